Context: an optimization exercise on an open-source flow, tuned for small area, a short achievable clock period and few clock cycles. The choices shown serve that exercise and are no tape-out recipe.
At most, simulation tests tie the RTL to the original design; equivalence was not proved.
Order is by start time. A run may have started before the one above it ended, and the first run may already hold edits.
Not every run is shown, and edits may drop behaviour that the tests do not exercise.
No functional check of the RTL was part of runs 2 to 4, 8 to 13, 26 to 30, 38, 39 and 50.
The flow treats the clock pin as an ideal source, which a real chip does not have.

<file path="flow/config.mk">
export PLATFORM = sky130hd
export DESIGN_NAME = BAS
export DESIGN_NICKNAME = BAS
export VERILOG_FILES = /design/flow/design.v
export SDC_FILE = /design/flow/constraint.sdc
export NUM_CORES = 8
export LEC_CHECK = 0
export CAP_MARGIN = 20
export CORE_MARGIN = 2
export CORE_UTILIZATION = 45
export SLEW_MARGIN = 20
</file>
<file path="flow/constraint.sdc">
create_clock -name core_clock -period 72.0 [get_ports {clk}]
set_input_delay 14.4000 -clock core_clock [delete_from_list [all_inputs] [get_ports {clk}]]
set_output_delay 14.4000 -clock core_clock [all_outputs]
set_load 0.01 [all_outputs]
</file>
<file path="flow/design.v">
module Bfloat16_add(
    input [15:0]c,
    input [15:0]d,
    output reg [15:0]sum);
    wire [7:0]e1, e2;
    wire s1, s2;
    reg C, sign;
    reg [2:0]position;
    reg [7:0]n1, n2;    
    reg [7:0]exponent, S;
    reg [6:0]mantissa;
    assign e1 = c[14:7];
    assign e2 = d[14:7];
    assign s1 = c[15];
    assign s2 = d[15];
    always@(*)
    begin
        if(e1>e2)
        begin
            n1 = {1'b1, c[6:0]}; 
            n2 = {1'b1, d[6:0]}>>(e1-e2);
            sign = s1;
            if(~(s1^s2))
            begin
                {C, S} = n1+n2;
                if(C)
                begin
                    mantissa = S[7:1];
                    exponent = e1+1;
                end
                else
                begin
                    mantissa = S[6:0];
                    exponent = e1;
                end
            end
            else
            begin
                S = n1-n2;
                position = S[7]?0:(S[6]?1:(S[5]?2:(S[4]?3:(S[3]?4:(S[2]?5:S[1]?6:7)))));
                exponent = e1-position;
                case(position)
                    3'd0: mantissa = S[6:0];
                    3'd1: mantissa = {S[5:0], 1'd0};
                    3'd2: mantissa = {S[4:0], 2'd0};
                    3'd3: mantissa = {S[3:0], 3'd0};
                    3'd4: mantissa = {S[2:0], 4'd0};
                    3'd5: mantissa = {S[1:0], 5'd0};
                    3'd6: mantissa = {S[0], 6'd0};
                    3'd7: mantissa = 0;
                    default: mantissa = 0;               
                endcase
            end            
        end       
        else if(e2>e1)
        begin
            n1 = {1'b1, c[6:0]}>>(e2-e1); 
            n2 = {1'b1, d[6:0]};
            sign = s2;
            if(~(s1^s2))
            begin
                {C, S} = n1+n2;
                if(C)
                begin
                    mantissa = S[7:1];
                    exponent = e2+1;
                end
                else
                begin
                    mantissa = S[6:0];
                    exponent = e2;
                end
            end
            else
            begin
                S = n2-n1;
                position = S[7]?0:(S[6]?1:(S[5]?2:(S[4]?3:(S[3]?4:(S[2]?5:S[1]?6:7)))));
                exponent = e2-position;
                case(position)
                    3'd0: mantissa = S[6:0];
                    3'd1: mantissa = {S[5:0], 1'd0};
                    3'd2: mantissa = {S[4:0], 2'd0};
                    3'd3: mantissa = {S[3:0], 3'd0};
                    3'd4: mantissa = {S[2:0], 4'd0};
                    3'd5: mantissa = {S[1:0], 5'd0};
                    3'd6: mantissa = {S[0], 6'd0};
                    3'd7: mantissa = 0;
                    default: mantissa = 0;               
                endcase
            end            
        end
    else
    begin
         n1 = {1'b1, c[6:0]}; 
         n2 = {1'b1, d[6:0]};
         if(~(s1^s2))
         begin
            sign = s1;
            {C, S} = n1+n2;
            if(C)
            begin
                 mantissa = S[7:1];
                 exponent = e1+1;
            end
            else
            begin
                 mantissa = S[6:0];
                 exponent = e1;
            end
         end
         else
         begin
            if(n1>n2)
            begin
                S = n1-n2;
                position = S[6]?1:(S[5]?2:(S[4]?3:(S[3]?4:(S[2]?5:S[1]?6:7))));
                case(position)
                    3'd0: mantissa = S[6:0];
                    3'd1: mantissa = {S[5:0], 1'd0};
                    3'd2: mantissa = {S[4:0], 2'd0};
                    3'd3: mantissa = {S[3:0], 3'd0};
                    3'd4: mantissa = {S[2:0], 4'd0};
                    3'd5: mantissa = {S[1:0], 5'd0};
                    3'd6: mantissa = {S[0], 6'd0};
                    3'd7: mantissa = 7'd0;              
                endcase
                exponent = e1 - position;
                sign = s1;
            end
            else if(n2>n1)
            begin
                S = n2-n1;
                position = S[6]?1:(S[5]?2:(S[4]?3:(S[3]?4:(S[2]?5:S[1]?6:7))));
                case(position)
                    3'd0: mantissa = S[6:0];
                    3'd1: mantissa = {S[5:0], 1'd0};
                    3'd2: mantissa = {S[4:0], 2'd0};
                    3'd3: mantissa = {S[3:0], 3'd0};
                    3'd4: mantissa = {S[2:0], 4'd0};
                    3'd5: mantissa = {S[1:0], 5'd0};
                    3'd6: mantissa = {S[0], 6'd0};
                    3'd7: mantissa = 0;               
                endcase
                exponent = e2 - position;
                sign = s2;
            end
            else
            begin
                {sign, exponent, mantissa} = 0;
            end
         end
      end
      sum = {sign, exponent, mantissa};           
    end   
endmodule
module Bfloat16_mul(
    input [15:0]a, 
    input [15:0]b, 
    output reg [15:0]product);
    reg sign, carry;
    reg [15:0] mul, inter;
    reg [1:0]temp, position;
    reg [7:0]exponent, n1, n2;
    reg [6:0]mantissa;
    reg [7:0]roundoff;
    wire [4:0] point;
    wire [2:0]count1, count2;
    assign count1 = a[0]?3'd7:(a[1]?3'd6:(a[2]?3'd5:(a[3]?3'd4:(a[4]?3'd3:(a[5]?3'd2:(a[6]?3'd1:3'd0))))));
    assign count2 = b[0]?3'd7:(b[1]?3'd6:(b[2]?3'd5:(b[3]?3'd4:(b[4]?3'd3:(b[5]?3'd2:(b[6]?3'd1:3'd0))))));
    assign point = count1+count2;
    always@(*)
    begin
        if(count1 == 3'd7)
            n1 = {1'b1, a[6:0]};
        else if(count1 == 3'd6)
            n1 = {1'b0, 1'b1, a[6:1]};
        else if(count1 == 3'd5)
            n1 = {2'b0, 1'b1, a[6:2]};
        else if(count1 == 3'd4)
            n1 = {3'b0, 1'b1, a[6:3]};
        else if(count1 == 3'd3)
            n1 = {4'b0, 1'b1, a[6:4]};
        else if(count1 == 3'd2)
            n1 = {5'b0, 1'b1, a[6:5]};
        else if(count1 == 3'd1)
            n1 = {6'b0, 1'b1, a[6]};
        else
            n1 = {7'b0, 1'b1};
        if(count2 == 3'd7)
            n2 = {1'b1, b[6:0]};
        else if(count2 == 3'd6)
            n2 = {1'b0, 1'b1, b[6:1]};
        else if(count2 == 3'd5)
            n2 = {2'b0, 1'b1, b[6:2]};
        else if(count2 == 3'd4)
            n2 = {3'b0, 1'b1, b[6:3]};
        else if(count2 == 3'd3)
            n2 = {4'b0, 1'b1, b[6:4]};
        else if(count2 == 3'd2)
            n2 = {5'b0, 1'b1, b[6:5]};
        else if(count2 == 3'd1)
            n2 = {6'b0, 1'b1, b[6]};
        else
            n2 = {7'b0, 1'b1};
    end
    always@(*)
    begin
        if(a[14:0] == 0 | b[14:0] ==0)
        begin
            product = 0;
        end
        else if(a[14:7] == 255 | b[14:7] == 255)
        begin
            sign = a[15]^b[15];
            product = {sign, 8'd255, 7'b0};
        end
        else
        begin
            sign = a[15]^b[15];
            mul = n1*n2;
            temp = mul >> point;
            position = temp[1]?2'd2:(temp[0]?2'd1:2'd0);
            inter = mul[15]?mul:(mul[14]?(mul<<1):(mul[13]?(mul<<2):(mul[12]?(mul<<3):(mul[11]?(mul<<4):(mul[10]?(mul<<5):(mul[9]?(mul<<6):(mul[8]?(mul<<7):(mul[7]?(mul<<8):(mul[6]?(mul<<9):(mul[5]?(mul<<10):(mul[4]?(mul<<11):(mul[3]?(mul<<12):(mul[2]?(mul<<13):(mul[1]?(mul<<14):(mul<<15)))))))))))))));
            if(inter[7])
            begin
                {carry, roundoff} = inter[15:8]+1;
                if(carry)
                begin
                    mantissa = roundoff[7:1];
                    exponent = a[14:7] + b[14:7] - 127 + position;
                end
                else
                begin
                    mantissa = roundoff[6:0];
                    exponent = a[14:7] + b[14:7] - 127 + position - 1;
                end
            end
            else
            begin
                mantissa = inter[14:8]; 
                exponent = a[14:7] + b[14:7] - 127 + position - 1;
            end
            product = {sign, exponent, mantissa};
        end 
    end          
endmodule
module fitness_func(input [15:0]x, input [15:0]y, output [15:0]out);
    wire [15:0]num2 = 16'h4000;
    wire [15:0]num5 = 16'hC0A0;
    wire [15:0]num7 = 16'hC0E0;
    wire [15:0]w1, w2, w3, w4, w5, w6, w7, w8;
    Bfloat16_mul m1(num2, y, w1);
    Bfloat16_mul m2(num2, x, w2);
    Bfloat16_add a3(x, w1, w3);
    Bfloat16_add a4(w2, y, w4);
    Bfloat16_add a5(w3, num7, w5);
    Bfloat16_add a6(w4, num5, w6);
    Bfloat16_mul m7(w5, w5, w7);
    Bfloat16_mul m8(w6, w6, w8);
    Bfloat16_add a9(w7, w8, out);
endmodule
module twin_lfsr(input clk, input reset, input [8:0]seed1, input [8:0]seed2, output [15:0]n1, output [15:0]n2);
    reg [8:0]N1, N2;
    always @(posedge clk)
    begin
        if(reset)
        begin
            N1 <= seed1;
            N2 <= seed2;
        end
        else 
        begin
            N1[8] <= N1[7];             N2[8] <= N2[7];
            N1[7] <= N1[6];             N2[7] <= N2[6];
            N1[6] <= N1[5]^N1[8];       N2[6] <= N2[5]^N2[8];
            N1[5] <= N1[8];             N2[5] <= N2[8];
            N1[4] <= N1[0];             N2[4] <= N2[0];
            N1[3] <= N1[4];             N2[3] <= N2[4];
            N1[2] <= N1[3]^N1[0];       N2[2] <= N2[3]^N2[0];
            N1[1] <= N1[2];             N2[1] <= N2[2];
            N1[0] <= N1[1];             N2[0] <= N2[1];
        end
    end
    assign n1 = {N1[8], 5'b01111, N1[7], 1'b1, 1'b0, N1[6:0]};
    assign n2 = {N2[8], 5'b01111, N2[7], 1'b1, 1'b0, N2[6:0]};
endmodule
`timescale 1ns / 1ps
module BAS(input clk, input reset, input [8:0]count, input [8:0]seed1, input [8:0]seed2, input [15:0]xi, input [15:0]yi, input [15:0]P, input [15:0]E, output [15:0]xo, output [15:0]yo, output [15:0]fo, output reg [31:0]clk_cnt, output reg done);
    reg [8:0]counter;
    reg [15:0]x, y, f, x_temp, y_temp, r1, x1, y1;
    wire [15:0]dx, dy, xr, yr, xl, yl, dfx, dfy;
    wire [15:0]w1, w2, w3, w4, w5, w6, w7, w8, w9, w10, w11, fr, fl, f_temp, p_t, e_t;
    reg sign;
    reg [15:0]p, e, tt;
    twin_lfsr i1(clk, reset, seed1, seed2, dx, dy);
    assign w1 = {~dx[15], dx[14:0]};
    assign w2 = {~dy[15], dy[14:0]};
    Bfloat16_mul i2(p, dx, w3);
    Bfloat16_mul i3(p, dy, w4);
    Bfloat16_add i4(w3, x, xr);
    Bfloat16_add i5(w4, y, yr);
    Bfloat16_mul i6(p, w1, w5);
    Bfloat16_mul i7(p, w2, w6);
    Bfloat16_add i8(w5, x, xl);
    Bfloat16_add i9(w6, y, yl);
    fitness_func i10(xr, yr, fr);
    fitness_func i11(xl, yl, fl);
    fitness_func i12(x_temp, y_temp, f_temp);
    Bfloat16_mul i13(dfx, e, w7);
    Bfloat16_mul i14(dfy, e, w8);
    Bfloat16_add i15(x, w7, w9);
    Bfloat16_add i16(y, w8, w10);
    assign dfx = {sign, dx[14:0]};
    assign dfy = {sign, dy[14:0]};
    always@(posedge clk)
    begin
        if(reset) begin
            counter <= count;
            clk_cnt <= 0;
            done <= 0;
            x <= xi;
            y <= yi;
            p <= P;
            e <= E;
            f <= f_temp;
        end
        else begin
            counter <= (counter != 0)?(counter-1'b1):(counter);
            if(counter == 0)
            begin
                clk_cnt <= clk_cnt;
                done <= 1'b1;
                x <= x;
                y <= y;
                f <= f;
            end
            else
            begin
                clk_cnt <= clk_cnt + 1;
                done <= 0;
                x <= x1;
                y <= y1;
                f <= r1;
            end
        end
    end
    always@(*)
    begin
        if(fr[15] == 1'b1 & fl[15] == 1'b0)         sign = 1'b1;
        else if(fr[15] == 1'b0 & fl[15] == 1'b1)    sign = 1'b0;
        else
        begin
            if(fr[14:10] > fl[14:10])               sign = fr[15]?1'b1:1'b0;
            else if(fr[14:10] < fl[14:10])          sign = fr[15]?1'b0:1'b1;
            else
            begin
                if(fr[9:0] > fl[9:0])               sign = fr[15]?1'b1:1'b0;
                else                                sign = fr[15]?1'b0:1'b1;
            end
        end 
    end
    always@(*)
    begin
        if(reset) begin
            x_temp = xi;
            y_temp = yi;
        end
        else begin
            x_temp = w9;
            y_temp = w10;
        end            
    end
    always@(*)
    begin
        if(f_temp[15] == 1'b1 & f[15] == 1'b0) begin
            r1 = f_temp;
            x1 = x_temp;
            y1 = y_temp;
        end
        else if(f_temp[15] == 1'b0 & f[15] == 1'b1) begin   
            r1 = f;
            x1 = x;
            y1 = y;
        end
        else
        begin
            if(f_temp[14:10] > f[14:10]) begin
                r1 = f[15]?f_temp:f;
                x1 = f[15]?x_temp:x;
                y1 = f[15]?y_temp:y;
            end
            else if(f_temp[14:10] < f[14:10]) begin          
                r1 = f[15]?f:f_temp;
                x1 = f[15]?x:x_temp;
                y1 = f[15]?y:y_temp;
            end
            else
            begin
                if(f_temp[9:0] > f[9:0]) begin
                    r1 = f[15]?f_temp:f;
                    x1 = f[15]?x_temp:x;
                    y1 = f[15]?y_temp:y;
                 end
                else begin                                 
                    r1 = f[15]?f:f_temp;
                    x1 = f[15]?x:x_temp;
                    y1 = f[15]?y:y_temp;
                end
            end
        end           
    end
    assign xo = x;
    assign yo = y;
    assign fo = f;
endmodule
</file>
<file path="flow/run.sh">
#!/bin/bash
# synth_recipe.tcl (not shown) runs the flow's synth.tcl, then flattens the netlist and writes it again
# the make line also repeats each setting of config.mk as NAME=value (left out here)
make -C /OpenROAD-flow-scripts/flow DESIGN_CONFIG=/design/flow/config.mk WORK_HOME=/design/flow/orfs CLKGATE_MAP_FILE= SYNTH_SCRIPT=/design/flow/synth_recipe.tcl finish
</file>
==> notes.md, run 1 <==
Crit path top cell by count a21oi_1; largest net degree at the start of global routing 69; crit share post-route 95.10%; TritonCTS Buffers 25; GRT Util Overall 34.70%; run status complete, no violations; CTS root buffer clkbuf_16; Post-CTS Hold Buffers 0; Synth Register Bits 139; vias 171,400; row cnt 210; Initial Utilization 45.31%; Design Area, Final 0.1678 mm^2; H-tree levels 4; slowest CP cell or4b_4; worst skew pair latency 0.56 ns; maximum fanout along the worst path 12; DRC Markers 0; GRT overflow 0; share of layout cells above drive strength 1 13.53%; core area 0.3279 mm^2; CTS tree yes; Worst Hold Class reg2reg; Routed WL 616,000 um; vias in the first global route 157,300; fin. max-slew vios 0; DIE HEIGHT 578.6 um; Main synth FF type edfxtp_1; Post-Synthesis Mean Instance Area 6.708 um^2; Post-synth EDFFs 88; fmax 14.60 MHz; area grow syn2layout 12.94%; DRT Pass-1 Iters 12; CTS Sinks 139; worst-margin pin slew 1.264 ns; Clock Path Buffers 3; Critical Path RT 72.23 ns; Initial DRC Count 17,830; routed length per instance 22.89 um; Startpoint Class flop; Worst slew margin 15.75%; first-pass GRT wire length 936,300 um; synthesized instance count 22,150; asr flop ratio synth 0%; kind of critical path reg2reg; crit path capture type flop; via/cell ratio 6.369; Crit path arrival time 68.70 ns; boundary pin count 174; sequential area share after synthesis 2.466%; Clock Skew 0.04585 ns; Post-DP Area 0.1597 mm^2; number of I/O port buffers 172; Crit path largest cell delay 0.61 ns; Tmin final 68.47 ns; Max Cap Viol 0; endpoints failing setup 0; Yosys warning count 4; hpwl dp 492,800 um; Final GP Congestion 1.036; NumNets Final 24,700; Post-Syn Area 0.1486 mm^2; initial antenna violation count 14; die span in x 578.6 um; Die ar. 0.3348 mm^2; Worst-path clk slew 0.08 ns; antenna viol nets, final 0; library cells used by synthesis 160; endpoints failing hold 0
-- layer usage --
layer  track usage (%)  up-vias  wire length, um
met5                 0        -               45
met4             16.26        8            33410
met3             3.892     1388            47100
met2             56.14     7759           275400
met1             45.95    81060           260000
li1                  -    81170                -
-- cells in the mapped netlist (450+ instances only) --
cell,number,area (um^2)
nor3_1,585,2928
nand2_1,2006,7530
fa_1,480,9609
ha_1,1573,19680
xnor2_1,1053,9223
a21oi_1,1733,8673
o21ai_0,1349,6751
nand3_1,576,2883
clkbuf_1,955,3585
a21o_1,450,3378
inv_1,1623,6092
a211oi_1,489,3671
nor2_1,2710,10170
-- sequential cells by signal (all words and copies together), names as in the netlist --
| name | flops |
|---|---|
| e | 16 |
| i1.N1 | 9 |
| counter | 9 |
| y | 16 |
| i1.N2 | 9 |
| clk_cnt | 32 |
| f | 15 |
| done | 1 |
| x | 16 |
| p | 16 |
-- cell type report --
cell class	count	area, um^2
Sequential cell	139	3667
Fill cell	33530	160100
Inverter	1715	6469
Timing Repair Buffer	1556	12420
Multi-Input combinational cell	19110	139100
Antenna cell	4	10.01
Tap cell	4346	5438
Clock buffer	26	629.4
Clock inverter	7	57.56
-- placed cells by master (no fill, tap or decap), drive strengths merged, types with 90 or more instances in the layout --
| master | instances |
|---|---|
| a211o | 91 |
| a211oi | 510 |
| a21o | 452 |
| a21oi | 1744 |
| a221oi | 140 |
| a22oi | 99 |
| a311oi | 123 |
| a31oi | 301 |
| and2 | 191 |
| and3 | 191 |
| buf | 1375 |
| clkdlybuf4s50 | 171 |
| fa | 480 |
| ha | 1573 |
| inv | 1679 |
| mux2 | 133 |
| mux2i | 403 |
| nand2 | 2015 |
| nand2b | 229 |
| nand3 | 579 |
| nand4 | 198 |
| nor2 | 2720 |
| nor2b | 220 |
| nor3 | 598 |
| nor4 | 167 |
| o2111ai | 91 |
| o211ai | 325 |
| o21a | 157 |
| o21ai | 1445 |
| o21bai | 241 |
| o221ai | 119 |
| o22ai | 217 |
| o311ai | 90 |
| o31ai | 180 |
| or2 | 167 |
| or3 | 202 |
| xnor2 | 1059 |
| xor2 | 394 |
-- repair_timing --
action | 4_1_cts | 5_1_grt
endpoints found under the setup margin | 62 | 62
pin swaps | 5 | 247
resized for setup | 143 | 1050
setup buffers | 12 | 260
gates cloned | 0 | 12
-- path summary, 6_finish.rpt --
| path | to | startpoint | depth (start not counted) | slack (ns) |
|---|---|---|---|---|
| hold / removal | clk_cnt[16]$_SDFFE_PP0N_ | clk_cnt[16]$_SDFFE_PP0N_ | 2 | 0.51 |
| setup / recovery | y[12]$_DFFE_PP_ | p[6]$_DFFE_PP_ | 341 | 3.53 |
| hold reg to reg | clk_cnt[16]$_SDFFE_PP0N_ | clk_cnt[16]$_SDFFE_PP0N_ | 2 | 0.51 |
| setup reg to reg | y[12]$_DFFE_PP_ | p[6]$_DFFE_PP_ | 341 | 3.53 |
-- per-stage QoR --
| stage | hold slack, ns | worst slack [ns] | util (%) | instances | setup TNS (ns) |
|---|---|---|---|---|---|
| global route | 0.5302 | -0.5144 | 51.17 | 26900 | -23.10 |
| global placement | 0.4867 | -2.483 | 48.70 | 26590 | -115.48 |
| detailed placement | 0.4965 | -3.130 | 48.71 | 26590 | -149.82 |
| finish | 0.5072 | 3.529 | 51.18 | 26910 | 0 |
| floorplan | 0.4946 | 0.2362 | - | 22170 | 0 |
| CTS | 0.5091 | 0.009962 | 49.14 | 26630 | 0 |
-- critical path, delay by kind of cell (launching register included) --
kind / cells / cell delay [ns]
xor+xnor: 15 / 2.11
buf+inv: 54 / 7.41
mux: 5 / 1.56
flops: 1 / 0.41
compound gates: 133 / 25.03
simple gates: 92 / 16.16
fa+ha+maj: 42 / 15.27
-- logic make-up after synthesis --
logic type | count (synthesis) | share of synthesized area (%)
xor+xnor | 1452 | 8.603
compound gates | 7239 | 32.96
buf+inv | 2918 | 7.596
other cells | 1 | 0.002524
simple gates | 7780 | 24.45
flops | 139 | 2.466
fa+ha+maj | 2054 | 19.72
mux | 567 | 4.200
Testbench counts, summed over its fixed seeds: cycles 48,332.
Power of run 1 is not shown: default switching activity piles up to over one toggle a cycle in this logic, so the estimate is an artifact.
==> run 2: changes to the inputs <==
==> flow/design.v (replaced) <==
module Bfloat16_add(input [15:0] c, input [15:0] d, output [15:0] sum);
    wire cbig = c[14:0] >= d[14:0];
    wire [15:0] b = cbig ? c : d;
    wire [15:0] s = cbig ? d : c;
    wire [7:0] ed = b[14:7] - s[14:7];
    wire [7:0] ns = (ed[7:3] != 5'd0) ? 8'd0 : ({1'b1, s[6:0]} >> ed[2:0]);
    wire [7:0] nb = {1'b1, b[6:0]};
    wire sub = c[15] ^ d[15];
    wire [8:0] r = sub ? {1'b0, nb} - {1'b0, ns} : {1'b0, nb} + {1'b0, ns};
    reg [2:0] pos;
    always @(*) begin
        casez (r[7:1])
            7'b1??????: pos = 3'd0;
            7'b01?????: pos = 3'd1;
            7'b001????: pos = 3'd2;
            7'b0001???: pos = 3'd3;
            7'b00001??: pos = 3'd4;
            7'b000001?: pos = 3'd5;
            7'b0000001: pos = 3'd6;
            default:    pos = 3'd7;
        endcase
    end
    wire [7:0] sh = r[7:0] << pos;
    wire [15:0] addres = r[8] ? {b[15], b[14:7] + 8'd1, r[7:1]} : {b[15], b[14:7], r[6:0]};
    wire [15:0] subres = (r[7:0] == 8'd0) ? 16'd0 :
                         {b[15], b[14:7] - {5'd0, pos}, (pos == 3'd7) ? 7'd0 : sh[6:0]};
    assign sum = sub ? subres : addres;
endmodule
module bf_addpos(input [14:0] c, input [14:0] d, output [14:0] sum);
    wire cbig = c >= d;
    wire [14:0] b = cbig ? c : d;
    wire [14:0] s = cbig ? d : c;
    wire [7:0] ed = b[14:7] - s[14:7];
    wire [7:0] ns = (ed[7:3] != 5'd0) ? 8'd0 : ({1'b1, s[6:0]} >> ed[2:0]);
    wire [8:0] r = {2'b01, b[6:0]} + {1'b0, ns};
    assign sum = r[8] ? {b[14:7] + 8'd1, r[7:1]} : {b[14:7], r[6:0]};
endmodule
module Bfloat16_mul(input [15:0] a, input [15:0] b, output [15:0] product);
    wire [15:0] fp = {1'b1, a[6:0]} * {1'b1, b[6:0]};
    wire [7:0] m8 = fp[15] ? fp[15:8] : fp[14:7];
    wire rb = fp[15] ? fp[7] : fp[6];
    wire [8:0] rm = {1'b0, m8} + {8'd0, rb};
    wire [7:0] ex = a[14:7] + b[14:7] + 8'd129 + {7'd0, fp[15]} + {7'd0, rm[8]};
    wire sg = a[15] ^ b[15];
    assign product = (a[14:0] == 15'd0 || b[14:0] == 15'd0) ? 16'd0 :
                     (a[14:7] == 8'd255 || b[14:7] == 8'd255) ? {sg, 8'd255, 7'd0} :
                     {sg, ex, rm[8] ? 7'd0 : rm[6:0]};
endmodule
module bf_sq(input [14:0] a, output [14:0] product);
    wire [15:0] fp = {1'b1, a[6:0]} * {1'b1, a[6:0]};
    wire [7:0] m8 = fp[15] ? fp[15:8] : fp[14:7];
    wire rb = fp[15] ? fp[7] : fp[6];
    wire [8:0] rm = {1'b0, m8} + {8'd0, rb};
    wire [7:0] ex = {a[13:7], 1'b0} + 8'd129 + {7'd0, fp[15]} + {7'd0, rm[8]};
    assign product = (a == 15'd0) ? 15'd0 :
                     (a[14:7] == 8'd255) ? {8'd255, 7'd0} :
                     {ex, rm[8] ? 7'd0 : rm[6:0]};
endmodule
module bf_dbl(input [15:0] a, output [15:0] y);
    assign y = (a[14:0] == 15'd0) ? 16'd0 :
               (a[14:7] == 8'd255) ? {a[15], 8'd255, 7'd0} :
               {a[15], a[14:7] + 8'd1, a[6:0]};
endmodule
module fitness_lin(input [15:0] x, input [15:0] y, output [15:0] u, output [15:0] v);
    wire [15:0] x2, y2, s1, s2;
    bf_dbl d1(y, y2);
    bf_dbl d2(x, x2);
    Bfloat16_add a1(x, y2, s1);
    Bfloat16_add a2(x2, y, s2);
    Bfloat16_add a3(s1, 16'hC0E0, u);
    Bfloat16_add a4(s2, 16'hC0A0, v);
endmodule
module fitness_sq(input [15:0] u, input [15:0] v, output [14:0] f);
    wire [14:0] u2, v2;
    bf_sq q1(u[14:0], u2);
    bf_sq q2(v[14:0], v2);
    bf_addpos a1(u2, v2, f);
endmodule
module twin_lfsr(input clk, input reset, input step, input [8:0] seed1, input [8:0] seed2,
                 output [15:0] n1, output [15:0] n2);
    reg [8:0] N1, N2;
    always @(posedge clk) begin
        if (reset) begin
            N1 <= seed1;
            N2 <= seed2;
        end else if (step) begin
            N1 <= {N1[7], N1[6], N1[5] ^ N1[8], N1[8], N1[0], N1[4], N1[3] ^ N1[0], N1[2], N1[1]};
            N2 <= {N2[7], N2[6], N2[5] ^ N2[8], N2[8], N2[0], N2[4], N2[3] ^ N2[0], N2[2], N2[1]};
        end
    end
    assign n1 = {N1[8], 5'b01111, N1[7], 1'b1, 1'b0, N1[6:0]};
    assign n2 = {N2[8], 5'b01111, N2[7], 1'b1, 1'b0, N2[6:0]};
endmodule
module BAS(input clk, input reset, input [8:0]count, input [8:0]seed1, input [8:0]seed2, input [15:0]xi, input [15:0]yi, input [15:0]P, input [15:0]E, output [15:0]xo, output [15:0]yo, output [15:0]fo, output [31:0]clk_cnt, output reg done);
    localparam K_NONE = 3'd0, K_INIT = 3'd1, K_R = 3'd2, K_L = 3'd3, K_T0 = 3'd4, K_T1 = 3'd5;
    reg [15:0] x, y, p, e;
    reg [14:0] f;
    reg [8:0] cnt, itc;
    reg [2:0] ph;
    reg ini, run;
    wire [15:0] dx, dy;
    twin_lfsr lfsr(clk, reset, run && ph == 3'd2, seed1, seed2, dx, dy);
    wire s0_e = run && (ph == 3'd1 || ph == 3'd2);
    wire s0_sx = (run && ph == 3'd0) ? ~dx[15] : (run && ph == 3'd1) ? 1'b0 : (run && ph == 3'd2) ? 1'b1 : dx[15];
    wire s0_sy = (run && ph == 3'd0) ? ~dy[15] : (run && ph == 3'd1) ? 1'b0 : (run && ph == 3'd2) ? 1'b1 : dy[15];
    wire [15:0] s0_a = s0_e ? e : p;
    wire [15:0] mx, my;
    Bfloat16_mul m1(s0_a, {s0_sx, dx[14:0]}, mx);
    Bfloat16_mul m2(s0_a, {s0_sy, dy[14:0]}, my);
    reg [15:0] opx, opy;
    wire [2:0] k0 = ini ? K_INIT : !run ? K_NONE :
                    (ph == 3'd0) ? K_R : (ph == 3'd1) ? K_L : (ph == 3'd2) ? K_T0 : (ph == 3'd3) ? K_T1 : K_NONE;
    wire [15:0] ax, ay;
    Bfloat16_add a1(x, opx, ax);
    Bfloat16_add a2(y, opy, ay);
    reg [15:0] x1, y1;
    reg [2:0] k1;
    wire [15:0] u, v;
    fitness_lin lin(x1, y1, u, v);
    reg [15:0] u2, v2;
    reg [2:0] k2;
    reg [15:0] xt0, yt0;
    wire [14:0] fs;
    fitness_sq sq(u2, v2, fs);
    reg [14:0] fr, ft0;
    reg sg;
    wire [14:0] fc = sg ? fs : ft0;
    wire acc = fc <= f;
    wire last = (itc + 9'd1 == cnt);
    always @(posedge clk) begin
        opx <= mx;
        opy <= my;
        if (k0 != K_NONE) begin
            x1 <= ini ? x : ax;
            y1 <= ini ? y : ay;
        end
        u2 <= u;
        v2 <= v;
        if (k1 == K_T0) begin
            xt0 <= x1;
            yt0 <= y1;
        end
        if (k2 == K_R) fr <= fs;
        if (k2 == K_L) sg <= !(fr > fs);
        if (k2 == K_T0) ft0 <= fs;
        if (reset) begin
            x <= xi;
            y <= yi;
            p <= P;
            e <= E;
            cnt <= count;
            itc <= 9'd0;
            ph <= 3'd0;
            ini <= 1'b1;
            run <= 1'b0;
            done <= 1'b0;
            k1 <= K_NONE;
            k2 <= K_NONE;
        end else begin
            ini <= 1'b0;
            k1 <= k0;
            k2 <= k1;
            if (ini) run <= (cnt != 9'd0);
            if (run) ph <= (ph == 3'd5) ? 3'd0 : ph + 3'd1;
            if (k2 == K_INIT) begin
                f <= fs;
                if (cnt == 9'd0) done <= 1'b1;
            end
            if (k2 == K_T1) begin
                if (acc) begin
                    x <= sg ? x1 : xt0;
                    y <= sg ? y1 : yt0;
                    f <= fc;
                end
                itc <= itc + 9'd1;
                if (last) begin
                    done <= 1'b1;
                    run <= 1'b0;
                end
            end
        end
    end
    assign xo = x;
    assign yo = y;
    assign fo = {1'b0, f};
    assign clk_cnt = {23'd0, itc};
endmodule
==> notes.md, run 2 <==
area grow syn2layout 9.569%; Max Cap Viol 0; Post-CTS Hold Buffers 0; synth top area cells edfxtp_1 16%, ha_1 12%, fa_1 7.2%, nand2_1 4.8%, dfxtp_1 4.4%; post-synthesis mux area share 6.709%; endpoints failing setup 0; antenna viol nets, final 0; Synth top area share 15.98%; Routed WL 111,900 um; Post-synth EDFFs 201; Die ar. 0.08625 mm^2; most common cell after layout, fill and taps aside nand2_1; WHS Path Cells 1; Initial DRC Count 2,801; number of I/O port buffers 149; fraction of the mapped netlist area in simple logic gates 20.02%; TritonCTS Buffers 38; Critical Path RT 72.17 ns; hpwl dp 88,340 um; Post-Synth Adder-Cell Area 18.72%; commonest non-fill, non-tap cells in the layout 483 x nand2_1, 420 x inv_1, 368 x nor2_1; Post-Syn Area 0.03776 mm^2; NumNets Final 5,260; Worst slew margin 23.25%; Clock Path Buffers 3; Startpoint Class flop; xor and xnor fraction of the mapped netlist area 6.116%; Crit path arrival time 18.03 ns; Main synth FF type edfxtp_1; run status complete, no violations; fin. max-slew vios 0; Final GP Congestion 0.9661; Yosys warning count 3; row cnt 106; R2R depth 82; Crit path largest cell delay 0.95 ns; Clock Skew 0.03830 ns; crit path capture type flop; CTS resizes 0; critical path's top delay family compound AO/OA/AOI/OAI gates; post-CTS setup buffers 0; Synth Register Bits 284; GRT Util Overall 25.79%; slowest CP cell nand2_2; r2r setup slk 54.14 ns; top-count cell post-synth nand2_1; Inst Count DP 5,723; core area 0.08342 mm^2; CTS Sinks 284; via/cell ratio 5.914; DRT Pass-1 Iters 6; synthesized instance count 4,640; routed length per instance 19.32 um; WP buf/inv 11; most frequent cells after synthesis 484 x nand2_1, 420 x inv_1, 369 x nor2_1; Hold Startpoint k1[2]$_SDFF_PP0_; vias 34,260; worst skew pair latency 0.58 ns; Tmin final 17.86 ns; DRC Markers 0; die span in x 293.7 um; kind of critical path reg2reg; setup tns final 0 ns; initial antenna violation count 1; Worst Hold Class reg2reg; filler instances 8,220; Initial Utilization 45.27%; area leader, netlist edfxtp_1; sequential area share after synthesis 20.38%; fmax 55.98 MHz; Worst-path clk slew 0.06 ns; RSZ-0062 raised after global routing no; largest net degree at the start of global routing 86; maximum fanout along the worst path 32; worst-margin pin slew 1.139 ns; non-filler cells, final 5,793; library cells used by synthesis 125; boundary pin count 174; asr flop ratio synth 0%; reg-to-reg endpoint x[9]$_DFFE_PP_; endpoints failing hold 0; Post-Synthesis Mean Instance Area 8.139 um^2; Compound-Gate Fraction of Synth Area 21.08%; vias in the first global route 32,660; CTS tree yes; n_diodes 0; WHS Endpoint k2[2]$_SDFF_PP0_; Reg-to-Reg Start u2[4]$_DFF_P_; CTS root buffer clkbuf_16; first-pass GRT wire length 181,100 um; GRT overflow 0; H-tree levels 2; share of layout cells above drive strength 1 6.005%; Crit path top cell by count ha_1; DIE HEIGHT 293.7 um; largest family of logic cells by synthesized area compound AO/OA/AOI/OAI gates; crit share post-route 24.81%
run 2: cell count changes after synthesis, sizes merged, moves of 289 or more:
cell    before  now
a21oi     1744  273
o21ai     1445  265
nor2      2720  369
nand3      579   99
nor3       598  122
xnor2     1057  157
clkbuf     955  143
fa         480  135
ha        1573  349
a211oi     510   39
a21o       452   70
xor2       394  105
inv       1682  425
nand2     2015  485
run 2: final cells by class:
type                            count  area, um^2  area share [%]
Clock buffer                       53        1101           2.661
Multi-Input combinational cell   3733       27610           66.72
Clock inverter                     17       150.1          0.3629
Timing Repair Buffer              199        1868           4.515
Inverter                          427        1603           3.874
Tap cell                         1080        1351           3.266
Sequential cell                   284        7699           18.61
run 2: worst max-delay path by stage:
| stage | from | end | slack [ns] | cells past startpoint |
|---|---|---|---|---|
| after CTS | u2[4]$_DFF_P_ | x[9]$_DFFE_PP_ | 54.20 | 82 |
| after floorplan | reset | x[0]$_DFFE_PP_ | 55.50 | 4 |
| after detailed placement | u2[4]$_DFF_P_ | x[11]$_DFFE_PP_ | 54.31 | 82 |
| after global placement | u2[2]$_DFF_P_ | x[11]$_DFFE_PP_ | 54.88 | 80 |
| after global routing | u2[4]$_DFF_P_ | x[13]$_DFFE_PP_ | 52.37 | 82 |
| final | u2[4]$_DFF_P_ | x[9]$_DFFE_PP_ | 54.14 | 82 |
run 2: per-stage QoR:
step           utilization, %  cell area, um^2  hold slack [ns]  setup WS (ns)
2_1_floorplan               -            37860           0.4206          55.50
3_3_place_gp            48.08            40110           0.4552          54.88
3_5_place_dp            48.09            40120           0.4587          54.31
4_1_cts                 49.59            41370           0.4430          54.20
5_1_grt                 49.60            41380           0.4638          52.37
6_report                49.60            41380           0.4544          54.14
run 2: layer usage:
layer | GRT usage (%) | vias to the layer above | part of all wire, %
li1 | - | 16740 | -
met2 | 40.07 | 983 | 44
met3 | 3.391 | 167 | 5.8
met4 | 7.753 | 0 | 3.1
met1 | 37.14 | 16370 | 47
met5 | 0 | - | 0
Power of run 2 is left out for the same reason.
==> run 3: changes to the inputs <==
--- a/flow/design.v
+++ b/flow/design.v
@@ -100,17 +100,21 @@
     reg ini, run;
+    wire ph0 = ph == 3'd0, ph1 = ph == 3'd1, ph2 = ph == 3'd2;
+    wire ph3 = ph == 3'd3, ph4 = ph == 3'd4, ph5 = ph == 3'd5;
     wire [15:0] dx, dy;
-    twin_lfsr lfsr(clk, reset, run && ph == 3'd2, seed1, seed2, dx, dy);
-    wire s0_e = run && (ph == 3'd1 || ph == 3'd2);
-    wire s0_sx = (run && ph == 3'd0) ? ~dx[15] : (run && ph == 3'd1) ? 1'b0 : (run && ph == 3'd2) ? 1'b1 : dx[15];
-    wire s0_sy = (run && ph == 3'd0) ? ~dy[15] : (run && ph == 3'd1) ? 1'b0 : (run && ph == 3'd2) ? 1'b1 : dy[15];
-    wire [15:0] s0_a = s0_e ? e : p;
-    wire [15:0] mx, my;
-    Bfloat16_mul m1(s0_a, {s0_sx, dx[14:0]}, mx);
-    Bfloat16_mul m2(s0_a, {s0_sy, dy[14:0]}, my);
-    reg [15:0] opx, opy;
+    twin_lfsr lfsr(clk, reset, ph1, seed1, seed2, dx, dy);
+    wire useE = ph0 | ph1;
+    wire useY = ph5 | ph1;
+    wire [15:0] ma = useE ? e : p;
+    wire [15:0] d = useY ? dy : dx;
+    wire [15:0] mp;
+    Bfloat16_mul m1(ma, {d[15] & !useE, d[14:0]}, mp);
+    reg [15:0] opx, opy, opt;
+    wire flip = (ph1 & (p[14:0] != 15'd0)) | ((ph3 | (ph4 & sg)) & (e[14:0] != 15'd0));
+    wire [15:0] sx = {opx[15] ^ flip, opx[14:0]};
+    wire [15:0] sy = {opy[15] ^ flip, opy[14:0]};
+    wire [15:0] ax, ay;
+    Bfloat16_add a1(x, sx, ax);
+    Bfloat16_add a2(y, sy, ay);
     wire [2:0] k0 = ini ? K_INIT : !run ? K_NONE :
-                    (ph == 3'd0) ? K_R : (ph == 3'd1) ? K_L : (ph == 3'd2) ? K_T0 : (ph == 3'd3) ? K_T1 : K_NONE;
-    wire [15:0] ax, ay;
-    Bfloat16_add a1(x, opx, ax);
-    Bfloat16_add a2(y, opy, ay);
+                    ph0 ? K_R : ph1 ? K_L : ph2 ? K_T0 : ph3 ? K_T1 : K_NONE;
     reg [15:0] x1, y1;
@@ -121,14 +125,14 @@
     reg [2:0] k2;
-    reg [15:0] xt0, yt0;
     wire [14:0] fs;
     fitness_sq sq(u2, v2, fs);
-    reg [14:0] fr, ft0;
-    reg sg;
-    wire [14:0] fc = sg ? fs : ft0;
-    wire acc = fc <= f;
+    reg [14:0] fr;
+    reg sg, acc0;
+    wire acc = fs <= f;
     wire last = (itc + 9'd1 == cnt);
     always @(posedge clk) begin
-        opx <= mx;
-        opy <= my;
-        if (k0 != K_NONE) begin
+        if (ph4) opx <= mp;
+        if (ph1) opx <= opt;
+        if (ph0) opt <= mp;
+        if (ph5 | ph1) opy <= mp;
+        if (ini | (k0 != K_NONE) | ph4) begin
             x1 <= ini ? x : ax;
@@ -138,9 +142,5 @@
         v2 <= v;
-        if (k1 == K_T0) begin
-            xt0 <= x1;
-            yt0 <= y1;
-        end
         if (k2 == K_R) fr <= fs;
         if (k2 == K_L) sg <= !(fr > fs);
-        if (k2 == K_T0) ft0 <= fs;
+        if (k2 == K_T0) acc0 <= acc;
         if (reset) begin
@@ -152,5 +152,5 @@
             itc <= 9'd0;
-            ph <= 3'd0;
+            ph <= 3'd4;
             ini <= 1'b1;
-            run <= 1'b0;
+            run <= count != 9'd0;
             done <= 1'b0;
@@ -162,14 +162,14 @@
             k2 <= k1;
-            if (ini) run <= (cnt != 9'd0);
-            if (run) ph <= (ph == 3'd5) ? 3'd0 : ph + 3'd1;
+            ph <= ph5 ? 3'd0 : ph + 3'd1;
             if (k2 == K_INIT) begin
                 f <= fs;
-                if (cnt == 9'd0) done <= 1'b1;
+                if (!run) done <= 1'b1;
             end
+            if (k2 == K_T0 && !sg && acc) f <= fs;
             if (k2 == K_T1) begin
-                if (acc) begin
-                    x <= sg ? x1 : xt0;
-                    y <= sg ? y1 : yt0;
-                    f <= fc;
+                if (sg ? acc : acc0) begin
+                    x <= x1;
+                    y <= y1;
                 end
+                if (sg && acc) f <= fs;
                 itc <= itc + 9'd1;
==> notes.md, run 3 <==
Crit path largest cell delay 0.70 ns; GRT overflow 0; asr flop ratio synth 0%; core area 0.07708 mm^2; number of I/O port buffers 149; maximum fanout along the worst path 25; CTS root buffer clkbuf_16; GRT Util Overall 24.86%; H-tree levels 2; Final GP Congestion 0.9496; crit share post-route 24.46%; initial antenna violation count 0; row cnt 102; boundary pin count 174; Post-Syn Area 0.03486 mm^2; Post-Synth Adder-Cell Area 17.21%; critical path's top delay family compound AO/OA/AOI/OAI gates; Post-Synthesis Mean Instance Area 8.046 um^2; CTS resizes 0; fraction of the mapped netlist area in simple logic gates 19.25%; xor and xnor fraction of the mapped netlist area 6.684%; Initial DRC Count 2,538; library cells used by synthesis 111; worst-margin pin slew 1.120 ns; DRT Pass-1 Iters 6; largest net degree at the start of global routing 65; Yosys warning count 3; Max Cap Viol 0; Routed WL 101,200 um; crit path capture type flop; fin util 49.86%; synth top area cells edfxtp_1 18%, ha_1 12%, fa_1 5.7%, nand2_1 4.7%, xnor2_1 4.3%; DIE HEIGHT 282.3 um; run status complete, no violations; first-pass GRT wire length 161,300 um; largest family of logic cells by synthesized area compound AO/OA/AOI/OAI gates; Die ar. 0.07970 mm^2; vias 32,040; hold slack final 0.4491 ns; CTS tree yes; CTS Sinks 254; Post-synth EDFFs 204; Initial Utilization 45.22%; Tmin final 17.61 ns; die span in x 282.3 um; WHS Path Cells 1; antenna viol nets, final 0; RSZ-0062 raised after global routing no; Synth top area share 17.57%; endpoints failing setup 0; kind of critical path reg2reg; vias in the first global route 30,110; area leader, netlist edfxtp_1; NumNets Final 4,899; most common cell after layout, fill and taps aside nand2_1; commonest non-fill, non-tap cells in the layout 439 x nand2_1, 366 x inv_1, 341 x nor2_1; synthesized instance count 4,332; most frequent cells after synthesis 439 x nand2_1, 366 x inv_1, 341 x nor2_1; Startpoint Class flop; Design Area, Final 0.03844 mm^2; Worst Hold Class reg2reg; fin. max-slew vios 0; WP buf/inv 9; area grow syn2layout 10.27%; setup tns final 0 ns; n_diodes 0; Main synth FF type edfxtp_1; Worst slew margin 25.13%; Worst-path clk slew 0.06 ns; Crit path arrival time 17.91 ns; fmax 56.78 MHz; R2R depth 79; hpwl dp 79,320 um; endpoints failing hold 0; share of layout cells above drive strength 1 6.597%; post-synthesis mux area share 7.068%; Clock Skew 0.02302 ns; CP Depth 79; Crit path top cell by count a21oi_1; via/cell ratio 5.878; Compound-Gate Fraction of Synth Area 22.75%; sequential area share after synthesis 20.45%; Critical Path RT 72.30 ns; routed length per instance 18.56 um; Synth Register Bits 254; DRC Markers 0; Post-CTS Hold Buffers 0; slowest CP cell or4b_2; TritonCTS Buffers 34; Post-DP Area 0.03727 mm^2; Clock Path Buffers 3; worst skew pair latency 0.56 ns; post-CTS setup buffers 0; top-count cell post-synth nand2_1
## run 3: cell count changes after synthesis, moves of 23 or more
cell | previous run | this run
mux2_2 | 60 | 86
and2_1 | 94 | 53
buf_2 | 30 | 7
o21a_1 | 59 | 31
a21oi_1 | 270 | 299
fa_1 | 135 | 99
nand2_1 | 484 | 439
mux2i_1 | 157 | 119
inv_1 | 420 | 366
nor2_1 | 369 | 341
dfxtp_1 | 83 | 50
ha_1 | 349 | 321
## run 3: area by class of cell
class,count,area [um^2]
fill,7695,38650
multi-input combinational,3524,25610
sequential,254,7128
timing repair buffer,201,1899
inverter,371,1393
tap,1040,1301
clock buffer,43,894.6
clock inverter,18,215.2
## run 3: final timing paths
kind                    startpoint               end  slack (ns)
hold / removal    k1[1]$_SDFF_PP0_  k2[1]$_SDFF_PP0_        0.45
setup reg to reg     v2[0]$_DFF_P_    f[1]$_DFFE_PN_       54.39
setup / recovery     v2[0]$_DFF_P_    f[1]$_DFFE_PN_       54.39
hold reg to reg   k1[1]$_SDFF_PP0_  k2[1]$_SDFF_PP0_        0.45
## run 3: cell families after synthesis
kind of cell	count (synthesis)
other	1
DFF	254
muxes	219
xor gates and xnor gates	266
adders and majority gates	420
AOI/OAI and AO/OA	1193
buffers and inverters	577
and+or+nand+nor	1402
## run 3: metrics by stage
step / worst slack [ns] / cells
2_1_floorplan: 54.58 / 4355
3_3_place_gp: 54.67 / 5389
3_5_place_dp: 54.08 / 5389
4_1_cts: 54.03 / 5450
5_1_grt: 52.86 / 5451
6_report: 54.39 / 5451
## run 3: per-layer routing
layer	vias to the layer above	track usage, %	routed length, um
met3	139	2.395	5198
met4	0	7.068	2754
li1	15840	-	-
met5	-	0	0
met2	916	41.15	47020
met1	15140	34.42	46200
Power of run 3 is left out for the same reason.
==> run 4: changes to the inputs <==
--- a/flow/config.mk
+++ b/flow/config.mk
@@ -7,2 +7,3 @@
 export LEC_CHECK = 0
+export ABC_AREA = 1
 export CAP_MARGIN = 20
==> notes.md, run 4 <==
run status complete, no violations; critical path's top delay family simple AND/OR/NAND/NOR gates; Routed WL 89,910 um; maximum fanout along the worst path 30; commonest non-fill, non-tap cells in the layout 1,146 x nand2_1, 755 x inv_1, 404 x o21ai_0; most frequent cells after synthesis 1,146 x nand2_1, 756 x inv_1, 406 x o21ai_0; row cnt 100; Worst-path clk slew 0.06 ns; Post-synth EDFFs 204; TritonCTS Buffers 34; DRT Pass-1 Iters 5; area grow syn2layout 9.806%; top-count cell post-synth nand2_1; antenna viol nets, final 0; Main synth FF type edfxtp_1; Post-Synthesis Mean Instance Area 6.897 um^2; WP buf/inv 16; Post-CTS Hold Buffers 0; endpoints failing setup 0; Worst slew margin 22.62%; Startpoint Class flop; Tmin final 16.94 ns; RSZ-0062 raised after global routing no; worst-margin pin slew 1.146 ns; Clock Skew 0.01297 ns; Clock Path Buffers 3; Max Used Layer met4; CTS tree yes; vias in the first global route 28,720; sequential area share after synthesis 21.25%; setup tns final 0 ns; R2R depth 85; hpwl dp 74,060 um; WHS Path Cells 2; library cells used by synthesis 83; fin. max-slew vios 0; kind of critical path reg2reg; area leader, netlist edfxtp_1; Initial DRC Count 2,132; CTS root buffer clkbuf_16; via/cell ratio 5.191; fin util 49.71%; routed length per instance 15.11 um; Crit path largest cell delay 0.77 ns; met3 wire length 3689 um; Worst Hold Class reg2reg; Final GP Congestion 0.9346; core area 0.07407 mm^2; first-pass GRT wire length 146,300 um; DRC Markers 0; Crit path top cell by count nand2_1; fmax 59.04 MHz; Max Cap Viol 0; CTS resizes 0; DIE HEIGHT 277.0 um; synthesized instance count 4,862; Crit path arrival time 17.25 ns; synth top area cells edfxtp_1 18%, nand2_1 13%, ha_1 12%, inv_1 8.5%, o21ai_0 6.1%; n_diodes 0; PnR worst setup slack 55.06 ns; post-CTS setup buffers 0; GRT overflow 0; worst skew pair latency 0.57 ns; Post-Syn Area 0.03353 mm^2; vias 30,880; die span in x 277.0 um; Die ar. 0.07671 mm^2; Critical Path RT 72.31 ns; crit path capture type flop; largest net degree at the start of global routing 92; crit share post-route 23.52%; most common cell after layout, fill and taps aside nand2_1; Yosys warning count 3; boundary pin count 174; number of I/O port buffers 149; M1 WL 42,040 um; Synth Register Bits 254; endpoints failing hold 0; NumNets Final 5,468; share of layout cells above drive strength 1 6.647%; Placement Setup Slack 55.09 ns; GRT Util Overall 23.07%; Synth top area share 18.27%; met2 WL 41,660 um; initial antenna violation count 0; slowest CP cell nand2_1; asr flop ratio synth 0%; CTS Sinks 254; H-tree levels 2; Initial Utilization 45.27%; CP Depth 85
## run 4: cell count changes after synthesis, sizes merged, moves of 69 or more
| cell | change |
|---|---|
| a21oi | -97 |
| xnor2 | -108 |
| inv | +416 |
| mux2 | -79 |
| nor2 | +76 |
| clkbuf | -69 |
| nand2 | +804 |
| nand3 | +194 |
| mux2i | -113 |
| o21ai | +195 |
## run 4: final timing paths
path,to,startpoint,slack (ns)
setup / recovery,f[8]$_DFFE_PN_,v2[3]$_DFF_P_,55.06
hold reg to reg,k2[0]$_SDFF_PP0_,k1[0]$_SDFF_PP0_,0.40
setup reg to reg,f[8]$_DFFE_PN_,v2[3]$_DFF_P_,55.06
hold / removal,k2[0]$_SDFF_PP0_,k1[0]$_SDFF_PP0_,0.40
## run 4: routing by layer
layer | vias to the layer above | track usage (%)
li1 | 16090 | -
met1 | 14040 | 31.11
met2 | 626 | 39.03
met3 | 124 | 2.430
met4 | 0 | 6.703
met5 | - | 0
## run 4: through the flow
stage	hold WS [ns]	std cells	instance area (um^2)
after floorplan	0.3883	4885	33620
after detailed placement	0.3933	5888	35670
after global placement	0.3907	5888	35670
after CTS	0.4031	5949	36820
final	0.4031	5949	36820
after global routing	0.4268	5949	36820
## run 4: kinds of logic after synthesis
family	Yosys count	synth area share, %
and+or+nand+nor	2212	29.82
buffers and inverters	922	11.23
AOI/OAI and AO/OA	847	14.31
adders and majority gates	420	17.89
DFF	254	21.25
xor gates and xnor gates	192	5.038
muxes	14	0.4478
other	1	0.01118
## run 4: layout make-up
cell class / instances / area (um^2)
inverters: 794 / 2998
clock inverters: 18 / 252.7
repair buffers: 162 / 1587
multi-input cells: 3709 / 22750
flip-flops and latches: 254 / 7127
well taps: 969 / 1212
fillers: 7583 / 37250
clock buffers: 43 / 894.6
## run 4: tightest hold or removal path, delay by kind of cell (launching register included)
family	cells	cell delay (ns)
buf+inv	1	0.04
simple gates	1	0.03
flops	1	0.29
Power of run 4 is left out for the same reason.
==> run 5: changes to the inputs <==
--- a/flow/design.v
+++ b/flow/design.v
@@ -111,3 +111,13 @@
     reg [15:0] opx, opy, opt;
-    wire flip = (ph1 & (p[14:0] != 15'd0)) | ((ph3 | (ph4 & sg)) & (e[14:0] != 15'd0));
+    reg [14:0] f3, fr;
+    reg [15:0] x1, y1;
+    reg [2:0] k1, k2, k3;
+    reg sg, acc0;
+    wire sgc = !(fr > f3);                           
+    wire le = f3 <= f;
+    wire upd = (k3 == K_T1) && (sg ? le : acc0);      
+    wire last = (itc + 9'd1 == cnt);
+    wire [15:0] xs = upd ? x1 : x;
+    wire [15:0] ys = upd ? y1 : y;
+    wire flip = (ph1 & (p[14:0] != 15'd0)) | ((ph3 | (ph4 & sgc)) & (e[14:0] != 15'd0));
     wire [15:0] sx = {opx[15] ^ flip, opx[14:0]};
@@ -115,8 +125,6 @@
     wire [15:0] ax, ay;
-    Bfloat16_add a1(x, sx, ax);
-    Bfloat16_add a2(y, sy, ay);
+    Bfloat16_add a1(xs, sx, ax);
+    Bfloat16_add a2(ys, sy, ay);
     wire [2:0] k0 = ini ? K_INIT : !run ? K_NONE :
                     ph0 ? K_R : ph1 ? K_L : ph2 ? K_T0 : ph3 ? K_T1 : K_NONE;
-    reg [15:0] x1, y1;
-    reg [2:0] k1;
     wire [15:0] u, v;
@@ -124,9 +132,4 @@
     reg [15:0] u2, v2;
-    reg [2:0] k2;
     wire [14:0] fs;
     fitness_sq sq(u2, v2, fs);
-    reg [14:0] fr;
-    reg sg, acc0;
-    wire acc = fs <= f;
-    wire last = (itc + 9'd1 == cnt);
     always @(posedge clk) begin
@@ -142,5 +145,6 @@
         v2 <= v;
-        if (k2 == K_R) fr <= fs;
-        if (k2 == K_L) sg <= !(fr > fs);
-        if (k2 == K_T0) acc0 <= acc;
+        f3 <= fs;
+        if (k3 == K_R) fr <= f3;
+        if (k3 == K_L) sg <= sgc;
+        if (k3 == K_T0) acc0 <= le;
         if (reset) begin
@@ -158,2 +162,3 @@
             k2 <= K_NONE;
+            k3 <= K_NONE;
         end else begin
@@ -162,14 +167,13 @@
             k2 <= k1;
+            k3 <= k2;
             ph <= ph5 ? 3'd0 : ph + 3'd1;
-            if (k2 == K_INIT) begin
-                f <= fs;
+            if (k3 == K_INIT) begin
+                f <= f3;
                 if (!run) done <= 1'b1;
             end
-            if (k2 == K_T0 && !sg && acc) f <= fs;
-            if (k2 == K_T1) begin
-                if (sg ? acc : acc0) begin
-                    x <= x1;
-                    y <= y1;
-                end
-                if (sg && acc) f <= fs;
+            if (k3 == K_T0 && !sg && le) f <= f3;
+            if (k3 == K_T1) begin
+                if (sg && le) f <= f3;
+                x <= xs;
+                y <= ys;
                 itc <= itc + 9'd1;
==> notes.md, run 5 <==
run status complete, no violations; area leader, netlist edfxtp_1; Initial DRC Count 2,353; boundary pin count 174; setup tns final 0 ns; routed length per instance 15.40 um; hold slack final 0.3919 ns; asr flop ratio synth 0%; Post-CTS Hold Buffers 0; Critical Path RT 72.19 ns; Tmin final 16.26 ns; maximum fanout along the worst path 64; commonest non-fill, non-tap cells in the layout 1,195 x nand2_1, 763 x inv_1, 419 x o21ai_0; Post-synth EDFFs 204; Crit path arrival time 16.45 ns; post-CTS setup buffers 0; Worst-path clk slew 0.06 ns; initial antenna violation count 0; area grow syn2layout 9.649%; Reg-to-Reg Start y1[8]$_DFFE_PP_; Post-Synthesis Mean Instance Area 6.909 um^2; largest net degree at the start of global routing 81; H-tree levels 2; NumNets Final 5,580; RSZ-0062 raised after global routing no; DRT Pass-1 Iters 6; Final GP Congestion 0.9292; fin. max-slew vios 0; CTS resizes 0; sequential area share after synthesis 21.86%; die span in x 279.9 um; Clock Skew 0.02858 ns; vias 31,670; most frequent cells after synthesis 1,197 x nand2_1, 765 x inv_1, 419 x o21ai_0; Worst Hold Class reg2reg; core area 0.07570 mm^2; Initial Utilization 45.24%; Synth top area share 17.89%; Clock Path Buffers 3; Synth Register Bits 272; R2R depth 84; endpoints failing hold 0; crit path capture type flop; worst-margin pin slew 1.062 ns; Yosys warning count 3; Main synth FF type edfxtp_1; crit share post-route 22.58%; Hold Startpoint k2[1]$_SDFF_PP0_; number of I/O port buffers 149; DIE HEIGHT 279.9 um; share of layout cells above drive strength 1 7.053%; fmax 61.50 MHz; Startpoint Class primary input; kind of critical path in2reg; vias in the first global route 29,560; filler instances 7,752; Post-Syn Area 0.03425 mm^2; synth top area cells edfxtp_1 18%, nand2_1 13%, ha_1 12%, inv_1 8.4%, o21ai_0 6.1%; Die ar. 0.07833 mm^2; most common cell after layout, fill and taps aside nand2_1; WHS Path Cells 2; DRC Markers 0; Worst slew margin 29.06%; GRT overflow 0; hpwl dp 76,230 um; library cells used by synthesis 84; r2r setup slk 57.43 ns; endpoints failing setup 0; GRT Util Overall 23.70%; Max Cap Viol 0; row cnt 101; Routed WL 93,450 um; antenna viol nets, final 0; CTS root buffer clkbuf_16; synthesized instance count 4,957; top-count cell post-synth nand2_1; CTS tree yes; worst skew pair latency 0.56 ns; reg-to-reg endpoint u2[13]$_DFF_P_; WHS Endpoint k3[1]$_SDFF_PP0_; via/cell ratio 5.220; n_diodes 0; TritonCTS Buffers 34; first-pass GRT wire length 151,800 um; CTS Sinks 272
-- run 5: cell count changes in the layout (fill, tap and decap cells not counted), sizes merged, moves of 9 or more --
cell and delta:
clkinv +10, a31oi +10, a21oi -13, nand4 +13
inv +9, o21ai +16, nand2 +59, nor3 -10
dfxtp +18
-- run 5: cells by family after synthesis --
logic type / count (synthesis) / share of synthesized area, %
compound gates: 841 / 13.92
simple gates: 2281 / 30.13
buf+inv: 932 / 11.07
xor+xnor: 191 / 4.885
flops: 272 / 21.86
other cells: 1 / 0.01095
mux: 16 / 0.5005
fa+ha+maj: 423 / 17.62
-- run 5: per-stage QoR --
stage                     utilization (%)  area (um^2)  setup slack [ns]  instances
final                               49.61        37550             55.74       6068
after global routing                49.61        37550             55.58       6068
after CTS                           49.61        37550             55.72       6068
after detailed placement            48.22        36500             55.15       6006
after global placement              48.22        36500             55.16       6006
after floorplan                         -        34340             55.76       4981
-- run 5: layout make-up --
class / instances / area [um^2] / share of cell area [%]
clock buffers: 44 / 909.6 / 2.422
clock inverters: 18 / 142.6 / 0.3798
inverters: 809 / 3065 / 8.163
multi-input cells: 3777 / 23080 / 61.45
flip-flops and latches: 272 / 7487 / 19.94
well taps: 978 / 1224 / 3.259
repair buffers: 170 / 1647 / 4.385
-- run 5: how the worst max path moves through the flow --
stage	startpoint	to	depth (start not counted)
final	reset	y[12]$_DFFE_PP_	4
after global routing	reset	y[12]$_DFFE_PP_	4
after CTS	reset	x[10]$_DFFE_PP_	4
after detailed placement	reset	x[10]$_DFFE_PP_	4
after global placement	reset	y[5]$_DFFE_PP_	4
after floorplan	reset	lfsr.N1[0]$_DFFE_PP_	4
-- run 5: critical path, stage by stage --
cell,delay [ns]
buf_4,0.51
inv_2,0.59
nand2_2,0.35
buf_4,0.47
-- run 5: metal layers --
metal | part of all wire, % | vias to the layer above | global-route usage [%]
li1 | - | 16440 | -
met1 | 47 | 14450 | 32.65
met2 | 46 | 654 | 39.43
met3 | 4.4 | 130 | 2.369
met4 | 2.8 | 0 | 6.637
met5 | 0 | - | 0
Testbench counts for the RTL of run 5, summed over its fixed seeds: cycles 288,456.
Power of run 5 is left out for the same reason.
==> run 6: changes to the inputs <==
==> flow/flow/run.sh (new file) <==
#!/bin/bash
# The standard layout, with plain buf_1 cells as the port buffers
set -euo pipefail
bash standard.sh "BUFFER_PORTS_ARGS=-buffer_cell sky130_fd_sc_hd__buf_1" finish > standard.log 2>&1
==> flow/standard.sh (new file) <==
#!/bin/bash
# synth_recipe.tcl (not shown) runs the flow's synth.tcl, then flattens the netlist and writes it again
# the make line also repeats each setting of config.mk as NAME=value (left out here)
make -C /OpenROAD-flow-scripts/flow DESIGN_CONFIG=/design/flow/config.mk WORK_HOME=/design/flow/orfs CLKGATE_MAP_FILE= SYNTH_SCRIPT=/design/flow/synth_recipe.tcl "${@:-finish}"
removed: flow/run.sh
==> notes.md, run 6 <==
worst skew pair latency 0.56 ns; Initial Utilization 45.24%; non-filler cells, final 6,075; Hold Startpoint k2[0]$_SDFF_PP0_; share of layout cells above drive strength 1 7.282%; crit share post-route 22.37%; Inst Count DP 6,008; library cells used by synthesis 84; CTS tree yes; synthesized instance count 4,957; Yosys warning count 3; Multi-input gate area 0.02308 mm^2; r2r setup slk 57.21 ns; most common cell after layout, fill and taps aside nand2_1; Post-Synthesis Mean Instance Area 6.909 um^2; sequential area share after synthesis 21.86%; routed length per instance 15.24 um; largest net degree at the start of global routing 67; synth top area cells edfxtp_1 18%, nand2_1 13%, ha_1 12%, inv_1 8.4%, o21ai_0 6.1%; boundary pin count 174; post-CTS setup buffers 0; Max Cap Viol 0; top-count cell post-synth nand2_1; area leader, netlist edfxtp_1; Main synth FF type edfxtp_1; area grow syn2layout 7.395%; Initial DRC Count 2,093; most frequent cells after synthesis 1,197 x nand2_1, 765 x inv_1, 419 x o21ai_0; NumNets Final 5,584; DRC Markers 0; initial antenna violation count 1; Post-CTS Hold Buffers 0; Post-synth EDFFs 204; Post-Syn Area 0.03425 mm^2; Critical Path RT 72.08 ns; run status complete, no violations; hpwl dp 75,780 um; commonest non-fill, non-tap cells in the layout 1,195 x nand2_1, 763 x inv_1, 419 x o21ai_0; Clock Skew 0.02134 ns; core area 0.07570 mm^2; Routed WL 92,560 um; RSZ-0062 raised after global routing no; die span in x 279.9 um; Final GP Congestion 0.9372; Reg-to-Reg Start y1[8]$_DFFE_PP_; WHS Endpoint k3[0]$_SDFF_PP0_; Design Area, Final 0.03678 mm^2; first-pass GRT wire length 149,900 um; Die ar. 0.07833 mm^2; GRT Max-Usage Layer met2; sequential cell area 0.007487 mm^2; R2R depth 88; kind of critical path in2reg; Worst-path clk slew 0.06 ns; Post-DP Area 0.03559 mm^2; vias in the first global route 29,300; routing usage on met1 31.90%; antenna viol nets, final 0; TritonCTS Buffers 36; Synth Register Bits 272; DIE HEIGHT 279.9 um; Tmin final 16.10 ns; crit path capture type flop; setup tns final 0 ns; Startpoint Class primary input; reg-to-reg endpoint u2[13]$_DFF_P_; H-tree levels 2; DRT Pass-1 Iters 6; CTS Sinks 272; grt met2 use 39.20%; PnR worst setup slack 55.90 ns; WHS Path Cells 2; fin. max-slew vios 0; via/cell ratio 5.212; Clock Path Buffers 3; GRT overflow 0; Synth top area share 17.89%; met3 usage in global routing 2.836%; maximum fanout along the worst path 34; endpoints failing hold 0; Worst slew margin 30.58%; number of I/O port buffers 149; Crit path arrival time 16.19 ns; GRT Util Overall 23.43%; fmax 62.10 MHz; asr flop ratio synth 0%; vias 31,660; endpoints failing setup 0; Placement Setup Slack 55.29 ns; Worst Hold Class reg2reg; hold slack final 0.4027 ns; CTS root buffer clkbuf_16; fin util 48.59%; row cnt 101; worst-margin pin slew 1.041 ns; filler instances 7,681; CTS resizes 0
-- run 6: cell counts after synthesis --
Identical to the previous run, type by type.
-- run 6: logic make-up (layout without fill, tap and decap cells) --
group                    after synthesis  after routing  share of synthesized area, %
flip-flops                           272            272                         21.86
AO/OA/AOI/OAI                        841            841                         13.92
multiplexers                          16             16                        0.5005
other                                  1             27                       0.01095
AND/OR/NAND/NOR                     2281           2281                         30.13
XOR/XNOR                             191            191                         4.885
adder cells (fa/ha/maj)              423            423                         17.62
buffers and inverters                932           1046                         11.07
-- run 6: cell type report --
| class | instances | area share (%) |
|---|---|---|
| antenna | 2 | 0.01361 |
| clock buffer | 43 | 2.633 |
| clock inverter | 22 | 0.5919 |
| inverter | 809 | 8.335 |
| multi-input combinational | 3777 | 62.74 |
| sequential | 272 | 20.36 |
| tap | 978 | 3.327 |
| timing repair buffer | 172 | 2.000 |
-- run 6: layer usage --
layer | share of wire [%] | vias to the layer above | routed length (um)
met5 | 0 | - | 0
met4 | 2.6 | 0 | 2384
met3 | 4.5 | 129 | 4204
met2 | 46 | 673 | 42790
met1 | 47 | 14410 | 43180
li1 | - | 16450 | -
-- run 6: worst max-delay path by stage --
| stage | startpoint | end | depth (start not counted) |
|---|---|---|---|
| 6_report | reset | lfsr.N1[6]$_DFFE_PP_ | 3 |
| 5_1_grt | y1[8]$_DFFE_PP_ | u2[13]$_DFF_P_ | 88 |
| 4_1_cts | reset | lfsr.N1[6]$_DFFE_PP_ | 3 |
| 3_5_place_dp | reset | lfsr.N1[6]$_DFFE_PP_ | 3 |
| 3_3_place_gp | reset | lfsr.N2[0]$_DFFE_PP_ | 3 |
| 2_1_floorplan | reset | lfsr.N1[0]$_DFFE_PP_ | 4 |
-- run 6: worst max-delay path: stages --
cell      delay (ns)
clkbuf_4        0.22
inv_2           0.77
nand2_1         0.77
Power of run 6 is left out for the same reason.
==> run 7: changes to the inputs <==
==> flow/flow/run.sh (replaced) <==
#!/bin/bash
# The standard layout, with plain buf_1 cells as the port buffers and
# timing repair aiming at 57 ns of setup slack (a 15 ns path)
set -euo pipefail
bash standard.sh "BUFFER_PORTS_ARGS=-buffer_cell sky130_fd_sc_hd__buf_1" SETUP_SLACK_MARGIN=57 finish > standard.log 2>&1
==> notes.md, run 7 <==
fin. max-slew vios 0; Reg-to-Reg Start y1[8]$_DFFE_PP_; via/cell ratio 5.256; CTS tree yes; first-pass GRT wire length 154,200 um; Routed WL 96,310 um; Initial DRC Count 2,355; number of I/O port buffers 149; synthesized instance count 4,957; Worst slew margin 23.03%; top-count cell post-synth nand2_1; crit share post-route 21.57%; NumNets Final 5,668; Post-Synthesis Mean Instance Area 6.909 um^2; Final GP Congestion 0.8934; critical-path cell list clkbuf_2; fmax 64.38 MHz; Post-synth EDFFs 204; Critical Path RT 57.60 ns; Synth Register Bits 272; reg-to-reg endpoint u2[13]$_DFF_P_; endpoints failing setup 0; die span in x 279.9 um; Tmin final 15.53 ns; antenna viol nets, final 0; RSZ-0062 raised after global routing yes; Clock Path Buffers 3; initial antenna violation count 1; row cnt 101; area leader, netlist edfxtp_1; WP buf/inv 1; vias in the first global route 30,100; Die ar. 0.07833 mm^2; Max Cap Viol 0; CTS root buffer clkbuf_16; synth top area cells edfxtp_1 18%, nand2_1 13%, ha_1 12%, inv_1 8.4%, o21ai_0 6.1%; worst skew pair latency 0.57 ns; commonest non-fill, non-tap cells in the layout 1,191 x nand2_1, 758 x inv_1, 414 x o21ai_0; worst-margin pin slew 1.152 ns; setup tns final 0 ns; r2r setup slk 58.16 ns; most frequent cells after synthesis 1,197 x nand2_1, 765 x inv_1, 419 x o21ai_0; share of layout cells above drive strength 1 10.51%; Crit path arrival time 1.13 ns; Startpoint Class flop; Initial Utilization 45.24%; critical path's top delay family flip-flops; Crit path largest cell delay 0.42 ns; maximum fanout along the worst path 2; core area 0.07570 mm^2; routed length per instance 15.65 um; endpoints failing hold 0; sequential area share after synthesis 21.86%; WHS Path Cells 2; largest net degree at the start of global routing 64; asr flop ratio synth 0%; library cells used by synthesis 84; DIE HEIGHT 279.9 um; Synth top area share 17.89%; GRT Util Overall 24.00%; DRC Markers 0; WHS Endpoint k3[0]$_SDFF_PP0_; vias 32,350; run status complete, no violations; Worst Hold Class reg2reg; R2R depth 86; Clock Skew 0.02721 ns; Post-Syn Area 0.03425 mm^2; H-tree levels 2; crit path capture type output pin; GRT overflow 0; slowest CP cell edfxtp_1; Worst-path clk slew 0.06 ns; DRT Pass-1 Iters 8; most common cell after layout, fill and taps aside nand2_1; Main synth FF type edfxtp_1; kind of critical path reg2out; Hold Startpoint k2[0]$_SDFF_PP0_; boundary pin count 174; TritonCTS Buffers 34; Yosys warning count 3; hpwl dp 75,520 um; filler instances 7,589; area grow syn2layout 11.02%; CTS Sinks 272
run 7: cell counts after synthesis:
Identical to the previous run, type by type.
run 7: logic make-up after synthesis:
kind of cell             after synthesis  synth area share, %
AND/OR/NAND/NOR                     2281                30.13
buffers and inverters                932                11.07
AO/OA/AOI/OAI                        841                13.92
adder cells (fa/ha/maj)              423                17.62
flip-flops                           272                21.86
XOR/XNOR                             191                4.885
multiplexers                          16               0.5005
other                                  1              0.01095
run 7: layout make-up:
class | instances | area (um^2) | share of cell area, %
sequential | 272 | 7505 | 19.74
tap | 978 | 1224 | 3.218
timing repair inverter | 1 | 11.26 | 0.02962
clock inverter | 25 | 357.8 | 0.9412
multi-input combinational | 3784 | 23340 | 61.39
antenna | 1 | 2.502 | 0.006582
inverter | 809 | 3099 | 8.152
clock buffer | 36 | 889.6 | 2.340
timing repair buffer | 250 | 1592 | 4.186
run 7: worst max path at each step:
stage,cells past startpoint,end,startpoint
finish,1,xo[2],x[2]$_DFFE_PP_
CTS,1,xo[2],x[2]$_DFFE_PP_
floorplan,4,x[0]$_DFFE_PP_,reset
global placement,4,y[5]$_DFFE_PP_,reset
detailed placement,4,x[9]$_DFFE_PP_,reset
global route,1,xo[2],x[2]$_DFFE_PP_
run 7: layer usage:
layer	vias to the layer above	global-route usage (%)	routed length (um)
li1	16630	-	-
met1	14920	32.33	44540
met2	690	41.41	45470
met3	117	2.319	4128
met4	0	5.608	2170
met5	-	0	0
run 7: repair_timing:
action / in CTS / in global routing
resized for setup: 64 / 71
cloned: 4 / 7
hold buffers: 0 / 0
endpoints found under the setup margin: 190 / 139
pin swaps: 1 / 7
buffers inserted: 46 / 33
run 7: stage by stage:
step | util [%] | hold slack [ns] | area (um^2) | setup WS (ns) | cells
after floorplan | - | 0.3883 | 34430 | 56.79 | 4981
after global placement | 47.01 | 0.3915 | 35580 | 55.60 | 6004
after detailed placement | 47.01 | 0.3946 | 35580 | 55.61 | 6004
after CTS | 49.47 | 0.4033 | 37440 | 56.44 | 6115
after global routing | 50.23 | 0.4157 | 38020 | 56.42 | 6156
final | 50.23 | 0.4016 | 38020 | 56.47 | 6156
Power of run 7 is left out for the same reason.
==> run 8: changes to the inputs <==
--- a/flow/design.v
+++ b/flow/design.v
@@ -37,4 +37,70 @@
 endmodule
+module bf_add_slow(input [15:0] c, input [15:0] d, output [15:0] sum);
+    wire [15:0] cmpc;
+    assign cmpc[0] = 1'b1;
+    genvar k;
+    generate for (k = 0; k < 15; k = k + 1) begin : cm
+        assign cmpc[k+1] = (c[k] & ~d[k]) | (c[k] & cmpc[k]) | (~d[k] & cmpc[k]);
+    end endgenerate
+    wire cbig = cmpc[15];
+    wire [15:0] b = cbig ? c : d;
+    wire [15:0] s = cbig ? d : c;
+    wire [7:0] ed; wire edc;
+    radd8 r1(b[14:7], ~s[14:7], 1'b1, ed, edc);
+    wire [7:0] ns = (ed[7:3] != 5'd0) ? 8'd0 : ({1'b1, s[6:0]} >> ed[2:0]);
+    wire [7:0] nb = {1'b1, b[6:0]};
+    wire sub = c[15] ^ d[15];
+    wire [7:0] rr; wire rco;
+    radd8 r2(nb, sub ? ~ns : ns, sub, rr, rco);
+    wire [8:0] r = {rco & !sub, rr};
+    reg [2:0] pos;
+    always @(*) begin
+        casez (r[7:1])
+            7'b1??????: pos = 3'd0;
+            7'b01?????: pos = 3'd1;
+            7'b001????: pos = 3'd2;
+            7'b0001???: pos = 3'd3;
+            7'b00001??: pos = 3'd4;
+            7'b000001?: pos = 3'd5;
+            7'b0000001: pos = 3'd6;
+            default:    pos = 3'd7;
+        endcase
+    end
+    wire [7:0] sh = r[7:0] << pos;
+    wire [7:0] einc, edec; wire ic, dc;
+    radd8 r3(b[14:7], 8'd0, 1'b1, einc, ic);
+    radd8 r4(b[14:7], ~{5'd0, pos}, 1'b1, edec, dc);
+    wire [15:0] addres = r[8] ? {b[15], einc, r[7:1]} : {b[15], b[14:7], r[6:0]};
+    wire [15:0] subres = (r[7:0] == 8'd0) ? 16'd0 :
+                         {b[15], edec, (pos == 3'd7) ? 7'd0 : sh[6:0]};
+    assign sum = sub ? subres : addres;
+endmodule
+module radd8(input [7:0] a, input [7:0] b, input ci, output [7:0] s, output co);
+    wire [8:0] c;
+    assign c[0] = ci;
+    genvar k;
+    generate for (k = 0; k < 8; k = k + 1) begin : rc
+        assign s[k] = a[k] ^ b[k] ^ c[k];
+        assign c[k+1] = (a[k] & b[k]) | (a[k] & c[k]) | (b[k] & c[k]);
+    end endgenerate
+    assign co = c[8];
+endmodule
 module Bfloat16_mul(input [15:0] a, input [15:0] b, output [15:0] product);
-    wire [15:0] fp = {1'b1, a[6:0]} * {1'b1, b[6:0]};
+    wire [15:0] fp;
+    mant_mul m(a[6:0], b[6:0], fp);
+    wire [7:0] m8 = fp[15] ? fp[15:8] : fp[14:7];
+    wire rb = fp[15] ? fp[7] : fp[6];
+    wire [7:0] rm; wire rc;
+    radd8 r1(m8, 8'd0, rb, rm, rc);
+    wire [7:0] e0, ex; wire c0, c1;
+    radd8 r2(a[14:7], b[14:7], fp[15], e0, c0);
+    radd8 r3(e0, 8'd129, rc, ex, c1);
+    wire sg = a[15] ^ b[15];
+    assign product = (a[14:0] == 15'd0 || b[14:0] == 15'd0) ? 16'd0 :
+                     (a[14:7] == 8'd255 || b[14:7] == 8'd255) ? {sg, 8'd255, 7'd0} :
+                     {sg, ex, rc ? 7'd0 : rm[6:0]};
+endmodule
+module bf_sq(input [14:0] a, output [14:0] product);
+    wire [15:0] fp;
+    mant_sq m(a[6:0], fp);
     wire [7:0] m8 = fp[15] ? fp[15:8] : fp[14:7];
@@ -42,14 +108,3 @@
     wire [8:0] rm = {1'b0, m8} + {8'd0, rb};
-    wire [7:0] ex = a[14:7] + b[14:7] + 8'd129 + {7'd0, fp[15]} + {7'd0, rm[8]};
-    wire sg = a[15] ^ b[15];
-    assign product = (a[14:0] == 15'd0 || b[14:0] == 15'd0) ? 16'd0 :
-                     (a[14:7] == 8'd255 || b[14:7] == 8'd255) ? {sg, 8'd255, 7'd0} :
-                     {sg, ex, rm[8] ? 7'd0 : rm[6:0]};
-endmodule
-module bf_sq(input [14:0] a, output [14:0] product);
-    wire [15:0] fp = {1'b1, a[6:0]} * {1'b1, a[6:0]};
-    wire [7:0] m8 = fp[15] ? fp[15:8] : fp[14:7];
-    wire rb = fp[15] ? fp[7] : fp[6];
-    wire [8:0] rm = {1'b0, m8} + {8'd0, rb};
-    wire [7:0] ex = {a[13:7], 1'b0} + 8'd129 + {7'd0, fp[15]} + {7'd0, rm[8]};
+    wire [7:0] ex = {a[13:7], fp[15]} + 8'd129 + {7'd0, rm[8]};
     assign product = (a == 15'd0) ? 15'd0 :
@@ -62,2 +117,138 @@
                {a[15], a[14:7] + 8'd1, a[6:0]};
+endmodule
+module mant_mul(input [6:0] a, input [6:0] b, output [15:0] p);
+    wire t1 = (a[0] & b[6]) ^ (a[1] & b[5]);
+    wire t2 = (a[0] & b[6]) & (a[1] & b[5]);
+    wire t3 = a[0] ^ (a[1] & b[6]) ^ (a[2] & b[5]);
+    wire t4 = (a[0] & (a[1] & b[6])) | (a[0] & (a[2] & b[5])) | ((a[1] & b[6]) & (a[2] & b[5]));
+    wire t5 = (a[3] & b[4]) ^ (a[4] & b[3]);
+    wire t6 = (a[3] & b[4]) & (a[4] & b[3]);
+    wire t7 = a[1] ^ (a[2] & b[6]) ^ (a[3] & b[5]);
+    wire t8 = (a[1] & (a[2] & b[6])) | (a[1] & (a[3] & b[5])) | ((a[2] & b[6]) & (a[3] & b[5]));
+    wire t9 = (a[4] & b[4]) ^ (a[5] & b[3]);
+    wire t10 = (a[4] & b[4]) & (a[5] & b[3]);
+    wire t11 = a[2] ^ (a[3] & b[6]) ^ (a[4] & b[5]);
+    wire t12 = (a[2] & (a[3] & b[6])) | (a[2] & (a[4] & b[5])) | ((a[3] & b[6]) & (a[4] & b[5]));
+    wire t13 = (a[0] & b[4]) ^ (a[1] & b[3]);
+    wire t14 = (a[0] & b[4]) & (a[1] & b[3]);
+    wire t15 = (a[0] & b[5]) ^ (a[1] & b[4]) ^ (a[2] & b[3]);
+    wire t16 = ((a[0] & b[5]) & (a[1] & b[4])) | ((a[0] & b[5]) & (a[2] & b[3])) | ((a[1] & b[4]) & (a[2] & b[3]));
+    wire t17 = (a[3] & b[2]) ^ (a[4] & b[1]);
+    wire t18 = (a[3] & b[2]) & (a[4] & b[1]);
+    wire t19 = t1 ^ (a[2] & b[4]) ^ (a[3] & b[3]);
+    wire t20 = (t1 & (a[2] & b[4])) | (t1 & (a[3] & b[3])) | ((a[2] & b[4]) & (a[3] & b[3]));
+    wire t21 = (a[4] & b[2]) ^ (a[5] & b[1]) ^ (a[6] & b[0]);
+    wire t22 = ((a[4] & b[2]) & (a[5] & b[1])) | ((a[4] & b[2]) & (a[6] & b[0])) | ((a[5] & b[1]) & (a[6] & b[0]));
+    wire t23 = t2 ^ t3 ^ t5;
+    wire t24 = (t2 & t3) | (t2 & t5) | (t3 & t5);
+    wire t25 = (a[5] & b[2]) ^ (a[6] & b[1]) ^ b[0];
+    wire t26 = ((a[5] & b[2]) & (a[6] & b[1])) | ((a[5] & b[2]) & b[0]) | ((a[6] & b[1]) & b[0]);
+    wire t27 = t4 ^ t6 ^ t7;
+    wire t28 = (t4 & t6) | (t4 & t7) | (t6 & t7);
+    wire t29 = t9 ^ (a[6] & b[2]) ^ b[1];
+    wire t30 = (t9 & (a[6] & b[2])) | (t9 & b[1]) | ((a[6] & b[2]) & b[1]);
+    wire t31 = t8 ^ t10 ^ t11;
+    wire t32 = (t8 & t10) | (t8 & t11) | (t10 & t11);
+    wire t33 = (a[5] & b[4]) ^ (a[6] & b[3]) ^ b[2];
+    wire t34 = ((a[5] & b[4]) & (a[6] & b[3])) | ((a[5] & b[4]) & b[2]) | ((a[6] & b[3]) & b[2]);
+    wire t35 = t12 ^ a[3] ^ (a[4] & b[6]);
+    wire t36 = (t12 & a[3]) | (t12 & (a[4] & b[6])) | (a[3] & (a[4] & b[6]));
+    wire t37 = (a[5] & b[5]) ^ (a[6] & b[4]) ^ b[3];
+    wire t38 = ((a[5] & b[5]) & (a[6] & b[4])) | ((a[5] & b[5]) & b[3]) | ((a[6] & b[4]) & b[3]);
+    wire t39 = a[4] ^ (a[5] & b[6]) ^ (a[6] & b[5]);
+    wire t40 = (a[4] & (a[5] & b[6])) | (a[4] & (a[6] & b[5])) | ((a[5] & b[6]) & (a[6] & b[5]));
+    wire t41 = (a[0] & b[3]) ^ (a[1] & b[2]);
+    wire t42 = (a[0] & b[3]) & (a[1] & b[2]);
+    wire t43 = t13 ^ (a[2] & b[2]) ^ (a[3] & b[1]);
+    wire t44 = (t13 & (a[2] & b[2])) | (t13 & (a[3] & b[1])) | ((a[2] & b[2]) & (a[3] & b[1]));
+    wire t45 = t14 ^ t15 ^ t17;
+    wire t46 = (t14 & t15) | (t14 & t17) | (t15 & t17);
+    wire t47 = t16 ^ t18 ^ t19;
+    wire t48 = (t16 & t18) | (t16 & t19) | (t18 & t19);
+    wire t49 = t20 ^ t22 ^ t23;
+    wire t50 = (t20 & t22) | (t20 & t23) | (t22 & t23);
+    wire t51 = t24 ^ t26 ^ t27;
+    wire t52 = (t24 & t26) | (t24 & t27) | (t26 & t27);
+    wire t53 = t28 ^ t30 ^ t31;
+    wire t54 = (t28 & t30) | (t28 & t31) | (t30 & t31);
+    wire t55 = t32 ^ t34 ^ t35;
+    wire t56 = (t32 & t34) | (t32 & t35) | (t34 & t35);
+    wire t57 = t36 ^ t38 ^ t39;
+    wire t58 = (t36 & t38) | (t36 & t39) | (t38 & t39);
+    wire t59 = t40 ^ a[5] ^ (a[6] & b[6]);
+    wire t60 = (t40 & a[5]) | (t40 & (a[6] & b[6])) | (a[5] & (a[6] & b[6]));
+    wire t61 = (a[0] & b[2]) ^ (a[1] & b[1]);
+    wire t62 = (a[0] & b[2]) & (a[1] & b[1]);
+    wire t63 = t41 ^ (a[2] & b[1]) ^ (a[3] & b[0]);
+    wire t64 = (t41 & (a[2] & b[1])) | (t41 & (a[3] & b[0])) | ((a[2] & b[1]) & (a[3] & b[0]));
+    wire t65 = t42 ^ t43 ^ (a[4] & b[0]);
+    wire t66 = (t42 & t43) | (t42 & (a[4] & b[0])) | (t43 & (a[4] & b[0]));
+    wire t67 = t44 ^ t45 ^ (a[5] & b[0]);
+    wire t68 = (t44 & t45) | (t44 & (a[5] & b[0])) | (t45 & (a[5] & b[0]));
+    wire t69 = t46 ^ t47 ^ t21;
+    wire t70 = (t46 & t47) | (t46 & t21) | (t47 & t21);
+    wire t71 = t48 ^ t49 ^ t25;
+    wire t72 = (t48 & t49) | (t48 & t25) | (t49 & t25);
+    wire t73 = t50 ^ t51 ^ t29;
+    wire t74 = (t50 & t51) | (t50 & t29) | (t51 & t29);
+    wire t75 = t52 ^ t53 ^ t33;
+    wire t76 = (t52 & t53) | (t52 & t33) | (t53 & t33);
+    wire t77 = t54 ^ t55 ^ t37;
+    wire t78 = (t54 & t55) | (t54 & t37) | (t55 & t37);
+    wire t79 = t56 ^ t57 ^ b[4];
+    wire t80 = (t56 & t57) | (t56 & b[4]) | (t57 & b[4]);
+    wire t81 = t58 ^ t59 ^ b[5];
+    wire t82 = (t58 & t59) | (t58 & b[5]) | (t59 & b[5]);
+    wire t83 = t60 ^ a[6] ^ b[6];
+    wire t84 = (t60 & a[6]) | (t60 & b[6]) | (a[6] & b[6]);
+    wire [15:0] r0 = {1'b0, t84, t82, t80, t78, t76, t74, t72, t70, t68, t66, t64, t62, t61, (a[0] & b[1]), (a[0] & b[0])};
+    wire [15:0] r1 = {1'b0, 1'b1, t83, t81, t79, t77, t75, t73, t71, t69, t67, t65, t63, (a[2] & b[0]), (a[1] & b[0]), 1'b0};
+    wire [16:0] cy;
+    assign cy[0] = 1'b0;
+    genvar k;
+    generate for (k = 0; k < 16; k = k + 1) begin : rc
+        assign p[k] = r0[k] ^ r1[k] ^ cy[k];
+        assign cy[k+1] = (r0[k] & r1[k]) | (r0[k] & cy[k]) | (r1[k] & cy[k]);
+    end endgenerate
+endmodule
+module mant_sq(input [6:0] a, output [15:0] p);
+    wire t1 = a[0] ^ (a[1] & a[6]);
+    wire t2 = a[0] & (a[1] & a[6]);
+    wire t3 = (a[0] & a[5]) ^ (a[1] & a[4]);
+    wire t4 = (a[0] & a[5]) & (a[1] & a[4]);
+    wire t5 = (a[0] & a[6]) ^ (a[1] & a[5]);
+    wire t6 = (a[0] & a[6]) & (a[1] & a[5]);
+    wire t7 = t1 ^ (a[2] & a[5]) ^ (a[3] & a[4]);
+    wire t8 = (t1 & (a[2] & a[5])) | (t1 & (a[3] & a[4])) | ((a[2] & a[5]) & (a[3] & a[4]));
+    wire t9 = t2 ^ a[1] ^ (a[2] & a[6]);
+    wire t10 = (t2 & a[1]) | (t2 & (a[2] & a[6])) | (a[1] & (a[2] & a[6]));
+    wire t11 = a[2] ^ (a[3] & a[6]) ^ (a[4] & a[5]);
+    wire t12 = (a[2] & (a[3] & a[6])) | (a[2] & (a[4] & a[5])) | ((a[3] & a[6]) & (a[4] & a[5]));
+    wire t13 = (a[0] & a[3]) ^ (a[1] & a[2]);
+    wire t14 = (a[0] & a[3]) & (a[1] & a[2]);
+    wire t15 = (a[0] & a[4]) ^ (a[1] & a[3]);
+    wire t16 = (a[0] & a[4]) & (a[1] & a[3]);
+    wire t17 = t3 ^ (a[2] & a[3]) ^ a[3];
+    wire t18 = (t3 & (a[2] & a[3])) | (t3 & a[3]) | ((a[2] & a[3]) & a[3]);
+    wire t19 = t4 ^ t5 ^ (a[2] & a[4]);
+    wire t20 = (t4 & t5) | (t4 & (a[2] & a[4])) | (t5 & (a[2] & a[4]));
+    wire t21 = t6 ^ t7 ^ a[4];
+    wire t22 = (t6 & t7) | (t6 & a[4]) | (t7 & a[4]);
+    wire t23 = t8 ^ t9 ^ (a[3] & a[5]);
+    wire t24 = (t8 & t9) | (t8 & (a[3] & a[5])) | (t9 & (a[3] & a[5]));
+    wire t25 = t10 ^ t11 ^ a[5];
+    wire t26 = (t10 & t11) | (t10 & a[5]) | (t11 & a[5]);
+    wire t27 = t12 ^ a[3] ^ (a[4] & a[6]);
+    wire t28 = (t12 & a[3]) | (t12 & (a[4] & a[6])) | (a[3] & (a[4] & a[6]));
+    wire t29 = a[4] ^ (a[5] & a[6]) ^ a[6];
+    wire t30 = (a[4] & (a[5] & a[6])) | (a[4] & a[6]) | ((a[5] & a[6]) & a[6]);
+    wire [15:0] r0 = {1'b0, a[6], t30, t28, t26, t24, t22, t20, t18, t16, t14, t13, (a[0] & a[2]), (a[0] & a[1]), 1'b0, a[0]};
+    wire [15:0] r1 = {1'b0, 1'b1, a[5], t29, t27, t25, t23, t21, t19, t17, t15, a[2], 1'b0, a[1], 1'b0, 1'b0};
+    wire [16:0] cy;
+    assign cy[0] = 1'b0;
+    genvar k;
+    generate for (k = 0; k < 16; k = k + 1) begin : rc
+        assign p[k] = r0[k] ^ r1[k] ^ cy[k];
+        assign cy[k+1] = (r0[k] & r1[k]) | (r0[k] & cy[k]) | (r1[k] & cy[k]);
+    end endgenerate
 endmodule
@@ -125,4 +316,4 @@
     wire [15:0] ax, ay;
-    Bfloat16_add a1(xs, sx, ax);
-    Bfloat16_add a2(ys, sy, ay);
+    bf_add_slow a1(xs, sx, ax);
+    bf_add_slow a2(ys, sy, ay);
     wire [2:0] k0 = ini ? K_INIT : !run ? K_NONE :
==> flow/flow/run.sh (replaced) <==
#!/bin/bash
# The standard layout, with plain buf_1 cells as the port buffers
set -euo pipefail
bash standard.sh "BUFFER_PORTS_ARGS=-buffer_cell sky130_fd_sc_hd__buf_1" finish > standard.log 2>&1
==> notes.md, run 8 <==
Synth Register Bits 272; endpoints failing setup 0; routed length per instance 15.30 um; hold slack final 0.3991 ns; GRT Max-Usage Layer met2; synth top area cells edfxtp_1 20%, nand2_1 16%, ha_1 9.5%, inv_1 8.6%, fa_1 6.5%; largest family of logic cells by synthesized area simple AND/OR/NAND/NOR gates; Main synth FF type edfxtp_1; Die ar. 0.07096 mm^2; Max Cap Viol 0; GRT overflow 0; post-CTS setup buffers 0; Post-synth EDFFs 204; antenna viol nets, final 0; commonest non-fill, non-tap cells in the layout 1,313 x nand2_1, 713 x inv_1, 376 x o21ai_0; Final GP Congestion 0.9033; hpwl dp 69,290 um; Crit path largest cell delay 0.65 ns; WHS Path Cells 2; CTS tree yes; grt met2 use 41.50%; area leader, netlist edfxtp_1; Worst-path clk slew 0.05 ns; library cells used by synthesis 72; Synth top area share 19.77%; DIE HEIGHT 266.4 um; area grow syn2layout 8.263%; Initial Utilization 45.33%; CTS Sinks 272; R2R depth 75; die span in x 266.4 um; WHS Endpoint k3[0]$_SDFF_PP0_; Crit path arrival time 16.14 ns; TritonCTS Buffers 36; r2r setup slk 56.84 ns; post-synthesis mux area share 0.1939%; routing usage on met1 32.34%; first-pass GRT wire length 139,200 um; filler instances 7,105; Startpoint Class primary input; M1 WL 39,070 um; run status complete, no violations; reg-to-reg endpoint v2[12]$_DFF_P_; vias 29,030; met3 wire length 3795 um; Tmin final 15.93 ns; CTS root buffer clkbuf_16; Initial DRC Count 1,887; Reg-to-Reg Start x1[8]$_DFFE_PP_; endpoints failing hold 0; sequential area share after synthesis 24.17%; core area 0.06835 mm^2; RSZ-0062 raised after global routing no; NumNets Final 5,153; Hold Startpoint k2[0]$_SDFF_PP0_; asr flop ratio synth 0%; Max Used Layer met4; maximum fanout along the worst path 66; Post-Syn Area 0.03098 mm^2; fin. max-slew vios 0; Worst Hold Class reg2reg; critical path's top delay family buffers and inverters; Compound-Gate Fraction of Synth Area 13.74%; Clock Skew 0.03096 ns; worst skew pair latency 0.57 ns; met3 usage in global routing 2.620%; largest net degree at the start of global routing 82; worst-margin pin slew 1.138 ns; share of layout cells above drive strength 1 5.388%; xor and xnor fraction of the mapped netlist area 3.865%; kind of critical path in2reg; initial antenna violation count 1; GRT Util Overall 24.23%; synthesized instance count 4,609; Post-Synthesis Mean Instance Area 6.722 um^2; Post-Synth Adder-Cell Area 15.98%; critical-path cell list clkbuf_4 -> clkinv_1 -> buf_4 -> nand2_1; met2 WL 41,010 um; setup tns final 0 ns; Worst slew margin 23.45%; vias in the first global route 26,740; crit path capture type flop; Clock Path Buffers 3; most common cell after layout, fill and taps aside nand2_1; WP buf/inv 3; top-count cell post-synth nand2_1; Yosys warning count 4; Post-CTS Hold Buffers 0; most frequent cells after synthesis 1,315 x nand2_1, 713 x inv_1, 376 x o21ai_0; DRT Pass-1 Iters 6; DRC Markers 0; Routed WL 86,220 um; CTS resizes 0; fmax 62.76 MHz; slowest CP cell nand2_1; row cnt 96; H-tree levels 2; crit share post-route 22.13%; fraction of the mapped netlist area in simple logic gates 30.75%; boundary pin count 174; via/cell ratio 5.153; Critical Path RT 72.20 ns; number of I/O port buffers 149
run 8: changes by cell type after synthesis, sizes merged, moves of 30 or more:
cell | previous run | this run
a21oi | 190 | 160
o21ai | 471 | 435
inv | 795 | 751
xor2 | 135 | 99
nand2 | 1302 | 1369
a31oi | 43 | 13
nor2 | 426 | 392
ha | 324 | 234
run 8: how the worst max path moves through the flow:
| stage | from | cells after the start | to | slack (ns) |
|---|---|---|---|---|
| global placement | reset | 4 | x[12]$_DFFE_PP_ | 55.18 |
| CTS | reset | 4 | x[9]$_DFFE_PP_ | 55.77 |
| detailed placement | reset | 4 | x[12]$_DFFE_PP_ | 55.18 |
| finish | reset | 4 | lfsr.N2[1]$_DFFE_PP_ | 56.07 |
| global route | x1[8]$_DFFE_PP_ | 75 | v2[12]$_DFF_P_ | 55.10 |
| floorplan | reset | 4 | lfsr.N1[0]$_DFFE_PP_ | 55.70 |
run 8: metrics by stage:
| step | cell area, um^2 | instances | util [%] | setup WS (ns) |
|---|---|---|---|---|
| floorplan | 31070 | 4632 | - | 55.70 |
| global placement | 32300 | 5569 | 47.26 | 55.18 |
| detailed placement | 32300 | 5569 | 47.26 | 55.18 |
| CTS | 33530 | 5633 | 49.06 | 55.77 |
| global route | 33540 | 5634 | 49.07 | 55.10 |
| finish | 33540 | 5634 | 49.07 | 56.07 |
run 8: worst register-to-register path, delay by kind of cell, from the launching register on:
kind / cells / cell delay [ns]
adder cells (fa/ha/maj): 9 / 3.04
XOR/XNOR: 3 / 1.08
AND/OR/NAND/NOR: 35 / 5.23
flip-flops: 1 / 0.50
AO/OA/AOI/OAI: 16 / 3.90
buffers and inverters: 12 / 1.34
run 8: area by class of cell:
type	count	area (um^2)	area share [%]
diodes	1	2.502	0.007461
inverters	761	2859	8.524
clock buffers	45	934.6	2.787
clock inverters	19	296.5	0.8841
well taps	882	1104	3.290
repair buffers	175	758.2	2.261
multi-input cells	3479	20100	59.92
flip-flops and latches	272	7487	22.32
Power of run 8 is left out for the same reason.
==> run 9: changes to the inputs <==
==> flow/flow/run.sh (replaced) <==
#!/bin/bash
# The standard layout, with plain buf_1 cells as the port buffers and
# timing repair aiming at 57 ns of setup slack (a 15 ns path)
set -euo pipefail
bash standard.sh "BUFFER_PORTS_ARGS=-buffer_cell sky130_fd_sc_hd__buf_1" SETUP_SLACK_MARGIN=57 finish > standard.log 2>&1
==> notes.md, run 9 <==
Tmin final 15.55 ns; Clock Skew 0.04771 ns; WP buf/inv 1; TritonCTS Buffers 37; RSZ-0062 raised after global routing yes; r2r setup slk 58.40 ns; Multi-input gate area 0.02031 mm^2; Crit path arrival time 1.15 ns; CTS tree yes; Design Area, Final 0.03446 mm^2; maximum fanout along the worst path 2; Synth top area share 19.77%; DIE HEIGHT 266.4 um; CTS Sinks 272; Die ar. 0.07096 mm^2; Routed WL 87,880 um; sequential area share after synthesis 24.17%; CP startpoint x[8]$_DFFE_PP_; Post-Syn Area 0.03098 mm^2; top-count cell post-synth nand2_1; CP Depth 1; vias in the first global route 26,570; Initial DRC Count 1,898; synthesized instance count 4,609; initial antenna violation count 0; R2R depth 87; endpoints failing hold 0; commonest non-fill, non-tap cells in the layout 1,311 x nand2_1, 712 x inv_1, 367 x nor2_1; kind of critical path reg2out; most common cell after layout, fill and taps aside nand2_1; largest net degree at the start of global routing 65; endpoints failing setup 0; DRC Markers 0; die span in x 266.4 um; fmax 64.33 MHz; via/cell ratio 5.177; boundary pin count 174; Worst Hold Class reg2reg; n_diodes 0; number of I/O port buffers 149; fin util 50.42%; crit path capture type output pin; filler instances 6,998; Post-synth EDFFs 204; Max Cap Viol 0; synth top area cells edfxtp_1 20%, nand2_1 16%, ha_1 9.5%, inv_1 8.6%, fa_1 6.5%; fin. max-slew vios 0; routed length per instance 15.41 um; library cells used by synthesis 72; core area 0.06835 mm^2; crit share post-route 21.59%; share of layout cells above drive strength 1 8.632%; Critical Path RT 57.60 ns; Reg-to-Reg Start y1[7]$_DFFE_PP_; Worst-path clk slew 0.06 ns; critical path endpoint xo[8]; DRT Pass-1 Iters 8; WHS Endpoint k2[1]$_SDFF_PP0_; Post-CTS Hold Buffers 0; Crit path largest cell delay 0.40 ns; Clock Path Buffers 3; asr flop ratio synth 0%; Post-Synthesis Mean Instance Area 6.722 um^2; run status complete, no violations; Synth Register Bits 272; Startpoint Class flop; reg-to-reg endpoint u2[13]$_DFF_P_; Yosys warning count 4; vias 29,510; critical-path cell list buf_2; area grow syn2layout 11.23%; NumNets Final 5,218; row cnt 96; Post-DP Area 0.03230 mm^2; setup tns final 0 ns; area leader, netlist edfxtp_1; Final GP Congestion 0.9040; Worst slew margin 24.63%; slowest CP cell edfxtp_1; antenna viol nets, final 0; GRT overflow 0; WHS Path Cells 2; sequential cell area 0.007505 mm^2; critical path's top delay family flip-flops; most frequent cells after synthesis 1,315 x nand2_1, 713 x inv_1, 376 x o21ai_0; H-tree levels 2; worst-margin pin slew 1.121 ns; CTS root buffer clkbuf_16; hpwl dp 69,720 um; first-pass GRT wire length 139,300 um; Hold Startpoint k1[1]$_SDFF_PP0_; Initial Utilization 45.33%; worst skew pair latency 0.59 ns; Main synth FF type edfxtp_1; GRT Util Overall 24.31%
## run 9: cell counts after synthesis
Identical to the previous run, type by type.
## run 9: cell type report
class                      count  area share [%]
multi-input combinational   3483           58.95
sequential                   272           21.78
inverter                     761           8.373
timing repair buffer         235           4.023
tap                          882           3.203
clock buffer                  41           2.730
clock inverter                27          0.9404
## run 9: through the flow
step	setup slack [ns]	std cells	hold WS, ns
6_report	56.45	5701	0.4007
3_3_place_gp	55.96	5563	0.3891
5_1_grt	56.41	5701	0.4087
3_5_place_dp	55.92	5563	0.3928
4_1_cts	56.44	5674	0.4011
2_1_floorplan	56.78	4632	0.3883
## run 9: kinds of logic (layout without fill, tap and decap cells)
| family | after synthesis | count (layout) | share of synthesized area [%] |
|---|---|---|---|
| XOR/XNOR | 135 | 135 | 3.865 |
| flip-flops | 272 | 272 | 24.17 |
| adder cells (fa/ha/maj) | 335 | 335 | 15.98 |
| AND/OR/NAND/NOR | 2221 | 2225 | 30.75 |
| multiplexers | 6 | 6 | 0.1939 |
| other | 1 | 24 | 0.01210 |
| buffers and inverters | 881 | 1064 | 11.29 |
| AO/OA/AOI/OAI | 758 | 758 | 13.74 |
## run 9: metal layers
| layer | vias to the layer above | wire length, um | GRT usage, % |
|---|---|---|---|
| li1 | 15340 | - | - |
| met3 | 107 | 4125 | 2.832 |
| met4 | 0 | 2029 | 5.876 |
| met1 | 13390 | 39450 | 32.38 |
| met2 | 679 | 42270 | 41.97 |
| met5 | - | 0 | 0 |
## run 9: timing repair
action / CTS / global route
endpoints found under the setup margin: 205 / 156
pin swaps: 1 / 5
buffers inserted: 42 / 24
gates resized for setup: 50 / 71
gates cloned: 1 / 3
Power of run 9 is left out for the same reason.
==> run 10: changes to the inputs <==
--- a/flow/design.v
+++ b/flow/design.v
@@ -285,3 +285,2 @@
 module BAS(input clk, input reset, input [8:0]count, input [8:0]seed1, input [8:0]seed2, input [15:0]xi, input [15:0]yi, input [15:0]P, input [15:0]E, output [15:0]xo, output [15:0]yo, output [15:0]fo, output [31:0]clk_cnt, output reg done);
-    localparam K_NONE = 3'd0, K_INIT = 3'd1, K_R = 3'd2, K_L = 3'd3, K_T0 = 3'd4, K_T1 = 3'd5;
     reg [15:0] x, y, p, e;
@@ -301,10 +300,8 @@
     Bfloat16_mul m1(ma, {d[15] & !useE, d[14:0]}, mp);
-    reg [15:0] opx, opy, opt;
-    reg [14:0] f3, fr;
+    reg [15:0] opa, opb, opc;
+    reg q1, q2, i1, i2;
+    reg [14:0] fr;                       
     reg [15:0] x1, y1;
-    reg [2:0] k1, k2, k3;
-    reg sg, acc0;
-    wire sgc = !(fr > f3);                           
-    wire le = f3 <= f;
-    wire upd = (k3 == K_T1) && (sg ? le : acc0);      
+    reg sg, acc0, fin, updr;
+    wire upd = fin & updr;               
     wire last = (itc + 9'd1 == cnt);
@@ -312,5 +309,6 @@
     wire [15:0] ys = upd ? y1 : y;
-    wire flip = (ph1 & (p[14:0] != 15'd0)) | ((ph3 | (ph4 & sgc)) & (e[14:0] != 15'd0));
-    wire [15:0] sx = {opx[15] ^ flip, opx[14:0]};
-    wire [15:0] sy = {opy[15] ^ flip, opy[14:0]};
+    wire flip = (ph1 & (p[14:0] != 15'd0)) | ((ph3 | (ph5 & sg)) & (e[14:0] != 15'd0));
+    wire [15:0] ox = (ph0 | ph1) ? opa : opc;
+    wire [15:0] sx = {ox[15] ^ flip, ox[14:0]};
+    wire [15:0] sy = {opb[15] ^ flip, opb[14:0]};
     wire [15:0] ax, ay;
@@ -318,4 +316,3 @@
     bf_add_slow a2(ys, sy, ay);
-    wire [2:0] k0 = ini ? K_INIT : !run ? K_NONE :
-                    ph0 ? K_R : ph1 ? K_L : ph2 ? K_T0 : ph3 ? K_T1 : K_NONE;
+    wire issue = run & (ph0 | ph1 | ph2 | ph3);
     wire [15:0] u, v;
@@ -325,17 +322,15 @@
     fitness_sq sq(u2, v2, fs);
+    wire le = fs <= f;
     always @(posedge clk) begin
-        if (ph4) opx <= mp;
-        if (ph1) opx <= opt;
-        if (ph0) opt <= mp;
-        if (ph5 | ph1) opy <= mp;
-        if (ini | (k0 != K_NONE) | ph4) begin
-            x1 <= ini ? x : ax;
-            y1 <= ini ? y : ay;
-        end
+        if (ph4) opa <= mp;
+        if (ph0) opc <= mp;
+        if (ph5 | ph1) opb <= mp;
+        x1 <= ini ? x : ax;
+        y1 <= ini ? y : ay;
         u2 <= u;
         v2 <= v;
-        f3 <= fs;
-        if (k3 == K_R) fr <= f3;
-        if (k3 == K_L) sg <= sgc;
-        if (k3 == K_T0) acc0 <= le;
+        if (ph2) fr <= fs;
+        if (ph3) sg <= !(fr > fs);
+        if (ph4) acc0 <= le;
+        if (ph5) updr <= sg ? le : acc0;
         if (reset) begin
@@ -351,18 +346,21 @@
             done <= 1'b0;
-            k1 <= K_NONE;
-            k2 <= K_NONE;
-            k3 <= K_NONE;
+            q1 <= 1'b0;
+            q2 <= 1'b0;
+            i1 <= 1'b0;
+            i2 <= 1'b0;
+            fin <= 1'b0;
         end else begin
             ini <= 1'b0;
-            k1 <= k0;
-            k2 <= k1;
-            k3 <= k2;
+            q1 <= issue;
+            q2 <= q1;
+            i1 <= ini;
+            i2 <= i1;
             ph <= ph5 ? 3'd0 : ph + 3'd1;
-            if (k3 == K_INIT) begin
-                f <= f3;
+            fin <= q2 & ph5;
+            if (i2) begin
+                f <= fs;
                 if (!run) done <= 1'b1;
             end
-            if (k3 == K_T0 && !sg && le) f <= f3;
-            if (k3 == K_T1) begin
-                if (sg && le) f <= f3;
+            if (q2 && (ph4 && !sg || ph5 && sg) && le) f <= fs;
+            if (fin) begin
                 x <= xs;
==> flow/flow/run.sh (replaced) <==
#!/bin/bash
# The standard layout, with plain buf_1 cells as the port buffers
set -euo pipefail
bash standard.sh "BUFFER_PORTS_ARGS=-buffer_cell sky130_fd_sc_hd__buf_1" finish > standard.log 2>&1
==> notes.md, run 10 <==
run status complete, no violations; CTS resizes 0; antenna viol nets, final 0; NumNets Final 5,067; Tapcells 873; Initial Utilization 45.44%; Post-Synthesis Mean Instance Area 6.721 um^2; number of I/O port buffers 149; GRT overflow 0; Clock Skew 0.03171 ns; kind of critical path reg2reg; top-count cell post-synth nand2_1; n_diodes 0; worst skew pair latency 0.60 ns; RSZ-0062 raised after global routing no; Post-synth EDFFs 173; library cells used by synthesis 80; boundary pin count 174; Synth Register Bits 254; Crit path top cell by count inv_1; Design Area, Final 0.03276 mm^2; R2R depth 70; crit path capture type flop; endpoints failing hold 0; hpwl dp 67,730 um; Initial DRC Count 2,051; WHS Path Cells 2; row cnt 95; area leader, netlist edfxtp_1; clk cell area share 3.025%; Synth top area share 17.05%; Crit path arrival time 16.50 ns; synthesized instance count 4,532; most frequent cells after synthesis 1,164 x nand2_1, 737 x inv_1, 380 x nor2_1; Routed WL 82,510 um; slowest CP cell a21oi_2; worst-margin pin slew 1.009 ns; Crit path largest cell delay 0.85 ns; Worst-path clk slew 0.06 ns; fraction of area in multi-input gates 61.70%; TritonCTS Buffers 30; sequential cell area 0.006817 mm^2; GRT Util Overall 23.38%; clk_buf instances 42; Clock Path Buffers 3; via/cell ratio 5.156; non-clock buffer count 169; area grow syn2layout 7.546%; endpoints failing setup 0; vias in the first global route 26,540; Tmin final 16.30 ns; first-pass GRT wire length 134,200 um; Main synth FF type edfxtp_1; synth top area cells edfxtp_1 17%, nand2_1 14%, ha_1 9.6%, inv_1 9.1%, fa_1 6.6%; post-CTS setup buffers 0; most common cell after layout, fill and taps aside nand2_1; Max Cap Viol 0; non-clk buf share 2.177%; CTS Sinks 254; sequential share of cell area 20.81%; fin. max-slew vios 0; r2r setup slk 55.70 ns; Worst Hold Class reg2reg; CP startpoint u2[5]$_DFF_P_; Post-Syn Area 0.03046 mm^2; CTS tree yes; vias 28,540; Leading cell kind multi-input gates; largest net degree at the start of global routing 75; Final GP Congestion 0.9231; Startpoint Class flop; CTS root buffer clkbuf_16; DIE HEIGHT 264.2 um; Hold Startpoint q1$_SDFF_PP0_; Worst slew margin 32.18%; setup tns final 0 ns; asr flop ratio synth 0%; H-tree levels 1; commonest non-fill, non-tap cells in the layout 1,163 x nand2_1, 736 x inv_1, 379 x nor2_1; DRT Pass-1 Iters 6; Post-CTS Hold Buffers 0; filler instances 7,031; DRC Markers 0; Critical Path RT 72.20 ns; flip-flop and latch count 254; maximum fanout along the worst path 30; Post-DP Area 0.03177 mm^2; fmax 61.36 MHz; Reg-to-Reg Start u2[5]$_DFF_P_; Multi-input gate area 0.02021 mm^2; routed length per instance 14.90 um; die span in x 264.2 um; sequential area share after synthesis 22.38%; initial antenna violation count 1; Die ar. 0.06979 mm^2; multi-input combinational cell count 3,405; share of layout cells above drive strength 1 5.704%; crit share post-route 22.64%; invs w/o clock 779; Yosys warning count 4; core area 0.06704 mm^2
-- run 10: cell types whose count changed after synthesis, sizes merged, moves of 9 or more --
cell / previous run / this run
nand2: 1369 / 1237
edfxtp: 204 / 173
nand3: 294 / 314
or2: 27 / 45
a21oi: 160 / 144
o21ai: 435 / 420
o22ai: 31 / 17
dfxtp: 68 / 81
inv: 751 / 764
nor3: 32 / 45
mux2i: 6 / 15
-- run 10: through the flow --
stage | cells | hold WS [ns] | utilization [%] | worst slack [ns]
2_1_floorplan | 4555 | 0.3883 | - | 55.74
3_3_place_gp | 5480 | 0.3937 | 47.39 | 55.64
3_5_place_dp | 5480 | 0.3963 | 47.39 | 55.62
4_1_cts | 5536 | 0.4068 | 48.87 | 55.66
5_1_grt | 5536 | 0.4316 | 48.87 | 54.00
6_report | 5536 | 0.4057 | 48.87 | 55.70
-- run 10: final timing paths --
path	to
max	f[0]$_DFFE_PP_
min reg2reg	q2$_SDFF_PP0_
max reg2reg	f[0]$_DFFE_PP_
min	q2$_SDFF_PP0_
-- run 10: worst max-delay path, delay by kind of cell, from the launching register on --
| kind | cells | cell delay, ns |
|---|---|---|
| buffers and inverters | 15 | 1.47 |
| adders and majority gates | 18 | 5.74 |
| xor gates and xnor gates | 3 | 0.51 |
| and+or+nand+nor | 21 | 3.47 |
| AOI/OAI and AO/OA | 13 | 4.19 |
| DFF | 1 | 0.49 |
-- run 10: kinds of logic (layout without fill, tap and decap cells) --
logic type	after synthesis	count (layout)	synth area share (%)
compound gates	734	734	13.81
flops	254	254	22.38
buf+inv	896	1004	11.59
fa+ha+maj	335	335	16.25
mux	15	15	0.4929
simple gates	2155	2155	31.34
other cells	1	24	0.01231
xor+xnor	142	142	4.132
-- run 10: per-layer routing --
layer | global-route usage (%) | vias to the layer above | share of wire (%)
met1 | 31.83 | 13010 | 47
li1 | - | 14920 | -
met4 | 5.789 | 0 | 2.4
met2 | 39.86 | 521 | 47
met3 | 2.200 | 96 | 4.2
met5 | 0 | - | 0
Power of run 10 is left out for the same reason.
==> run 11: changes to the inputs <==
--- a/flow/design.v
+++ b/flow/design.v
@@ -285,2 +285,3 @@
 module BAS(input clk, input reset, input [8:0]count, input [8:0]seed1, input [8:0]seed2, input [15:0]xi, input [15:0]yi, input [15:0]P, input [15:0]E, output [15:0]xo, output [15:0]yo, output [15:0]fo, output [31:0]clk_cnt, output reg done);
+    localparam K_NONE = 3'd0, K_INIT = 3'd1, K_R = 3'd2, K_L = 3'd3, K_T0 = 3'd4, K_T1 = 3'd5;
     reg [15:0] x, y, p, e;
@@ -300,6 +301,6 @@
     Bfloat16_mul m1(ma, {d[15] & !useE, d[14:0]}, mp);
-    reg [15:0] opa, opb, opc;
-    reg q1, q2, i1, i2;
+    reg [15:0] opx, opy, opt;
     reg [14:0] fr;                       
     reg [15:0] x1, y1;
+    reg [2:0] k1, k2;
     reg sg, acc0, fin, updr;
@@ -309,6 +310,5 @@
     wire [15:0] ys = upd ? y1 : y;
-    wire flip = (ph1 & (p[14:0] != 15'd0)) | ((ph3 | (ph5 & sg)) & (e[14:0] != 15'd0));
-    wire [15:0] ox = (ph0 | ph1) ? opa : opc;
-    wire [15:0] sx = {ox[15] ^ flip, ox[14:0]};
-    wire [15:0] sy = {opb[15] ^ flip, opb[14:0]};
+    wire flip = (ph1 & (p[14:0] != 15'd0)) | ((ph3 | (ph4 & sg)) & (e[14:0] != 15'd0));
+    wire [15:0] sx = {opx[15] ^ flip, opx[14:0]};
+    wire [15:0] sy = {opy[15] ^ flip, opy[14:0]};
     wire [15:0] ax, ay;
@@ -316,3 +316,4 @@
     bf_add_slow a2(ys, sy, ay);
-    wire issue = run & (ph0 | ph1 | ph2 | ph3);
+    wire [2:0] k0 = ini ? K_INIT : !run ? K_NONE :
+                    ph0 ? K_R : ph1 ? K_L : ph2 ? K_T0 : ph3 ? K_T1 : K_NONE;
     wire [15:0] u, v;
@@ -324,13 +325,16 @@
     always @(posedge clk) begin
-        if (ph4) opa <= mp;
-        if (ph0) opc <= mp;
-        if (ph5 | ph1) opb <= mp;
-        x1 <= ini ? x : ax;
-        y1 <= ini ? y : ay;
+        if (ph4) opx <= mp;
+        if (ph1) opx <= opt;
+        if (ph0) opt <= mp;
+        if (ph5 | ph1) opy <= mp;
+        if (ini | (k0 != K_NONE) | ph4) begin
+            x1 <= ini ? x : ax;
+            y1 <= ini ? y : ay;
+        end
         u2 <= u;
         v2 <= v;
-        if (ph2) fr <= fs;
-        if (ph3) sg <= !(fr > fs);
-        if (ph4) acc0 <= le;
-        if (ph5) updr <= sg ? le : acc0;
+        if (k2 == K_R) fr <= fs;
+        if (k2 == K_L) sg <= !(fr > fs);
+        if (k2 == K_T0) acc0 <= le;
+        if (k2 == K_T1) updr <= sg ? le : acc0;
         if (reset) begin
@@ -346,16 +350,12 @@
             done <= 1'b0;
-            q1 <= 1'b0;
-            q2 <= 1'b0;
-            i1 <= 1'b0;
-            i2 <= 1'b0;
             fin <= 1'b0;
+            k1 <= K_NONE;
+            k2 <= K_NONE;
         end else begin
             ini <= 1'b0;
-            q1 <= issue;
-            q2 <= q1;
-            i1 <= ini;
-            i2 <= i1;
+            k1 <= k0;
+            k2 <= k1;
             ph <= ph5 ? 3'd0 : ph + 3'd1;
-            fin <= q2 & ph5;
-            if (i2) begin
+            fin <= (k2 == K_T1);
+            if (k2 == K_INIT) begin
                 f <= fs;
@@ -363,3 +363,3 @@
             end
-            if (q2 && (ph4 && !sg || ph5 && sg) && le) f <= fs;
+            if (((k2 == K_T0) && !sg || (k2 == K_T1) && sg) && le) f <= fs;
             if (fin) begin
==> notes.md, run 11 <==
Final GP Congestion 0.9197; DIE HEIGHT 264.0 um; asr flop ratio synth 0%; DRC Markers 0; Post-Synth Adder-Cell Area 16.28%; setup tns final 0 ns; die span in x 264.0 um; Main synth FF type edfxtp_1; filler instances 7,031; kind of critical path in2reg; Worst slew margin 24.82%; hpwl dp 67,920 um; Initial DRC Count 2,098; CTS tree yes; Worst-path clk slew 0.06 ns; initial antenna violation count 2; sequential cell area 0.007177 mm^2; Initial Utilization 45.36%; Post-CTS Hold Buffers 0; Reg-to-Reg Start u2[5]$_DFF_P_; Yosys warning count 4; H-tree levels 1; maximum fanout along the worst path 75; run status complete, no violations; routed length per instance 15.07 um; Compound-Gate Fraction of Synth Area 14.55%; Synth top area share 20.24%; Critical Path RT 72.24 ns; Crit path arrival time 16.34 ns; fin. max-slew vios 0; post-synthesis mux area share 0.2304%; Worst Hold Class reg2reg; CTS resizes 0; Die ar. 0.06968 mm^2; Max Cap Viol 0; critical-path cell list clkbuf_4 -> buf_4 -> inv_1 -> nand2_1; r2r setup slk 56.21 ns; CP startpoint reset; largest net degree at the start of global routing 76; area leader, netlist edfxtp_1; commonest non-fill, non-tap cells in the layout 1,235 x nand2_1, 745 x inv_1, 376 x nor2_1, 376 x o21ai_0, 249 x nand3_1; vias 28,850; Post-Syn Area 0.03041 mm^2; largest family of logic cells by synthesized area simple AND/OR/NAND/NOR gates; Routed WL 83,380 um; post-CTS setup buffers 0; Startpoint Class primary input; most frequent cells after synthesis 1,236 x nand2_1, 745 x inv_1, 377 x nor2_1; via/cell ratio 5.215; reg-to-reg endpoint f[11]$_DFFE_PP_; Tmin final 16.10 ns; worst-margin pin slew 1.124 ns; fraction of the mapped netlist area in simple logic gates 29.74%; Post-synth EDFFs 205; first-pass GRT wire length 136,200 um; Multi-input gate area 0.01987 mm^2; endpoints failing setup 0; most common cell after layout, fill and taps aside nand2_1; endpoints failing hold 0; library cells used by synthesis 70; slowest CP cell nand2_1; crit share post-route 22.36%; CTS root buffer clkbuf_16; GRT overflow 0; NumNets Final 5,062; crit path capture type flop; n_diodes 0; Clock Skew 0.03640 ns; area grow syn2layout 7.690%; xor and xnor fraction of the mapped netlist area 4.139%; top-count cell post-synth nand2_1; CTS Sinks 256; sequential area share after synthesis 23.60%; number of I/O port buffers 149; worst skew pair latency 0.62 ns; RSZ-0062 raised after global routing no; share of layout cells above drive strength 1 4.616%; Crit path largest cell delay 0.71 ns; core area 0.06704 mm^2; synth top area cells edfxtp_1 20%, nand2_1 15%, ha_1 9.6%, inv_1 9.2%, fa_1 6.6%; synthesized instance count 4,528; critical path endpoint lfsr.N1[5]$_DFFE_PP_; R2R depth 72; fmax 62.13 MHz; Post-Synthesis Mean Instance Area 6.716 um^2; row cnt 95; Synth Register Bits 256; TritonCTS Buffers 30; Clock Path Buffers 3; antenna viol nets, final 0; boundary pin count 174; GRT Util Overall 23.66%; vias in the first global route 26,980; DRT Pass-1 Iters 5
## run 11: worst min path at each step
stage                startpoint                to  slack, ns  cells after the start
3_5_place_dp   k1[0]$_SDFF_PP0_  k2[0]$_SDFF_PP0_       0.40                      2
6_report       k1[0]$_SDFF_PP0_  k2[0]$_SDFF_PP0_       0.40                      2
2_1_floorplan  k1[0]$_SDFF_PP0_  k2[0]$_SDFF_PP0_       0.39                      2
3_3_place_gp   k1[2]$_SDFF_PP0_  k2[2]$_SDFF_PP0_       0.39                      2
4_1_cts        k1[0]$_SDFF_PP0_  k2[0]$_SDFF_PP0_       0.40                      2
5_1_grt        k1[1]$_SDFF_PP0_  k2[1]$_SDFF_PP0_       0.42                      2
## run 11: metrics by stage
step	setup slack [ns]	instance area (um^2)	util, %	std cells	hold slack (ns)
after floorplan	55.75	30500	-	4551	0.3883
after global placement	55.27	31740	47.34	5474	0.3887
after detailed placement	55.27	31740	47.34	5474	0.3952
after CTS	55.89	32710	48.80	5530	0.4036
after global routing	54.43	32750	48.85	5531	0.4215
final	55.90	32750	48.85	5531	0.4013
## run 11: final cells by class
class                   instances  share of cell area, %
well taps                     873                  3.335
clock inverters                25                 0.6724
flip-flops and latches        256                  21.91
repair buffers                169                  2.239
clock buffers                  31                  2.304
multi-input cells            3404                  60.68
inverters                     773                  8.860
## run 11: logic make-up after synthesis
family	count (synthesis)
buffers and inverters	891
muxes	7
other	1
adders and majority gates	335
and+or+nand+nor	2120
DFF	256
AOI/OAI and AO/OA	776
xor gates and xnor gates	142
## run 11: worst max-delay path: cells and delay by family
kind	cells	cell delay, ns
buf+inv	3	1.17
simple gates	1	0.71
## run 11: routing by layer
layer,up-vias,GRT usage (%),part of all wire (%)
met5,-,0,0.0096
met4,2,5.421,2.2
met3,111,2.163,3.9
met2,557,40.57,47
met1,13220,32.27,47
li1,14950,-,-
Power of run 11 is left out for the same reason.
==> run 12: changes to the inputs <==
==> flow/design.v: back to that of run 10 <==
==> flow/flow/run.sh (replaced) <==
#!/bin/bash
# The standard layout, with plain buf_1 cells as the port buffers and
# timing repair aiming at 56.5 ns of setup slack
set -euo pipefail
bash standard.sh "BUFFER_PORTS_ARGS=-buffer_cell sky130_fd_sc_hd__buf_1" SETUP_SLACK_MARGIN=56.5 finish > standard.log 2>&1
==> notes.md, run 12 <==
run status complete, no violations; Yosys warning count 4; GRT Util Overall 23.61%; Crit path largest cell delay 0.46 ns; reg-to-reg endpoint u2[13]$_DFF_P_; Routed WL 83,730 um; worst skew pair latency 0.59 ns; Worst-path clk slew 0.06 ns; Hold Startpoint i1$_SDFF_PP0_; NumNets Final 5,142; Worst Hold Class reg2reg; largest net degree at the start of global routing 74; Clock Skew 0.01866 ns; filler instances 6,938; DIE HEIGHT 264.2 um; Post-synth EDFFs 173; crit path capture type output pin; endpoints failing hold 0; fmax 64.07 MHz; library cells used by synthesis 80; first-pass GRT wire length 136,100 um; die span in x 264.2 um; top-count cell post-synth nand2_1; maximum fanout along the worst path 2; synthesized instance count 4,532; core area 0.06704 mm^2; Clock Path Buffers 3; Placement Setup Slack 55.61 ns; area grow syn2layout 10.50%; Crit path arrival time 1.21 ns; Initial Utilization 45.44%; n_diodes 0; number of I/O port buffers 149; DRT Pass-1 Iters 6; Main synth FF type edfxtp_1; WP buf/inv 1; vias in the first global route 26,570; Worst slew margin 36.33%; PnR worst setup slack 56.39 ns; routed length per instance 14.92 um; slowest CP cell edfxtp_1; row cnt 95; Die ar. 0.06979 mm^2; Max Cap Viol 0; via/cell ratio 5.141; H-tree levels 1; RSZ-0062 raised after global routing yes; Post-CTS Hold Buffers 0; Reg-to-Reg Start y1[8]$_DFF_P_; WHS Path Cells 2; kind of critical path reg2out; hold slack final 0.4078 ns; crit share post-route 21.68%; Tmin final 15.61 ns; area leader, netlist edfxtp_1; Design Area, Final 0.03366 mm^2; Final GP Congestion 0.9232; Startpoint Class flop; antenna viol nets, final 0; CTS root buffer clkbuf_16; TritonCTS Buffers 30; Inst Count DP 5,482; Synth Register Bits 254; Synth top area share 17.05%; Initial DRC Count 2,187; DRC Markers 0; most frequent cells after synthesis 1,164 x nand2_1, 737 x inv_1, 380 x nor2_1; Post-Synthesis Mean Instance Area 6.721 um^2; worst-margin pin slew 0.9427 ns; R2R depth 68; r2r setup slk 57.77 ns; CTS tree yes; sequential area share after synthesis 22.38%; vias 28,840; Critical Path RT 57.60 ns; non-filler cells, final 5,610; most common cell after layout, fill and taps aside nand2_1; endpoints failing setup 0; hpwl dp 67,700 um; setup tns final 0 ns; fin util 50.21%; WHS Endpoint i2$_SDFF_PP0_; share of layout cells above drive strength 1 8.930%; critical-path cell list clkbuf_2; initial antenna violation count 0; fin. max-slew vios 0; GRT overflow 0; boundary pin count 174; commonest non-fill, non-tap cells in the layout 1,163 x nand2_1, 735 x inv_1, 376 x nor2_1; synth top area cells edfxtp_1 17%, nand2_1 14%, ha_1 9.6%, inv_1 9.1%, fa_1 6.6%; Post-DP Area 0.03180 mm^2; asr flop ratio synth 0%; Post-Syn Area 0.03046 mm^2; critical path's top delay family flip-flops; CTS Sinks 254
-- run 12: changes by cell type after synthesis, sizes merged, moves of 6 or more --
cell,previous run,this run
a21oi,161,144
clkinv,5,15
dfxtp,51,81
edfxtp,205,173
mux2i,7,15
nand2,1276,1237
nand3,261,314
nor2,393,399
o21a,18,4
o21ai,430,420
or2,28,45
-- run 12: layout make-up --
cell class | count | area, um^2 | area share [%]
clock buffers | 39 | 805.8 | 2.394
clock inverters | 16 | 221.5 | 0.6580
inverters | 779 | 2937 | 8.725
multi-input cells | 3408 | 20360 | 60.49
flip-flops and latches | 254 | 6842 | 20.33
well taps | 873 | 1092 | 3.245
repair buffers | 240 | 1395 | 4.145
repair inverters | 1 | 5.005 | 0.01487
-- run 12: what timing repair did --
| item | 4_1_cts | 5_1_grt |
|---|---|---|
| resized for setup | 44 | 72 |
| pin swaps | 1 | 9 |
| buffers inserted | 41 | 28 |
| endpoints found under the setup margin | 111 | 114 |
| gates cloned | 1 | 3 |
-- run 12: cell families after synthesis --
family | count (synthesis) | synth area share, %
AOI/OAI and AO/OA | 734 | 13.81
other | 1 | 0.01231
buffers and inverters | 896 | 11.59
and+or+nand+nor | 2155 | 31.34
adders and majority gates | 335 | 16.25
DFF | 254 | 22.38
xor gates and xnor gates | 142 | 4.132
muxes | 15 | 0.4929
-- run 12: worst max-delay path by stage --
| stage | startpoint | cells after the start | endpoint | slack, ns |
|---|---|---|---|---|
| after global routing | f[10]$_DFFE_PP_ | 1 | fo[10] | 56.36 |
| after floorplan | reset | 4 | f[0]$_DFFE_PP_ | 56.50 |
| after global placement | reset | 4 | y[1]$_DFFE_PP_ | 55.64 |
| after detailed placement | reset | 4 | x[13]$_DFFE_PP_ | 55.61 |
| final | x[14]$_DFFE_PP_ | 1 | xo[14] | 56.39 |
| after CTS | y[15]$_DFFE_PP_ | 1 | yo[15] | 56.36 |
-- run 12: per-layer routing --
layer	global-route usage, %	vias up	part of all wire (%)
met2	40.52	555	47
li1	-	15080	-
met5	0	-	0
met1	32.71	13110	47
met4	4.622	0	1.9
met3	1.678	95	3.7
Power of run 12 is left out for the same reason.
==> run 13: changes to the inputs <==
==> flow/design.v: back to that of run 11 <==
==> notes.md, run 13 <==
asr flop ratio synth 0%; first-pass GRT wire length 137,100 um; boundary pin count 174; sequential area share after synthesis 23.60%; DIE HEIGHT 264.0 um; Tmin final 15.66 ns; CTS tree yes; Worst-path clk slew 0.06 ns; Multi-input gate area 0.02011 mm^2; Post-Syn Area 0.03041 mm^2; Worst slew margin 32.92%; vias 29,340; slowest CP cell edfxtp_1; CP Depth 1; WHS Endpoint k2[1]$_SDFF_PP0_; CTS Sinks 256; Crit path arrival time 1.26 ns; library cells used by synthesis 70; crit path capture type output pin; Crit path largest cell delay 0.47 ns; NumNets Final 5,139; DRT Pass-1 Iters 6; Clock Path Buffers 3; vias in the first global route 27,070; top-count cell post-synth nand2_1; synthesized instance count 4,528; r2r setup slk 57.71 ns; R2R depth 71; kind of critical path reg2out; sequential cell area 0.007199 mm^2; most frequent cells after synthesis 1,236 x nand2_1, 745 x inv_1, 377 x nor2_1; die span in x 264.0 um; filler instances 6,902; area grow syn2layout 10.91%; run status complete, no violations; Die ar. 0.06968 mm^2; GRT Util Overall 23.85%; Post-Synthesis Mean Instance Area 6.716 um^2; via/cell ratio 5.231; row cnt 95; critical path's top delay family flip-flops; hpwl dp 68,450 um; H-tree levels 1; critical path endpoint yo[1]; share of layout cells above drive strength 1 8.193%; Startpoint Class flop; Reg-to-Reg Start v2[4]$_DFF_P_; initial antenna violation count 0; TritonCTS Buffers 31; CP startpoint y[1]$_DFFE_PP_; Hold Startpoint k1[1]$_SDFF_PP0_; Initial DRC Count 2,352; Initial Utilization 45.36%; number of I/O port buffers 149; largest family of logic cells by synthesized area simple AND/OR/NAND/NOR gates; Post-DP Area 0.03176 mm^2; most common cell after layout, fill and taps aside nand2_1; endpoints failing setup 0; WP buf/inv 1; Max Cap Viol 0; fraction of the mapped netlist area in simple logic gates 29.74%; core area 0.06704 mm^2; RSZ-0062 raised after global routing yes; Main synth FF type edfxtp_1; fmax 63.86 MHz; area leader, netlist edfxtp_1; Compound-Gate Fraction of Synth Area 14.55%; commonest non-fill, non-tap cells in the layout 1,231 x nand2_1, 744 x inv_1, 373 x nor2_1; WHS Path Cells 2; Worst Hold Class reg2reg; Design Area, Final 0.03373 mm^2; maximum fanout along the worst path 3; Routed WL 85,470 um; critical-path cell list buf_1; Yosys warning count 4; worst skew pair latency 0.63 ns; DRC Markers 0; reg-to-reg endpoint f[12]$_DFFE_PP_; setup tns final 0 ns; fin util 50.31%; Synth Register Bits 256; crit share post-route 21.75%; Critical Path RT 57.60 ns; antenna viol nets, final 0; n_diodes 0; xor and xnor fraction of the mapped netlist area 4.139%; GRT overflow 0; synth top area cells edfxtp_1 20%, nand2_1 15%, ha_1 9.6%, inv_1 9.2%, fa_1 6.6%; largest net degree at the start of global routing 75; CTS root buffer clkbuf_16; post-synthesis mux area share 0.2304%; routed length per instance 15.24 um; Clock Skew 0.03824 ns; Synth top area share 20.24%; fin. max-slew vios 0; endpoints failing hold 0; Final GP Congestion 0.8927; Post-synth EDFFs 205; worst-margin pin slew 1.006 ns; Post-CTS Hold Buffers 0; Post-Synth Adder-Cell Area 16.28%
==> run 13: changes by cell type in the layout (fill, tap and decap cells not counted), moves of 11 or more <==
cell      previous run  this run
nand2_1           1163      1231
nand3_1            297       246
edfxtp_1           173       205
dfxtp_1             63        37
a21oi_1            140       158
nand2_2             53        36
o21a_1               4        18
nand2_4             20         8
or2_2               37        26
==> run 13: metrics by stage <==
| step | cells | setup slack (ns) | hold WS (ns) |
|---|---|---|---|
| after global routing | 5609 | 56.32 | 0.4305 |
| after CTS | 5574 | 56.30 | 0.4104 |
| after floorplan | 4551 | 56.51 | 0.3883 |
| final | 5609 | 56.34 | 0.4093 |
| after detailed placement | 5475 | 55.58 | 0.3958 |
| after global placement | 5475 | 55.62 | 0.3900 |
==> run 13: timing repair <==
action	CTS	global route
pin swaps	1	4
buffers inserted	41	33
endpoints found under the hold margin	0	0
gates cloned	0	2
gates resized for setup	47	85
setup endpoints to repair	115	123
==> run 13: cells by family (layout without fill, tap and decap cells) <==
logic type      count (synthesis)  after routing
simple gates                 2120           2122
xor+xnor                      142            142
fa+ha+maj                     335            335
other cells                     1             24
mux                             7              7
buf+inv                       891           1074
flops                         256            256
compound gates                776            776
==> run 13: metal layers <==
layer  global-route usage [%]  vias up  routed length (um)
met5                        0        -                   0
met4                    6.158        0                2158
met3                    2.442      103                3858
met2                    40.41      658               39810
met1                    32.50    13490               39650
li1                         -    15100                   -
==> run 13: cell type report <==
type	instances	area share, %
multi-input combinational	3406	59.62
tap	873	3.238
sequential	256	21.35
timing repair buffer	243	4.199
clock inverter	26	0.6677
inverter	773	8.614
clock buffer	32	2.311
==> run 13: worst min-delay path: cells and delay by family, from the launching register on <==
family / cells / cell delay, ns
flip-flops: 1 / 0.30
AND/OR/NAND/NOR: 1 / 0.03
buffers and inverters: 1 / 0.04
Power of run 13 is left out for the same reason.
==> run 14: changes to the inputs <==
--- a/flow/design.v
+++ b/flow/design.v
@@ -285,3 +285,2 @@
 module BAS(input clk, input reset, input [8:0]count, input [8:0]seed1, input [8:0]seed2, input [15:0]xi, input [15:0]yi, input [15:0]P, input [15:0]E, output [15:0]xo, output [15:0]yo, output [15:0]fo, output [31:0]clk_cnt, output reg done);
-    localparam K_NONE = 3'd0, K_INIT = 3'd1, K_R = 3'd2, K_L = 3'd3, K_T0 = 3'd4, K_T1 = 3'd5;
     reg [15:0] x, y, p, e;
@@ -301,8 +300,10 @@
     Bfloat16_mul m1(ma, {d[15] & !useE, d[14:0]}, mp);
-    reg [15:0] opx, opy, opt;
-    reg [14:0] fr;                       
+    reg [15:0] opa, opb, opc;
+    reg q1, q2, q3, i1, i2, i3;
+    reg [14:0] f3;
     reg [15:0] x1, y1;
-    reg [2:0] k1, k2;
-    reg sg, acc0, fin, updr;
-    wire upd = fin & updr;               
+    reg sg, acc0;
+    wire le = f3 <= f;
+    wire fin = q3 & ph0;                 
+    wire upd = fin & (sg ? le : acc0);   
     wire last = (itc + 9'd1 == cnt);
@@ -310,5 +311,6 @@
     wire [15:0] ys = upd ? y1 : y;
-    wire flip = (ph1 & (p[14:0] != 15'd0)) | ((ph3 | (ph4 & sg)) & (e[14:0] != 15'd0));
-    wire [15:0] sx = {opx[15] ^ flip, opx[14:0]};
-    wire [15:0] sy = {opy[15] ^ flip, opy[14:0]};
+    wire flip = (ph1 & (p[14:0] != 15'd0)) | ((ph3 | (ph5 & sg)) & (e[14:0] != 15'd0));
+    wire [15:0] ox = (ph0 | ph1) ? opa : opc;
+    wire [15:0] sx = {ox[15] ^ flip, ox[14:0]};
+    wire [15:0] sy = {opb[15] ^ flip, opb[14:0]};
     wire [15:0] ax, ay;
@@ -316,4 +318,3 @@
     bf_add_slow a2(ys, sy, ay);
-    wire [2:0] k0 = ini ? K_INIT : !run ? K_NONE :
-                    ph0 ? K_R : ph1 ? K_L : ph2 ? K_T0 : ph3 ? K_T1 : K_NONE;
+    wire issue = run & (ph0 | ph1 | ph2 | ph3);
     wire [15:0] u, v;
@@ -323,18 +324,13 @@
     fitness_sq sq(u2, v2, fs);
-    wire le = fs <= f;
     always @(posedge clk) begin
-        if (ph4) opx <= mp;
-        if (ph1) opx <= opt;
-        if (ph0) opt <= mp;
-        if (ph5 | ph1) opy <= mp;
-        if (ini | (k0 != K_NONE) | ph4) begin
-            x1 <= ini ? x : ax;
-            y1 <= ini ? y : ay;
-        end
+        if (ph4) opa <= mp;
+        if (ph0) opc <= mp;
+        if (ph5 | ph1) opb <= mp;
+        x1 <= ini ? x : ax;
+        y1 <= ini ? y : ay;
         u2 <= u;
         v2 <= v;
-        if (k2 == K_R) fr <= fs;
-        if (k2 == K_L) sg <= !(fr > fs);
-        if (k2 == K_T0) acc0 <= le;
-        if (k2 == K_T1) updr <= sg ? le : acc0;
+        f3 <= fs;
+        if (ph3) sg <= !(f3 > fs);
+        if (ph5) acc0 <= le;
         if (reset) begin
@@ -350,16 +346,22 @@
             done <= 1'b0;
-            fin <= 1'b0;
-            k1 <= K_NONE;
-            k2 <= K_NONE;
+            q1 <= 1'b0;
+            q2 <= 1'b0;
+            q3 <= 1'b0;
+            i1 <= 1'b0;
+            i2 <= 1'b0;
+            i3 <= 1'b0;
         end else begin
             ini <= 1'b0;
-            k1 <= k0;
-            k2 <= k1;
+            q1 <= issue;
+            q2 <= q1;
+            q3 <= q2;
+            i1 <= ini;
+            i2 <= i1;
+            i3 <= i2;
             ph <= ph5 ? 3'd0 : ph + 3'd1;
-            fin <= (k2 == K_T1);
-            if (k2 == K_INIT) begin
-                f <= fs;
+            if (i3) begin
+                f <= f3;
                 if (!run) done <= 1'b1;
             end
-            if (((k2 == K_T0) && !sg || (k2 == K_T1) && sg) && le) f <= fs;
+            if (q3 && (ph5 && !sg || ph0 && sg) && le) f <= f3;
             if (fin) begin
==> notes.md, run 14 <==
met3 wire length 3316 um; DRT Pass-1 Iters 6; crit path capture type output pin; hpwl dp 67,030 um; Post-synth EDFFs 157; number of I/O port buffers 149; NumNets Final 5,150; boundary pin count 174; Post-Syn Area 0.03029 mm^2; worst-margin pin slew 1.107 ns; Clock Skew 0.02677 ns; Post-Synthesis Mean Instance Area 6.630 um^2; setup tns final 0 ns; H-tree levels 1; endpoints failing setup 0; WP buf/inv 1; critical path's top delay family flip-flops; Critical Path RT 57.60 ns; Startpoint Class flop; DIE HEIGHT 263.4 um; Worst Hold Class reg2reg; Clock Path Buffers 3; Final GP Congestion 0.8995; library cells used by synthesis 75; Crit path largest cell delay 0.55 ns; share of layout cells above drive strength 1 8.240%; critical-path cell list buf_1; top-count cell post-synth nand2_1; CTS Sinks 254; GRT Util Overall 23.45%; core area 0.06692 mm^2; maximum fanout along the worst path 3; vias 28,900; first-pass GRT wire length 135,300 um; Worst-path clk slew 0.07 ns; kind of critical path reg2out; GRT overflow 0; met3 usage in global routing 2.105%; endpoints failing hold 0; M1 WL 37,280 um; run status complete, no violations; via/cell ratio 5.145; area grow syn2layout 9.455%; synthesized instance count 4,569; CTS root buffer clkbuf_16; TritonCTS Buffers 29; fin. max-slew vios 0; antenna viol nets, final 0; sequential area share after synthesis 21.98%; asr flop ratio synth 0%; initial antenna violation count 0; n_diodes 0; most common cell after layout, fill and taps aside nand2_1; Crit path arrival time 1.34 ns; most frequent cells after synthesis 1,216 x nand2_1, 744 x inv_1, 401 x nor2_1; fmax 63.53 MHz; largest net degree at the start of global routing 78; die span in x 263.4 um; Synth Register Bits 254; slowest CP cell edfxtp_1; routed length per instance 14.71 um; Tmin final 15.74 ns; Routed WL 82,650 um; synth top area cells edfxtp_1 16%, nand2_1 15%, ha_1 9.7%, inv_1 9.2%, fa_1 6.7%; grt met2 use 41.02%; area leader, netlist edfxtp_1; vias in the first global route 26,880; Initial Utilization 45.26%; GRT Max-Usage Layer met2; crit share post-route 21.86%; commonest non-fill, non-tap cells in the layout 1,215 x nand2_1, 742 x inv_1, 399 x nor2_1; RSZ-0062 raised after global routing yes; Max Cap Viol 0; CTS tree yes; Yosys warning count 4; Max Used Layer met4; Main synth FF type edfxtp_1; worst skew pair latency 0.61 ns; met2 WL 39,660 um; DRC Markers 0; routing usage on met1 30.83%; Die ar. 0.06940 mm^2; Worst slew margin 25.42%; Synth top area share 15.56%; Initial DRC Count 1,918; row cnt 95
[run 14: layout make-up]
cell class | instances | area, um^2
timing repair inverter | 1 | 5.005
multi-input combinational | 3435 | 20250
timing repair buffer | 213 | 1154
clock inverter | 19 | 205.2
sequential | 254 | 6671
inverter | 788 | 2968
fill | 6932 | 33770
tap | 873 | 1092
clock buffer | 35 | 804.5
[run 14: per-stage QoR]
stage | hold slack (ns) | util (%) | setup WS [ns] | cell area, um^2 | cells
finish | 0.4029 | 49.54 | 56.26 | 33150 | 5618
global route | 0.4163 | 49.54 | 56.22 | 33150 | 5618
CTS | 0.4080 | 49.19 | 56.23 | 32920 | 5603
detailed placement | 0.3986 | 47.22 | 55.58 | 31600 | 5517
global placement | 0.3894 | 47.22 | 55.66 | 31600 | 5517
floorplan | 0.3883 | - | 56.50 | 30440 | 4592
[run 14: timing repair]
action                                  in CTS  in global routing
resized for setup                           37                 51
gates cloned                                 0                  2
endpoints found under the setup margin      97                 67
setup buffers                               32                 13
pin swaps                                    0                  1
hold buffers                                 0                  0
[run 14: final timing paths]
check | startpoint | end | slack [ns] | cells past startpoint
worst max-delay path | x[0]$_DFFE_PP_ | xo[0] | 56.26 | 1
worst min-delay path | q1$_SDFF_PP0_ | q2$_SDFF_PP0_ | 0.40 | 2
worst max register to register | x1[8]$_DFF_P_ | v2[13]$_DFF_P_ | 57.72 | 70
worst min register to register | q1$_SDFF_PP0_ | q2$_SDFF_PP0_ | 0.40 | 2
[run 14: kinds of logic (layout without fill, tap and decap cells)]
group                      count (synthesis)  count (layout)  share of synthesized area (%)
xor gates and xnor gates                 137             137                          3.961
muxes                                     16              16                         0.5287
buffers and inverters                    904            1056                          11.84
other                                      1              24                        0.01238
DFF                                      254             254                          21.98
adders and majority gates                335             335                          16.34
AOI/OAI and AO/OA                        764             764                          14.45
and+or+nand+nor                         2158            2159                          30.89
Testbench counts for the RTL of run 14, summed over its fixed seeds: cycles 288,456.
Power of run 14 is left out for the same reason.
==> run 15: changes to the inputs <==
==> flow/flow/run.sh (replaced) <==
#!/bin/bash
# The standard layout, with plain buf_1 cells as the port buffers
set -euo pipefail
bash standard.sh "BUFFER_PORTS_ARGS=-buffer_cell sky130_fd_sc_hd__buf_1" finish > standard.log 2>&1
==> notes.md, run 15 <==
WHS Endpoint i3$_SDFF_PP0_; maximum fanout along the worst path 47; Final GP Congestion 0.9079; row cnt 95; WHS Path Cells 2; Reg-to-Reg Start u2[4]$_DFF_P_; CTS root buffer clkbuf_16; most frequent cells after synthesis 1,216 x nand2_1, 744 x inv_1, 401 x nor2_1; Critical Path RT 72.23 ns; RSZ-0062 raised after global routing no; initial antenna violation count 0; kind of critical path in2reg; hold slack final 0.4046 ns; Tmin final 16.06 ns; Post-CTS Hold Buffers 0; CTS tree yes; synth top area cells edfxtp_1 16%, nand2_1 15%, ha_1 9.7%, inv_1 9.2%, fa_1 6.7%; first-pass GRT wire length 132,400 um; M1 WL 36,710 um; Routed WL 81,430 um; H-tree levels 1; DRT Pass-1 Iters 5; boundary pin count 174; Max Cap Viol 0; DIE HEIGHT 263.4 um; n_diodes 0; GRT overflow 0; via/cell ratio 5.108; library cells used by synthesis 75; Worst slew margin 31.61%; Crit path arrival time 16.29 ns; vias in the first global route 26,320; Startpoint Class primary input; Initial DRC Count 1,583; commonest non-fill, non-tap cells in the layout 1,215 x nand2_1, 744 x inv_1, 399 x nor2_1; fin util 48.71%; Worst Hold Class reg2reg; hpwl dp 66,570 um; GRT Util Overall 23.08%; Die ar. 0.06940 mm^2; Clock Skew 0.01979 ns; Clock Path Buffers 3; top-count cell post-synth nand2_1; endpoints failing setup 0; Initial Utilization 45.26%; NumNets Final 5,104; share of layout cells above drive strength 1 5.623%; r2r setup slk 56.81 ns; antenna viol nets, final 0; filler instances 6,891; die span in x 263.4 um; core area 0.06692 mm^2; CTS resizes 0; Post-synth EDFFs 157; sequential area share after synthesis 21.98%; fin. max-slew vios 0; number of I/O port buffers 149; run status complete, no violations; DRC Markers 0; Main synth FF type edfxtp_1; met3 wire length 3286 um; area leader, netlist edfxtp_1; area grow syn2layout 7.617%; Post-DP Area 0.03159 mm^2; reg-to-reg endpoint sg$_DFFE_PP_; most common cell after layout, fill and taps aside nand2_1; worst skew pair latency 0.60 ns; endpoints failing hold 0; CTS Sinks 254; Post-Syn Area 0.03029 mm^2; Design Area, Final 0.03260 mm^2; routed length per instance 14.62 um; R2R depth 73; largest net degree at the start of global routing 98; crit path capture type flop; synthesized instance count 4,569; post-CTS setup buffers 0; setup tns final 0 ns; Synth top area share 15.56%; crit share post-route 22.30%; vias 28,440; Synth Register Bits 254; Hold Startpoint i2$_SDFF_PP0_; Max Used Layer met4; fmax 62.27 MHz; Yosys warning count 4; Post-Synthesis Mean Instance Area 6.630 um^2; asr flop ratio synth 0%; met2 WL 39,250 um; TritonCTS Buffers 29; Worst-path clk slew 0.06 ns; worst-margin pin slew 1.015 ns
-- run 15: cell counts after synthesis --
No cell type changed its count.
-- run 15: logic make-up (layout without fill, tap and decap cells) --
kind of cell             after synthesis  in the layout  share of synthesized area [%]
other                                  1             24                        0.01238
AO/OA/AOI/OAI                        764            764                          14.45
flip-flops                           254            254                          21.98
multiplexers                          16             16                         0.5287
XOR/XNOR                             137            137                          3.961
buffers and inverters                904           1007                          11.84
adder cells (fa/ha/maj)              335            335                          16.34
AND/OR/NAND/NOR                     2158           2158                          30.89
-- run 15: worst max-delay path: stages --
cell and delay [ns]:
clkbuf_4 0.45, clkinv_1 0.64, nand2_4 0.71
-- run 15: per-stage QoR --
| stage | std cells | worst slack, ns |
|---|---|---|
| floorplan | 4592 | 55.82 |
| global placement | 5518 | 55.04 |
| detailed placement | 5518 | 54.99 |
| CTS | 5568 | 55.63 |
| global route | 5568 | 55.16 |
| finish | 5568 | 55.94 |
-- run 15: worst max path at each step --
stage	slack [ns]	start	cells after the start	end
2_1_floorplan	55.82	reset	4	lfsr.N1[0]$_DFFE_PP_
6_report	55.94	reset	3	x[2]$_DFFE_PP_
5_1_grt	55.16	u2[4]$_DFF_P_	72	sg$_DFFE_PP_
4_1_cts	55.63	reset	3	x[2]$_DFFE_PP_
3_5_place_dp	54.99	reset	3	x[2]$_DFFE_PP_
3_3_place_gp	55.04	reset	3	x[2]$_DFFE_PP_
-- run 15: final cells by class --
class | count | area [um^2] | area share, %
multi-input combinational | 3434 | 20170 | 61.89
sequential | 254 | 6656 | 20.42
inverter | 788 | 2963 | 9.089
tap | 873 | 1092 | 3.351
clock buffer | 32 | 737.0 | 2.261
timing repair buffer | 169 | 713.2 | 2.188
clock inverter | 18 | 262.8 | 0.8060
-- run 15: routing by layer --
layer  GRT usage (%)  vias up
li1                -    14960
met4           6.069        0
met3           2.535      109
met1           30.12    12880
met5               0        -
met2           40.45      490
Power of run 15 is left out for the same reason.
==> run 16: changes to the inputs <==
==> flow/flow/run.sh (replaced) <==
#!/bin/bash
# The standard layout, except:
# - synthesis maps the logic with the ABC script flow/area.abc in place of
#   ORFS's area script (same synthesis otherwise: synth_recipe.tcl);
# - plain buf_1 cells as the port buffers;
# - timing repair aiming at 56.5 ns of setup slack.
set -euo pipefail
W=$PWD
cat > "$W/flow_synth.tcl" <<TCL
proc abc {args} {
  set i [lsearch -exact \$args -script]
  if {\$i >= 0} { lset args [expr {\$i + 1}] $W/flow/area.abc }
  yosys abc {*}\$args
}
source $W/synth_recipe.tcl
TCL
bash standard.sh "SYNTH_SCRIPT=$W/flow_synth.tcl" "BUFFER_PORTS_ARGS=-buffer_cell sky130_fd_sc_hd__buf_1" SETUP_SLACK_MARGIN=56.5 finish > standard.log 2>&1
==> flow/flow/area.abc (new file) <==
strash
dch
map -a
topo
stime -c
buffer -c
upsize -c
dnsize -c
==> notes.md, run 16 <==
Synth top area share 16.85%; Design Area, Final 0.03231 mm^2; endpoints failing hold 0; r2r setup slk 57.48 ns; area grow syn2layout 15.49%; CTS Sinks 254; Post-Synthesis Mean Instance Area 6.987 um^2; Placement Setup Slack 55.40 ns; maximum fanout along the worst path 2; hpwl dp 63,180 um; fmax 63.80 MHz; largest net degree at the start of global routing 81; WHS Path Cells 2; Crit path largest cell delay 0.50 ns; Worst-path clk slew 0.06 ns; fraction of the mapped netlist area in simple logic gates 22.48%; vias in the first global route 24,280; PnR worst setup slack 56.33 ns; CTS root buffer clkbuf_16; Yosys warning count 4; core area 0.06160 mm^2; Worst Hold Class reg2reg; sequential area share after synthesis 23.79%; library cells used by synthesis 78; endpoints failing setup 0; Clock Skew 0.04246 ns; TritonCTS Buffers 30; largest family of logic cells by synthesized area simple AND/OR/NAND/NOR gates; Post-DP Area 0.02932 mm^2; non-filler cells, final 5,117; Worst slew margin 29.99%; crit path capture type output pin; Max Cap Viol 0; Compound-Gate Fraction of Synth Area 19.67%; Hold Startpoint q2$_SDFF_PP0_; die span in x 253.3 um; DRT Pass-1 Iters 6; worst skew pair latency 0.63 ns; commonest non-fill, non-tap cells in the layout 681 x nand2_1, 583 x inv_1, 526 x nor2_1; Die ar. 0.06418 mm^2; boundary pin count 174; GRT overflow 0; Reg-to-Reg Start x1[8]$_DFF_P_; row cnt 91; Post-Syn Area 0.02798 mm^2; NumNets Final 4,684; H-tree levels 1; slowest CP cell edfxtp_1; Synth Register Bits 254; number of I/O port buffers 149; antenna viol nets, final 0; worst-margin pin slew 1.046 ns; Post-Synth Adder-Cell Area 17.73%; R2R depth 100; Tmin final 15.67 ns; first-pass GRT wire length 124,700 um; critical path's top delay family flip-flops; asr flop ratio synth 0%; critical-path cell list buf_1; crit share post-route 21.77%; Initial Utilization 45.42%; setup tns final 0 ns; most frequent cells after synthesis 693 x nand2_1, 594 x inv_1, 550 x nor2_1; xor and xnor fraction of the mapped netlist area 4.656%; routed length per instance 15.65 um; Crit path arrival time 1.27 ns; RSZ-0062 raised after global routing yes; n_diodes 0; via/cell ratio 5.297; fin. max-slew vios 0; Clock Path Buffers 3; Startpoint Class flop; CTS tree yes; Routed WL 80,090 um; most common cell after layout, fill and taps aside nand2_1; WP buf/inv 1; Initial DRC Count 1,859; WHS Endpoint q3$_SDFF_PP0_; vias 27,110; post-synthesis mux area share 0.8945%; area leader, netlist edfxtp_1; kind of critical path reg2out; run status complete, no violations; synth top area cells edfxtp_1 17%, ha_1 10%, nand2_1 9.3%, inv_1 8.0%, nor2_1 7.4%; Post-synth EDFFs 157; fin util 52.45%; top-count cell post-synth nand2_1; Inst Count DP 4,922; synthesized instance count 4,004; reg-to-reg endpoint v2[13]$_DFF_P_; hold slack final 0.4029 ns; share of layout cells above drive strength 1 12.97%; GRT Util Overall 23.98%; initial antenna violation count 1; DRC Markers 0; DIE HEIGHT 253.3 um; Final GP Congestion 0.9380; Critical Path RT 57.60 ns; Main synth FF type edfxtp_1
[run 16: cell types whose count changed in the layout (fill, tap and decap cells not counted), sizes merged, moves of 18 or more]
cell and delta:
nand4 -22, nand2 -583, nand3 -192, inv -136, or2 -19, nor3 +18
buf +108, a21oi +133, nor2 +159, o21ai +30, o211ai -32, clkbuf +36
[run 16: area by class of cell]
| type | count | area, um^2 |
|---|---|---|
| flip-flops and latches | 254 | 6695 |
| clock inverters | 18 | 186.4 |
| well taps | 837 | 1047 |
| repair inverters | 1 | 7.507 |
| clock buffers | 38 | 800.8 |
| inverters | 656 | 2505 |
| multi-input cells | 3006 | 19100 |
| fillers | 6188 | 29290 |
| repair buffers | 307 | 1967 |
[run 16: per-layer routing]
metal / vias up / wire length [um] / track usage, %
met1: 12460 / 35880 / 32.33
met5: - / 13 / 0
met4: 2 / 2313 / 6.441
met2: 743 / 37630 / 40.54
met3: 135 / 4252 / 2.806
li1: 13770 / - / -
[run 16: tightest hold or removal path: cells and delay by family, from the launching register on]
| kind | cells | cell delay [ns] |
|---|---|---|
| DFF | 1 | 0.29 |
| buffers and inverters | 1 | 0.04 |
| and+or+nand+nor | 1 | 0.03 |
[run 16: logic make-up after synthesis]
group | Yosys count
compound gates | 961
xor+xnor | 147
fa+ha+maj | 336
buf+inv | 768
flops | 254
mux | 25
other cells | 1
simple gates | 1512
[run 16: what timing repair did]
item,in CTS,in global routing
gates resized for setup,78,216
gates cloned,0,3
buffers inserted,43,93
hold buffers,0,0
setup endpoints to repair,185,125
endpoints found under the hold margin,0,0
pin swaps,1,66
[run 16: worst max-delay path by stage]
stage / from / endpoint / depth (start not counted)
after floorplan: reset / lfsr.N1[0]$_DFFE_PP_ / 4
after global placement: y1[7]$_DFF_P_ / u2[13]$_DFF_P_ / 83
after detailed placement: y1[7]$_DFF_P_ / u2[13]$_DFF_P_ / 83
after CTS: x[1]$_DFFE_PP_ / xo[1] / 1
after global routing: x1[8]$_DFF_P_ / v2[12]$_DFF_P_ / 100
final: x[1]$_DFFE_PP_ / xo[1] / 1
Power of run 16 is left out for the same reason.
==> run 17: changes to the inputs <==
==> flow/flow/area.abc (replaced) <==
strash
&get -n
&dch -f
&nf -p -R 1000
&put
topo
stime -c
buffer -c
upsize -c
dnsize -c
==> notes.md, run 17 <==
worst skew pair latency 0.61 ns; Synth Register Bits 254; H-tree levels 1; Compound-Gate Fraction of Synth Area 17.77%; Startpoint Class flop; Main synth FF type edfxtp_1; sequential area share after synthesis 24.11%; Tmin final 15.65 ns; most frequent cells after synthesis 390 x nand2_1, 305 x nor2_1, 288 x inv_1; slowest CP cell edfxtp_1; row cnt 90; die span in x 251.7 um; DIE HEIGHT 251.7 um; synthesized instance count 3,382; met2 WL 37,070 um; hpwl dp 56,660 um; Synth top area share 17.07%; boundary pin count 174; largest net degree at the start of global routing 76; Initial Utilization 45.66%; Post-Synthesis Mean Instance Area 8.164 um^2; area leader, netlist edfxtp_1; Die ar. 0.06336 mm^2; Initial DRC Count 1,586; filler instances 5,663; largest family of logic cells by synthesized area adder cells; crit path capture type output pin; Design Area, Final 0.03250 mm^2; Post-Syn Area 0.02761 mm^2; Routed WL 75,350 um; Post-Synth Adder-Cell Area 18.51%; DRT Pass-1 Iters 8; run status complete, no violations; Placement Setup Slack 53.95 ns; Max Used Layer met4; commonest non-fill, non-tap cells in the layout 377 x nand2_1, 291 x nor2_1, 286 x inv_1; vias 24,640; critical-path cell list buf_1; routed length per instance 16.90 um; PnR worst setup slack 56.35 ns; Inst Count DP 4,219; top-count cell post-synth nand2_1; setup tns final 0 ns; Worst Hold Class reg2reg; share of layout cells above drive strength 1 16.90%; Post-DP Area 0.02888 mm^2; first-pass GRT wire length 117,500 um; area grow syn2layout 17.72%; RSZ-0062 raised after global routing yes; Clock Skew 0.02516 ns; maximum fanout along the worst path 2; post-synthesis mux area share 7.445%; DRC Markers 0; vias in the first global route 22,450; initial antenna violation count 0; Worst-path clk slew 0.06 ns; M1 WL 33,520 um; fin. max-slew vios 0; GRT overflow 0; via/cell ratio 5.527; endpoints failing setup 0; Worst slew margin 34.02%; Max Cap Viol 0; fraction of the mapped netlist area in simple logic gates 18.22%; CTS root buffer clkbuf_16; synth top area cells edfxtp_1 17%, ha_1 11%, fa_1 7.3%, dfxtp_1 7.0%, nand2_1 5.3%; core area 0.06047 mm^2; antenna viol nets, final 0; xor and xnor fraction of the mapped netlist area 7.219%; Crit path largest cell delay 0.48 ns; most common cell after layout, fill and taps aside nand2_1; Critical Path RT 57.60 ns; WP buf/inv 1; CTS Sinks 254; endpoints failing hold 0; Post-synth EDFFs 157; library cells used by synthesis 102; fmax 63.88 MHz; met3 wire length 2524 um; Crit path arrival time 1.25 ns; GRT Util Overall 22.65%; Yosys warning count 4; critical path's top delay family flip-flops; kind of critical path reg2out; Clock Path Buffers 3; asr flop ratio synth 0%; worst-margin pin slew 0.9807 ns; TritonCTS Buffers 31; crit share post-route 21.74%; number of I/O port buffers 149; Final GP Congestion 0.9063; CTS tree yes; NumNets Final 4,078; non-filler cells, final 4,458
## run 17: cell types whose count changed in the layout (fill, tap and decap cells not counted), sizes merged, moves of 49 or more
cell / previous run / this run
o21ai: 464 / 301
inv: 644 / 305
mux2i: 25 / 144
xnor2: 47 / 111
and2: 4 / 53
mux2: 0 / 50
nor2: 575 / 313
nand2: 696 / 393
## run 17: logic make-up after synthesis
kind of cell	Yosys count
simple gates	1077
mux	195
buf+inv	455
flops	254
fa+ha+maj	351
xor+xnor	225
compound gates	824
other cells	1
## run 17: per-stage QoR
step / hold WS (ns) / util [%]
after CTS: 0.4298 / 51.26
after detailed placement: 0.4221 / 47.75
after floorplan: 0.4082 / -
final: 0.4344 / 53.75
after global routing: 0.4576 / 53.75
after global placement: 0.4101 / 47.75
## run 17: routing by layer
layer / track usage [%] / vias up
li1: - / 12340
met1: 29.74 / 11650
met2: 39.90 / 519
met3: 1.826 / 126
met4: 6.293 / 0
met5: 0 / -
## run 17: cell type report
class	count	area (um^2)	area share (%)
multi-input cells	2699	20100	61.83
flip-flops and latches	254	6716	20.66
repair buffers	362	2459	7.564
inverters	301	1139	3.503
well taps	782	978.4	3.010
clock buffers	34	807.0	2.483
clock inverters	24	296.5	0.9123
repair inverters	1	7.507	0.02310
diodes	1	2.502	0.007699
## run 17: worst paths after layout
kind | from | to | slack [ns] | cells after the start
setup reg to reg | f[2]$_DFFE_PP_ | x1[14]$_DFF_P_ | 57.14 | 67
hold / removal | f3[0]$_DFF_P_ | f[0]$_DFFE_PP_ | 0.43 | 0
hold reg to reg | f3[0]$_DFF_P_ | f[0]$_DFFE_PP_ | 0.43 | 0
setup / recovery | y[10]$_DFFE_PP_ | yo[10] | 56.35 | 1
## run 17: repair_timing
action | CTS | global route
pin swaps | 24 | 66
setup endpoints to repair | 134 | 90
hold buffers | 0 | 0
setup buffers | 79 | 90
gates resized for setup | 107 | 194
cloned | 4 | 7
Power of run 17 is left out for the same reason.
==> run 18: changes to the inputs <==
--- a/flow/flow/run.sh
+++ b/flow/flow/run.sh
@@ -5,3 +5,3 @@
 # - plain buf_1 cells as the port buffers;
-# - timing repair aiming at 56.5 ns of setup slack.
+# - timing repair aiming at 56.2 ns of setup slack.
 set -euo pipefail
@@ -16,2 +16,2 @@
 TCL
-bash standard.sh "SYNTH_SCRIPT=$W/flow_synth.tcl" "BUFFER_PORTS_ARGS=-buffer_cell sky130_fd_sc_hd__buf_1" SETUP_SLACK_MARGIN=56.5 finish > standard.log 2>&1
+bash standard.sh "SYNTH_SCRIPT=$W/flow_synth.tcl" "BUFFER_PORTS_ARGS=-buffer_cell sky130_fd_sc_hd__buf_1" SETUP_SLACK_MARGIN=56.2 finish > standard.log 2>&1
==> flow/flow/area.abc (replaced) <==
strash
dch
map -a
topo
stime -c
buffer -c
upsize -c
dnsize -c
==> notes.md, run 18 <==
endpoints failing hold 0; vias in the first global route 24,240; Worst slew margin 35.03%; top-count cell post-synth nand2_1; boundary pin count 174; Final GP Congestion 0.9293; CTS Sinks 254; WHS Endpoint i3$_SDFF_PP0_; Main synth FF type edfxtp_1; synthesized instance count 4,004; routing usage on met1 32.51%; kind of critical path reg2out; hold slack final 0.4053 ns; R2R depth 93; H-tree levels 1; Clock Path Buffers 3; Worst Hold Class reg2reg; Post-CTS Hold Buffers 0; Crit path arrival time 1.32 ns; number of I/O port buffers 149; Synth top area share 16.85%; Startpoint Class flop; first-pass GRT wire length 125,100 um; share of layout cells above drive strength 1 9.037%; Initial DRC Count 2,206; critical path's top delay family flip-flops; Die ar. 0.06418 mm^2; row cnt 91; WHS Path Cells 2; crit share post-route 21.83%; library cells used by synthesis 78; Post-Syn Area 0.02798 mm^2; met3 usage in global routing 2.447%; initial antenna violation count 0; run status complete, no violations; sequential area share after synthesis 23.79%; Routed WL 78,780 um; area grow syn2layout 12.09%; worst-margin pin slew 0.9709 ns; GRT Max-Usage Layer met2; NumNets Final 4,597; CTS tree yes; vias 26,370; worst skew pair latency 0.62 ns; setup tns final 0 ns; endpoints failing setup 0; fmax 63.61 MHz; DIE HEIGHT 253.3 um; via/cell ratio 5.241; DRC Markers 0; slowest CP cell edfxtp_1; WP buf/inv 1; Hold Startpoint i2$_SDFF_PP0_; asr flop ratio synth 0%; r2r setup slk 57.18 ns; Crit path largest cell delay 0.47 ns; area leader, netlist edfxtp_1; fin util 50.91%; DRT Pass-1 Iters 6; critical-path cell list buf_1; RSZ-0062 raised after global routing yes; Clock Skew 0.03186 ns; GRT overflow 0; Worst-path clk slew 0.07 ns; die span in x 253.3 um; antenna viol nets, final 0; reg-to-reg endpoint v2[12]$_DFF_P_; routed length per instance 15.66 um; most common cell after layout, fill and taps aside nand2_1; Initial Utilization 45.42%; largest net degree at the start of global routing 86; most frequent cells after synthesis 693 x nand2_1, 594 x inv_1, 550 x nor2_1; hpwl dp 63,310 um; grt met2 use 40.91%; Tmin final 15.72 ns; CTS root buffer clkbuf_16; Synth Register Bits 254; Post-Synthesis Mean Instance Area 6.987 um^2; fin. max-slew vios 0; Critical Path RT 57.60 ns; synth top area cells edfxtp_1 17%, ha_1 10%, nand2_1 9.3%, inv_1 8.0%, nor2_1 7.4%; TritonCTS Buffers 31; Reg-to-Reg Start x1[8]$_DFF_P_; crit path capture type output pin; core area 0.06160 mm^2; n_diodes 0; Yosys warning count 4; filler instances 6,224; Post-synth EDFFs 157; commonest non-fill, non-tap cells in the layout 683 x nand2_1, 585 x inv_1, 531 x nor2_1; GRT Util Overall 24.04%; Max Cap Viol 0; maximum fanout along the worst path 3
[run 18: cell types whose count changed after synthesis, moves of 38 or more]
cell     before  now
inv_1       288  594
nand2_1     390  693
nor2_1      305  550
o21ai_0     268  406
mux2i_1     141   25
xnor2_1     111   47
mux2_2       50    0
and2_1       50    4
inv_2        12   50
[run 18: cells by family after synthesis]
kind of cell	share of synthesized area [%]
flops	23.79
compound gates	19.67
other cells	0.01340
fa+ha+maj	17.73
simple gates	22.48
buf+inv	10.77
mux	0.8945
xor+xnor	4.656
[run 18: metrics by stage]
step | std cells | area (um^2) | setup slack [ns]
after floorplan | 4027 | 28070 | 56.24
after global placement | 4924 | 29320 | 55.07
after detailed placement | 4924 | 29320 | 55.06
after CTS | 4985 | 30490 | 56.12
after global routing | 5031 | 31360 | 56.06
final | 5031 | 31360 | 56.28
[run 18: layer usage]
metal	wire length, um	part of all wire (%)
met4	2178	2.8
met1	35960	46
met5	0	0
met2	37070	47
met3	3567	4.5
[run 18: worst max-delay path by stage]
stage,startpoint,end,slack [ns],depth (start not counted)
after floorplan,reset,x[0]$_DFFE_PP_,56.24,3
after global placement,reset,y[4]$_DFFE_PP_,55.07,4
after detailed placement,reset,x[2]$_DFFE_PP_,55.06,4
after CTS,x1[8]$_DFF_P_,v2[13]$_DFF_P_,56.12,103
after global routing,x1[8]$_DFF_P_,v2[12]$_DFF_P_,56.06,101
final,y[4]$_DFFE_PP_,yo[4],56.28,1
[run 18: final cells by class]
type	instances	area, um^2	area share, %
Multi-Input combinational cell	3006	18920	60.32
Sequential cell	254	6671	21.28
Inverter	656	2494	7.952
Timing Repair Buffer	220	1149	3.663
Tap cell	837	1047	3.340
Clock buffer	32	789.5	2.518
Clock inverter	26	291.5	0.9297
[run 18: what timing repair did]
action | 4_1_cts | 5_1_grt
gates resized for setup | 20 | 136
pin swaps | 1 | 39
setup buffers | 3 | 45
endpoints found under the hold margin | 0 | 0
setup endpoints to repair | 66 | 34
gates cloned | 0 | 1
Power of run 18 is left out for the same reason.
==> run 19: changes to the inputs <==
==> flow/flow/area.abc (replaced) <==
strash
dch -f
amap
topo
stime -c
buffer -c
upsize -c
dnsize -c
==> notes.md, run 19 <==
H-tree levels 2; initial antenna violation count 0; Synth top area share 17.77%; synthesized instance count 3,515; core area 0.05803 mm^2; run status complete, no violations; DRT Pass-1 Iters 8; DRC Markers 0; routed length per instance 17.35 um; asr flop ratio synth 0%; Tmin final 15.75 ns; TritonCTS Buffers 34; die span in x 246.8 um; Critical Path RT 57.60 ns; hold slack final 0.4258 ns; via/cell ratio 5.788; Yosys warning count 4; Max Cap Viol 0; top-count cell post-synth nor2_1; number of I/O port buffers 149; endpoints failing setup 0; Worst Hold Class reg2reg; Post-CTS Hold Buffers 0; setup tns final 0 ns; Routed WL 80,190 um; critical path's top delay family flip-flops; boundary pin count 174; Design Area, Final 0.03241 mm^2; GRT Util Overall 24.68%; Clock Path Buffers 3; Crit path arrival time 1.35 ns; WP buf/inv 1; Startpoint Class flop; hpwl dp 58,940 um; largest net degree at the start of global routing 71; filler instances 5,435; CTS Sinks 254; kind of critical path reg2out; CTS root buffer clkbuf_16; critical-path cell list buf_1; Post-DP Area 0.02787 mm^2; vias in the first global route 23,770; Die ar. 0.06090 mm^2; RSZ-0062 raised after global routing yes; Final GP Congestion 0.9084; most frequent cells after synthesis 535 x nor2_1, 520 x inv_1, 292 x o22ai_1; share of layout cells above drive strength 1 17.63%; sequential cell area 0.006700 mm^2; Worst slew margin 25.45%; crit share post-route 21.87%; Placement Setup Slack 53.23 ns; fmax 63.50 MHz; Post-Syn Area 0.02652 mm^2; Worst-path clk slew 0.05 ns; GRT overflow 0; slowest CP cell edfxtp_1; synth top area cells edfxtp_1 18%, ha_1 11%, fa_1 7.6%, nor2_1 7.6%, inv_1 7.4%; fin. max-slew vios 0; worst-margin pin slew 1.117 ns; maximum fanout along the worst path 3; first-pass GRT wire length 122,300 um; PnR worst setup slack 56.25 ns; n_diodes 0; Post-synth EDFFs 157; area leader, netlist edfxtp_1; area grow syn2layout 22.18%; Main synth FF type edfxtp_1; sequential area share after synthesis 25.10%; Multi-input gate area 0.01912 mm^2; library cells used by synthesis 80; vias 26,750; Crit path largest cell delay 0.45 ns; Initial DRC Count 1,976; worst skew pair latency 0.58 ns; DIE HEIGHT 246.8 um; commonest non-fill, non-tap cells in the layout 507 x nor2_1, 483 x inv_1, 273 x nand2_1; antenna viol nets, final 0; Post-Synthesis Mean Instance Area 7.546 um^2; NumNets Final 4,259; Synth Register Bits 254; crit path capture type output pin; row cnt 88; most common cell after layout, fill and taps aside nor2_1; CTS tree yes; Initial Utilization 45.71%; Clock Skew 0.02503 ns; endpoints failing hold 0
[run 19: cell count changes after synthesis, moves of 47 or more]
cell / change
o22ai_1: +267
o21ai_0: -170
nand2_1: -407
inv_1: -74
xor2_1: -96
xnor2_1: -47
[run 19: what timing repair did]
| action | CTS | global route |
|---|---|---|
| cloned | 5 | 6 |
| pin swaps | 29 | 168 |
| setup endpoints to repair | 96 | 59 |
| setup buffers | 37 | 143 |
| resized for setup | 111 | 362 |
[run 19: layout make-up]
cell class	count	area share (%)
clock buffer	44	2.803
clock inverter	17	0.6757
inverter	553	6.645
multi-input combinational	2613	59.00
sequential	254	20.67
tap	765	2.954
timing repair buffer	370	7.166
timing repair inverter	5	0.08494
[run 19: final timing paths]
kind	depth (start not counted)	from	end	slack, ns
worst max-delay path	1	x[0]$_DFFE_PP_	xo[0]	56.25
worst min-delay path	0	f3[0]$_DFF_P_	f[0]$_DFFE_PP_	0.43
worst max register to register	98	x1[10]$_DFF_P_	v2[13]$_DFF_P_	56.66
worst min register to register	0	f3[0]$_DFF_P_	f[0]$_DFFE_PP_	0.43
[run 19: layer usage]
metal	global-route usage, %	vias up	share of wire, %
li1	-	13290	-
met4	7.335	0	3.1
met5	0	-	0
met1	32.82	12460	43
met2	42.22	833	48
met3	2.616	161	5.2
[run 19: logic make-up (layout without fill, tap and decap cells)]
| group | Yosys count | after routing | synth area share [%] |
|---|---|---|---|
| adders and majority gates | 335 | 335 | 18.66 |
| and+or+nand+nor | 1097 | 1098 | 18.00 |
| buffers and inverters | 672 | 989 | 9.892 |
| DFF | 254 | 254 | 25.10 |
| xor gates and xnor gates | 2 | 2 | 0.06605 |
| other | 1 | 24 | 0.01414 |
| AOI/OAI and AO/OA | 1154 | 1154 | 28.27 |
[run 19: through the flow]
step / instances / util, %
after global placement: 4368 / 48.03
after CTS: 4471 / 51.39
final: 4621 / 55.85
after detailed placement: 4368 / 48.03
after floorplan: 3538 / -
after global routing: 4621 / 55.85
Power of run 19 is left out for the same reason.
==> run 20: changes to the inputs <==
--- a/flow/flow/run.sh
+++ b/flow/flow/run.sh
@@ -5,3 +5,3 @@
 # - plain buf_1 cells as the port buffers;
-# - timing repair aiming at 56.2 ns of setup slack.
+# - timing repair aiming at 55.8 ns of setup slack.
 set -euo pipefail
@@ -16,2 +16,2 @@
 TCL
-bash standard.sh "SYNTH_SCRIPT=$W/flow_synth.tcl" "BUFFER_PORTS_ARGS=-buffer_cell sky130_fd_sc_hd__buf_1" SETUP_SLACK_MARGIN=56.2 finish > standard.log 2>&1
+bash standard.sh "SYNTH_SCRIPT=$W/flow_synth.tcl" "BUFFER_PORTS_ARGS=-buffer_cell sky130_fd_sc_hd__buf_1" SETUP_SLACK_MARGIN=55.8 finish > standard.log 2>&1
==> flow/flow/area.abc (replaced) <==
strash
dch
map -a
topo
stime -c
buffer -c
upsize -c
dnsize -c
==> notes.md, run 20 <==
endpoints failing setup 0; crit path capture type flop; crit share post-route 22.18%; Max Cap Viol 0; endpoints failing hold 0; WP buf/inv 4; first-pass GRT wire length 123,500 um; area leader, netlist edfxtp_1; maximum fanout along the worst path 69; Main synth FF type edfxtp_1; n_diodes 0; setup tns final 0 ns; Post-Synthesis Mean Instance Area 6.987 um^2; WHS Endpoint q3$_SDFF_PP0_; vias 26,330; RSZ-0062 raised after global routing yes; synth top area cells edfxtp_1 17%, ha_1 10%, nand2_1 9.3%, inv_1 8.0%, nor2_1 7.4%; kind of critical path in2reg; Routed WL 77,920 um; DRC Markers 0; fmax 62.61 MHz; CTS Sinks 254; core area 0.06160 mm^2; xor and xnor fraction of the mapped netlist area 4.656%; antenna viol nets, final 0; largest family of logic cells by synthesized area simple AND/OR/NAND/NOR gates; hold slack final 0.4040 ns; GRT Util Overall 23.75%; Startpoint Class primary input; top-count cell post-synth nand2_1; Initial Utilization 45.42%; most frequent cells after synthesis 693 x nand2_1, 594 x inv_1, 550 x nor2_1; worst-margin pin slew 0.9718 ns; Synth Register Bits 254; Post-Syn Area 0.02798 mm^2; Worst slew margin 34.97%; area grow syn2layout 11.11%; NumNets Final 4,590; worst skew pair latency 0.62 ns; die span in x 253.3 um; routed length per instance 15.52 um; Worst-path clk slew 0.06 ns; Final GP Congestion 0.9337; fraction of the mapped netlist area in simple logic gates 22.48%; Design Area, Final 0.03108 mm^2; Crit path arrival time 16.29 ns; Clock Skew 0.03698 ns; Reg-to-Reg Start x1[7]$_DFF_P_; Tmin final 15.97 ns; WHS Path Cells 2; sequential area share after synthesis 23.79%; row cnt 91; commonest non-fill, non-tap cells in the layout 685 x nand2_1, 588 x inv_1, 536 x nor2_1; Post-DP Area 0.02935 mm^2; filler instances 6,277; Compound-Gate Fraction of Synth Area 19.67%; Critical Path RT 72.32 ns; synthesized instance count 4,004; CTS tree yes; share of layout cells above drive strength 1 8.005%; Clock Path Buffers 3; Initial DRC Count 1,842; DIE HEIGHT 253.3 um; GRT overflow 0; Yosys warning count 4; r2r setup slk 57.00 ns; R2R depth 101; largest net degree at the start of global routing 77; Synth top area share 16.85%; Crit path largest cell delay 0.60 ns; Post-synth EDFFs 157; number of I/O port buffers 149; non-filler cells, final 5,022; initial antenna violation count 0; run status complete, no violations; post-synthesis mux area share 0.8945%; Hold Startpoint q2$_SDFF_PP0_; TritonCTS Buffers 31; most common cell after layout, fill and taps aside nand2_1; DRT Pass-1 Iters 6; vias in the first global route 24,010; fin. max-slew vios 0; Post-Synth Adder-Cell Area 17.73%; Worst Hold Class reg2reg; H-tree levels 1; Die ar. 0.06418 mm^2; CTS root buffer clkbuf_16; Inst Count DP 4,926; via/cell ratio 5.242; hpwl dp 62,810 um; library cells used by synthesis 78; critical path's top delay family buffers and inverters; reg-to-reg endpoint v2[13]$_DFF_P_; slowest CP cell buf_4; boundary pin count 174; asr flop ratio synth 0%; critical-path cell list clkbuf_4 -> buf_4 -> clkinv_2 -> nand2_4 -> buf_16
run 20: cell count changes in the layout (fill, tap and decap cells not counted), sizes merged, moves of 27 or more:
cell    previous run  this run
o221ai            47         6
nand3             39        80
o22ai            301        25
nor2             539       576
o21ai            264       464
inv              541       647
xnor2              0        47
o32a              28         1
nand2            286       696
a21oi            261       294
nor3             100        61
xor2               2       100
buf              364       211
run 20: cell families after synthesis:
| kind of cell | after synthesis |
|---|---|
| xor+xnor | 147 |
| flops | 254 |
| mux | 25 |
| buf+inv | 768 |
| fa+ha+maj | 336 |
| compound gates | 961 |
| other cells | 1 |
| simple gates | 1512 |
run 20: repair_timing:
| action | in CTS | in global routing |
|---|---|---|
| setup buffers | 1 | 36 |
| resized for setup | 13 | 109 |
| pin swaps | 1 | 25 |
| setup endpoints to repair | 49 | 31 |
| cloned | 1 | 2 |
| hold buffers | 0 | 0 |
run 20: routing by layer:
layer	global-route usage, %	part of all wire, %	vias to the layer above
met2	40.39	47	567
met1	32.23	46	12090
met3	2.323	3.9	101
met5	0	0	-
li1	-	-	13560
met4	6.019	2.5	0
run 20: worst max-delay path by stage:
stage,from,to,depth (start not counted)
floorplan,reset,lfsr.N1[0]$_DFFE_PP_,4
global placement,reset,x[0]$_DFFE_PP_,4
detailed placement,reset,x[12]$_DFFE_PP_,5
CTS,x1[7]$_DFF_P_,v2[13]$_DFF_P_,103
global route,x1[8]$_DFF_P_,v2[13]$_DFF_P_,100
finish,reset,x[15]$_DFFE_PP_,5
run 20: stage by stage:
step	setup WS [ns]	utilization, %
2_1_floorplan	55.86	-
3_3_place_gp	54.73	47.61
3_5_place_dp	54.86	47.65
4_1_cts	55.78	49.35
5_1_grt	55.66	50.46
6_report	56.03	50.46
run 20: final cells by class:
class	instances	area (um^2)	share of cell area (%)
multi-input cells	3006	18800	60.47
flip-flops and latches	254	6670	21.46
inverters	656	2489	8.007
repair buffers	212	1085	3.490
well taps	837	1047	3.369
clock buffers	38	812.0	2.613
clock inverters	18	178.9	0.5756
repair inverters	1	5.005	0.01610
Power of run 20 is left out for the same reason.
==> run 21: changes to the inputs <==
--- a/flow/flow/run.sh
+++ b/flow/flow/run.sh
@@ -5,3 +5,3 @@
 # - plain buf_1 cells as the port buffers;
-# - timing repair aiming at 55.8 ns of setup slack.
+# - timing repair aiming at 56.2 ns of setup slack.
 set -euo pipefail
@@ -16,2 +16,2 @@
 TCL
-bash standard.sh "SYNTH_SCRIPT=$W/flow_synth.tcl" "BUFFER_PORTS_ARGS=-buffer_cell sky130_fd_sc_hd__buf_1" SETUP_SLACK_MARGIN=55.8 finish > standard.log 2>&1
+bash standard.sh "SYNTH_SCRIPT=$W/flow_synth.tcl" "BUFFER_PORTS_ARGS=-buffer_cell sky130_fd_sc_hd__buf_1" SETUP_SLACK_MARGIN=56.2 finish > standard.log 2>&1
==> flow/flow/area.abc (replaced) <==
strash
dc2
dch -f
map -a
topo
stime -c
buffer -c
upsize -c
dnsize -c
==> notes.md, run 21 <==
CTS tree yes; H-tree levels 2; area grow syn2layout 10.78%; Post-Synthesis Mean Instance Area 7.000 um^2; GRT Max-Usage Layer met2; boundary pin count 174; number of I/O port buffers 149; WHS Path Cells 2; library cells used by synthesis 84; Crit path largest cell delay 0.48 ns; via/cell ratio 5.286; top-count cell post-synth nand2_1; kind of critical path reg2out; Post-synth EDFFs 157; Final GP Congestion 0.9265; filler instances 6,294; Worst-path clk slew 0.06 ns; Tmin final 15.64 ns; Clock Path Buffers 3; hpwl dp 62,360 um; Routed WL 77,810 um; run status complete, no violations; Initial Utilization 45.34%; sequential area share after synthesis 23.88%; Max Cap Viol 0; worst-margin pin slew 1.052 ns; CTS root buffer clkbuf_16; Reg-to-Reg Start v2[4]$_DFF_P_; routed length per instance 15.68 um; row cnt 91; most frequent cells after synthesis 680 x nand2_1, 634 x inv_1, 531 x nor2_1; critical path's top delay family flip-flops; Main synth FF type edfxtp_1; Worst Hold Class reg2reg; initial antenna violation count 0; R2R depth 73; routing usage on met1 31.95%; crit share post-route 21.72%; Hold Startpoint i1$_SDFF_PP0_; antenna viol nets, final 0; synthesized instance count 3,983; first-pass GRT wire length 123,500 um; fin util 50.23%; DIE HEIGHT 252.9 um; WHS Endpoint i2$_SDFF_PP0_; met3 usage in global routing 2.539%; GRT overflow 0; DRT Pass-1 Iters 6; Critical Path RT 57.60 ns; worst skew pair latency 0.56 ns; WP buf/inv 1; CTS Sinks 254; synth top area cells edfxtp_1 17%, ha_1 11%, nand2_1 9.2%, inv_1 8.5%, fa_1 7.3%; Synth top area share 16.91%; core area 0.06148 mm^2; vias 26,230; vias in the first global route 24,000; RSZ-0062 raised after global routing yes; Post-Syn Area 0.02788 mm^2; NumNets Final 4,574; endpoints failing setup 0; most common cell after layout, fill and taps aside nand2_1; Clock Skew 0.03087 ns; fin. max-slew vios 0; area leader, netlist edfxtp_1; Worst slew margin 29.84%; maximum fanout along the worst path 7; DRC Markers 0; setup tns final 0 ns; Synth Register Bits 254; Initial DRC Count 1,748; GRT Util Overall 23.85%; critical-path cell list buf_1; r2r setup slk 57.53 ns; Yosys warning count 4; slowest CP cell dfxtp_1; commonest non-fill, non-tap cells in the layout 673 x nand2_1, 633 x inv_1, 523 x nor2_1; reg-to-reg endpoint sg$_DFFE_PP_; fmax 63.95 MHz; Startpoint Class flop; endpoints failing hold 0; share of layout cells above drive strength 1 7.454%; Die ar. 0.06396 mm^2; crit path capture type output pin; grt met2 use 40.58%; n_diodes 0; largest net degree at the start of global routing 77; TritonCTS Buffers 34; Crit path arrival time 1.24 ns; die span in x 252.9 um; asr flop ratio synth 0%
-- run 21: worst max-delay path by stage --
stage / from / end / slack (ns) / cells after the start
after floorplan: reset / lfsr.N1[0]$_DFFE_PP_ / 56.35 / 4
after global placement: reset / y[5]$_DFFE_PP_ / 55.69 / 3
after detailed placement: reset / y[15]$_DFFE_PP_ / 55.62 / 4
after CTS: reset / y[15]$_DFFE_PP_ / 56.23 / 4
after global routing: x1[7]$_DFF_P_ / v2[13]$_DFF_P_ / 56.06 / 102
final: itc[0]$_SDFFE_PP0P_ / clk_cnt[0] / 56.36 / 1
-- run 21: cell type report --
cell class                 instances  area (um^2)  share of cell area [%]
clock buffer                      43        884.6                   2.864
clock inverter                    19        285.3                  0.9237
inverter                         695         2639                   8.544
multi-input combinational       2955        18420                   59.65
sequential                       254         6665                   21.58
tap                              790        988.4                   3.200
timing repair buffer             206        998.5                   3.233
-- run 21: repair_timing --
| action | CTS | global route |
|---|---|---|
| setup buffers | 0 | 31 |
| gates resized for setup | 0 | 68 |
| endpoints found under the setup margin | 0 | 87 |
| hold buffers | 0 | 0 |
-- run 21: metrics by stage --
stage	setup WS (ns)	std cells	instance area [um^2]	hold WS, ns
floorplan	56.35	4006	27980	0.3883
global placement	55.69	4866	29200	0.3951
detailed placement	55.62	4866	29200	0.3986
CTS	56.23	4928	30370	0.4082
global route	56.06	4962	30880	0.4339
finish	56.36	4962	30880	0.4062
-- run 21: metal layers --
layer | vias to the layer above | wire length (um)
met5 | - | 0
met4 | 0 | 2162
met3 | 117 | 3378
met2 | 597 | 36730
met1 | 12030 | 35530
li1 | 13490 | -
-- run 21: logic make-up after synthesis --
| logic type | count (synthesis) | share of synthesized area (%) |
|---|---|---|
| buf+inv | 800 | 11.28 |
| simple gates | 1499 | 22.71 |
| mux | 19 | 0.6822 |
| compound gates | 950 | 19.70 |
| fa+ha+maj | 335 | 17.75 |
| other cells | 1 | 0.01345 |
| xor+xnor | 125 | 3.981 |
| flops | 254 | 23.88 |
Power of run 21 is left out for the same reason.
==> run 22: changes to the inputs <==
--- a/flow/design.v
+++ b/flow/design.v
@@ -37,3 +37,3 @@
 endmodule
-module bf_add_slow(input [15:0] c, input [15:0] d, output [15:0] sum);
+module bf_add_slow(input [15:0] c, input [15:0] d, input byp, output [15:0] sum);
     wire [15:0] cmpc;
@@ -44,3 +44,3 @@
     end endgenerate
-    wire cbig = cmpc[15];
+    wire cbig = cmpc[15] | byp;
     wire [15:0] b = cbig ? c : d;
@@ -49,3 +49,3 @@
     radd8 r1(b[14:7], ~s[14:7], 1'b1, ed, edc);
-    wire [7:0] ns = (ed[7:3] != 5'd0) ? 8'd0 : ({1'b1, s[6:0]} >> ed[2:0]);
+    wire [7:0] ns = (byp || ed[7:3] != 5'd0) ? 8'd0 : ({1'b1, s[6:0]} >> ed[2:0]);
     wire [7:0] nb = {1'b1, b[6:0]};
@@ -316,4 +316,4 @@
     wire [15:0] ax, ay;
-    bf_add_slow a1(xs, sx, ax);
-    bf_add_slow a2(ys, sy, ay);
+    bf_add_slow a1(xs, sx, ini, ax);
+    bf_add_slow a2(ys, sy, ini, ay);
     wire issue = run & (ph0 | ph1 | ph2 | ph3);
@@ -328,4 +328,4 @@
         if (ph5 | ph1) opb <= mp;
-        x1 <= ini ? x : ax;
-        y1 <= ini ? y : ay;
+        x1 <= ax;
+        y1 <= ay;
         u2 <= u;
==> flow/flow/run.sh (replaced) <==
#!/bin/bash
# The standard layout, except:
# - synthesis maps all the logic with the ABC script flow/area.abc, in place
#   of ORFS's area script and without first mapping adders to full/half-adder
#   cells (ADDER_MAP_FILE empty); otherwise synth_recipe.tcl unchanged;
# - plain buf_1 cells as the port buffers;
# - timing repair aiming at 56.2 ns of setup slack.
set -euo pipefail
W=$PWD
cat > "$W/flow_synth.tcl" <<TCL
proc abc {args} {
  set i [lsearch -exact \$args -script]
  if {\$i >= 0} { lset args [expr {\$i + 1}] $W/flow/area.abc }
  yosys abc {*}\$args
}
source $W/synth_recipe.tcl
TCL
bash standard.sh "SYNTH_SCRIPT=$W/flow_synth.tcl" ADDER_MAP_FILE= "BUFFER_PORTS_ARGS=-buffer_cell sky130_fd_sc_hd__buf_1" SETUP_SLACK_MARGIN=56.2 finish > standard.log 2>&1
==> flow/flow/area.abc (replaced) <==
strash
dch -f
amap
topo
stime -c
buffer -c
upsize -c
dnsize -c
==> notes.md, run 22 <==
Hold Startpoint q1$_SDFF_PP0_; die span in x 239.8 um; critical-path cell list clkbuf_4 -> inv_1 -> nand2_2; Yosys warning count 4; H-tree levels 1; Die ar. 0.05752 mm^2; Initial DRC Count 1,837; Reg-to-Reg Start x1[8]$_DFF_P_; CTS Sinks 254; Crit path largest cell delay 0.76 ns; synthesized instance count 3,742; CTS tree yes; WHS Path Cells 1; WHS Endpoint q2$_SDFF_PP0_; Clock Path Buffers 3; Critical Path RT 72.20 ns; core area 0.05509 mm^2; Synth Register Bits 254; Post-CTS Hold Buffers 0; row cnt 86; Post-Synthesis Mean Instance Area 6.688 um^2; endpoints failing setup 0; Initial Utilization 45.43%; sequential area share after synthesis 26.60%; crit share post-route 21.74%; Startpoint Class primary input; CTS root buffer clkbuf_16; area grow syn2layout 11.16%; Post-Syn Area 0.02503 mm^2; worst skew pair latency 0.58 ns; worst-margin pin slew 1.045 ns; boundary pin count 174; initial antenna violation count 0; r2r setup slk 57.68 ns; GRT overflow 0; Main synth FF type edfxtp_1; Final GP Congestion 0.8912; n_diodes 0; top-count cell post-synth nor2_1; Tmin final 15.65 ns; slowest CP cell nand2_2; commonest non-fill, non-tap cells in the layout 746 x nor2_1, 423 x nand2_1, 342 x inv_1; hold slack final 0.4334 ns; Crit path arrival time 15.85 ns; asr flop ratio synth 0%; kind of critical path in2reg; Routed WL 73,730 um; DIE HEIGHT 239.8 um; Worst slew margin 30.37%; NumNets Final 4,006; fmax 63.90 MHz; synth top area cells edfxtp_1 19%, nor2_1 11%, o22ai_1 8.6%, dfxtp_1 7.8%, nand2_1 6.4%; Worst Hold Class reg2reg; share of layout cells above drive strength 1 11.05%; Post-synth EDFFs 157; most frequent cells after synthesis 754 x nor2_1, 426 x nand2_1, 346 x o22ai_1; Clock Skew 0.01554 ns; run status complete, no violations; TritonCTS Buffers 29; critical path's top delay family simple AND/OR/NAND/NOR gates; RSZ-0062 raised after global routing no; Synth top area share 18.84%; hpwl dp 57,400 um; CP Depth 3; Worst-path clk slew 0.06 ns; antenna viol nets, final 0; first-pass GRT wire length 117,300 um; routed length per instance 15.74 um; area leader, netlist edfxtp_1; GRT Util Overall 24.82%; reg-to-reg endpoint v2[11]$_DFF_P_; most common cell after layout, fill and taps aside nor2_1; crit path capture type flop; largest net degree at the start of global routing 93; R2R depth 96; setup tns final 0 ns; via/cell ratio 5.610; DRC Markers 0; WP buf/inv 2; maximum fanout along the worst path 47; vias 26,280; number of I/O port buffers 149; Max Cap Viol 0; DRT Pass-1 Iters 6; vias in the first global route 23,270; endpoints failing hold 0; fin. max-slew vios 0; library cells used by synthesis 119
## run 22: changes by cell type in the layout (fill, tap and decap cells not counted), sizes merged, moves of 101 or more
cell,change
inv,-296
nand2,-253
nor2,+258
o22ai,+298
ha,-234
fa,-101
## run 22: per-layer routing
metal	track usage, %	vias to the layer above	share of wire, %
met5	0	-	0
met1	33.90	11800	47
met4	5.552	0	1.8
met3	2.167	77	4.1
met2	42.53	522	47
li1	-	13880	-
## run 22: cell type report
type / instances / area, um^2
Clock inverter: 11 / 122.6
Multi-Input combinational cell: 2993 / 16430
Clock buffer: 43 / 893.4
Sequential cell: 254 / 6663
Timing Repair inverter: 2 / 10.01
Timing Repair Buffer: 221 / 1136
Tap cell: 748 / 935.9
Fill cell: 5698 / 27270
Inverter: 412 / 1630
## run 22: worst max path at each step
| stage | from | to |
|---|---|---|
| final | reset | y[5]$_DFFE_PP_ |
| after CTS | y1[7]$_DFF_P_ | u2[12]$_DFF_P_ |
| after global routing | x1[8]$_DFF_P_ | v2[11]$_DFF_P_ |
| after floorplan | reset | x[0]$_DFFE_PP_ |
| after detailed placement | reset | run$_SDFFCE_PN0P_ |
| after global placement | reset | y[7]$_DFFE_PP_ |
## run 22: cell families after synthesis
family                    Yosys count  synth area share (%)
buffers and inverters             520                 9.209
DFF                               254                 26.60
other                               1               0.01498
and+or+nand+nor                  1541                 27.27
xor gates and xnor gates            9                0.3149
AOI/OAI and AO/OA                1417                 36.60
## run 22: worst register-to-register path, delay by kind of cell (launching register included)
| kind | cells | cell delay [ns] |
|---|---|---|
| simple gates | 42 | 5.66 |
| flops | 1 | 0.44 |
| buf+inv | 17 | 1.58 |
| compound gates | 37 | 6.52 |
## run 22: repair_timing
action                     4_1_cts  5_1_grt
gates resized for setup          0       63
setup endpoints to repair        0       64
buffers inserted                 0       39
## run 22: stage by stage
step	util (%)	std cells	instance area, um^2	setup slack, ns
after floorplan	-	3765	25120	56.33
after global placement	47.55	4587	26200	55.74
after detailed placement	47.55	4587	26200	55.75
after CTS	49.39	4641	27210	56.30
after global routing	50.50	4684	27820	56.18
final	50.50	4684	27820	56.35
Testbench counts for the RTL of run 22, summed over its fixed seeds: cycles 288,456.
Power of run 22 is left out for the same reason.
==> run 23: changes to the inputs <==
==> flow/flow/area.abc (replaced) <==
strash
dc2
dch -f
map -a
topo
stime -c
buffer -c
upsize -c
dnsize -c
==> notes.md, run 23 <==
run status complete, no violations; vias 27,110; post-synthesis mux area share 0.5284%; largest net degree at the start of global routing 74; sequential area share after synthesis 25.10%; critical path's top delay family flip-flops; routed length per instance 14.44 um; setup tns final 0 ns; hold slack final 0.4034 ns; CP Depth 1; Final GP Congestion 0.9294; Clock Skew 0.02582 ns; Yosys warning count 4; endpoints failing hold 0; Worst-path clk slew 0.06 ns; library cells used by synthesis 91; Post-synth EDFFs 157; Placement Setup Slack 55.54 ns; synth top area cells edfxtp_1 18%, nand2_1 15%, nor2_1 9.6%, o21ai_0 8.8%, inv_1 8.4%; DIE HEIGHT 246.8 um; share of layout cells above drive strength 1 8.982%; Compound-Gate Fraction of Synth Area 21.17%; non-filler cells, final 5,285; Startpoint Class flop; RSZ-0062 raised after global routing no; xor and xnor fraction of the mapped netlist area 6.737%; TritonCTS Buffers 30; Worst slew margin 30.53%; fin. max-slew vios 0; antenna viol nets, final 0; DRT Pass-1 Iters 6; CP startpoint itc[0]$_SDFFE_PP0P_; Post-Syn Area 0.02652 mm^2; crit share post-route 21.70%; Post-Synth Adder-Cell Area 0.1510%; filler instances 6,137; NumNets Final 4,589; slowest CP cell dfxtp_1; CTS root buffer clkbuf_16; Routed WL 76,330 um; area grow syn2layout 8.936%; WHS Endpoint q2$_SDFF_PP0_; commonest non-fill, non-tap cells in the layout 1,027 x nand2_1, 677 x nor2_1, 594 x inv_1; reg-to-reg endpoint u2[11]$_DFF_P_; number of I/O port buffers 149; endpoints failing setup 0; kind of critical path reg2out; Post-Synthesis Mean Instance Area 6.094 um^2; Clock Path Buffers 3; area leader, netlist edfxtp_1; maximum fanout along the worst path 6; fraction of the mapped netlist area in simple logic gates 34.31%; Inst Count DP 5,207; vias in the first global route 24,070; worst-margin pin slew 1.033 ns; fmax 63.99 MHz; first-pass GRT wire length 120,900 um; Hold Startpoint q1$_SDFF_PP0_; boundary pin count 174; most common cell after layout, fill and taps aside nand2_1; asr flop ratio synth 0%; synthesized instance count 4,352; top-count cell post-synth nand2_1; WHS Path Cells 2; H-tree levels 1; Tmin final 15.63 ns; CTS Sinks 254; Die ar. 0.06089 mm^2; initial antenna violation count 0; GRT Util Overall 24.22%; core area 0.05803 mm^2; Crit path arrival time 1.23 ns; r2r setup slk 57.73 ns; n_diodes 0; largest family of logic cells by synthesized area simple AND/OR/NAND/NOR gates; GRT overflow 0; Worst Hold Class reg2reg; die span in x 246.8 um; CTS tree yes; Reg-to-Reg Start y1[7]$_DFF_P_; PnR worst setup slack 56.37 ns; critical path endpoint clk_cnt[0]; R2R depth 106; Max Cap Viol 0; WP buf/inv 1; row cnt 88; DRC Markers 0; most frequent cells after synthesis 1,028 x nand2_1, 681 x nor2_1, 594 x inv_1; crit path capture type output pin; Initial DRC Count 2,188; hpwl dp 60,490 um; Initial Utilization 45.70%; worst skew pair latency 0.59 ns; Critical Path RT 57.60 ns; Crit path largest cell delay 0.46 ns; Synth Register Bits 254; Synth top area share 17.78%; via/cell ratio 5.129; Main synth FF type edfxtp_1; critical-path cell list buf_1
## run 23: cell count changes in the layout (fill, tap and decap cells not counted), moves of 30 or more
cell     previous run  this run
xnor2_1             5        61
nor2_1            746       677
or2_2              21        96
o22ai_1           340        45
nor2b_1            44         0
nand2_1           423      1027
o21ai_0           289       462
a21oi_1           298       217
o22a_1             48         1
inv_1             342       594
o21a_1             38         8
nand3_1            27        74
xor2_1              4       143
## run 23: kinds of logic after synthesis
kind of cell	after synthesis
compound gates	975
xor+xnor	204
fa+ha+maj	4
buf+inv	769
flops	254
mux	14
other cells	1
simple gates	2131
## run 23: final cells by class
class                   instances  area (um^2)  share of cell area [%]
clock inverters                13        127.6                  0.4418
flip-flops and latches        254         6656                   23.04
repair buffers                192        898.4                   3.110
inverters                     664         2517                   8.714
multi-input cells            3354        16880                   58.43
well taps                     765        957.2                   3.313
clock buffers                  43        852.1                   2.949
## run 23: what timing repair did
action / in CTS / in global routing
endpoints found under the hold margin: 0 / 0
endpoints found under the setup margin: 32 / 29
cloned: 0 / 2
pin swaps: 0 / 6
buffers inserted: 0 / 20
hold buffers: 0 / 0
gates resized for setup: 1 / 12
## run 23: stage by stage
step                      area [um^2]  utilization, %
after floorplan                 26620               -
after global placement          27670           47.68
after detailed placement        27670           47.68
after CTS                       28650           49.37
after global routing            28890           49.79
final                           28890           49.79
## run 23: per-layer routing
| metal | global-route usage (%) | share of wire (%) | wire (um) | up-vias |
|---|---|---|---|---|
| met1 | 33.88 | 48 | 36490 | 12050 |
| met5 | 0 | 0 | 0 | - |
| met3 | 2.366 | 4.7 | 3623 | 102 |
| met4 | 6.680 | 2.5 | 1891 | 0 |
| met2 | 39.66 | 45 | 34320 | 600 |
| li1 | - | - | - | 14360 |
## run 23: tightest hold or removal path, cell delays in order, from the launching register on
cell     delay, ns
dfxtp_1       0.30
inv_1         0.04
nor2_1        0.03
Power of run 23 is left out for the same reason.
==> run 24: changes to the inputs <==
==> flow/flow/area.abc (replaced) <==
strash
dc2
dch -f
amap
topo
stime -c
buffer -c
upsize -c
dnsize -c
==> notes.md, run 24 <==
fmax 63.88 MHz; library cells used by synthesis 88; routed length per instance 15.95 um; TritonCTS Buffers 28; sequential area share after synthesis 27.70%; number of I/O port buffers 149; slowest CP cell clkbuf_4; post-CTS setup buffers 3; endpoints failing hold 0; CTS tree yes; Post-synth EDFFs 157; NumNets Final 3,980; Routed WL 73,310 um; Worst-path clk slew 0.06 ns; Startpoint Class primary input; largest net degree at the start of global routing 88; row cnt 84; Yosys warning count 4; vias in the first global route 22,990; endpoints failing setup 0; crit share post-route 21.74%; DIE HEIGHT 235.1 um; Clock Path Buffers 3; GRT Util Overall 24.56%; Main synth FF type edfxtp_1; Crit path largest cell delay 0.55 ns; crit path capture type flop; Clock Skew 0.02312 ns; synthesized instance count 3,671; H-tree levels 1; die span in x 235.1 um; Worst Hold Class reg2reg; CTS root buffer clkbuf_16; setup tns final 0 ns; Final GP Congestion 0.9047; vias 26,480; Crit path arrival time 15.89 ns; n_diodes 0; top-count cell post-synth nor2_1; CTS resizes 8; DRT Pass-1 Iters 7; Synth top area share 19.62%; Post-CTS Hold Buffers 0; DRC Markers 0; GRT overflow 0; filler instances 5,341; RSZ-0062 raised after global routing yes; core area 0.05266 mm^2; Multi-input gate area 0.01596 mm^2; Initial Utilization 45.63%; kind of critical path in2reg; maximum fanout along the worst path 60; fin. max-slew vios 0; synth top area cells edfxtp_1 20%, nor2_1 12%, o22ai_1 8.1%, dfxtp_1 8.1%, o21ai_0 6.9%; Tmin final 15.65 ns; Initial DRC Count 2,092; worst-margin pin slew 0.9869 ns; Worst slew margin 34.01%; critical-path cell list clkbuf_4 -> inv_1 -> o21ai_1 -> buf_4; Post-Synthesis Mean Instance Area 6.546 um^2; critical path's top delay family buffers and inverters; Max Cap Viol 0; sequential cell area 0.006673 mm^2; worst skew pair latency 0.56 ns; Synth Register Bits 254; initial antenna violation count 0; boundary pin count 174; CTS Sinks 254; most frequent cells after synthesis 795 x nor2_1, 380 x nand2_1, 346 x inv_1; Die ar. 0.05526 mm^2; run status complete, no violations; asr flop ratio synth 0%; most common cell after layout, fill and taps aside nor2_1; share of layout cells above drive strength 1 11.33%; hpwl dp 55,560 um; first-pass GRT wire length 114,700 um; via/cell ratio 5.759; Post-Syn Area 0.02403 mm^2; antenna viol nets, final 0; area grow syn2layout 14.13%; commonest non-fill, non-tap cells in the layout 776 x nor2_1, 375 x nand2_1, 345 x inv_1; WP buf/inv 3; area leader, netlist edfxtp_1; Critical Path RT 72.24 ns
[run 24: cell types whose count changed after synthesis, sizes merged, moves of 38 or more]
cell | before | now
xnor2 | 61 | 3
o21ai | 531 | 394
nor2 | 732 | 846
nor2b | 0 | 38
o22ai | 46 | 317
or2 | 106 | 42
nand3 | 80 | 22
a21oi | 226 | 285
o32ai | 6 | 46
xor2 | 143 | 1
inv | 649 | 394
nand2 | 1071 | 392
[run 24: area by class of cell]
| type | instances | area share, % |
|---|---|---|
| multi-input combinational | 2925 | 58.19 |
| tap | 688 | 3.139 |
| timing repair inverter | 1 | 0.01825 |
| clock inverter | 18 | 0.5201 |
| inverter | 410 | 5.753 |
| timing repair buffer | 267 | 5.302 |
| sequential | 254 | 24.33 |
| clock buffer | 34 | 2.751 |
[run 24: through the flow]
stage | hold slack (ns) | worst slack [ns] | utilization (%) | area, um^2 | instances
global placement | 0.4161 | 55.32 | 47.93 | 25240 | 4447
floorplan | 0.4082 | 56.32 | - | 24120 | 3694
detailed placement | 0.4252 | 55.28 | 47.93 | 25240 | 4447
global route | 0.4349 | 55.77 | 52.08 | 27420 | 4597
CTS | 0.4285 | 56.14 | 49.79 | 26220 | 4503
finish | 0.4305 | 56.35 | 52.08 | 27420 | 4597
[run 24: metal layers]
metal	track usage, %	wire length [um]
met5	0	0
met2	41.24	34010
met1	33.72	33330
met3	2.984	4409
met4	5.447	1555
[run 24: cells by family after synthesis]
logic type	count (synthesis)	share of synthesized area [%]
buffers and inverters	519	8.597
other	1	0.01561
XOR/XNOR	4	0.1458
AND/OR/NAND/NOR	1522	27.48
flip-flops	254	27.70
AO/OA/AOI/OAI	1371	36.06
[run 24: final timing paths]
check / start / endpoint / slack, ns / depth (start not counted)
worst min register to register: f3[6]$_DFF_P_ / f[6]$_DFFE_PP_ / 0.43 / 0
worst max-delay path: reset / lfsr.N1[3]$_DFFE_PP_ / 56.35 / 4
worst min-delay path: f3[6]$_DFF_P_ / f[6]$_DFFE_PP_ / 0.43 / 0
worst max register to register: y1[7]$_DFF_P_ / u2[5]$_DFF_P_ / 57.19 / 104
Power of run 24 is left out for the same reason.
==> run 25: changes to the inputs <==
==> flow/flow/area.abc (replaced) <==
strash
ifraig
dc2
dch -f
amap
topo
stime -c
buffer -c
upsize -c
dnsize -c
==> notes.md, run 25 <==
Startpoint Class flop; initial antenna violation count 0; CP Depth 1; critical path's top delay family flip-flops; share of layout cells above drive strength 1 12.42%; Die ar. 0.05519 mm^2; Synth top area share 19.65%; WHS Path Cells 1; Yosys warning count 4; area leader, netlist edfxtp_1; Final GP Congestion 0.8914; synthesized instance count 3,612; hold slack final 0.4334 ns; worst-margin pin slew 1.046 ns; boundary pin count 174; row cnt 84; non-filler cells, final 4,536; Post-CTS Hold Buffers 0; fin util 52.07%; sequential area share after synthesis 27.74%; via/cell ratio 5.704; area grow syn2layout 14.24%; CTS Sinks 254; Initial Utilization 45.58%; xor and xnor fraction of the mapped netlist area 0.03650%; GRT Util Overall 24.61%; largest net degree at the start of global routing 82; most common cell after layout, fill and taps aside nor2_1; kind of critical path reg2out; Routed WL 72,990 um; Post-Synthesis Mean Instance Area 6.644 um^2; crit share post-route 21.73%; Crit path largest cell delay 0.50 ns; number of I/O port buffers 149; filler instances 5,316; Synth Register Bits 254; endpoints failing hold 0; die span in x 234.9 um; vias 25,870; slowest CP cell edfxtp_1; Post-Synth Adder-Cell Area 0%; R2R depth 105; CTS root buffer clkbuf_16; fin. max-slew vios 0; most frequent cells after synthesis 791 x nor2_1, 351 x nand2_1, 346 x inv_1; critical-path cell list buf_1; Crit path arrival time 1.25 ns; crit path capture type output pin; Worst-path clk slew 0.06 ns; Max Cap Viol 0; NumNets Final 3,918; GRT Max-Usage Layer met2; Main synth FF type edfxtp_1; grt met2 use 42.20%; routed length per instance 16.09 um; top-count cell post-synth nor2_1; run status complete, no violations; core area 0.05266 mm^2; commonest non-fill, non-tap cells in the layout 780 x nor2_1, 348 x nand2_1, 342 x inv_1; Inst Count DP 4,395; Worst slew margin 30.25%; antenna viol nets, final 0; DIE HEIGHT 234.9 um; TritonCTS Buffers 30; GRT overflow 0; first-pass GRT wire length 114,700 um; fmax 63.91 MHz; routing usage on met1 32.77%; n_diodes 0; vias in the first global route 23,020; Post-Syn Area 0.02400 mm^2; DRC Markers 0; Worst Hold Class reg2reg; H-tree levels 1; Post-synth EDFFs 157; Clock Path Buffers 3; WP buf/inv 1; r2r setup slk 57.14 ns; asr flop ratio synth 0%; maximum fanout along the worst path 2; largest family of logic cells by synthesized area compound AO/OA/AOI/OAI gates; CTS tree yes; DRT Pass-1 Iters 6; Critical Path RT 57.60 ns; Initial DRC Count 1,894; fraction of the mapped netlist area in simple logic gates 27.23%; endpoints failing setup 0; post-synthesis mux area share 0%; synth top area cells edfxtp_1 20%, nor2_1 12%, dfxtp_1 8.1%, o22ai_1 8.1%, o21ai_0 6.6%; Compound-Gate Fraction of Synth Area 36.15%; worst skew pair latency 0.58 ns; Tmin final 15.65 ns; Clock Skew 0.01445 ns; hpwl dp 55,280 um; met3 usage in global routing 2.444%; RSZ-0062 raised after global routing no; library cells used by synthesis 105; setup tns final 0 ns
## run 25: changes by cell type in the layout (fill, tap and decap cells not counted), moves of 8 or more
cell,before,now
o21ai_0,319,304
buf_4,115,100
nand2_1,375,348
a21oi_2,7,28
o21ai_1,49,34
a211oi_1,22,30
o22ai_2,7,16
## run 25: cells by family after synthesis
| family | Yosys count |
|---|---|
| AOI/OAI and AO/OA | 1350 |
| xor gates and xnor gates | 1 |
| buffers and inverters | 511 |
| DFF | 254 |
| other | 1 |
| and+or+nand+nor | 1495 |
## run 25: final cells by class
cell class              instances  area (um^2)  share of cell area, %
well taps                     688        860.8                  3.140
repair buffers                255         1414                  5.157
multi-input cells            2872        15880                  57.93
clock inverters                13        130.1                 0.4746
flip-flops and latches        254         6670                  24.33
inverters                     410         1572                  5.732
clock buffers                  42        878.3                  3.204
repair inverters                2        10.01                0.03651
## run 25: through the flow
stage	worst slack [ns]	area (um^2)
6_report	56.35	27420
5_1_grt	55.86	27420
4_1_cts	56.23	26250
3_5_place_dp	55.45	25160
2_1_floorplan	56.38	24090
3_3_place_gp	55.42	25160
## run 25: metal layers
| metal | part of all wire (%) | vias up |
|---|---|---|
| met4 | 2.5 | 0 |
| li1 | - | 13460 |
| met1 | 45 | 11680 |
| met3 | 5.0 | 106 |
| met5 | 0 | - |
| met2 | 48 | 628 |
## run 25: path summary, 6_finish.rpt
check | start | end
max reg2reg | x1[7]$_DFF_P_ | v2[13]$_DFF_P_
min reg2reg | i1$_SDFF_PP0_ | i2$_SDFF_PP0_
min | i1$_SDFF_PP0_ | i2$_SDFF_PP0_
max | x[9]$_DFFE_PP_ | xo[9]
## run 25: repair_timing
action                                  in CTS  in global routing
gates cloned                                 2                  2
pin swaps                                    2                 41
setup buffers                                3                 79
gates resized for setup                     10                128
endpoints found under the setup margin      56                 43
Power of run 25 is left out for the same reason.
==> run 26: changes to the inputs <==
--- a/flow/design.v
+++ b/flow/design.v
@@ -260,4 +260,4 @@
     Bfloat16_add a2(x2, y, s2);
-    Bfloat16_add a3(s1, 16'hC0E0, u);
-    Bfloat16_add a4(s2, 16'hC0A0, v);
+    bf_addk #(7'h60) a3(s1, u);      
+    bf_addk #(7'h20) a4(s2, v);      
 endmodule
@@ -269,2 +269,29 @@
 endmodule
+module bf_addk #(parameter [6:0] MK = 7'h60) (input [15:0] a, output [15:0] sum);
+    localparam [7:0] NK = {1'b1, MK};
+    wire s = a[15];
+    wire [7:0] e = a[14:7];
+    wire [7:0] n = {1'b1, a[6:0]};
+    wire abig = a[14:0] >= {8'd129, MK};
+    wire [7:0] sha = e - 8'd129;
+    wire [7:0] nka = (sha[7:3] != 5'd0) ? 8'd0 : (NK >> sha[2:0]);
+    wire [7:0] shb = 8'd129 - e;
+    wire [7:0] nab = (shb[7:3] != 5'd0) ? 8'd0 : (n >> shb[2:0]);
+    wire [7:0] nb = abig ? n : NK;
+    wire [7:0] ns = abig ? nka : nab;
+    wire [7:0] eb = abig ? e : 8'd129;
+    wire sb = abig ? s : 1'b1;
+    wire sub = !s;
+    wire [8:0] r = sub ? {1'b0, nb} - {1'b0, ns} : {1'b0, nb} + {1'b0, ns};
+    wire z4 = r[7:4] == 4'd0;
+    wire [7:0] n4 = z4 ? {r[3:0], 4'd0} : r[7:0];
+    wire z2 = n4[7:6] == 2'd0;
+    wire [7:0] n2 = z2 ? {n4[5:0], 2'd0} : n4;
+    wire z1 = !n2[7];
+    wire [7:0] sh = z1 ? {n2[6:0], 1'b0} : n2;
+    wire [2:0] pos = {z4, z2, z1};
+    wire [15:0] addres = r[8] ? {sb, eb + 8'd1, r[7:1]} : {sb, eb, r[6:0]};
+    wire [15:0] subres = (r[7:0] == 8'd0) ? 16'd0 : {sb, eb - {5'd0, pos}, sh[6:0]};
+    assign sum = sub ? subres : addres;
+endmodule
 module twin_lfsr(input clk, input reset, input step, input [8:0] seed1, input [8:0] seed2,
@@ -299,4 +326,4 @@
     wire [15:0] mp;
-    Bfloat16_mul m1(ma, {d[15] & !useE, d[14:0]}, mp);
-    reg [15:0] opa, opb, opc;
+    Bfloat16_mul m1(ma, {1'b0, d[14:0]}, mp);
+    reg [14:0] opa, opb, opc;            
     reg q1, q2, q3, i1, i2, i3;
@@ -311,6 +338,8 @@
     wire [15:0] ys = upd ? y1 : y;
-    wire flip = (ph1 & (p[14:0] != 15'd0)) | ((ph3 | (ph5 & sg)) & (e[14:0] != 15'd0));
-    wire [15:0] ox = (ph0 | ph1) ? opa : opc;
-    wire [15:0] sx = {ox[15] ^ flip, ox[14:0]};
-    wire [15:0] sy = {opb[15] ^ flip, opb[14:0]};
+    wire pe = ph0 | ph1;
+    wire nz = pe ? (p[14:0] != 15'd0) : (e[14:0] != 15'd0);
+    wire neg = ph1 | ph3 | (ph5 & sg);
+    wire [14:0] ox = pe ? opa : opc;
+    wire [15:0] sx = {nz & ((pe ? p[15] ^ dx[15] : e[15]) ^ neg), ox};
+    wire [15:0] sy = {nz & ((pe ? p[15] ^ dy[15] : e[15]) ^ neg), opb};
     wire [15:0] ax, ay;
@@ -325,5 +354,5 @@
     always @(posedge clk) begin
-        if (ph4) opa <= mp;
-        if (ph0) opc <= mp;
-        if (ph5 | ph1) opb <= mp;
+        if (ph4) opa <= mp[14:0];
+        if (ph0) opc <= mp[14:0];
+        if (ph5 | ph1) opb <= mp[14:0];
         x1 <= ax;
==> notes.md, run 26 <==
run status complete, no violations; number of I/O port buffers 149; CP Depth 1; critical-path cell list buf_1; slowest CP cell edfxtp_1; Yosys warning count 4; Post-Synthesis Mean Instance Area 6.620 um^2; via/cell ratio 5.759; R2R depth 91; DRT Pass-1 Iters 6; CP startpoint x[1]$_DFFE_PP_; worst skew pair latency 0.58 ns; boundary pin count 174; sequential area share after synthesis 27.32%; Die ar. 0.05528 mm^2; Worst slew margin 31.15%; crit path capture type output pin; hpwl dp 56,660 um; hold slack final 0.4335 ns; routing usage on met1 34.46%; Worst-path clk slew 0.07 ns; CTS Sinks 251; DRC Markers 0; largest net degree at the start of global routing 80; worst-margin pin slew 1.020 ns; most frequent cells after synthesis 812 x nor2_1, 368 x nand2_1, 349 x inv_1; Post-Syn Area 0.02404 mm^2; fin util 50.99%; setup tns final 0 ns; fin. max-slew vios 0; Crit path largest cell delay 0.43 ns; Inst Count DP 4,419; fmax 63.86 MHz; synthesized instance count 3,631; core area 0.05266 mm^2; Final GP Congestion 0.9224; most common cell after layout, fill and taps aside nor2_1; WP buf/inv 1; routed length per instance 16.29 um; n_diodes 0; NumNets Final 3,886; area leader, netlist edfxtp_1; die span in x 235.1 um; crit share post-route 21.75%; vias 25,940; TritonCTS Buffers 29; area grow syn2layout 11.70%; critical path endpoint xo[1]; maximum fanout along the worst path 2; Initial Utilization 45.65%; non-filler cells, final 4,504; Worst Hold Class reg2reg; first-pass GRT wire length 115,900 um; Post-CTS Hold Buffers 0; Post-DP Area 0.02518 mm^2; Post-synth EDFFs 154; Startpoint Class flop; Synth top area share 19.24%; grt met2 use 42.07%; H-tree levels 1; Tmin final 15.66 ns; GRT overflow 0; Design Area, Final 0.02685 mm^2; library cells used by synthesis 105; reg-to-reg endpoint u2[10]$_DFF_P_; RSZ-0062 raised after global routing yes; CTS root buffer clkbuf_16; Initial DRC Count 2,344; Critical Path RT 57.60 ns; PnR worst setup slack 56.34 ns; Crit path arrival time 1.26 ns; Clock Path Buffers 3; critical path's top delay family flip-flops; synth top area cells edfxtp_1 19%, nor2_1 13%, dfxtp_1 8.1%, o22ai_1 7.7%, o21ai_0 6.7%; r2r setup slk 57.38 ns; commonest non-fill, non-tap cells in the layout 801 x nor2_1, 366 x nand2_1, 347 x inv_1; vias in the first global route 22,850; row cnt 84; kind of critical path reg2out; Routed WL 73,350 um; met3 usage in global routing 2.380%; Synth Register Bits 251; share of layout cells above drive strength 1 9.486%; antenna viol nets, final 0; CTS tree yes; GRT Util Overall 24.94%; Placement Setup Slack 55.40 ns; Main synth FF type edfxtp_1; endpoints failing hold 0; DIE HEIGHT 235.1 um; top-count cell post-synth nor2_1; Max Cap Viol 0; endpoints failing setup 0; GRT Max-Usage Layer met2; asr flop ratio synth 0%; Clock Skew 0.02289 ns; Reg-to-Reg Start y1[9]$_DFF_P_; initial antenna violation count 0
==> run 26: cell types whose count changed after synthesis, moves of 8 or more <==
cell,before,now
nor3_1,92,68
o32a_1,6,14
o21ai_1,31,42
o21ai_0,316,324
o32ai_1,40,32
a221oi_1,22,11
nand2_1,351,368
nor2_2,45,31
a21oi_1,295,304
nor2_1,791,812
o22a_1,36,46
o211ai_1,10,18
o22ai_1,310,297
==> run 26: cells by family after synthesis <==
logic type | after synthesis | synth area share [%]
and+or+nand+nor | 1497 | 26.88
other | 1 | 0.01560
buffers and inverters | 509 | 9.011
xor gates and xnor gates | 1 | 0.03645
AOI/OAI and AO/OA | 1372 | 36.74
DFF | 251 | 27.32
==> run 26: repair_timing <==
item	in CTS	in global routing
buffers inserted	0	27
pin swaps	0	14
gates cloned	0	4
endpoints found under the setup margin	15	55
resized for setup	1	67
==> run 26: cell type report <==
cell class	count	area, um^2
inverters	407	1562
clock inverters	23	356.6
well taps	688	860.8
repair inverters	2	10.01
repair buffers	206	994.7
clock buffers	31	743.2
multi-input cells	2896	15750
fillers	5412	25810
flip-flops and latches	251	6570
==> run 26: metal layers <==
layer	wire, um	part of all wire [%]	vias up
li1	-	-	13400
met1	33410	46	11780
met2	34430	47	659
met3	3932	5.4	95
met4	1585	2.2	0
met5	0	0	-
==> run 26: how the worst min path moves through the flow <==
stage	end	startpoint	cells after the start	slack, ns
3_3_place_gp	f[6]$_DFFE_PP_	f3[6]$_DFF_P_	0	0.41
4_1_cts	i2$_SDFF_PP0_	i1$_SDFF_PP0_	1	0.44
5_1_grt	f[9]$_DFFE_PP_	f3[9]$_DFF_P_	0	0.45
6_report	i2$_SDFF_PP0_	i1$_SDFF_PP0_	1	0.43
2_1_floorplan	f[12]$_DFFE_PP_	f3[12]$_DFF_P_	0	0.41
3_5_place_dp	i2$_SDFF_PP0_	i1$_SDFF_PP0_	1	0.42
Power of run 26 is left out for the same reason.
==> run 27: changes to the inputs <==
--- a/flow/config.mk
+++ b/flow/config.mk
@@ -10,3 +10,3 @@
 export CORE_MARGIN = 2
-export CORE_UTILIZATION = 45
+export CORE_UTILIZATION = 60
 export SLEW_MARGIN = 20
==> notes.md, run 27 <==
synthesized instance count 3,631; Crit path arrival time 1.20 ns; GRT Util Overall 33.20%; library cells used by synthesis 105; n_diodes 0; Synth top area share 19.24%; crit share post-route 21.66%; Worst-path clk slew 0.06 ns; routing usage on met1 43.16%; Post-DP Area 0.02490 mm^2; CTS tree yes; Design Area, Final 0.02634 mm^2; Initial DRC Count 2,848; worst-margin pin slew 1.056 ns; Worst slew margin 28.69%; maximum fanout along the worst path 2; Tmin final 15.60 ns; Post-Syn Area 0.02404 mm^2; GRT overflow 0; asr flop ratio synth 0%; fin. max-slew vios 0; endpoints failing hold 0; Clock Skew 0.02119 ns; Final GP Congestion 1.013; Post-CTS Hold Buffers 0; run status complete, no violations; Critical Path RT 57.60 ns; core area 0.03964 mm^2; top-count cell post-synth nor2_1; Post-synth EDFFs 154; CTS Sinks 251; die span in x 204.2 um; Routed WL 73,110 um; Worst Hold Class reg2reg; most frequent cells after synthesis 812 x nor2_1, 368 x nand2_1, 349 x inv_1; largest net degree at the start of global routing 85; Main synth FF type edfxtp_1; DIE HEIGHT 204.2 um; commonest non-fill, non-tap cells in the layout 801 x nor2_1, 366 x nand2_1, 347 x inv_1; Initial Utilization 60.63%; antenna viol nets, final 0; Max Cap Viol 0; slowest CP cell edfxtp_1; vias in the first global route 24,060; kind of critical path reg2out; hpwl dp 55,780 um; RSZ-0062 raised after global routing no; fmax 64.11 MHz; routed length per instance 16.88 um; crit path capture type output pin; share of layout cells above drive strength 1 9.172%; initial antenna violation count 0; sequential area share after synthesis 27.32%; H-tree levels 1; number of I/O port buffers 149; most common cell after layout, fill and taps aside nor2_1; synth top area cells edfxtp_1 19%, nor2_1 13%, dfxtp_1 8.1%, o22ai_1 7.7%, o21ai_0 6.7%; Yosys warning count 4; DRC Markers 0; Synth Register Bits 251; GRT Max-Usage Layer met2; endpoints failing setup 0; Die ar. 0.04168 mm^2; critical path's top delay family flip-flops; first-pass GRT wire length 115,200 um; worst skew pair latency 0.58 ns; NumNets Final 3,877; Post-Synthesis Mean Instance Area 6.620 um^2; area leader, netlist edfxtp_1; via/cell ratio 6.309; WP buf/inv 1; vias 27,320; Startpoint Class flop; area grow syn2layout 9.594%; TritonCTS Buffers 27; DRT Pass-1 Iters 6; row cnt 73; met3 usage in global routing 3.555%; grt met2 use 57.60%; Crit path largest cell delay 0.43 ns; setup tns final 0 ns; boundary pin count 174; Clock Path Buffers 3; CTS root buffer clkbuf_16; critical-path cell list buf_1
## run 27: cell count changes in the layout (fill, tap and decap cells not counted), sizes merged
cell,delta
clkinvlp,-4
clkinv,+3
bufinv,-7
clkbuf,+2
buf,-5
## run 27: cell type report
class / instances / area, um^2
Clock buffer: 34 / 711.9
Clock inverter: 16 / 128.9
Fill cell: 3622 / 13300
Inverter: 407 / 1562
Multi-Input combinational cell: 2896 / 15760
Sequential cell: 251 / 6573
Tap cell: 525 / 656.9
Timing Repair Buffer: 200 / 949.7
Timing Repair inverter: 1 / 5.005
## run 27: final timing paths
kind | from | end | slack, ns | cells past startpoint
max | x[7]$_DFFE_PP_ | xo[7] | 56.40 | 1
min | f3[7]$_DFF_P_ | f[7]$_DFFE_PP_ | 0.43 | 0
max reg2reg | y1[7]$_DFF_P_ | u2[10]$_DFF_P_ | 57.05 | 91
min reg2reg | f3[7]$_DFF_P_ | f[7]$_DFFE_PP_ | 0.43 | 0
## run 27: logic make-up after synthesis
group | share of synthesized area, %
flops | 27.32
xor+xnor | 0.03645
compound gates | 36.74
buf+inv | 9.011
other cells | 0.01560
simple gates | 26.88
## run 27: repair_timing
action                                  CTS  global route
cloned                                    1             2
endpoints found under the setup margin   58           150
buffers inserted                          0            30
gates resized for setup                   3            72
pin swaps                                 0            15
## run 27: per-stage QoR
| stage | hold slack, ns | worst slack, ns | util, % | instances |
|---|---|---|---|---|
| floorplan | 0.4082 | 56.20 | - | 3654 |
| global placement | 0.4186 | 55.30 | 62.81 | 4247 |
| detailed placement | 0.4267 | 55.20 | 62.81 | 4247 |
| CTS | 0.4366 | 56.14 | 65.01 | 4298 |
| global route | 0.4550 | 56.09 | 66.45 | 4330 |
| finish | 0.4344 | 56.40 | 66.45 | 4330 |
## run 27: layer usage
layer  vias up  routed length, um
li1      13390                  -
met1     12470              30420
met2      1243              34550
met3       210               5595
met4         0               2548
met5         -                  0
Power of run 27 is left out for the same reason.
==> run 28: changes to the inputs <==
--- a/flow/config.mk
+++ b/flow/config.mk
@@ -10,3 +10,4 @@
 export CORE_MARGIN = 2
-export CORE_UTILIZATION = 60
+export CORE_UTILIZATION = 45
+export CTS_BUF_LIST = sky130_fd_sc_hd__clkbuf_8
 export SLEW_MARGIN = 20
==> notes.md, run 28 <==
GRT overflow 0; synth top area cells edfxtp_1 19%, nor2_1 13%, dfxtp_1 8.1%, o22ai_1 7.7%, o21ai_0 6.7%; critical path's top delay family flip-flops; area leader, netlist edfxtp_1; most frequent cells after synthesis 812 x nor2_1, 368 x nand2_1, 349 x inv_1; most common cell after layout, fill and taps aside nor2_1; Die ar. 0.05528 mm^2; RSZ-0062 raised after global routing no; GRT Util Overall 25.12%; initial antenna violation count 0; CTS Sinks 251; routed length per instance 16.24 um; Critical Path RT 57.60 ns; DRT Pass-1 Iters 6; NumNets Final 3,908; row cnt 84; fin util 50.71%; core area 0.05266 mm^2; commonest non-fill, non-tap cells in the layout 799 x nor2_1, 366 x nand2_1, 364 x inv_1; maximum fanout along the worst path 2; filler instances 5,446; Tmin final 15.71 ns; Startpoint Class flop; boundary pin count 174; H-tree levels 2; sequential area share after synthesis 27.32%; top-count cell post-synth nor2_1; run status complete, no violations; Final GP Congestion 0.9224; Post-Syn Area 0.02404 mm^2; crit path capture type output pin; first-pass GRT wire length 115,700 um; endpoints failing hold 0; hpwl dp 56,660 um; worst-margin pin slew 1.020 ns; Clock Skew 0.03855 ns; library cells used by synthesis 105; die span in x 235.1 um; Worst slew margin 31.99%; slowest CP cell edfxtp_1; synthesized instance count 3,631; share of layout cells above drive strength 1 9.971%; vias 26,050; fin. max-slew vios 0; Crit path largest cell delay 0.43 ns; Initial Utilization 45.65%; worst skew pair latency 0.63 ns; vias in the first global route 22,990; WP buf/inv 1; hold slack final 0.4320 ns; Clock Path Buffers 3; Main synth FF type edfxtp_1; crit share post-route 21.82%; kind of critical path reg2out; DIE HEIGHT 235.1 um; endpoints failing setup 0; Synth top area share 19.24%; Routed WL 73,710 um; Max Cap Viol 0; TritonCTS Buffers 44; asr flop ratio synth 0%; Post-synth EDFFs 154; setup tns final 0 ns; non-filler cells, final 4,539; Yosys warning count 4; Synth Register Bits 251; Crit path arrival time 1.31 ns; n_diodes 0; fmax 63.67 MHz; Worst-path clk slew 0.06 ns; Initial DRC Count 2,141; CTS root buffer clkbuf_8; area grow syn2layout 11.09%; critical-path cell list buf_1; DRC Markers 0; Post-Synthesis Mean Instance Area 6.620 um^2; Inst Count DP 4,419; via/cell ratio 5.739; Worst Hold Class reg2reg; antenna viol nets, final 0; number of I/O port buffers 149; Post-CTS Hold Buffers 0; CTS tree yes; largest net degree at the start of global routing 80
## run 28: changes by cell type in the layout (fill, tap and decap cells not counted), moves of 3 or more
cell       delta
clkbuf_16    -27
clkbuf_1      -6
buf_4        +12
o21ai_1       +5
o21ai_2       -4
nor2_2        +3
inv_1        +17
clkbuf_8     +51
clkinv_4      -3
## run 28: final timing paths
check	from	end	slack (ns)	cells past startpoint
min reg2reg	i1$_SDFF_PP0_	i2$_SDFF_PP0_	0.43	1
max	x[1]$_DFFE_PP_	xo[1]	56.29	1
max reg2reg	y1[7]$_DFF_P_	u2[10]$_DFF_P_	57.41	93
min	i1$_SDFF_PP0_	i2$_SDFF_PP0_	0.43	1
## run 28: through the flow
step / setup slack (ns) / instance area (um^2)
floorplan: 56.20 / 24130
global placement: 55.42 / 25180
detailed placement: 55.40 / 25180
CTS: 56.25 / 26070
global route: 56.09 / 26700
finish: 56.29 / 26700
## run 28: area by class of cell
type | instances | area, um^2 | share of cell area (%)
clock buffers | 52 | 715.7 | 2.680
flip-flops and latches | 251 | 6571 | 24.61
inverters | 407 | 1562 | 5.848
clock inverters | 30 | 168.9 | 0.6326
well taps | 688 | 860.8 | 3.224
repair buffers | 213 | 1047 | 3.922
multi-input cells | 2896 | 15770 | 59.05
repair inverters | 2 | 10.01 | 0.03749
## run 28: cell families after synthesis
kind of cell | synth area share, %
AO/OA/AOI/OAI | 36.74
XOR/XNOR | 0.03645
buffers and inverters | 9.011
flip-flops | 27.32
other | 0.01560
AND/OR/NAND/NOR | 26.88
## run 28: what timing repair did
item | CTS | global route
cloned | 0 | 4
gates resized for setup | 1 | 73
hold endpoints to repair | 0 | 0
pin swaps | 0 | 15
endpoints found under the setup margin | 15 | 55
setup buffers | 0 | 34
## run 28: per-layer routing
layer	global-route usage (%)	part of all wire [%]	vias up
li1	-	-	13460
met4	8.707	3.3	0
met5	0	0	-
met1	33.90	45	11700
met3	3.705	6.0	129
met2	41.00	46	760
Power of run 28 is left out for the same reason.
==> run 29: changes to the inputs <==
--- a/flow/design.v
+++ b/flow/design.v
@@ -362,2 +362,3 @@
         f3 <= fs;
+        if (i3 || q3 && (ph5 && !sg || ph0 && sg) && le) f <= f3;
         if (ph3) sg <= !(f3 > fs);
@@ -390,7 +391,3 @@
             ph <= ph5 ? 3'd0 : ph + 3'd1;
-            if (i3) begin
-                f <= f3;
-                if (!run) done <= 1'b1;
-            end
-            if (q3 && (ph5 && !sg || ph0 && sg) && le) f <= f3;
+            if (i3 && !run) done <= 1'b1;
             if (fin) begin
--- a/flow/config.mk
+++ b/flow/config.mk
@@ -10,3 +10,3 @@
 export CORE_MARGIN = 2
-export CORE_UTILIZATION = 45
+export CORE_UTILIZATION = 70
 export CTS_BUF_LIST = sky130_fd_sc_hd__clkbuf_8
==> notes.md, run 29 <==
non-filler cells, final 4,300; hold slack final 0.4362 ns; GRT overflow 0; library cells used by synthesis 86; Tmin final 15.65 ns; area leader, netlist edfxtp_1; Clock Path Buffers 3; critical path endpoint x[11]$_DFFE_PP_; endpoints failing hold 0; endpoints failing setup 0; Post-synth EDFFs 154; kind of critical path in2reg; Clock Skew 0.05219 ns; NumNets Final 3,914; area grow syn2layout 10.77%; share of layout cells above drive strength 1 9.398%; critical-path cell list clkbuf_4 -> inv_1 -> nand2_4; r2r setup slk 57.02 ns; reg-to-reg endpoint u2[11]$_DFF_P_; setup tns final 0 ns; core area 0.03345 mm^2; Worst slew margin 27.18%; most common cell after layout, fill and taps aside nor2_1; CTS Sinks 251; slowest CP cell nand2_4; CP startpoint reset; crit path capture type flop; Post-DP Area 0.02460 mm^2; Routed WL 75,840 um; CTS tree yes; asr flop ratio synth 0%; Post-Syn Area 0.02370 mm^2; boundary pin count 174; synthesized instance count 3,644; crit share post-route 21.74%; run status complete, no violations; routed length per instance 17.64 um; Worst Hold Class reg2reg; DRC Markers 0; Initial DRC Count 3,484; Max Cap Viol 0; worst skew pair latency 0.60 ns; Startpoint Class primary input; maximum fanout along the worst path 43; vias in the first global route 25,800; die span in x 188 um; Synth top area share 19.51%; vias 28,500; commonest non-fill, non-tap cells in the layout 815 x nor2_1, 367 x inv_1, 359 x nand2_1; R2R depth 100; via/cell ratio 6.628; Main synth FF type edfxtp_1; Final GP Congestion 0.9873; top-count cell post-synth nor2_1; Crit path arrival time 15.85 ns; Initial Utilization 70.85%; Design Area, Final 0.02625 mm^2; Synth Register Bits 251; fmax 63.90 MHz; Worst-path clk slew 0.06 ns; worst-margin pin slew 1.092 ns; Reg-to-Reg Start y1[7]$_DFF_P_; GRT Util Overall 40.33%; Post-Synthesis Mean Instance Area 6.504 um^2; DIE HEIGHT 188 um; initial antenna violation count 0; synth top area cells edfxtp_1 20%, nor2_1 13%, dfxtp_1 8.2%, o22ai_1 7.8%, o21ai_0 7.1%; antenna viol nets, final 0; CTS root buffer clkbuf_8; DRT Pass-1 Iters 9; hpwl dp 55,150 um; sequential area share after synthesis 27.71%; first-pass GRT wire length 120,100 um; Inst Count DP 4,181; number of I/O port buffers 149; Die ar. 0.03534 mm^2; Hold Startpoint q1$_SDFF_PP0_; RSZ-0062 raised after global routing yes; most frequent cells after synthesis 826 x nor2_1, 363 x inv_1, 363 x nand2_1; fin. max-slew vios 0; H-tree levels 2; Yosys warning count 4; TritonCTS Buffers 42; n_diodes 0; largest net degree at the start of global routing 106; Critical Path RT 72.20 ns; Crit path largest cell delay 0.56 ns; row cnt 67
## run 29: cell count changes after synthesis, moves of 11 or more
| cell | delta |
|---|---|
| nor3_1 | +12 |
| o211ai_1 | -11 |
| or2_2 | +12 |
| inv_1 | +14 |
| clkbuf_1 | +16 |
| nor2b_1 | +12 |
| nor2_1 | +14 |
| o21ai_0 | +12 |
| inv_2 | -11 |
| o32ai_1 | +15 |
## run 29: cell families (layout without fill, tap and decap cells)
kind of cell,after synthesis,after routing,synth area share (%)
AOI/OAI and AO/OA,1349,1349,35.86
buffers and inverters,510,695,8.526
other,1,24,0.01582
and+or+nand+nor,1532,1532,27.85
xor gates and xnor gates,1,1,0.03696
DFF,251,251,27.71
## run 29: stage by stage
step | util [%] | setup slack, ns
after floorplan | - | 56.38
after global routing | 78.48 | 55.93
after detailed placement | 73.56 | 55.55
after global placement | 73.56 | 55.64
after CTS | 76.34 | 56.15
final | 78.48 | 56.35
## run 29: worst max-delay path: cells and delay by family
kind | cells | cell delay (ns)
AND/OR/NAND/NOR | 1 | 0.56
buffers and inverters | 2 | 0.83
## run 29: worst min-delay path by stage
stage,end,cells past startpoint
after CTS,q2$_SDFF_PP0_,1
after global routing,f[11]$_DFFE_PP_,0
final,q2$_SDFF_PP0_,1
after floorplan,f[11]$_DFFE_PP_,0
after detailed placement,f[7]$_DFFE_PP_,0
after global placement,i2$_SDFF_PP0_,1
## run 29: area by class of cell
class / instances / area [um^2]
well taps: 448 / 560.5
repair inverters: 2 / 10.01
fillers: 2425 / 7198
flip-flops and latches: 251 / 6579
inverters: 406 / 1544
repair buffers: 212 / 1044
clock buffers: 47 / 646.9
multi-input cells: 2906 / 15660
clock inverters: 28 / 211.5
## run 29: layer usage
layer,track usage (%),vias to the layer above,share of wire [%]
li1,-,13440,-
met1,49.13,12790,37
met2,68.28,1887,47
met3,7.150,378,11
met4,20.96,0,5.4
met5,0,-,0
## run 29: repair_timing
action,CTS,global route
setup buffers,4,38
gates cloned,0,2
resized for setup,7,103
endpoints found under the setup margin,46,86
hold buffers,0,0
pin swaps,1,20
Power of run 29 is left out for the same reason.
==> run 30: changes to the inputs <==
--- a/flow/config.mk
+++ b/flow/config.mk
@@ -10,3 +10,3 @@
 export CORE_MARGIN = 2
-export CORE_UTILIZATION = 70
+export CORE_UTILIZATION = 60
 export CTS_BUF_LIST = sky130_fd_sc_hd__clkbuf_8
==> notes.md, run 30 <==
run status complete, no violations; Routed WL 73,130 um; Clock Skew 0.05158 ns; Post-Synthesis Mean Instance Area 6.504 um^2; Post-synth EDFFs 154; hpwl dp 55,270 um; RSZ-0062 raised after global routing yes; synth top area cells edfxtp_1 20%, nor2_1 13%, dfxtp_1 8.2%, o22ai_1 7.8%, o21ai_0 7.1%; worst-margin pin slew 1.063 ns; fin. max-slew vios 0; Synth Register Bits 251; Critical Path RT 72.27 ns; vias 27,420; Post-CTS Hold Buffers 0; row cnt 72; n_diodes 0; worst skew pair latency 0.62 ns; boundary pin count 174; CTS Sinks 251; setup tns final 0 ns; core area 0.03883 mm^2; GRT Util Overall 33.42%; Initial Utilization 61.04%; GRT overflow 0; Startpoint Class primary input; most common cell after layout, fill and taps aside nor2_1; H-tree levels 2; Worst Hold Class reg2reg; Die ar. 0.04110 mm^2; Max Cap Viol 0; Yosys warning count 4; top-count cell post-synth nor2_1; Post-Syn Area 0.02370 mm^2; commonest non-fill, non-tap cells in the layout 810 x nor2_1, 366 x inv_1, 359 x nand2_1; DRT Pass-1 Iters 8; synthesized instance count 3,644; Design Area, Final 0.02658 mm^2; first-pass GRT wire length 114,900 um; critical path's top delay family buffers and inverters; die span in x 202.7 um; Post-DP Area 0.02471 mm^2; Initial DRC Count 3,139; routed length per instance 16.70 um; endpoints failing hold 0; TritonCTS Buffers 41; slowest CP cell clkbuf_4; Final GP Congestion 1.005; crit share post-route 21.70%; library cells used by synthesis 86; Worst-path clk slew 0.06 ns; most frequent cells after synthesis 826 x nor2_1, 363 x inv_1, 363 x nand2_1; fin util 68.45%; crit path capture type flop; WP buf/inv 3; Synth top area share 19.51%; share of layout cells above drive strength 1 9.946%; asr flop ratio synth 0%; largest net degree at the start of global routing 82; maximum fanout along the worst path 67; Worst slew margin 29.13%; antenna viol nets, final 0; number of I/O port buffers 149; Clock Path Buffers 3; vias in the first global route 24,180; DIE HEIGHT 202.7 um; initial antenna violation count 0; critical-path cell list clkbuf_4 -> inv_1 -> o21ai_1 -> buf_4; DRC Markers 0; PnR worst setup slack 56.38 ns; Placement Setup Slack 55.35 ns; NumNets Final 3,924; via/cell ratio 6.261; area grow syn2layout 12.14%; Crit path largest cell delay 0.59 ns; Crit path arrival time 15.89 ns; Main synth FF type edfxtp_1; CTS tree yes; area leader, netlist edfxtp_1; sequential area share after synthesis 27.71%; CTS root buffer clkbuf_8; fmax 64.02 MHz; endpoints failing setup 0; Tmin final 15.62 ns; kind of critical path in2reg
## run 30: cell counts after synthesis
Identical to the previous run, type by type.
## run 30: final cells by class
| type | count | area [um^2] |
|---|---|---|
| repair inverters | 2 | 10.01 |
| clock inverters | 24 | 173.9 |
| fillers | 3417 | 12250 |
| flip-flops and latches | 251 | 6574 |
| clock buffers | 49 | 674.4 |
| multi-input cells | 2908 | 15790 |
| inverters | 406 | 1567 |
| repair buffers | 221 | 1140 |
| well taps | 518 | 648.1 |
## run 30: timing repair
item,in CTS,in global routing
gates resized for setup,5,128
pin swaps,2,21
setup buffers,4,45
setup endpoints to repair,59,96
cloned,1,3
endpoints found under the hold margin,0,0
## run 30: cells by family after synthesis
family / synth area share, %
AO/OA/AOI/OAI: 35.86
flip-flops: 27.71
XOR/XNOR: 0.03696
AND/OR/NAND/NOR: 27.85
buffers and inverters: 8.526
other: 0.01582
## run 30: layer usage
metal  vias to the layer above  global-route usage [%]  wire, um
met2                      1206                   57.52     34850
met4                         0                   12.15      2517
met3                       224                   4.334      5404
met1                     12510                   42.98     30350
li1                      13480                       -         -
met5                         -                       0         0
## run 30: path summary, 6_finish.rpt
| path | startpoint | end | slack [ns] | depth (start not counted) |
|---|---|---|---|---|
| setup / recovery | reset | lfsr.N1[0]$_DFFE_PP_ | 56.38 | 4 |
| hold / removal | f3[13]$_DFF_P_ | f[13]$_DFFE_PP_ | 0.44 | 0 |
| setup reg to reg | x1[8]$_DFF_P_ | v2[10]$_DFF_P_ | 56.98 | 92 |
| hold reg to reg | f3[13]$_DFF_P_ | f[13]$_DFFE_PP_ | 0.44 | 0 |
## run 30: stage by stage
stage,hold slack [ns],std cells
2_1_floorplan,0.4082,3667
3_3_place_gp,0.4173,4253
3_5_place_dp,0.4171,4253
4_1_cts,0.4363,4331
5_1_grt,0.4486,4379
6_report,0.4407,4379
## run 30: worst register-to-register path: cells and delay by family, from the launching register on
family / cells / cell delay [ns]
AOI/OAI and AO/OA: 30 / 5.51
DFF: 1 / 0.43
buffers and inverters: 14 / 1.80
and+or+nand+nor: 48 / 7.20
Power of run 30 is left out for the same reason.
==> run 31: changes to the inputs <==
--- a/flow/design.v
+++ b/flow/design.v
@@ -51,3 +51,3 @@
     wire [7:0] nb = {1'b1, b[6:0]};
-    wire sub = c[15] ^ d[15];
+    wire sub = (c[15] ^ d[15]) & !byp;
     wire [7:0] rr; wire rco;
@@ -328,15 +328,10 @@
     reg [14:0] opa, opb, opc;            
-    reg q1, q2, q3, i1, i2, i3;
-    reg [14:0] f3;
+    reg q1, q2, i1, i2;
+    reg [14:0] fr;
     reg [15:0] x1, y1;
     reg sg, acc0;
-    wire le = f3 <= f;
-    wire fin = q3 & ph0;                 
-    wire upd = fin & (sg ? le : acc0);   
     wire last = (itc + 9'd1 == cnt);
-    wire [15:0] xs = upd ? x1 : x;
-    wire [15:0] ys = upd ? y1 : y;
     wire pe = ph0 | ph1;
     wire nz = pe ? (p[14:0] != 15'd0) : (e[14:0] != 15'd0);
-    wire neg = ph1 | ph3 | (ph5 & sg);
+    wire neg = ph1 | ph3 | ((ph4 | ph5) & sg);
     wire [14:0] ox = pe ? opa : opc;
@@ -345,4 +340,4 @@
     wire [15:0] ax, ay;
-    bf_add_slow a1(xs, sx, ini, ax);
-    bf_add_slow a2(ys, sy, ini, ay);
+    bf_add_slow a1(x, sx, ini, ax);
+    bf_add_slow a2(y, sy, ini, ay);
     wire issue = run & (ph0 | ph1 | ph2 | ph3);
@@ -353,2 +348,5 @@
     fitness_sq sq(u2, v2, fs);
+    wire le = fs <= f;
+    wire t0 = q2 & ph4, t1 = q2 & ph5;
+    wire take = t1 & (sg ? le : acc0);   
     always @(posedge clk) begin
@@ -361,6 +359,6 @@
         v2 <= v;
-        f3 <= fs;
-        if (i3 || q3 && (ph5 && !sg || ph0 && sg) && le) f <= f3;
-        if (ph3) sg <= !(f3 > fs);
-        if (ph5) acc0 <= le;
+        if (ph2) fr <= fs;
+        if (ph3) sg <= !(fr > fs);
+        if (ph4) acc0 <= le;
+        if (i2 || (t0 && !sg || t1 && sg) && le) f <= fs;
         if (reset) begin
@@ -378,6 +376,4 @@
             q2 <= 1'b0;
-            q3 <= 1'b0;
             i1 <= 1'b0;
             i2 <= 1'b0;
-            i3 <= 1'b0;
         end else begin
@@ -386,11 +382,11 @@
             q2 <= q1;
-            q3 <= q2;
             i1 <= ini;
             i2 <= i1;
-            i3 <= i2;
             ph <= ph5 ? 3'd0 : ph + 3'd1;
-            if (i3 && !run) done <= 1'b1;
-            if (fin) begin
-                x <= xs;
-                y <= ys;
+            if (i2 && !run) done <= 1'b1;
+            if (take) begin
+                x <= x1;
+                y <= y1;
+            end
+            if (t1) begin
                 itc <= itc + 9'd1;
--- a/flow/config.mk
+++ b/flow/config.mk
@@ -11,3 +11,2 @@
 export CORE_UTILIZATION = 60
-export CTS_BUF_LIST = sky130_fd_sc_hd__clkbuf_8
 export SLEW_MARGIN = 20
==> notes.md, run 31 <==
CTS tree yes; maximum fanout along the worst path 5; asr flop ratio synth 0%; Tmin final 15.75 ns; initial antenna violation count 1; antenna viol nets, final 0; share of layout cells above drive strength 1 9.670%; Post-Syn Area 0.02391 mm^2; largest net degree at the start of global routing 94; worst skew pair latency 0.60 ns; crit path capture type output pin; library cells used by synthesis 93; Worst-path clk slew 0.06 ns; Initial Utilization 60.47%; NumNets Final 3,887; hpwl dp 55,280 um; vias 26,860; Startpoint Class flop; Post-CTS Hold Buffers 0; sequential cell area 0.006679 mm^2; GRT overflow 0; DRC Markers 0; Max Cap Viol 0; Clock Path Buffers 3; run status complete, no violations; crit share post-route 21.87%; fin. max-slew vios 0; Worst Hold Class reg2reg; Die ar. 0.04147 mm^2; DIE HEIGHT 203.6 um; boundary pin count 174; filler instances 3,471; Crit path arrival time 1.35 ns; Post-DP Area 0.02494 mm^2; synthesized instance count 3,634; worst-margin pin slew 1.047 ns; Post-synth EDFFs 169; core area 0.03955 mm^2; via/cell ratio 6.186; r2r setup slk 57.34 ns; WP buf/inv 1; Clock Skew 0.05463 ns; Main synth FF type edfxtp_1; Critical Path RT 57.60 ns; area grow syn2layout 10.55%; fin util 66.85%; setup tns final 0 ns; endpoints failing hold 0; first-pass GRT wire length 113,500 um; row cnt 73; TritonCTS Buffers 28; area leader, netlist edfxtp_1; critical-path cell list buf_1; routed length per instance 16.62 um; number of I/O port buffers 149; sequential area share after synthesis 27.92%; Multi-input gate area 0.01569 mm^2; Routed WL 72,170 um; slowest CP cell edfxtp_1; Design Area, Final 0.02644 mm^2; most common cell after layout, fill and taps aside nor2_1; Worst slew margin 30.18%; die span in x 203.6 um; most frequent cells after synthesis 834 x nor2_1, 380 x nand2_1, 335 x inv_1; top-count cell post-synth nor2_1; kind of critical path reg2out; CTS root buffer clkbuf_16; Synth top area share 21.22%; Final GP Congestion 0.9823; H-tree levels 1; RSZ-0062 raised after global routing yes; synth top area cells edfxtp_1 21%, nor2_1 13%, dfxtp_1 6.7%, o21ai_0 6.5%, o22ai_1 6.3%; GRT Util Overall 32.99%; Yosys warning count 4; Crit path largest cell delay 0.55 ns; hold slack final 0.4555 ns; critical path's top delay family flip-flops; commonest non-fill, non-tap cells in the layout 830 x nor2_1, 378 x nand2_1, 333 x inv_1; vias in the first global route 23,450; endpoints failing setup 0; Initial DRC Count 2,636; CTS Sinks 249; fmax 63.50 MHz; Synth Register Bits 249; DRT Pass-1 Iters 8; Post-Synthesis Mean Instance Area 6.581 um^2
==> run 31: changes by cell type after synthesis, moves of 12 or more <==
cell	before	now
dfxtp_1	97	80
nand2_1	363	380
o21ai_2	7	19
inv_2	35	52
nor2_2	24	42
or2_2	36	24
o21ai_0	336	311
edfxtp_1	154	169
o22ai_1	294	241
inv_1	363	335
a21oi_1	305	287
o21ai_1	32	60
==> run 31: layer usage <==
layer / track usage, % / up-vias / wire length (um)
met5: 0 / - / 0
li1: - / 13340 / -
met4: 10.38 / 0 / 2320
met3: 4.394 / 205 / 6392
met2: 54.22 / 1226 / 32510
met1: 45.03 / 12100 / 30950
==> run 31: final cells by class <==
cell class,count,area share (%)
multi-input cells,2911,59.34
flip-flops and latches,249,25.26
inverters,398,5.717
repair buffers,205,3.781
clock buffers,36,2.840
well taps,525,2.485
clock inverters,16,0.5348
repair inverters,1,0.01893
diodes,2,0.01893
==> run 31: path summary, 6_finish.rpt <==
check / startpoint / cells after the start / end
hold / removal: q1$_SDFF_PP0_ / 1 / q2$_SDFF_PP0_
setup reg to reg: y1[7]$_DFF_P_ / 99 / u2[10]$_DFF_P_
hold reg to reg: q1$_SDFF_PP0_ / 1 / q2$_SDFF_PP0_
setup / recovery: x[1]$_DFFE_PP_ / 1 / xo[1]
==> run 31: kinds of logic after synthesis <==
group	Yosys count	share of synthesized area, %
flops	249	27.92
other cells	1	0.01568
xor+xnor	1	0.03663
simple gates	1575	28.85
compound gates	1307	34.79
buf+inv	501	8.387
==> run 31: through the flow <==
| stage | std cells | setup WS (ns) |
|---|---|---|
| floorplan | 3657 | 56.38 |
| global placement | 4253 | 55.52 |
| detailed placement | 4253 | 55.45 |
| CTS | 4305 | 56.26 |
| global route | 4341 | 55.99 |
| finish | 4343 | 56.25 |
==> run 31: timing repair <==
item | in CTS | in global routing
cloned | 0 | 5
buffers inserted | 0 | 31
endpoints found under the setup margin | 44 | 79
pin swaps | 0 | 12
resized for setup | 1 | 58
Testbench counts for the RTL of run 31, summed over its fixed seeds: cycles 288,264.
Power of run 31 is left out for the same reason.
==> run 32: changes to the inputs <==
--- a/flow/flow/run.sh
+++ b/flow/flow/run.sh
@@ -6,3 +6,4 @@
 # - plain buf_1 cells as the port buffers;
-# - timing repair aiming at 56.2 ns of setup slack.
+# - timing repair aiming at 56.2 ns of setup slack, and after CTS a repair
+#   of the input and output paths only (flow/io_repair.tcl).
 set -euo pipefail
@@ -17,2 +18,2 @@
 TCL
-bash standard.sh "SYNTH_SCRIPT=$W/flow_synth.tcl" ADDER_MAP_FILE= "BUFFER_PORTS_ARGS=-buffer_cell sky130_fd_sc_hd__buf_1" SETUP_SLACK_MARGIN=56.2 finish > standard.log 2>&1
+bash standard.sh "SYNTH_SCRIPT=$W/flow_synth.tcl" ADDER_MAP_FILE= "BUFFER_PORTS_ARGS=-buffer_cell sky130_fd_sc_hd__buf_1" SETUP_SLACK_MARGIN=56.2 "POST_CTS_TCL=$W/flow/io_repair.tcl" finish > standard.log 2>&1
==> flow/flow/area.abc (replaced) <==
strash
ifraig
dc2
dch -f
amap -m
topo
stime -c
buffer -c
upsize -c -D 12500
dnsize -c -D 12500
==> flow/flow/io_repair.tcl (new file) <==
# Run after CTS (POST_CTS_TCL): a timing repair of the paths from the inputs
# and to the outputs only, aiming at 56.8 ns of slack; the paths between
# registers are left to the standard repair. The false paths are set for
# this repair only and removed again before the design is written.
set_false_path -from [all_registers] -to [all_registers]
repair_timing -setup -setup_margin 56.8 -verbose
reset_path -from [all_registers] -to [all_registers]
detailed_placement
check_placement -verbose
estimate_parasitics -placement
report_worst_slack -max
==> notes.md, run 32 <==
hpwl dp 55,590 um; Initial Utilization 60.96%; DIE HEIGHT 202.4 um; asr flop ratio synth 0%; Post-Synthesis Mean Instance Area 6.484 um^2; error msg Error: cts.tcl, 90 invalid command name "reset_path"; sequential area share after synthesis 28.27%; Synth Register Bits 249; failing step 4_1_cts; Main synth FF type edfxtp_1; area leader, netlist edfxtp_1; Inst Count DP 4,256; boundary pin count 174; row cnt 72; Yosys warning count 4; Post-Syn Area 0.02361 mm^2; synthesized instance count 3,642; Synth top area share 21.49%; Final GP Congestion 1.003; synth top area cells edfxtp_1 21%, nor2_1 14%, o21ai_0 7.1%, dfxtp_1 6.8%, nand2_1 6.6%; number of I/O port buffers 149; Post-synth EDFFs 169; run status aborted with a tool error; top-count cell post-synth nor2_1; CTS Sinks 249; most frequent cells after synthesis 852 x nor2_1, 417 x nand2_1, 355 x inv_1; die span in x 202.4 um; library cells used by synthesis 86
run 32: cell count changes after synthesis, sizes merged, moves of 5 or more:
cell	previous run	this run
a31oi	31	36
a21oi	301	291
or3	15	8
nand2	387	420
buf	44	33
nor2b	59	54
o21ai	391	400
a21o	17	4
a221oi	21	29
clkbuf	59	66
o21a	32	50
nor2	889	877
nand3	26	19
run 32: worst max path at each step:
stage,slack (ns),start,depth (start not counted),to
3_5_place_dp,55.75,reset,3,x[13]$_DFFE_PP_
2_1_floorplan,56.38,reset,3,lfsr.N1[0]$_DFFE_PP_
3_3_place_gp,55.85,reset,3,y[14]$_DFFE_PP_
run 32: kinds of logic after synthesis:
logic type	synth area share, %
AO/OA/AOI/OAI	34.80
XOR/XNOR	0.03710
AND/OR/NAND/NOR	28.47
flip-flops	28.27
buffers and inverters	8.398
other	0.01588
run 32: through the flow:
step                hold slack [ns]  area (um^2)  worst slack [ns]  utilization, %
detailed placement           0.4365        24650             55.75           63.63
floorplan                    0.4138        23700             56.38               -
global placement             0.4168        24640             55.85           63.62
==> run 33: changes to the inputs <==
--- a/flow/flow/run.sh
+++ b/flow/flow/run.sh
@@ -6,4 +6,3 @@
 # - plain buf_1 cells as the port buffers;
-# - timing repair aiming at 56.2 ns of setup slack, and after CTS a repair
-#   of the input and output paths only (flow/io_repair.tcl).
+# - timing repair aiming at 56.2 ns of setup slack.
 set -euo pipefail
@@ -18,2 +17,2 @@
 TCL
-bash standard.sh "SYNTH_SCRIPT=$W/flow_synth.tcl" ADDER_MAP_FILE= "BUFFER_PORTS_ARGS=-buffer_cell sky130_fd_sc_hd__buf_1" SETUP_SLACK_MARGIN=56.2 "POST_CTS_TCL=$W/flow/io_repair.tcl" finish > standard.log 2>&1
+bash standard.sh "SYNTH_SCRIPT=$W/flow_synth.tcl" ADDER_MAP_FILE= "BUFFER_PORTS_ARGS=-buffer_cell sky130_fd_sc_hd__buf_1" SETUP_SLACK_MARGIN=56.2 finish > standard.log 2>&1
removed: flow/flow/io_repair.tcl
==> notes.md, run 33 <==
Initial Utilization 60.96%; H-tree levels 1; Main synth FF type edfxtp_1; crit path capture type output pin; Crit path arrival time 1.33 ns; sequential area share after synthesis 28.27%; commonest non-fill, non-tap cells in the layout 841 x nor2_1, 413 x nand2_1, 352 x inv_1; WHS Endpoint i2$_SDFF_PP0_; boundary pin count 174; top-count cell post-synth nor2_1; endpoints failing setup 0; n_diodes 0; Post-Syn Area 0.02361 mm^2; Max Cap Viol 0; critical path's top delay family flip-flops; WHS Path Cells 1; synth top area cells edfxtp_1 21%, nor2_1 14%, o21ai_0 7.1%, dfxtp_1 6.8%, nand2_1 6.6%; DIE HEIGHT 202.4 um; RSZ-0062 raised after global routing no; Critical Path RT 57.60 ns; Worst slew margin 23.81%; DRC Markers 0; GRT overflow 0; worst skew pair latency 0.56 ns; crit share post-route 21.85%; Post-Synthesis Mean Instance Area 6.484 um^2; GRT Util Overall 33.82%; TritonCTS Buffers 28; maximum fanout along the worst path 5; sequential cell area 0.006684 mm^2; Clock Path Buffers 3; Worst-path clk slew 0.06 ns; synthesized instance count 3,642; first-pass GRT wire length 115,900 um; Reg-to-Reg Start y1[7]$_DFF_P_; kind of critical path reg2out; Post-synth EDFFs 169; filler instances 3,349; number of I/O port buffers 149; Post-CTS Hold Buffers 0; vias in the first global route 24,080; endpoints failing hold 0; run status complete, no violations; DRT Pass-1 Iters 6; Synth Register Bits 249; CP startpoint x[6]$_DFFE_PP_; die span in x 202.4 um; Multi-input gate area 0.01551 mm^2; R2R depth 96; most frequent cells after synthesis 852 x nor2_1, 417 x nand2_1, 355 x inv_1; PnR worst setup slack 56.27 ns; CTS root buffer clkbuf_16; fin. max-slew vios 0; row cnt 72; share of layout cells above drive strength 1 8.490%; area grow syn2layout 11.78%; setup tns final 0 ns; NumNets Final 3,911; CTS tree yes; most common cell after layout, fill and taps aside nor2_1; hpwl dp 55,590 um; fmax 63.56 MHz; Die ar. 0.04096 mm^2; CTS Sinks 249; initial antenna violation count 0; slowest CP cell edfxtp_1; library cells used by synthesis 86; via/cell ratio 6.253; Worst Hold Class reg2reg; Synth top area share 21.49%; Clock Skew 0.009766 ns; Routed WL 73,210 um; Final GP Congestion 1.003; asr flop ratio synth 0%; Placement Setup Slack 55.75 ns; Crit path largest cell delay 0.58 ns; Tmin final 15.73 ns; WP buf/inv 1; Startpoint Class flop; worst-margin pin slew 1.143 ns; largest net degree at the start of global routing 97; core area 0.03874 mm^2; reg-to-reg endpoint u2[10]$_DFF_P_; r2r setup slk 57.46 ns; antenna viol nets, final 0; Initial DRC Count 2,926; critical-path cell list buf_1; Yosys warning count 4; routed length per instance 16.80 um; Hold Startpoint i1$_SDFF_PP0_; vias 27,250; area leader, netlist edfxtp_1
[run 33: cell families after synthesis]
family	share of synthesized area, %
other cells	0.01588
xor+xnor	0.03710
simple gates	28.47
buf+inv	8.398
compound gates	34.80
flops	28.27
[run 33: area by class of cell]
type                    instances  share of cell area [%]
repair buffers                218                   4.233
clock buffers                  41                   3.034
multi-input cells            2918                   58.78
flip-flops and latches        249                   25.32
inverters                     401                   5.769
clock inverters                11                  0.3697
repair inverters                2                 0.03792
well taps                     518                   2.455
[run 33: through the flow]
| stage | utilization, % | area (um^2) | hold WS [ns] | instances |
|---|---|---|---|---|
| 2_1_floorplan | - | 23700 | 0.4138 | 3665 |
| 3_3_place_gp | 63.62 | 24640 | 0.4168 | 4256 |
| 3_5_place_dp | 63.63 | 24650 | 0.4365 | 4256 |
| 4_1_cts | 65.95 | 25550 | 0.4537 | 4308 |
| 5_1_grt | 68.14 | 26400 | 0.4678 | 4358 |
| 6_report | 68.14 | 26400 | 0.4498 | 4358 |
[run 33: layer usage]
metal | vias to the layer above | part of all wire [%] | GRT usage, %
met5 | - | 0 | 0
met4 | 0 | 3.6 | 12.25
met3 | 213 | 9.5 | 4.482
met2 | 1400 | 45 | 54.99
met1 | 12280 | 42 | 46.11
li1 | 13360 | - | -
[run 33: repair_timing]
action                                  in CTS  in global routing
endpoints found under the setup margin       0                106
gates resized for setup                      0                 98
buffers inserted                             0                 45
[run 33: worst max path at each step]
stage                                      end  slack [ns]  cells past startpoint
after global routing            v2[11]$_DFF_P_       56.03                    112
final                                    xo[6]       56.27                      1
after CTS                      x[14]$_DFFE_PP_       56.31                      3
after global placement         y[14]$_DFFE_PP_       55.85                      3
after detailed placement       x[13]$_DFFE_PP_       55.75                      3
after floorplan           lfsr.N1[0]$_DFFE_PP_       56.38                      3
Power of run 33 is left out for the same reason.
==> run 34: changes to the inputs <==
--- a/flow/flow/run.sh
+++ b/flow/flow/run.sh
@@ -6,3 +6,4 @@
 # - plain buf_1 cells as the port buffers;
-# - timing repair aiming at 56.2 ns of setup slack.
+# - timing repair aiming at 56.2 ns of setup slack, and after CTS a repair
+#   of the paths from the inputs only (flow/io_repair.tcl).
 set -euo pipefail
@@ -17,2 +18,2 @@
 TCL
-bash standard.sh "SYNTH_SCRIPT=$W/flow_synth.tcl" ADDER_MAP_FILE= "BUFFER_PORTS_ARGS=-buffer_cell sky130_fd_sc_hd__buf_1" SETUP_SLACK_MARGIN=56.2 finish > standard.log 2>&1
+bash standard.sh "SYNTH_SCRIPT=$W/flow_synth.tcl" ADDER_MAP_FILE= "BUFFER_PORTS_ARGS=-buffer_cell sky130_fd_sc_hd__buf_1" SETUP_SLACK_MARGIN=56.2 "POST_CTS_TCL=$W/flow/io_repair.tcl" finish > standard.log 2>&1
==> flow/flow/io_repair.tcl (new file) <==
# Run after CTS (POST_CTS_TCL): a timing repair of the paths from the inputs
# to the registers only, aiming at 56.9 ns of slack; the other paths are left
# to the standard repair. The false paths are set for this repair only and
# removed again before the design is written.
set_false_path -from [all_registers] -to [all_registers]
set_false_path -to [all_outputs]
repair_timing -setup -setup_margin 56.9 -verbose
sta::unset_path_exceptions -from [all_registers] -to [all_registers]
sta::unset_path_exceptions -to [all_outputs]
detailed_placement
check_placement -verbose
estimate_parasitics -placement
report_worst_slack -max
==> notes.md, run 34 <==
run status complete, no violations; hpwl dp 55,590 um; Post-Syn Area 0.02361 mm^2; n_diodes 0; Initial DRC Count 2,883; area leader, netlist edfxtp_1; Initial Utilization 60.96%; top-count cell post-synth nor2_1; Post-synth EDFFs 169; CP Depth 1; crit path capture type output pin; Crit path largest cell delay 0.58 ns; fmax 63.53 MHz; Critical Path RT 57.60 ns; fin. max-slew vios 0; slowest CP cell edfxtp_1; Worst Hold Class reg2reg; GRT overflow 0; Synth top area share 21.49%; endpoints failing hold 0; Reg-to-Reg Start y1[7]$_DFF_P_; vias 27,250; Post-Synthesis Mean Instance Area 6.484 um^2; crit share post-route 21.86%; Startpoint Class flop; share of layout cells above drive strength 1 8.544%; hold slack final 0.4542 ns; Main synth FF type edfxtp_1; endpoints failing setup 0; routed length per instance 16.97 um; asr flop ratio synth 0%; critical path's top delay family flip-flops; Synth Register Bits 249; die span in x 202.4 um; fin util 68.26%; core area 0.03874 mm^2; WP buf/inv 1; Tmin final 15.74 ns; vias in the first global route 24,130; M1 WL 30,600 um; DRC Markers 0; setup tns final 0 ns; Max Used Layer met4; GRT Util Overall 33.98%; area grow syn2layout 11.97%; met3 wire length 7254 um; antenna viol nets, final 0; CP startpoint x[6]$_DFFE_PP_; via/cell ratio 6.255; met2 WL 33,310 um; filler instances 3,328; r2r setup slk 57.43 ns; sequential area share after synthesis 28.27%; largest net degree at the start of global routing 97; kind of critical path reg2out; library cells used by synthesis 86; Yosys warning count 4; NumNets Final 3,910; Hold Startpoint i1$_SDFF_PP0_; boundary pin count 174; commonest non-fill, non-tap cells in the layout 841 x nor2_1, 413 x nand2_1, 351 x inv_1; critical-path cell list buf_1; Final GP Congestion 1.003; CTS tree yes; Clock Skew 0.01254 ns; number of I/O port buffers 149; RSZ-0062 raised after global routing no; Max Cap Viol 0; Worst-path clk slew 0.06 ns; critical path endpoint xo[6]; reg-to-reg endpoint u2[10]$_DFF_P_; worst skew pair latency 0.56 ns; maximum fanout along the worst path 5; most frequent cells after synthesis 852 x nor2_1, 417 x nand2_1, 355 x inv_1; Crit path arrival time 1.34 ns; first-pass GRT wire length 116,400 um; Routed WL 73,920 um; synthesized instance count 3,642; synth top area cells edfxtp_1 21%, nor2_1 14%, o21ai_0 7.1%, dfxtp_1 6.8%, nand2_1 6.6%; Die ar. 0.04096 mm^2; DRT Pass-1 Iters 6; DIE HEIGHT 202.4 um; Worst slew margin 28.45%; R2R depth 97; initial antenna violation count 0; worst-margin pin slew 1.065 ns; CTS Sinks 249; most common cell after layout, fill and taps aside nor2_1; row cnt 72
==> run 34: changes by cell type in the layout (fill, tap and decap cells not counted), sizes merged <==
cell,change
buf,-2
clkbuf,-1
clkinvlp,+1
inv,-1
nand2,+1
o21ai,+1
==> run 34: worst min-delay path by stage <==
stage / end / slack, ns / cells past startpoint
after detailed placement: i2$_SDFF_PP0_ / 0.44 / 1
after global placement: q2$_SDFF_PP0_ / 0.42 / 1
after global routing: q2$_SDFF_PP0_ / 0.46 / 1
final: i2$_SDFF_PP0_ / 0.45 / 1
after floorplan: i2$_SDFF_PP0_ / 0.41 / 1
==> run 34: cell families after synthesis <==
logic type	count (synthesis)	synth area share [%]
flip-flops	249	28.27
buffers and inverters	500	8.398
other	1	0.01588
XOR/XNOR	1	0.03710
AO/OA/AOI/OAI	1313	34.80
AND/OR/NAND/NOR	1578	28.47
==> run 34: layer usage <==
| layer | GRT usage (%) | vias to the layer above |
|---|---|---|
| li1 | - | 13350 |
| met1 | 46.29 | 12280 |
| met2 | 55.16 | 1410 |
| met3 | 4.676 | 211 |
| met4 | 12.30 | 0 |
| met5 | 0 | - |
==> run 34: per-stage QoR <==
step | setup WS, ns | cell area, um^2 | std cells
after floorplan | 56.38 | 23700 | 3665
after global placement | 55.85 | 24640 | 4256
final | 56.26 | 26440 | 4357
after global routing | 56.03 | 26440 | 4357
after detailed placement | 55.75 | 24650 | 4256
==> run 34: layout make-up <==
cell class | instances | area, um^2 | area share (%)
repair buffers | 215 | 1116 | 4.221
clock buffers | 41 | 800.8 | 3.028
flip-flops and latches | 249 | 6684 | 25.28
inverters | 401 | 1526 | 5.773
multi-input cells | 2920 | 15560 | 58.84
repair inverters | 2 | 10.01 | 0.03786
clock inverters | 11 | 97.59 | 0.3691
well taps | 518 | 648.1 | 2.451
Power of run 34 is left out for the same reason.
==> run 35: changes to the inputs <==
--- a/flow/flow/run.sh
+++ b/flow/flow/run.sh
@@ -7,3 +7,3 @@
 # - timing repair aiming at 56.2 ns of setup slack, and after CTS a repair
-#   of the paths from the inputs only (flow/io_repair.tcl).
+#   of the paths from the inputs and to the outputs only (flow/io_repair.tcl).
 set -euo pipefail
==> flow/flow/io_repair.tcl (replaced) <==
# Run after CTS (POST_CTS_TCL): a timing repair of the paths from the inputs
# and to the outputs only, aiming at 56.6 ns of slack; the paths between
# registers are left to the standard repair. The false paths are set for
# this repair only and removed again before the design is written.
set_false_path -from [all_registers] -to [all_registers]
repair_timing -setup -setup_margin 56.6 -verbose
sta::unset_path_exceptions -from [all_registers] -to [all_registers]
detailed_placement
check_placement -verbose
estimate_parasitics -placement
report_worst_slack -max
==> notes.md, run 35 <==
NumNets Final 3,965; most frequent cells after synthesis 852 x nor2_1, 417 x nand2_1, 355 x inv_1; crit path capture type output pin; n_diodes 0; PnR worst setup slack 56.33 ns; boundary pin count 174; Final GP Congestion 1.003; slowest CP cell edfxtp_1; R2R depth 94; Routed WL 76,500 um; GRT overflow 0; critical-path cell list buf_1; Worst-path clk slew 0.06 ns; setup tns final 0 ns; Tmin final 15.67 ns; Initial Utilization 60.96%; synth top area cells edfxtp_1 21%, nor2_1 14%, o21ai_0 7.1%, dfxtp_1 6.8%, nand2_1 6.6%; RSZ-0062 raised after global routing no; Startpoint Class flop; Die ar. 0.04096 mm^2; area leader, netlist edfxtp_1; CTS tree yes; crit share post-route 21.77%; synthesized instance count 3,642; most common cell after layout, fill and taps aside nor2_1; Post-Syn Area 0.02361 mm^2; via/cell ratio 6.301; DRT Pass-1 Iters 7; die span in x 202.4 um; asr flop ratio synth 0%; area grow syn2layout 14.34%; WHS Path Cells 1; Yosys warning count 4; top-count cell post-synth nor2_1; Worst Hold Class reg2reg; Critical Path RT 57.60 ns; Worst slew margin 24.98%; r2r setup slk 57.43 ns; sequential area share after synthesis 28.27%; Main synth FF type edfxtp_1; DIE HEIGHT 202.4 um; antenna viol nets, final 0; worst skew pair latency 0.56 ns; worst-margin pin slew 1.125 ns; Crit path arrival time 1.27 ns; largest net degree at the start of global routing 97; hpwl dp 55,590 um; initial antenna violation count 0; share of layout cells above drive strength 1 11.12%; library cells used by synthesis 86; Synth top area share 21.49%; GRT Util Overall 35.15%; CTS Sinks 249; maximum fanout along the worst path 2; DRC Markers 0; number of I/O port buffers 149; WP buf/inv 1; commonest non-fill, non-tap cells in the layout 839 x nor2_1, 413 x nand2_1, 349 x inv_1; first-pass GRT wire length 119,800 um; Post-synth EDFFs 169; vias in the first global route 24,620; endpoints failing hold 0; vias 27,800; run status complete, no violations; Post-Synthesis Mean Instance Area 6.484 um^2; CP Depth 1; Max Cap Viol 0; fmax 63.80 MHz; Initial DRC Count 3,042; Placement Setup Slack 55.75 ns; Synth Register Bits 249; kind of critical path reg2out; fin. max-slew vios 0; Clock Skew 0.01498 ns; Crit path largest cell delay 0.52 ns; critical path's top delay family flip-flops; core area 0.03874 mm^2; routed length per instance 17.34 um; endpoints failing setup 0; row cnt 72
==> run 35: cell counts after synthesis <==
Identical to the previous run, type by type.
==> run 35: final cells by class <==
class,count,area [um^2]
Multi-Input combinational cell,2919,15580
Sequential cell,249,6699
Tap cell,518,648.1
Timing Repair inverter,2,10.01
Clock buffer,41,800.8
Inverter,401,1530
Fill cell,3239,11740
Timing Repair Buffer,271,1635
Clock inverter,11,97.59
==> run 35: through the flow <==
step / instance area (um^2) / hold slack, ns / instances / util, %
finish: 27000 / 0.4486 / 4412 / 69.70
global route: 27000 / 0.4594 / 4412 / 69.70
detailed placement: 24650 / 0.4365 / 4256 / 63.63
global placement: 24640 / 0.4168 / 4256 / 63.62
floorplan: 23700 / 0.4138 / 3665 / -
==> run 35: kinds of logic (layout without fill, tap and decap cells) <==
family	Yosys count	after routing	share of synthesized area (%)
AOI/OAI and AO/OA	1313	1316	34.80
xor gates and xnor gates	1	1	0.03710
buffers and inverters	500	726	8.398
DFF	249	249	28.27
other	1	24	0.01588
and+or+nand+nor	1578	1578	28.47
==> run 35: metal layers <==
metal  GRT usage [%]  part of all wire [%]  vias to the layer above
met5               0                     0                        -
met4           13.87                   4.3                        0
met3           5.724                    10                      275
met2           56.89                    44                     1605
met1           47.01                    41                    12460
li1                -                     -                    13460
==> run 35: worst paths after layout <==
kind | start | end
min | i1$_SDFF_PP0_ | i2$_SDFF_PP0_
max reg2reg | v2[6]$_DFF_P_ | y[11]$_DFFE_PP_
max | x[5]$_DFFE_PP_ | xo[5]
min reg2reg | i1$_SDFF_PP0_ | i2$_SDFF_PP0_
==> run 35: worst reg2reg max path, delay by kind of cell (launching register included) <==
family	cells	cell delay, ns
AND/OR/NAND/NOR	50	6.82
flip-flops	1	0.42
buffers and inverters	6	0.91
AO/OA/AOI/OAI	38	6.18
Power of run 35 is left out for the same reason.
==> run 36: changes to the inputs <==
--- a/flow/flow/run.sh
+++ b/flow/flow/run.sh
@@ -7,3 +7,3 @@
 # - timing repair aiming at 56.2 ns of setup slack, and after CTS a repair
-#   of the paths from the inputs and to the outputs only (flow/io_repair.tcl).
+#   of the paths from the inputs only (flow/io_repair.tcl).
 set -euo pipefail
==> flow/flow/io_repair.tcl (replaced) <==
# Run after CTS (POST_CTS_TCL): a timing repair of the paths from the inputs
# to the registers only, aiming at 56.9 ns of slack; the other paths are left
# to the standard repair. The false paths are set for this repair only and
# removed again before the design is written.
set_false_path -from [all_registers] -to [all_registers]
set_false_path -to [all_outputs]
repair_timing -setup -setup_margin 56.9 -verbose
sta::unset_path_exceptions -from [all_registers] -to [all_registers]
sta::unset_path_exceptions -to [all_outputs]
detailed_placement
check_placement -verbose
estimate_parasitics -placement
report_worst_slack -max
--- a/flow/config.mk
+++ b/flow/config.mk
@@ -11,2 +11,4 @@
 export CORE_UTILIZATION = 60
+export CTS_CLUSTER_DIAMETER = 120
+export CTS_CLUSTER_SIZE = 24
 export SLEW_MARGIN = 20
==> notes.md, run 36 <==
run status complete, no violations; hold slack final 0.4566 ns; NumNets Final 3,892; worst skew pair latency 0.51 ns; Initial Utilization 60.96%; post-synthesis mux area share 0%; vias in the first global route 23,970; Max Cap Viol 0; boundary pin count 174; first-pass GRT wire length 115,200 um; share of layout cells above drive strength 1 7.803%; crit share post-route 21.81%; die span in x 202.4 um; initial antenna violation count 0; Synth top area share 21.49%; most frequent cells after synthesis 852 x nor2_1, 417 x nand2_1, 355 x inv_1; area grow syn2layout 9.638%; Crit path arrival time 1.30 ns; Compound-Gate Fraction of Synth Area 34.80%; Worst-path clk slew 0.10 ns; worst-margin pin slew 1.121 ns; n_diodes 0; hpwl dp 55,590 um; commonest non-fill, non-tap cells in the layout 842 x nor2_1, 413 x nand2_1, 351 x inv_1; synthesized instance count 3,642; sequential area share after synthesis 28.27%; r2r setup slk 57.52 ns; DIE HEIGHT 202.4 um; Main synth FF type edfxtp_1; crit path capture type output pin; via/cell ratio 6.272; RSZ-0062 raised after global routing no; R2R depth 109; Tmin final 15.70 ns; Routed WL 72,870 um; Inst Count DP 4,256; Worst Hold Class reg2reg; antenna viol nets, final 0; Die ar. 0.04096 mm^2; routed length per instance 16.85 um; GRT Util Overall 33.62%; CP startpoint x[6]$_DFFE_PP_; CTS Sinks 249; Initial DRC Count 2,706; setup tns final 0 ns; DRC Markers 0; non-filler cells, final 4,324; kind of critical path reg2out; asr flop ratio synth 0%; slowest CP cell edfxtp_1; Reg-to-Reg Start x1[7]$_DFF_P_; CTS tree yes; Yosys warning count 4; critical path endpoint xo[6]; Post-Synthesis Mean Instance Area 6.484 um^2; WP buf/inv 1; core area 0.03874 mm^2; largest family of logic cells by synthesized area compound AO/OA/AOI/OAI gates; Clock Skew 0.02624 ns; top-count cell post-synth nor2_1; library cells used by synthesis 86; fin util 66.83%; endpoints failing hold 0; Crit path largest cell delay 0.60 ns; Worst slew margin 24.48%; reg-to-reg endpoint v2[11]$_DFF_P_; Post-Synth Adder-Cell Area 0%; CP Depth 1; synth top area cells edfxtp_1 21%, nor2_1 14%, o21ai_0 7.1%, dfxtp_1 6.8%, nand2_1 6.6%; fin. max-slew vios 0; fraction of the mapped netlist area in simple logic gates 28.47%; critical path's top delay family flip-flops; critical-path cell list buf_1; maximum fanout along the worst path 5; endpoints failing setup 0; Post-synth EDFFs 169; largest net degree at the start of global routing 97; most common cell after layout, fill and taps aside nor2_1; Post-Syn Area 0.02361 mm^2; number of I/O port buffers 149; GRT overflow 0; fmax 63.68 MHz; Final GP Congestion 1.003; Startpoint Class flop; Critical Path RT 57.60 ns; xor and xnor fraction of the mapped netlist area 0.03709%; Synth Register Bits 249; DRT Pass-1 Iters 8; row cnt 72; vias 27,120; area leader, netlist edfxtp_1
run 36: cell counts after synthesis:
No cell type changed its count.
run 36: layout make-up:
| type | count | area [um^2] |
|---|---|---|
| Clock buffer | 22 | 402.9 |
| Clock inverter | 1 | 16.27 |
| Fill cell | 3429 | 12850 |
| Inverter | 401 | 1526 |
| Multi-Input combinational cell | 2919 | 15520 |
| Sequential cell | 249 | 6686 |
| Tap cell | 518 | 648.1 |
| Timing Repair Buffer | 211 | 1074 |
| Timing Repair inverter | 3 | 15.01 |
run 36: cell families (layout without fill, tap and decap cells):
| logic type | Yosys count | in the layout |
|---|---|---|
| buffers and inverters | 500 | 638 |
| DFF | 249 | 249 |
| other | 1 | 24 |
| xor gates and xnor gates | 1 | 1 |
| and+or+nand+nor | 1578 | 1578 |
| AOI/OAI and AO/OA | 1313 | 1316 |
run 36: metrics by stage:
step / area [um^2] / setup slack (ns)
3_5_place_dp: 24650 / 55.75
6_report: 25890 / 56.30
5_1_grt: 25890 / 56.05
3_3_place_gp: 24640 / 55.85
2_1_floorplan: 23700 / 56.38
run 36: worst min-delay path by stage:
stage             startpoint       endpoint  slack, ns  depth (start not counted)
2_1_floorplan  i1$_SDFF_PP0_  i2$_SDFF_PP0_       0.41                          1
3_3_place_gp   q1$_SDFF_PP0_  q2$_SDFF_PP0_       0.42                          1
3_5_place_dp   i1$_SDFF_PP0_  i2$_SDFF_PP0_       0.44                          1
5_1_grt        i1$_SDFF_PP0_  i2$_SDFF_PP0_       0.47                          1
6_report       i1$_SDFF_PP0_  i2$_SDFF_PP0_       0.46                          1
run 36: per-layer routing:
metal,share of wire (%),vias to the layer above,track usage [%]
li1,-,13290,-
met1,43,12220,45.93
met2,45,1389,54.71
met3,9.1,225,4.579
met4,3.7,0,11.68
met5,0,-,0
Power of run 36 is left out for the same reason.
==> run 37: changes to the inputs <==
--- a/flow/config.mk
+++ b/flow/config.mk
@@ -11,4 +11,4 @@
 export CORE_UTILIZATION = 60
-export CTS_CLUSTER_DIAMETER = 120
-export CTS_CLUSTER_SIZE = 24
+export CTS_CLUSTER_DIAMETER = 100
+export CTS_CLUSTER_SIZE = 20
 export SLEW_MARGIN = 20
==> notes.md, run 37 <==
endpoints failing setup 0; vias in the first global route 24,010; Hold Startpoint i1$_SDFF_PP0_; library cells used by synthesis 86; Synth Register Bits 249; critical path's top delay family flip-flops; most frequent cells after synthesis 852 x nor2_1, 417 x nand2_1, 355 x inv_1; initial antenna violation count 0; met2 WL 32,720 um; first-pass GRT wire length 115,300 um; hpwl dp 55,590 um; Crit path arrival time 1.25 ns; WHS Path Cells 1; DRC Markers 0; Worst-path clk slew 0.08 ns; Post-Synth Adder-Cell Area 0%; commonest non-fill, non-tap cells in the layout 841 x nor2_1, 413 x nand2_1, 351 x inv_1; row cnt 72; Routed WL 73,260 um; slowest CP cell edfxtp_1; M1 WL 30,860 um; synth top area cells edfxtp_1 21%, nor2_1 14%, o21ai_0 7.1%, dfxtp_1 6.8%, nand2_1 6.6%; critical-path cell list buf_1; GRT Util Overall 33.66%; fraction of the mapped netlist area in simple logic gates 28.47%; share of layout cells above drive strength 1 8.047%; Multi-input gate area 0.01553 mm^2; area leader, netlist edfxtp_1; DRT Pass-1 Iters 10; area grow syn2layout 10.21%; asr flop ratio synth 0%; Worst slew margin 23.32%; r2r setup slk 57.44 ns; Yosys warning count 4; Main synth FF type edfxtp_1; Worst Hold Class reg2reg; boundary pin count 174; Synth top area share 21.49%; Initial DRC Count 2,856; worst-margin pin slew 1.138 ns; fmax 63.88 MHz; Initial Utilization 60.96%; Critical Path RT 57.60 ns; WHS Endpoint i2$_SDFF_PP0_; Startpoint Class flop; vias 27,170; run status complete, no violations; most common cell after layout, fill and taps aside nor2_1; filler instances 3,404; fin. max-slew vios 0; largest net degree at the start of global routing 97; CTS Sinks 249; antenna viol nets, final 0; RSZ-0062 raised after global routing no; crit path capture type output pin; Clock Skew 0.02705 ns; die span in x 202.4 um; sequential cell area 0.006684 mm^2; routed length per instance 16.91 um; Die ar. 0.04096 mm^2; sequential area share after synthesis 28.27%; Tmin final 15.65 ns; maximum fanout along the worst path 6; Reg-to-Reg Start y1[7]$_DFF_P_; Post-Synthesis Mean Instance Area 6.484 um^2; Final GP Congestion 1.003; fin util 67.18%; Compound-Gate Fraction of Synth Area 34.80%; setup tns final 0 ns; DIE HEIGHT 202.4 um; Post-synth EDFFs 169; reg-to-reg endpoint u2[10]$_DFF_P_; non-filler cells, final 4,333; Post-Syn Area 0.02361 mm^2; kind of critical path reg2out; Max Cap Viol 0; Inst Count DP 4,256; top-count cell post-synth nor2_1; largest family of logic cells by synthesized area compound AO/OA/AOI/OAI gates; number of I/O port buffers 149; endpoints failing hold 0; core area 0.03874 mm^2; CTS tree yes; n_diodes 0; Max Used Layer met4; synthesized instance count 3,642; via/cell ratio 6.271; xor and xnor fraction of the mapped netlist area 0.03709%; WP buf/inv 1; R2R depth 96; post-synthesis mux area share 0%; Crit path largest cell delay 0.55 ns; NumNets Final 3,898; worst skew pair latency 0.52 ns; GRT overflow 0; met3 wire length 6792 um; crit share post-route 21.74%
run 37: how the worst max path moves through the flow:
| stage | startpoint | to | slack [ns] | cells past startpoint |
|---|---|---|---|---|
| 5_1_grt | x1[7]$_DFF_P_ | v2[11]$_DFF_P_ | 56.00 | 112 |
| 3_3_place_gp | reset | y[14]$_DFFE_PP_ | 55.85 | 3 |
| 3_5_place_dp | reset | x[13]$_DFFE_PP_ | 55.75 | 3 |
| 2_1_floorplan | reset | lfsr.N1[0]$_DFFE_PP_ | 56.38 | 3 |
| 6_report | y[12]$_DFFE_PP_ | yo[12] | 56.35 | 1 |
run 37: through the flow:
stage               hold WS [ns]  instance area, um^2  setup slack [ns]
floorplan                 0.4138                23700             56.38
global placement          0.4168                24640             55.85
detailed placement        0.4365                24650             55.75
global route              0.4632                26030             56.00
finish                    0.4571                26030             56.35
run 37: cells by family (layout without fill, tap and decap cells):
group,count (synthesis),after routing
other cells,1,24
compound gates,1313,1316
buf+inv,500,647
xor+xnor,1,1
flops,249,249
simple gates,1578,1578
run 37: final cells by class:
| type | instances | share of cell area [%] |
|---|---|---|
| clock buffer | 25 | 1.832 |
| multi-input combinational | 2919 | 59.69 |
| timing repair buffer | 215 | 4.255 |
| clock inverter | 4 | 0.1442 |
| tap | 518 | 2.490 |
| sequential | 249 | 25.68 |
| timing repair inverter | 2 | 0.03846 |
| inverter | 401 | 5.865 |
run 37: metal layers:
layer | vias up | GRT usage, %
met5 | - | 0
met4 | 0 | 12.62
met3 | 228 | 4.289
met2 | 1399 | 54.37
met1 | 12220 | 46.14
li1 | 13330 | -
Power of run 37 is left out for the same reason.
==> run 38: changes to the inputs <==
--- a/flow/design.v
+++ b/flow/design.v
@@ -297,4 +297,6 @@
 module twin_lfsr(input clk, input reset, input step, input [8:0] seed1, input [8:0] seed2,
-                 output [15:0] n1, output [15:0] n2);
+                 output [15:0] n1, output [15:0] n2, output [15:0] nn1, output [15:0] nn2);
     reg [8:0] N1, N2;
+    wire [8:0] M1 = {N1[7], N1[6], N1[5] ^ N1[8], N1[8], N1[0], N1[4], N1[3] ^ N1[0], N1[2], N1[1]};
+    wire [8:0] M2 = {N2[7], N2[6], N2[5] ^ N2[8], N2[8], N2[0], N2[4], N2[3] ^ N2[0], N2[2], N2[1]};
     always @(posedge clk) begin
@@ -304,4 +306,4 @@
         end else if (step) begin
-            N1 <= {N1[7], N1[6], N1[5] ^ N1[8], N1[8], N1[0], N1[4], N1[3] ^ N1[0], N1[2], N1[1]};
-            N2 <= {N2[7], N2[6], N2[5] ^ N2[8], N2[8], N2[0], N2[4], N2[3] ^ N2[0], N2[2], N2[1]};
+            N1 <= M1;
+            N2 <= M2;
         end
@@ -310,4 +312,7 @@
     assign n2 = {N2[8], 5'b01111, N2[7], 1'b1, 1'b0, N2[6:0]};
+    assign nn1 = {M1[8], 5'b01111, M1[7], 1'b1, 1'b0, M1[6:0]};
+    assign nn2 = {M2[8], 5'b01111, M2[7], 1'b1, 1'b0, M2[6:0]};
 endmodule
 module BAS(input clk, input reset, input [8:0]count, input [8:0]seed1, input [8:0]seed2, input [15:0]xi, input [15:0]yi, input [15:0]P, input [15:0]E, output [15:0]xo, output [15:0]yo, output [15:0]fo, output [31:0]clk_cnt, output reg done);
+    localparam K_NONE = 3'd0, K_INIT = 3'd1, K_R = 3'd2, K_L = 3'd3, K_T0 = 3'd4, K_T1 = 3'd5;
     reg [15:0] x, y, p, e;
@@ -315,26 +320,29 @@
     reg [8:0] cnt, itc;
-    reg [2:0] ph;
-    reg ini, run;
-    wire ph0 = ph == 3'd0, ph1 = ph == 3'd1, ph2 = ph == 3'd2;
-    wire ph3 = ph == 3'd3, ph4 = ph == 3'd4, ph5 = ph == 3'd5;
-    wire [15:0] dx, dy;
-    twin_lfsr lfsr(clk, reset, ph1, seed1, seed2, dx, dy);
-    wire useE = ph0 | ph1;
-    wire useY = ph5 | ph1;
+    reg [1:0] pc;                        
+    reg act;                             
+    reg [1:0] k;                         
+    wire s0 = act & (k == 2'd0), s1 = act & (k == 2'd1);
+    wire s2 = act & (k == 2'd2), s3 = act & (k == 2'd3);
+    wire [15:0] dx, dy, ndx, ndy;
+    twin_lfsr lfsr(clk, reset, s3, seed1, seed2, dx, dy, ndx, ndy);
+    wire useE = s0 | s1;
+    wire useY = (pc == 2'd1) | s1 | s3;
     wire [15:0] ma = useE ? e : p;
-    wire [15:0] d = useY ? dy : dx;
+    wire [15:0] d = (s2 | s3) ? (useY ? ndy : ndx) : (useY ? dy : dx);
     wire [15:0] mp;
     Bfloat16_mul m1(ma, {1'b0, d[14:0]}, mp);
-    reg [14:0] opa, opb, opc;            
-    reg q1, q2, i1, i2;
-    reg [14:0] fr;
-    reg [15:0] x1, y1;
-    reg sg, acc0;
+    reg [14:0] opa, opb, opc, opd;       
+    reg [2:0] k1, k2;                    
+    reg [14:0] fr;                       
+    reg [15:0] x1, y1, xsel, ysel;
+    reg sg;
     wire last = (itc + 9'd1 == cnt);
-    wire pe = ph0 | ph1;
+    wire ini = (pc == 2'd2);
+    wire pe = s0 | s1;
     wire nz = pe ? (p[14:0] != 15'd0) : (e[14:0] != 15'd0);
-    wire neg = ph1 | ph3 | ((ph4 | ph5) & sg);
+    wire neg = s1 | s3;
     wire [14:0] ox = pe ? opa : opc;
+    wire [14:0] oy = pe ? opb : opd;
     wire [15:0] sx = {nz & ((pe ? p[15] ^ dx[15] : e[15]) ^ neg), ox};
-    wire [15:0] sy = {nz & ((pe ? p[15] ^ dy[15] : e[15]) ^ neg), opb};
+    wire [15:0] sy = {nz & ((pe ? p[15] ^ dy[15] : e[15]) ^ neg), oy};
     wire [15:0] ax, ay;
@@ -342,3 +350,3 @@
     bf_add_slow a2(y, sy, ini, ay);
-    wire issue = run & (ph0 | ph1 | ph2 | ph3);
+    wire [2:0] k0 = ini ? K_INIT : s0 ? K_R : s1 ? K_L : s2 ? K_T0 : s3 ? K_T1 : K_NONE;
     wire [15:0] u, v;
@@ -348,9 +356,12 @@
     fitness_sq sq(u2, v2, fs);
+    wire sgn = !(fr > fs);               
     wire le = fs <= f;
-    wire t0 = q2 & ph4, t1 = q2 & ph5;
-    wire take = t1 & (sg ? le : acc0);   
+    wire dec = (k2 == K_T0) & !sg | (k2 == K_T1) & sg;    
+    wire take = dec & le;
+    wire redo = take & !last;            
     always @(posedge clk) begin
-        if (ph4) opa <= mp[14:0];
-        if (ph0) opc <= mp[14:0];
-        if (ph5 | ph1) opb <= mp[14:0];
+        if ((pc == 2'd2) | s2) opa <= mp[14:0];
+        if ((pc == 2'd1) | s3) opb <= mp[14:0];
+        if (s0) opc <= mp[14:0];
+        if (s1) opd <= mp[14:0];
         x1 <= ax;
@@ -359,6 +370,9 @@
         v2 <= v;
-        if (ph2) fr <= fs;
-        if (ph3) sg <= !(fr > fs);
-        if (ph4) acc0 <= le;
-        if (i2 || (t0 && !sg || t1 && sg) && le) f <= fs;
+        if (k2 == K_R) fr <= fs;
+        if (k2 == K_L) begin
+            sg <= sgn;
+            xsel <= sgn ? ax : x1;       
+            ysel <= sgn ? ay : y1;
+        end
+        if ((k2 == K_INIT) | take) f <= fs;
         if (reset) begin
@@ -370,23 +384,17 @@
             itc <= 9'd0;
-            ph <= 3'd4;
-            ini <= 1'b1;
-            run <= count != 9'd0;
+            pc <= 2'd2;
+            act <= 1'b0;
+            k <= 2'd0;
             done <= 1'b0;
-            q1 <= 1'b0;
-            q2 <= 1'b0;
-            i1 <= 1'b0;
-            i2 <= 1'b0;
+            k1 <= K_NONE;
+            k2 <= K_NONE;
         end else begin
-            ini <= 1'b0;
-            q1 <= issue;
-            q2 <= q1;
-            i1 <= ini;
-            i2 <= i1;
-            ph <= ph5 ? 3'd0 : ph + 3'd1;
-            if (i2 && !run) done <= 1'b1;
+            if (pc != 2'd0) pc <= pc - 2'd1;
+            if (pc == 2'd1) act <= (cnt != 9'd0);
+            if ((k2 == K_INIT) && (cnt == 9'd0)) done <= 1'b1;
             if (take) begin
-                x <= x1;
-                y <= y1;
+                x <= xsel;
+                y <= ysel;
             end
-            if (t1) begin
+            if (dec) begin
                 itc <= itc + 9'd1;
@@ -394,3 +402,15 @@
                     done <= 1'b1;
-                    run <= 1'b0;
+                    act <= 1'b0;
+                end
+            end
+            if (redo) begin
+                k <= 2'd0;
+                k1 <= K_NONE;
+                k2 <= K_NONE;
+            end else begin
+                k1 <= k0;
+                k2 <= k1;
+                if (act) begin
+                    k <= k + 2'd1;
+                    if (s3 && !(itc + 9'd1 < cnt)) act <= 1'b0;
                 end
==> notes.md, run 38 <==
Main synth FF type edfxtp_1; CTS Sinks 297; critical-path cell list buf_1; DRT Pass-1 Iters 8; Tmin final 15.69 ns; WP buf/inv 1; RSZ-0062 raised after global routing no; commonest non-fill, non-tap cells in the layout 798 x nor2_1, 405 x nand2_1, 353 x inv_1; most frequent cells after synthesis 804 x nor2_1, 408 x nand2_1, 358 x inv_1; vias in the first global route 24,950; Initial DRC Count 3,359; Post-DP Area 0.02723 mm^2; kind of critical path reg2out; DIE HEIGHT 213.9 um; Initial Utilization 61.09%; Max Cap Viol 0; endpoints failing setup 0; Post-Synthesis Mean Instance Area 6.996 um^2; Final GP Congestion 1.003; crit path capture type output pin; Worst slew margin 33.00%; Clock Skew 0.03062 ns; CTS tree yes; Post-Syn Area 0.02643 mm^2; critical path's top delay family flip-flops; Synth Register Bits 297; fin. max-slew vios 0; routed length per instance 17.61 um; Synth top area share 24.31%; r2r setup slk 57.41 ns; Routed WL 79,410 um; filler instances 3,889; Post-synth EDFFs 214; antenna viol nets, final 0; DRC Markers 0; top-count cell post-synth nor2_1; Crit path arrival time 1.29 ns; slowest CP cell edfxtp_1; initial antenna violation count 0; worst skew pair latency 0.55 ns; Inst Count DP 4,451; via/cell ratio 6.266; setup tns final 0 ns; Crit path largest cell delay 0.48 ns; Yosys warning count 4; NumNets Final 4,003; share of layout cells above drive strength 1 10.50%; crit share post-route 21.79%; vias 28,250; die span in x 213.9 um; core area 0.04327 mm^2; hold slack final 0.4593 ns; endpoints failing hold 0; Startpoint Class flop; library cells used by synthesis 114; boundary pin count 174; most common cell after layout, fill and taps aside nor2_1; GRT Util Overall 33.22%; Worst-path clk slew 0.09 ns; number of I/O port buffers 149; hpwl dp 60,430 um; synthesized instance count 3,778; row cnt 76; Design Area, Final 0.02835 mm^2; sequential area share after synthesis 30.60%; largest net degree at the start of global routing 54; Critical Path RT 57.60 ns; worst-margin pin slew 0.9958 ns; fmax 63.73 MHz; n_diodes 0; GRT overflow 0; Worst Hold Class reg2reg; run status complete, no violations; area grow syn2layout 7.257%; maximum fanout along the worst path 5; synth top area cells edfxtp_1 24%, nor2_1 11%, o22ai_1 6.4%, dfxtp_1 6.3%, o21ai_0 6.1%; first-pass GRT wire length 124,200 um; asr flop ratio synth 0%; area leader, netlist edfxtp_1; non-filler cells, final 4,508; Die ar. 0.04575 mm^2
run 38: cell count changes in the layout (fill, tap and decap cells not counted), moves of 17 or more:
cell	before	now
buf_4	62	36
a22o_1	8	39
o22ai_1	239	264
nor2_1	841	798
edfxtp_1	169	214
nor2_2	25	42
nor2b_1	54	37
run 38: logic make-up (layout without fill, tap and decap cells):
kind of cell	count (synthesis)	after routing	synth area share [%]
and+or+nand+nor	1582	1585	26.40
AOI/OAI and AO/OA	1368	1368	33.85
buffers and inverters	526	645	9.004
DFF	297	297	30.60
xor gates and xnor gates	4	4	0.1326
other	1	24	0.01419
run 38: layer usage:
metal / global-route usage, % / wire length [um] / share of wire (%)
met1: 45.23 / 33980 / 43
met2: 56.07 / 36350 / 46
met3: 4.042 / 7009 / 8.8
met4: 8.621 / 2068 / 2.6
met5: 0 / 0 / 0
run 38: area by class of cell:
type                       count  area, um^2  share of cell area, %
timing repair inverter         2       10.01                0.03531
tap                          585       732.0                  2.582
timing repair buffer         190       918.4                  3.239
clock inverter                 5       40.04                 0.1412
multi-input combinational   2981       16430                  57.95
clock buffer                  29       513.0                  1.810
sequential                   297        8092                  28.54
inverter                     419        1617                  5.702
run 38: through the flow:
| step | setup WS [ns] | util (%) |
|---|---|---|
| 2_1_floorplan | 56.10 | - |
| 3_3_place_gp | 55.27 | 62.92 |
| 3_5_place_dp | 55.17 | 62.94 |
| 5_1_grt | 56.01 | 65.52 |
| 6_report | 56.31 | 65.52 |
run 38: path summary, 6_finish.rpt:
| kind | startpoint | to | depth (start not counted) |
|---|---|---|---|
| worst max register to register | x1[8]$_DFF_P_ | v2[10]$_DFF_P_ | 85 |
| worst min register to register | k1[1]$_SDFF_PP0_ | k2[1]$_SDFF_PP0_ | 1 |
| worst min-delay path | k1[1]$_SDFF_PP0_ | k2[1]$_SDFF_PP0_ | 1 |
| worst max-delay path | x[3]$_DFFE_PP_ | xo[3] | 1 |
Power of run 38 is left out for the same reason.
==> run 39: changes to the inputs <==
--- a/flow/design.v
+++ b/flow/design.v
@@ -338,2 +338,5 @@
     reg sg;
+    reg pend;                            
+    reg [2:0] hist;                      
+    wire pred = (hist[0] & hist[1]) | (hist[0] & hist[2]) | (hist[1] & hist[2]);
     wire last = (itc + 9'd1 == cnt);
@@ -342,3 +345,3 @@
     wire nz = pe ? (p[14:0] != 15'd0) : (e[14:0] != 15'd0);
-    wire neg = s1 | s3;
+    wire neg = s1 | s2;
     wire [14:0] ox = pe ? opa : opc;
@@ -348,5 +351,8 @@
     wire [15:0] ax, ay;
-    bf_add_slow a1(x, sx, ini, ax);
-    bf_add_slow a2(y, sy, ini, ay);
-    wire [2:0] k0 = ini ? K_INIT : s0 ? K_R : s1 ? K_L : s2 ? K_T0 : s3 ? K_T1 : K_NONE;
+    wire usel = pend & pred;             
+    wire [15:0] xs = usel ? xsel : x;
+    wire [15:0] ys = usel ? ysel : y;
+    bf_add_slow a1(xs, sx, ini, ax);
+    bf_add_slow a2(ys, sy, ini, ay);
+    wire [2:0] k0 = ini ? K_INIT : s0 ? K_R : s1 ? K_L : s2 ? K_T1 : s3 ? K_T0 : K_NONE;
     wire [15:0] u, v;
@@ -360,3 +366,3 @@
     wire take = dec & le;
-    wire redo = take & !last;            
+    wire redo = dec & (le != pred) & !last;   
     always @(posedge clk) begin
@@ -373,4 +379,4 @@
             sg <= sgn;
-            xsel <= sgn ? ax : x1;       
-            ysel <= sgn ? ay : y1;
+            xsel <= sgn ? x1 : ax;       
+            ysel <= sgn ? y1 : ay;
         end
@@ -390,2 +396,4 @@
             k2 <= K_NONE;
+            pend <= 1'b0;
+            hist <= 3'd0;
         end else begin
@@ -400,2 +408,4 @@
                 itc <= itc + 9'd1;
+                hist <= {hist[1:0], le};
+                pend <= 1'b0;
                 if (last) begin
@@ -414,3 +424,6 @@
                     k <= k + 2'd1;
-                    if (s3 && !(itc + 9'd1 < cnt)) act <= 1'b0;
+                    if (s3) begin
+                        if (itc + 9'd1 < cnt) pend <= 1'b1;
+                        else act <= 1'b0;
+                    end
                 end
==> notes.md, run 39 <==
synth top area cells edfxtp_1 24%, nor2_1 12%, o22ai_1 7.8%, dfxtp_1 6.6%, a21oi_1 6.0%; Initial Utilization 60.88%; Worst Hold Class reg2reg; Post-Syn Area 0.02628 mm^2; NumNets Final 4,055; commonest non-fill, non-tap cells in the layout 823 x nor2_1, 378 x nand2_1, 376 x inv_1; initial antenna violation count 5; Tmin final 15.65 ns; Worst-path clk slew 0.09 ns; filler instances 3,861; number of I/O port buffers 149; share of layout cells above drive strength 1 8.979%; critical-path cell list buf_1; die span in x 213.3 um; Startpoint Class flop; Initial DRC Count 2,914; Post-Synthesis Mean Instance Area 6.877 um^2; crit path capture type output pin; slowest CP cell edfxtp_1; DIE HEIGHT 213.3 um; Max Used Layer met5; fmax 63.91 MHz; GRT overflow 0; top-count cell post-synth nor2_1; R2R depth 95; endpoints failing hold 0; kind of critical path reg2out; Routed WL 81,590 um; fin util 66.37%; vias 28,570; critical path's top delay family flip-flops; CP Depth 1; hpwl dp 61,480 um; PnR worst setup slack 56.35 ns; DRT Pass-1 Iters 9; met2 WL 37,670 um; asr flop ratio synth 0%; WP buf/inv 1; antenna viol nets, final 0; Crit path arrival time 1.25 ns; via/cell ratio 6.259; crit share post-route 21.73%; Worst slew margin 26.24%; non-filler cells, final 4,564; Yosys warning count 4; DRC Markers 0; GRT Util Overall 34.39%; boundary pin count 174; most frequent cells after synthesis 828 x nor2_1, 384 x nand2_1, 379 x inv_1; Final GP Congestion 0.9976; area grow syn2layout 9.017%; first-pass GRT wire length 127,200 um; vias in the first global route 25,430; M1 WL 33,640 um; Crit path largest cell delay 0.38 ns; endpoints failing setup 0; worst-margin pin slew 1.100 ns; library cells used by synthesis 97; WHS Path Cells 1; CTS tree yes; Inst Count DP 4,489; Max Cap Viol 0; sequential area share after synthesis 31.08%; Post-synth EDFFs 214; core area 0.04317 mm^2; most common cell after layout, fill and taps aside nor2_1; Synth Register Bits 301; Critical Path RT 57.60 ns; area leader, netlist edfxtp_1; CTS Sinks 301; Placement Setup Slack 55.29 ns; synthesized instance count 3,822; setup tns final 0 ns; Die ar. 0.04549 mm^2; routed length per instance 17.88 um; row cnt 76; RSZ-0062 raised after global routing no; maximum fanout along the worst path 2; run status complete, no violations; Synth top area share 24.45%; worst skew pair latency 0.55 ns; Clock Skew 0.03108 ns; met3 wire length 7503 um; Main synth FF type edfxtp_1; largest net degree at the start of global routing 55; fin. max-slew vios 0
[run 39: changes by cell type in the layout (fill, tap and decap cells not counted), sizes merged, moves of 8 or more]
cell,change
o22ai,+50
o21ai,-40
nand2,-29
a21oi,+27
inv,+21
buf,+15
nor3,-15
a211oi,-10
and2b,-9
o22a,+9
nand3,+8
o221ai,+8
[run 39: path summary, 6_finish.rpt]
path                    startpoint                to  slack [ns]
setup / recovery    y[6]$_DFFE_PP_             yo[6]       56.35
hold / removal    k1[1]$_SDFF_PP0_  k2[1]$_SDFF_PP0_        0.48
setup reg to reg     x1[7]$_DFF_P_    v2[10]$_DFF_P_       57.55
hold reg to reg   k1[1]$_SDFF_PP0_  k2[1]$_SDFF_PP0_        0.48
[run 39: layout make-up]
type                            count  area [um^2]  area share [%]
Multi-Input combinational cell   2991        16340           57.03
Sequential cell                   301         8173           28.52
Inverter                          440         1673           5.838
Timing Repair Buffer              208         1122           3.917
Tap cell                          585        732.0           2.555
Clock buffer                       31        541.8           1.891
Clock inverter                      5        63.81          0.2227
Antenna cell                        3        7.507         0.02620
[run 39: cells by family (layout without fill, tap and decap cells)]
group | after synthesis | in the layout | synth area share (%)
AOI/OAI and AO/OA | 1405 | 1407 | 34.31
xor gates and xnor gates | 2 | 2 | 0.06666
buffers and inverters | 558 | 684 | 8.831
DFF | 301 | 301 | 31.08
other | 1 | 27 | 0.01427
and+or+nand+nor | 1555 | 1558 | 25.70
[run 39: metrics by stage]
step                      hold slack (ns)  cell area [um^2]
after global placement             0.4529             27250
after detailed placement           0.4514             27250
after floorplan                    0.4436             26370
after global routing               0.5002             28650
final                              0.4771             28650
[run 39: routing by layer]
layer / track usage (%) / vias up
li1: - / 14070
met1: 45.50 / 13050
met2: 57.29 / 1236
met3: 5.839 / 204
met4: 11.02 / 6
met5: 0 / -
Power of run 39 is left out for the same reason.
==> run 40: changes to the inputs <==
--- a/flow/design.v
+++ b/flow/design.v
@@ -339,4 +339,5 @@
     reg pend;                            
-    reg [2:0] hist;                      
-    wire pred = (hist[0] & hist[1]) | (hist[0] & hist[2]) | (hist[1] & hist[2]);
+    reg [1:0] c0, c1;                    
+    wire [1:0] cs = sg ? c1 : c0;
+    wire pred = cs[1];                   
     wire last = (itc + 9'd1 == cnt);
@@ -397,3 +398,4 @@
             pend <= 1'b0;
-            hist <= 3'd0;
+            c0 <= 2'd2;
+            c1 <= 2'd2;
         end else begin
@@ -408,3 +410,4 @@
                 itc <= itc + 9'd1;
-                hist <= {hist[1:0], le};
+                if (sg) c1 <= le ? (c1 == 2'd3 ? c1 : c1 + 2'd1) : (c1 == 2'd0 ? c1 : c1 - 2'd1);
+                else c0 <= le ? (c0 == 2'd3 ? c0 : c0 + 2'd1) : (c0 == 2'd0 ? c0 : c0 - 2'd1);
                 pend <= 1'b0;
==> notes.md, run 40 <==
run status complete, no violations; Initial DRC Count 3,478; endpoints failing setup 0; via/cell ratio 6.365; Synth Register Bits 302; DRC Markers 0; Initial Utilization 60.75%; worst skew pair latency 0.55 ns; Worst Hold Class reg2reg; critical-path cell list buf_1; boundary pin count 174; Clock Skew 0.01841 ns; hold slack final 0.4611 ns; Post-Synthesis Mean Instance Area 6.842 um^2; row cnt 76; GRT overflow 0; Main synth FF type edfxtp_1; Synth top area share 24.56%; number of I/O port buffers 149; Die ar. 0.04530 mm^2; Max Cap Viol 0; Crit path arrival time 1.22 ns; hpwl dp 62,130 um; asr flop ratio synth 0%; most common cell after layout, fill and taps aside nor2_1; fin util 66.87%; Startpoint Class flop; worst-margin pin slew 1.135 ns; Tmin final 15.62 ns; PnR worst setup slack 56.38 ns; Routed WL 82,270 um; Yosys warning count 4; fin. max-slew vios 0; Crit path largest cell delay 0.38 ns; library cells used by synthesis 95; vias 29,150; synthesized instance count 3,825; non-filler cells, final 4,579; RSZ-0062 raised after global routing no; maximum fanout along the worst path 2; Inst Count DP 4,492; Placement Setup Slack 55.63 ns; crit share post-route 21.69%; Worst-path clk slew 0.08 ns; sequential area share after synthesis 31.29%; kind of critical path reg2out; Final GP Congestion 0.9986; Critical Path RT 57.60 ns; Post-DP Area 0.02722 mm^2; largest net degree at the start of global routing 89; CTS tree yes; top-count cell post-synth nor2_1; Worst slew margin 23.93%; DIE HEIGHT 212.8 um; antenna viol nets, final 0; filler instances 3,837; routed length per instance 17.97 um; setup tns final 0 ns; DRT Pass-1 Iters 8; initial antenna violation count 3; GRT Util Overall 34.42%; Post-Syn Area 0.02617 mm^2; fmax 64.04 MHz; commonest non-fill, non-tap cells in the layout 810 x nor2_1, 408 x nand2_1, 352 x inv_1; slowest CP cell edfxtp_1; crit path capture type output pin; area grow syn2layout 10.07%; most frequent cells after synthesis 820 x nor2_1, 412 x nand2_1, 355 x inv_1; area leader, netlist edfxtp_1; Post-synth EDFFs 214; vias in the first global route 25,710; Design Area, Final 0.02881 mm^2; first-pass GRT wire length 127,700 um; endpoints failing hold 0; die span in x 212.8 um; CTS Sinks 302; NumNets Final 4,072; synth top area cells edfxtp_1 25%, nor2_1 12%, o22ai_1 7.9%, dfxtp_1 6.7%, nand2_1 5.9%; WP buf/inv 1; share of layout cells above drive strength 1 8.515%; critical path's top delay family flip-flops; core area 0.04308 mm^2
==> run 40: per-layer routing <==
layer / part of all wire, % / vias to the layer above / global-route usage, %
met1: 41 / 13430 / 45.55
met3: 9.3 / 196 / 5.957
met5: 0.030 / - / 0
li1: - / 14150 / -
met2: 46 / 1361 / 56.73
met4: 3.6 / 4 / 12.15
==> run 40: logic make-up after synthesis <==
logic type / count (synthesis) / share of synthesized area (%)
buffers and inverters: 535 / 8.156
other: 1 / 0.01433
AND/OR/NAND/NOR: 1562 / 25.53
AO/OA/AOI/OAI: 1423 / 34.94
XOR/XNOR: 2 / 0.06695
flip-flops: 302 / 31.29
==> run 40: worst reg2reg max path, delay by kind of cell, from the launching register on <==
| kind | cells | cell delay (ns) |
|---|---|---|
| AOI/OAI and AO/OA | 36 | 6.48 |
| buffers and inverters | 20 | 2.01 |
| DFF | 1 | 0.41 |
| and+or+nand+nor | 37 | 5.82 |
==> run 40: final timing paths <==
path | from | to | slack [ns] | cells after the start
setup / recovery | x[12]$_DFFE_PP_ | xo[12] | 56.38 | 1
hold / removal | pc[1]$_SDFFE_PP1P_ | pc[1]$_SDFFE_PP1P_ | 0.46 | 2
setup reg to reg | y1[8]$_DFF_P_ | u2[12]$_DFF_P_ | 57.24 | 93
hold reg to reg | pc[1]$_SDFFE_PP1P_ | pc[1]$_SDFFE_PP1P_ | 0.46 | 2
==> run 40: layout make-up <==
class                           count  area [um^2]  share of cell area, %
Clock buffer                       32        588.1                  2.041
Tap cell                          585        732.0                  2.541
Timing Repair Buffer              214         1139                  3.953
Sequential cell                   302         8189                  28.43
Antenna cell                        1        2.502               0.008687
Inverter                          421         1612                  5.594
Timing Repair inverter              1        5.005                0.01737
Multi-Input combinational cell   3019        16500                  57.28
Clock inverter                      4        38.79                 0.1346
Testbench counts for the RTL of run 40, summed over its fixed seeds: cycles 200,424.
Power of run 40 is left out for the same reason.
==> run 41: changes to the inputs <==
==> flow/flow/area.abc (replaced) <==
strash
ifraig
dc2
dch -f
amap
topo
stime -c
buffer -c
upsize -c
dnsize -c
==> notes.md, run 41 <==
run status complete, no violations; Die ar. 0.04673 mm^2; synthesized instance count 3,845; DIE HEIGHT 216.2 um; Main synth FF type edfxtp_1; share of layout cells above drive strength 1 10.18%; die span in x 216.2 um; NumNets Final 4,057; fin. max-slew vios 0; initial antenna violation count 2; kind of critical path reg2out; via/cell ratio 6.291; Tmin final 15.62 ns; routed length per instance 17.58 um; Worst Hold Class reg2reg; Yosys warning count 4; endpoints failing setup 0; first-pass GRT wire length 128,400 um; row cnt 77; number of I/O port buffers 149; Initial DRC Count 2,806; Multi-input gate area 0.01679 mm^2; critical path's top delay family flip-flops; Final GP Congestion 0.9840; filler instances 3,958; Initial Utilization 60.94%; CP Depth 1; Routed WL 80,350 um; area leader, netlist edfxtp_1; reg-to-reg endpoint u2[10]$_DFF_P_; GRT Util Overall 32.95%; vias in the first global route 25,880; Startpoint Class flop; Worst slew margin 26.26%; crit share post-route 21.69%; Synth Register Bits 302; maximum fanout along the worst path 7; boundary pin count 174; vias 28,760; worst skew pair latency 0.55 ns; CTS Sinks 302; r2r setup slk 57.42 ns; Post-Syn Area 0.02701 mm^2; Reg-to-Reg Start y1[9]$_DFF_P_; synth top area cells edfxtp_1 24%, nor2_1 11%, o22ai_1 7.3%, dfxtp_1 6.5%, a21oi_1 5.3%; DRC Markers 0; antenna viol nets, final 0; Hold Startpoint pc[1]$_SDFFE_PP1P_; largest net degree at the start of global routing 63; Max Cap Viol 0; Post-synth EDFFs 214; asr flop ratio synth 0%; WHS Endpoint pc[1]$_SDFFE_PP1P_; worst-margin pin slew 1.106 ns; Crit path arrival time 1.22 ns; Crit path largest cell delay 0.46 ns; commonest non-fill, non-tap cells in the layout 805 x nor2_1, 372 x nand2_1, 346 x inv_1; Synth top area share 23.79%; WP buf/inv 1; Critical Path RT 57.60 ns; endpoints failing hold 0; Post-Synthesis Mean Instance Area 7.024 um^2; slowest CP cell dfxtp_1; DRT Pass-1 Iters 6; area grow syn2layout 6.991%; fmax 64.04 MHz; hpwl dp 61,830 um; Worst-path clk slew 0.08 ns; sequential cell area 0.008188 mm^2; R2R depth 95; Clock Skew 0.02532 ns; core area 0.04432 mm^2; setup tns final 0 ns; top-count cell post-synth nor2_1; WHS Path Cells 2; CTS tree yes; most frequent cells after synthesis 808 x nor2_1, 373 x nand2_1, 347 x inv_1; GRT overflow 0; sequential area share after synthesis 30.32%; RSZ-0062 raised after global routing no; library cells used by synthesis 116; crit path capture type output pin; critical-path cell list buf_1; most common cell after layout, fill and taps aside nor2_1
run 41: metal layers:
metal | vias to the layer above | part of all wire [%] | global-route usage [%]
li1 | 14100 | - | -
met4 | 2 | 3.2 | 10.14
met1 | 13280 | 43 | 45.13
met3 | 150 | 7.9 | 3.326
met2 | 1230 | 46 | 55.05
met5 | - | 0.016 | 0
run 41: cells by family (layout without fill, tap and decap cells):
| family | Yosys count | in the layout | share of synthesized area [%] |
|---|---|---|---|
| other cells | 1 | 25 | 0.01388 |
| xor+xnor | 2 | 2 | 0.06487 |
| simple gates | 1588 | 1589 | 26.47 |
| buf+inv | 542 | 649 | 8.487 |
| flops | 302 | 302 | 30.32 |
| compound gates | 1410 | 1412 | 34.65 |
run 41: final cells by class:
cell class	count	share of cell area (%)
multi-input cells	3027	58.09
flip-flops and latches	302	28.34
inverters	428	5.767
repair buffers	185	3.070
well taps	592	2.563
clock buffers	33	2.009
clock inverters	3	0.1515
diodes	1	0.008660
run 41: worst max-delay path by stage:
stage                                    from                   end  slack, ns
final                     itc[0]$_SDFFE_PP0P_            clk_cnt[0]      56.39
after floorplan                         reset        x[0]$_DFFE_PP_      56.29
after detailed placement                reset  lfsr.N1[5]$_DFFE_PP_      55.08
after global placement                  reset  lfsr.N1[5]$_DFFE_PP_      55.24
after global routing            x1[7]$_DFF_P_        v2[10]$_DFF_P_      56.22
run 41: per-stage QoR:
step                      setup slack [ns]  area, um^2  util [%]  cells  hold slack (ns)
after detailed placement             55.08       28000     63.17   4521           0.4386
after floorplan                      56.29       27100         -   3868           0.4225
final                                56.39       28900     65.20   4571           0.4543
after global placement               55.24       27990     63.16   4521           0.4297
after global routing                 56.22       28890     65.20   4570           0.4664
Power of run 41 is left out for the same reason.
==> run 42: changes to the inputs <==
==> flow/flow/area.abc (replaced) <==
strash
dc2
dc2
dch -f
amap
topo
stime -c
buffer -c
upsize -c
dnsize -c
==> notes.md, run 42 <==
GRT Util Overall 33.87%; reg-to-reg endpoint v2[11]$_DFF_P_; Synth top area share 24.02%; RSZ-0062 raised after global routing no; Clock Skew 0.02871 ns; Crit path arrival time 1.29 ns; Final GP Congestion 0.9752; worst-margin pin slew 1.035 ns; Worst Hold Class reg2reg; library cells used by synthesis 109; row cnt 77; Hold Startpoint k1[2]$_SDFF_PP0_; CTS tree yes; Worst slew margin 30.44%; first-pass GRT wire length 130,700 um; commonest non-fill, non-tap cells in the layout 834 x nor2_1, 340 x nand2_1, 325 x a21oi_1; slowest CP cell edfxtp_1; crit path capture type output pin; endpoints failing hold 0; synth top area cells edfxtp_1 24%, nor2_1 12%, o22ai_1 7.1%, dfxtp_1 6.6%, a21oi_1 6.2%; Post-Syn Area 0.02676 mm^2; met3 usage in global routing 2.930%; Worst-path clk slew 0.09 ns; run status complete, no violations; Die ar. 0.04630 mm^2; fmax 63.72 MHz; sequential cell area 0.008189 mm^2; number of I/O port buffers 149; critical path's top delay family flip-flops; Startpoint Class flop; Synth Register Bits 302; fraction of the mapped netlist area in simple logic gates 26.84%; Tmin final 15.69 ns; vias in the first global route 26,210; share of layout cells above drive strength 1 11.61%; crit share post-route 21.80%; fin. max-slew vios 0; largest family of logic cells by synthesized area compound AO/OA/AOI/OAI gates; initial antenna violation count 0; antenna viol nets, final 0; Post-synth EDFFs 214; DRT Pass-1 Iters 6; area leader, netlist edfxtp_1; setup tns final 0 ns; Yosys warning count 4; NumNets Final 4,073; most common cell after layout, fill and taps aside nor2_1; asr flop ratio synth 0%; top-count cell post-synth nor2_1; GRT overflow 0; worst skew pair latency 0.56 ns; routed length per instance 18.29 um; via/cell ratio 6.407; Multi-input gate area 0.01697 mm^2; largest net degree at the start of global routing 69; post-synthesis mux area share 0%; Max Cap Viol 0; synthesized instance count 3,819; Main synth FF type edfxtp_1; CTS Sinks 302; Initial DRC Count 3,317; boundary pin count 174; Crit path largest cell delay 0.40 ns; most frequent cells after synthesis 844 x nor2_1, 341 x nand2_1, 333 x a21oi_1; Compound-Gate Fraction of Synth Area 34.57%; GRT Max-Usage Layer met2; Routed WL 83,900 um; routing usage on met1 45.93%; Reg-to-Reg Start x1[7]$_DFF_P_; vias 29,390; grt met2 use 57.41%; xor and xnor fraction of the mapped netlist area 0.1637%; Critical Path RT 57.60 ns; core area 0.04412 mm^2; DIE HEIGHT 215.2 um; area grow syn2layout 9.114%; Post-Synth Adder-Cell Area 0%; kind of critical path reg2out; Post-Synthesis Mean Instance Area 7.006 um^2; critical-path cell list buf_1; DRC Markers 0; sequential area share after synthesis 30.60%; Initial Utilization 60.64%; r2r setup slk 57.31 ns; die span in x 215.2 um; WP buf/inv 1; endpoints failing setup 0; filler instances 3,887; R2R depth 101; hpwl dp 63,270 um; n_diodes 0; WHS Endpoint k2[2]$_SDFF_PP0_; maximum fanout along the worst path 2; WHS Path Cells 1
run 42: worst max path at each step:
| stage | slack (ns) | cells after the start | start | end |
|---|---|---|---|---|
| after floorplan | 56.25 | 5 | reset | x[0]$_DFFE_PP_ |
| after global placement | 55.66 | 5 | reset | y[0]$_DFFE_PP_ |
| after detailed placement | 55.59 | 4 | reset | lfsr.N1[0]$_DFFE_PP_ |
| after global routing | 56.08 | 97 | v2[1]$_DFF_P_ | xsel[2]$_DFFE_PN_ |
| final | 56.31 | 1 | x[7]$_DFFE_PP_ | xo[7] |
run 42: through the flow:
stage | std cells | area [um^2] | hold WS [ns] | util, % | worst slack [ns]
floorplan | 3842 | 26860 | 0.4138 | - | 56.25
global placement | 4498 | 27740 | 0.4215 | 62.87 | 55.66
detailed placement | 4498 | 27740 | 0.4245 | 62.87 | 55.59
global route | 4587 | 29190 | 0.4707 | 66.16 | 56.08
finish | 4587 | 29190 | 0.4401 | 66.16 | 56.31
run 42: logic make-up (layout without fill, tap and decap cells):
group,count (synthesis),after routing
AOI/OAI and AO/OA,1427,1432
xor gates and xnor gates,5,5
buffers and inverters,482,630
DFF,302,302
other,1,24
and+or+nand+nor,1602,1602
run 42: cell type report:
| class | instances | share of cell area, % |
|---|---|---|
| multi-input combinational | 3063 | 58.12 |
| sequential | 302 | 28.05 |
| inverter | 366 | 4.869 |
| timing repair buffer | 225 | 4.089 |
| tap | 592 | 2.537 |
| clock buffer | 33 | 2.061 |
| clock inverter | 5 | 0.2529 |
| timing repair inverter | 1 | 0.01714 |
run 42: layer usage:
| metal | wire length (um) | up-vias |
|---|---|---|
| met5 | 0 | - |
| li1 | - | 14170 |
| met4 | 2809 | 0 |
| met1 | 34670 | 13490 |
| met2 | 39080 | 1524 |
| met3 | 7333 | 211 |
Power of run 42 is left out for the same reason.
==> run 43: changes to the inputs <==
==> flow/flow/area.abc (replaced) <==
strash
ifraig
dc2
dch -f
amap -m
topo
stime -c
buffer -c
upsize -c -D 12500
dnsize -c -D 12500
--- a/flow/config.mk
+++ b/flow/config.mk
@@ -10,3 +10,3 @@
 export CORE_MARGIN = 2
-export CORE_UTILIZATION = 60
+export CORE_UTILIZATION = 70
 export CTS_CLUSTER_DIAMETER = 100
==> notes.md, run 43 <==
via/cell ratio 6.705; row cnt 70; GRT Util Overall 40.02%; Critical Path RT 57.60 ns; most frequent cells after synthesis 820 x nor2_1, 412 x nand2_1, 355 x inv_1; number of I/O port buffers 149; Initial DRC Count 3,193; fin. max-slew vios 0; first-pass GRT wire length 128,700 um; worst-margin pin slew 1.100 ns; most common cell after layout, fill and taps aside nor2_1; core area 0.03670 mm^2; area leader, netlist edfxtp_1; Crit path largest cell delay 0.42 ns; M1 WL 31,030 um; Crit path arrival time 1.23 ns; n_diodes 0; antenna viol nets, final 0; critical-path cell list buf_1; maximum fanout along the worst path 4; worst skew pair latency 0.54 ns; endpoints failing hold 0; asr flop ratio synth 0%; DRC Markers 0; setup tns final 0 ns; vias in the first global route 26,880; Startpoint Class flop; largest net degree at the start of global routing 88; share of layout cells above drive strength 1 8.396%; synthesized instance count 3,825; vias 29,890; synth top area cells edfxtp_1 25%, nor2_1 12%, o22ai_1 7.9%, dfxtp_1 6.7%, nand2_1 5.9%; hpwl dp 60,830 um; top-count cell post-synth nor2_1; fmax 64.00 MHz; CTS tree yes; Worst Hold Class reg2reg; GRT overflow 0; critical path's top delay family flip-flops; endpoints failing setup 0; Tmin final 15.63 ns; fin util 77.71%; boundary pin count 174; slowest CP cell edfxtp_1; Clock Skew 0.01662 ns; commonest non-fill, non-tap cells in the layout 806 x nor2_1, 407 x nand2_1, 352 x inv_1; NumNets Final 4,070; Worst-path clk slew 0.09 ns; Initial Utilization 71.31%; met2 WL 37,900 um; WP buf/inv 1; Synth top area share 24.56%; routed length per instance 18.52 um; Final GP Congestion 0.9878; library cells used by synthesis 95; crit share post-route 21.70%; Max Used Layer met4; Routed WL 82,570 um; Main synth FF type edfxtp_1; r2r setup slk 57.20 ns; area grow syn2layout 8.969%; Yosys warning count 4; Worst slew margin 26.21%; RSZ-0062 raised after global routing no; Post-Synthesis Mean Instance Area 6.842 um^2; crit path capture type output pin; met3 wire length 9850 um; run status complete, no violations; Design Area, Final 0.02852 mm^2; die span in x 197.4 um; DIE HEIGHT 197.4 um; kind of critical path reg2out; Post-synth EDFFs 214; CTS Sinks 302; Max Cap Viol 0; Die ar. 0.03895 mm^2; Synth Register Bits 302; Post-DP Area 0.02707 mm^2; initial antenna violation count 0; DRT Pass-1 Iters 9; sequential area share after synthesis 31.29%; Post-Syn Area 0.02617 mm^2
run 43: cell count changes after synthesis, moves of 14 or more:
cell and delta:
a22o_1 +34, inv_1 +61, a21oi_1 -41, nor2_2 -52, clkbuf_1 +14, o22ai_1 +26, nor2b_1 -19, nor2_1 -24
nand2_1 +71, o22a_1 -42
run 43: metal layers:
layer	GRT usage, %	vias to the layer above
met2	67.38	1867
met4	16.29	0
met1	50.20	13520
met5	0	-
met3	8.332	332
li1	-	14170
run 43: final timing paths:
path / to / from / cells after the start
hold / removal: pc[1]$_SDFFE_PP1P_ / pc[1]$_SDFFE_PP1P_ / 2
setup / recovery: fo[9] / f[9]$_DFFE_PP_ / 1
setup reg to reg: u2[12]$_DFF_P_ / y1[8]$_DFF_P_ / 95
hold reg to reg: pc[1]$_SDFFE_PP1P_ / pc[1]$_SDFFE_PP1P_ / 2
run 43: cell families (layout without fill, tap and decap cells):
| logic type | Yosys count | in the layout | share of synthesized area [%] |
|---|---|---|---|
| compound gates | 1423 | 1428 | 34.94 |
| xor+xnor | 2 | 2 | 0.06695 |
| buf+inv | 535 | 668 | 8.156 |
| flops | 302 | 302 | 31.29 |
| other cells | 1 | 24 | 0.01433 |
| simple gates | 1562 | 1566 | 25.53 |
run 43: cell type report:
cell class / instances / area [um^2]
multi-input combinational: 3020 / 16450
sequential: 302 / 8189
fill: 2740 / 8180
inverter: 421 / 1612
timing repair buffer: 211 / 1066
tap: 468 / 585.6
clock buffer: 30 / 559.3
clock inverter: 5 / 46.29
timing repair inverter: 1 / 7.507
run 43: metrics by stage:
stage / hold WS (ns) / std cells / worst slack, ns
floorplan: 0.4225 / 3848 / 56.20
global placement: 0.4289 / 4373 / 55.36
detailed placement: 0.4445 / 4373 / 55.24
global route: 0.4756 / 4458 / 56.02
finish: 0.4526 / 4458 / 56.37
run 43: worst register-to-register path: cells and delay by family (launching register included):
kind            cells  cell delay, ns
flops               1            0.41
simple gates       36            5.54
buf+inv            20            1.92
compound gates     39            6.86
Power of run 43 is left out for the same reason.
==> run 44: changes to the inputs <==
--- a/flow/config.mk
+++ b/flow/config.mk
@@ -10,5 +10,5 @@
 export CORE_MARGIN = 2
-export CORE_UTILIZATION = 70
-export CTS_CLUSTER_DIAMETER = 100
-export CTS_CLUSTER_SIZE = 20
+export CORE_UTILIZATION = 60
+export CTS_CLUSTER_DIAMETER = 120
+export CTS_CLUSTER_SIZE = 24
 export SLEW_MARGIN = 20
==> notes.md, run 44 <==
most frequent cells after synthesis 820 x nor2_1, 412 x nand2_1, 355 x inv_1; endpoints failing hold 0; kind of critical path reg2out; post-synthesis mux area share 0%; Crit path arrival time 1.22 ns; endpoints failing setup 0; GRT Util Overall 34.42%; Initial DRC Count 3,446; Post-Syn Area 0.02617 mm^2; CTS tree yes; Startpoint Class flop; Tmin final 15.62 ns; synthesized instance count 3,825; Die ar. 0.04530 mm^2; routed length per instance 17.95 um; Main synth FF type edfxtp_1; fin. max-slew vios 0; fmax 64.03 MHz; n_diodes 0; vias 29,090; Worst-path clk slew 0.10 ns; xor and xnor fraction of the mapped netlist area 0.06693%; Compound-Gate Fraction of Synth Area 34.94%; RSZ-0062 raised after global routing no; maximum fanout along the worst path 2; Synth top area share 24.56%; number of I/O port buffers 149; Synth Register Bits 302; slowest CP cell edfxtp_1; sequential cell area 0.008190 mm^2; critical-path cell list buf_1; DRT Pass-1 Iters 8; Initial Utilization 60.75%; setup tns final 0 ns; Worst Hold Class reg2reg; critical path's top delay family flip-flops; via/cell ratio 6.357; worst-margin pin slew 1.115 ns; Yosys warning count 4; row cnt 76; Worst slew margin 25.25%; hold slack final 0.4668 ns; GRT overflow 0; vias in the first global route 25,720; fin util 66.59%; Post-Synthesis Mean Instance Area 6.842 um^2; WP buf/inv 1; filler instances 3,860; synth top area cells edfxtp_1 25%, nor2_1 12%, o22ai_1 7.9%, dfxtp_1 6.7%, nand2_1 5.9%; die span in x 212.8 um; run status complete, no violations; largest family of logic cells by synthesized area compound AO/OA/AOI/OAI gates; worst skew pair latency 0.54 ns; boundary pin count 174; Multi-input gate area 0.01650 mm^2; DRC Markers 0; first-pass GRT wire length 127,700 um; fraction of the mapped netlist area in simple logic gates 25.53%; crit path capture type output pin; share of layout cells above drive strength 1 8.544%; DIE HEIGHT 212.8 um; Critical Path RT 57.60 ns; largest net degree at the start of global routing 89; asr flop ratio synth 0%; Max Cap Viol 0; top-count cell post-synth nor2_1; commonest non-fill, non-tap cells in the layout 811 x nor2_1, 408 x nand2_1, 352 x inv_1; crit share post-route 21.69%; CTS Sinks 302; Crit path largest cell delay 0.49 ns; sequential area share after synthesis 31.29%; area leader, netlist edfxtp_1; antenna viol nets, final 0; Post-Synth Adder-Cell Area 0%; Routed WL 82,160 um; r2r setup slk 57.14 ns; library cells used by synthesis 95; Clock Skew 0.01959 ns; NumNets Final 4,074; area grow syn2layout 9.610%; most common cell after layout, fill and taps aside nor2_1; initial antenna violation count 2; hpwl dp 62,130 um; core area 0.04308 mm^2; Final GP Congestion 0.9986; Post-synth EDFFs 214
==> run 44: cell families (layout without fill, tap and decap cells) <==
group	count (synthesis)	count (layout)
other	1	24
and+or+nand+nor	1562	1567
AOI/OAI and AO/OA	1423	1426
DFF	302	302
buffers and inverters	535	670
xor gates and xnor gates	2	2
==> run 44: per-stage QoR <==
stage	cell area, um^2	setup WS (ns)	instances
after floorplan	26270	56.20	3848
after global placement	27220	55.72	4492
after detailed placement	27220	55.63	4492
after global routing	28690	56.12	4576
final	28690	56.38	4576
==> run 44: layer usage <==
metal	wire, um	GRT usage, %	vias up
met2	37570	56.74	1313
met4	2894	12.20	4
li1	-	-	14160
met3	7559	6.045	188
met1	34110	45.47	13420
met5	24	0	-
==> run 44: path summary, 6_finish.rpt <==
check	start	to	cells after the start
worst min register to register	pc[1]$_SDFFE_PP1P_	pc[1]$_SDFFE_PP1P_	2
worst max-delay path	x[9]$_DFFE_PP_	xo[9]	1
worst max register to register	y1[8]$_DFF_P_	u2[12]$_DFF_P_	98
worst min-delay path	pc[1]$_SDFFE_PP1P_	pc[1]$_SDFFE_PP1P_	2
==> run 44: area by class of cell <==
| cell class | count | area share (%) |
|---|---|---|
| Tap cell | 585 | 2.552 |
| Clock buffer | 27 | 1.614 |
| Inverter | 421 | 5.609 |
| Multi-Input combinational cell | 3019 | 57.54 |
| Clock inverter | 1 | 0.03926 |
| Timing Repair Buffer | 221 | 4.096 |
| Sequential cell | 302 | 28.55 |
Power of run 44 is left out for the same reason.
==> run 45: changes to the inputs <==
--- a/flow/flow/run.sh
+++ b/flow/flow/run.sh
@@ -6,3 +6,3 @@
 # - plain buf_1 cells as the port buffers;
-# - timing repair aiming at 56.2 ns of setup slack, and after CTS a repair
+# - timing repair aiming at 56.1 ns of setup slack, and after CTS a repair
 #   of the paths from the inputs only (flow/io_repair.tcl).
@@ -18,2 +18,2 @@
 TCL
-bash standard.sh "SYNTH_SCRIPT=$W/flow_synth.tcl" ADDER_MAP_FILE= "BUFFER_PORTS_ARGS=-buffer_cell sky130_fd_sc_hd__buf_1" SETUP_SLACK_MARGIN=56.2 "POST_CTS_TCL=$W/flow/io_repair.tcl" finish > standard.log 2>&1
+bash standard.sh "SYNTH_SCRIPT=$W/flow_synth.tcl" ADDER_MAP_FILE= "BUFFER_PORTS_ARGS=-buffer_cell sky130_fd_sc_hd__buf_1" SETUP_SLACK_MARGIN=56.1 "POST_CTS_TCL=$W/flow/io_repair.tcl" finish > standard.log 2>&1
--- a/flow/config.mk
+++ b/flow/config.mk
@@ -11,4 +11,4 @@
 export CORE_UTILIZATION = 60
-export CTS_CLUSTER_DIAMETER = 120
-export CTS_CLUSTER_SIZE = 24
+export CTS_CLUSTER_DIAMETER = 100
+export CTS_CLUSTER_SIZE = 20
 export SLEW_MARGIN = 20
==> notes.md, run 45 <==
run status complete, no violations; DRT Pass-1 Iters 6; critical path's top delay family flip-flops; n_diodes 0; top-count cell post-synth nor2_1; Synth top area share 24.56%; synth top area cells edfxtp_1 25%, nor2_1 12%, o22ai_1 7.9%, dfxtp_1 6.7%, nand2_1 5.9%; Worst Hold Class reg2reg; Post-Synthesis Mean Instance Area 6.842 um^2; Tmin final 15.63 ns; share of layout cells above drive strength 1 8.038%; vias 29,000; Critical Path RT 57.60 ns; boundary pin count 174; sequential area share after synthesis 31.29%; row cnt 76; WP buf/inv 1; RSZ-0062 raised after global routing yes; fraction of the mapped netlist area in simple logic gates 25.53%; via/cell ratio 6.350; Crit path arrival time 1.23 ns; fmax 63.98 MHz; fin. max-slew vios 0; CTS Sinks 302; Worst-path clk slew 0.08 ns; CTS tree yes; hpwl dp 61,300 um; initial antenna violation count 2; Routed WL 81,940 um; vias in the first global route 25,390; Compound-Gate Fraction of Synth Area 34.94%; synthesized instance count 3,825; most frequent cells after synthesis 820 x nor2_1, 412 x nand2_1, 355 x inv_1; Synth Register Bits 302; DIE HEIGHT 212.8 um; routed length per instance 17.95 um; post-synthesis mux area share 0%; Crit path largest cell delay 0.41 ns; Initial Utilization 60.75%; core area 0.04308 mm^2; endpoints failing setup 0; most common cell after layout, fill and taps aside nor2_1; die span in x 212.8 um; Final GP Congestion 1.027; xor and xnor fraction of the mapped netlist area 0.06693%; worst-margin pin slew 1.162 ns; worst skew pair latency 0.55 ns; r2r setup slk 57.13 ns; critical-path cell list buf_1; Initial DRC Count 3,513; Die ar. 0.04530 mm^2; endpoints failing hold 0; Yosys warning count 4; number of I/O port buffers 149; first-pass GRT wire length 126,100 um; kind of critical path reg2out; slowest CP cell edfxtp_1; largest net degree at the start of global routing 56; largest family of logic cells by synthesized area compound AO/OA/AOI/OAI gates; fin util 66.43%; crit path capture type output pin; area grow syn2layout 9.342%; Post-Syn Area 0.02617 mm^2; filler instances 3,796; Clock Skew 0.02851 ns; DRC Markers 0; Max Cap Viol 0; Post-synth EDFFs 214; area leader, netlist edfxtp_1; Main synth FF type edfxtp_1; commonest non-fill, non-tap cells in the layout 812 x nor2_1, 408 x nand2_1, 350 x inv_1; Worst slew margin 22.11%; GRT overflow 0; antenna viol nets, final 0; crit share post-route 21.71%; NumNets Final 4,060; Post-Synth Adder-Cell Area 0%; asr flop ratio synth 0%; Startpoint Class flop; GRT Util Overall 34.26%; library cells used by synthesis 95; maximum fanout along the worst path 4; setup tns final 0 ns
## run 45: kinds of logic after synthesis
family,Yosys count
AOI/OAI and AO/OA,1423
DFF,302
and+or+nand+nor,1562
xor gates and xnor gates,2
buffers and inverters,535
other,1
## run 45: layer usage
layer / GRT usage (%) / vias up / part of all wire, %
met3: 5.265 / 165 / 9.1
li1: - / 14130 / -
met1: 45.93 / 13350 / 42
met4: 10.47 / 2 / 2.8
met2: 57.03 / 1349 / 46
met5: 0 / - / 0.013
## run 45: path summary, 6_finish.rpt
| kind | depth (start not counted) | endpoint | start |
|---|---|---|---|
| worst max-delay path | 1 | fo[9] | f[9]$_DFFE_PP_ |
| worst min-delay path | 2 | pc[1]$_SDFFE_PP1P_ | pc[1]$_SDFFE_PP1P_ |
| worst min register to register | 2 | pc[1]$_SDFFE_PP1P_ | pc[1]$_SDFFE_PP1P_ |
| worst max register to register | 96 | u2[12]$_DFF_P_ | y1[8]$_DFF_P_ |
## run 45: final cells by class
type                            instances  area, um^2  share of cell area, %
Tap cell                              585       732.0                  2.558
Timing Repair Buffer                  203        1072                  3.747
Inverter                              421        1613                  5.636
Multi-Input combinational cell       3019       16400                  57.30
Clock buffer                           31       563.0                  1.968
Sequential cell                       302        8189                  28.62
Clock inverter                          5       50.05                 0.1749
## run 45: metrics by stage
stage | instances | cell area [um^2] | setup slack [ns] | hold WS [ns]
2_1_floorplan | 3848 | 26260 | 56.19 | 0.4225
3_3_place_gp | 4492 | 27220 | 55.56 | 0.4293
3_5_place_dp | 4492 | 27220 | 55.50 | 0.4441
5_1_grt | 4566 | 28610 | 55.91 | 0.4768
6_report | 4566 | 28610 | 56.37 | 0.4548
Power of run 45 is left out for the same reason.
==> run 46: changes to the inputs <==
--- a/flow/flow/run.sh
+++ b/flow/flow/run.sh
@@ -6,3 +6,3 @@
 # - plain buf_1 cells as the port buffers;
-# - timing repair aiming at 56.1 ns of setup slack, and after CTS a repair
+# - timing repair aiming at 56.3 ns of setup slack, and after CTS a repair
 #   of the paths from the inputs only (flow/io_repair.tcl).
@@ -18,2 +18,2 @@
 TCL
-bash standard.sh "SYNTH_SCRIPT=$W/flow_synth.tcl" ADDER_MAP_FILE= "BUFFER_PORTS_ARGS=-buffer_cell sky130_fd_sc_hd__buf_1" SETUP_SLACK_MARGIN=56.1 "POST_CTS_TCL=$W/flow/io_repair.tcl" finish > standard.log 2>&1
+bash standard.sh "SYNTH_SCRIPT=$W/flow_synth.tcl" ADDER_MAP_FILE= "BUFFER_PORTS_ARGS=-buffer_cell sky130_fd_sc_hd__buf_1" SETUP_SLACK_MARGIN=56.3 "POST_CTS_TCL=$W/flow/io_repair.tcl" finish > standard.log 2>&1
==> notes.md, run 46 <==
fmax 64.04 MHz; largest net degree at the start of global routing 70; WP buf/inv 1; Yosys warning count 4; Crit path largest cell delay 0.51 ns; first-pass GRT wire length 125,700 um; vias 29,210; crit path capture type output pin; DRC Markers 0; Routed WL 82,080 um; endpoints failing hold 0; DRT Pass-1 Iters 8; n_diodes 0; row cnt 76; Initial Utilization 60.75%; Startpoint Class flop; antenna viol nets, final 0; Worst slew margin 13.82%; fin. max-slew vios 0; Crit path arrival time 1.22 ns; endpoints failing setup 0; Tmin final 15.62 ns; synthesized instance count 3,825; vias in the first global route 25,300; Post-Synthesis Mean Instance Area 6.842 um^2; top-count cell post-synth nor2_1; Post-Syn Area 0.02617 mm^2; Final GP Congestion 0.9928; slowest CP cell edfxtp_1; CTS Sinks 302; Worst Hold Class reg2reg; RSZ-0062 raised after global routing yes; critical-path cell list buf_1; crit share post-route 21.69%; area grow syn2layout 9.691%; fin util 66.64%; Post-synth EDFFs 214; asr flop ratio synth 0%; share of layout cells above drive strength 1 8.385%; Synth Register Bits 302; GRT overflow 0; most common cell after layout, fill and taps aside nor2_1; initial antenna violation count 0; most frequent cells after synthesis 820 x nor2_1, 412 x nand2_1, 355 x inv_1; run status complete, no violations; setup tns final 0 ns; DIE HEIGHT 212.8 um; area leader, netlist edfxtp_1; commonest non-fill, non-tap cells in the layout 811 x nor2_1, 407 x nand2_1, 350 x inv_1; CTS tree yes; GRT Util Overall 34.06%; routed length per instance 17.92 um; sequential area share after synthesis 31.29%; synth top area cells edfxtp_1 25%, nor2_1 12%, o22ai_1 7.9%, dfxtp_1 6.7%, nand2_1 5.9%; PnR worst setup slack 56.38 ns; Synth top area share 24.56%; kind of critical path reg2out; Main synth FF type edfxtp_1; Critical Path RT 57.60 ns; Worst-path clk slew 0.08 ns; Placement Setup Slack 55.62 ns; Max Cap Viol 0; number of I/O port buffers 149; Initial DRC Count 3,492; via/cell ratio 6.377; NumNets Final 4,074; worst-margin pin slew 1.285 ns; core area 0.04308 mm^2; boundary pin count 174; Die ar. 0.04530 mm^2; Clock Skew 0.03696 ns; critical path's top delay family flip-flops; maximum fanout along the worst path 4; hpwl dp 61,910 um; die span in x 212.8 um; worst skew pair latency 0.56 ns; library cells used by synthesis 95
-- run 46: cell counts after synthesis --
No cell type changed its count.
-- run 46: kinds of logic after synthesis --
kind of cell              Yosys count  share of synthesized area (%)
buffers and inverters             535                          8.156
and+or+nand+nor                  1562                          25.53
xor gates and xnor gates            2                        0.06695
other                               1                        0.01433
DFF                               302                          31.29
AOI/OAI and AO/OA                1423                          34.94
-- run 46: path summary, 6_finish.rpt --
check                     startpoint                  to  slack (ns)  cells after the start
hold / removal    pc[1]$_SDFFE_PP1P_  pc[1]$_SDFFE_PP1P_        0.45                      2
setup / recovery     f[13]$_DFFE_PP_              fo[13]       56.38                      1
hold reg to reg   pc[1]$_SDFFE_PP1P_  pc[1]$_SDFFE_PP1P_        0.45                      2
setup reg to reg       y1[8]$_DFF_P_      u2[12]$_DFF_P_       57.31                    100
-- run 46: layout make-up --
type                            instances  area [um^2]
Fill cell                            3829        14370
Clock inverter                          4        42.54
Tap cell                              585        732.0
Clock buffer                           32        586.8
Multi-Input combinational cell       3017        16370
Timing Repair inverter                  1        5.005
Timing Repair Buffer                  218         1166
Sequential cell                       302         8189
Inverter                              421         1610
-- run 46: per-layer routing --
layer  vias to the layer above  GRT usage, %  wire [um]
met5                         -             0          0
li1                      14180             -          -
met1                     13410         46.36      34410
met4                         0         11.14       3009
met3                       209         4.751       7634
met2                      1409         55.89      37030
-- run 46: per-stage QoR --
step | area (um^2) | hold WS [ns] | cells
global placement | 27230 | 0.4304 | 4493
finish | 28710 | 0.4493 | 4580
floorplan | 26270 | 0.4225 | 3848
global route | 28710 | 0.4731 | 4580
detailed placement | 27230 | 0.4426 | 4493
Power of run 46 is left out for the same reason.
==> run 47: changes to the inputs <==
--- a/flow/flow/run.sh
+++ b/flow/flow/run.sh
@@ -6,4 +6,5 @@
 # - plain buf_1 cells as the port buffers;
-# - timing repair aiming at 56.3 ns of setup slack, and after CTS a repair
-#   of the paths from the inputs only (flow/io_repair.tcl).
+# - timing repair aiming at 56.2 ns of setup slack, and after CTS a repair
+#   of the paths from the inputs only, with buf_2 output port buffers
+#   (flow/io_repair.tcl).
 set -euo pipefail
@@ -18,2 +19,2 @@
 TCL
-bash standard.sh "SYNTH_SCRIPT=$W/flow_synth.tcl" ADDER_MAP_FILE= "BUFFER_PORTS_ARGS=-buffer_cell sky130_fd_sc_hd__buf_1" SETUP_SLACK_MARGIN=56.3 "POST_CTS_TCL=$W/flow/io_repair.tcl" finish > standard.log 2>&1
+bash standard.sh "SYNTH_SCRIPT=$W/flow_synth.tcl" ADDER_MAP_FILE= "BUFFER_PORTS_ARGS=-buffer_cell sky130_fd_sc_hd__buf_1" SETUP_SLACK_MARGIN=56.2 "POST_CTS_TCL=$W/flow/io_repair.tcl" finish > standard.log 2>&1
==> flow/flow/io_repair.tcl (replaced) <==
# Run after CTS (POST_CTS_TCL).
# 1. The output ports' buffers become buf_2 (the port buffers are buf_1).
foreach port [get_ports -filter "direction==output"] {
  foreach pin [get_pins -of_objects [get_nets -of_objects $port] -filter "direction==output"] {
    set inst [get_cells -of_objects $pin]
    if {[get_property $inst ref_name] == "sky130_fd_sc_hd__buf_1"} {
      replace_cell $inst sky130_fd_sc_hd__buf_2
    }
  }
}
# 2. A timing repair of the paths from the inputs to the registers only,
# aiming at 56.9 ns of slack; the other paths are left to the standard
# repair. The false paths are set for this repair only and removed again
# before the design is written.
set_false_path -from [all_registers] -to [all_registers]
set_false_path -to [all_outputs]
repair_timing -setup -setup_margin 56.9 -verbose
sta::unset_path_exceptions -from [all_registers] -to [all_registers]
sta::unset_path_exceptions -to [all_outputs]
detailed_placement
check_placement -verbose
estimate_parasitics -placement
report_worst_slack -max
--- a/flow/config.mk
+++ b/flow/config.mk
@@ -11,4 +11,4 @@
 export CORE_UTILIZATION = 60
-export CTS_CLUSTER_DIAMETER = 100
-export CTS_CLUSTER_SIZE = 20
+export CTS_CLUSTER_DIAMETER = 120
+export CTS_CLUSTER_SIZE = 24
 export SLEW_MARGIN = 20
==> notes.md, run 47 <==
hpwl dp 62,130 um; error msg [ERROR STA-0100] unsupported object type Port.; Initial Utilization 60.75%; failing step 4_1_cts; most frequent cells after synthesis 820 x nor2_1, 412 x nand2_1, 355 x inv_1; number of I/O port buffers 149; sequential area share after synthesis 31.29%; Synth Register Bits 302; area leader, netlist edfxtp_1; Synth top area share 24.56%; library cells used by synthesis 95; Yosys warning count 4; top-count cell post-synth nor2_1; die span in x 212.8 um; row cnt 76; asr flop ratio synth 0%; boundary pin count 174; Post-synth EDFFs 214; synthesized instance count 3,825; Final GP Congestion 0.9986; Main synth FF type edfxtp_1; CTS Sinks 302; run status aborted with a tool error; Post-DP Area 0.02722 mm^2; Placement Setup Slack 55.63 ns; DIE HEIGHT 212.8 um; synth top area cells edfxtp_1 25%, nor2_1 12%, o22ai_1 7.9%, dfxtp_1 6.7%, nand2_1 5.9%; Post-Syn Area 0.02617 mm^2; Post-Synthesis Mean Instance Area 6.842 um^2
run 47: cell counts after synthesis:
Identical to the previous run, type by type.
run 47: worst min-delay path by stage:
stage	slack (ns)	cells past startpoint	endpoint
3_3_place_gp	0.43	2	pc[1]$_SDFFE_PP1P_
3_5_place_dp	0.45	2	pc[1]$_SDFFE_PP1P_
2_1_floorplan	0.42	2	pc[1]$_SDFFE_PP1P_
run 47: stage by stage:
step / cells / util [%]
after detailed placement: 4492 / 63.20
after floorplan: 3848 / -
after global placement: 4492 / 63.20
run 47: kinds of logic after synthesis:
family / share of synthesized area [%]
compound gates: 34.94
flops: 31.29
xor+xnor: 0.06695
simple gates: 25.53
other cells: 0.01433
buf+inv: 8.156
==> run 48: changes to the inputs <==
--- a/flow/flow/io_repair.tcl
+++ b/flow/flow/io_repair.tcl
@@ -3,3 +3,5 @@
 foreach port [get_ports -filter "direction==output"] {
-  foreach pin [get_pins -of_objects [get_nets -of_objects $port] -filter "direction==output"] {
+  set net [get_nets -quiet [get_full_name $port]]
+  if {$net == ""} { continue }
+  foreach pin [get_pins -quiet -of_objects $net -filter "direction==output"] {
     set inst [get_cells -of_objects $pin]
==> notes.md, run 48 <==
Die ar. 0.04530 mm^2; CP startpoint x[9]$_DFFE_PP_; row cnt 76; Reg-to-Reg Start y1[8]$_DFF_P_; reg-to-reg endpoint u2[12]$_DFF_P_; crit share post-route 21.70%; Yosys warning count 4; DRT Pass-1 Iters 8; endpoints failing hold 0; Post-Syn Area 0.02617 mm^2; most frequent cells after synthesis 820 x nor2_1, 412 x nand2_1, 355 x inv_1; via/cell ratio 6.372; endpoints failing setup 0; hpwl dp 62,130 um; NumNets Final 4,073; fmax 63.99 MHz; Clock Skew 0.01941 ns; worst-margin pin slew 1.109 ns; critical path's top delay family flip-flops; run status complete, no violations; area leader, netlist edfxtp_1; antenna viol nets, final 0; Hold Startpoint pc[0]$_SDFFE_PP0P_; slowest CP cell edfxtp_1; Initial Utilization 60.75%; GRT overflow 0; GRT Util Overall 34.44%; Worst Hold Class reg2reg; Worst-path clk slew 0.11 ns; first-pass GRT wire length 127,800 um; CP Depth 1; Startpoint Class flop; n_diodes 0; Initial DRC Count 3,293; Crit path arrival time 1.23 ns; area grow syn2layout 9.868%; core area 0.04308 mm^2; top-count cell post-synth nor2_1; synth top area cells edfxtp_1 25%, nor2_1 12%, o22ai_1 7.9%, dfxtp_1 6.7%, nand2_1 5.9%; routed length per instance 17.95 um; filler instances 3,845; DRC Markers 0; setup tns final 0 ns; DIE HEIGHT 212.8 um; critical path endpoint xo[9]; Synth top area share 24.56%; Final GP Congestion 0.9986; r2r setup slk 57.16 ns; commonest non-fill, non-tap cells in the layout 811 x nor2_1, 408 x nand2_1, 352 x inv_1; largest net degree at the start of global routing 89; Tmin final 15.63 ns; Crit path largest cell delay 0.49 ns; initial antenna violation count 2; fin. max-slew vios 0; synthesized instance count 3,825; crit path capture type output pin; WP buf/inv 1; Routed WL 82,140 um; boundary pin count 174; Post-Synthesis Mean Instance Area 6.842 um^2; critical-path cell list buf_2; maximum fanout along the worst path 2; number of I/O port buffers 149; Max Cap Viol 0; library cells used by synthesis 95; vias 29,150; CTS Sinks 302; asr flop ratio synth 0%; RSZ-0062 raised after global routing no; share of layout cells above drive strength 1 9.950%; R2R depth 101; Worst slew margin 25.66%; kind of critical path reg2out; Post-synth EDFFs 214; Main synth FF type edfxtp_1; hold slack final 0.4654 ns; vias in the first global route 25,740; CTS tree yes; Critical Path RT 57.60 ns; worst skew pair latency 0.54 ns; die span in x 212.8 um; Synth Register Bits 302; most common cell after layout, fill and taps aside nor2_1; sequential area share after synthesis 31.29%
==> run 48: worst min-delay path by stage <==
stage / slack (ns) / endpoint / depth (start not counted)
floorplan: 0.42 / pc[1]$_SDFFE_PP1P_ / 2
global placement: 0.43 / pc[1]$_SDFFE_PP1P_ / 2
detailed placement: 0.45 / pc[1]$_SDFFE_PP1P_ / 2
global route: 0.51 / pc[1]$_SDFFE_PP1P_ / 2
finish: 0.47 / pc[1]$_SDFFE_PP1P_ / 2
==> run 48: routing by layer <==
metal | track usage, % | wire length [um] | share of wire (%)
met1 | 45.58 | 33910 | 41
met2 | 56.76 | 37410 | 46
met3 | 5.854 | 7721 | 9.4
met4 | 12.32 | 3083 | 3.8
met5 | 0 | 26 | 0.032
==> run 48: worst register-to-register path, delay by kind of cell, from the launching register on <==
kind | cells | cell delay, ns
simple gates | 39 | 5.84
flops | 1 | 0.41
compound gates | 39 | 6.33
buf+inv | 23 | 2.17
==> run 48: through the flow <==
stage | instance area, um^2 | worst slack, ns | std cells | util (%)
floorplan | 26270 | 56.20 | 3848 | -
detailed placement | 27220 | 55.63 | 4492 | 63.20
finish | 28750 | 56.37 | 4575 | 66.75
global route | 28750 | 56.12 | 4575 | 66.75
global placement | 27220 | 55.72 | 4492 | 63.20
==> run 48: cell type report <==
| cell class | instances | area [um^2] | area share (%) |
|---|---|---|---|
| Clock buffer | 27 | 462.9 | 1.610 |
| Clock inverter | 1 | 11.26 | 0.03916 |
| Inverter | 421 | 1609 | 5.596 |
| Multi-Input combinational cell | 3019 | 16500 | 57.40 |
| Sequential cell | 302 | 8190 | 28.49 |
| Tap cell | 585 | 732.0 | 2.546 |
| Timing Repair Buffer | 220 | 1242 | 4.321 |
==> run 48: cells by family (layout without fill, tap and decap cells) <==
family | count (synthesis) | after routing | share of synthesized area, %
other | 1 | 24 | 0.01433
buffers and inverters | 535 | 669 | 8.156
AO/OA/AOI/OAI | 1423 | 1426 | 34.94
XOR/XNOR | 2 | 2 | 0.06695
AND/OR/NAND/NOR | 1562 | 1567 | 25.53
flip-flops | 302 | 302 | 31.29
Power of run 48 is left out for the same reason.
==> run 49: changes to the inputs <==
--- a/flow/design.v
+++ b/flow/design.v
@@ -428,3 +428,3 @@
                     if (s3) begin
-                        if (itc + 9'd1 < cnt) pend <= 1'b1;
+                        if (!last) pend <= 1'b1;
                         else act <= 1'b0;
--- a/flow/flow/run.sh
+++ b/flow/flow/run.sh
@@ -7,4 +7,3 @@
 # - timing repair aiming at 56.2 ns of setup slack, and after CTS a repair
-#   of the paths from the inputs only, with buf_2 output port buffers
-#   (flow/io_repair.tcl).
+#   of the paths from the inputs only (flow/io_repair.tcl).
 set -euo pipefail
==> flow/flow/io_repair.tcl (replaced) <==
# Run after CTS (POST_CTS_TCL): a timing repair of the paths from the inputs
# to the registers only, aiming at 56.9 ns of slack; the other paths are left
# to the standard repair. The false paths are set for this repair only and
# removed again before the design is written.
set_false_path -from [all_registers] -to [all_registers]
set_false_path -to [all_outputs]
repair_timing -setup -setup_margin 56.9 -verbose
sta::unset_path_exceptions -from [all_registers] -to [all_registers]
sta::unset_path_exceptions -to [all_outputs]
detailed_placement
check_placement -verbose
estimate_parasitics -placement
report_worst_slack -max
==> notes.md, run 49 <==
run status complete, no violations; Initial DRC Count 3,282; crit path capture type output pin; endpoints failing hold 0; fmax 64.21 MHz; Worst Hold Class reg2reg; crit share post-route 21.63%; largest net degree at the start of global routing 73; routing usage on met1 44.79%; endpoints failing setup 0; hpwl dp 60,180 um; first-pass GRT wire length 122,200 um; fin. max-slew vios 0; Final GP Congestion 1.025; sequential area share after synthesis 31.24%; Crit path arrival time 1.17 ns; Post-Syn Area 0.02621 mm^2; Synth Register Bits 302; top-count cell post-synth nor2_1; Compound-Gate Fraction of Synth Area 35.22%; critical path's top delay family flip-flops; CTS Sinks 302; fraction of the mapped netlist area in simple logic gates 24.83%; Routed WL 78,790 um; CTS tree yes; row cnt 76; synth top area cells edfxtp_1 25%, nor2_1 11%, o22ai_1 8.2%, dfxtp_1 6.7%, o21ai_0 6.0%; setup tns final 0 ns; Max Cap Viol 0; Post-Synthesis Mean Instance Area 6.903 um^2; DRC Markers 0; GRT Max-Usage Layer met2; die span in x 213 um; asr flop ratio synth 0%; grt met2 use 54.99%; Tmin final 15.57 ns; Die ar. 0.04537 mm^2; xor and xnor fraction of the mapped netlist area 0%; boundary pin count 174; CP Depth 1; sequential cell area 0.008193 mm^2; largest family of logic cells by synthesized area compound AO/OA/AOI/OAI gates; GRT Util Overall 32.92%; worst skew pair latency 0.53 ns; area leader, netlist edfxtp_1; GRT overflow 0; maximum fanout along the worst path 2; Worst slew margin 31.09%; number of I/O port buffers 149; R2R depth 103; Clock Skew 0.01415 ns; critical-path cell list buf_1; synthesized instance count 3,797; routed length per instance 17.38 um; via/cell ratio 6.319; post-synthesis mux area share 0%; met3 usage in global routing 4.515%; slowest CP cell edfxtp_1; filler instances 3,848; WHS Path Cells 2; area grow syn2layout 8.125%; Initial Utilization 60.84%; WP buf/inv 1; Synth top area share 24.52%; Post-Synth Adder-Cell Area 0%; initial antenna violation count 1; Critical Path RT 57.60 ns; Post-synth EDFFs 214; n_diodes 0; share of layout cells above drive strength 1 8.080%; Yosys warning count 4; core area 0.04308 mm^2; Multi-input gate area 0.01621 mm^2; Startpoint Class flop; antenna viol nets, final 0; DIE HEIGHT 213 um; vias 28,640; commonest non-fill, non-tap cells in the layout 779 x nor2_1, 403 x nand2_1, 375 x inv_1; NumNets Final 4,031; DRT Pass-1 Iters 8; Crit path largest cell delay 0.39 ns; worst-margin pin slew 1.033 ns; most frequent cells after synthesis 787 x nor2_1, 406 x nand2_1, 378 x inv_1; Worst-path clk slew 0.10 ns; Main synth FF type edfxtp_1; RSZ-0062 raised after global routing no; most common cell after layout, fill and taps aside nor2_1; vias in the first global route 24,800; library cells used by synthesis 103; kind of critical path reg2out
[run 49: cell count changes in the layout (fill, tap and decap cells not counted), sizes merged, moves of 8 or more]
cell	before	now
a211oi	29	40
nor3	89	79
buf	219	206
or2	37	29
inv	405	416
o22ai	334	348
o21ai	370	394
nor2	847	815
a31oi	44	34
a21oi	306	298
[run 49: metal layers]
layer	routed length, um	share of wire [%]	vias to the layer above
met5	11	0.014	-
met4	2142	2.7	2
met3	7091	9.0	165
met2	35980	46	1338
met1	33560	43	13110
li1	-	-	14020
[run 49: worst paths after layout]
path / from / end / slack, ns
setup / recovery: x[2]$_DFFE_PP_ / xo[2] / 56.43
hold / removal: pc[1]$_SDFFE_PP1P_ / pc[1]$_SDFFE_PP1P_ / 0.45
setup reg to reg: y1[7]$_DFF_P_ / u2[10]$_DFF_P_ / 57.32
hold reg to reg: pc[1]$_SDFFE_PP1P_ / pc[1]$_SDFFE_PP1P_ / 0.45
[run 49: logic make-up after synthesis]
kind of cell,Yosys count
other,1
flip-flops,302
AND/OR/NAND/NOR,1513
AO/OA/AOI/OAI,1437
buffers and inverters,544
[run 49: through the flow]
stage / instance area (um^2) / hold slack, ns / utilization (%) / worst slack [ns] / cells
2_1_floorplan: 26310 / 0.4138 / - / 56.28 / 3820
3_3_place_gp: 27190 / 0.4302 / 63.12 / 55.80 / 4470
3_5_place_dp: 27190 / 0.4373 / 63.12 / 55.73 / 4470
5_1_grt: 28340 / 0.4738 / 65.79 / 56.08 / 4533
6_report: 28340 / 0.4528 / 65.79 / 56.43 / 4533
[run 49: final cells by class]
type | count | share of cell area (%)
clock inverter | 2 | 0.04857
tap | 585 | 2.583
inverter | 434 | 5.890
timing repair buffer | 207 | 3.740
multi-input combinational | 2977 | 57.21
sequential | 302 | 28.91
clock buffer | 26 | 1.620
Testbench counts for the RTL of run 49, summed over its fixed seeds: cycles 200,424.
Power of run 49 is left out for the same reason.
==> run 50: changes to the inputs <==
--- a/flow/design.v
+++ b/flow/design.v
@@ -297,6 +297,4 @@
 module twin_lfsr(input clk, input reset, input step, input [8:0] seed1, input [8:0] seed2,
-                 output [15:0] n1, output [15:0] n2, output [15:0] nn1, output [15:0] nn2);
+                 output [15:0] n1, output [15:0] n2);
     reg [8:0] N1, N2;
-    wire [8:0] M1 = {N1[7], N1[6], N1[5] ^ N1[8], N1[8], N1[0], N1[4], N1[3] ^ N1[0], N1[2], N1[1]};
-    wire [8:0] M2 = {N2[7], N2[6], N2[5] ^ N2[8], N2[8], N2[0], N2[4], N2[3] ^ N2[0], N2[2], N2[1]};
     always @(posedge clk) begin
@@ -306,4 +304,4 @@
         end else if (step) begin
-            N1 <= M1;
-            N2 <= M2;
+            N1 <= {N1[7], N1[6], N1[5] ^ N1[8], N1[8], N1[0], N1[4], N1[3] ^ N1[0], N1[2], N1[1]};
+            N2 <= {N2[7], N2[6], N2[5] ^ N2[8], N2[8], N2[0], N2[4], N2[3] ^ N2[0], N2[2], N2[1]};
         end
@@ -312,4 +310,2 @@
     assign n2 = {N2[8], 5'b01111, N2[7], 1'b1, 1'b0, N2[6:0]};
-    assign nn1 = {M1[8], 5'b01111, M1[7], 1'b1, 1'b0, M1[6:0]};
-    assign nn2 = {M2[8], 5'b01111, M2[7], 1'b1, 1'b0, M2[6:0]};
 endmodule
@@ -325,4 +321,5 @@
     wire s2 = act & (k == 2'd2), s3 = act & (k == 2'd3);
-    wire [15:0] dx, dy, ndx, ndy;
-    twin_lfsr lfsr(clk, reset, s3, seed1, seed2, dx, dy, ndx, ndy);
+    wire [15:0] dx, dy;
+    wire redo;
+    twin_lfsr lfsr(clk, reset, s1 & !redo, seed1, seed2, dx, dy);
     wire useE = s0 | s1;
@@ -330,3 +327,3 @@
     wire [15:0] ma = useE ? e : p;
-    wire [15:0] d = (s2 | s3) ? (useY ? ndy : ndx) : (useY ? dy : dx);
+    wire [15:0] d = useY ? dy : dx;
     wire [15:0] mp;
@@ -367,3 +364,3 @@
     wire take = dec & le;
-    wire redo = dec & (le != pred) & !last;   
+    assign redo = dec & (le != pred) & !last;   
     always @(posedge clk) begin
==> notes.md, run 50 <==
kind of critical path reg2out; maximum fanout along the worst path 2; Initial DRC Count 2,850; commonest non-fill, non-tap cells in the layout 806 x nor2_1, 378 x nand2_1, 343 x inv_1; GRT overflow 0; Main synth FF type edfxtp_1; die span in x 213.7 um; number of I/O port buffers 149; endpoints failing setup 0; share of layout cells above drive strength 1 9.262%; area leader, netlist edfxtp_1; row cnt 76; Max Cap Viol 0; worst skew pair latency 0.54 ns; slowest CP cell edfxtp_1; synth top area cells edfxtp_1 24%, nor2_1 12%, o22ai_1 7.2%, dfxtp_1 6.7%, a21oi_1 5.7%; boundary pin count 174; critical-path cell list buf_1; vias in the first global route 24,830; post-synthesis mux area share 0%; Crit path arrival time 1.20 ns; hpwl dp 61,820 um; DRT Pass-1 Iters 8; core area 0.04327 mm^2; Tmin final 15.60 ns; endpoints failing hold 0; filler instances 3,791; Final GP Congestion 0.9997; Startpoint Class flop; crit path capture type output pin; Clock Skew 0.03670 ns; Crit path largest cell delay 0.38 ns; DIE HEIGHT 213.7 um; Yosys warning count 4; Critical Path RT 57.60 ns; CTS Sinks 302; antenna viol nets, final 0; most frequent cells after synthesis 810 x nor2_1, 379 x nand2_1, 346 x inv_1; Post-synth EDFFs 214; sequential area share after synthesis 31.05%; fin. max-slew vios 0; routed length per instance 17.77 um; CTS tree yes; fraction of the mapped netlist area in simple logic gates 25.29%; crit share post-route 21.66%; Compound-Gate Fraction of Synth Area 35.01%; library cells used by synthesis 107; Worst Hold Class reg2reg; sequential cell area 0.008190 mm^2; RSZ-0062 raised after global routing no; Post-Synthesis Mean Instance Area 6.972 um^2; vias 28,370; largest family of logic cells by synthesized area compound AO/OA/AOI/OAI gates; n_diodes 0; xor and xnor fraction of the mapped netlist area 0%; asr flop ratio synth 0%; Post-Synth Adder-Cell Area 0%; initial antenna violation count 0; NumNets Final 4,014; Initial Utilization 60.96%; Worst slew margin 13.87%; via/cell ratio 6.282; setup tns final 0 ns; largest net degree at the start of global routing 66; Routed WL 80,250 um; Multi-input gate area 0.01626 mm^2; DRC Markers 0; top-count cell post-synth nor2_1; Synth Register Bits 302; critical path's top delay family flip-flops; area grow syn2layout 7.685%; GRT Util Overall 33.56%; most common cell after layout, fill and taps aside nor2_1; fmax 64.11 MHz; worst-margin pin slew 1.259 ns; run status complete, no violations; Synth top area share 24.37%; synthesized instance count 3,783; Die ar. 0.04565 mm^2; first-pass GRT wire length 125,200 um; Post-Syn Area 0.02637 mm^2; WP buf/inv 1; Worst-path clk slew 0.11 ns
## run 50: cell types whose count changed in the layout (fill, tap and decap cells not counted), moves of 6 or more
cell      delta
o21ai_0     -18
inv_1       -32
buf_4        -6
nor2_2       +7
o22ai_1     -36
o221ai_1     +9
inv_2       +16
o22a_1       +6
a21oi_1     +12
nand2_1     -25
a221oi_1     -6
or2_1        +6
nor2_1      +27
## run 50: worst paths after layout
kind | start | to | slack (ns) | cells past startpoint
max | x[2]$_DFFE_PP_ | xo[2] | 56.40 | 1
min | pc[1]$_SDFFE_PP1P_ | pc[1]$_SDFFE_PP1P_ | 0.45 | 2
max reg2reg | x1[7]$_DFF_P_ | v2[13]$_DFF_P_ | 57.46 | 101
min reg2reg | pc[1]$_SDFFE_PP1P_ | pc[1]$_SDFFE_PP1P_ | 0.45 | 2
## run 50: metal layers
metal  wire [um]  up-vias  global-route usage (%)
li1            -    13970                       -
met1       34000    12920                   45.01
met2       36970     1301                   57.04
met3        6531      170                   3.705
met4        2749        0                   10.30
met5           0        -                       0
## run 50: area by class of cell
type	instances	share of cell area, %
inverters	423	5.974
clock buffers	25	1.604
well taps	585	2.577
repair inverters	2	0.04405
multi-input cells	2974	57.25
clock inverters	3	0.1366
repair buffers	201	3.573
flip-flops and latches	302	28.84
## run 50: cell families after synthesis
| kind of cell | count (synthesis) |
|---|---|
| AOI/OAI and AO/OA | 1420 |
| other | 1 |
| buffers and inverters | 531 |
| and+or+nand+nor | 1529 |
| DFF | 302 |
## run 50: through the flow
stage	util, %	setup WS [ns]	hold slack (ns)	cells	instance area [um^2]
after floorplan	-	56.31	0.4138	3806	26480
after detailed placement	63.33	55.15	0.4365	4458	27400
final	65.64	56.40	0.4538	4515	28400
after global routing	65.64	56.15	0.4644	4515	28400
after global placement	63.31	55.28	0.4246	4458	27390
Power of run 50 is left out for the same reason.
==> run 51: changes to the inputs <==
--- a/flow/design.v
+++ b/flow/design.v
@@ -297,4 +297,6 @@
 module twin_lfsr(input clk, input reset, input step, input [8:0] seed1, input [8:0] seed2,
-                 output [15:0] n1, output [15:0] n2);
+                 output [15:0] n1, output [15:0] n2, output [15:0] nn1, output [15:0] nn2);
     reg [8:0] N1, N2;
+    wire [8:0] M1 = {N1[7], N1[6], N1[5] ^ N1[8], N1[8], N1[0], N1[4], N1[3] ^ N1[0], N1[2], N1[1]};
+    wire [8:0] M2 = {N2[7], N2[6], N2[5] ^ N2[8], N2[8], N2[0], N2[4], N2[3] ^ N2[0], N2[2], N2[1]};
     always @(posedge clk) begin
@@ -304,4 +306,4 @@
         end else if (step) begin
-            N1 <= {N1[7], N1[6], N1[5] ^ N1[8], N1[8], N1[0], N1[4], N1[3] ^ N1[0], N1[2], N1[1]};
-            N2 <= {N2[7], N2[6], N2[5] ^ N2[8], N2[8], N2[0], N2[4], N2[3] ^ N2[0], N2[2], N2[1]};
+            N1 <= M1;
+            N2 <= M2;
         end
@@ -310,2 +312,4 @@
     assign n2 = {N2[8], 5'b01111, N2[7], 1'b1, 1'b0, N2[6:0]};
+    assign nn1 = {M1[8], 5'b01111, M1[7], 1'b1, 1'b0, M1[6:0]};
+    assign nn2 = {M2[8], 5'b01111, M2[7], 1'b1, 1'b0, M2[6:0]};
 endmodule
@@ -321,5 +325,4 @@
     wire s2 = act & (k == 2'd2), s3 = act & (k == 2'd3);
-    wire [15:0] dx, dy;
-    wire redo;
-    twin_lfsr lfsr(clk, reset, s1 & !redo, seed1, seed2, dx, dy);
+    wire [15:0] dx, dy, ndx, ndy;
+    twin_lfsr lfsr(clk, reset, s3, seed1, seed2, dx, dy, ndx, ndy);
     wire useE = s0 | s1;
@@ -327,3 +330,3 @@
     wire [15:0] ma = useE ? e : p;
-    wire [15:0] d = useY ? dy : dx;
+    wire [15:0] d = (s2 | s3) ? (useY ? ndy : ndx) : (useY ? dy : dx);
     wire [15:0] mp;
@@ -364,3 +367,3 @@
     wire take = dec & le;
-    assign redo = dec & (le != pred) & !last;   
+    wire redo = dec & (le != pred) & !last;   
     always @(posedge clk) begin
--- a/flow/config.mk
+++ b/flow/config.mk
@@ -11,4 +11,5 @@
 export CORE_UTILIZATION = 60
-export CTS_CLUSTER_DIAMETER = 120
-export CTS_CLUSTER_SIZE = 24
+export CTS_BUF_LIST = sky130_fd_sc_hd__clkbuf_4 sky130_fd_sc_hd__clkbuf_8
+export CTS_CLUSTER_DIAMETER = 80
+export CTS_CLUSTER_SIZE = 16
 export SLEW_MARGIN = 20
==> notes.md, run 51 <==
CTS Sinks 302; kind of critical path reg2out; fin. max-slew vios 0; Initial DRC Count 3,334; commonest non-fill, non-tap cells in the layout 779 x nor2_1, 403 x nand2_1, 375 x inv_1; endpoints failing hold 0; vias 28,700; Worst-path clk slew 0.10 ns; most frequent cells after synthesis 787 x nor2_1, 406 x nand2_1, 378 x inv_1; Post-Synthesis Mean Instance Area 6.903 um^2; via/cell ratio 6.307; DRC Markers 0; CP Depth 1; hpwl dp 60,180 um; worst-margin pin slew 1.128 ns; Startpoint Class flop; Post-DP Area 0.02719 mm^2; initial antenna violation count 1; Crit path largest cell delay 0.44 ns; synthesized instance count 3,797; Clock Skew 0.03518 ns; crit path capture type output pin; boundary pin count 174; first-pass GRT wire length 122,800 um; R2R depth 103; Post-Syn Area 0.02621 mm^2; Synth Register Bits 302; crit share post-route 21.75%; area leader, netlist edfxtp_1; Worst slew margin 24.54%; fmax 63.87 MHz; n_diodes 0; largest net degree at the start of global routing 73; Initial Utilization 60.84%; Die ar. 0.04537 mm^2; area grow syn2layout 8.393%; run status complete, no violations; die span in x 213 um; top-count cell post-synth nor2_1; asr flop ratio synth 0%; synth top area cells edfxtp_1 25%, nor2_1 11%, o22ai_1 8.2%, dfxtp_1 6.7%, o21ai_0 6.0%; endpoints failing setup 0; critical path's top delay family flip-flops; Crit path arrival time 1.26 ns; WHS Path Cells 2; critical-path cell list buf_1; Critical Path RT 57.60 ns; vias in the first global route 24,940; core area 0.04308 mm^2; slowest CP cell dfxtp_1; row cnt 76; GRT overflow 0; Yosys warning count 4; Design Area, Final 0.02841 mm^2; antenna viol nets, final 0; Max Cap Viol 0; sequential area share after synthesis 31.24%; DIE HEIGHT 213 um; library cells used by synthesis 103; Main synth FF type edfxtp_1; most common cell after layout, fill and taps aside nor2_1; Worst Hold Class reg2reg; Tmin final 15.66 ns; Final GP Congestion 1.025; maximum fanout along the worst path 7; Post-synth EDFFs 214; share of layout cells above drive strength 1 8.701%; Synth top area share 24.52%; GRT Util Overall 33.08%; routed length per instance 17.38 um; number of I/O port buffers 149; Routed WL 79,070 um; NumNets Final 4,040; setup tns final 0 ns; CTS tree yes; DRT Pass-1 Iters 7; WP buf/inv 1; RSZ-0062 raised after global routing yes; worst skew pair latency 0.63 ns
-- run 51: changes by cell type in the layout (fill, tap and decap cells not counted), sizes merged, moves of 6 or more --
| cell | change |
|---|---|
| inv | +14 |
| o21a | -6 |
| o21ai | +21 |
| o22ai | +32 |
| nor2 | -35 |
| buf | +6 |
| a21oi | -19 |
| a211oi | +7 |
| o221ai | -8 |
| nand2 | +18 |
| clkbuf | +15 |
-- run 51: stage by stage --
stage,hold slack (ns),setup WS (ns),util [%],std cells
after floorplan,0.4138,56.28,-,3820
after global placement,0.4302,55.80,63.12,4470
after detailed placement,0.4373,55.73,63.12,4470
after global routing,0.4737,56.07,65.95,4550
final,0.4556,56.34,65.95,4550
-- run 51: worst paths after layout --
path	startpoint	end	slack, ns
setup / recovery	itc[0]$_SDFFE_PP0P_	clk_cnt[0]	56.34
hold / removal	pc[1]$_SDFFE_PP1P_	pc[1]$_SDFFE_PP1P_	0.46
setup reg to reg	y1[7]$_DFF_P_	u2[10]$_DFF_P_	57.28
hold reg to reg	pc[1]$_SDFFE_PP1P_	pc[1]$_SDFFE_PP1P_	0.46
-- run 51: per-layer routing --
layer	part of all wire (%)	global-route usage, %
met5	0.014	0
met4	2.9	9.670
met2	46	55.26
met1	42	44.58
met3	9.0	4.721
-- run 51: final cells by class --
type                       instances  area, um^2
fill                            3842       14670
multi-input combinational       2977       16220
tap                              585       732.0
timing repair buffer             208        1067
clock inverter                     5       72.57
sequential                       302        8193
clock buffer                      39       455.4
inverter                         434        1665
-- run 51: kinds of logic (layout without fill, tap and decap cells) --
| family | Yosys count | count (layout) | synth area share (%) |
|---|---|---|---|
| DFF | 302 | 302 | 31.24 |
| AOI/OAI and AO/OA | 1437 | 1439 | 35.22 |
| other | 1 | 24 | 0.01431 |
| buffers and inverters | 544 | 686 | 8.693 |
| and+or+nand+nor | 1513 | 1514 | 24.83 |
Testbench counts for the RTL of run 51, summed over its fixed seeds: cycles 200,424.
Power of run 51 is left out for the same reason.
==> run 52: changes to the inputs <==
==> flow/flow/area.abc (replaced) <==
strash
ifraig
dc2
dch -f
amap -m
topo
stime -c
buffer -c
upsize -c -D 14500
dnsize -c -D 14500
--- a/flow/config.mk
+++ b/flow/config.mk
@@ -11,5 +11,4 @@
 export CORE_UTILIZATION = 60
-export CTS_BUF_LIST = sky130_fd_sc_hd__clkbuf_4 sky130_fd_sc_hd__clkbuf_8
-export CTS_CLUSTER_DIAMETER = 80
-export CTS_CLUSTER_SIZE = 16
+export CTS_CLUSTER_DIAMETER = 120
+export CTS_CLUSTER_SIZE = 24
 export SLEW_MARGIN = 20
==> notes.md, run 52 <==
run status complete, no violations; Crit path arrival time 1.19 ns; fin. max-slew vios 0; worst-margin pin slew 1.151 ns; Synth Register Bits 302; Worst slew margin 22.96%; Critical Path RT 57.60 ns; Inst Count DP 4,424; die span in x 210.4 um; Initial Utilization 60.80%; RSZ-0062 raised after global routing no; row cnt 75; most common cell after layout, fill and taps aside nor2_1; non-filler cells, final 4,536; Synth top area share 25.14%; most frequent cells after synthesis 812 x nor2_1, 414 x nand2_1, 412 x inv_1; crit path capture type output pin; largest net degree at the start of global routing 71; fin util 68.47%; R2R depth 98; Initial DRC Count 3,938; Design Area, Final 0.02879 mm^2; Reg-to-Reg Start x1[7]$_DFF_P_; routed length per instance 18.56 um; Crit path largest cell delay 0.43 ns; DRT Pass-1 Iters 9; WHS Endpoint k2[0]$_SDFF_PP0_; sequential area share after synthesis 32.03%; first-pass GRT wire length 128,300 um; filler instances 3,541; GRT overflow 0; Post-synth EDFFs 214; fmax 64.14 MHz; Multi-input gate area 0.01630 mm^2; DRC Markers 0; Yosys warning count 4; critical-path cell list buf_1; r2r setup slk 56.94 ns; synthesized instance count 3,797; Worst-path clk slew 0.10 ns; Main synth FF type edfxtp_1; endpoints failing setup 0; slowest CP cell edfxtp_1; hold slack final 0.4528 ns; Startpoint Class flop; worst skew pair latency 0.55 ns; PnR worst setup slack 56.41 ns; Worst Hold Class reg2reg; via/cell ratio 6.572; Clock Skew 0.03511 ns; NumNets Final 4,078; Final GP Congestion 1.040; Post-Synthesis Mean Instance Area 6.732 um^2; Post-DP Area 0.02666 mm^2; endpoints failing hold 0; WHS Path Cells 1; sequential cell area 0.008200 mm^2; number of I/O port buffers 149; Max Cap Viol 0; area grow syn2layout 12.61%; maximum fanout along the worst path 3; Placement Setup Slack 54.36 ns; WP buf/inv 1; kind of critical path reg2out; commonest non-fill, non-tap cells in the layout 782 x nor2_1, 406 x nand2_1, 399 x inv_1; library cells used by synthesis 66; boundary pin count 174; Routed WL 84,190 um; CTS Sinks 302; critical path's top delay family flip-flops; synth top area cells edfxtp_1 25%, nor2_1 12%, o22ai_1 8.5%, o21ai_0 7.2%, dfxtp_1 6.9%; Tmin final 15.59 ns; CTS tree yes; Post-Syn Area 0.02556 mm^2; share of layout cells above drive strength 1 8.559%; setup tns final 0 ns; area leader, netlist edfxtp_1; crit share post-route 21.65%; asr flop ratio synth 0%; Hold Startpoint k1[0]$_SDFF_PP0_; antenna viol nets, final 0; hpwl dp 61,580 um; reg-to-reg endpoint v2[12]$_DFF_P_; DIE HEIGHT 210.4 um; core area 0.04204 mm^2; vias 29,810; GRT Util Overall 35.01%; vias in the first global route 25,800; initial antenna violation count 0; top-count cell post-synth nor2_1; Die ar. 0.04427 mm^2
[run 52: cell count changes after synthesis, moves of 11 or more]
cell,previous run,this run
nor2_1,787,812
a21oi_2,11,0
inv_2,37,3
clkbuf_1,55,76
o21ai_2,15,1
o21ai_0,314,366
inv_1,378,412
a21oi_1,287,298
o21ai_1,62,25
nor2_2,21,3
[run 52: worst max path at each step]
stage / startpoint / end / slack (ns) / cells after the start
finish: f[14]$_DFFE_PP_ / fo[14] / 56.41 / 1
global route: x1[7]$_DFF_P_ / v2[12]$_DFF_P_ / 55.58 / 102
floorplan: reset / x[0]$_DFFE_PP_ / 56.21 / 5
detailed placement: y1[7]$_DFF_P_ / u2[12]$_DFF_P_ / 54.36 / 101
global placement: v2[6]$_DFF_P_ / xsel[7]$_DFFE_PN_ / 54.60 / 91
[run 52: final cells by class]
cell class                      instances  share of cell area (%)
Multi-Input combinational cell       2977                   56.63
Sequential cell                       302                   28.49
Inverter                              434                   5.820
Timing Repair Buffer                  250                   4.833
Tap cell                              539                   2.343
Clock buffer                           24                   1.569
Clock inverter                          6                  0.2521
Timing Repair inverter                  3                 0.05216
Antenna cell                            1                0.008693
[run 52: kinds of logic (layout without fill, tap and decap cells)]
kind of cell | after synthesis | after routing | share of synthesized area [%]
AO/OA/AOI/OAI | 1437 | 1440 | 34.99
buffers and inverters | 544 | 717 | 8.346
flip-flops | 302 | 302 | 32.03
other | 1 | 25 | 0.01467
AND/OR/NAND/NOR | 1513 | 1513 | 24.62
[run 52: worst reg2reg max path: cells and delay by family, from the launching register on]
kind | cells | cell delay, ns
flops | 1 | 0.40
compound gates | 35 | 6.44
simple gates | 45 | 5.99
buf+inv | 18 | 2.11
[run 52: metal layers]
layer / up-vias / wire (um) / GRT usage (%)
met5: - / 0 / 0
met4: 0 / 3332 / 11.29
met3: 318 / 8583 / 4.559
met2: 1815 / 38660 / 58.85
met1: 13560 / 33610 / 46.93
li1: 14120 / - / -
Power of run 52 is left out for the same reason.
==> run 53: changes to the inputs <==
==> flow/flow/area.abc (replaced) <==
strash
ifraig
dc2
dch -f
amap -m
topo
stime -c
buffer -c
upsize -c -D 13500
dnsize -c -D 13500
==> notes.md, run 53 <==
CTS Sinks 302; die span in x 210.7 um; share of layout cells above drive strength 1 7.758%; library cells used by synthesis 73; area leader, netlist edfxtp_1; fin. max-slew vios 0; Synth Register Bits 302; routed length per instance 17.97 um; Crit path largest cell delay 0.49 ns; row cnt 75; boundary pin count 174; Worst Hold Class reg2reg; Routed WL 81,030 um; critical-path cell list buf_1; Initial Utilization 60.99%; GRT overflow 0; run status complete, no violations; area grow syn2layout 10.99%; vias in the first global route 25,410; Yosys warning count 4; most frequent cells after synthesis 807 x nor2_1, 413 x nand2_1, 405 x inv_1; Clock Skew 0.03557 ns; r2r setup slk 57.33 ns; setup tns final 0 ns; synthesized instance count 3,797; synth top area cells edfxtp_1 25%, nor2_1 12%, o22ai_1 8.5%, dfxtp_1 6.9%, o21ai_0 6.8%; Die ar. 0.04441 mm^2; CTS tree yes; Post-DP Area 0.02670 mm^2; DRC Markers 0; fmax 64.07 MHz; top-count cell post-synth nor2_1; RSZ-0062 raised after global routing no; NumNets Final 4,053; hpwl dp 60,390 um; Max Cap Viol 0; largest net degree at the start of global routing 70; crit share post-route 21.68%; Post-synth EDFFs 214; Post-Syn Area 0.02564 mm^2; Crit path arrival time 1.21 ns; Worst-path clk slew 0.10 ns; Tmin final 15.61 ns; endpoints failing hold 0; Startpoint Class flop; GRT Util Overall 34.08%; sequential area share after synthesis 31.93%; Final GP Congestion 1.004; DRT Pass-1 Iters 8; core area 0.04204 mm^2; critical path's top delay family flip-flops; endpoints failing setup 0; number of I/O port buffers 149; most common cell after layout, fill and taps aside nor2_1; Post-Synthesis Mean Instance Area 6.753 um^2; worst-margin pin slew 1.080 ns; commonest non-fill, non-tap cells in the layout 785 x nor2_1, 405 x nand2_1, 397 x inv_1; kind of critical path reg2out; slowest CP cell edfxtp_1; DIE HEIGHT 210.7 um; via/cell ratio 6.466; worst skew pair latency 0.56 ns; asr flop ratio synth 0%; initial antenna violation count 1; Design Area, Final 0.02846 mm^2; Main synth FF type edfxtp_1; first-pass GRT wire length 124,900 um; vias 29,160; Critical Path RT 57.60 ns; WP buf/inv 1; maximum fanout along the worst path 2; Initial DRC Count 3,279; n_diodes 0; antenna viol nets, final 0; Worst slew margin 27.71%; crit path capture type output pin; Synth top area share 25.06%
run 53: cell types whose count changed after synthesis, moves of 2 or more:
cell	previous run	this run
o21ai_1	25	41
nor2_1	812	807
clkinv_1	19	16
nor3_2	0	4
o21ai_0	366	350
nor2_2	3	5
inv_2	3	13
nor3_1	78	74
clkbuf_1	76	71
buf_1	9	12
inv_1	412	405
nor2_4	0	3
run 53: layout make-up:
class	instances	area [um^2]
Clock buffer	26	437.9
Clock inverter	2	27.53
Fill cell	3627	13580
Inverter	434	1668
Multi-Input combinational cell	2976	16220
Sequential cell	302	8197
Tap cell	539	674.4
Timing Repair Buffer	227	1216
Timing Repair inverter	3	15.01
run 53: cells by family after synthesis:
family / after synthesis / share of synthesized area (%)
buffers and inverters: 544 / 8.339
other: 1 / 0.01463
AOI/OAI and AO/OA: 1437 / 34.95
DFF: 302 / 31.93
and+or+nand+nor: 1513 / 24.76
run 53: per-stage QoR:
stage	hold slack, ns	setup WS (ns)	cells	utilization, %
2_1_floorplan	0.4138	56.21	3820	-
3_3_place_gp	0.4313	55.51	4421	63.43
3_5_place_dp	0.4294	55.43	4422	63.51
5_1_grt	0.4585	55.98	4509	67.70
6_report	0.4484	56.39	4509	67.70
run 53: worst register-to-register path: cells and delay by family (launching register included):
| kind | cells | cell delay, ns |
|---|---|---|
| AOI/OAI and AO/OA | 38 | 5.65 |
| DFF | 1 | 0.40 |
| buffers and inverters | 16 | 1.59 |
| and+or+nand+nor | 47 | 6.99 |
run 53: final timing paths:
path	from	endpoint	cells after the start
max reg2reg	y1[7]$_DFF_P_	u2[12]$_DFF_P_	101
min	k1[1]$_SDFF_PP0_	k2[1]$_SDFF_PP0_	1
min reg2reg	k1[1]$_SDFF_PP0_	k2[1]$_SDFF_PP0_	1
max	x[15]$_DFFE_PP_	xo[15]	1
run 53: metal layers:
layer	up-vias	global-route usage, %	wire (um)
met5	-	0	12
met4	2	14.08	3658
met3	252	3.999	7669
met2	1556	54.67	36070
met1	13270	46.93	33620
li1	14080	-	-
Power of run 53 is left out for the same reason.
==> run 54: changes to the inputs <==
==> flow/flow/area.abc (replaced) <==
strash
ifraig
dc2
dch -f
amap -m
topo
stime -c
buffer -c
upsize -c -D 12500
dnsize -c -D 12500
--- a/flow/config.mk
+++ b/flow/config.mk
@@ -13,2 +13,3 @@
 export CTS_CLUSTER_SIZE = 24
+export GPL_TIMING_DRIVEN = 0
 export SLEW_MARGIN = 20
==> notes.md, run 54 <==
Reg-to-Reg Start y1[7]$_DFF_P_; Die ar. 0.04537 mm^2; most frequent cells after synthesis 787 x nor2_1, 406 x nand2_1, 378 x inv_1; antenna viol nets, final 0; Worst-path clk slew 0.10 ns; Post-synth EDFFs 214; core area 0.04308 mm^2; sequential area share after synthesis 31.24%; endpoints failing hold 0; Initial Utilization 60.84%; WHS Path Cells 1; hpwl dp 65,690 um; initial antenna violation count 4; top-count cell post-synth nor2_1; Worst slew margin 11.32%; share of layout cells above drive strength 1 9.008%; asr flop ratio synth 0%; synthesized instance count 3,797; reg-to-reg endpoint u2[10]$_DFF_P_; r2r setup slk 57.51 ns; area grow syn2layout 10.58%; Initial DRC Count 3,258; WHS Endpoint k2[0]$_SDFF_PP0_; WP buf/inv 1; slowest CP cell edfxtp_1; RSZ-0062 raised after global routing no; area leader, netlist edfxtp_1; met2 WL 38,640 um; Routed WL 84,620 um; Startpoint Class flop; GRT Util Overall 35.76%; commonest non-fill, non-tap cells in the layout 779 x nor2_1, 404 x nand2_1, 375 x inv_1; crit share post-route 21.66%; kind of critical path reg2out; first-pass GRT wire length 131,600 um; run status complete, no violations; Max Used Layer met5; Post-Syn Area 0.02621 mm^2; Crit path largest cell delay 0.45 ns; worst skew pair latency 0.55 ns; Post-Synthesis Mean Instance Area 6.903 um^2; maximum fanout along the worst path 3; critical path's top delay family flip-flops; setup tns final 0 ns; number of I/O port buffers 149; met3 wire length 8551 um; M1 WL 33,640 um; row cnt 76; most common cell after layout, fill and taps aside nor2_1; NumNets Final 4,124; CTS tree yes; DIE HEIGHT 213 um; CTS Sinks 302; Max Cap Viol 0; vias 29,650; GRT overflow 0; Main synth FF type edfxtp_1; boundary pin count 174; DRC Markers 0; largest net degree at the start of global routing 26; critical-path cell list buf_1; Worst Hold Class reg2reg; vias in the first global route 26,580; Clock Skew 0.04084 ns; fmax 64.11 MHz; synth top area cells edfxtp_1 25%, nor2_1 11%, o22ai_1 8.2%, dfxtp_1 6.7%, o21ai_0 6.0%; Synth Register Bits 302; Final GP Congestion 1.015; library cells used by synthesis 103; Crit path arrival time 1.20 ns; worst-margin pin slew 1.325 ns; Yosys warning count 4; endpoints failing setup 0; Tmin final 15.60 ns; Critical Path RT 57.60 ns; die span in x 213 um; DRT Pass-1 Iters 8; via/cell ratio 6.407; R2R depth 104; Synth top area share 24.52%; Hold Startpoint k1[0]$_SDFF_PP0_; routed length per instance 18.29 um; crit path capture type output pin; fin. max-slew vios 0
==> run 54: cell types whose count changed after synthesis, sizes merged <==
cell	previous run	this run
buf	39	45
or2b	0	1
nor2b	37	34
nand2b	2	1
and2b	2	5
clkbuf	71	65
==> run 54: worst max-delay path by stage <==
stage	end	cells after the start	startpoint	slack, ns
after floorplan	x[0]$_DFFE_PP_	5	reset	56.28
after global placement	y[0]$_DFFE_PP_	6	reset	53.80
after detailed placement	y[0]$_DFFE_PP_	7	reset	55.02
after global routing	ysel[12]$_DFFE_PN_	95	u2[6]$_DFF_P_	56.20
final	fo[14]	1	f[14]$_DFFE_PP_	56.40
==> run 54: kinds of logic (layout without fill, tap and decap cells) <==
| group | count (synthesis) | in the layout | synth area share, % |
|---|---|---|---|
| buffers and inverters | 544 | 762 | 8.693 |
| DFF | 302 | 302 | 31.24 |
| other | 1 | 25 | 0.01431 |
| and+or+nand+nor | 1513 | 1515 | 24.83 |
| AOI/OAI and AO/OA | 1437 | 1438 | 35.22 |
==> run 54: cell type report <==
type	instances	area, um^2
Antenna cell	1	2.502
Clock inverter	2	27.53
Buffer	110	693.2
Sequential cell	302	8192
Timing Repair Buffer	190	1007
Multi-Input combinational cell	2977	16240
Inverter	434	1647
Tap cell	585	732.0
Clock buffer	26	441.7
Fill cell	3784	14090
==> run 54: metal layers <==
metal | global-route usage (%) | up-vias
li1 | - | 14210
met5 | 0 | -
met4 | 15.10 | 4
met3 | 5.118 | 307
met2 | 59.64 | 1723
met1 | 46.47 | 13400
==> run 54: metrics by stage <==
stage | instance area (um^2) | util [%] | std cells | hold WS, ns | setup slack, ns
floorplan | 26310 | - | 3820 | 0.4138 | 56.28
global placement | 27600 | 64.08 | 4554 | 0.4259 | 53.80
detailed placement | 27720 | 64.35 | 4562 | 0.4260 | 55.02
finish | 28980 | 67.28 | 4627 | 0.4491 | 56.40
global route | 28980 | 67.27 | 4626 | 0.4536 | 56.20
Power of run 54 is left out for the same reason.
==> run 55: changes to the inputs <==
--- a/flow/config.mk
+++ b/flow/config.mk
@@ -13,3 +13,3 @@
 export CTS_CLUSTER_SIZE = 24
-export GPL_TIMING_DRIVEN = 0
+export GPL_ROUTABILITY_DRIVEN = 0
 export SLEW_MARGIN = 20
==> notes.md, run 55 <==
Multi-input gate area 0.01618 mm^2; initial antenna violation count 2; Main synth FF type edfxtp_1; slowest CP cell dfxtp_1; run status complete, no violations; row cnt 76; setup tns final 0 ns; Post-synth EDFFs 214; Placement Setup Slack 55.69 ns; vias in the first global route 24,950; Startpoint Class flop; crit path capture type output pin; die span in x 213 um; area leader, netlist edfxtp_1; number of I/O port buffers 149; DRC Markers 0; endpoints failing hold 0; WP buf/inv 1; sequential area share after synthesis 31.24%; boundary pin count 174; Initial DRC Count 2,778; Initial Utilization 60.84%; RSZ-0062 raised after global routing no; Crit path arrival time 1.18 ns; sequential cell area 0.008193 mm^2; Crit path largest cell delay 0.46 ns; share of layout cells above drive strength 1 7.837%; critical-path cell list buf_1; via/cell ratio 6.284; area grow syn2layout 7.920%; maximum fanout along the worst path 7; Worst Hold Class reg2reg; Critical Path RT 57.60 ns; Routed WL 79,040 um; Tmin final 15.58 ns; top-count cell post-synth nor2_1; vias 28,460; Synth Register Bits 302; filler instances 3,864; asr flop ratio synth 0%; fmax 64.18 MHz; Yosys warning count 4; critical path's top delay family flip-flops; worst skew pair latency 0.54 ns; first-pass GRT wire length 124,000 um; largest net degree at the start of global routing 70; GRT Util Overall 33.43%; library cells used by synthesis 103; PnR worst setup slack 56.42 ns; core area 0.04308 mm^2; crit share post-route 21.64%; Die ar. 0.04537 mm^2; antenna viol nets, final 0; hpwl dp 59,870 um; most common cell after layout, fill and taps aside nor2_1; CTS Sinks 302; most frequent cells after synthesis 787 x nor2_1, 406 x nand2_1, 378 x inv_1; CTS tree yes; commonest non-fill, non-tap cells in the layout 780 x nor2_1, 404 x nand2_1, 377 x inv_1; routed length per instance 17.45 um; fin. max-slew vios 0; GRT overflow 0; Post-Syn Area 0.02621 mm^2; DIE HEIGHT 213 um; endpoints failing setup 0; synth top area cells edfxtp_1 25%, nor2_1 11%, o22ai_1 8.2%, dfxtp_1 6.7%, o21ai_0 6.0%; Worst slew margin 25.02%; kind of critical path reg2out; Synth top area share 24.52%; NumNets Final 4,026; Max Cap Viol 0; Post-Synthesis Mean Instance Area 6.903 um^2; synthesized instance count 3,797; Clock Skew 0.04797 ns; DRT Pass-1 Iters 6; worst-margin pin slew 1.121 ns; Worst-path clk slew 0.10 ns
run 55: worst paths after layout:
| path | end | depth (start not counted) | from | slack, ns |
|---|---|---|---|---|
| setup / recovery | clk_cnt[0] | 1 | itc[0]$_SDFFE_PP0P_ | 56.42 |
| hold / removal | k2[1]$_SDFF_PP0_ | 1 | k1[1]$_SDFF_PP0_ | 0.45 |
| setup reg to reg | u2[12]$_DFF_P_ | 100 | y1[7]$_DFF_P_ | 57.43 |
| hold reg to reg | k2[1]$_SDFF_PP0_ | 1 | k1[1]$_SDFF_PP0_ | 0.45 |
run 55: cells by family after synthesis:
logic type | count (synthesis) | synth area share, %
simple gates | 1513 | 24.83
other cells | 1 | 0.01431
buf+inv | 544 | 8.693
flops | 302 | 31.24
compound gates | 1437 | 35.22
run 55: per-layer routing:
layer,vias up,routed length (um),GRT usage (%)
met2,1285,36050,56.25
met5,-,13,0
met3,202,6680,4.280
li1,14020,-,-
met4,2,2713,10.68
met1,12950,33580,44.68
run 55: layout make-up:
cell class / instances / area share, %
multi-input combinational: 2978 / 57.19
sequential: 302 / 28.97
inverter: 434 / 5.870
timing repair buffer: 200 / 3.623
tap: 585 / 2.588
clock buffer: 26 / 1.623
clock inverter: 3 / 0.1327
antenna: 1 / 0.008847
run 55: per-stage QoR:
stage / cell area [um^2] / utilization, % / instances / hold slack, ns
2_1_floorplan: 26310 / - / 3820 / 0.4138
3_3_place_gp: 27170 / 63.06 / 4467 / 0.4284
3_5_place_dp: 27170 / 63.06 / 4467 / 0.4336
5_1_grt: 28280 / 65.66 / 4528 / 0.4580
6_report: 28280 / 65.66 / 4529 / 0.4532
Power of run 55 is left out for the same reason.
==> run 56: changes to the inputs <==
--- a/flow/config.mk
+++ b/flow/config.mk
@@ -13,3 +13,3 @@
 export CTS_CLUSTER_SIZE = 24
-export GPL_ROUTABILITY_DRIVEN = 0
+export PLACE_DENSITY = 0.75
 export SLEW_MARGIN = 20
==> notes.md, run 56 <==
hpwl dp 61,370 um; fin util 66.12%; Max Cap Viol 0; library cells used by synthesis 103; DRT Pass-1 Iters 9; most common cell after layout, fill and taps aside nor2_1; Synth top area share 24.52%; Worst-path clk slew 0.10 ns; DIE HEIGHT 213 um; Routed WL 80,970 um; antenna viol nets, final 0; synth top area cells edfxtp_1 25%, nor2_1 11%, o22ai_1 8.2%, dfxtp_1 6.7%, o21ai_0 6.0%; Post-Syn Area 0.02621 mm^2; most frequent cells after synthesis 787 x nor2_1, 406 x nand2_1, 378 x inv_1; Startpoint Class flop; die span in x 213 um; Yosys warning count 4; CTS Sinks 302; Worst slew margin 25.77%; Clock Skew 0.03067 ns; Initial Utilization 60.84%; boundary pin count 174; core area 0.04308 mm^2; slowest CP cell dfxtp_1; Crit path arrival time 1.17 ns; GRT Util Overall 34.11%; kind of critical path reg2out; RSZ-0062 raised after global routing yes; fmax 64.22 MHz; setup tns final 0 ns; crit share post-route 21.63%; vias 29,060; vias in the first global route 25,690; first-pass GRT wire length 126,800 um; asr flop ratio synth 0%; number of I/O port buffers 149; crit path capture type output pin; hold slack final 0.4468 ns; Initial DRC Count 3,021; largest net degree at the start of global routing 87; DRC Markers 0; row cnt 76; area grow syn2layout 8.674%; sequential area share after synthesis 31.24%; initial antenna violation count 0; synthesized instance count 3,797; via/cell ratio 6.397; Critical Path RT 57.60 ns; critical-path cell list buf_1; area leader, netlist edfxtp_1; Post-Synthesis Mean Instance Area 6.903 um^2; routed length per instance 17.82 um; run status complete, no violations; Post-synth EDFFs 214; Crit path largest cell delay 0.45 ns; NumNets Final 4,040; Worst Hold Class reg2reg; Final GP Congestion 1.042; CTS tree yes; fin. max-slew vios 0; Tmin final 15.57 ns; endpoints failing setup 0; Synth Register Bits 302; Main synth FF type edfxtp_1; critical path's top delay family flip-flops; WP buf/inv 1; maximum fanout along the worst path 7; share of layout cells above drive strength 1 8.592%; commonest non-fill, non-tap cells in the layout 779 x nor2_1, 403 x nand2_1, 375 x inv_1; top-count cell post-synth nor2_1; endpoints failing hold 0; GRT overflow 0; worst-margin pin slew 1.106 ns; Die ar. 0.04537 mm^2; worst skew pair latency 0.54 ns
run 56: worst paths after layout:
path / startpoint / to / slack, ns / cells after the start
max: itc[0]$_SDFFE_PP0P_ / clk_cnt[0] / 56.43 / 1
min: k1[0]$_SDFF_PP0_ / k2[0]$_SDFF_PP0_ / 0.45 / 1
max reg2reg: y1[7]$_DFF_P_ / u2[12]$_DFF_P_ / 57.25 / 104
min reg2reg: k1[0]$_SDFF_PP0_ / k2[0]$_SDFF_PP0_ / 0.45 / 1
run 56: logic make-up (layout without fill, tap and decap cells):
kind of cell | count (synthesis) | in the layout | synth area share (%)
AO/OA/AOI/OAI | 1437 | 1439 | 35.22
flip-flops | 302 | 302 | 31.24
other | 1 | 25 | 0.01431
buffers and inverters | 544 | 678 | 8.693
AND/OR/NAND/NOR | 1513 | 1514 | 24.83
run 56: per-layer routing:
| layer | track usage [%] | vias up | wire, um |
|---|---|---|---|
| met5 | 0 | - | 0 |
| met4 | 11.86 | 0 | 3142 |
| met3 | 3.530 | 244 | 7366 |
| met2 | 56.78 | 1460 | 36730 |
| met1 | 46.25 | 13300 | 33730 |
| li1 | - | 14060 | - |
run 56: layout make-up:
class	count	area, um^2
inverters	434	1664
flip-flops and latches	302	8192
clock inverters	3	38.79
diodes	1	2.502
multi-input cells	2977	16270
repair buffers	214	1120
fillers	3872	14590
well taps	585	732.0
clock buffers	26	460.4
repair inverters	1	5.005
run 56: through the flow:
step	worst slack, ns	cell area, um^2	cells
2_1_floorplan	56.28	26310	3820
3_3_place_gp	55.91	27180	4469
3_5_place_dp	55.86	27180	4469
5_1_grt	56.03	28480	4542
6_report	56.43	28480	4543
run 56: worst reg2reg max path, delay by kind of cell (launching register included):
| family | cells | cell delay (ns) |
|---|---|---|
| DFF | 1 | 0.42 |
| buffers and inverters | 17 | 1.75 |
| and+or+nand+nor | 51 | 7.03 |
| AOI/OAI and AO/OA | 36 | 5.49 |
Power of run 56 is left out for the same reason.
==> run 57: changes to the inputs <==
--- a/flow/config.mk
+++ b/flow/config.mk
@@ -10,6 +10,5 @@
 export CORE_MARGIN = 2
-export CORE_UTILIZATION = 60
+export CORE_UTILIZATION = 50
 export CTS_CLUSTER_DIAMETER = 120
 export CTS_CLUSTER_SIZE = 24
-export PLACE_DENSITY = 0.75
 export SLEW_MARGIN = 20
==> notes.md, run 57 <==
run status complete, no violations; crit share post-route 21.69%; DRC Markers 0; fmax 64.04 MHz; worst skew pair latency 0.55 ns; Crit path largest cell delay 0.46 ns; GRT overflow 0; DRT Pass-1 Iters 7; setup tns final 0 ns; WP buf/inv 1; CTS Sinks 302; vias 28,080; critical path's top delay family flip-flops; synthesized instance count 3,797; Crit path arrival time 1.22 ns; Post-synth EDFFs 214; Worst-path clk slew 0.10 ns; Synth Register Bits 302; commonest non-fill, non-tap cells in the layout 775 x nor2_1, 404 x nand2_1, 374 x inv_1; filler instances 5,053; initial antenna violation count 0; via/cell ratio 6.076; sequential area share after synthesis 31.24%; row cnt 83; most frequent cells after synthesis 787 x nor2_1, 406 x nand2_1, 378 x inv_1; library cells used by synthesis 103; xor and xnor fraction of the mapped netlist area 0%; Worst Hold Class reg2reg; core area 0.05161 mm^2; boundary pin count 174; Tmin final 15.62 ns; largest net degree at the start of global routing 89; RSZ-0062 raised after global routing no; Final GP Congestion 0.9652; worst-margin pin slew 0.9473 ns; Yosys warning count 4; antenna viol nets, final 0; fraction of the mapped netlist area in simple logic gates 24.83%; GRT Util Overall 29.02%; Critical Path RT 57.60 ns; top-count cell post-synth nor2_1; Post-Synth Adder-Cell Area 0%; share of layout cells above drive strength 1 8.297%; most common cell after layout, fill and taps aside nor2_1; Clock Skew 0.03205 ns; Main synth FF type edfxtp_1; hpwl dp 63,070 um; CTS tree yes; maximum fanout along the worst path 7; Compound-Gate Fraction of Synth Area 35.22%; Worst slew margin 36.27%; number of I/O port buffers 149; routed length per instance 17.88 um; DIE HEIGHT 233.0 um; Die ar. 0.05427 mm^2; area grow syn2layout 8.984%; Max Cap Viol 0; first-pass GRT wire length 128,000 um; hold slack final 0.4514 ns; post-synthesis mux area share 0%; fin. max-slew vios 0; slowest CP cell dfxtp_1; Initial Utilization 50.78%; Synth top area share 24.52%; largest family of logic cells by synthesized area compound AO/OA/AOI/OAI gates; synth top area cells edfxtp_1 25%, nor2_1 11%, o22ai_1 8.2%, dfxtp_1 6.7%, o21ai_0 6.0%; kind of critical path reg2out; crit path capture type output pin; area leader, netlist edfxtp_1; Initial DRC Count 2,652; Routed WL 82,630 um; fin util 55.34%; die span in x 233.0 um; Startpoint Class flop; vias in the first global route 24,920; endpoints failing setup 0; NumNets Final 4,022; critical-path cell list buf_1; Post-Synthesis Mean Instance Area 6.903 um^2; Post-Syn Area 0.02621 mm^2; asr flop ratio synth 0%; endpoints failing hold 0
==> run 57: changes by cell type in the layout (fill, tap and decap cells not counted), moves of 2 or more <==
cell / before / now
inv_6: 3 / 5
nor2_2: 21 / 26
nor2_1: 779 / 775
a21oi_2: 19 / 15
buf_8: 2 / 0
a21oi_1: 279 / 283
clkbuf_16: 17 / 20
buf_6: 1 / 4
o21ai_0: 302 / 300
buf_12: 4 / 6
buf_4: 59 / 38
==> run 57: logic make-up after synthesis <==
kind of cell / after synthesis
other: 1
AOI/OAI and AO/OA: 1437
and+or+nand+nor: 1513
DFF: 302
buffers and inverters: 544
==> run 57: metrics by stage <==
stage               instances  worst slack (ns)  instance area, um^2
floorplan                3820             56.28                26310
global placement         4565             55.82                27310
detailed placement       4565             55.76                27310
global route             4621             56.09                28560
finish                   4622             56.38                28560
==> run 57: layer usage <==
metal / wire, um / share of wire (%) / up-vias / GRT usage, %
met5: 0 / 0 / - / 0
met2: 37220 / 45 / 1018 / 47.51
li1: - / - / 14040 / -
met3: 5221 / 6.3 / 146 / 2.794
met4: 2639 / 3.2 / 0 / 9.275
met1: 37560 / 45 / 12880 / 40.28
==> run 57: area by class of cell <==
type	count	area [um^2]	area share, %
Clock buffer	28	509.2	1.783
Inverter	434	1688	5.909
Timing Repair Buffer	197	1031	3.609
Multi-Input combinational cell	2976	16220	56.78
Antenna cell	1	2.502	0.008761
Tap cell	680	850.8	2.979
Sequential cell	302	8193	28.68
Clock inverter	4	70.07	0.2453
==> run 57: worst paths after layout <==
kind / startpoint / to / slack [ns] / cells after the start
max reg2reg: y1[7]$_DFF_P_ / u2[11]$_DFF_P_ / 57.51 / 102
min reg2reg: pc[1]$_SDFFE_PP1P_ / pc[1]$_SDFFE_PP1P_ / 0.45 / 2
min: pc[1]$_SDFFE_PP1P_ / pc[1]$_SDFFE_PP1P_ / 0.45 / 2
max: itc[0]$_SDFFE_PP0P_ / clk_cnt[0] / 56.38 / 1
Power of run 57 is left out for the same reason.
==> run 58: changes to the inputs <==
--- a/flow/flow/run.sh
+++ b/flow/flow/run.sh
@@ -18,2 +18,2 @@
 TCL
-bash standard.sh "SYNTH_SCRIPT=$W/flow_synth.tcl" ADDER_MAP_FILE= "BUFFER_PORTS_ARGS=-buffer_cell sky130_fd_sc_hd__buf_1" SETUP_SLACK_MARGIN=56.2 "POST_CTS_TCL=$W/flow/io_repair.tcl" finish > standard.log 2>&1
+bash standard.sh "SYNTH_SCRIPT=$W/flow_synth.tcl" ADDER_MAP_FILE= "BUFFER_PORTS_ARGS=-buffer_cell sky130_fd_sc_hd__buf_1" SETUP_SLACK_MARGIN=56.2 "POST_CTS_TCL=$W/flow/io_repair.tcl" "CTS_ARGS=-sink_clustering_enable -sink_clustering_size 24 -sink_clustering_max_diameter 120 -repair_clock_nets -sink_clustering_levels 1" finish > standard.log 2>&1
--- a/flow/config.mk
+++ b/flow/config.mk
@@ -10,3 +10,3 @@
 export CORE_MARGIN = 2
-export CORE_UTILIZATION = 50
+export CORE_UTILIZATION = 60
 export CTS_CLUSTER_DIAMETER = 120
==> notes.md, run 58 <==
kind of critical path reg2out; critical path's top delay family flip-flops; critical-path cell list buf_1; Post-Syn Area 0.02621 mm^2; synth top area cells edfxtp_1 25%, nor2_1 11%, o22ai_1 8.2%, dfxtp_1 6.7%, o21ai_0 6.0%; row cnt 76; top-count cell post-synth nor2_1; worst skew pair latency 0.53 ns; RSZ-0062 raised after global routing no; reg-to-reg endpoint u2[10]$_DFF_P_; DRC Markers 0; Critical Path RT 57.60 ns; fin util 65.79%; GRT overflow 0; Post-synth EDFFs 214; Worst slew margin 31.09%; non-filler cells, final 4,533; Clock Skew 0.01415 ns; sequential cell area 0.008193 mm^2; Worst Hold Class reg2reg; share of layout cells above drive strength 1 8.080%; via/cell ratio 6.319; library cells used by synthesis 103; n_diodes 0; run status complete, no violations; commonest non-fill, non-tap cells in the layout 779 x nor2_1, 403 x nand2_1, 375 x inv_1; maximum fanout along the worst path 2; fraction of the mapped netlist area in simple logic gates 24.83%; largest family of logic cells by synthesized area compound AO/OA/AOI/OAI gates; met2 WL 35,980 um; most common cell after layout, fill and taps aside nor2_1; die span in x 213 um; Initial Utilization 60.84%; hpwl dp 60,180 um; Tmin final 15.57 ns; number of I/O port buffers 149; crit path capture type output pin; vias in the first global route 24,800; Synth Register Bits 302; first-pass GRT wire length 122,200 um; setup tns final 0 ns; GRT Util Overall 32.92%; core area 0.04308 mm^2; Routed WL 78,790 um; Multi-input gate area 0.01621 mm^2; endpoints failing hold 0; synthesized instance count 3,797; Crit path largest cell delay 0.39 ns; Initial DRC Count 3,282; NumNets Final 4,031; Synth top area share 24.52%; fin. max-slew vios 0; M1 WL 33,560 um; crit share post-route 21.63%; worst-margin pin slew 1.033 ns; Post-DP Area 0.02719 mm^2; endpoints failing setup 0; boundary pin count 174; CTS tree yes; Yosys warning count 4; Max Used Layer met5; Startpoint Class flop; Hold Startpoint pc[1]$_SDFFE_PP1P_; Inst Count DP 4,470; antenna viol nets, final 0; fmax 64.21 MHz; Main synth FF type edfxtp_1; Final GP Congestion 1.025; r2r setup slk 57.32 ns; area grow syn2layout 8.125%; Compound-Gate Fraction of Synth Area 35.22%; xor and xnor fraction of the mapped netlist area 0%; routed length per instance 17.38 um; initial antenna violation count 1; met3 wire length 7091 um; Post-Synthesis Mean Instance Area 6.903 um^2; WHS Endpoint pc[1]$_SDFFE_PP1P_; sequential area share after synthesis 31.24%; asr flop ratio synth 0%; most frequent cells after synthesis 787 x nor2_1, 406 x nand2_1, 378 x inv_1; CTS Sinks 302; Worst-path clk slew 0.10 ns; Crit path arrival time 1.17 ns; area leader, netlist edfxtp_1; largest net degree at the start of global routing 73; Die ar. 0.04537 mm^2; post-synthesis mux area share 0%; DIE HEIGHT 213 um; Max Cap Viol 0; Post-Synth Adder-Cell Area 0%; filler instances 3,848; DRT Pass-1 Iters 8; R2R depth 103; Reg-to-Reg Start y1[7]$_DFF_P_; WP buf/inv 1; Design Area, Final 0.02834 mm^2; vias 28,640; slowest CP cell edfxtp_1; WHS Path Cells 2
[run 58: cell counts after synthesis]
No cell type changed its count.
[run 58: worst max-delay path by stage]
stage                   start                 end  slack, ns  cells after the start
2_1_floorplan           reset      x[0]$_DFFE_PP_      56.28                      5
3_3_place_gp            reset      y[0]$_DFFE_PP_      55.80                      3
3_5_place_dp            reset      y[2]$_DFFE_PP_      55.73                      3
5_1_grt         u2[6]$_DFF_P_  ysel[11]$_DFFE_PN_      56.08                     95
6_report       x[2]$_DFFE_PP_               xo[2]      56.43                      1
[run 58: area by class of cell]
| class | instances | share of cell area (%) |
|---|---|---|
| multi-input cells | 2977 | 57.21 |
| flip-flops and latches | 302 | 28.91 |
| inverters | 434 | 5.890 |
| repair buffers | 207 | 3.740 |
| well taps | 585 | 2.583 |
| clock buffers | 26 | 1.620 |
| clock inverters | 2 | 0.04857 |
[run 58: per-stage QoR]
stage	setup WS [ns]	hold WS, ns
2_1_floorplan	56.28	0.4138
3_3_place_gp	55.80	0.4302
3_5_place_dp	55.73	0.4373
5_1_grt	56.08	0.4738
6_report	56.43	0.4528
[run 58: logic make-up (layout without fill, tap and decap cells)]
logic type             Yosys count  after routing
other                            1             24
buffers and inverters          544            669
DFF                            302            302
AOI/OAI and AO/OA             1437           1439
and+or+nand+nor               1513           1514
[run 58: metal layers]
| metal | GRT usage, % | vias to the layer above |
|---|---|---|
| li1 | - | 14020 |
| met1 | 44.79 | 13110 |
| met2 | 54.99 | 1338 |
| met3 | 4.515 | 165 |
| met4 | 8.802 | 2 |
| met5 | 0 | - |
Power of run 58 is left out for the same reason.
==> run 59: changes to the inputs <==
--- a/flow/flow/run.sh
+++ b/flow/flow/run.sh
@@ -18,2 +18,2 @@
 TCL
-bash standard.sh "SYNTH_SCRIPT=$W/flow_synth.tcl" ADDER_MAP_FILE= "BUFFER_PORTS_ARGS=-buffer_cell sky130_fd_sc_hd__buf_1" SETUP_SLACK_MARGIN=56.2 "POST_CTS_TCL=$W/flow/io_repair.tcl" "CTS_ARGS=-sink_clustering_enable -sink_clustering_size 24 -sink_clustering_max_diameter 120 -repair_clock_nets -sink_clustering_levels 1" finish > standard.log 2>&1
+bash standard.sh "SYNTH_SCRIPT=$W/flow_synth.tcl" ADDER_MAP_FILE= "BUFFER_PORTS_ARGS=-buffer_cell sky130_fd_sc_hd__buf_1" SETUP_SLACK_MARGIN=56.2 "POST_CTS_TCL=$W/flow/io_repair.tcl" "CTS_ARGS=-sink_clustering_enable -sink_clustering_size 24 -sink_clustering_max_diameter 120 -repair_clock_nets -num_static_layers 1" finish > standard.log 2>&1
==> notes.md, run 59 <==
run status complete, no violations; maximum fanout along the worst path 2; area grow syn2layout 8.149%; Post-Synthesis Mean Instance Area 6.903 um^2; hold slack final 0.4532 ns; endpoints failing hold 0; GRT Util Overall 33.01%; filler instances 3,846; Worst Hold Class reg2reg; DRT Pass-1 Iters 7; Max Cap Viol 0; share of layout cells above drive strength 1 8.105%; library cells used by synthesis 103; synthesized instance count 3,797; NumNets Final 4,031; Post-synth EDFFs 214; sequential cell area 0.008193 mm^2; crit share post-route 21.62%; Worst-path clk slew 0.10 ns; GRT overflow 0; RSZ-0062 raised after global routing no; Crit path largest cell delay 0.48 ns; first-pass GRT wire length 122,400 um; setup tns final 0 ns; most common cell after layout, fill and taps aside nor2_1; Main synth FF type edfxtp_1; Startpoint Class flop; n_diodes 0; endpoints failing setup 0; top-count cell post-synth nor2_1; Worst slew margin 33.53%; Yosys warning count 4; synth top area cells edfxtp_1 25%, nor2_1 11%, o22ai_1 8.2%, dfxtp_1 6.7%, o21ai_0 6.0%; routed length per instance 17.37 um; hpwl dp 60,180 um; fmax 64.24 MHz; kind of critical path reg2out; row cnt 76; critical-path cell list buf_1; vias 28,590; Post-Syn Area 0.02621 mm^2; Multi-input gate area 0.01621 mm^2; Synth Register Bits 302; vias in the first global route 24,830; Crit path arrival time 1.17 ns; Final GP Congestion 1.025; Critical Path RT 57.60 ns; Tmin final 15.57 ns; slowest CP cell edfxtp_1; crit path capture type output pin; largest net degree at the start of global routing 73; area leader, netlist edfxtp_1; critical path's top delay family flip-flops; fin. max-slew vios 0; DRC Markers 0; PnR worst setup slack 56.43 ns; WP buf/inv 1; number of I/O port buffers 149; sequential area share after synthesis 31.24%; Initial Utilization 60.84%; most frequent cells after synthesis 787 x nor2_1, 406 x nand2_1, 378 x inv_1; worst skew pair latency 0.53 ns; CTS Sinks 302; boundary pin count 174; fin util 65.80%; Synth top area share 24.52%; die span in x 213 um; via/cell ratio 6.308; Die ar. 0.04537 mm^2; Placement Setup Slack 55.73 ns; antenna viol nets, final 0; CTS tree yes; Routed WL 78,720 um; commonest non-fill, non-tap cells in the layout 778 x nor2_1, 403 x nand2_1, 375 x inv_1; Clock Skew 0.01355 ns; initial antenna violation count 1; worst-margin pin slew 0.9969 ns; Initial DRC Count 3,348; core area 0.04308 mm^2; DIE HEIGHT 213 um; asr flop ratio synth 0%
==> run 59: cell type report <==
type | instances | share of cell area (%)
repair buffers | 207 | 3.752
clock buffers | 26 | 1.620
inverters | 434 | 5.889
clock inverters | 2 | 0.04856
multi-input cells | 2977 | 57.20
flip-flops and latches | 302 | 28.90
well taps | 585 | 2.582
==> run 59: path summary, 6_finish.rpt <==
check / from / end / slack [ns] / depth (start not counted)
worst max-delay path: x[15]$_DFFE_PP_ / xo[15] / 56.43 / 1
worst min-delay path: pc[1]$_SDFFE_PP1P_ / pc[1]$_SDFFE_PP1P_ / 0.45 / 2
worst max register to register: y1[7]$_DFF_P_ / u2[10]$_DFF_P_ / 57.34 / 103
worst min register to register: pc[1]$_SDFFE_PP1P_ / pc[1]$_SDFFE_PP1P_ / 0.45 / 2
==> run 59: stage by stage <==
stage,cell area [um^2],std cells
floorplan,26310,3820
global placement,27190,4470
detailed placement,27190,4470
global route,28340,4533
finish,28340,4533
==> run 59: worst reg2reg max path: cells and delay by family (launching register included) <==
family                 cells  cell delay [ns]
AOI/OAI and AO/OA         37             5.58
buffers and inverters     16             1.57
DFF                        1             0.40
and+or+nand+nor           50             6.98
==> run 59: kinds of logic (layout without fill, tap and decap cells) <==
| kind of cell | Yosys count | in the layout | share of synthesized area (%) |
|---|---|---|---|
| AOI/OAI and AO/OA | 1437 | 1439 | 35.22 |
| buffers and inverters | 544 | 669 | 8.693 |
| DFF | 302 | 302 | 31.24 |
| other | 1 | 24 | 0.01431 |
| and+or+nand+nor | 1513 | 1514 | 24.83 |
==> run 59: layer usage <==
layer,share of wire (%),track usage (%),vias to the layer above,routed length [um]
met4,2.6,8.802,2,2023
met3,9.0,4.530,139,7112
met5,0.014,0,-,11
met1,42,44.83,13130,33450
li1,-,-,14030,-
met2,46,55.26,1298,36120
Power of run 59 is left out for the same reason.

-- re-timing with driven ports --
How much do the figures lean on ideal ports? The routed layouts below were timed once more, with nothing changed but the port constraints.
Step 1 assumes that a clkbuf_16 drives the clock port and a buf_2 every other input.
Step 2 moves the port delays by t, midway between the first and last clock arrival at a register: inputs arrive t later, outputs are due t later. That takes back most of the time a late clock gives input paths.
Three values: ideal, step 1, step 2; two values: the first two.
run | t (ns) | setup WS [ns] | worst hold slack (ns) | worst setup path after step 2 | latest minus earliest clock arrival (ns)
run 1 | 0.617 | 3.529 / 3.529 / 3.529 | 0.507 / 0.507 / 0.507 | register to register | 0.046 / 0.046
run 2 | 0.633 | 54.138 / 54.138 / 54.138 | 0.454 / 0.454 / 0.454 | register to register | 0.038 / 0.039
run 3 | 0.615 | 54.389 / 54.389 / 54.389 | 0.449 / 0.449 / 0.449 | register to register | 0.024 / 0.023
run 4 | 0.625 | 55.063 / 55.063 / 55.063 | 0.403 / 0.403 / 0.403 | register to register | 0.013 / 0.013
run 5 | 0.613 | 55.740 / 55.781 / 55.168 | 0.392 / 0.392 / 0.392 | input to register | 0.031 / 0.032
run 6 | 0.612 | 55.897 / 55.937 / 55.325 | 0.403 / 0.403 / 0.403 | input to register | 0.022 / 0.022
run 7 | 0.621 | 56.467 / 56.402 / 56.439 | 0.402 / 0.402 / 0.402 | input to register | 0.032 / 0.031
run 8 | 0.623 | 56.066 / 56.107 / 55.484 | 0.399 / 0.399 / 0.399 | input to register | 0.038 / 0.038
run 9 | 0.629 | 56.455 / 56.388 / 56.509 | 0.401 / 0.401 / 0.401 | input to register | 0.054 / 0.053
run 10 | 0.647 | 55.702 / 55.702 / 55.591 | 0.406 / 0.406 / 0.406 | input to register | 0.031 / 0.032
run 11 | 0.665 | 55.903 / 55.942 / 55.278 | 0.401 / 0.401 / 0.401 | input to register | 0.039 / 0.039
run 12 | 0.639 | 56.391 / 56.329 / 55.998 | 0.408 / 0.408 / 0.408 | input to register | 0.019 / 0.019
run 13 | 0.669 | 56.340 / 56.278 / 56.012 | 0.409 / 0.409 / 0.409 | input to register | 0.039 / 0.038
run 14 | 0.669 | 56.260 / 56.191 / 56.035 | 0.403 / 0.403 / 0.403 | input to register | 0.027 / 0.027
run 15 | 0.656 | 55.941 / 55.983 / 55.327 | 0.405 / 0.405 / 0.405 | input to register | 0.020 / 0.020
run 16 | 0.667 | 56.326 / 56.266 / 55.961 | 0.403 / 0.403 / 0.403 | input to register | 0.044 / 0.044
run 17 | 0.661 | 56.346 / 56.284 / 55.976 | 0.434 / 0.434 / 0.434 | input to register | 0.026 / 0.025
run 18 | 0.669 | 56.280 / 56.217 / 55.690 | 0.405 / 0.405 / 0.405 | input to register | 0.036 / 0.035
run 19 | 0.624 | 56.251 / 56.190 / 55.787 | 0.426 / 0.426 / 0.426 | input to register | 0.025 / 0.026
run 20 | 0.665 | 56.028 / 56.069 / 55.405 | 0.404 / 0.404 / 0.404 | input to register | 0.037 / 0.037
run 21 | 0.611 | 56.364 / 56.304 / 55.802 | 0.406 / 0.406 / 0.406 | input to register | 0.037 / 0.037
run 22 | 0.629 | 56.351 / 56.317 / 55.756 | 0.433 / 0.433 / 0.433 | input to register | 0.016 / 0.016
run 23 | 0.633 | 56.373 / 56.314 / 55.887 | 0.403 / 0.403 / 0.403 | input to register | 0.027 / 0.026
run 24 | 0.615 | 56.347 / 56.308 / 55.771 | 0.431 / 0.431 / 0.431 | input to register | 0.023 / 0.023
run 25 | 0.635 | 56.354 / 56.292 / 55.855 | 0.433 / 0.433 / 0.433 | input to register | 0.015 / 0.016
run 26 | 0.633 | 56.340 / 56.279 / 55.779 | 0.434 / 0.434 / 0.434 | input to register | 0.023 / 0.023
run 27 | 0.626 | 56.401 / 56.343 / 55.823 | 0.434 / 0.434 / 0.434 | input to register | 0.023 / 0.022
run 28 | 0.667 | 56.293 / 56.238 / 55.781 | 0.432 / 0.432 / 0.432 | input to register | 0.039 / 0.039
run 29 | 0.624 | 56.350 / 56.338 / 55.737 | 0.436 / 0.436 / 0.436 | input to register | 0.052 / 0.052
run 30 | 0.645 | 56.379 / 56.335 / 55.748 | 0.441 / 0.441 / 0.441 | input to register | 0.052 / 0.052
run 31 | 0.625 | 56.253 / 56.196 / 55.924 | 0.456 / 0.456 / 0.456 | input to register | 0.054 / 0.055
run 33 | 0.615 | 56.266 / 56.206 / 55.885 | 0.450 / 0.450 / 0.450 | input to register | 0.011 / 0.010
run 34 | 0.615 | 56.259 / 56.200 / 56.268 | 0.454 / 0.454 / 0.454 | input to register | 0.013 / 0.013
run 35 | 0.615 | 56.325 / 56.265 / 55.975 | 0.449 / 0.449 / 0.449 | input to register | 0.015 / 0.014
run 36 | 0.561 | 56.297 / 56.234 / 56.314 | 0.457 / 0.457 / 0.457 | input to register | 0.026 / 0.026
run 37 | 0.564 | 56.346 / 56.289 / 56.334 | 0.457 / 0.457 / 0.457 | input to register | 0.027 / 0.027
run 38 | 0.597 | 56.309 / 56.249 / 56.320 | 0.459 / 0.459 / 0.459 | input to register | 0.031 / 0.031
run 39 | 0.598 | 56.353 / 56.293 / 56.305 | 0.477 / 0.477 / 0.477 | input to register | 0.032 / 0.032
run 40 | 0.605 | 56.384 / 56.322 / 56.291 | 0.461 / 0.461 / 0.461 | input to register | 0.018 / 0.018
run 41 | 0.597 | 56.385 / 56.326 / 56.369 | 0.454 / 0.454 / 0.454 | input to register | 0.025 / 0.025
run 42 | 0.603 | 56.307 / 56.248 / 56.258 | 0.440 / 0.440 / 0.440 | input to register | 0.029 / 0.028
run 43 | 0.594 | 56.374 / 56.317 / 56.272 | 0.453 / 0.453 / 0.453 | input to register | 0.018 / 0.018
run 44 | 0.595 | 56.382 / 56.321 / 56.294 | 0.467 / 0.467 / 0.467 | input to register | 0.020 / 0.020
run 45 | 0.596 | 56.371 / 56.310 / 56.136 | 0.455 / 0.455 / 0.455 | input to register | 0.028 / 0.028
run 46 | 0.601 | 56.385 / 56.323 / 56.259 | 0.449 / 0.449 / 0.449 | input to register | 0.036 / 0.037
run 48 | 0.593 | 56.373 / 56.312 / 56.289 | 0.465 / 0.465 / 0.465 | input to register | 0.020 / 0.019
run 49 | 0.583 | 56.426 / 56.365 / 56.207 | 0.453 / 0.453 / 0.453 | input to register | 0.015 / 0.015
run 50 | 0.583 | 56.402 / 56.341 / 56.308 | 0.454 / 0.454 / 0.454 | input to register | 0.037 / 0.037
run 51 | 0.670 | 56.343 / 56.285 / 56.205 | 0.456 / 0.456 / 0.456 | input to register | 0.036 / 0.035
run 52 | 0.591 | 56.410 / 56.351 / 56.180 | 0.453 / 0.453 / 0.453 | input to register | 0.035 / 0.035
run 53 | 0.607 | 56.393 / 56.328 / 56.164 | 0.448 / 0.448 / 0.448 | input to register | 0.036 / 0.036
run 54 | 0.597 | 56.402 / 56.338 / 56.155 | 0.449 / 0.449 / 0.449 | input to register | 0.041 / 0.041
run 55 | 0.579 | 56.420 / 56.359 / 56.272 | 0.453 / 0.453 / 0.453 | input to register | 0.048 / 0.048
run 56 | 0.589 | 56.429 / 56.367 / 56.273 | 0.447 / 0.447 / 0.447 | input to register | 0.030 / 0.031
run 57 | 0.594 | 56.385 / 56.325 / 56.351 | 0.451 / 0.451 / 0.451 | input to register | 0.032 / 0.032
run 58 | 0.583 | 56.426 / 56.365 / 56.207 | 0.453 / 0.453 / 0.453 | input to register | 0.015 / 0.015
run 59 | 0.585 | 56.433 / 56.370 / 56.190 | 0.453 / 0.453 / 0.453 | input to register | 0.014 / 0.014
After both steps setup and hold are still met in every run listed. The setup slack of run 30, which loses most, moves by -0.044 ns with the drivers and by -0.631 ns with both steps.
